Background: an optimization exercise with open tools, aiming at small area and a short achievable clock period. Do not read the settings as production practice.
In this exercise RTL edits were held to simulation tests only and were not proved equivalent to the original.
Runs are listed by start time; runs that overlapped did not see each other's results, and the first one shown may already differ from the original design.
Not every run is shown, and edits may drop behaviour that the tests do not exercise.

==> design.v <==
module band_scale(scaled, POT, audio, clk);
input clk;			 
input [23:0] POT;		 
input signed [15:0] audio;	 
output signed [15:0] scaled;	 
wire signed [12:0] FIR_scale;	 
reg signed [12:0] FIR;		 
wire signed [28:0] scale_audio;	 
wire signed [3:0] sat;		 
wire signed [15:0] result;	 
wire sat_neg;			 
wire sat_pos;			 
assign FIR_scale = {1'b0,{POT[23:12]}};
always_ff @(posedge clk)
	FIR <= FIR_scale;
assign scale_audio = FIR*audio;
assign result = {scale_audio[25:10]};
assign sat = {scale_audio[28:25]};
assign sat_neg = sat[3] & ~&sat[2:0];
assign sat_pos = ~sat[3] & |sat[2:0];
assign scaled =	sat_neg ? 16'h8000		 
			  : sat_pos ? 16'h7FFF	 
			  : result;		 
endmodule 
module eq_mix( lft_out, rht_out,
	       POT_LP, POT_B1, POT_B2, POT_B3, POT_HP, VOLUME,
	       lft_LP, rht_LP, lft_B1, rht_B1, lft_B2, rht_B2,
	       lft_B3, rht_B3, lft_HP, rht_HP, clk );
output signed [15:0]	lft_out,
			rht_out;	 
input [23:0] 	POT_LP, POT_B1, POT_B2,
				POT_B3, POT_HP;
input [11:0]	VOLUME;  
input signed [15:0] lft_LP, rht_LP, lft_B1, rht_B1, lft_B2, rht_B2,
		    lft_B3, rht_B3, lft_HP, rht_HP;	 
input clk;			 
logic signed [15:0] lft_LP_scaled, lft_B1_scaled,
		    lft_B2_scaled, lft_B3_scaled, lft_HP_scaled,
		    rht_LP_scaled, rht_B1_scaled,
		    rht_B2_scaled, rht_B3_scaled, rht_HP_scaled;	 
logic signed [28:0] lft_sum, rht_sum;
logic signed [28:0] lft_sum_vol, rht_sum_vol;	 
logic signed [12:0] sign_vol;			 
band_scale lft_LP_BS (.scaled(lft_LP_scaled), .POT(POT_LP), .audio(lft_LP), .clk(clk));
band_scale lft_B1_BS (.scaled(lft_B1_scaled), .POT(POT_B1), .audio(lft_B1), .clk(clk));
band_scale lft_B2_BS (.scaled(lft_B2_scaled), .POT(POT_B2), .audio(lft_B2), .clk(clk));
band_scale lft_B3_BS (.scaled(lft_B3_scaled), .POT(POT_B3), .audio(lft_B3), .clk(clk));
band_scale lft_HP_BS (.scaled(lft_HP_scaled), .POT(POT_HP), .audio(lft_HP), .clk(clk));
band_scale rht_LP_BS (.scaled(rht_LP_scaled), .POT(POT_LP), .audio(rht_LP), .clk(clk));
band_scale rht_B1_BS (.scaled(rht_B1_scaled), .POT(POT_B1), .audio(rht_B1), .clk(clk));
band_scale rht_B2_BS (.scaled(rht_B2_scaled), .POT(POT_B2), .audio(rht_B2), .clk(clk));
band_scale rht_B3_BS (.scaled(rht_B3_scaled), .POT(POT_B3), .audio(rht_B3), .clk(clk));
band_scale rht_HP_BS (.scaled(rht_HP_scaled), .POT(POT_HP), .audio(rht_HP), .clk(clk));
assign sign_vol = {1'b0, VOLUME[11:0]};
always_ff @(posedge clk) begin
	lft_sum <= (lft_LP_scaled + lft_B1_scaled + lft_B2_scaled + 
				lft_B3_scaled + lft_HP_scaled);
	rht_sum <= (rht_LP_scaled + rht_B1_scaled + rht_B2_scaled +
				rht_B3_scaled + rht_HP_scaled);
end
assign lft_sum_vol = sign_vol * lft_sum;
assign rht_sum_vol = sign_vol * rht_sum;
assign lft_out = {lft_sum_vol[27:12]};
assign rht_out = {rht_sum_vol[27:12]};
endmodule
==> run.sh <==
#!/bin/bash
# synth_recipe.tcl (not shown) runs the flow's synth.tcl, then flattens the netlist and writes it again
# the make line also repeats each setting of config.mk as NAME=value (left out here)
make -C /OpenROAD-flow-scripts/flow DESIGN_CONFIG=/design/flow/config.mk WORK_HOME=/design/flow/orfs CLKGATE_MAP_FILE= SYNTH_SCRIPT=/design/flow/synth_recipe.tcl finish
==> config.mk <==
export PLATFORM = sky130hd
export DESIGN_NAME = eq_mix
export DESIGN_NICKNAME = eq_mix
export VERILOG_FILES = /design/flow/design.v
export SDC_FILE = /design/flow/constraint.sdc
export NUM_CORES = 4
export LEC_CHECK = 0
export CAP_MARGIN = 20
export CORE_MARGIN = 2
export CORE_UTILIZATION = 45
export PLACE_DENSITY = 0.6
export SLEW_MARGIN = 20
==> constraint.sdc <==
create_clock -name core_clock -period 12.0 [get_ports {clk}]
set_input_delay 2.4000 -clock core_clock [delete_from_list [all_inputs] [get_ports {clk}]]
set_output_delay 2.4000 -clock core_clock [all_outputs]
set_load 0.01 [all_outputs]
==> results of run 1 <==
layer usage:
metal / up-vias / wire length (um) / global-route usage
met5: - / 107 / 0
li1: 30400 / - / -
met4: 16 / 5760 / 0.0577
met2: 1142 / 111000 / 0.402
met3: 219 / 8060 / 0.0178
met1: 33800 / 98600 / 0.304
worst max path at each step:
| stage | from | to | slack (ps) |
|---|---|---|---|
| after floorplan | rht_B1[15] | rht_sum[19] | 70 |
| after global placement | lft_B1[7] | lft_sum[19] | -820 |
| final | rht_B1[7] | rht_sum[18] | 210 |
| after detailed placement | lft_B1[7] | lft_sum[19] | -990 |
| after global routing | rht_B1[7] | rht_sum[18] | -140 |
| after CTS | lft_B2[7] | lft_sum[17] | -10 |
state kept, by name, summed over array words and instances, names as in the netlist:
register and flops:
rht_sum 20, rht_B3_BS.FIR 12, rht_LP_BS.FIR 12, rht_HP_BS.FIR 12
rht_B2_BS.FIR 12, rht_B1_BS.FIR 12, lft_sum 20
area by class of cell:
type                            count  share of cell area
Antenna cell                        4           0.0000977
Clock buffer                        9             0.00220
Clock inverter                      7            0.000928
Inverter                         2789               0.102
Multi-Input combinational cell   6808               0.754
Sequential cell                   100              0.0196
Tap cell                         2656              0.0324
Timing Repair Buffer             1075              0.0884
tightest hold or removal path: cells and delay by family (launching register included):
| kind | cells | cell delay (ps) |
|---|---|---|
| and+or+nand+nor | 3 | 540 |
| buffers and inverters | 1 | 310 |
| AOI/OAI and AO/OA | 3 | 370 |
| DFF | 1 | 330 |
| adders and majority gates | 1 | 190 |
through the flow:
step | setup WS (ps) | cell area, um^2
after global routing | -141 | 102000
after detailed placement | -994 | 101000
after floorplan | 70.6 | 90700
after global placement | -822 | 101000
final | 208 | 102000
after CTS | -11.6 | 101000
cells by family after synthesis:
family	Yosys count
AOI/OAI and AO/OA	648
xor gates and xnor gates	305
adders and majority gates	3038
buffers and inverters	3233
DFF	100
muxes	3
and+or+nand+nor	2814
synth_stat cells (23+ instances only):
| cell | instances | area (um^2) |
|---|---|---|
| a21o_1 | 76 | 571 |
| a21oi_1 | 155 | 776 |
| a21oi_2 | 28 | 245 |
| and2_1 | 1205 | 7540 |
| clkbuf_1 | 425 | 1600 |
| dfxtp_1 | 100 | 2000 |
| fa_1 | 2248 | 45000 |
| ha_1 | 790 | 9880 |
| inv_1 | 2789 | 10500 |
| nand2_1 | 1234 | 4630 |
| nand2b_1 | 24 | 150 |
| nand3_1 | 30 | 150 |
| nand4_1 | 34 | 213 |
| nor2_1 | 147 | 552 |
| nor2b_1 | 39 | 244 |
| nor3_1 | 43 | 215 |
| o21a_1 | 115 | 863 |
| o21ai_0 | 61 | 305 |
| o21bai_1 | 23 | 173 |
| xnor2_1 | 220 | 1930 |
| xor2_1 | 83 | 727 |
repair_timing:
action | in CTS | in global routing
setup buffers | 11 | 25
cloned | 0 | 3
endpoints found under the hold margin | 0 | 0
pin swaps | 34 | 102
setup endpoints to repair | 12 | 24
resized for setup | 55 | 184
==> impl_results.md, run 1 <==
- HPWL after DPL: approximately 200,000 um
- Initial antenna violation count: 14
- Total GRT Usage: 0.228
- Final period utilization: 0.983
- Fmax: approximately 85 MHz
- R2R setup slack: 1580 ps
- Drt total wl: between 200,000 and 250,000 um
- H-tree depth: 3
- Placed Cells: 13,400
- Syn nets: 13,500
- CP max stage delay: 530 ps
- Vias per cell: around 4.9
- Slowest cell on crit path: fa_1
- Antenna viol nets, final: 0
- Fin cells: 13,400
- Final core occ: 0.512
- Post-synth EDFFs: 0
- Post-route DRC: 0
- Initial DRC count: 3,048
- DR vias: 65,600
- Worst hold endpoint: lft_sum[0]
- Num CTS Buffers: 9
- WP buf/inv: 9
- Syn Area/Cell: 8.95 um^2
- Hold Slack: around 1800 ps
- Port Buf Inserts: 264
- Fill cells: between 15,000 and 20,000
- Largest family of logic cells by synthesized area: adder cells
- Distinct cells, synth: a little over 100
- Simple-gate share of the synthesized area: 0.156
- NumNets Final: about 14,000
- Slew Viols, Final: 0
- Worst-path maximum fanout: 13
- Initial core utilization: 0.453
- Placeable Area: roughly 0.20 mm^2
- Reg-to-reg endpoint: lft_sum[17]
- Synthesis-stage register bit count: 100
- Hold path depth: 8
- I/O pin total: between 300 and 400
- Row count: approximately 160
- Grt ovf: 0
- Final Hold Fails: 0
- Post-synthesis cell area: 0.0907 mm^2
- Worst-margin pin slew: between 1000 and 1500 ps
- Initial DRT Pass Iterations: 5
- GP Congestion: just under 0.9
- Post-synthesis adder-cell area fraction: 0.605
- Storage cell area: 0.00201 mm^2
- Area of the multi-input gates: around 0.077 mm^2
- Ys flop type: dfxtp_1
- Clock net sink count: 100
- Seq/Total Area, Yosys: 0.0221
- Setup repair after global routing missed its margin: yes
- Setup CP Type: in -> reg
- CP required: 12,390 ps
- Critical path depth in cells: 42
- Yosys warns: 2
- Per-cell routed wire length: 16.6 um
- Die area: a little over 0.2 mm^2
- Max Cap Viol: 0
- Share of synthesized registers carrying an async set or reset: 0
- Layout cells sized above 1: 0.0981
- Clk Latency, worst-skew pair: ~500 ps
- Data arrival, critical path: 12,180 ps
- Cell family with most CP delay: adder cells
- Largest net degree at the start of global routing: 41
- Crit-path most repeated cell: fa_1
- Post-synthesis xor/xnor area fraction: 0.0297
- Hold Startpoint: rht_HP_BS.FIR[0]
- Gate Count Post-Synth: 10,100
- Multiplexer area fraction after synthesis: 0.000359
- Post-Route Setup TNS: 0 ps
- Final min period: 11,790 ps
- Vias in the first global route: between 70,000 and 80,000
- CTS Root Cell: clkbuf_16
- HP Class: reg -> reg
- CTS Buffer Depth: 2
- Status: complete, no violations
- R2r worst-path depth: 37
- Die height: 453 um
- Commonest non-fill, non-tap cells in the layout: 2,778 x inv_1, 2,240 x fa_1, 1,234 x nand2_1
- Leading cell type in the layout, fill and taps excluded: inv_1
- CTS hold repair buffers: 0
- Slew headroom: 0.257
- Clock Skews: 29.2 ps
- Layout area overhead: 12.9%
- Setup Viol. Count Final: 0
- First-pass GRT wire length: 377,000 um
- Clock-pin slew on the worst setup and hold paths: about 120 ps
- Compound-Gate Fraction of Synth Area: 0.0524
- Critical Path Start Type: primary input
- Crit end category: flip-flop
- CTS tree: yes
- Reg2reg start: rht_B1_BS.FIR[1]
- Width of the die: roughly 450 um
Power of run 1 is left out: the tool's default activity adds up to more than one toggle a clock period on the data nets, which glitch-free logic cannot reach.
--- run 2: outline of the changes from run 1 ---
design.v: 65 -> 1127 lines; modules unchanged: 0
  band_scale: edited, 24 -> 296 lines
  eq_mix: edited, 41 -> 831 lines, shown in part
==> module band_scale as of run 2 <==
module band_scale(scaled, G, G3, audio);
input  [11:0] G;
input  [13:0] G3;
input  signed [15:0] audio;
output signed [15:0] scaled;
wire [13:0] D1 = {2'b00, G};
wire [13:0] D2 = {1'b0, G, 1'b0};
wire [13:0] D3 = G3;
wire [15:0] x = audio;
wire s1_0 = x[0] & ~x[1];
wire s2_0 = ~x[0] & x[1];
wire s3_0 = x[0] & x[1];
wire pp0_0 = (D1[0] & s1_0) | (D3[0] & s3_0);
wire pp0_1 = (D1[1] & s1_0) | (D2[1] & s2_0) | (D3[1] & s3_0);
wire pp0_2 = (D1[2] & s1_0) | (D2[2] & s2_0) | (D3[2] & s3_0);
wire pp0_3 = (D1[3] & s1_0) | (D2[3] & s2_0) | (D3[3] & s3_0);
wire pp0_4 = (D1[4] & s1_0) | (D2[4] & s2_0) | (D3[4] & s3_0);
wire pp0_5 = (D1[5] & s1_0) | (D2[5] & s2_0) | (D3[5] & s3_0);
wire pp0_6 = (D1[6] & s1_0) | (D2[6] & s2_0) | (D3[6] & s3_0);
wire pp0_7 = (D1[7] & s1_0) | (D2[7] & s2_0) | (D3[7] & s3_0);
wire pp0_8 = (D1[8] & s1_0) | (D2[8] & s2_0) | (D3[8] & s3_0);
wire pp0_9 = (D1[9] & s1_0) | (D2[9] & s2_0) | (D3[9] & s3_0);
wire pp0_10 = (D1[10] & s1_0) | (D2[10] & s2_0) | (D3[10] & s3_0);
wire pp0_11 = (D1[11] & s1_0) | (D2[11] & s2_0) | (D3[11] & s3_0);
wire pp0_12 = (D2[12] & s2_0) | (D3[12] & s3_0);
wire pp0_13 = (D3[13] & s3_0);
wire s1_1 = x[2] & ~x[3];
wire s2_1 = ~x[2] & x[3];
wire s3_1 = x[2] & x[3];
wire pp1_0 = (D1[0] & s1_1) | (D3[0] & s3_1);
wire pp1_1 = (D1[1] & s1_1) | (D2[1] & s2_1) | (D3[1] & s3_1);
wire pp1_2 = (D1[2] & s1_1) | (D2[2] & s2_1) | (D3[2] & s3_1);
wire pp1_3 = (D1[3] & s1_1) | (D2[3] & s2_1) | (D3[3] & s3_1);
wire pp1_4 = (D1[4] & s1_1) | (D2[4] & s2_1) | (D3[4] & s3_1);
wire pp1_5 = (D1[5] & s1_1) | (D2[5] & s2_1) | (D3[5] & s3_1);
wire pp1_6 = (D1[6] & s1_1) | (D2[6] & s2_1) | (D3[6] & s3_1);
wire pp1_7 = (D1[7] & s1_1) | (D2[7] & s2_1) | (D3[7] & s3_1);
wire pp1_8 = (D1[8] & s1_1) | (D2[8] & s2_1) | (D3[8] & s3_1);
wire pp1_9 = (D1[9] & s1_1) | (D2[9] & s2_1) | (D3[9] & s3_1);
wire pp1_10 = (D1[10] & s1_1) | (D2[10] & s2_1) | (D3[10] & s3_1);
wire pp1_11 = (D1[11] & s1_1) | (D2[11] & s2_1) | (D3[11] & s3_1);
wire pp1_12 = (D2[12] & s2_1) | (D3[12] & s3_1);
wire pp1_13 = (D3[13] & s3_1);
wire s1_2 = x[4] & ~x[5];
wire s2_2 = ~x[4] & x[5];
wire s3_2 = x[4] & x[5];
wire pp2_0 = (D1[0] & s1_2) | (D3[0] & s3_2);
wire pp2_1 = (D1[1] & s1_2) | (D2[1] & s2_2) | (D3[1] & s3_2);
wire pp2_2 = (D1[2] & s1_2) | (D2[2] & s2_2) | (D3[2] & s3_2);
wire pp2_3 = (D1[3] & s1_2) | (D2[3] & s2_2) | (D3[3] & s3_2);
wire pp2_4 = (D1[4] & s1_2) | (D2[4] & s2_2) | (D3[4] & s3_2);
wire pp2_5 = (D1[5] & s1_2) | (D2[5] & s2_2) | (D3[5] & s3_2);
wire pp2_6 = (D1[6] & s1_2) | (D2[6] & s2_2) | (D3[6] & s3_2);
wire pp2_7 = (D1[7] & s1_2) | (D2[7] & s2_2) | (D3[7] & s3_2);
wire pp2_8 = (D1[8] & s1_2) | (D2[8] & s2_2) | (D3[8] & s3_2);
wire pp2_9 = (D1[9] & s1_2) | (D2[9] & s2_2) | (D3[9] & s3_2);
wire pp2_10 = (D1[10] & s1_2) | (D2[10] & s2_2) | (D3[10] & s3_2);
wire pp2_11 = (D1[11] & s1_2) | (D2[11] & s2_2) | (D3[11] & s3_2);
wire pp2_12 = (D2[12] & s2_2) | (D3[12] & s3_2);
wire pp2_13 = (D3[13] & s3_2);
wire s1_3 = x[6] & ~x[7];
wire s2_3 = ~x[6] & x[7];
wire s3_3 = x[6] & x[7];
wire pp3_0 = (D1[0] & s1_3) | (D3[0] & s3_3);
wire pp3_1 = (D1[1] & s1_3) | (D2[1] & s2_3) | (D3[1] & s3_3);
wire pp3_2 = (D1[2] & s1_3) | (D2[2] & s2_3) | (D3[2] & s3_3);
wire pp3_3 = (D1[3] & s1_3) | (D2[3] & s2_3) | (D3[3] & s3_3);
wire pp3_4 = (D1[4] & s1_3) | (D2[4] & s2_3) | (D3[4] & s3_3);
wire pp3_5 = (D1[5] & s1_3) | (D2[5] & s2_3) | (D3[5] & s3_3);
wire pp3_6 = (D1[6] & s1_3) | (D2[6] & s2_3) | (D3[6] & s3_3);
wire pp3_7 = (D1[7] & s1_3) | (D2[7] & s2_3) | (D3[7] & s3_3);
wire pp3_8 = (D1[8] & s1_3) | (D2[8] & s2_3) | (D3[8] & s3_3);
wire pp3_9 = (D1[9] & s1_3) | (D2[9] & s2_3) | (D3[9] & s3_3);
wire pp3_10 = (D1[10] & s1_3) | (D2[10] & s2_3) | (D3[10] & s3_3);
wire pp3_11 = (D1[11] & s1_3) | (D2[11] & s2_3) | (D3[11] & s3_3);
wire pp3_12 = (D2[12] & s2_3) | (D3[12] & s3_3);
wire pp3_13 = (D3[13] & s3_3);
wire s1_4 = x[8] & ~x[9];
wire s2_4 = ~x[8] & x[9];
wire s3_4 = x[8] & x[9];
wire pp4_0 = (D1[0] & s1_4) | (D3[0] & s3_4);
wire pp4_1 = (D1[1] & s1_4) | (D2[1] & s2_4) | (D3[1] & s3_4);
wire pp4_2 = (D1[2] & s1_4) | (D2[2] & s2_4) | (D3[2] & s3_4);
wire pp4_3 = (D1[3] & s1_4) | (D2[3] & s2_4) | (D3[3] & s3_4);
wire pp4_4 = (D1[4] & s1_4) | (D2[4] & s2_4) | (D3[4] & s3_4);
wire pp4_5 = (D1[5] & s1_4) | (D2[5] & s2_4) | (D3[5] & s3_4);
wire pp4_6 = (D1[6] & s1_4) | (D2[6] & s2_4) | (D3[6] & s3_4);
wire pp4_7 = (D1[7] & s1_4) | (D2[7] & s2_4) | (D3[7] & s3_4);
wire pp4_8 = (D1[8] & s1_4) | (D2[8] & s2_4) | (D3[8] & s3_4);
wire pp4_9 = (D1[9] & s1_4) | (D2[9] & s2_4) | (D3[9] & s3_4);
wire pp4_10 = (D1[10] & s1_4) | (D2[10] & s2_4) | (D3[10] & s3_4);
wire pp4_11 = (D1[11] & s1_4) | (D2[11] & s2_4) | (D3[11] & s3_4);
wire pp4_12 = (D2[12] & s2_4) | (D3[12] & s3_4);
wire pp4_13 = (D3[13] & s3_4);
wire s1_5 = x[10] & ~x[11];
wire s2_5 = ~x[10] & x[11];
wire s3_5 = x[10] & x[11];
wire pp5_0 = (D1[0] & s1_5) | (D3[0] & s3_5);
wire pp5_1 = (D1[1] & s1_5) | (D2[1] & s2_5) | (D3[1] & s3_5);
wire pp5_2 = (D1[2] & s1_5) | (D2[2] & s2_5) | (D3[2] & s3_5);
wire pp5_3 = (D1[3] & s1_5) | (D2[3] & s2_5) | (D3[3] & s3_5);
wire pp5_4 = (D1[4] & s1_5) | (D2[4] & s2_5) | (D3[4] & s3_5);
wire pp5_5 = (D1[5] & s1_5) | (D2[5] & s2_5) | (D3[5] & s3_5);
wire pp5_6 = (D1[6] & s1_5) | (D2[6] & s2_5) | (D3[6] & s3_5);
wire pp5_7 = (D1[7] & s1_5) | (D2[7] & s2_5) | (D3[7] & s3_5);
wire pp5_8 = (D1[8] & s1_5) | (D2[8] & s2_5) | (D3[8] & s3_5);
wire pp5_9 = (D1[9] & s1_5) | (D2[9] & s2_5) | (D3[9] & s3_5);
wire pp5_10 = (D1[10] & s1_5) | (D2[10] & s2_5) | (D3[10] & s3_5);
wire pp5_11 = (D1[11] & s1_5) | (D2[11] & s2_5) | (D3[11] & s3_5);
wire pp5_12 = (D2[12] & s2_5) | (D3[12] & s3_5);
wire pp5_13 = (D3[13] & s3_5);
wire s1_6 = x[12] & ~x[13];
wire s2_6 = ~x[12] & x[13];
wire s3_6 = x[12] & x[13];
wire pp6_0 = (D1[0] & s1_6) | (D3[0] & s3_6);
wire pp6_1 = (D1[1] & s1_6) | (D2[1] & s2_6) | (D3[1] & s3_6);
wire pp6_2 = (D1[2] & s1_6) | (D2[2] & s2_6) | (D3[2] & s3_6);
wire pp6_3 = (D1[3] & s1_6) | (D2[3] & s2_6) | (D3[3] & s3_6);
wire pp6_4 = (D1[4] & s1_6) | (D2[4] & s2_6) | (D3[4] & s3_6);
wire pp6_5 = (D1[5] & s1_6) | (D2[5] & s2_6) | (D3[5] & s3_6);
wire pp6_6 = (D1[6] & s1_6) | (D2[6] & s2_6) | (D3[6] & s3_6);
wire pp6_7 = (D1[7] & s1_6) | (D2[7] & s2_6) | (D3[7] & s3_6);
wire pp6_8 = (D1[8] & s1_6) | (D2[8] & s2_6) | (D3[8] & s3_6);
wire pp6_9 = (D1[9] & s1_6) | (D2[9] & s2_6) | (D3[9] & s3_6);
wire pp6_10 = (D1[10] & s1_6) | (D2[10] & s2_6) | (D3[10] & s3_6);
wire pp6_11 = (D1[11] & s1_6) | (D2[11] & s2_6) | (D3[11] & s3_6);
wire pp6_12 = (D2[12] & s2_6) | (D3[12] & s3_6);
wire pp6_13 = (D3[13] & s3_6);
wire t1 = x[14] & ~x[15];    
wire tm1 = x[14] & x[15];    
wire tm2 = ~x[14] & x[15];   
wire pp7_0 = (G[0] & t1) | (~G[0] & tm1) | tm2;
wire pp7_1 = (G[1] & t1) | (~G[1] & tm1) | (~G[0] & tm2);
wire pp7_2 = (G[2] & t1) | (~G[2] & tm1) | (~G[1] & tm2);
wire pp7_3 = (G[3] & t1) | (~G[3] & tm1) | (~G[2] & tm2);
wire pp7_4 = (G[4] & t1) | (~G[4] & tm1) | (~G[3] & tm2);
wire pp7_5 = (G[5] & t1) | (~G[5] & tm1) | (~G[4] & tm2);
wire pp7_6 = (G[6] & t1) | (~G[6] & tm1) | (~G[5] & tm2);
wire pp7_7 = (G[7] & t1) | (~G[7] & tm1) | (~G[6] & tm2);
wire pp7_8 = (G[8] & t1) | (~G[8] & tm1) | (~G[7] & tm2);
wire pp7_9 = (G[9] & t1) | (~G[9] & tm1) | (~G[8] & tm2);
wire pp7_10 = (G[10] & t1) | (~G[10] & tm1) | (~G[9] & tm2);
wire pp7_11 = (G[11] & t1) | (~G[11] & tm1) | (~G[10] & tm2);
wire pp7_12 = tm1 | (~G[11] & tm2);
wire pp7_13 = tm1 | tm2;
  wire bt0, bt1;
  assign {bt1, bt0} = {1'b0, pp0_4} + {1'b0, pp1_2} + {1'b0, pp2_0};
  wire bt2, bt3;
  assign {bt3, bt2} = {1'b0, pp0_5} + {1'b0, pp1_3} + {1'b0, pp2_1};
  wire bt4, bt5;
  assign {bt5, bt4} = {1'b0, pp0_6} + {1'b0, pp1_4} + {1'b0, pp2_2};
  wire bt6, bt7;
  assign {bt7, bt6} = {1'b0, pp3_0} + {1'b0, bt3} + {1'b0, bt4};
  wire bt8, bt9;
  assign {bt9, bt8} = {1'b0, pp0_7} + {1'b0, pp1_5} + {1'b0, pp2_3};
  wire bt10, bt11;
  assign {bt11, bt10} = {1'b0, pp3_1} + {1'b0, bt5} + {1'b0, bt8};
  wire bt12, bt13;
  assign {bt13, bt12} = {1'b0, pp0_8} + {1'b0, pp1_6} + {1'b0, pp2_4};
  wire bt14, bt15;
  assign {bt15, bt14} = {1'b0, pp3_2} + {1'b0, pp4_0} + {1'b0, bt9};
  wire bt16, bt17;
  assign {bt17, bt16} = {1'b0, bt12} + {1'b0, bt11} + {1'b0, bt14};
  wire bt18, bt19;
  assign {bt19, bt18} = {1'b0, pp0_9} + {1'b0, pp1_7} + {1'b0, pp2_5};
  wire bt20, bt21;
  assign {bt21, bt20} = {1'b0, pp3_3} + {1'b0, pp4_1} + {1'b0, bt13};
  wire bt22, bt23;
  assign {bt23, bt22} = {1'b0, bt18} + {1'b0, bt15} + {1'b0, bt20};
  wire bt24, bt25;
  assign {bt25, bt24} = {1'b0, pp0_10} + {1'b0, pp1_8} + {1'b0, pp2_6};
  wire bt26, bt27;
  assign {bt27, bt26} = {1'b0, pp3_4} + {1'b0, pp4_2} + {1'b0, pp5_0};
  wire bt28, bt29;
  assign {bt29, bt28} = {1'b0, bt19} + {1'b0, bt24} + {1'b0, bt26};
  wire bt30, bt31;
  assign {bt31, bt30} = {1'b0, bt21} + {1'b0, bt28} + {1'b0, bt23};
  wire bt32, bt33;
  assign {bt33, bt32} = {1'b0, pp0_11} + {1'b0, pp1_9} + {1'b0, pp2_7};
  wire bt34, bt35;
  assign {bt35, bt34} = {1'b0, pp3_5} + {1'b0, pp4_3} + {1'b0, pp5_1};
  wire bt36, bt37;
  assign {bt37, bt36} = {1'b0, bt25} + {1'b0, bt27} + {1'b0, bt32};
  wire bt38, bt39;
  assign {bt39, bt38} = {1'b0, bt34} + {1'b0, bt29} + {1'b0, bt36};
  wire bt40, bt41;
  assign {bt41, bt40} = {1'b0, pp0_12} + {1'b0, pp1_10} + {1'b0, pp2_8};
  wire bt42, bt43;
  assign {bt43, bt42} = {1'b0, pp3_6} + {1'b0, pp4_4} + {1'b0, pp5_2};
  wire bt44, bt45;
  assign {bt45, bt44} = {1'b0, pp6_0} + {1'b0, bt33} + {1'b0, bt35};
  wire bt46, bt47;
  assign {bt47, bt46} = {1'b0, bt40} + {1'b0, bt42} + {1'b0, bt37};
  wire bt48, bt49;
  assign {bt49, bt48} = {1'b0, bt44} + {1'b0, bt46} + {1'b0, bt39};
  wire bt50, bt51;
  assign {bt51, bt50} = {1'b0, pp0_13} + {1'b0, pp1_11} + {1'b0, pp2_9};
  wire bt52, bt53;
  assign {bt53, bt52} = {1'b0, pp3_7} + {1'b0, pp4_5} + {1'b0, pp5_3};
  wire bt54, bt55;
  assign {bt55, bt54} = {1'b0, pp6_1} + {1'b0, bt41} + {1'b0, bt43};
  wire bt56, bt57;
  assign {bt57, bt56} = {1'b0, bt50} + {1'b0, bt52} + {1'b0, bt45};
  wire bt58, bt59;
  assign {bt59, bt58} = {1'b0, bt54} + {1'b0, bt47} + {1'b0, bt56};
  wire bt60, bt61;
  assign {bt61, bt60} = {1'b0, x[15]} + {1'b0, pp1_12} + {1'b0, pp2_10};
  wire bt62, bt63;
  assign {bt63, bt62} = {1'b0, pp3_8} + {1'b0, pp4_6} + {1'b0, pp5_4};
  wire bt64, bt65;
  assign {bt65, bt64} = {1'b0, pp6_2} + {1'b0, pp7_0} + {1'b0, bt51};
  wire bt66, bt67;
  assign {bt67, bt66} = {1'b0, bt53} + {1'b0, bt60} + {1'b0, bt62};
  wire bt68, bt69;
  assign {bt69, bt68} = {1'b0, bt55} + {1'b0, bt64} + {1'b0, bt66};
  wire bt70, bt71;
  assign {bt71, bt70} = {1'b0, bt57} + {1'b0, bt68} + {1'b0, bt59};
  wire bt72, bt73;
  assign {bt73, bt72} = {1'b0, pp1_13} + {1'b0, pp2_11} + {1'b0, pp3_9};
  wire bt74, bt75;
  assign {bt75, bt74} = {1'b0, pp4_7} + {1'b0, pp5_5} + {1'b0, pp6_3};
  wire bt76, bt77;
  assign {bt77, bt76} = {1'b0, pp7_1} + {1'b0, bt61} + {1'b0, bt63};
  wire bt78, bt79;
  assign {bt79, bt78} = {1'b0, bt72} + {1'b0, bt74} + {1'b0, bt65};
  wire bt80, bt81;
  assign {bt81, bt80} = {1'b0, bt67} + {1'b0, bt76} + {1'b0, bt78};
  wire bt82, bt83;
  assign {bt83, bt82} = {1'b0, bt69} + {1'b0, bt80} + {1'b0, bt71};
  wire bt84, bt85;
  assign {bt85, bt84} = {1'b0, pp2_12} + {1'b0, pp3_10} + {1'b0, pp4_8};
  wire bt86, bt87;
  assign {bt87, bt86} = {1'b0, pp5_6} + {1'b0, pp6_4} + {1'b0, pp7_2};
  wire bt88, bt89;
  assign {bt89, bt88} = {1'b0, bt73} + {1'b0, bt75} + {1'b0, bt84};
  wire bt90, bt91;
  assign {bt91, bt90} = {1'b0, bt86} + {1'b0, bt77} + {1'b0, bt88};
  wire bt92, bt93;
  assign {bt93, bt92} = {1'b0, bt79} + {1'b0, bt90} + {1'b0, bt81};
  wire bt94, bt95;
  assign {bt95, bt94} = {1'b0, pp2_13} + {1'b0, pp3_11} + {1'b0, pp4_9};
  wire bt96, bt97;
  assign {bt97, bt96} = {1'b0, pp5_7} + {1'b0, pp6_5} + {1'b0, pp7_3};
  wire bt98, bt99;
  assign {bt99, bt98} = {1'b0, bt85} + {1'b0, bt87} + {1'b0, bt94};
  wire bt100, bt101;
  assign {bt101, bt100} = {1'b0, bt96} + {1'b0, bt89} + {1'b0, bt98};
  wire bt102, bt103;
  assign {bt103, bt102} = {1'b0, bt91} + {1'b0, bt100} + {1'b0, bt93};
  wire bt104, bt105;
  assign {bt105, bt104} = {1'b0, pp3_12} + {1'b0, pp4_10} + {1'b0, pp5_8};
  wire bt106, bt107;
  assign {bt107, bt106} = {1'b0, pp6_6} + {1'b0, pp7_4} + {1'b0, bt95};
  wire bt108, bt109;
  assign {bt109, bt108} = {1'b0, bt97} + {1'b0, bt104} + {1'b0, bt99};
  wire bt110, bt111;
  assign {bt111, bt110} = {1'b0, bt106} + {1'b0, bt101} + {1'b0, bt108};
  wire bt112, bt113;
  assign {bt113, bt112} = {1'b0, pp3_13} + {1'b0, pp4_11} + {1'b0, pp5_9};
  wire bt114, bt115;
  assign {bt115, bt114} = {1'b0, pp6_7} + {1'b0, pp7_5} + {1'b0, bt105};
  wire bt116, bt117;
  assign {bt117, bt116} = {1'b0, bt112} + {1'b0, bt107} + {1'b0, bt114};
  wire bt118, bt119;
  assign {bt119, bt118} = {1'b0, bt109} + {1'b0, bt116} + {1'b0, bt111};
  wire bt120, bt121;
  assign {bt121, bt120} = {1'b0, pp4_12} + {1'b0, pp5_10} + {1'b0, pp6_8};
  wire bt122, bt123;
  assign {bt123, bt122} = {1'b0, pp7_6} + {1'b0, bt113} + {1'b0, bt120};
  wire bt124, bt125;
  assign {bt125, bt124} = {1'b0, bt115} + {1'b0, bt122} + {1'b0, bt117};
  wire bt126, bt127;
  assign {bt127, bt126} = {1'b0, pp4_13} + {1'b0, pp5_11} + {1'b0, pp6_9};
  wire bt128, bt129;
  assign {bt129, bt128} = {1'b0, pp7_7} + {1'b0, bt121} + {1'b0, bt126};
  wire bt130, bt131;
  assign {bt131, bt130} = {1'b0, bt123} + {1'b0, bt128} + {1'b0, bt125};
  wire bt132, bt133;
  assign {bt133, bt132} = {1'b0, pp5_12} + {1'b0, pp6_10} + {1'b0, pp7_8};
  wire bt134, bt135;
  assign {bt135, bt134} = {1'b0, bt127} + {1'b0, bt132} + {1'b0, bt129};
  wire bt136, bt137;
  assign {bt137, bt136} = {1'b0, pp5_13} + {1'b0, pp6_11} + {1'b0, pp7_9};
  wire bt138, bt139;
  assign {bt139, bt138} = {1'b0, bt133} + {1'b0, bt136} + {1'b0, bt135};
  wire bt140, bt141;
  assign {bt141, bt140} = {1'b0, pp6_12} + {1'b0, pp7_10} + {1'b0, bt137};
  wire bt142, bt143;
  assign {bt143, bt142} = {1'b0, pp6_13} + {1'b0, pp7_11} + {1'b0, bt141};
wire [27:0] pa = {pp7_13, pp7_12, bt142, bt140, bt138, bt134, bt130, bt124, bt118, bt110, bt102, bt92, bt82, bt70, bt49, bt48, bt38, bt30, bt17, bt16, bt7, bt6, bt1, bt0, pp0_3, pp0_2, pp0_1, pp0_0};
wire [27:0] pb = {1'b0, bt143, 1'b0, bt139, 1'b0, bt131, 1'b0, bt119, 1'b0, bt103, 1'b0, bt83, 1'b0, 1'b0, bt58, 1'b0, bt31, 1'b0, bt22, 1'b0, bt10, 1'b0, bt2, 1'b0, pp1_1, pp1_0, 1'b0, 1'b0};
wire [27:0] p = pa + pb;
wire sat_pos = ~p[27] & (p[26] | p[25]);
wire sat_neg = p[27] & ~(p[26] & p[25]);
assign scaled = sat_pos ? 16'h7FFF : sat_neg ? 16'h8000 : p[25:10];
endmodule
==> module eq_mix as of run 2, first 38 of 831 lines <==
module eq_mix( lft_out, rht_out,
	       POT_LP, POT_B1, POT_B2, POT_B3, POT_HP, VOLUME,
	       lft_LP, rht_LP, lft_B1, rht_B1, lft_B2, rht_B2,
	       lft_B3, rht_B3, lft_HP, rht_HP, clk );
output signed [15:0] lft_out, rht_out;
input [23:0] POT_LP, POT_B1, POT_B2, POT_B3, POT_HP;
input [11:0] VOLUME;
input signed [15:0] lft_LP, rht_LP, lft_B1, rht_B1, lft_B2, rht_B2,
		    lft_B3, rht_B3, lft_HP, rht_HP;
input clk;
reg [11:0] G_LP;
always_ff @(posedge clk) G_LP <= POT_LP[23:12];
wire [13:0] G3_LP = {2'b00, G_LP} + {1'b0, G_LP, 1'b0};
reg [11:0] G_B1;
always_ff @(posedge clk) G_B1 <= POT_B1[23:12];
wire [13:0] G3_B1 = {2'b00, G_B1} + {1'b0, G_B1, 1'b0};
reg [11:0] G_B2;
always_ff @(posedge clk) G_B2 <= POT_B2[23:12];
wire [13:0] G3_B2 = {2'b00, G_B2} + {1'b0, G_B2, 1'b0};
reg [11:0] G_B3;
always_ff @(posedge clk) G_B3 <= POT_B3[23:12];
wire [13:0] G3_B3 = {2'b00, G_B3} + {1'b0, G_B3, 1'b0};
reg [11:0] G_HP;
always_ff @(posedge clk) G_HP <= POT_HP[23:12];
wire [13:0] G3_HP = {2'b00, G_HP} + {1'b0, G_HP, 1'b0};
wire signed [15:0] lft_LP_scaled;
band_scale lft_LP_BS (.scaled(lft_LP_scaled), .G(G_LP), .G3(G3_LP), .audio(lft_LP));
wire signed [15:0] lft_B1_scaled;
band_scale lft_B1_BS (.scaled(lft_B1_scaled), .G(G_B1), .G3(G3_B1), .audio(lft_B1));
wire signed [15:0] lft_B2_scaled;
band_scale lft_B2_BS (.scaled(lft_B2_scaled), .G(G_B2), .G3(G3_B2), .audio(lft_B2));
wire signed [15:0] lft_B3_scaled;
band_scale lft_B3_BS (.scaled(lft_B3_scaled), .G(G_B3), .G3(G3_B3), .audio(lft_B3));
wire signed [15:0] lft_HP_scaled;
band_scale lft_HP_BS (.scaled(lft_HP_scaled), .G(G_HP), .G3(G3_HP), .audio(lft_HP));
wire signed [15:0] rht_LP_scaled;
band_scale rht_LP_BS (.scaled(rht_LP_scaled), .G(G_LP), .G3(G3_LP), .audio(rht_LP));
wire signed [15:0] rht_B1_scaled;
==> impl_results.md, run 2 <==
- Status: complete, no violations
- HPWL after DPL: 159,000 um
- First-pass GRT wire length: 326,000 um
- WP buf/inv: 5
- Num CTS Buffers: 9
- Critical Path Start Type: primary input
- Final Hold Fails: 0
- Clock Skews: 31.7 ps
- Clk Latency, worst-skew pair: approximately 460 ps
- Largest family of logic cells by synthesized area: adder cells
- Die area: 0.140 mm^2
- Multiplexer area fraction after synthesis: 0.137
- M3 GR Usage: 0.0379
- Syn nets: 8,610
- Most Crowded Layer GR: met2
- Worst-path maximum fanout: 13
- Initial DRC count: 6,370
- Post-synth top area cell: fa_1
- Per-cell routed wire length: 23.1 um
- Antenna viol nets, final: 0
- Max Cap Viol: 0
- Slew headroom: 0.282
- Row count: 135
- Ys flop type: dfxtp_1
- Yosys warns: 1
- Distinct cells, synth: 97
- Storage cell area: 0.00197 mm^2
- Share of synthesized registers carrying an async set or reset: 0
- Final period utilization: 0.957
- Post-synth EDFFs: 0
- Width of the die: 374 um
- Post-synthesis cell area: slightly above 0.06 mm^2
- Fill cells: about 13,000
- Most common cell in the netlist: fa_1
- CP max stage delay: 590 ps
- Setup Viol. Count Final: 0
- GR Layer Usage met1: 0.411
- H-tree depth: 3
- R2R setup slack: ~700 ps
- Seq/Total Area, Yosys: 0.0318
- Total GRT Usage: 0.293
- Crit-path most repeated cell: fa_1
- Slowest cell on crit path: fa_1
- Layout cells sized above 1: 0.199
- Compound-Gate Fraction of Synth Area: 0.217
- Top Registers: lft_sum x19, rht_sum x19
- Clock-pin slew on the worst setup and hold paths: 100 ps
- Clock net sink count: 98
- Setup repair after global routing missed its margin: yes
- Data arrival, critical path: 11,850 ps
- Post-synthesis xor/xnor area fraction: 0.0635
- Port Buf Inserts: approximately 260
- Met2 Usage GRT: 0.466
- CTS tree: yes
- Area of the multi-input gates: 0.0548 mm^2
- Simple-gate share of the synthesized area: 0.0935
- Placeable Area: 0.136 mm^2
- Leading cell type in the layout, fill and taps excluded: fa_1
- Initial DRT Pass Iterations: 7
- CTS Root Cell: clkbuf_16
- CTS hold repair buffers: 0
- Initial core utilization: 0.454
- Cell family with most CP delay: adder cells
- Post-synthesis adder-cell area fraction: 0.373
- Layout area overhead: 11.4%
- Syn Area/Cell: a little under 9 um^2
- Setup CP Type: in -> reg
- Post-route DRC: 0
- Worst-margin pin slew: 1070 ps
- I/O pin total: 325
- Largest net degree at the start of global routing: 46
- Vias per cell: 6.11
- GP Congestion: 0.946
- Hold Slack: 1590 ps
- DR vias: between 50,000 and 60,000
- Crit end category: flip-flop
- Vias in the first global route: 55,100
- CP required: between 10,000 and 15,000 ps
- Final min period: 11,490 ps
- Commonest non-fill, non-tap cells in the layout: 959 x fa_1, 798 x a22oi_1, 714 x mux2_2
- Drt total wl: 208,000 um
- Slew Viols, Final: 0
- Area share of the largest cell type after synthesis: 0.314
- Grt ovf: 0
- Gate Count Post-Synth: a little over 7,000
- HP Class: reg -> reg
- Synthesis-stage register bit count: slightly below 100
- Top post-synthesis cells by area: fa_1 31%, mux2_2 13%, a22oi_1 9.8%
- NumNets Final: 8,739
- Fmax: 87.1 MHz
- Die height: 374 um
- CTS Buffer Depth: 2
- Commonest cells in the netlist: 967 x fa_1, 802 x a22oi_1, 714 x mux2_2, 632 x inv_1, 580 x clkbuf_1
- Initial antenna violation count: 3
-- run 2: cell types whose count changed after synthesis, sizes merged, moves of 167 or more --
cell	delta
ha	-502
fa	-1281
nand2	-852
a22o	+167
inv	-2157
and2	-1185
nor2	+231
mux2	+713
a22oi	+803
a21oi	+288
-- run 2: layout make-up --
| class | count | area share |
|---|---|---|
| antenna | 2 | 0.0000729 |
| clock buffer | 9 | 0.00328 |
| clock inverter | 7 | 0.00104 |
| inverter | 632 | 0.0346 |
| multi-input combinational | 5615 | 0.798 |
| sequential | 98 | 0.0286 |
| tap | 1781 | 0.0325 |
| timing repair buffer | 835 | 0.102 |
-- run 2: final timing paths --
check	to	from	cells after the start
worst max-delay path	lft_sum[15]	lft_B2[4]	37
worst min-delay path	lft_sum[0]	G_B3[0]	6
worst max register to register	lft_sum[15]	G_B2[1]	47
worst min register to register	lft_sum[0]	G_B3[0]	6
-- run 2: logic make-up after synthesis --
| group | count (synthesis) |
|---|---|
| fa+ha+maj | 1255 |
| flops | 98 |
| buf+inv | 1349 |
| simple gates | 1220 |
| compound gates | 1936 |
| mux | 757 |
| xor+xnor | 447 |
-- run 2: metrics by stage --
stage	cells	worst slack [ps]	setup TNS [ps]	util	cell area, um^2
after floorplan	7062	11.8	0	-	61600
after global placement	8952	-323	-1280	0.501	68000
after detailed placement	8952	-353	-1850	0.501	68000
after CTS	8968	84.4	0	0.504	68300
after global routing	8979	-6.82	-6.82	0.506	68600
final	8979	513	0	0.506	68600
-- run 2: timing repair --
action                     CTS  global route
buffers inserted             0             9
setup endpoints to repair    0            17
resized for setup            0            70
-- run 2: per-layer routing --
metal	vias up	share of wire
met5	-	0
met4	0	0.031
met3	354	0.074
met2	2625	0.46
met1	27100	0.43
li1	24700	-
-- run 2: worst register-to-register path: cells and delay by family, from the launching register on --
family          cells  cell delay, ps
fa+ha+maj          13            4910
compound gates     21            4320
simple gates        7             830
buf+inv             5             560
flops               1             350
xor+xnor            1             270
Power of run 2 is left out for the same reason.
## Run 3: large edit since run 2, in outline
design.v: 1127 -> 2299 lines; modules unchanged: 0
  band_scale: edited, 296 -> 490 lines
  eq_mix: edited, 831 -> 1809 lines, shown in part
==> module band_scale as of run 3 <==
module band_scale(scaled, G, G3, audio);
input  [11:0] G;
input  [13:0] G3;
input  signed [15:0] audio;
output signed [15:0] scaled;
wire [13:0] D1 = {2'b00, G};
wire [13:0] D2 = {1'b0, G, 1'b0};
wire [13:0] D3 = G3;
wire [15:0] x = audio;
wire s1_0 = x[0] & ~x[1];
wire s2_0 = ~x[0] & x[1];
wire s3_0 = x[0] & x[1];
wire pp0_0 = (D1[0] & s1_0) | (D3[0] & s3_0);
wire pp0_1 = (D1[1] & s1_0) | (D2[1] & s2_0) | (D3[1] & s3_0);
wire pp0_2 = (D1[2] & s1_0) | (D2[2] & s2_0) | (D3[2] & s3_0);
wire pp0_3 = (D1[3] & s1_0) | (D2[3] & s2_0) | (D3[3] & s3_0);
wire pp0_4 = (D1[4] & s1_0) | (D2[4] & s2_0) | (D3[4] & s3_0);
wire pp0_5 = (D1[5] & s1_0) | (D2[5] & s2_0) | (D3[5] & s3_0);
wire pp0_6 = (D1[6] & s1_0) | (D2[6] & s2_0) | (D3[6] & s3_0);
wire pp0_7 = (D1[7] & s1_0) | (D2[7] & s2_0) | (D3[7] & s3_0);
wire pp0_8 = (D1[8] & s1_0) | (D2[8] & s2_0) | (D3[8] & s3_0);
wire pp0_9 = (D1[9] & s1_0) | (D2[9] & s2_0) | (D3[9] & s3_0);
wire pp0_10 = (D1[10] & s1_0) | (D2[10] & s2_0) | (D3[10] & s3_0);
wire pp0_11 = (D1[11] & s1_0) | (D2[11] & s2_0) | (D3[11] & s3_0);
wire pp0_12 = (D2[12] & s2_0) | (D3[12] & s3_0);
wire pp0_13 = (D3[13] & s3_0);
wire s1_1 = x[2] & ~x[3];
wire s2_1 = ~x[2] & x[3];
wire s3_1 = x[2] & x[3];
wire pp1_0 = (D1[0] & s1_1) | (D3[0] & s3_1);
wire pp1_1 = (D1[1] & s1_1) | (D2[1] & s2_1) | (D3[1] & s3_1);
wire pp1_2 = (D1[2] & s1_1) | (D2[2] & s2_1) | (D3[2] & s3_1);
wire pp1_3 = (D1[3] & s1_1) | (D2[3] & s2_1) | (D3[3] & s3_1);
wire pp1_4 = (D1[4] & s1_1) | (D2[4] & s2_1) | (D3[4] & s3_1);
wire pp1_5 = (D1[5] & s1_1) | (D2[5] & s2_1) | (D3[5] & s3_1);
wire pp1_6 = (D1[6] & s1_1) | (D2[6] & s2_1) | (D3[6] & s3_1);
wire pp1_7 = (D1[7] & s1_1) | (D2[7] & s2_1) | (D3[7] & s3_1);
wire pp1_8 = (D1[8] & s1_1) | (D2[8] & s2_1) | (D3[8] & s3_1);
wire pp1_9 = (D1[9] & s1_1) | (D2[9] & s2_1) | (D3[9] & s3_1);
wire pp1_10 = (D1[10] & s1_1) | (D2[10] & s2_1) | (D3[10] & s3_1);
wire pp1_11 = (D1[11] & s1_1) | (D2[11] & s2_1) | (D3[11] & s3_1);
wire pp1_12 = (D2[12] & s2_1) | (D3[12] & s3_1);
wire pp1_13 = (D3[13] & s3_1);
wire s1_2 = x[4] & ~x[5];
wire s2_2 = ~x[4] & x[5];
wire s3_2 = x[4] & x[5];
wire pp2_0 = (D1[0] & s1_2) | (D3[0] & s3_2);
wire pp2_1 = (D1[1] & s1_2) | (D2[1] & s2_2) | (D3[1] & s3_2);
wire pp2_2 = (D1[2] & s1_2) | (D2[2] & s2_2) | (D3[2] & s3_2);
wire pp2_3 = (D1[3] & s1_2) | (D2[3] & s2_2) | (D3[3] & s3_2);
wire pp2_4 = (D1[4] & s1_2) | (D2[4] & s2_2) | (D3[4] & s3_2);
wire pp2_5 = (D1[5] & s1_2) | (D2[5] & s2_2) | (D3[5] & s3_2);
wire pp2_6 = (D1[6] & s1_2) | (D2[6] & s2_2) | (D3[6] & s3_2);
wire pp2_7 = (D1[7] & s1_2) | (D2[7] & s2_2) | (D3[7] & s3_2);
wire pp2_8 = (D1[8] & s1_2) | (D2[8] & s2_2) | (D3[8] & s3_2);
wire pp2_9 = (D1[9] & s1_2) | (D2[9] & s2_2) | (D3[9] & s3_2);
wire pp2_10 = (D1[10] & s1_2) | (D2[10] & s2_2) | (D3[10] & s3_2);
wire pp2_11 = (D1[11] & s1_2) | (D2[11] & s2_2) | (D3[11] & s3_2);
wire pp2_12 = (D2[12] & s2_2) | (D3[12] & s3_2);
wire pp2_13 = (D3[13] & s3_2);
wire s1_3 = x[6] & ~x[7];
wire s2_3 = ~x[6] & x[7];
wire s3_3 = x[6] & x[7];
wire pp3_0 = (D1[0] & s1_3) | (D3[0] & s3_3);
wire pp3_1 = (D1[1] & s1_3) | (D2[1] & s2_3) | (D3[1] & s3_3);
wire pp3_2 = (D1[2] & s1_3) | (D2[2] & s2_3) | (D3[2] & s3_3);
wire pp3_3 = (D1[3] & s1_3) | (D2[3] & s2_3) | (D3[3] & s3_3);
wire pp3_4 = (D1[4] & s1_3) | (D2[4] & s2_3) | (D3[4] & s3_3);
wire pp3_5 = (D1[5] & s1_3) | (D2[5] & s2_3) | (D3[5] & s3_3);
wire pp3_6 = (D1[6] & s1_3) | (D2[6] & s2_3) | (D3[6] & s3_3);
wire pp3_7 = (D1[7] & s1_3) | (D2[7] & s2_3) | (D3[7] & s3_3);
wire pp3_8 = (D1[8] & s1_3) | (D2[8] & s2_3) | (D3[8] & s3_3);
wire pp3_9 = (D1[9] & s1_3) | (D2[9] & s2_3) | (D3[9] & s3_3);
wire pp3_10 = (D1[10] & s1_3) | (D2[10] & s2_3) | (D3[10] & s3_3);
wire pp3_11 = (D1[11] & s1_3) | (D2[11] & s2_3) | (D3[11] & s3_3);
wire pp3_12 = (D2[12] & s2_3) | (D3[12] & s3_3);
wire pp3_13 = (D3[13] & s3_3);
wire s1_4 = x[8] & ~x[9];
wire s2_4 = ~x[8] & x[9];
wire s3_4 = x[8] & x[9];
wire pp4_0 = (D1[0] & s1_4) | (D3[0] & s3_4);
wire pp4_1 = (D1[1] & s1_4) | (D2[1] & s2_4) | (D3[1] & s3_4);
wire pp4_2 = (D1[2] & s1_4) | (D2[2] & s2_4) | (D3[2] & s3_4);
wire pp4_3 = (D1[3] & s1_4) | (D2[3] & s2_4) | (D3[3] & s3_4);
wire pp4_4 = (D1[4] & s1_4) | (D2[4] & s2_4) | (D3[4] & s3_4);
wire pp4_5 = (D1[5] & s1_4) | (D2[5] & s2_4) | (D3[5] & s3_4);
wire pp4_6 = (D1[6] & s1_4) | (D2[6] & s2_4) | (D3[6] & s3_4);
wire pp4_7 = (D1[7] & s1_4) | (D2[7] & s2_4) | (D3[7] & s3_4);
wire pp4_8 = (D1[8] & s1_4) | (D2[8] & s2_4) | (D3[8] & s3_4);
wire pp4_9 = (D1[9] & s1_4) | (D2[9] & s2_4) | (D3[9] & s3_4);
wire pp4_10 = (D1[10] & s1_4) | (D2[10] & s2_4) | (D3[10] & s3_4);
wire pp4_11 = (D1[11] & s1_4) | (D2[11] & s2_4) | (D3[11] & s3_4);
wire pp4_12 = (D2[12] & s2_4) | (D3[12] & s3_4);
wire pp4_13 = (D3[13] & s3_4);
wire s1_5 = x[10] & ~x[11];
wire s2_5 = ~x[10] & x[11];
wire s3_5 = x[10] & x[11];
wire pp5_0 = (D1[0] & s1_5) | (D3[0] & s3_5);
wire pp5_1 = (D1[1] & s1_5) | (D2[1] & s2_5) | (D3[1] & s3_5);
wire pp5_2 = (D1[2] & s1_5) | (D2[2] & s2_5) | (D3[2] & s3_5);
wire pp5_3 = (D1[3] & s1_5) | (D2[3] & s2_5) | (D3[3] & s3_5);
wire pp5_4 = (D1[4] & s1_5) | (D2[4] & s2_5) | (D3[4] & s3_5);
wire pp5_5 = (D1[5] & s1_5) | (D2[5] & s2_5) | (D3[5] & s3_5);
wire pp5_6 = (D1[6] & s1_5) | (D2[6] & s2_5) | (D3[6] & s3_5);
wire pp5_7 = (D1[7] & s1_5) | (D2[7] & s2_5) | (D3[7] & s3_5);
wire pp5_8 = (D1[8] & s1_5) | (D2[8] & s2_5) | (D3[8] & s3_5);
wire pp5_9 = (D1[9] & s1_5) | (D2[9] & s2_5) | (D3[9] & s3_5);
wire pp5_10 = (D1[10] & s1_5) | (D2[10] & s2_5) | (D3[10] & s3_5);
wire pp5_11 = (D1[11] & s1_5) | (D2[11] & s2_5) | (D3[11] & s3_5);
wire pp5_12 = (D2[12] & s2_5) | (D3[12] & s3_5);
wire pp5_13 = (D3[13] & s3_5);
wire s1_6 = x[12] & ~x[13];
wire s2_6 = ~x[12] & x[13];
wire s3_6 = x[12] & x[13];
wire pp6_0 = (D1[0] & s1_6) | (D3[0] & s3_6);
wire pp6_1 = (D1[1] & s1_6) | (D2[1] & s2_6) | (D3[1] & s3_6);
wire pp6_2 = (D1[2] & s1_6) | (D2[2] & s2_6) | (D3[2] & s3_6);
wire pp6_3 = (D1[3] & s1_6) | (D2[3] & s2_6) | (D3[3] & s3_6);
wire pp6_4 = (D1[4] & s1_6) | (D2[4] & s2_6) | (D3[4] & s3_6);
wire pp6_5 = (D1[5] & s1_6) | (D2[5] & s2_6) | (D3[5] & s3_6);
wire pp6_6 = (D1[6] & s1_6) | (D2[6] & s2_6) | (D3[6] & s3_6);
wire pp6_7 = (D1[7] & s1_6) | (D2[7] & s2_6) | (D3[7] & s3_6);
wire pp6_8 = (D1[8] & s1_6) | (D2[8] & s2_6) | (D3[8] & s3_6);
wire pp6_9 = (D1[9] & s1_6) | (D2[9] & s2_6) | (D3[9] & s3_6);
wire pp6_10 = (D1[10] & s1_6) | (D2[10] & s2_6) | (D3[10] & s3_6);
wire pp6_11 = (D1[11] & s1_6) | (D2[11] & s2_6) | (D3[11] & s3_6);
wire pp6_12 = (D2[12] & s2_6) | (D3[12] & s3_6);
wire pp6_13 = (D3[13] & s3_6);
wire t1 = x[14] & ~x[15];    
wire tm1 = x[14] & x[15];    
wire tm2 = ~x[14] & x[15];   
wire pp7_0 = (G[0] & t1) | (~G[0] & tm1) | tm2;
wire pp7_1 = (G[1] & t1) | (~G[1] & tm1) | (~G[0] & tm2);
wire pp7_2 = (G[2] & t1) | (~G[2] & tm1) | (~G[1] & tm2);
wire pp7_3 = (G[3] & t1) | (~G[3] & tm1) | (~G[2] & tm2);
wire pp7_4 = (G[4] & t1) | (~G[4] & tm1) | (~G[3] & tm2);
wire pp7_5 = (G[5] & t1) | (~G[5] & tm1) | (~G[4] & tm2);
wire pp7_6 = (G[6] & t1) | (~G[6] & tm1) | (~G[5] & tm2);
wire pp7_7 = (G[7] & t1) | (~G[7] & tm1) | (~G[6] & tm2);
wire pp7_8 = (G[8] & t1) | (~G[8] & tm1) | (~G[7] & tm2);
wire pp7_9 = (G[9] & t1) | (~G[9] & tm1) | (~G[8] & tm2);
wire pp7_10 = (G[10] & t1) | (~G[10] & tm1) | (~G[9] & tm2);
wire pp7_11 = (G[11] & t1) | (~G[11] & tm1) | (~G[10] & tm2);
wire pp7_12 = tm1 | (~G[11] & tm2);
wire pp7_13 = tm1 | tm2;
  wire bt0, bt1;
  assign bt0 = pp0_12 ^ pp1_10;
  assign bt1 = pp0_12 & pp1_10;
  wire bt2, bt3;
  assign {bt3, bt2} = {1'b0, pp0_13} + {1'b0, pp1_11} + {1'b0, pp2_9};
  wire bt4, bt5;
  assign {bt5, bt4} = {1'b0, x[15]} + {1'b0, pp1_12} + {1'b0, pp2_10};
  wire bt6, bt7;
  assign bt6 = pp3_8 ^ pp4_6;
  assign bt7 = pp3_8 & pp4_6;
  wire bt8, bt9;
  assign {bt9, bt8} = {1'b0, pp1_13} + {1'b0, pp2_11} + {1'b0, pp3_9};
  wire bt10, bt11;
  assign bt10 = pp4_7 ^ pp5_5;
  assign bt11 = pp4_7 & pp5_5;
  wire bt12, bt13;
  assign {bt13, bt12} = {1'b0, pp2_12} + {1'b0, pp3_10} + {1'b0, pp4_8};
  wire bt14, bt15;
  assign bt14 = pp2_13 ^ pp3_11;
  assign bt15 = pp2_13 & pp3_11;
  wire bt16, bt17;
  assign bt16 = pp0_8 ^ pp1_6;
  assign bt17 = pp0_8 & pp1_6;
  wire bt18, bt19;
  assign {bt19, bt18} = {1'b0, pp0_9} + {1'b0, pp1_7} + {1'b0, pp2_5};
  wire bt20, bt21;
  assign {bt21, bt20} = {1'b0, pp0_10} + {1'b0, pp1_8} + {1'b0, pp2_6};
  wire bt22, bt23;
  assign bt22 = pp3_4 ^ pp4_2;
  assign bt23 = pp3_4 & pp4_2;
  wire bt24, bt25;
  assign {bt25, bt24} = {1'b0, pp0_11} + {1'b0, pp1_9} + {1'b0, pp2_7};
  wire bt26, bt27;
  assign {bt27, bt26} = {1'b0, pp3_5} + {1'b0, pp4_3} + {1'b0, pp5_1};
  wire bt28, bt29;
  assign {bt29, bt28} = {1'b0, pp2_8} + {1'b0, pp3_6} + {1'b0, pp4_4};
  wire bt30, bt31;
  assign {bt31, bt30} = {1'b0, pp5_2} + {1'b0, pp6_0} + {1'b0, bt0};
  wire bt32, bt33;
  assign {bt33, bt32} = {1'b0, pp3_7} + {1'b0, pp4_5} + {1'b0, pp5_3};
  wire bt34, bt35;
  assign {bt35, bt34} = {1'b0, pp6_1} + {1'b0, bt1} + {1'b0, bt2};
  wire bt36, bt37;
  assign {bt37, bt36} = {1'b0, pp5_4} + {1'b0, pp6_2} + {1'b0, pp7_0};
  wire bt38, bt39;
  assign {bt39, bt38} = {1'b0, bt6} + {1'b0, bt3} + {1'b0, bt4};
  wire bt40, bt41;
  assign {bt41, bt40} = {1'b0, pp6_3} + {1'b0, pp7_1} + {1'b0, bt7};
  wire bt42, bt43;
  assign {bt43, bt42} = {1'b0, bt10} + {1'b0, bt5} + {1'b0, bt8};
  wire bt44, bt45;
  assign {bt45, bt44} = {1'b0, pp5_6} + {1'b0, pp6_4} + {1'b0, pp7_2};
  wire bt46, bt47;
  assign {bt47, bt46} = {1'b0, bt11} + {1'b0, bt9} + {1'b0, bt12};
  wire bt48, bt49;
  assign {bt49, bt48} = {1'b0, pp4_9} + {1'b0, pp5_7} + {1'b0, pp6_5};
  wire bt50, bt51;
  assign {bt51, bt50} = {1'b0, pp7_3} + {1'b0, bt14} + {1'b0, bt13};
  wire bt52, bt53;
  assign {bt53, bt52} = {1'b0, pp3_12} + {1'b0, pp4_10} + {1'b0, pp5_8};
  wire bt54, bt55;
  assign {bt55, bt54} = {1'b0, pp6_6} + {1'b0, pp7_4} + {1'b0, bt15};
  wire bt56, bt57;
  assign {bt57, bt56} = {1'b0, pp3_13} + {1'b0, pp4_11} + {1'b0, pp5_9};
  wire bt58, bt59;
  assign bt58 = pp6_7 ^ pp7_5;
  assign bt59 = pp6_7 & pp7_5;
  wire bt60, bt61;
  assign {bt61, bt60} = {1'b0, pp4_12} + {1'b0, pp5_10} + {1'b0, pp6_8};
  wire bt62, bt63;
  assign bt62 = pp4_13 ^ pp5_11;
  assign bt63 = pp4_13 & pp5_11;
  wire bt64, bt65;
  assign bt64 = pp0_6 ^ pp1_4;
  assign bt65 = pp0_6 & pp1_4;
  wire bt66, bt67;
  assign {bt67, bt66} = {1'b0, pp0_7} + {1'b0, pp1_5} + {1'b0, pp2_3};
  wire bt68, bt69;
  assign {bt69, bt68} = {1'b0, pp2_4} + {1'b0, pp3_2} + {1'b0, pp4_0};
  wire bt70, bt71;
  assign {bt71, bt70} = {1'b0, pp3_3} + {1'b0, pp4_1} + {1'b0, bt17};
  wire bt72, bt73;
  assign {bt73, bt72} = {1'b0, pp5_0} + {1'b0, bt22} + {1'b0, bt19};
  wire bt74, bt75;
  assign {bt75, bt74} = {1'b0, bt23} + {1'b0, bt21} + {1'b0, bt24};
  wire bt76, bt77;
  assign {bt77, bt76} = {1'b0, bt25} + {1'b0, bt27} + {1'b0, bt28};
  wire bt78, bt79;
  assign {bt79, bt78} = {1'b0, bt29} + {1'b0, bt32} + {1'b0, bt31};
  wire bt80, bt81;
  assign {bt81, bt80} = {1'b0, bt33} + {1'b0, bt36} + {1'b0, bt35};
  wire bt82, bt83;
  assign {bt83, bt82} = {1'b0, bt37} + {1'b0, bt40} + {1'b0, bt39};
  wire bt84, bt85;
  assign {bt85, bt84} = {1'b0, bt44} + {1'b0, bt41} + {1'b0, bt43};
  wire bt86, bt87;
  assign {bt87, bt86} = {1'b0, bt45} + {1'b0, bt48} + {1'b0, bt47};
  wire bt88, bt89;
  assign {bt89, bt88} = {1'b0, bt49} + {1'b0, bt52} + {1'b0, bt54};
  wire bt90, bt91;
  assign {bt91, bt90} = {1'b0, bt58} + {1'b0, bt53} + {1'b0, bt56};
  wire bt92, bt93;
  assign {bt93, bt92} = {1'b0, pp7_6} + {1'b0, bt59} + {1'b0, bt57};
  wire bt94, bt95;
  assign {bt95, bt94} = {1'b0, pp6_9} + {1'b0, pp7_7} + {1'b0, bt62};
  wire bt96, bt97;
  assign {bt97, bt96} = {1'b0, pp5_12} + {1'b0, pp6_10} + {1'b0, pp7_8};
  wire bt98, bt99;
  assign bt98 = pp5_13 ^ pp6_11;
  assign bt99 = pp5_13 & pp6_11;
  wire bt100, bt101;
  assign bt100 = pp0_4 ^ pp1_2;
  assign bt101 = pp0_4 & pp1_2;
  wire bt102, bt103;
  assign {bt103, bt102} = {1'b0, pp0_5} + {1'b0, pp1_3} + {1'b0, pp2_1};
  wire bt104, bt105;
  assign {bt105, bt104} = {1'b0, pp2_2} + {1'b0, pp3_0} + {1'b0, bt64};
  wire bt106, bt107;
  assign {bt107, bt106} = {1'b0, pp3_1} + {1'b0, bt65} + {1'b0, bt66};
  wire bt108, bt109;
  assign {bt109, bt108} = {1'b0, bt16} + {1'b0, bt67} + {1'b0, bt68};
  wire bt110, bt111;
  assign {bt111, bt110} = {1'b0, bt69} + {1'b0, bt18} + {1'b0, bt70};
  wire bt112, bt113;
  assign {bt113, bt112} = {1'b0, bt20} + {1'b0, bt71} + {1'b0, bt72};
  wire bt114, bt115;
  assign {bt115, bt114} = {1'b0, bt26} + {1'b0, bt73} + {1'b0, bt74};
  wire bt116, bt117;
  assign {bt117, bt116} = {1'b0, bt30} + {1'b0, bt75} + {1'b0, bt76};
  wire bt118, bt119;
  assign {bt119, bt118} = {1'b0, bt77} + {1'b0, bt34} + {1'b0, bt78};
  wire bt120, bt121;
  assign {bt121, bt120} = {1'b0, bt38} + {1'b0, bt79} + {1'b0, bt80};
  wire bt122, bt123;
  assign {bt123, bt122} = {1'b0, bt42} + {1'b0, bt81} + {1'b0, bt82};
  wire bt124, bt125;
  assign {bt125, bt124} = {1'b0, bt46} + {1'b0, bt83} + {1'b0, bt84};
  wire bt126, bt127;
  assign {bt127, bt126} = {1'b0, bt50} + {1'b0, bt85} + {1'b0, bt86};
  wire bt128, bt129;
  assign {bt129, bt128} = {1'b0, bt51} + {1'b0, bt88} + {1'b0, bt87};
  wire bt130, bt131;
  assign {bt131, bt130} = {1'b0, bt55} + {1'b0, bt90} + {1'b0, bt89};
  wire bt132, bt133;
  assign {bt133, bt132} = {1'b0, bt60} + {1'b0, bt91} + {1'b0, bt92};
  wire bt134, bt135;
  assign {bt135, bt134} = {1'b0, bt61} + {1'b0, bt94} + {1'b0, bt93};
  wire bt136, bt137;
  assign {bt137, bt136} = {1'b0, bt63} + {1'b0, bt96} + {1'b0, bt95};
  wire bt138, bt139;
  assign {bt139, bt138} = {1'b0, pp7_9} + {1'b0, bt98} + {1'b0, bt97};
  wire bt140, bt141;
  assign {bt141, bt140} = {1'b0, pp6_12} + {1'b0, pp7_10} + {1'b0, bt99};
  wire bt142, bt143;
  assign bt142 = pp6_13 ^ pp7_11;
  assign bt143 = pp6_13 & pp7_11;
wire cp_g0_0 = pp0_0 & 1'b0;
wire cp_p0_0 = pp0_0 ^ 1'b0;
wire cp_g1_0 = pp0_1 & 1'b0;
wire cp_p1_0 = pp0_1 ^ 1'b0;
wire cp_g2_0 = pp0_2 & pp1_0;
wire cp_p2_0 = pp0_2 ^ pp1_0;
wire cp_g3_0 = pp0_3 & pp1_1;
wire cp_p3_0 = pp0_3 ^ pp1_1;
wire cp_g4_0 = bt100 & pp2_0;
wire cp_p4_0 = bt100 ^ pp2_0;
wire cp_g5_0 = bt101 & bt102;
wire cp_p5_0 = bt101 ^ bt102;
wire cp_g6_0 = bt103 & bt104;
wire cp_p6_0 = bt103 ^ bt104;
wire cp_g7_0 = bt105 & bt106;
wire cp_p7_0 = bt105 ^ bt106;
wire cp_g8_0 = bt107 & bt108;
wire cp_p8_0 = bt107 ^ bt108;
wire cp_g9_0 = bt109 & bt110;
wire cp_p9_0 = bt109 ^ bt110;
wire cp_g10_0 = bt111 & bt112;
wire cp_p10_0 = bt111 ^ bt112;
wire cp_g11_0 = bt113 & bt114;
wire cp_p11_0 = bt113 ^ bt114;
wire cp_g12_0 = bt115 & bt116;
wire cp_p12_0 = bt115 ^ bt116;
wire cp_g13_0 = bt117 & bt118;
wire cp_p13_0 = bt117 ^ bt118;
wire cp_g14_0 = bt119 & bt120;
wire cp_p14_0 = bt119 ^ bt120;
wire cp_g15_0 = bt121 & bt122;
wire cp_p15_0 = bt121 ^ bt122;
wire cp_g16_0 = bt123 & bt124;
wire cp_p16_0 = bt123 ^ bt124;
wire cp_g17_0 = bt125 & bt126;
wire cp_p17_0 = bt125 ^ bt126;
wire cp_g18_0 = bt127 & bt128;
wire cp_p18_0 = bt127 ^ bt128;
wire cp_g19_0 = bt129 & bt130;
wire cp_p19_0 = bt129 ^ bt130;
wire cp_g20_0 = bt131 & bt132;
wire cp_p20_0 = bt131 ^ bt132;
wire cp_g21_0 = bt133 & bt134;
wire cp_p21_0 = bt133 ^ bt134;
wire cp_g22_0 = bt135 & bt136;
wire cp_p22_0 = bt135 ^ bt136;
wire cp_g23_0 = bt137 & bt138;
wire cp_p23_0 = bt137 ^ bt138;
wire cp_g24_0 = bt139 & bt140;
wire cp_p24_0 = bt139 ^ bt140;
wire cp_g25_0 = bt141 & bt142;
wire cp_p25_0 = bt141 ^ bt142;
wire cp_g26_0 = bt143 & pp7_12;
wire cp_p26_0 = bt143 ^ pp7_12;
wire cp_g27_0 = pp7_13 & 1'b0;
wire cp_p27_0 = pp7_13 ^ 1'b0;
wire cp_g1_1 = cp_g1_0 | (cp_p1_0 & cp_g0_0);
wire cp_p1_1 = cp_p1_0 & cp_p0_0;
wire cp_g3_1 = cp_g3_0 | (cp_p3_0 & cp_g2_0);
wire cp_p3_1 = cp_p3_0 & cp_p2_0;
wire cp_g5_1 = cp_g5_0 | (cp_p5_0 & cp_g4_0);
wire cp_p5_1 = cp_p5_0 & cp_p4_0;
wire cp_g7_1 = cp_g7_0 | (cp_p7_0 & cp_g6_0);
wire cp_p7_1 = cp_p7_0 & cp_p6_0;
wire cp_g9_1 = cp_g9_0 | (cp_p9_0 & cp_g8_0);
wire cp_p9_1 = cp_p9_0 & cp_p8_0;
wire cp_g11_1 = cp_g11_0 | (cp_p11_0 & cp_g10_0);
wire cp_p11_1 = cp_p11_0 & cp_p10_0;
wire cp_g13_1 = cp_g13_0 | (cp_p13_0 & cp_g12_0);
wire cp_p13_1 = cp_p13_0 & cp_p12_0;
wire cp_g15_1 = cp_g15_0 | (cp_p15_0 & cp_g14_0);
wire cp_p15_1 = cp_p15_0 & cp_p14_0;
wire cp_g17_1 = cp_g17_0 | (cp_p17_0 & cp_g16_0);
wire cp_p17_1 = cp_p17_0 & cp_p16_0;
wire cp_g19_1 = cp_g19_0 | (cp_p19_0 & cp_g18_0);
wire cp_p19_1 = cp_p19_0 & cp_p18_0;
wire cp_g21_1 = cp_g21_0 | (cp_p21_0 & cp_g20_0);
wire cp_p21_1 = cp_p21_0 & cp_p20_0;
wire cp_g23_1 = cp_g23_0 | (cp_p23_0 & cp_g22_0);
wire cp_p23_1 = cp_p23_0 & cp_p22_0;
wire cp_g25_1 = cp_g25_0 | (cp_p25_0 & cp_g24_0);
wire cp_p25_1 = cp_p25_0 & cp_p24_0;
wire cp_g27_1 = cp_g27_0 | (cp_p27_0 & cp_g26_0);
wire cp_p27_1 = cp_p27_0 & cp_p26_0;
wire cp_g2_2 = cp_g2_0 | (cp_p2_0 & cp_g1_1);
wire cp_p2_2 = cp_p2_0 & cp_p1_1;
wire cp_g3_2 = cp_g3_1 | (cp_p3_1 & cp_g1_1);
wire cp_p3_2 = cp_p3_1 & cp_p1_1;
wire cp_g6_2 = cp_g6_0 | (cp_p6_0 & cp_g5_1);
wire cp_p6_2 = cp_p6_0 & cp_p5_1;
wire cp_g7_2 = cp_g7_1 | (cp_p7_1 & cp_g5_1);
wire cp_p7_2 = cp_p7_1 & cp_p5_1;
wire cp_g10_2 = cp_g10_0 | (cp_p10_0 & cp_g9_1);
wire cp_p10_2 = cp_p10_0 & cp_p9_1;
wire cp_g11_2 = cp_g11_1 | (cp_p11_1 & cp_g9_1);
wire cp_p11_2 = cp_p11_1 & cp_p9_1;
wire cp_g14_2 = cp_g14_0 | (cp_p14_0 & cp_g13_1);
wire cp_p14_2 = cp_p14_0 & cp_p13_1;
wire cp_g15_2 = cp_g15_1 | (cp_p15_1 & cp_g13_1);
wire cp_p15_2 = cp_p15_1 & cp_p13_1;
wire cp_g18_2 = cp_g18_0 | (cp_p18_0 & cp_g17_1);
wire cp_p18_2 = cp_p18_0 & cp_p17_1;
wire cp_g19_2 = cp_g19_1 | (cp_p19_1 & cp_g17_1);
wire cp_p19_2 = cp_p19_1 & cp_p17_1;
wire cp_g22_2 = cp_g22_0 | (cp_p22_0 & cp_g21_1);
wire cp_p22_2 = cp_p22_0 & cp_p21_1;
wire cp_g23_2 = cp_g23_1 | (cp_p23_1 & cp_g21_1);
wire cp_p23_2 = cp_p23_1 & cp_p21_1;
wire cp_g26_2 = cp_g26_0 | (cp_p26_0 & cp_g25_1);
wire cp_p26_2 = cp_p26_0 & cp_p25_1;
wire cp_g27_2 = cp_g27_1 | (cp_p27_1 & cp_g25_1);
wire cp_p27_2 = cp_p27_1 & cp_p25_1;
wire cp_g4_3 = cp_g4_0 | (cp_p4_0 & cp_g3_2);
wire cp_p4_3 = cp_p4_0 & cp_p3_2;
wire cp_g5_3 = cp_g5_1 | (cp_p5_1 & cp_g3_2);
wire cp_p5_3 = cp_p5_1 & cp_p3_2;
wire cp_g6_3 = cp_g6_2 | (cp_p6_2 & cp_g3_2);
wire cp_p6_3 = cp_p6_2 & cp_p3_2;
wire cp_g7_3 = cp_g7_2 | (cp_p7_2 & cp_g3_2);
wire cp_p7_3 = cp_p7_2 & cp_p3_2;
wire cp_g12_3 = cp_g12_0 | (cp_p12_0 & cp_g11_2);
wire cp_p12_3 = cp_p12_0 & cp_p11_2;
wire cp_g13_3 = cp_g13_1 | (cp_p13_1 & cp_g11_2);
wire cp_p13_3 = cp_p13_1 & cp_p11_2;
wire cp_g14_3 = cp_g14_2 | (cp_p14_2 & cp_g11_2);
wire cp_p14_3 = cp_p14_2 & cp_p11_2;
wire cp_g15_3 = cp_g15_2 | (cp_p15_2 & cp_g11_2);
wire cp_p15_3 = cp_p15_2 & cp_p11_2;
wire cp_g20_3 = cp_g20_0 | (cp_p20_0 & cp_g19_2);
wire cp_p20_3 = cp_p20_0 & cp_p19_2;
wire cp_g21_3 = cp_g21_1 | (cp_p21_1 & cp_g19_2);
wire cp_p21_3 = cp_p21_1 & cp_p19_2;
wire cp_g22_3 = cp_g22_2 | (cp_p22_2 & cp_g19_2);
wire cp_p22_3 = cp_p22_2 & cp_p19_2;
wire cp_g23_3 = cp_g23_2 | (cp_p23_2 & cp_g19_2);
wire cp_p23_3 = cp_p23_2 & cp_p19_2;
wire cp_g8_4 = cp_g8_0 | (cp_p8_0 & cp_g7_3);
wire cp_p8_4 = cp_p8_0 & cp_p7_3;
wire cp_g9_4 = cp_g9_1 | (cp_p9_1 & cp_g7_3);
wire cp_p9_4 = cp_p9_1 & cp_p7_3;
wire cp_g10_4 = cp_g10_2 | (cp_p10_2 & cp_g7_3);
wire cp_p10_4 = cp_p10_2 & cp_p7_3;
wire cp_g11_4 = cp_g11_2 | (cp_p11_2 & cp_g7_3);
wire cp_p11_4 = cp_p11_2 & cp_p7_3;
wire cp_g12_4 = cp_g12_3 | (cp_p12_3 & cp_g7_3);
wire cp_p12_4 = cp_p12_3 & cp_p7_3;
wire cp_g13_4 = cp_g13_3 | (cp_p13_3 & cp_g7_3);
wire cp_p13_4 = cp_p13_3 & cp_p7_3;
wire cp_g14_4 = cp_g14_3 | (cp_p14_3 & cp_g7_3);
wire cp_p14_4 = cp_p14_3 & cp_p7_3;
wire cp_g15_4 = cp_g15_3 | (cp_p15_3 & cp_g7_3);
wire cp_p15_4 = cp_p15_3 & cp_p7_3;
wire cp_g24_4 = cp_g24_0 | (cp_p24_0 & cp_g23_3);
wire cp_p24_4 = cp_p24_0 & cp_p23_3;
wire cp_g25_4 = cp_g25_1 | (cp_p25_1 & cp_g23_3);
wire cp_p25_4 = cp_p25_1 & cp_p23_3;
wire cp_g26_4 = cp_g26_2 | (cp_p26_2 & cp_g23_3);
wire cp_p26_4 = cp_p26_2 & cp_p23_3;
wire cp_g27_4 = cp_g27_2 | (cp_p27_2 & cp_g23_3);
wire cp_p27_4 = cp_p27_2 & cp_p23_3;
wire cp_g16_5 = cp_g16_0 | (cp_p16_0 & cp_g15_4);
wire cp_p16_5 = cp_p16_0 & cp_p15_4;
wire cp_g17_5 = cp_g17_1 | (cp_p17_1 & cp_g15_4);
wire cp_p17_5 = cp_p17_1 & cp_p15_4;
wire cp_g18_5 = cp_g18_2 | (cp_p18_2 & cp_g15_4);
wire cp_p18_5 = cp_p18_2 & cp_p15_4;
wire cp_g19_5 = cp_g19_2 | (cp_p19_2 & cp_g15_4);
wire cp_p19_5 = cp_p19_2 & cp_p15_4;
wire cp_g20_5 = cp_g20_3 | (cp_p20_3 & cp_g15_4);
wire cp_p20_5 = cp_p20_3 & cp_p15_4;
wire cp_g21_5 = cp_g21_3 | (cp_p21_3 & cp_g15_4);
wire cp_p21_5 = cp_p21_3 & cp_p15_4;
wire cp_g22_5 = cp_g22_3 | (cp_p22_3 & cp_g15_4);
wire cp_p22_5 = cp_p22_3 & cp_p15_4;
wire cp_g23_5 = cp_g23_3 | (cp_p23_3 & cp_g15_4);
wire cp_p23_5 = cp_p23_3 & cp_p15_4;
wire cp_g24_5 = cp_g24_4 | (cp_p24_4 & cp_g15_4);
wire cp_p24_5 = cp_p24_4 & cp_p15_4;
wire cp_g25_5 = cp_g25_4 | (cp_p25_4 & cp_g15_4);
wire cp_p25_5 = cp_p25_4 & cp_p15_4;
wire cp_g26_5 = cp_g26_4 | (cp_p26_4 & cp_g15_4);
wire cp_p26_5 = cp_p26_4 & cp_p15_4;
wire cp_g27_5 = cp_g27_4 | (cp_p27_4 & cp_g15_4);
wire cp_p27_5 = cp_p27_4 & cp_p15_4;
wire [27:0] p = {(cp_p27_0 ^ cp_g26_5), (cp_p26_0 ^ cp_g25_5), (cp_p25_0 ^ cp_g24_5), (cp_p24_0 ^ cp_g23_5), (cp_p23_0 ^ cp_g22_5), (cp_p22_0 ^ cp_g21_5), (cp_p21_0 ^ cp_g20_5), (cp_p20_0 ^ cp_g19_5), (cp_p19_0 ^ cp_g18_5), (cp_p18_0 ^ cp_g17_5), (cp_p17_0 ^ cp_g16_5), (cp_p16_0 ^ cp_g15_4), (cp_p15_0 ^ cp_g14_4), (cp_p14_0 ^ cp_g13_4), (cp_p13_0 ^ cp_g12_4), (cp_p12_0 ^ cp_g11_4), (cp_p11_0 ^ cp_g10_4), (cp_p10_0 ^ cp_g9_4), (cp_p9_0 ^ cp_g8_4), (cp_p8_0 ^ cp_g7_3), (cp_p7_0 ^ cp_g6_3), (cp_p6_0 ^ cp_g5_3), (cp_p5_0 ^ cp_g4_3), (cp_p4_0 ^ cp_g3_2), (cp_p3_0 ^ cp_g2_2), (cp_p2_0 ^ cp_g1_1), (cp_p1_0 ^ cp_g0_0), cp_p0_0};
wire sat_pos = ~p[27] & (p[26] | p[25]);
wire sat_neg = p[27] & ~(p[26] & p[25]);
assign scaled = sat_pos ? 16'h7FFF : sat_neg ? 16'h8000 : p[25:10];
endmodule
==> module eq_mix, changes in run 3, first 25 of 1823 lines <==
@@ -44,213 +44,223 @@
 wire signed [15:0] rht_HP_scaled;
 band_scale rht_HP_BS (.scaled(rht_HP_scaled), .G(G_HP), .G3(G3_HP), .audio(rht_HP));
 wire lft_st0, lft_st1;
-assign {lft_st1, lft_st0} = {1'b0, lft_LP_scaled[0]} + {1'b0, lft_B1_scaled[0]} + {1'b0, lft_B2_scaled[0]};
+assign lft_st0 = lft_LP_scaled[0] ^ lft_B1_scaled[0];
+assign lft_st1 = lft_LP_scaled[0] & lft_B1_scaled[0];
 wire lft_st2, lft_st3;
-assign {lft_st3, lft_st2} = {1'b0, lft_B3_scaled[0]} + {1'b0, lft_HP_scaled[0]} + {1'b0, lft_st0};
+assign {lft_st3, lft_st2} = {1'b0, lft_LP_scaled[1]} + {1'b0, lft_B1_scaled[1]} + {1'b0, lft_B2_scaled[1]};
 wire lft_st4, lft_st5;
-assign {lft_st5, lft_st4} = {1'b0, lft_LP_scaled[1]} + {1'b0, lft_B1_scaled[1]} + {1'b0, lft_B2_scaled[1]};
+assign {lft_st5, lft_st4} = {1'b0, lft_LP_scaled[2]} + {1'b0, lft_B1_scaled[2]} + {1'b0, lft_B2_scaled[2]};
 wire lft_st6, lft_st7;
-assign {lft_st7, lft_st6} = {1'b0, lft_B3_scaled[1]} + {1'b0, lft_HP_scaled[1]} + {1'b0, lft_st1};
+assign {lft_st7, lft_st6} = {1'b0, lft_LP_scaled[3]} + {1'b0, lft_B1_scaled[3]} + {1'b0, lft_B2_scaled[3]};
 wire lft_st8, lft_st9;
-assign {lft_st9, lft_st8} = {1'b0, lft_st4} + {1'b0, lft_st3} + {1'b0, lft_st6};
+assign {lft_st9, lft_st8} = {1'b0, lft_LP_scaled[4]} + {1'b0, lft_B1_scaled[4]} + {1'b0, lft_B2_scaled[4]};
 wire lft_st10, lft_st11;
-assign {lft_st11, lft_st10} = {1'b0, lft_LP_scaled[2]} + {1'b0, lft_B1_scaled[2]} + {1'b0, lft_B2_scaled[2]};
+assign {lft_st11, lft_st10} = {1'b0, lft_LP_scaled[5]} + {1'b0, lft_B1_scaled[5]} + {1'b0, lft_B2_scaled[5]};
 wire lft_st12, lft_st13;
-assign {lft_st13, lft_st12} = {1'b0, lft_B3_scaled[2]} + {1'b0, lft_HP_scaled[2]} + {1'b0, lft_st5};
+assign {lft_st13, lft_st12} = {1'b0, lft_LP_scaled[6]} + {1'b0, lft_B1_scaled[6]} + {1'b0, lft_B2_scaled[6]};
--- a/config.mk
+++ b/config.mk
@@ -5,6 +5,7 @@
 export SDC_FILE = /design/flow/constraint.sdc
 export NUM_CORES = 4
 export LEC_CHECK = 0
+export ABC_AREA = 1
 export CAP_MARGIN = 20
 export CORE_MARGIN = 2
 export CORE_UTILIZATION = 45
==> impl_results.md, run 3 <==
- Critical Path Start Type: primary input
- Initial antenna violation count: 0
- Drt total wl: 235,000 um
- Worst setup path startpoint: VOLUME[2]
- Reg2reg start: G_B2[2]
- Port Buf Inserts: 264
- Initial core utilization: 0.452
- Final Cell Area: approximately 0.07 mm^2
- Die area: 0.149 mm^2
- Num CTS Buffers: 17
- Antenna viol nets, final: 0
- Seq/Total Area, Yosys: 0.0402
- Post-synth top area cell: fa_1
- GP Congestion: 0.988
- Synthesis-stage register bit count: 132
- Post-route DRC: 0
- Ys flop type: dfxtp_1
- H-tree depth: 4
- I/O pin total: 325
- Placed Cells: ~11,000
- Post_cts resized: 0
- HP Class: reg -> reg
- Area after DPL: 0.0698 mm^2
- Yosys warns: 1
- Storage cell area: 0.00264 mm^2
- Fill cells: 14,900
- Final min period: 11,020 ps
- Commonest cells in the netlist: 2,280 x inv_1, 1,998 x nand2_1, 923 x fa_1, 649 x o221ai_1, 563 x ha_1
- Clk Latency, worst-skew pair: 540 ps
- Setup CP Type: in -> out
- Setup repair after global routing missed its margin: no
- Clock Skews: 26.3 ps
- Syn Area/Cell: 6.92 um^2
- Largest net degree at the start of global routing: 32
- Final Hold Fails: 0
- Data arrival, critical path: 8620 ps
- Antenna cells: 0
- Layout cells sized above 1: 0.0264
- Max Cap Viol: 0
- Per-cell routed wire length: 20.6 um
- CTS Root Cell: clkbuf_16
- Initial DRC count: a little over 7,000
- Hold Startpoint: G_B3[11]
- CTS tree: yes
- Crit end category: output pin
- Fin cells: ~11,000
- First-pass GRT wire length: 366,000 um
- CTS hold repair buffers: 0
- NumNets Final: 11,200
- Area of the multi-input gates: 0.0526 mm^2
- Commonest non-fill, non-tap cells in the layout: 2,279 x inv_1, 1,998 x nand2_1, 923 x fa_1
- Top post-synthesis cells by area: fa_1 28%, inv_1 13%, nand2_1 11%
- Slew headroom: 0.198
- Post-synthesis cell area: 0.0658 mm^2
- Width of the die: 386 um
- Die height: about 390 um
- Distinct cells, synth: 50
- HPWL after DPL: 187,000 um
- CTS Buffer Depth: 2
- Worst-margin pin slew: 1200 ps
- Vias in the first global route: around 63,000
- Placeable Area: 0.145 mm^2
- Post-synth EDFFs: 0
- Most common cell in the netlist: inv_1
- Fmax: 90.7 MHz
- Worst-path maximum fanout: 24
- Final period utilization: 0.918
- Clock-pin slew on the worst setup and hold paths: 60 ps
- Syn nets: 11,300
- Status: complete, no violations
- Setup Viol. Count Final: 0
- Post-Route Setup TNS: 0 ps
- Area share of the largest cell type after synthesis: 0.281
- Grt ovf: 0
- CP required: 9600 ps
- Row count: 140
- Initial DRT Pass Iterations: 8
- Share of synthesized registers carrying an async set or reset: 0
- Vias per cell: 5.78
- Slew Viols, Final: 0
- Layout area overhead: 7.15%
- Total GRT Usage: 0.313
- Gate Count Post-Synth: 9,504
- Postcts setup bufs: 0
- Clock net sink count: 132
- DR vias: 65,900
- Leading cell type in the layout, fill and taps excluded: inv_1
[run 3: changes by cell type in the layout (fill, tap and decap cells not counted), moves of 111 or more]
cell | previous run | this run
inv_1 | 632 | 2279
nand2_1 | 383 | 1998
a22oi_1 | 798 | 0
mux2_2 | 714 | 0
o221ai_1 | 1 | 649
buf_4 | 562 | 107
o22ai_1 | 11 | 445
nand3_1 | 23 | 451
ha_1 | 288 | 563
a22o_1 | 168 | 0
xnor2_1 | 247 | 81
nor2b_1 | 140 | 0
xor2_1 | 191 | 73
o21ai_0 | 168 | 57
[run 3: kinds of logic (layout without fill, tap and decap cells)]
group           Yosys count  in the layout  share of synthesized area
simple gates           3031           3031                      0.188
buf+inv                2764           2741                      0.161
compound gates         1931           1931                      0.201
fa+ha+maj              1486           1486                      0.388
xor+xnor                160            160                     0.0213
flops                   132            132                     0.0402
[run 3: final timing paths]
kind	end	slack, ps	depth (start not counted)
min	rht_sb[17]	1470	7
max	rht_out[14]	980	19
max reg2reg	lft_sb[2]	2320	35
min reg2reg	rht_sb[17]	1470	7
[run 3: cell type report]
class / instances / share of cell area
Clock inverter: 15 / 0.00234
Sequential cell: 132 / 0.0375
Inverter: 2337 / 0.125
Multi-Input combinational cell: 6608 / 0.746
Clock buffer: 17 / 0.00604
Tap cell: 1917 / 0.0340
Timing Repair Buffer: 372 / 0.0491
[run 3: metrics by stage]
stage / setup WS (ps) / hold WS (ps) / util
floorplan: 3230 / 1090 / -
global route: 566 / 1530 / 0.485
detailed placement: 1270 / 1470 / 0.480
finish: 978 / 1470 / 0.485
CTS: 1270 / 1490 / 0.484
global placement: 1330 / 1470 / 0.480
[run 3: per-layer routing]
metal  vias to the layer above  routed length (um)  track usage
met4                         2                8020       0.0993
met2                      3332              102000        0.486
met1                     31300              103000        0.446
li1                      30800                   -            -
met3                       484               21100       0.0461
met5                         -                  97      0.00455
[run 3: worst max-delay path: stages]
cell and delay, ps:
clkdlybuf4s50_1 600, inv_1 110, nor2_1 140, clkinv_1 890, o221ai_1 490, inv_1 130, fa_1 520, fa_1 440
fa_1 510, inv_1 40, ha_1 300, inv_1 70, nor3_1 480, nand2_1 170, inv_1 120, nand3_1 90
nand2_1 110, xor2_1 370, clkdlybuf4s50_1 620
Power of run 3 is left out for the same reason.
==> run 4, diff against run 3 <==
==> flow/run.sh (new file) <==
#!/bin/bash
# Standard ORFS layout, with one step added after synthesis: flow/polarity.py
# complements full adders (FA(~a,~b,~c) = ~FA(a,b,c)) to remove inverters that
# synthesis leaves around them.  Registers and the rest of the flow are untouched.
set -euo pipefail
R=orfs/results/${FLOW_PLATFORM}/eq_mix/base
bash standard.sh synth > synth.log 2>&1
cp $R/1_2_yosys.v $R/1_2_yosys.standard.v
python3 flow/polarity.py $R/1_2_yosys.standard.v $R/1_2_yosys.pol.v > polarity.log 2>&1
mv $R/1_2_yosys.pol.v $R/1_2_yosys.v
rm -f $R/1_synth.odb $R/1_synth.sdc
bash standard.sh finish > layout.log 2>&1
==> flow/polarity.py (new file) <==
#!/usr/bin/env python3
"""Remove inverters around full adders in a mapped sky130hd netlist.

A full adder is self-dual: FA(~a, ~b, ~c) = (~sum, ~cout).  Synthesis leaves many
inverters between full adders and between full adders and the logic around them.
This script chooses, for each full adder, whether to complement all of its pins,
so that as few inverters as possible are needed, and rewrites the netlist.  The
logic function of every net that is not internal to this rewrite is unchanged.

usage: polarity.py IN.v OUT.v
"""
import re
import sys
from collections import defaultdict

INV_RE = re.compile(r'^sky130_fd_sc_hd__(clk)?inv_\d+$')
FA_RE = re.compile(r'^sky130_fd_sc_hd__fa_\d+$')
OUT_PINS = {'X', 'Y', 'Q', 'Q_N', 'SUM', 'COUT', 'HI', 'LO'}

src = open(sys.argv[1]).read()

inst_re = re.compile(r'^  (sky130_fd_sc_hd__\w+) (\\\S+ |\S+) ?\((.*?)\n  \);\n', re.S | re.M)
pin_re = re.compile(r'\.(\w+)\((.*?)\)(?:,|\s*$)', re.M)

cells = []          # [type, name, {pin: net}]
spans = []
for m in inst_re.finditer(src):
    pins = {}
    for pm in pin_re.finditer(m.group(3)):
        pins[pm.group(1)] = pm.group(2).strip()
    cells.append([m.group(1), m.group(2), pins])
    spans.append((m.start(), m.end()))

header = src[:spans[0][0]]
assert 'sky130_fd_sc_hd__' not in header.split('*/', 1)[-1], 'unparsed cell before the first one'
footer = src[spans[-1][1]:]
between = [src[spans[i][1]:spans[i + 1][0]] for i in range(len(spans) - 1)]
assert all(b.strip() == '' for b in between), 'unexpected text between cells'

# ports
port_nets = set()
for m in re.finditer(r'^\s*(input|output|inout)\s+(\[\d+:\d+\]\s+)?(\S+?)\s*;', header, re.M):
    name = m.group(3)
    if m.group(2):
        hi, lo = map(int, re.findall(r'\d+', m.group(2)))
        for i in range(min(hi, lo), max(hi, lo) + 1):
            port_nets.add(f'{name}[{i}]')
    else:
        port_nets.add(name)

driver = {}
loads = defaultdict(list)   # net -> [(cell index, pin)]
for ci, (typ, name, pins) in enumerate(cells):
    for p, n in pins.items():
        if p in OUT_PINS:
            driver[n] = (ci, p)
        else:
            loads[n].append((ci, p))

is_inv = [bool(INV_RE.match(c[0])) for c in cells]
is_fa = [bool(FA_RE.match(c[0])) for c in cells]


def base_of(net):
    """(base net, polarity): net == base ^ polarity, following inverter chains."""
    pol = 0
    seen = 0
    while net in driver and is_inv[driver[net][0]] and seen < 10:
        net = cells[driver[net][0]][2]['A']
        pol ^= 1
        seen += 1
    return net, pol


# inverters whose output is a port keep their output net; treat them as ordinary cells
fixed_inv = set()
for ci in range(len(cells)):
    if is_inv[ci] and cells[ci][2]['Y'] in port_nets:
        fixed_inv.add(ci)
        is_inv[ci] = False

# loads of every base signal: (cell, pin, polarity of the original connection)
base_loads = defaultdict(list)
for ci, (typ, name, pins) in enumerate(cells):
    if is_inv[ci]:
        continue
    for p, n in pins.items():
        if p in OUT_PINS:
            continue
        b, pol = base_of(n)
        base_loads[b].append((ci, p, pol))

# a base net that is a port, or driven by a fa output that is a port, stays as it is
locked = [False] * len(cells)
for n in port_nets:
    if n in driver and is_fa[driver[n][0]]:
        locked[driver[n][0]] = True

flip = [0] * len(cells)


def native(b):
    """Polarity of the physical driver output of base b relative to its original value."""
    if b in driver and is_fa[driver[b][0]]:
        return flip[driver[b][0]]
    return 0


def cost(b):
    nat = native(b)
    for ci, p, pol in base_loads[b]:
        req = pol ^ (flip[ci] if is_fa[ci] else 0)
        if req != nat:
            return 1
    return 0


def touched(ci):
    out = set()
    for p, n in cells[ci][2].items():
        if p in OUT_PINS:
            out.add(n)
        else:
            out.add(base_of(n)[0])
    return out


fa_list = [ci for ci in range(len(cells)) if is_fa[ci] and not locked[ci]]
before = sum(cost(b) for b in list(base_loads))
for it in range(30):
    changed = 0
    for ci in fa_list:
        bs = touched(ci)
        c0 = sum(cost(b) for b in bs)
        flip[ci] ^= 1
        c1 = sum(cost(b) for b in bs)
        if c1 < c0:
            changed += 1
        else:
            flip[ci] ^= 1
    if not changed:
        break
after = sum(cost(b) for b in list(base_loads))

# rewrite
new_cells = []
inv_of = {}
k = 0
extra_wires = []


def inverted(net):
    global k
    if net not in inv_of:
        k += 1
        out = f'_pol{k}_'
        extra_wires.append(out)
        new_cells.append(['sky130_fd_sc_hd__inv_1', f'_polinv{k}_', {'A': net, 'Y': out}])
        inv_of[net] = out
    return inv_of[net]


for ci, (typ, name, pins) in enumerate(cells):
    if is_inv[ci]:
        continue
    newpins = {}
    for p, n in pins.items():
        if p in OUT_PINS:
            newpins[p] = n
            continue
        b, pol = base_of(n)
        req = pol ^ (flip[ci] if is_fa[ci] else 0)
        newpins[p] = b if req == native(b) else inverted(b)
    new_cells.append([typ, name, newpins])

# a removed inverter's output net may still be a port: make sure every port is driven
drv_new = {}
for typ, name, pins in new_cells:
    for p, n in pins.items():
        if p in OUT_PINS:
            drv_new[n] = name
for n in port_nets:
    if n in driver and n not in drv_new:
        raise SystemExit(f'port {n} lost its driver')


def fmt(n):
    return n + ' ' if n.startswith('\\') else n


out = [header]
for typ, name, pins in new_cells:
    items = list(pins.items())
    body = ',\n'.join(f'    .{p}({fmt(n)})' for p, n in items)
    out.append(f'  {typ} {name}{"" if name.endswith(" ") else " "}(\n{body}\n  );\n')
out.append(footer)
text = ''.join(out)
decl = ''.join(f'  wire {w};\n' for w in extra_wires)
# put the new wire declarations before the first cell
first = text.index('  sky130_fd_sc_hd__')
text = text[:first] + decl + text[first:]
open(sys.argv[2], 'w').write(text)
n_inv_before = sum(1 for c in cells if INV_RE.match(c[0]))
n_inv_after = sum(1 for c in new_cells if INV_RE.match(c[0]))
print(f'polarity: {sum(flip)} of {len(fa_list)} full adders complemented; '
      f'inverters {n_inv_before} -> {n_inv_after} (bases needing one {before} -> {after})')
==> standard.sh (new file) <==
#!/bin/bash
# synth_recipe.tcl (not shown) runs the flow's synth.tcl, then flattens the netlist and writes it again
# the make line also repeats each setting of config.mk as NAME=value (left out here)
make -C /OpenROAD-flow-scripts/flow DESIGN_CONFIG=/design/flow/config.mk WORK_HOME=/design/flow/orfs CLKGATE_MAP_FILE= SYNTH_SCRIPT=/design/flow/synth_recipe.tcl "${@:-finish}"
removed: run.sh
==> impl_results.md, run 4 <==
- HP Class: reg -> reg
- Fmax: 93.6 MHz
- Leading cell type in the layout, fill and taps excluded: nand2_1
- Placeable Area: around 0.14 mm^2
- Clk Latency, worst-skew pair: 560 ps
- Gate Count Post-Synth: 8,600
- Pre-CTS setup slack: 1350 ps
- Largest net degree at the start of global routing: 32
- Initial antenna violation count: 1
- I/O pin total: 325
- Syn nets: approximately 10,000
- Final Hold Fails: 0
- Drt total wl: around 230,000 um
- Vias per cell: slightly above 6
- Crit end category: output pin
- Final core occ: 0.487
- Clock-pin slew on the worst setup and hold paths: 100 ps
- First-pass GRT wire length: 357,000 um
- Syn Area/Cell: 7.25 um^2
- Final min period: 10,680 ps
- CP required: around 9600 ps
- Data arrival, critical path: approximately 8300 ps
- Storage cell area: approximately 0.0026 mm^2
- Clock net sink count: 132
- Num CTS Buffers: 17
- Post_cts resized: 0
- Port Buf Inserts: 264
- Initial DRC count: 7,460
- HPWL after DPL: 181,000 um
- Status: complete, no violations
- Vias in the first global route: 61,800
- Grt ovf: 0
- Fill cells: 13,900
- Total GRT Usage: 0.321
- Critical Path Start Type: flip-flop
- Max Cap Viol: 0
- CTS tree: yes
- Die area: 0.142 mm^2
- CTS Root Cell: clkbuf_16
- DR vias: 63,200
- Row count: 136
- Final period utilization: 0.890
- Worst setup margin: about 1300 ps
- Postcts setup bufs: 0
- Slew headroom: 0.213
- Yosys warns: 1
- CTS hold repair buffers: 0
- Post-route DRC: 0
- Layout cells sized above 1: 0.0280
- Post-synthesis cell area: 0.0624 mm^2
- NumNets Final: 10,300
- GP Congestion: slightly below 1
- Layout area overhead: 7.29%
- Antenna viol nets, final: 0
- Initial DRT Pass Iterations: 6
- Slew Viols, Final: 0
- Setup CP Type: reg -> out
- Per-cell routed wire length: around 22 um
- Setup Viol. Count Final: 0
- Antenna cells: 0
- Die height: 376 um
- Worst-margin pin slew: 1180 ps
- Initial core utilization: 0.454
- Commonest non-fill, non-tap cells in the layout: 1,998 x nand2_1, 1,433 x inv_1, 923 x fa_1
- Setup repair after global routing missed its margin: no
- Clock Skews: 30.6 ps
- CTS Buffer Depth: 2
- H-tree depth: 4
- Post-Route Setup TNS: 0 ps
- Width of the die: 376 um
- Worst-path maximum fanout: 11
- Area of the multi-input gates: ~0.053 mm^2
-- run 4: final timing paths --
check / start / slack [ps] / cells after the start / end
worst max register to register: G_LP[8] / 2350 / 30 / rht_sb[14]
worst max-delay path: rht_sb[2] / 1320 / 24 / rht_out[4]
worst min-delay path: G_B3[11] / 1540 / 8 / lft_sb[17]
worst min register to register: G_B3[11] / 1540 / 8 / lft_sb[17]
-- run 4: worst max-delay path: stages, from the launching register on --
cell and delay, ps:
dfxtp_1 460, fa_1 490, fa_1 470, ha_1 310, or2_2 330, nand3_1 100
nand2_1 170, fa_1 420, xnor2_1 730, o22ai_1 130, a21oi_1 250, fa_1 470
fa_1 490, fa_1 510, inv_1 40, ha_1 310, a21o_1 180, a21oi_1 170
nor2_1 60, a211oi_1 170, nand2_1 310, inv_1 160, fa_1 420, inv_1 60
clkdlybuf4s50_1 550
-- run 4: metal layers --
metal / global-route usage / vias to the layer above / routed length (um)
met5: 0.00103 / - / 13
met4: 0.117 / 2 / 9100
met3: 0.0569 / 592 / 21100
met2: 0.512 / 3449 / 103000
met1: 0.436 / 30200 / 96400
li1: - / 28900 / -
-- run 4: cell type report --
class                           instances  area share
Clock buffer                           18     0.00656
Tap cell                             1794      0.0336
Clock inverter                         14     0.00208
Multi-Input combinational cell       6608       0.787
Timing Repair Buffer                  368      0.0514
Inverter                             1433      0.0804
Sequential cell                       132      0.0395
-- run 4: per-stage QoR --
step | hold WS [ps] | std cells | area (um^2)
after floorplan | 1090 | 8600 | 62400
after global placement | 1550 | 10300 | 66300
after detailed placement | 1560 | 10300 | 66300
after CTS | 1540 | 10400 | 66900
after global routing | 1650 | 10400 | 66900
final | 1540 | 10400 | 66900
Power of run 4 is left out for the same reason.
==> run 5, diff against run 4 <==
--- a/config.mk
+++ b/config.mk
@@ -10,4 +10,5 @@
 export CORE_MARGIN = 2
 export CORE_UTILIZATION = 45
 export PLACE_DENSITY = 0.6
+export SETUP_SLACK_MARGIN = 3.0
 export SLEW_MARGIN = 20
==> impl_results.md, run 5 <==
- Leading cell type in the layout, fill and taps excluded: nand2_1
- CTS hold repair buffers: 0
- Final min period: approximately 9000 ps
- Largest net degree at the start of global routing: 32
- Initial core utilization: 0.454
- Critical Path Start Type: primary input
- Worst-path maximum fanout: 5
- Worst setup margin: 2860 ps
- GP Congestion: 0.963
- Data arrival, critical path: 6740 ps
- Grt ovf: 0
- Layout area overhead: 11.8%
- CTS Buffer Depth: 2
- CP required: approximately 9600 ps
- Layout cells sized above 1: 0.0931
- Clock-pin slew on the worst setup and hold paths: ~100 ps
- Reg2reg start: G_B1[0]
- CP max stage delay: 520 ps
- Row count: 136
- DR vias: roughly 64,000
- Commonest non-fill, non-tap cells in the layout: 1,916 x nand2_1, 1,368 x inv_1, 896 x fa_1
- HP Class: reg -> reg
- Gate Count Post-Synth: roughly 8,600
- I/O pin total: roughly 330
- Clock Skews: between 30 and 40 ps
- Fmax: about 110 MHz
- Max Cap Viol: 0
- First-pass GRT wire length: 362,000 um
- Antenna cells: 0
- Worst-margin pin slew: 1160 ps
- CTS tree: yes
- Setup Viol. Count Final: 0
- Slew headroom: 0.226
- Crit end category: output pin
- Per-cell routed wire length: roughly 22 um
- Setup CP Type: in -> out
- Width of the die: ~380 um
- Post-Route Setup TNS: 0 ps
- Num CTS Buffers: 17
- Setup repair after global routing missed its margin: yes
- Vias in the first global route: 62,900
- Antenna viol nets, final: 0
- Pre-CTS setup slack: 1350 ps
- Slowest cell on crit path: fa_1
- Clk Latency, worst-skew pair: 560 ps
- Port Buf Inserts: 264
- Die height: 376 um
- Crit path cell chain: dlygate4sd2_1 > inv_1 > nor2_4 > clkinvlp_4 > buf_4 > o22ai_1 > a21oi_1 > fa_1 > fa_1 > fa_1 > inv_1 > ha_4 > nand2_1 > nor2_2 > nand3_1 > nand2_2 > inv_1 > fa_1 > xnor2_1 > buf_2
- CTS Root Cell: clkbuf_16
- Final period utilization: 0.762
- Syn Area/Cell: around 7.3 um^2
- Crit-path most repeated cell: fa_1
- Vias per cell: 6.11
- Initial antenna violation count: 1
- Slew Viols, Final: 0
- HPWL after DPL: between 150,000 and 200,000 um
- Yosys warns: 1
- Final Hold Fails: 0
- H-tree depth: 4
- Syn nets: 10,400
- Status: complete, no violations
- Post-route DRC: 0
- Worst setup path startpoint: VOLUME[11]
- Initial DRC count: between 8,000 and 9,000
- Placeable Area: 0.137 mm^2
- Total GRT Usage: 0.326
- Die area: 0.142 mm^2
- Drt total wl: 234,000 um
- Hold Startpoint: G_B3[11]
- NumNets Final: approximately 10,000
- Post-synthesis cell area: 0.0624 mm^2
- Initial DRT Pass Iterations: 6
- Clock net sink count: 132
-- run 5: cell count changes in the layout (fill, tap and decap cells not counted), moves of 39 or more --
cell             change
a21oi_1             -40
buf_4               +95
clkdlybuf4s50_1     -46
dfxtp_1             -61
dfxtp_2             +39
inv_1               -65
inv_2               +48
nand2_1             -82
nand2_2             +53
nor2_1              -41
-- run 5: path summary, 6_finish.rpt --
path,end,slack (ps),depth (start not counted)
worst max-delay path,rht_out[5],2860,20
worst min-delay path,lft_sb[17],1580,8
worst max register to register,lft_sb[11],3510,38
worst min register to register,lft_sb[17],1580,8
-- run 5: final cells by class --
| class | instances | area [um^2] |
|---|---|---|
| Clock buffer | 18 | 439 |
| Clock inverter | 14 | 139 |
| Fill cell | 13600 | 67800 |
| Inverter | 1433 | 5440 |
| Multi-Input combinational cell | 6611 | 54500 |
| Sequential cell | 132 | 2770 |
| Tap cell | 1794 | 2240 |
| Timing Repair Buffer | 475 | 4170 |
| Timing Repair inverter | 3 | 22.5 |
-- run 5: repair_timing --
item,in CTS,in global routing
pin swaps,99,114
resized for setup,432,285
hold endpoints to repair,0,0
cloned,6,2
endpoints found under the setup margin,92,96
buffers inserted,69,36
-- run 5: critical path: cells and delay by family --
kind | cells | cell delay, ps
xor gates and xnor gates | 1 | 170
adders and majority gates | 5 | 2140
AOI/OAI and AO/OA | 2 | 250
and+or+nand+nor | 5 | 630
buffers and inverters | 7 | 1120
-- run 5: through the flow --
step / util / cell area, um^2 / std cells / hold WS, ps
finish: 0.507 / 69700 / 10500 / 1580
global route: 0.507 / 69700 / 10500 / 1710
CTS: 0.498 / 68500 / 10400 / 1540
detailed placement: 0.482 / 66300 / 10300 / 1560
global placement: 0.482 / 66300 / 10300 / 1550
floorplan: - / 62400 / 8600 / 1090
-- run 5: per-layer routing --
metal	global-route usage	up-vias	routed length, um	part of all wire
met5	0.00103	-	13	0.000056
li1	-	29100	-	-
met2	0.520	3592	105000	0.45
met1	0.439	30600	96500	0.41
met3	0.0592	686	22300	0.095
met4	0.123	2	10200	0.043
Power of run 5 is left out for the same reason.
==> run 6, diff against run 5 <==
--- a/flow/polarity.py
+++ b/flow/polarity.py
@@ -172,6 +172,61 @@
         req = pol ^ (flip[ci] if is_fa[ci] else 0)
         newpins[p] = b if req == native(b) else inverted(b)
     new_cells.append([typ, name, newpins])
+
+# absorb an inverter into the gate driving it when the inverter is that gate's only load
+TWIN = {
+    'nand2_1': 'and2_1', 'nor2_1': 'or2_1', 'a21oi_1': 'a21o_1', 'o21ai_0': 'o21a_1',
+    'o21ai_1': 'o21a_1', 'o221ai_1': 'o221a_1', 'xnor2_1': 'xor2_1', 'xor2_1': 'xnor2_1',
+    'a221oi_1': 'a221o_1', 'nand3_1': 'and3_1', 'o22ai_1': 'o22a_1', 'a31oi_1': 'a31o_1',
+    'o211ai_1': 'o211a_1', 'o21bai_1': 'o21ba_1', 'nand4_1': 'and4_1', 'a22oi_1': 'a22o_1',
+    'nor3_1': 'or3_1', 'a211oi_1': 'a211o_1', 'a21boi_0': 'a21bo_1', 'nand2b_1': 'and2b_1',
+    'nor2b_1': 'or2b_1',
+}
+P = 'sky130_fd_sc_hd__'
+nload = defaultdict(int)
+drv_i = {}
+for i, (typ, name, pins) in enumerate(new_cells):
+    for p, n in pins.items():
+        if p in OUT_PINS:
+            drv_i[n] = i
+        else:
+            nload[n] += 1
+dead = set()
+modified = set()
+absorbed = 0
+for i, (typ, name, pins) in enumerate(new_cells):
+    if not INV_RE.match(typ):
+        continue
+    a, y = pins['A'], pins['Y']
+    if a not in drv_i or nload[a] != 1 or a in port_nets:
+        continue
+    j = drv_i[a]
+    if j in dead or j in modified:
+        continue
+    modified.add(j)
+    dt, dn, dp = new_cells[j]
+    short = dt[len(P):]
+    if short in TWIN:
+        outp = 'Y' if 'Y' in dp else 'X'
+        # output pin of the twin: X for the non-inverting ones, Y for xnor2
+        twin = TWIN[short]
+        np = {p: n for p, n in dp.items() if p != outp}
+        np['Y' if twin == 'xnor2_1' else 'X'] = y
+        new_cells[j] = [P + twin, dn, np]
+        dead.add(i)
+        absorbed += 1
+    elif short == 'ha_1':
+        if dp.get('SUM') == a:
+            g1 = [P + 'xnor2_1', dn, {'A': dp['A'], 'B': dp['B'], 'Y': y}]
+            g2 = [P + 'and2_1', dn.rstrip() + '_c' + (' ' if dn.endswith(' ') else ''), {'A': dp['A'], 'B': dp['B'], 'X': dp['COUT']}]
+        else:
+            g1 = [P + 'xor2_1', dn, {'A': dp['A'], 'B': dp['B'], 'X': dp['SUM']}]
+            g2 = [P + 'nand2_1', dn.rstrip() + '_c' + (' ' if dn.endswith(' ') else ''), {'A': dp['A'], 'B': dp['B'], 'Y': y}]
+        new_cells[j] = g1
+        new_cells.append(g2)
+        dead.add(i)
+        absorbed += 1
+new_cells = [c for i, c in enumerate(new_cells) if i not in dead]
 
 # a removed inverter's output net may still be a port: make sure every port is driven
 drv_new = {}
@@ -203,4 +258,5 @@
 n_inv_before = sum(1 for c in cells if INV_RE.match(c[0]))
 n_inv_after = sum(1 for c in new_cells if INV_RE.match(c[0]))
 print(f'polarity: {sum(flip)} of {len(fa_list)} full adders complemented; '
-      f'inverters {n_inv_before} -> {n_inv_after} (bases needing one {before} -> {after})')
+      f'inverters {n_inv_before} -> {n_inv_after} (bases needing one {before} -> {after}); '
+      f'{absorbed} absorbed into the gate driving them')
--- a/config.mk
+++ b/config.mk
@@ -8,7 +8,7 @@
 export ABC_AREA = 1
 export CAP_MARGIN = 20
 export CORE_MARGIN = 2
-export CORE_UTILIZATION = 45
-export PLACE_DENSITY = 0.6
+export CORE_UTILIZATION = 55
+export PLACE_DENSITY = 0.7
 export SETUP_SLACK_MARGIN = 3.0
 export SLEW_MARGIN = 20
==> impl_results.md, run 6 <==
- Status: complete, no violations
- Slew Viols, Final: 0
- Metal2 WL: 95,900 um
- Num CTS Buffers: 17
- Placeable Area: roughly 0.11 mm^2
- Vias in the first global route: 60,900
- Grt ovf: 0
- I/O pin total: 325
- Worst setup path startpoint: rht_sb[6]
- DR vias: 63,300
- Total GRT Usage: 0.389
- Final min period: between 9000 and 10,000 ps
- Final Hold Fails: 0
- CTS Buffer Depth: 2
- Max Used Layer: met4
- Layout cells sized above 1: 0.104
- Yosys warns: 1
- Clock-pin slew on the worst setup and hold paths: around 80 ps
- Max Cap Viol: 0
- HP Class: reg -> reg
- Critical Path Start Type: flip-flop
- Clock net sink count: 132
- Setup CP Type: reg -> out
- Initial core utilization: 0.555
- Gate Count Post-Synth: 8,130
- Setup repair after global routing missed its margin: yes
- Per-cell routed wire length: between 20 and 25 um
- Commonest non-fill, non-tap cells in the layout: 1,816 x nand2_1, 899 x fa_1, 830 x inv_1
- Storage cell area: 0.00275 mm^2
- Width of the die: 338 um
- Clock Skews: 32.2 ps
- Syn nets: around 9,800
- CP required: 9600 ps
- Antenna viol nets, final: 0
- HPWL after DPL: 172,000 um
- Slew headroom: 0.210
- Setup Viol. Count Final: 0
- Final period utilization: 0.775
- First-pass GRT wire length: 347,000 um
- Layout area overhead: 12.1%
- Die height: 338 um
- CTS hold repair buffers: 0
- Row count: 122
- Post-Route Setup TNS: 0 ps
- Fill cells: 10,000
- Drt total wl: 225,000 um
- Area of the multi-input gates: 0.0556 mm^2
- CTS tree: yes
- CTS Root Cell: clkbuf_16
- Worst-path maximum fanout: 8
- Data arrival, critical path: 6900 ps
- Reg2reg start: G_B2[10]
- Post-synthesis cell area: 0.0614 mm^2
- Die area: 0.114 mm^2
- Initial DRC count: approximately 8,700
- Met3 WL post-DR: 26,500 um
- Leading cell type in the layout, fill and taps excluded: nand2_1
- Largest net degree at the start of global routing: 32
- Post-route DRC: 0
- H-tree depth: 4
- Clk Latency, worst-skew pair: 540 ps
- Initial antenna violation count: 1
- Initial DRT Pass Iterations: 9
- Crit end category: output pin
- GP Congestion: slightly above 1
- Hold Startpoint: G_B1[11]
- Fmax: 108 MHz
- Syn Area/Cell: 7.55 um^2
- DRT met1 WL: 91,900 um
- NumNets Final: ~10,000
- Port Buf Inserts: 264
- Worst-margin pin slew: 1180 ps
- Vias per cell: 6.49
run 6: worst paths after layout:
path / end / slack, ps / depth (start not counted)
worst max-delay path: rht_out[5] / 2700 / 24
worst min-delay path: lft_sb[0] / 1490 / 7
worst max register to register: lft_sb[11] / 3380 / 26
worst min register to register: lft_sb[0] / 1490 / 7
run 6: per-layer routing:
| metal | track usage | up-vias |
|---|---|---|
| met1 | 0.540 | 30100 |
| met2 | 0.584 | 4218 |
| met3 | 0.0872 | 722 |
| met5 | 0 | - |
| met4 | 0.165 | 0 |
| li1 | - | 28300 |
run 6: critical path, cell delays in order (launching register included):
cell        delay (ps)
dfxtp_4            360
fa_1               570
fa_2               510
xor2_4             190
nand2_1             90
nand2_1             90
a21oi_4            160
nand2_4             90
fa_2               550
clkinvlp_4         190
o221a_1            350
fa_2               560
fa_2               450
fa_2               550
inv_2               50
ha_4               260
and2_4             160
nand2_4             50
nor2_4             120
nand3_2            110
nand2_4            170
inv_2               50
fa_2               350
xnor2_2            200
buf_6              140
run 6: through the flow:
step | cell area, um^2 | setup WS [ps] | util | cells | hold WS (ps)
after floorplan | 61400 | 3190 | - | 8130 | 1110
after global placement | 65100 | 1460 | 0.588 | 9581 | 1440
after detailed placement | 65100 | 1330 | 0.588 | 9581 | 1460
after CTS | 67700 | 2800 | 0.611 | 9711 | 1510
after global routing | 68800 | 2530 | 0.622 | 9747 | 1600
final | 68800 | 2700 | 0.622 | 9748 | 1490
run 6: cell type report:
type,instances,area share
Tap cell,1488,0.0271
Clock inverter,14,0.00207
Timing Repair inverter,5,0.000509
Sequential cell,132,0.0400
Inverter,890,0.0495
Timing Repair Buffer,516,0.0664
Clock buffer,18,0.00624
Multi-Input combinational cell,6683,0.808
Antenna cell,2,0.0000727
run 6: repair_timing:
action                     4_1_cts  5_1_grt
pin swaps                      133      112
cloned                           5        3
setup endpoints to repair       88       94
buffers inserted                93       32
resized for setup              448      266
Power of run 6 is left out for the same reason.
==> run 7, diff against run 6 <==
--- a/design.v
+++ b/design.v
@@ -383,107 +383,75 @@
 wire cp_p25_1 = cp_p25_0 & cp_p24_0;
 wire cp_g27_1 = cp_g27_0 | (cp_p27_0 & cp_g26_0);
 wire cp_p27_1 = cp_p27_0 & cp_p26_0;
-wire cp_g2_2 = cp_g2_0 | (cp_p2_0 & cp_g1_1);
-wire cp_p2_2 = cp_p2_0 & cp_p1_1;
 wire cp_g3_2 = cp_g3_1 | (cp_p3_1 & cp_g1_1);
 wire cp_p3_2 = cp_p3_1 & cp_p1_1;
-wire cp_g6_2 = cp_g6_0 | (cp_p6_0 & cp_g5_1);
-wire cp_p6_2 = cp_p6_0 & cp_p5_1;
 wire cp_g7_2 = cp_g7_1 | (cp_p7_1 & cp_g5_1);
 wire cp_p7_2 = cp_p7_1 & cp_p5_1;
-wire cp_g10_2 = cp_g10_0 | (cp_p10_0 & cp_g9_1);
-wire cp_p10_2 = cp_p10_0 & cp_p9_1;
 wire cp_g11_2 = cp_g11_1 | (cp_p11_1 & cp_g9_1);
 wire cp_p11_2 = cp_p11_1 & cp_p9_1;
-wire cp_g14_2 = cp_g14_0 | (cp_p14_0 & cp_g13_1);
-wire cp_p14_2 = cp_p14_0 & cp_p13_1;
 wire cp_g15_2 = cp_g15_1 | (cp_p15_1 & cp_g13_1);
 wire cp_p15_2 = cp_p15_1 & cp_p13_1;
-wire cp_g18_2 = cp_g18_0 | (cp_p18_0 & cp_g17_1);
-wire cp_p18_2 = cp_p18_0 & cp_p17_1;
 wire cp_g19_2 = cp_g19_1 | (cp_p19_1 & cp_g17_1);
 wire cp_p19_2 = cp_p19_1 & cp_p17_1;
-wire cp_g22_2 = cp_g22_0 | (cp_p22_0 & cp_g21_1);
-wire cp_p22_2 = cp_p22_0 & cp_p21_1;
 wire cp_g23_2 = cp_g23_1 | (cp_p23_1 & cp_g21_1);
 wire cp_p23_2 = cp_p23_1 & cp_p21_1;
-wire cp_g26_2 = cp_g26_0 | (cp_p26_0 & cp_g25_1);
-wire cp_p26_2 = cp_p26_0 & cp_p25_1;
 wire cp_g27_2 = cp_g27_1 | (cp_p27_1 & cp_g25_1);
 wire cp_p27_2 = cp_p27_1 & cp_p25_1;
-wire cp_g4_3 = cp_g4_0 | (cp_p4_0 & cp_g3_2);
-wire cp_p4_3 = cp_p4_0 & cp_p3_2;
-wire cp_g5_3 = cp_g5_1 | (cp_p5_1 & cp_g3_2);
-wire cp_p5_3 = cp_p5_1 & cp_p3_2;
-wire cp_g6_3 = cp_g6_2 | (cp_p6_2 & cp_g3_2);
-wire cp_p6_3 = cp_p6_2 & cp_p3_2;
 wire cp_g7_3 = cp_g7_2 | (cp_p7_2 & cp_g3_2);
 wire cp_p7_3 = cp_p7_2 & cp_p3_2;
-wire cp_g12_3 = cp_g12_0 | (cp_p12_0 & cp_g11_2);
-wire cp_p12_3 = cp_p12_0 & cp_p11_2;
-wire cp_g13_3 = cp_g13_1 | (cp_p13_1 & cp_g11_2);
-wire cp_p13_3 = cp_p13_1 & cp_p11_2;
-wire cp_g14_3 = cp_g14_2 | (cp_p14_2 & cp_g11_2);
-wire cp_p14_3 = cp_p14_2 & cp_p11_2;
 wire cp_g15_3 = cp_g15_2 | (cp_p15_2 & cp_g11_2);
 wire cp_p15_3 = cp_p15_2 & cp_p11_2;
-wire cp_g20_3 = cp_g20_0 | (cp_p20_0 & cp_g19_2);
-wire cp_p20_3 = cp_p20_0 & cp_p19_2;
-wire cp_g21_3 = cp_g21_1 | (cp_p21_1 & cp_g19_2);
-wire cp_p21_3 = cp_p21_1 & cp_p19_2;
-wire cp_g22_3 = cp_g22_2 | (cp_p22_2 & cp_g19_2);
-wire cp_p22_3 = cp_p22_2 & cp_p19_2;
 wire cp_g23_3 = cp_g23_2 | (cp_p23_2 & cp_g19_2);
 wire cp_p23_3 = cp_p23_2 & cp_p19_2;
-wire cp_g8_4 = cp_g8_0 | (cp_p8_0 & cp_g7_3);
-wire cp_p8_4 = cp_p8_0 & cp_p7_3;
-wire cp_g9_4 = cp_g9_1 | (cp_p9_1 & cp_g7_3);
-wire cp_p9_4 = cp_p9_1 & cp_p7_3;
-wire cp_g10_4 = cp_g10_2 | (cp_p10_2 & cp_g7_3);
-wire cp_p10_4 = cp_p10_2 & cp_p7_3;
-wire cp_g11_4 = cp_g11_2 | (cp_p11_2 & cp_g7_3);
-wire cp_p11_4 = cp_p11_2 & cp_p7_3;
-wire cp_g12_4 = cp_g12_3 | (cp_p12_3 & cp_g7_3);
-wire cp_p12_4 = cp_p12_3 & cp_p7_3;
-wire cp_g13_4 = cp_g13_3 | (cp_p13_3 & cp_g7_3);
-wire cp_p13_4 = cp_p13_3 & cp_p7_3;
-wire cp_g14_4 = cp_g14_3 | (cp_p14_3 & cp_g7_3);
-wire cp_p14_4 = cp_p14_3 & cp_p7_3;
 wire cp_g15_4 = cp_g15_3 | (cp_p15_3 & cp_g7_3);
 wire cp_p15_4 = cp_p15_3 & cp_p7_3;
-wire cp_g24_4 = cp_g24_0 | (cp_p24_0 & cp_g23_3);
-wire cp_p24_4 = cp_p24_0 & cp_p23_3;
-wire cp_g25_4 = cp_g25_1 | (cp_p25_1 & cp_g23_3);
-wire cp_p25_4 = cp_p25_1 & cp_p23_3;
-wire cp_g26_4 = cp_g26_2 | (cp_p26_2 & cp_g23_3);
-wire cp_p26_4 = cp_p26_2 & cp_p23_3;
-wire cp_g27_4 = cp_g27_2 | (cp_p27_2 & cp_g23_3);
-wire cp_p27_4 = cp_p27_2 & cp_p23_3;
-wire cp_g16_5 = cp_g16_0 | (cp_p16_0 & cp_g15_4);
-wire cp_p16_5 = cp_p16_0 & cp_p15_4;
-wire cp_g17_5 = cp_g17_1 | (cp_p17_1 & cp_g15_4);
-wire cp_p17_5 = cp_p17_1 & cp_p15_4;
-wire cp_g18_5 = cp_g18_2 | (cp_p18_2 & cp_g15_4);
-wire cp_p18_5 = cp_p18_2 & cp_p15_4;
-wire cp_g19_5 = cp_g19_2 | (cp_p19_2 & cp_g15_4);
-wire cp_p19_5 = cp_p19_2 & cp_p15_4;
-wire cp_g20_5 = cp_g20_3 | (cp_p20_3 & cp_g15_4);
-wire cp_p20_5 = cp_p20_3 & cp_p15_4;
-wire cp_g21_5 = cp_g21_3 | (cp_p21_3 & cp_g15_4);
-wire cp_p21_5 = cp_p21_3 & cp_p15_4;
-wire cp_g22_5 = cp_g22_3 | (cp_p22_3 & cp_g15_4);
-wire cp_p22_5 = cp_p22_3 & cp_p15_4;
-wire cp_g23_5 = cp_g23_3 | (cp_p23_3 & cp_g15_4);
-wire cp_p23_5 = cp_p23_3 & cp_p15_4;
-wire cp_g24_5 = cp_g24_4 | (cp_p24_4 & cp_g15_4);
-wire cp_p24_5 = cp_p24_4 & cp_p15_4;
-wire cp_g25_5 = cp_g25_4 | (cp_p25_4 & cp_g15_4);
-wire cp_p25_5 = cp_p25_4 & cp_p15_4;
-wire cp_g26_5 = cp_g26_4 | (cp_p26_4 & cp_g15_4);
-wire cp_p26_5 = cp_p26_4 & cp_p15_4;
-wire cp_g27_5 = cp_g27_4 | (cp_p27_4 & cp_g15_4);
-wire cp_p27_5 = cp_p27_4 & cp_p15_4;
-wire [27:0] p = {(cp_p27_0 ^ cp_g26_5), (cp_p26_0 ^ cp_g25_5), (cp_p25_0 ^ cp_g24_5), (cp_p24_0 ^ cp_g23_5), (cp_p23_0 ^ cp_g22_5), (cp_p22_0 ^ cp_g21_5), (cp_p21_0 ^ cp_g20_5), (cp_p20_0 ^ cp_g19_5), (cp_p19_0 ^ cp_g18_5), (cp_p18_0 ^ cp_g17_5), (cp_p17_0 ^ cp_g16_5), (cp_p16_0 ^ cp_g15_4), (cp_p15_0 ^ cp_g14_4), (cp_p14_0 ^ cp_g13_4), (cp_p13_0 ^ cp_g12_4), (cp_p12_0 ^ cp_g11_4), (cp_p11_0 ^ cp_g10_4), (cp_p10_0 ^ cp_g9_4), (cp_p9_0 ^ cp_g8_4), (cp_p8_0 ^ cp_g7_3), (cp_p7_0 ^ cp_g6_3), (cp_p6_0 ^ cp_g5_3), (cp_p5_0 ^ cp_g4_3), (cp_p4_0 ^ cp_g3_2), (cp_p3_0 ^ cp_g2_2), (cp_p2_0 ^ cp_g1_1), (cp_p1_0 ^ cp_g0_0), cp_p0_0};
+wire cp_g23_7 = cp_g23_3 | (cp_p23_3 & cp_g15_4);
+wire cp_p23_7 = cp_p23_3 & cp_p15_4;
+wire cp_g11_8 = cp_g11_2 | (cp_p11_2 & cp_g7_3);
+wire cp_p11_8 = cp_p11_2 & cp_p7_3;
+wire cp_g19_8 = cp_g19_2 | (cp_p19_2 & cp_g15_4);
+wire cp_p19_8 = cp_p19_2 & cp_p15_4;
+wire cp_g27_8 = cp_g27_2 | (cp_p27_2 & cp_g23_7);
+wire cp_p27_8 = cp_p27_2 & cp_p23_7;
+wire cp_g5_9 = cp_g5_1 | (cp_p5_1 & cp_g3_2);
+wire cp_p5_9 = cp_p5_1 & cp_p3_2;
+wire cp_g9_9 = cp_g9_1 | (cp_p9_1 & cp_g7_3);
+wire cp_p9_9 = cp_p9_1 & cp_p7_3;
+wire cp_g13_9 = cp_g13_1 | (cp_p13_1 & cp_g11_8);
+wire cp_p13_9 = cp_p13_1 & cp_p11_8;
+wire cp_g17_9 = cp_g17_1 | (cp_p17_1 & cp_g15_4);
+wire cp_p17_9 = cp_p17_1 & cp_p15_4;
+wire cp_g21_9 = cp_g21_1 | (cp_p21_1 & cp_g19_8);
+wire cp_p21_9 = cp_p21_1 & cp_p19_8;
+wire cp_g25_9 = cp_g25_1 | (cp_p25_1 & cp_g23_7);
+wire cp_p25_9 = cp_p25_1 & cp_p23_7;
+wire cp_g2_10 = cp_g2_0 | (cp_p2_0 & cp_g1_1);
+wire cp_p2_10 = cp_p2_0 & cp_p1_1;
+wire cp_g4_10 = cp_g4_0 | (cp_p4_0 & cp_g3_2);
+wire cp_p4_10 = cp_p4_0 & cp_p3_2;
+wire cp_g6_10 = cp_g6_0 | (cp_p6_0 & cp_g5_9);
+wire cp_p6_10 = cp_p6_0 & cp_p5_9;
+wire cp_g8_10 = cp_g8_0 | (cp_p8_0 & cp_g7_3);
+wire cp_p8_10 = cp_p8_0 & cp_p7_3;
+wire cp_g10_10 = cp_g10_0 | (cp_p10_0 & cp_g9_9);
+wire cp_p10_10 = cp_p10_0 & cp_p9_9;
+wire cp_g12_10 = cp_g12_0 | (cp_p12_0 & cp_g11_8);
+wire cp_p12_10 = cp_p12_0 & cp_p11_8;
+wire cp_g14_10 = cp_g14_0 | (cp_p14_0 & cp_g13_9);
+wire cp_p14_10 = cp_p14_0 & cp_p13_9;
+wire cp_g16_10 = cp_g16_0 | (cp_p16_0 & cp_g15_4);
+wire cp_p16_10 = cp_p16_0 & cp_p15_4;
+wire cp_g18_10 = cp_g18_0 | (cp_p18_0 & cp_g17_9);
+wire cp_p18_10 = cp_p18_0 & cp_p17_9;
+wire cp_g20_10 = cp_g20_0 | (cp_p20_0 & cp_g19_8);
+wire cp_p20_10 = cp_p20_0 & cp_p19_8;
+wire cp_g22_10 = cp_g22_0 | (cp_p22_0 & cp_g21_9);
+wire cp_p22_10 = cp_p22_0 & cp_p21_9;
+wire cp_g24_10 = cp_g24_0 | (cp_p24_0 & cp_g23_7);
+wire cp_p24_10 = cp_p24_0 & cp_p23_7;
+wire cp_g26_10 = cp_g26_0 | (cp_p26_0 & cp_g25_9);
+wire cp_p26_10 = cp_p26_0 & cp_p25_9;
+wire [27:0] p = {(cp_p27_0 ^ cp_g26_10), (cp_p26_0 ^ cp_g25_9), (cp_p25_0 ^ cp_g24_10), (cp_p24_0 ^ cp_g23_7), (cp_p23_0 ^ cp_g22_10), (cp_p22_0 ^ cp_g21_9), (cp_p21_0 ^ cp_g20_10), (cp_p20_0 ^ cp_g19_8), (cp_p19_0 ^ cp_g18_10), (cp_p18_0 ^ cp_g17_9), (cp_p17_0 ^ cp_g16_10), (cp_p16_0 ^ cp_g15_4), (cp_p15_0 ^ cp_g14_10), (cp_p14_0 ^ cp_g13_9), (cp_p13_0 ^ cp_g12_10), (cp_p12_0 ^ cp_g11_8), (cp_p11_0 ^ cp_g10_10), (cp_p10_0 ^ cp_g9_9), (cp_p9_0 ^ cp_g8_10), (cp_p8_0 ^ cp_g7_3), (cp_p7_0 ^ cp_g6_10), (cp_p6_0 ^ cp_g5_9), (cp_p5_0 ^ cp_g4_10), (cp_p4_0 ^ cp_g3_2), (cp_p3_0 ^ cp_g2_10), (cp_p2_0 ^ cp_g1_1), (cp_p1_0 ^ cp_g0_0), cp_p0_0};
 wire sat_pos = ~p[27] & (p[26] | p[25]);
 wire sat_neg = p[27] & ~(p[26] & p[25]);
 assign scaled = sat_pos ? 16'h7FFF : sat_neg ? 16'h8000 : p[25:10];
--- a/flow/polarity.py
+++ b/flow/polarity.py
@@ -172,6 +172,34 @@
         req = pol ^ (flip[ci] if is_fa[ci] else 0)
         newpins[p] = b if req == native(b) else inverted(b)
     new_cells.append([typ, name, newpins])
+
+# a half adder whose two inputs both come through inverters: a^b == ~a^~b and
+# a&b == ~(~a|~b), so use xor2 and nor2 on the inverters' inputs instead
+inv_in = {}
+for typ, name, pins in new_cells:
+    if INV_RE.match(typ):
+        inv_in[pins['Y']] = pins['A']
+ha_swapped = 0
+extra = []
+for i, (typ, name, pins) in enumerate(new_cells):
+    if typ != 'sky130_fd_sc_hd__ha_1':
+        continue
+    a, b = pins['A'], pins['B']
+    if a in inv_in and b in inv_in and a not in port_nets and b not in port_nets:
+        na, nb = inv_in[a], inv_in[b]
+        new_cells[i] = ['sky130_fd_sc_hd__xor2_1', name, {'A': na, 'B': nb, 'X': pins['SUM']}]
+        if 'COUT' in pins:
+            cname = name.rstrip() + '_n' + (' ' if name.endswith(' ') else '')
+            extra.append(['sky130_fd_sc_hd__nor2_1', cname, {'A': na, 'B': nb, 'Y': pins['COUT']}])
+        ha_swapped += 1
+new_cells += extra
+# drop inverters left without loads
+used = defaultdict(int)
+for typ, name, pins in new_cells:
+    for p, n in pins.items():
+        if p not in OUT_PINS:
+            used[n] += 1
+new_cells = [c for c in new_cells if not (INV_RE.match(c[0]) and used[c[2]['Y']] == 0 and c[2]['Y'] not in port_nets)]
 
 # absorb an inverter into the gate driving it when the inverter is that gate's only load
 TWIN = {
@@ -259,4 +287,5 @@
 n_inv_after = sum(1 for c in new_cells if INV_RE.match(c[0]))
 print(f'polarity: {sum(flip)} of {len(fa_list)} full adders complemented; '
       f'inverters {n_inv_before} -> {n_inv_after} (bases needing one {before} -> {after}); '
-      f'{absorbed} absorbed into the gate driving them')
+      f'{absorbed} absorbed into the gate driving them; {ha_swapped} half adders fed by inverters '
+      'rebuilt as xor2+nor2')
--- a/config.mk
+++ b/config.mk
@@ -8,7 +8,7 @@
 export ABC_AREA = 1
 export CAP_MARGIN = 20
 export CORE_MARGIN = 2
-export CORE_UTILIZATION = 55
-export PLACE_DENSITY = 0.7
+export CORE_UTILIZATION = 45
+export PLACE_DENSITY = 0.6
 export SETUP_SLACK_MARGIN = 3.0
 export SLEW_MARGIN = 20
==> impl_results.md, run 7 <==
- Antenna viol nets, final: 0
- Num CTS Buffers: 17
- Setup Viol. Count Final: 0
- Crit path cell chain: clkdlybuf4s50_1 > inv_1 > nor2_2 > buf_4 > a21oi_1 > fa_1 > fa_1 > fa_1 > xor2_2 > a21o_1 > a21oi_2 > nor2_2 > a211oi_4 > buf_6 > nand2_8 > buf_6 > nand3_4 > nand2_4 > xor2_4 > buf_6
- H-tree depth: 4
- Layout area overhead: 17.7%
- First-pass GRT wire length: 349,000 um
- Yosys warns: 1
- Clock net sink count: 132
- HP Class: reg -> reg
- Clock-pin slew on the worst setup and hold paths: 90 ps
- Fmax: 109 MHz
- Hold Startpoint: G_HP[11]
- Initial DRT Pass Iterations: 8
- Layout cells sized above 1: 0.164
- Die area: about 0.14 mm^2
- Commonest non-fill, non-tap cells in the layout: 1,121 x nand2_1, 932 x fa_1, 781 x inv_1
- Worst-margin pin slew: about 1200 ps
- DR vias: 59,600
- CTS hold repair buffers: 0
- Initial DRC count: ~7,000
- Worst-path maximum fanout: 15
- Max Cap Viol: 0
- Reg2reg start: G_B2[4]
- Worst setup path startpoint: VOLUME[11]
- Drt total wl: approximately 230,000 um
- Status: complete, no violations
- Final Cell Area: 0.0704 mm^2
- CTS Buffer Depth: 2
- Row count: 133
- Post-synthesis cell area: 0.0598 mm^2
- Port Buf Inserts: 264
- Vias in the first global route: 58,100
- Syn nets: about 9,100
- Post-Route Setup TNS: 0 ps
- GP Congestion: a little under 1
- Crit end category: output pin
- NumNets Final: 9,355
- CTS Root Cell: clkbuf_16
- Slowest cell on crit path: fa_1
- Leading cell type in the layout, fill and taps excluded: nand2_1
- Total GRT Usage: 0.330
- Area after DPL: 0.0641 mm^2
- Largest net degree at the start of global routing: 35
- Slew Viols, Final: 0
- Post-route DRC: 0
- Grt ovf: 0
- Critical Path Start Type: primary input
- Setup repair after global routing missed its margin: yes
- Final Hold Fails: 0
- Initial core utilization: 0.454
- CP required: 9600 ps
- CTS tree: yes
- Die height: roughly 370 um
- Final period utilization: 0.766
- CP max stage delay: 520 ps
- Data arrival, critical path: between 6000 and 7000 ps
- Syn Area/Cell: 8.04 um^2
- I/O pin total: roughly 330
- Slew headroom: 0.201
- Setup CP Type: in -> out
- Clock Skews: between 30 and 40 ps
- Clk Latency, worst-skew pair: 550 ps
- Final min period: 9190 ps
- HPWL after DPL: 174,000 um
- Placeable Area: approximately 0.13 mm^2
- Gate Count Post-Synth: 7,437
- Vias per cell: 6.31
- Per-cell routed wire length: 24.4 um
- Width of the die: 369 um
- Initial antenna violation count: 1
==> run 7: timing repair <==
action,4_1_cts,5_1_grt
pin swaps,126,188
endpoints found under the setup margin,100,100
cloned,8,6
resized for setup,640,615
buffers inserted,118,95
==> run 7: per-layer routing <==
layer,up-vias,GRT usage,routed length [um]
met3,662,0.0569,23500
li1,26300,-,-
met5,-,0,0
met2,3639,0.502,100000
met1,28900,0.466,95900
met4,0,0.130,10400
==> run 7: area by class of cell <==
class / count / area, um^2
diodes: 2 / 5.00
clock buffers: 17 / 425
clock inverters: 15 / 179
fillers: 12300 / 61300
inverters: 888 / 3430
multi-input cells: 5988 / 55700
flip-flops and latches: 132 / 2750
well taps: 1755 / 2200
repair buffers: 627 / 5590
repair inverters: 11 / 80.1
==> run 7: path summary, 6_finish.rpt <==
check	endpoint	slack, ps	cells after the start
setup / recovery	rht_out[14]	2810	20
hold / removal	rht_sb[17]	1400	4
setup reg to reg	rht_sb[4]	3360	32
hold reg to reg	rht_sb[17]	1400	4
==> run 7: worst max-delay path, delay by kind of cell <==
family / cells / cell delay, ps
AO/OA/AOI/OAI: 4 / 780
XOR/XNOR: 2 / 380
buffers and inverters: 6 / 1370
AND/OR/NAND/NOR: 5 / 380
adder cells (fa/ha/maj): 3 / 1470
==> run 7: metrics by stage <==
step / cells / hold WS, ps / worst slack, ps / util
floorplan: 7437 / 983 / 3130 / -
global placement: 9173 / 1400 / 1380 / 0.487
detailed placement: 9173 / 1450 / 1330 / 0.487
CTS: 9331 / 1440 / 2830 / 0.511
global route: 9434 / 1460 / 2660 / 0.534
finish: 9435 / 1400 / 2810 / 0.535
Power of run 7 is left out for the same reason.
==> run 8, diff against run 7 <==
==> design.v: back to that of run 3 <==
==> flow/run.sh (replaced) <==
#!/bin/bash
# Standard ORFS layout, with one step added after synthesis: flow/polarity.py
# complements full adders (FA(~a,~b,~c) = ~FA(a,b,c)) to remove inverters that
# synthesis leaves around them, and folds inverters into the gates next to them.
# Registers and the rest of the flow are untouched.
set -euo pipefail
R=orfs/results/${FLOW_PLATFORM}/eq_mix/base
bash standard.sh synth > synth.log 2>&1
cp $R/1_2_yosys.v $R/1_2_yosys.standard.v
python3 flow/polarity.py $R/1_2_yosys.standard.v $R/1_2_yosys.pol.v > polarity.log 2>&1
mv $R/1_2_yosys.pol.v $R/1_2_yosys.v
rm -f $R/1_synth.odb $R/1_synth.sdc
# port buffers: a plain buf_4 instead of the delay buffer buffer_ports picks by default
bash standard.sh finish "BUFFER_PORTS_ARGS=-buffer_cell sky130_fd_sc_hd__buf_4" > layout.log 2>&1
--- a/config.mk
+++ b/config.mk
@@ -10,5 +10,5 @@
 export CORE_MARGIN = 2
 export CORE_UTILIZATION = 45
 export PLACE_DENSITY = 0.6
-export SETUP_SLACK_MARGIN = 3.0
+export SETUP_SLACK_MARGIN = 2.8
 export SLEW_MARGIN = 20
==> impl_results.md, run 8 <==
- Status: complete, no violations
- First-pass GRT wire length: around 350,000 um
- Gate Count Post-Synth: 8,104
- Largest net degree at the start of global routing: 33
- DR vias: 62,000
- Worst-margin pin slew: 1140 ps
- Drt total wl: 227,000 um
- Post-synthesis cell area: roughly 0.061 mm^2
- CTS tree: yes
- Die area: 0.139 mm^2
- HP Class: reg -> reg
- M3 GR Usage: 0.0476
- Width of the die: between 300 and 400 um
- Yosys warns: 1
- Slew headroom: 0.241
- Final min period: 9210 ps
- Clock-pin slew on the worst setup and hold paths: 70 ps
- Per-cell routed wire length: around 23 um
- Setup repair after global routing missed its margin: yes
- Total GRT Usage: 0.318
- Reg-to-reg endpoint: lft_sb[5]
- Initial DRC count: 7,920
- Hold Startpoint: G_B3[11]
- Vias in the first global route: 59,400
- Critical Path Start Type: flip-flop
- Initial DRT Pass Iterations: 7
- CTS hold repair buffers: 0
- Final Cell Area: 0.0675 mm^2
- I/O pin total: 325
- GR Layer Usage met1: 0.455
- CTS Buffer Depth: 2
- R2r worst-path depth: 33
- Final Hold Fails: 0
- Port Buf Inserts: 264
- Initial antenna violation count: 2
- Row count: approximately 140
- Setup CP Type: reg -> out
- Worst hold endpoint: rht_sb[17]
- Initial core utilization: 0.453
- Layout area overhead: 10.3%
- Final period utilization: 0.768
- H-tree depth: 4
- Syn Area/Cell: 7.55 um^2
- Syn nets: 9,788
- Fill cells: approximately 13,000
- NumNets Final: 9,845
- Clock net sink count: 132
- CTS Root Cell: clkbuf_16
- Most Crowded Layer GR: met2
- Clk Latency, worst-skew pair: 540 ps
- Num CTS Buffers: 17
- Vias per cell: just over 6
- Met2 Usage GRT: 0.489
- GP Congestion: about 1
- Commonest non-fill, non-tap cells in the layout: 1,858 x nand2_1, 898 x fa_1, 822 x inv_1
- Reg2reg start: G_LP[1]
- Post-route DRC: 0
- Post-Route Setup TNS: 0 ps
- HPWL after DPL: 177,000 um
- CP required: 9600 ps
- Placeable Area: 0.135 mm^2
- Max Cap Viol: 0
- Worst-path maximum fanout: 6
- Fmax: 109 MHz
- Setup Viol. Count Final: 0
- Leading cell type in the layout, fill and taps excluded: nand2_1
- Die height: about 370 um
- Clock Skews: 24.8 ps
- Crit end category: output pin
- Layout cells sized above 1: 0.109
- Grt ovf: 0
- Antenna viol nets, final: 0
- Hold path depth: 7
- Slew Viols, Final: 0
- Data arrival, critical path: 6810 ps
- R2R setup slack: 3310 ps
- Area after DPL: 0.0646 mm^2
run 8: cell types whose count changed in the layout (fill, tap and decap cells not counted), sizes merged, moves of 40 or more:
cell           before   now
nand2            1273  1935
nand3             262   442
clkdlybuf4s50     175     0
o21ai             188    69
nor2              339   421
fa               1003   923
buf               388   462
ha                394   468
xor2              253   189
o221a              97    44
a31oi              44     4
run 8: final cells by class:
cell class                 count  area, um^2  area share
timing repair buffer         462        3610      0.0535
clock inverter                13         173     0.00256
timing repair inverter         2        15.0    0.000222
inverter                     842        3190      0.0472
tap                         1781        2230      0.0330
multi-input combinational   6704       55100       0.816
antenna                        2        5.00   0.0000742
clock buffer                  18         429     0.00636
sequential                   132        2760      0.0408
run 8: worst max-delay path by stage:
stage	from	end	slack, ps	cells after the start
2_1_floorplan	VOLUME[4]	lft_out[5]	3230	19
3_3_place_gp	VOLUME[1]	lft_out[5]	2330	18
3_5_place_dp	VOLUME[4]	lft_out[5]	2280	18
4_1_cts	rht_sa[9]	rht_out[14]	2730	24
5_1_grt	rht_sa[13]	rht_out[14]	2520	23
6_report	rht_sa[12]	rht_out[14]	2790	23
run 8: per-stage QoR:
stage               utilization  std cells  hold WS, ps  setup slack [ps]
floorplan                     -       8104         1090              3230
global placement          0.478       9838         1440              2330
detailed placement        0.478       9838         1470              2280
CTS                       0.490       9894         1480              2730
global route              0.499       9956         1560              2520
finish                    0.499       9956         1490              2790
run 8: worst max-delay path: stages, from the launching register on:
cell and delay [ps]:
dfxtp_2 360, fa_1 510, fa_2 620, xor2_4 260
nand2_1 180, nor3_2 250, nand2_2 70, nand2_2 90
fa_2 450, inv_2 140, o221a_1 280, fa_2 460
fa_1 490, fa_2 600, nor2_1 50, a21o_1 210
a21oi_2 210, o21bai_4 120, a21oi_2 190, o21ai_4 100
a21oi_2 140, nand2_1 90, xor2_2 230, buf_4 170
run 8: what timing repair did:
item / CTS / global route
pin swaps: 41 / 102
hold endpoints to repair: 0 / 0
cloned: 3 / 0
gates resized for setup: 167 / 207
endpoints found under the setup margin: 32 / 87
setup buffers: 22 / 57
run 8: metal layers:
metal | share of wire | routed length [um]
met5 | 0 | 0
met1 | 0.43 | 97600
met3 | 0.095 | 21500
met2 | 0.44 | 98900
met4 | 0.038 | 8720
Power of run 8 is left out for the same reason.
==> run 9, diff against run 8 <==
--- a/flow/run.sh
+++ b/flow/run.sh
@@ -10,5 +10,5 @@
 python3 flow/polarity.py $R/1_2_yosys.standard.v $R/1_2_yosys.pol.v > polarity.log 2>&1
 mv $R/1_2_yosys.pol.v $R/1_2_yosys.v
 rm -f $R/1_synth.odb $R/1_synth.sdc
-# port buffers: a plain buf_4 instead of the delay buffer buffer_ports picks by default
-bash standard.sh finish "BUFFER_PORTS_ARGS=-buffer_cell sky130_fd_sc_hd__buf_4" > layout.log 2>&1
+# port buffers: a plain buf_2 instead of the delay buffer buffer_ports picks by default
+bash standard.sh finish "BUFFER_PORTS_ARGS=-buffer_cell sky130_fd_sc_hd__buf_2" > layout.log 2>&1
==> impl_results.md, run 9 <==
- Fmax: 108 MHz
- Fill cells: 13,300
- Reg2reg start: G_B2[10]
- Clock-pin slew on the worst setup and hold paths: 70 ps
- Post-route DRC: 0
- Row count: 135
- Drt total wl: 227,000 um
- Total GRT Usage: 0.318
- Final Hold Fails: 0
- R2R setup slack: ~3200 ps
- CTS Buffer Depth: 2
- GP Congestion: 0.986
- Port Buf Inserts: 264
- HP Class: reg -> reg
- Critical Path Start Type: primary input
- Num CTS Buffers: 17
- Setup repair after global routing missed its margin: yes
- Final core occ: 0.494
- First-pass GRT wire length: 351,000 um
- Initial DRC count: 7,489
- Data arrival, critical path: 6820 ps
- Reg-to-reg endpoint: lft_sb[5]
- Die area: 0.139 mm^2
- Layout area overhead: 9.06%
- Width of the die: 373 um
- Die height: 373 um
- Final period utilization: 0.768
- Vias per cell: 6.22
- CP required: 9600 ps
- Initial antenna violation count: 5
- Slew Viols, Final: 0
- Hold path depth: 8
- Antenna viol nets, final: 0
- Storage cell area: 0.00274 mm^2
- NumNets Final: 9,852
- Final min period: 9220 ps
- Setup Viol. Count Final: 0
- Worst-margin pin slew: 1180 ps
- Status: complete, no violations
- R2r worst-path depth: 26
- Grt ovf: 0
- Max Cap Viol: 0
- Per-cell routed wire length: about 23 um
- DR vias: 62,000
- Yosys warns: 1
- Initial DRT Pass Iterations: 7
- Leading cell type in the layout, fill and taps excluded: nand2_1
- Syn Area/Cell: 7.55 um^2
- Syn nets: 9,788
- Hold Startpoint: G_B3[11]
- Post-synthesis cell area: 0.0612 mm^2
- Vias in the first global route: 59,800
- Placeable Area: 0.135 mm^2
- Layout cells sized above 1: 0.110
- H-tree depth: 4
- Initial core utilization: 0.453
- I/O pin total: about 330
- Post-Route Setup TNS: 0 ps
- HPWL after DPL: 176,000 um
- Gate Count Post-Synth: 8,104
- Setup CP Type: in -> out
- CTS Root Cell: clkbuf_16
- Largest net degree at the start of global routing: 33
- Commonest non-fill, non-tap cells in the layout: 1,858 x nand2_1, 898 x fa_1, 817 x inv_1
- Area of the multi-input gates: 0.0550 mm^2
- Worst-path maximum fanout: 16
- Clock Skews: a little under 20 ps
- Clock net sink count: 132
- Slew headroom: 0.216
- Worst hold endpoint: lft_sb[17]
- CTS tree: yes
- Clk Latency, worst-skew pair: 530 ps
- Crit end category: output pin
[run 9: routing by layer]
layer / share of wire / vias to the layer above / GRT usage / routed length [um]
met1: 0.42 / 29900 / 0.450 / 96200
met2: 0.44 / 3517 / 0.490 / 99600
met5: 0 / - / 0 / 0
met4: 0.037 / 0 / 0.109 / 8300
met3: 0.10 / 527 / 0.0549 / 23300
li1: - / 28100 / - / -
[run 9: per-stage QoR]
step / hold WS, ps / cells / cell area [um^2] / setup slack [ps]
after floorplan: 1090 / 8104 / 61200 / 3230
after global placement: 1450 / 9844 / 64000 / 2010
after detailed placement: 1440 / 9844 / 64000 / 1980
after CTS: 1450 / 9903 / 65400 / 2770
after global routing: 1550 / 9966 / 66700 / 2550
final: 1450 / 9966 / 66700 / 2780
[run 9: how the worst max path moves through the flow]
stage,start,slack (ps),to
2_1_floorplan,VOLUME[4],3230,lft_out[5]
3_3_place_gp,VOLUME[4],2010,lft_out[5]
3_5_place_dp,VOLUME[4],1980,lft_out[5]
4_1_cts,lft_sa[10],2770,lft_out[15]
5_1_grt,rht_sa[4],2550,rht_out[5]
6_report,VOLUME[7],2780,rht_out[7]
[run 9: repair_timing]
action                     in CTS  in global routing
gates cloned                    3                  1
hold buffers                    0                  0
pin swaps                      55                123
buffers inserted               24                 58
setup endpoints to repair      62                 88
gates resized for setup       158                207
[run 9: final cells by class]
type / count / area share
multi-input cells: 6703 / 0.825
inverters: 842 / 0.0479
repair buffers: 469 / 0.0438
flip-flops and latches: 132 / 0.0410
well taps: 1781 / 0.0334
clock buffers: 20 / 0.00699
clock inverters: 12 / 0.00174
repair inverters: 3 / 0.000338
diodes: 4 / 0.000150
[run 9: worst max-delay path, stage by stage]
cell and delay [ps]:
buf_2 110, inv_1 70, nor2_1 140, buf_6 170, inv_1 140, buf_4 260
o22ai_1 190, a21oi_1 110, fa_2 460, fa_1 540, fa_1 460, xor2_2 210
a21o_1 220, a21oi_2 170, nor2_1 70, a211oi_2 260, nand2_4 130, buf_6 160
nand3_1 70, nand2_2 70, xor2_2 220, buf_2 180
Power of run 9 is left out for the same reason.
==> run 10, diff against run 9 <==
--- a/design.v
+++ b/design.v
@@ -1405,132 +1405,222 @@
 wire lft_vc_p27_0 = lft_vt147 ^ lft_vt148;
 wire lft_vc_g1_1 = lft_vc_g1_0 | (lft_vc_p1_0 & lft_vc_g0_0);
 wire lft_vc_p1_1 = lft_vc_p1_0 & lft_vc_p0_0;
+wire lft_vc_g2_1 = lft_vc_g2_0 | (lft_vc_p2_0 & lft_vc_g1_0);
+wire lft_vc_p2_1 = lft_vc_p2_0 & lft_vc_p1_0;
 wire lft_vc_g3_1 = lft_vc_g3_0 | (lft_vc_p3_0 & lft_vc_g2_0);
 wire lft_vc_p3_1 = lft_vc_p3_0 & lft_vc_p2_0;
+wire lft_vc_g4_1 = lft_vc_g4_0 | (lft_vc_p4_0 & lft_vc_g3_0);
+wire lft_vc_p4_1 = lft_vc_p4_0 & lft_vc_p3_0;
 wire lft_vc_g5_1 = lft_vc_g5_0 | (lft_vc_p5_0 & lft_vc_g4_0);
 wire lft_vc_p5_1 = lft_vc_p5_0 & lft_vc_p4_0;
+wire lft_vc_g6_1 = lft_vc_g6_0 | (lft_vc_p6_0 & lft_vc_g5_0);
+wire lft_vc_p6_1 = lft_vc_p6_0 & lft_vc_p5_0;
 wire lft_vc_g7_1 = lft_vc_g7_0 | (lft_vc_p7_0 & lft_vc_g6_0);
 wire lft_vc_p7_1 = lft_vc_p7_0 & lft_vc_p6_0;
+wire lft_vc_g8_1 = lft_vc_g8_0 | (lft_vc_p8_0 & lft_vc_g7_0);
+wire lft_vc_p8_1 = lft_vc_p8_0 & lft_vc_p7_0;
 wire lft_vc_g9_1 = lft_vc_g9_0 | (lft_vc_p9_0 & lft_vc_g8_0);
 wire lft_vc_p9_1 = lft_vc_p9_0 & lft_vc_p8_0;
+wire lft_vc_g10_1 = lft_vc_g10_0 | (lft_vc_p10_0 & lft_vc_g9_0);
+wire lft_vc_p10_1 = lft_vc_p10_0 & lft_vc_p9_0;
 wire lft_vc_g11_1 = lft_vc_g11_0 | (lft_vc_p11_0 & lft_vc_g10_0);
 wire lft_vc_p11_1 = lft_vc_p11_0 & lft_vc_p10_0;
+wire lft_vc_g12_1 = lft_vc_g12_0 | (lft_vc_p12_0 & lft_vc_g11_0);
+wire lft_vc_p12_1 = lft_vc_p12_0 & lft_vc_p11_0;
 wire lft_vc_g13_1 = lft_vc_g13_0 | (lft_vc_p13_0 & lft_vc_g12_0);
 wire lft_vc_p13_1 = lft_vc_p13_0 & lft_vc_p12_0;
+wire lft_vc_g14_1 = lft_vc_g14_0 | (lft_vc_p14_0 & lft_vc_g13_0);
+wire lft_vc_p14_1 = lft_vc_p14_0 & lft_vc_p13_0;
 wire lft_vc_g15_1 = lft_vc_g15_0 | (lft_vc_p15_0 & lft_vc_g14_0);
 wire lft_vc_p15_1 = lft_vc_p15_0 & lft_vc_p14_0;
+wire lft_vc_g16_1 = lft_vc_g16_0 | (lft_vc_p16_0 & lft_vc_g15_0);
+wire lft_vc_p16_1 = lft_vc_p16_0 & lft_vc_p15_0;
 wire lft_vc_g17_1 = lft_vc_g17_0 | (lft_vc_p17_0 & lft_vc_g16_0);
 wire lft_vc_p17_1 = lft_vc_p17_0 & lft_vc_p16_0;
+wire lft_vc_g18_1 = lft_vc_g18_0 | (lft_vc_p18_0 & lft_vc_g17_0);
+wire lft_vc_p18_1 = lft_vc_p18_0 & lft_vc_p17_0;
 wire lft_vc_g19_1 = lft_vc_g19_0 | (lft_vc_p19_0 & lft_vc_g18_0);
 wire lft_vc_p19_1 = lft_vc_p19_0 & lft_vc_p18_0;
+wire lft_vc_g20_1 = lft_vc_g20_0 | (lft_vc_p20_0 & lft_vc_g19_0);
+wire lft_vc_p20_1 = lft_vc_p20_0 & lft_vc_p19_0;
 wire lft_vc_g21_1 = lft_vc_g21_0 | (lft_vc_p21_0 & lft_vc_g20_0);
 wire lft_vc_p21_1 = lft_vc_p21_0 & lft_vc_p20_0;
+wire lft_vc_g22_1 = lft_vc_g22_0 | (lft_vc_p22_0 & lft_vc_g21_0);
+wire lft_vc_p22_1 = lft_vc_p22_0 & lft_vc_p21_0;
 wire lft_vc_g23_1 = lft_vc_g23_0 | (lft_vc_p23_0 & lft_vc_g22_0);
 wire lft_vc_p23_1 = lft_vc_p23_0 & lft_vc_p22_0;
+wire lft_vc_g24_1 = lft_vc_g24_0 | (lft_vc_p24_0 & lft_vc_g23_0);
+wire lft_vc_p24_1 = lft_vc_p24_0 & lft_vc_p23_0;
 wire lft_vc_g25_1 = lft_vc_g25_0 | (lft_vc_p25_0 & lft_vc_g24_0);
 wire lft_vc_p25_1 = lft_vc_p25_0 & lft_vc_p24_0;
+wire lft_vc_g26_1 = lft_vc_g26_0 | (lft_vc_p26_0 & lft_vc_g25_0);
+wire lft_vc_p26_1 = lft_vc_p26_0 & lft_vc_p25_0;
 wire lft_vc_g27_1 = lft_vc_g27_0 | (lft_vc_p27_0 & lft_vc_g26_0);
 wire lft_vc_p27_1 = lft_vc_p27_0 & lft_vc_p26_0;
-wire lft_vc_g2_2 = lft_vc_g2_0 | (lft_vc_p2_0 & lft_vc_g1_1);
-wire lft_vc_p2_2 = lft_vc_p2_0 & lft_vc_p1_1;
+wire lft_vc_g2_2 = lft_vc_g2_1 | (lft_vc_p2_1 & lft_vc_g0_0);
+wire lft_vc_p2_2 = lft_vc_p2_1 & lft_vc_p0_0;
 wire lft_vc_g3_2 = lft_vc_g3_1 | (lft_vc_p3_1 & lft_vc_g1_1);
 wire lft_vc_p3_2 = lft_vc_p3_1 & lft_vc_p1_1;
-wire lft_vc_g6_2 = lft_vc_g6_0 | (lft_vc_p6_0 & lft_vc_g5_1);
-wire lft_vc_p6_2 = lft_vc_p6_0 & lft_vc_p5_1;
+wire lft_vc_g4_2 = lft_vc_g4_1 | (lft_vc_p4_1 & lft_vc_g2_1);
+wire lft_vc_p4_2 = lft_vc_p4_1 & lft_vc_p2_1;
+wire lft_vc_g5_2 = lft_vc_g5_1 | (lft_vc_p5_1 & lft_vc_g3_1);
+wire lft_vc_p5_2 = lft_vc_p5_1 & lft_vc_p3_1;
+wire lft_vc_g6_2 = lft_vc_g6_1 | (lft_vc_p6_1 & lft_vc_g4_1);
+wire lft_vc_p6_2 = lft_vc_p6_1 & lft_vc_p4_1;
 wire lft_vc_g7_2 = lft_vc_g7_1 | (lft_vc_p7_1 & lft_vc_g5_1);
 wire lft_vc_p7_2 = lft_vc_p7_1 & lft_vc_p5_1;
-wire lft_vc_g10_2 = lft_vc_g10_0 | (lft_vc_p10_0 & lft_vc_g9_1);
-wire lft_vc_p10_2 = lft_vc_p10_0 & lft_vc_p9_1;
+wire lft_vc_g8_2 = lft_vc_g8_1 | (lft_vc_p8_1 & lft_vc_g6_1);
+wire lft_vc_p8_2 = lft_vc_p8_1 & lft_vc_p6_1;
+wire lft_vc_g9_2 = lft_vc_g9_1 | (lft_vc_p9_1 & lft_vc_g7_1);
+wire lft_vc_p9_2 = lft_vc_p9_1 & lft_vc_p7_1;
+wire lft_vc_g10_2 = lft_vc_g10_1 | (lft_vc_p10_1 & lft_vc_g8_1);
+wire lft_vc_p10_2 = lft_vc_p10_1 & lft_vc_p8_1;
 wire lft_vc_g11_2 = lft_vc_g11_1 | (lft_vc_p11_1 & lft_vc_g9_1);
 wire lft_vc_p11_2 = lft_vc_p11_1 & lft_vc_p9_1;
-wire lft_vc_g14_2 = lft_vc_g14_0 | (lft_vc_p14_0 & lft_vc_g13_1);
-wire lft_vc_p14_2 = lft_vc_p14_0 & lft_vc_p13_1;
+wire lft_vc_g12_2 = lft_vc_g12_1 | (lft_vc_p12_1 & lft_vc_g10_1);
+wire lft_vc_p12_2 = lft_vc_p12_1 & lft_vc_p10_1;
+wire lft_vc_g13_2 = lft_vc_g13_1 | (lft_vc_p13_1 & lft_vc_g11_1);
+wire lft_vc_p13_2 = lft_vc_p13_1 & lft_vc_p11_1;
+wire lft_vc_g14_2 = lft_vc_g14_1 | (lft_vc_p14_1 & lft_vc_g12_1);
+wire lft_vc_p14_2 = lft_vc_p14_1 & lft_vc_p12_1;
 wire lft_vc_g15_2 = lft_vc_g15_1 | (lft_vc_p15_1 & lft_vc_g13_1);
 wire lft_vc_p15_2 = lft_vc_p15_1 & lft_vc_p13_1;
-wire lft_vc_g18_2 = lft_vc_g18_0 | (lft_vc_p18_0 & lft_vc_g17_1);
-wire lft_vc_p18_2 = lft_vc_p18_0 & lft_vc_p17_1;
+wire lft_vc_g16_2 = lft_vc_g16_1 | (lft_vc_p16_1 & lft_vc_g14_1);
+wire lft_vc_p16_2 = lft_vc_p16_1 & lft_vc_p14_1;
+wire lft_vc_g17_2 = lft_vc_g17_1 | (lft_vc_p17_1 & lft_vc_g15_1);
+wire lft_vc_p17_2 = lft_vc_p17_1 & lft_vc_p15_1;
+wire lft_vc_g18_2 = lft_vc_g18_1 | (lft_vc_p18_1 & lft_vc_g16_1);
+wire lft_vc_p18_2 = lft_vc_p18_1 & lft_vc_p16_1;
 wire lft_vc_g19_2 = lft_vc_g19_1 | (lft_vc_p19_1 & lft_vc_g17_1);
 wire lft_vc_p19_2 = lft_vc_p19_1 & lft_vc_p17_1;
-wire lft_vc_g22_2 = lft_vc_g22_0 | (lft_vc_p22_0 & lft_vc_g21_1);
-wire lft_vc_p22_2 = lft_vc_p22_0 & lft_vc_p21_1;
+wire lft_vc_g20_2 = lft_vc_g20_1 | (lft_vc_p20_1 & lft_vc_g18_1);
+wire lft_vc_p20_2 = lft_vc_p20_1 & lft_vc_p18_1;
+wire lft_vc_g21_2 = lft_vc_g21_1 | (lft_vc_p21_1 & lft_vc_g19_1);
+wire lft_vc_p21_2 = lft_vc_p21_1 & lft_vc_p19_1;
+wire lft_vc_g22_2 = lft_vc_g22_1 | (lft_vc_p22_1 & lft_vc_g20_1);
+wire lft_vc_p22_2 = lft_vc_p22_1 & lft_vc_p20_1;
 wire lft_vc_g23_2 = lft_vc_g23_1 | (lft_vc_p23_1 & lft_vc_g21_1);
 wire lft_vc_p23_2 = lft_vc_p23_1 & lft_vc_p21_1;
-wire lft_vc_g26_2 = lft_vc_g26_0 | (lft_vc_p26_0 & lft_vc_g25_1);
-wire lft_vc_p26_2 = lft_vc_p26_0 & lft_vc_p25_1;
+wire lft_vc_g24_2 = lft_vc_g24_1 | (lft_vc_p24_1 & lft_vc_g22_1);
+wire lft_vc_p24_2 = lft_vc_p24_1 & lft_vc_p22_1;
+wire lft_vc_g25_2 = lft_vc_g25_1 | (lft_vc_p25_1 & lft_vc_g23_1);
+wire lft_vc_p25_2 = lft_vc_p25_1 & lft_vc_p23_1;
+wire lft_vc_g26_2 = lft_vc_g26_1 | (lft_vc_p26_1 & lft_vc_g24_1);
+wire lft_vc_p26_2 = lft_vc_p26_1 & lft_vc_p24_1;
 wire lft_vc_g27_2 = lft_vc_g27_1 | (lft_vc_p27_1 & lft_vc_g25_1);
 wire lft_vc_p27_2 = lft_vc_p27_1 & lft_vc_p25_1;
-wire lft_vc_g4_3 = lft_vc_g4_0 | (lft_vc_p4_0 & lft_vc_g3_2);
-wire lft_vc_p4_3 = lft_vc_p4_0 & lft_vc_p3_2;
-wire lft_vc_g5_3 = lft_vc_g5_1 | (lft_vc_p5_1 & lft_vc_g3_2);
-wire lft_vc_p5_3 = lft_vc_p5_1 & lft_vc_p3_2;
-wire lft_vc_g6_3 = lft_vc_g6_2 | (lft_vc_p6_2 & lft_vc_g3_2);
-wire lft_vc_p6_3 = lft_vc_p6_2 & lft_vc_p3_2;
+wire lft_vc_g4_3 = lft_vc_g4_2 | (lft_vc_p4_2 & lft_vc_g0_0);
+wire lft_vc_p4_3 = lft_vc_p4_2 & lft_vc_p0_0;
+wire lft_vc_g5_3 = lft_vc_g5_2 | (lft_vc_p5_2 & lft_vc_g1_1);
+wire lft_vc_p5_3 = lft_vc_p5_2 & lft_vc_p1_1;
+wire lft_vc_g6_3 = lft_vc_g6_2 | (lft_vc_p6_2 & lft_vc_g2_2);
+wire lft_vc_p6_3 = lft_vc_p6_2 & lft_vc_p2_2;
 wire lft_vc_g7_3 = lft_vc_g7_2 | (lft_vc_p7_2 & lft_vc_g3_2);
 wire lft_vc_p7_3 = lft_vc_p7_2 & lft_vc_p3_2;
-wire lft_vc_g12_3 = lft_vc_g12_0 | (lft_vc_p12_0 & lft_vc_g11_2);
-wire lft_vc_p12_3 = lft_vc_p12_0 & lft_vc_p11_2;
-wire lft_vc_g13_3 = lft_vc_g13_1 | (lft_vc_p13_1 & lft_vc_g11_2);
-wire lft_vc_p13_3 = lft_vc_p13_1 & lft_vc_p11_2;
-wire lft_vc_g14_3 = lft_vc_g14_2 | (lft_vc_p14_2 & lft_vc_g11_2);
-wire lft_vc_p14_3 = lft_vc_p14_2 & lft_vc_p11_2;
+wire lft_vc_g8_3 = lft_vc_g8_2 | (lft_vc_p8_2 & lft_vc_g4_2);
+wire lft_vc_p8_3 = lft_vc_p8_2 & lft_vc_p4_2;
+wire lft_vc_g9_3 = lft_vc_g9_2 | (lft_vc_p9_2 & lft_vc_g5_2);
+wire lft_vc_p9_3 = lft_vc_p9_2 & lft_vc_p5_2;
+wire lft_vc_g10_3 = lft_vc_g10_2 | (lft_vc_p10_2 & lft_vc_g6_2);
+wire lft_vc_p10_3 = lft_vc_p10_2 & lft_vc_p6_2;
+wire lft_vc_g11_3 = lft_vc_g11_2 | (lft_vc_p11_2 & lft_vc_g7_2);
+wire lft_vc_p11_3 = lft_vc_p11_2 & lft_vc_p7_2;
+wire lft_vc_g12_3 = lft_vc_g12_2 | (lft_vc_p12_2 & lft_vc_g8_2);
+wire lft_vc_p12_3 = lft_vc_p12_2 & lft_vc_p8_2;
+wire lft_vc_g13_3 = lft_vc_g13_2 | (lft_vc_p13_2 & lft_vc_g9_2);
+wire lft_vc_p13_3 = lft_vc_p13_2 & lft_vc_p9_2;
+wire lft_vc_g14_3 = lft_vc_g14_2 | (lft_vc_p14_2 & lft_vc_g10_2);
+wire lft_vc_p14_3 = lft_vc_p14_2 & lft_vc_p10_2;
 wire lft_vc_g15_3 = lft_vc_g15_2 | (lft_vc_p15_2 & lft_vc_g11_2);
 wire lft_vc_p15_3 = lft_vc_p15_2 & lft_vc_p11_2;
-wire lft_vc_g20_3 = lft_vc_g20_0 | (lft_vc_p20_0 & lft_vc_g19_2);
-wire lft_vc_p20_3 = lft_vc_p20_0 & lft_vc_p19_2;
-wire lft_vc_g21_3 = lft_vc_g21_1 | (lft_vc_p21_1 & lft_vc_g19_2);
-wire lft_vc_p21_3 = lft_vc_p21_1 & lft_vc_p19_2;
-wire lft_vc_g22_3 = lft_vc_g22_2 | (lft_vc_p22_2 & lft_vc_g19_2);
-wire lft_vc_p22_3 = lft_vc_p22_2 & lft_vc_p19_2;
+wire lft_vc_g16_3 = lft_vc_g16_2 | (lft_vc_p16_2 & lft_vc_g12_2);
+wire lft_vc_p16_3 = lft_vc_p16_2 & lft_vc_p12_2;
+wire lft_vc_g17_3 = lft_vc_g17_2 | (lft_vc_p17_2 & lft_vc_g13_2);
+wire lft_vc_p17_3 = lft_vc_p17_2 & lft_vc_p13_2;
+wire lft_vc_g18_3 = lft_vc_g18_2 | (lft_vc_p18_2 & lft_vc_g14_2);
+wire lft_vc_p18_3 = lft_vc_p18_2 & lft_vc_p14_2;
+wire lft_vc_g19_3 = lft_vc_g19_2 | (lft_vc_p19_2 & lft_vc_g15_2);
+wire lft_vc_p19_3 = lft_vc_p19_2 & lft_vc_p15_2;
+wire lft_vc_g20_3 = lft_vc_g20_2 | (lft_vc_p20_2 & lft_vc_g16_2);
+wire lft_vc_p20_3 = lft_vc_p20_2 & lft_vc_p16_2;
+wire lft_vc_g21_3 = lft_vc_g21_2 | (lft_vc_p21_2 & lft_vc_g17_2);
+wire lft_vc_p21_3 = lft_vc_p21_2 & lft_vc_p17_2;
+wire lft_vc_g22_3 = lft_vc_g22_2 | (lft_vc_p22_2 & lft_vc_g18_2);
+wire lft_vc_p22_3 = lft_vc_p22_2 & lft_vc_p18_2;
 wire lft_vc_g23_3 = lft_vc_g23_2 | (lft_vc_p23_2 & lft_vc_g19_2);
 wire lft_vc_p23_3 = lft_vc_p23_2 & lft_vc_p19_2;
-wire lft_vc_g8_4 = lft_vc_g8_0 | (lft_vc_p8_0 & lft_vc_g7_3);
-wire lft_vc_p8_4 = lft_vc_p8_0 & lft_vc_p7_3;
-wire lft_vc_g9_4 = lft_vc_g9_1 | (lft_vc_p9_1 & lft_vc_g7_3);
-wire lft_vc_p9_4 = lft_vc_p9_1 & lft_vc_p7_3;
-wire lft_vc_g10_4 = lft_vc_g10_2 | (lft_vc_p10_2 & lft_vc_g7_3);
-wire lft_vc_p10_4 = lft_vc_p10_2 & lft_vc_p7_3;
-wire lft_vc_g11_4 = lft_vc_g11_2 | (lft_vc_p11_2 & lft_vc_g7_3);
-wire lft_vc_p11_4 = lft_vc_p11_2 & lft_vc_p7_3;
-wire lft_vc_g12_4 = lft_vc_g12_3 | (lft_vc_p12_3 & lft_vc_g7_3);
-wire lft_vc_p12_4 = lft_vc_p12_3 & lft_vc_p7_3;
-wire lft_vc_g13_4 = lft_vc_g13_3 | (lft_vc_p13_3 & lft_vc_g7_3);
-wire lft_vc_p13_4 = lft_vc_p13_3 & lft_vc_p7_3;
-wire lft_vc_g14_4 = lft_vc_g14_3 | (lft_vc_p14_3 & lft_vc_g7_3);
-wire lft_vc_p14_4 = lft_vc_p14_3 & lft_vc_p7_3;
+wire lft_vc_g24_3 = lft_vc_g24_2 | (lft_vc_p24_2 & lft_vc_g20_2);
+wire lft_vc_p24_3 = lft_vc_p24_2 & lft_vc_p20_2;
+wire lft_vc_g25_3 = lft_vc_g25_2 | (lft_vc_p25_2 & lft_vc_g21_2);
+wire lft_vc_p25_3 = lft_vc_p25_2 & lft_vc_p21_2;
+wire lft_vc_g26_3 = lft_vc_g26_2 | (lft_vc_p26_2 & lft_vc_g22_2);
+wire lft_vc_p26_3 = lft_vc_p26_2 & lft_vc_p22_2;
+wire lft_vc_g27_3 = lft_vc_g27_2 | (lft_vc_p27_2 & lft_vc_g23_2);
+wire lft_vc_p27_3 = lft_vc_p27_2 & lft_vc_p23_2;
+wire lft_vc_g8_4 = lft_vc_g8_3 | (lft_vc_p8_3 & lft_vc_g0_0);
+wire lft_vc_p8_4 = lft_vc_p8_3 & lft_vc_p0_0;
+wire lft_vc_g9_4 = lft_vc_g9_3 | (lft_vc_p9_3 & lft_vc_g1_1);
+wire lft_vc_p9_4 = lft_vc_p9_3 & lft_vc_p1_1;
+wire lft_vc_g10_4 = lft_vc_g10_3 | (lft_vc_p10_3 & lft_vc_g2_2);
+wire lft_vc_p10_4 = lft_vc_p10_3 & lft_vc_p2_2;
+wire lft_vc_g11_4 = lft_vc_g11_3 | (lft_vc_p11_3 & lft_vc_g3_2);
+wire lft_vc_p11_4 = lft_vc_p11_3 & lft_vc_p3_2;
+wire lft_vc_g12_4 = lft_vc_g12_3 | (lft_vc_p12_3 & lft_vc_g4_3);
+wire lft_vc_p12_4 = lft_vc_p12_3 & lft_vc_p4_3;
+wire lft_vc_g13_4 = lft_vc_g13_3 | (lft_vc_p13_3 & lft_vc_g5_3);
+wire lft_vc_p13_4 = lft_vc_p13_3 & lft_vc_p5_3;
+wire lft_vc_g14_4 = lft_vc_g14_3 | (lft_vc_p14_3 & lft_vc_g6_3);
+wire lft_vc_p14_4 = lft_vc_p14_3 & lft_vc_p6_3;
 wire lft_vc_g15_4 = lft_vc_g15_3 | (lft_vc_p15_3 & lft_vc_g7_3);
 wire lft_vc_p15_4 = lft_vc_p15_3 & lft_vc_p7_3;
-wire lft_vc_g24_4 = lft_vc_g24_0 | (lft_vc_p24_0 & lft_vc_g23_3);
-wire lft_vc_p24_4 = lft_vc_p24_0 & lft_vc_p23_3;
-wire lft_vc_g25_4 = lft_vc_g25_1 | (lft_vc_p25_1 & lft_vc_g23_3);
-wire lft_vc_p25_4 = lft_vc_p25_1 & lft_vc_p23_3;
-wire lft_vc_g26_4 = lft_vc_g26_2 | (lft_vc_p26_2 & lft_vc_g23_3);
-wire lft_vc_p26_4 = lft_vc_p26_2 & lft_vc_p23_3;
-wire lft_vc_g27_4 = lft_vc_g27_2 | (lft_vc_p27_2 & lft_vc_g23_3);
-wire lft_vc_p27_4 = lft_vc_p27_2 & lft_vc_p23_3;
-wire lft_vc_g16_5 = lft_vc_g16_0 | (lft_vc_p16_0 & lft_vc_g15_4);
-wire lft_vc_p16_5 = lft_vc_p16_0 & lft_vc_p15_4;
-wire lft_vc_g17_5 = lft_vc_g17_1 | (lft_vc_p17_1 & lft_vc_g15_4);
-wire lft_vc_p17_5 = lft_vc_p17_1 & lft_vc_p15_4;
-wire lft_vc_g18_5 = lft_vc_g18_2 | (lft_vc_p18_2 & lft_vc_g15_4);
-wire lft_vc_p18_5 = lft_vc_p18_2 & lft_vc_p15_4;
-wire lft_vc_g19_5 = lft_vc_g19_2 | (lft_vc_p19_2 & lft_vc_g15_4);
-wire lft_vc_p19_5 = lft_vc_p19_2 & lft_vc_p15_4;
-wire lft_vc_g20_5 = lft_vc_g20_3 | (lft_vc_p20_3 & lft_vc_g15_4);
-wire lft_vc_p20_5 = lft_vc_p20_3 & lft_vc_p15_4;
-wire lft_vc_g21_5 = lft_vc_g21_3 | (lft_vc_p21_3 & lft_vc_g15_4);
-wire lft_vc_p21_5 = lft_vc_p21_3 & lft_vc_p15_4;
-wire lft_vc_g22_5 = lft_vc_g22_3 | (lft_vc_p22_3 & lft_vc_g15_4);
-wire lft_vc_p22_5 = lft_vc_p22_3 & lft_vc_p15_4;
-wire lft_vc_g23_5 = lft_vc_g23_3 | (lft_vc_p23_3 & lft_vc_g15_4);
-wire lft_vc_p23_5 = lft_vc_p23_3 & lft_vc_p15_4;
-wire lft_vc_g24_5 = lft_vc_g24_4 | (lft_vc_p24_4 & lft_vc_g15_4);
-wire lft_vc_p24_5 = lft_vc_p24_4 & lft_vc_p15_4;
-wire lft_vc_g25_5 = lft_vc_g25_4 | (lft_vc_p25_4 & lft_vc_g15_4);
-wire lft_vc_p25_5 = lft_vc_p25_4 & lft_vc_p15_4;
-wire lft_vc_g26_5 = lft_vc_g26_4 | (lft_vc_p26_4 & lft_vc_g15_4);
-wire lft_vc_p26_5 = lft_vc_p26_4 & lft_vc_p15_4;
-wire lft_vc_g27_5 = lft_vc_g27_4 | (lft_vc_p27_4 & lft_vc_g15_4);
-wire lft_vc_p27_5 = lft_vc_p27_4 & lft_vc_p15_4;
+wire lft_vc_g16_4 = lft_vc_g16_3 | (lft_vc_p16_3 & lft_vc_g8_3);
+wire lft_vc_p16_4 = lft_vc_p16_3 & lft_vc_p8_3;
+wire lft_vc_g17_4 = lft_vc_g17_3 | (lft_vc_p17_3 & lft_vc_g9_3);
+wire lft_vc_p17_4 = lft_vc_p17_3 & lft_vc_p9_3;
+wire lft_vc_g18_4 = lft_vc_g18_3 | (lft_vc_p18_3 & lft_vc_g10_3);
+wire lft_vc_p18_4 = lft_vc_p18_3 & lft_vc_p10_3;
+wire lft_vc_g19_4 = lft_vc_g19_3 | (lft_vc_p19_3 & lft_vc_g11_3);
+wire lft_vc_p19_4 = lft_vc_p19_3 & lft_vc_p11_3;
+wire lft_vc_g20_4 = lft_vc_g20_3 | (lft_vc_p20_3 & lft_vc_g12_3);
+wire lft_vc_p20_4 = lft_vc_p20_3 & lft_vc_p12_3;
+wire lft_vc_g21_4 = lft_vc_g21_3 | (lft_vc_p21_3 & lft_vc_g13_3);
+wire lft_vc_p21_4 = lft_vc_p21_3 & lft_vc_p13_3;
+wire lft_vc_g22_4 = lft_vc_g22_3 | (lft_vc_p22_3 & lft_vc_g14_3);
+wire lft_vc_p22_4 = lft_vc_p22_3 & lft_vc_p14_3;
+wire lft_vc_g23_4 = lft_vc_g23_3 | (lft_vc_p23_3 & lft_vc_g15_3);
+wire lft_vc_p23_4 = lft_vc_p23_3 & lft_vc_p15_3;
+wire lft_vc_g24_4 = lft_vc_g24_3 | (lft_vc_p24_3 & lft_vc_g16_3);
+wire lft_vc_p24_4 = lft_vc_p24_3 & lft_vc_p16_3;
+wire lft_vc_g25_4 = lft_vc_g25_3 | (lft_vc_p25_3 & lft_vc_g17_3);
+wire lft_vc_p25_4 = lft_vc_p25_3 & lft_vc_p17_3;
+wire lft_vc_g26_4 = lft_vc_g26_3 | (lft_vc_p26_3 & lft_vc_g18_3);
+wire lft_vc_p26_4 = lft_vc_p26_3 & lft_vc_p18_3;
+wire lft_vc_g27_4 = lft_vc_g27_3 | (lft_vc_p27_3 & lft_vc_g19_3);
+wire lft_vc_p27_4 = lft_vc_p27_3 & lft_vc_p19_3;
+wire lft_vc_g16_5 = lft_vc_g16_4 | (lft_vc_p16_4 & lft_vc_g0_0);
+wire lft_vc_p16_5 = lft_vc_p16_4 & lft_vc_p0_0;
+wire lft_vc_g17_5 = lft_vc_g17_4 | (lft_vc_p17_4 & lft_vc_g1_1);
+wire lft_vc_p17_5 = lft_vc_p17_4 & lft_vc_p1_1;
+wire lft_vc_g18_5 = lft_vc_g18_4 | (lft_vc_p18_4 & lft_vc_g2_2);
+wire lft_vc_p18_5 = lft_vc_p18_4 & lft_vc_p2_2;
+wire lft_vc_g19_5 = lft_vc_g19_4 | (lft_vc_p19_4 & lft_vc_g3_2);
+wire lft_vc_p19_5 = lft_vc_p19_4 & lft_vc_p3_2;
+wire lft_vc_g20_5 = lft_vc_g20_4 | (lft_vc_p20_4 & lft_vc_g4_3);
+wire lft_vc_p20_5 = lft_vc_p20_4 & lft_vc_p4_3;
+wire lft_vc_g21_5 = lft_vc_g21_4 | (lft_vc_p21_4 & lft_vc_g5_3);
+wire lft_vc_p21_5 = lft_vc_p21_4 & lft_vc_p5_3;
+wire lft_vc_g22_5 = lft_vc_g22_4 | (lft_vc_p22_4 & lft_vc_g6_3);
+wire lft_vc_p22_5 = lft_vc_p22_4 & lft_vc_p6_3;
+wire lft_vc_g23_5 = lft_vc_g23_4 | (lft_vc_p23_4 & lft_vc_g7_3);
+wire lft_vc_p23_5 = lft_vc_p23_4 & lft_vc_p7_3;
+wire lft_vc_g24_5 = lft_vc_g24_4 | (lft_vc_p24_4 & lft_vc_g8_4);
+wire lft_vc_p24_5 = lft_vc_p24_4 & lft_vc_p8_4;
+wire lft_vc_g25_5 = lft_vc_g25_4 | (lft_vc_p25_4 & lft_vc_g9_4);
+wire lft_vc_p25_5 = lft_vc_p25_4 & lft_vc_p9_4;
+wire lft_vc_g26_5 = lft_vc_g26_4 | (lft_vc_p26_4 & lft_vc_g10_4);
+wire lft_vc_p26_5 = lft_vc_p26_4 & lft_vc_p10_4;
+wire lft_vc_g27_5 = lft_vc_g27_4 | (lft_vc_p27_4 & lft_vc_g11_4);
+wire lft_vc_p27_5 = lft_vc_p27_4 & lft_vc_p11_4;
 wire [27:0] lft_vp = {(lft_vc_p27_0 ^ lft_vc_g26_5), (lft_vc_p26_0 ^ lft_vc_g25_5), (lft_vc_p25_0 ^ lft_vc_g24_5), (lft_vc_p24_0 ^ lft_vc_g23_5), (lft_vc_p23_0 ^ lft_vc_g22_5), (lft_vc_p22_0 ^ lft_vc_g21_5), (lft_vc_p21_0 ^ lft_vc_g20_5), (lft_vc_p20_0 ^ lft_vc_g19_5), (lft_vc_p19_0 ^ lft_vc_g18_5), (lft_vc_p18_0 ^ lft_vc_g17_5), (lft_vc_p17_0 ^ lft_vc_g16_5), (lft_vc_p16_0 ^ lft_vc_g15_4), (lft_vc_p15_0 ^ lft_vc_g14_4), (lft_vc_p14_0 ^ lft_vc_g13_4), (lft_vc_p13_0 ^ lft_vc_g12_4), (lft_vc_p12_0 ^ lft_vc_g11_4), (lft_vc_p11_0 ^ lft_vc_g10_4), (lft_vc_p10_0 ^ lft_vc_g9_4), (lft_vc_p9_0 ^ lft_vc_g8_4), (lft_vc_p8_0 ^ lft_vc_g7_3), (lft_vc_p7_0 ^ lft_vc_g6_3), (lft_vc_p6_0 ^ lft_vc_g5_3), (lft_vc_p5_0 ^ lft_vc_g4_3), (lft_vc_p4_0 ^ lft_vc_g3_2), (lft_vc_p3_0 ^ lft_vc_g2_2), (lft_vc_p2_0 ^ lft_vc_g1_1), (lft_vc_p1_0 ^ lft_vc_g0_0), lft_vc_p0_0};
 assign lft_out = lft_vp[27:12];
 wire rht_sc_g0_0 = rht_sa[0] & rht_sb[0];
@@ -2168,132 +2258,222 @@
 wire rht_vc_p27_0 = rht_vt147 ^ rht_vt148;
 wire rht_vc_g1_1 = rht_vc_g1_0 | (rht_vc_p1_0 & rht_vc_g0_0);
 wire rht_vc_p1_1 = rht_vc_p1_0 & rht_vc_p0_0;
+wire rht_vc_g2_1 = rht_vc_g2_0 | (rht_vc_p2_0 & rht_vc_g1_0);
+wire rht_vc_p2_1 = rht_vc_p2_0 & rht_vc_p1_0;
 wire rht_vc_g3_1 = rht_vc_g3_0 | (rht_vc_p3_0 & rht_vc_g2_0);
 wire rht_vc_p3_1 = rht_vc_p3_0 & rht_vc_p2_0;
+wire rht_vc_g4_1 = rht_vc_g4_0 | (rht_vc_p4_0 & rht_vc_g3_0);
+wire rht_vc_p4_1 = rht_vc_p4_0 & rht_vc_p3_0;
 wire rht_vc_g5_1 = rht_vc_g5_0 | (rht_vc_p5_0 & rht_vc_g4_0);
 wire rht_vc_p5_1 = rht_vc_p5_0 & rht_vc_p4_0;
+wire rht_vc_g6_1 = rht_vc_g6_0 | (rht_vc_p6_0 & rht_vc_g5_0);
+wire rht_vc_p6_1 = rht_vc_p6_0 & rht_vc_p5_0;
 wire rht_vc_g7_1 = rht_vc_g7_0 | (rht_vc_p7_0 & rht_vc_g6_0);
 wire rht_vc_p7_1 = rht_vc_p7_0 & rht_vc_p6_0;
+wire rht_vc_g8_1 = rht_vc_g8_0 | (rht_vc_p8_0 & rht_vc_g7_0);
+wire rht_vc_p8_1 = rht_vc_p8_0 & rht_vc_p7_0;
 wire rht_vc_g9_1 = rht_vc_g9_0 | (rht_vc_p9_0 & rht_vc_g8_0);
 wire rht_vc_p9_1 = rht_vc_p9_0 & rht_vc_p8_0;
+wire rht_vc_g10_1 = rht_vc_g10_0 | (rht_vc_p10_0 & rht_vc_g9_0);
+wire rht_vc_p10_1 = rht_vc_p10_0 & rht_vc_p9_0;
 wire rht_vc_g11_1 = rht_vc_g11_0 | (rht_vc_p11_0 & rht_vc_g10_0);
 wire rht_vc_p11_1 = rht_vc_p11_0 & rht_vc_p10_0;
+wire rht_vc_g12_1 = rht_vc_g12_0 | (rht_vc_p12_0 & rht_vc_g11_0);
+wire rht_vc_p12_1 = rht_vc_p12_0 & rht_vc_p11_0;
 wire rht_vc_g13_1 = rht_vc_g13_0 | (rht_vc_p13_0 & rht_vc_g12_0);
 wire rht_vc_p13_1 = rht_vc_p13_0 & rht_vc_p12_0;
+wire rht_vc_g14_1 = rht_vc_g14_0 | (rht_vc_p14_0 & rht_vc_g13_0);
+wire rht_vc_p14_1 = rht_vc_p14_0 & rht_vc_p13_0;
 wire rht_vc_g15_1 = rht_vc_g15_0 | (rht_vc_p15_0 & rht_vc_g14_0);
 wire rht_vc_p15_1 = rht_vc_p15_0 & rht_vc_p14_0;
+wire rht_vc_g16_1 = rht_vc_g16_0 | (rht_vc_p16_0 & rht_vc_g15_0);
+wire rht_vc_p16_1 = rht_vc_p16_0 & rht_vc_p15_0;
 wire rht_vc_g17_1 = rht_vc_g17_0 | (rht_vc_p17_0 & rht_vc_g16_0);
 wire rht_vc_p17_1 = rht_vc_p17_0 & rht_vc_p16_0;
+wire rht_vc_g18_1 = rht_vc_g18_0 | (rht_vc_p18_0 & rht_vc_g17_0);
+wire rht_vc_p18_1 = rht_vc_p18_0 & rht_vc_p17_0;
 wire rht_vc_g19_1 = rht_vc_g19_0 | (rht_vc_p19_0 & rht_vc_g18_0);
 wire rht_vc_p19_1 = rht_vc_p19_0 & rht_vc_p18_0;
+wire rht_vc_g20_1 = rht_vc_g20_0 | (rht_vc_p20_0 & rht_vc_g19_0);
+wire rht_vc_p20_1 = rht_vc_p20_0 & rht_vc_p19_0;
 wire rht_vc_g21_1 = rht_vc_g21_0 | (rht_vc_p21_0 & rht_vc_g20_0);
 wire rht_vc_p21_1 = rht_vc_p21_0 & rht_vc_p20_0;
+wire rht_vc_g22_1 = rht_vc_g22_0 | (rht_vc_p22_0 & rht_vc_g21_0);
+wire rht_vc_p22_1 = rht_vc_p22_0 & rht_vc_p21_0;
 wire rht_vc_g23_1 = rht_vc_g23_0 | (rht_vc_p23_0 & rht_vc_g22_0);
 wire rht_vc_p23_1 = rht_vc_p23_0 & rht_vc_p22_0;
+wire rht_vc_g24_1 = rht_vc_g24_0 | (rht_vc_p24_0 & rht_vc_g23_0);
+wire rht_vc_p24_1 = rht_vc_p24_0 & rht_vc_p23_0;
 wire rht_vc_g25_1 = rht_vc_g25_0 | (rht_vc_p25_0 & rht_vc_g24_0);
 wire rht_vc_p25_1 = rht_vc_p25_0 & rht_vc_p24_0;
+wire rht_vc_g26_1 = rht_vc_g26_0 | (rht_vc_p26_0 & rht_vc_g25_0);
+wire rht_vc_p26_1 = rht_vc_p26_0 & rht_vc_p25_0;
 wire rht_vc_g27_1 = rht_vc_g27_0 | (rht_vc_p27_0 & rht_vc_g26_0);
 wire rht_vc_p27_1 = rht_vc_p27_0 & rht_vc_p26_0;
-wire rht_vc_g2_2 = rht_vc_g2_0 | (rht_vc_p2_0 & rht_vc_g1_1);
-wire rht_vc_p2_2 = rht_vc_p2_0 & rht_vc_p1_1;
+wire rht_vc_g2_2 = rht_vc_g2_1 | (rht_vc_p2_1 & rht_vc_g0_0);
+wire rht_vc_p2_2 = rht_vc_p2_1 & rht_vc_p0_0;
 wire rht_vc_g3_2 = rht_vc_g3_1 | (rht_vc_p3_1 & rht_vc_g1_1);
 wire rht_vc_p3_2 = rht_vc_p3_1 & rht_vc_p1_1;
-wire rht_vc_g6_2 = rht_vc_g6_0 | (rht_vc_p6_0 & rht_vc_g5_1);
-wire rht_vc_p6_2 = rht_vc_p6_0 & rht_vc_p5_1;
+wire rht_vc_g4_2 = rht_vc_g4_1 | (rht_vc_p4_1 & rht_vc_g2_1);
+wire rht_vc_p4_2 = rht_vc_p4_1 & rht_vc_p2_1;
+wire rht_vc_g5_2 = rht_vc_g5_1 | (rht_vc_p5_1 & rht_vc_g3_1);
+wire rht_vc_p5_2 = rht_vc_p5_1 & rht_vc_p3_1;
+wire rht_vc_g6_2 = rht_vc_g6_1 | (rht_vc_p6_1 & rht_vc_g4_1);
+wire rht_vc_p6_2 = rht_vc_p6_1 & rht_vc_p4_1;
 wire rht_vc_g7_2 = rht_vc_g7_1 | (rht_vc_p7_1 & rht_vc_g5_1);
 wire rht_vc_p7_2 = rht_vc_p7_1 & rht_vc_p5_1;
-wire rht_vc_g10_2 = rht_vc_g10_0 | (rht_vc_p10_0 & rht_vc_g9_1);
-wire rht_vc_p10_2 = rht_vc_p10_0 & rht_vc_p9_1;
+wire rht_vc_g8_2 = rht_vc_g8_1 | (rht_vc_p8_1 & rht_vc_g6_1);
+wire rht_vc_p8_2 = rht_vc_p8_1 & rht_vc_p6_1;
+wire rht_vc_g9_2 = rht_vc_g9_1 | (rht_vc_p9_1 & rht_vc_g7_1);
+wire rht_vc_p9_2 = rht_vc_p9_1 & rht_vc_p7_1;
+wire rht_vc_g10_2 = rht_vc_g10_1 | (rht_vc_p10_1 & rht_vc_g8_1);
+wire rht_vc_p10_2 = rht_vc_p10_1 & rht_vc_p8_1;
 wire rht_vc_g11_2 = rht_vc_g11_1 | (rht_vc_p11_1 & rht_vc_g9_1);
 wire rht_vc_p11_2 = rht_vc_p11_1 & rht_vc_p9_1;
-wire rht_vc_g14_2 = rht_vc_g14_0 | (rht_vc_p14_0 & rht_vc_g13_1);
-wire rht_vc_p14_2 = rht_vc_p14_0 & rht_vc_p13_1;
+wire rht_vc_g12_2 = rht_vc_g12_1 | (rht_vc_p12_1 & rht_vc_g10_1);
+wire rht_vc_p12_2 = rht_vc_p12_1 & rht_vc_p10_1;
+wire rht_vc_g13_2 = rht_vc_g13_1 | (rht_vc_p13_1 & rht_vc_g11_1);
+wire rht_vc_p13_2 = rht_vc_p13_1 & rht_vc_p11_1;
+wire rht_vc_g14_2 = rht_vc_g14_1 | (rht_vc_p14_1 & rht_vc_g12_1);
+wire rht_vc_p14_2 = rht_vc_p14_1 & rht_vc_p12_1;
 wire rht_vc_g15_2 = rht_vc_g15_1 | (rht_vc_p15_1 & rht_vc_g13_1);
 wire rht_vc_p15_2 = rht_vc_p15_1 & rht_vc_p13_1;
-wire rht_vc_g18_2 = rht_vc_g18_0 | (rht_vc_p18_0 & rht_vc_g17_1);
-wire rht_vc_p18_2 = rht_vc_p18_0 & rht_vc_p17_1;
+wire rht_vc_g16_2 = rht_vc_g16_1 | (rht_vc_p16_1 & rht_vc_g14_1);
+wire rht_vc_p16_2 = rht_vc_p16_1 & rht_vc_p14_1;
+wire rht_vc_g17_2 = rht_vc_g17_1 | (rht_vc_p17_1 & rht_vc_g15_1);
+wire rht_vc_p17_2 = rht_vc_p17_1 & rht_vc_p15_1;
+wire rht_vc_g18_2 = rht_vc_g18_1 | (rht_vc_p18_1 & rht_vc_g16_1);
+wire rht_vc_p18_2 = rht_vc_p18_1 & rht_vc_p16_1;
 wire rht_vc_g19_2 = rht_vc_g19_1 | (rht_vc_p19_1 & rht_vc_g17_1);
 wire rht_vc_p19_2 = rht_vc_p19_1 & rht_vc_p17_1;
-wire rht_vc_g22_2 = rht_vc_g22_0 | (rht_vc_p22_0 & rht_vc_g21_1);
-wire rht_vc_p22_2 = rht_vc_p22_0 & rht_vc_p21_1;
+wire rht_vc_g20_2 = rht_vc_g20_1 | (rht_vc_p20_1 & rht_vc_g18_1);
+wire rht_vc_p20_2 = rht_vc_p20_1 & rht_vc_p18_1;
+wire rht_vc_g21_2 = rht_vc_g21_1 | (rht_vc_p21_1 & rht_vc_g19_1);
+wire rht_vc_p21_2 = rht_vc_p21_1 & rht_vc_p19_1;
+wire rht_vc_g22_2 = rht_vc_g22_1 | (rht_vc_p22_1 & rht_vc_g20_1);
+wire rht_vc_p22_2 = rht_vc_p22_1 & rht_vc_p20_1;
 wire rht_vc_g23_2 = rht_vc_g23_1 | (rht_vc_p23_1 & rht_vc_g21_1);
 wire rht_vc_p23_2 = rht_vc_p23_1 & rht_vc_p21_1;
-wire rht_vc_g26_2 = rht_vc_g26_0 | (rht_vc_p26_0 & rht_vc_g25_1);
-wire rht_vc_p26_2 = rht_vc_p26_0 & rht_vc_p25_1;
+wire rht_vc_g24_2 = rht_vc_g24_1 | (rht_vc_p24_1 & rht_vc_g22_1);
+wire rht_vc_p24_2 = rht_vc_p24_1 & rht_vc_p22_1;
+wire rht_vc_g25_2 = rht_vc_g25_1 | (rht_vc_p25_1 & rht_vc_g23_1);
+wire rht_vc_p25_2 = rht_vc_p25_1 & rht_vc_p23_1;
+wire rht_vc_g26_2 = rht_vc_g26_1 | (rht_vc_p26_1 & rht_vc_g24_1);
+wire rht_vc_p26_2 = rht_vc_p26_1 & rht_vc_p24_1;
 wire rht_vc_g27_2 = rht_vc_g27_1 | (rht_vc_p27_1 & rht_vc_g25_1);
 wire rht_vc_p27_2 = rht_vc_p27_1 & rht_vc_p25_1;
-wire rht_vc_g4_3 = rht_vc_g4_0 | (rht_vc_p4_0 & rht_vc_g3_2);
-wire rht_vc_p4_3 = rht_vc_p4_0 & rht_vc_p3_2;
-wire rht_vc_g5_3 = rht_vc_g5_1 | (rht_vc_p5_1 & rht_vc_g3_2);
-wire rht_vc_p5_3 = rht_vc_p5_1 & rht_vc_p3_2;
-wire rht_vc_g6_3 = rht_vc_g6_2 | (rht_vc_p6_2 & rht_vc_g3_2);
-wire rht_vc_p6_3 = rht_vc_p6_2 & rht_vc_p3_2;
+wire rht_vc_g4_3 = rht_vc_g4_2 | (rht_vc_p4_2 & rht_vc_g0_0);
+wire rht_vc_p4_3 = rht_vc_p4_2 & rht_vc_p0_0;
+wire rht_vc_g5_3 = rht_vc_g5_2 | (rht_vc_p5_2 & rht_vc_g1_1);
+wire rht_vc_p5_3 = rht_vc_p5_2 & rht_vc_p1_1;
+wire rht_vc_g6_3 = rht_vc_g6_2 | (rht_vc_p6_2 & rht_vc_g2_2);
+wire rht_vc_p6_3 = rht_vc_p6_2 & rht_vc_p2_2;
 wire rht_vc_g7_3 = rht_vc_g7_2 | (rht_vc_p7_2 & rht_vc_g3_2);
 wire rht_vc_p7_3 = rht_vc_p7_2 & rht_vc_p3_2;
-wire rht_vc_g12_3 = rht_vc_g12_0 | (rht_vc_p12_0 & rht_vc_g11_2);
-wire rht_vc_p12_3 = rht_vc_p12_0 & rht_vc_p11_2;
-wire rht_vc_g13_3 = rht_vc_g13_1 | (rht_vc_p13_1 & rht_vc_g11_2);
-wire rht_vc_p13_3 = rht_vc_p13_1 & rht_vc_p11_2;
-wire rht_vc_g14_3 = rht_vc_g14_2 | (rht_vc_p14_2 & rht_vc_g11_2);
-wire rht_vc_p14_3 = rht_vc_p14_2 & rht_vc_p11_2;
+wire rht_vc_g8_3 = rht_vc_g8_2 | (rht_vc_p8_2 & rht_vc_g4_2);
+wire rht_vc_p8_3 = rht_vc_p8_2 & rht_vc_p4_2;
+wire rht_vc_g9_3 = rht_vc_g9_2 | (rht_vc_p9_2 & rht_vc_g5_2);
+wire rht_vc_p9_3 = rht_vc_p9_2 & rht_vc_p5_2;
+wire rht_vc_g10_3 = rht_vc_g10_2 | (rht_vc_p10_2 & rht_vc_g6_2);
+wire rht_vc_p10_3 = rht_vc_p10_2 & rht_vc_p6_2;
+wire rht_vc_g11_3 = rht_vc_g11_2 | (rht_vc_p11_2 & rht_vc_g7_2);
+wire rht_vc_p11_3 = rht_vc_p11_2 & rht_vc_p7_2;
+wire rht_vc_g12_3 = rht_vc_g12_2 | (rht_vc_p12_2 & rht_vc_g8_2);
+wire rht_vc_p12_3 = rht_vc_p12_2 & rht_vc_p8_2;
+wire rht_vc_g13_3 = rht_vc_g13_2 | (rht_vc_p13_2 & rht_vc_g9_2);
+wire rht_vc_p13_3 = rht_vc_p13_2 & rht_vc_p9_2;
+wire rht_vc_g14_3 = rht_vc_g14_2 | (rht_vc_p14_2 & rht_vc_g10_2);
+wire rht_vc_p14_3 = rht_vc_p14_2 & rht_vc_p10_2;
 wire rht_vc_g15_3 = rht_vc_g15_2 | (rht_vc_p15_2 & rht_vc_g11_2);
 wire rht_vc_p15_3 = rht_vc_p15_2 & rht_vc_p11_2;
-wire rht_vc_g20_3 = rht_vc_g20_0 | (rht_vc_p20_0 & rht_vc_g19_2);
-wire rht_vc_p20_3 = rht_vc_p20_0 & rht_vc_p19_2;
-wire rht_vc_g21_3 = rht_vc_g21_1 | (rht_vc_p21_1 & rht_vc_g19_2);
-wire rht_vc_p21_3 = rht_vc_p21_1 & rht_vc_p19_2;
-wire rht_vc_g22_3 = rht_vc_g22_2 | (rht_vc_p22_2 & rht_vc_g19_2);
-wire rht_vc_p22_3 = rht_vc_p22_2 & rht_vc_p19_2;
+wire rht_vc_g16_3 = rht_vc_g16_2 | (rht_vc_p16_2 & rht_vc_g12_2);
+wire rht_vc_p16_3 = rht_vc_p16_2 & rht_vc_p12_2;
+wire rht_vc_g17_3 = rht_vc_g17_2 | (rht_vc_p17_2 & rht_vc_g13_2);
+wire rht_vc_p17_3 = rht_vc_p17_2 & rht_vc_p13_2;
+wire rht_vc_g18_3 = rht_vc_g18_2 | (rht_vc_p18_2 & rht_vc_g14_2);
+wire rht_vc_p18_3 = rht_vc_p18_2 & rht_vc_p14_2;
+wire rht_vc_g19_3 = rht_vc_g19_2 | (rht_vc_p19_2 & rht_vc_g15_2);
+wire rht_vc_p19_3 = rht_vc_p19_2 & rht_vc_p15_2;
+wire rht_vc_g20_3 = rht_vc_g20_2 | (rht_vc_p20_2 & rht_vc_g16_2);
+wire rht_vc_p20_3 = rht_vc_p20_2 & rht_vc_p16_2;
+wire rht_vc_g21_3 = rht_vc_g21_2 | (rht_vc_p21_2 & rht_vc_g17_2);
+wire rht_vc_p21_3 = rht_vc_p21_2 & rht_vc_p17_2;
+wire rht_vc_g22_3 = rht_vc_g22_2 | (rht_vc_p22_2 & rht_vc_g18_2);
+wire rht_vc_p22_3 = rht_vc_p22_2 & rht_vc_p18_2;
 wire rht_vc_g23_3 = rht_vc_g23_2 | (rht_vc_p23_2 & rht_vc_g19_2);
 wire rht_vc_p23_3 = rht_vc_p23_2 & rht_vc_p19_2;
-wire rht_vc_g8_4 = rht_vc_g8_0 | (rht_vc_p8_0 & rht_vc_g7_3);
-wire rht_vc_p8_4 = rht_vc_p8_0 & rht_vc_p7_3;
-wire rht_vc_g9_4 = rht_vc_g9_1 | (rht_vc_p9_1 & rht_vc_g7_3);
-wire rht_vc_p9_4 = rht_vc_p9_1 & rht_vc_p7_3;
-wire rht_vc_g10_4 = rht_vc_g10_2 | (rht_vc_p10_2 & rht_vc_g7_3);
-wire rht_vc_p10_4 = rht_vc_p10_2 & rht_vc_p7_3;
-wire rht_vc_g11_4 = rht_vc_g11_2 | (rht_vc_p11_2 & rht_vc_g7_3);
-wire rht_vc_p11_4 = rht_vc_p11_2 & rht_vc_p7_3;
-wire rht_vc_g12_4 = rht_vc_g12_3 | (rht_vc_p12_3 & rht_vc_g7_3);
-wire rht_vc_p12_4 = rht_vc_p12_3 & rht_vc_p7_3;
-wire rht_vc_g13_4 = rht_vc_g13_3 | (rht_vc_p13_3 & rht_vc_g7_3);
-wire rht_vc_p13_4 = rht_vc_p13_3 & rht_vc_p7_3;
-wire rht_vc_g14_4 = rht_vc_g14_3 | (rht_vc_p14_3 & rht_vc_g7_3);
-wire rht_vc_p14_4 = rht_vc_p14_3 & rht_vc_p7_3;
+wire rht_vc_g24_3 = rht_vc_g24_2 | (rht_vc_p24_2 & rht_vc_g20_2);
+wire rht_vc_p24_3 = rht_vc_p24_2 & rht_vc_p20_2;
+wire rht_vc_g25_3 = rht_vc_g25_2 | (rht_vc_p25_2 & rht_vc_g21_2);
+wire rht_vc_p25_3 = rht_vc_p25_2 & rht_vc_p21_2;
+wire rht_vc_g26_3 = rht_vc_g26_2 | (rht_vc_p26_2 & rht_vc_g22_2);
+wire rht_vc_p26_3 = rht_vc_p26_2 & rht_vc_p22_2;
+wire rht_vc_g27_3 = rht_vc_g27_2 | (rht_vc_p27_2 & rht_vc_g23_2);
+wire rht_vc_p27_3 = rht_vc_p27_2 & rht_vc_p23_2;
+wire rht_vc_g8_4 = rht_vc_g8_3 | (rht_vc_p8_3 & rht_vc_g0_0);
+wire rht_vc_p8_4 = rht_vc_p8_3 & rht_vc_p0_0;
+wire rht_vc_g9_4 = rht_vc_g9_3 | (rht_vc_p9_3 & rht_vc_g1_1);
+wire rht_vc_p9_4 = rht_vc_p9_3 & rht_vc_p1_1;
+wire rht_vc_g10_4 = rht_vc_g10_3 | (rht_vc_p10_3 & rht_vc_g2_2);
+wire rht_vc_p10_4 = rht_vc_p10_3 & rht_vc_p2_2;
+wire rht_vc_g11_4 = rht_vc_g11_3 | (rht_vc_p11_3 & rht_vc_g3_2);
+wire rht_vc_p11_4 = rht_vc_p11_3 & rht_vc_p3_2;
+wire rht_vc_g12_4 = rht_vc_g12_3 | (rht_vc_p12_3 & rht_vc_g4_3);
+wire rht_vc_p12_4 = rht_vc_p12_3 & rht_vc_p4_3;
+wire rht_vc_g13_4 = rht_vc_g13_3 | (rht_vc_p13_3 & rht_vc_g5_3);
+wire rht_vc_p13_4 = rht_vc_p13_3 & rht_vc_p5_3;
+wire rht_vc_g14_4 = rht_vc_g14_3 | (rht_vc_p14_3 & rht_vc_g6_3);
+wire rht_vc_p14_4 = rht_vc_p14_3 & rht_vc_p6_3;
 wire rht_vc_g15_4 = rht_vc_g15_3 | (rht_vc_p15_3 & rht_vc_g7_3);
 wire rht_vc_p15_4 = rht_vc_p15_3 & rht_vc_p7_3;
-wire rht_vc_g24_4 = rht_vc_g24_0 | (rht_vc_p24_0 & rht_vc_g23_3);
-wire rht_vc_p24_4 = rht_vc_p24_0 & rht_vc_p23_3;
-wire rht_vc_g25_4 = rht_vc_g25_1 | (rht_vc_p25_1 & rht_vc_g23_3);
-wire rht_vc_p25_4 = rht_vc_p25_1 & rht_vc_p23_3;
-wire rht_vc_g26_4 = rht_vc_g26_2 | (rht_vc_p26_2 & rht_vc_g23_3);
-wire rht_vc_p26_4 = rht_vc_p26_2 & rht_vc_p23_3;
-wire rht_vc_g27_4 = rht_vc_g27_2 | (rht_vc_p27_2 & rht_vc_g23_3);
-wire rht_vc_p27_4 = rht_vc_p27_2 & rht_vc_p23_3;
-wire rht_vc_g16_5 = rht_vc_g16_0 | (rht_vc_p16_0 & rht_vc_g15_4);
-wire rht_vc_p16_5 = rht_vc_p16_0 & rht_vc_p15_4;
-wire rht_vc_g17_5 = rht_vc_g17_1 | (rht_vc_p17_1 & rht_vc_g15_4);
-wire rht_vc_p17_5 = rht_vc_p17_1 & rht_vc_p15_4;
-wire rht_vc_g18_5 = rht_vc_g18_2 | (rht_vc_p18_2 & rht_vc_g15_4);
-wire rht_vc_p18_5 = rht_vc_p18_2 & rht_vc_p15_4;
-wire rht_vc_g19_5 = rht_vc_g19_2 | (rht_vc_p19_2 & rht_vc_g15_4);
-wire rht_vc_p19_5 = rht_vc_p19_2 & rht_vc_p15_4;
-wire rht_vc_g20_5 = rht_vc_g20_3 | (rht_vc_p20_3 & rht_vc_g15_4);
-wire rht_vc_p20_5 = rht_vc_p20_3 & rht_vc_p15_4;
-wire rht_vc_g21_5 = rht_vc_g21_3 | (rht_vc_p21_3 & rht_vc_g15_4);
-wire rht_vc_p21_5 = rht_vc_p21_3 & rht_vc_p15_4;
-wire rht_vc_g22_5 = rht_vc_g22_3 | (rht_vc_p22_3 & rht_vc_g15_4);
-wire rht_vc_p22_5 = rht_vc_p22_3 & rht_vc_p15_4;
-wire rht_vc_g23_5 = rht_vc_g23_3 | (rht_vc_p23_3 & rht_vc_g15_4);
-wire rht_vc_p23_5 = rht_vc_p23_3 & rht_vc_p15_4;
-wire rht_vc_g24_5 = rht_vc_g24_4 | (rht_vc_p24_4 & rht_vc_g15_4);
-wire rht_vc_p24_5 = rht_vc_p24_4 & rht_vc_p15_4;
-wire rht_vc_g25_5 = rht_vc_g25_4 | (rht_vc_p25_4 & rht_vc_g15_4);
-wire rht_vc_p25_5 = rht_vc_p25_4 & rht_vc_p15_4;
-wire rht_vc_g26_5 = rht_vc_g26_4 | (rht_vc_p26_4 & rht_vc_g15_4);
-wire rht_vc_p26_5 = rht_vc_p26_4 & rht_vc_p15_4;
-wire rht_vc_g27_5 = rht_vc_g27_4 | (rht_vc_p27_4 & rht_vc_g15_4);
-wire rht_vc_p27_5 = rht_vc_p27_4 & rht_vc_p15_4;
+wire rht_vc_g16_4 = rht_vc_g16_3 | (rht_vc_p16_3 & rht_vc_g8_3);
+wire rht_vc_p16_4 = rht_vc_p16_3 & rht_vc_p8_3;
+wire rht_vc_g17_4 = rht_vc_g17_3 | (rht_vc_p17_3 & rht_vc_g9_3);
+wire rht_vc_p17_4 = rht_vc_p17_3 & rht_vc_p9_3;
+wire rht_vc_g18_4 = rht_vc_g18_3 | (rht_vc_p18_3 & rht_vc_g10_3);
+wire rht_vc_p18_4 = rht_vc_p18_3 & rht_vc_p10_3;
+wire rht_vc_g19_4 = rht_vc_g19_3 | (rht_vc_p19_3 & rht_vc_g11_3);
+wire rht_vc_p19_4 = rht_vc_p19_3 & rht_vc_p11_3;
+wire rht_vc_g20_4 = rht_vc_g20_3 | (rht_vc_p20_3 & rht_vc_g12_3);
+wire rht_vc_p20_4 = rht_vc_p20_3 & rht_vc_p12_3;
+wire rht_vc_g21_4 = rht_vc_g21_3 | (rht_vc_p21_3 & rht_vc_g13_3);
+wire rht_vc_p21_4 = rht_vc_p21_3 & rht_vc_p13_3;
+wire rht_vc_g22_4 = rht_vc_g22_3 | (rht_vc_p22_3 & rht_vc_g14_3);
+wire rht_vc_p22_4 = rht_vc_p22_3 & rht_vc_p14_3;
+wire rht_vc_g23_4 = rht_vc_g23_3 | (rht_vc_p23_3 & rht_vc_g15_3);
+wire rht_vc_p23_4 = rht_vc_p23_3 & rht_vc_p15_3;
+wire rht_vc_g24_4 = rht_vc_g24_3 | (rht_vc_p24_3 & rht_vc_g16_3);
+wire rht_vc_p24_4 = rht_vc_p24_3 & rht_vc_p16_3;
+wire rht_vc_g25_4 = rht_vc_g25_3 | (rht_vc_p25_3 & rht_vc_g17_3);
+wire rht_vc_p25_4 = rht_vc_p25_3 & rht_vc_p17_3;
+wire rht_vc_g26_4 = rht_vc_g26_3 | (rht_vc_p26_3 & rht_vc_g18_3);
+wire rht_vc_p26_4 = rht_vc_p26_3 & rht_vc_p18_3;
+wire rht_vc_g27_4 = rht_vc_g27_3 | (rht_vc_p27_3 & rht_vc_g19_3);
+wire rht_vc_p27_4 = rht_vc_p27_3 & rht_vc_p19_3;
+wire rht_vc_g16_5 = rht_vc_g16_4 | (rht_vc_p16_4 & rht_vc_g0_0);
+wire rht_vc_p16_5 = rht_vc_p16_4 & rht_vc_p0_0;
+wire rht_vc_g17_5 = rht_vc_g17_4 | (rht_vc_p17_4 & rht_vc_g1_1);
+wire rht_vc_p17_5 = rht_vc_p17_4 & rht_vc_p1_1;
+wire rht_vc_g18_5 = rht_vc_g18_4 | (rht_vc_p18_4 & rht_vc_g2_2);
+wire rht_vc_p18_5 = rht_vc_p18_4 & rht_vc_p2_2;
+wire rht_vc_g19_5 = rht_vc_g19_4 | (rht_vc_p19_4 & rht_vc_g3_2);
+wire rht_vc_p19_5 = rht_vc_p19_4 & rht_vc_p3_2;
+wire rht_vc_g20_5 = rht_vc_g20_4 | (rht_vc_p20_4 & rht_vc_g4_3);
+wire rht_vc_p20_5 = rht_vc_p20_4 & rht_vc_p4_3;
+wire rht_vc_g21_5 = rht_vc_g21_4 | (rht_vc_p21_4 & rht_vc_g5_3);
+wire rht_vc_p21_5 = rht_vc_p21_4 & rht_vc_p5_3;
+wire rht_vc_g22_5 = rht_vc_g22_4 | (rht_vc_p22_4 & rht_vc_g6_3);
+wire rht_vc_p22_5 = rht_vc_p22_4 & rht_vc_p6_3;
+wire rht_vc_g23_5 = rht_vc_g23_4 | (rht_vc_p23_4 & rht_vc_g7_3);
+wire rht_vc_p23_5 = rht_vc_p23_4 & rht_vc_p7_3;
+wire rht_vc_g24_5 = rht_vc_g24_4 | (rht_vc_p24_4 & rht_vc_g8_4);
+wire rht_vc_p24_5 = rht_vc_p24_4 & rht_vc_p8_4;
+wire rht_vc_g25_5 = rht_vc_g25_4 | (rht_vc_p25_4 & rht_vc_g9_4);
+wire rht_vc_p25_5 = rht_vc_p25_4 & rht_vc_p9_4;
+wire rht_vc_g26_5 = rht_vc_g26_4 | (rht_vc_p26_4 & rht_vc_g10_4);
+wire rht_vc_p26_5 = rht_vc_p26_4 & rht_vc_p10_4;
+wire rht_vc_g27_5 = rht_vc_g27_4 | (rht_vc_p27_4 & rht_vc_g11_4);
+wire rht_vc_p27_5 = rht_vc_p27_4 & rht_vc_p11_4;
 wire [27:0] rht_vp = {(rht_vc_p27_0 ^ rht_vc_g26_5), (rht_vc_p26_0 ^ rht_vc_g25_5), (rht_vc_p25_0 ^ rht_vc_g24_5), (rht_vc_p24_0 ^ rht_vc_g23_5), (rht_vc_p23_0 ^ rht_vc_g22_5), (rht_vc_p22_0 ^ rht_vc_g21_5), (rht_vc_p21_0 ^ rht_vc_g20_5), (rht_vc_p20_0 ^ rht_vc_g19_5), (rht_vc_p19_0 ^ rht_vc_g18_5), (rht_vc_p18_0 ^ rht_vc_g17_5), (rht_vc_p17_0 ^ rht_vc_g16_5), (rht_vc_p16_0 ^ rht_vc_g15_4), (rht_vc_p15_0 ^ rht_vc_g14_4), (rht_vc_p14_0 ^ rht_vc_g13_4), (rht_vc_p13_0 ^ rht_vc_g12_4), (rht_vc_p12_0 ^ rht_vc_g11_4), (rht_vc_p11_0 ^ rht_vc_g10_4), (rht_vc_p10_0 ^ rht_vc_g9_4), (rht_vc_p9_0 ^ rht_vc_g8_4), (rht_vc_p8_0 ^ rht_vc_g7_3), (rht_vc_p7_0 ^ rht_vc_g6_3), (rht_vc_p6_0 ^ rht_vc_g5_3), (rht_vc_p5_0 ^ rht_vc_g4_3), (rht_vc_p4_0 ^ rht_vc_g3_2), (rht_vc_p3_0 ^ rht_vc_g2_2), (rht_vc_p2_0 ^ rht_vc_g1_1), (rht_vc_p1_0 ^ rht_vc_g0_0), rht_vc_p0_0};
 assign rht_out = rht_vp[27:12];
 endmodule
==> impl_results.md, run 10 <==
- Crit end category: output pin
- Yosys warns: 1
- CP required: 9600 ps
- Post-route DRC: 0
- Clock Skews: 33.9 ps
- Slowest cell on crit path: fa_2
- Worst-path maximum fanout: 11
- CTS Root Cell: clkbuf_16
- GP Congestion: a little under 1
- Worst setup path startpoint: VOLUME[8]
- Width of the die: 375 um
- Setup Viol. Count Final: 0
- Layout cells sized above 1: 0.119
- Syn Area/Cell: 7.53 um^2
- Vias in the first global route: 61,000
- Worst-margin pin slew: 1160 ps
- Antenna viol nets, final: 0
- Critical Path Start Type: primary input
- R2R setup slack: 3240 ps
- CTS Buffer Depth: 2
- Die area: 0.141 mm^2
- Reg2reg start: G_LP[10]
- CTS tree: yes
- Initial antenna violation count: 6
- Num CTS Buffers: 17
- First-pass GRT wire length: roughly 360,000 um
- Setup CP Type: in -> out
- Row count: 136
- Data arrival, critical path: 6790 ps
- Initial DRC count: about 7,000
- Per-cell routed wire length: ~23 um
- H-tree depth: 4
- Leading cell type in the layout, fill and taps excluded: nand2_1
- Layout area overhead: 9.41%
- Initial DRT Pass Iterations: 8
- Drt total wl: approximately 230,000 um
- CP max stage delay: 610 ps
- Slew headroom: 0.229
- Status: complete, no violations
- CTS hold repair buffers: 0
- Fmax: between 100 and 150 MHz
- Clock-pin slew on the worst setup and hold paths: around 60 ps
- Port Buf Inserts: 264
- Post-synthesis cell area: about 0.062 mm^2
- Die height: 375 um
- Clock net sink count: 132
- Final period utilization: 0.766
- DR vias: 63,100
- Commonest non-fill, non-tap cells in the layout: 1,870 x nand2_1, 893 x fa_1, 856 x inv_1
- I/O pin total: 325
- Slew Viols, Final: 0
- Post-Route Setup TNS: 0 ps
- Critical Path End: lft_out[12]
- Max Cap Viol: 0
- Largest net degree at the start of global routing: 34
- Final min period: 9190 ps
- HP Class: reg -> reg
- Gate Count Post-Synth: 8,245
- HPWL after DPL: 180,000 um
- Grt ovf: 0
- Crit path cell chain: buf_2 > inv_1 > nor2_1 > clkinvlp_4 > o22ai_1 > a31oi_1 > fa_1 > fa_1 > fa_2 > xor2_4 > nand2_2 > o21ai_1 > nand3_1 > a21oi_1 > a211oi_1 > nand2_1 > xor2_1 > buf_2
- NumNets Final: 9,990
- Clk Latency, worst-skew pair: 550 ps
- R2r worst-path depth: 31
- Initial core utilization: 0.452
- Placeable Area: 0.137 mm^2
- Vias per cell: 6.23
- Setup repair after global routing missed its margin: yes
- Syn nets: between 9,000 and 10,000
- Final Hold Fails: 0
- Total GRT Usage: 0.319
- Reg-to-reg endpoint: rht_sb[6]
## run 10: repair_timing
| item | 4_1_cts | 5_1_grt |
|---|---|---|
| setup endpoints to repair | 32 | 94 |
| buffers inserted | 13 | 64 |
| gates resized for setup | 105 | 307 |
| pin swaps | 26 | 142 |
| cloned | 0 | 4 |
## run 10: through the flow
step | utilization | hold slack, ps | cells | setup slack (ps) | instance area [um^2]
global route | 0.495 | 1510 | 10100 | 2620 | 67900
floorplan | - | 1090 | 8245 | 3140 | 62000
global placement | 0.474 | 1410 | 10000 | 2530 | 64900
CTS | 0.483 | 1410 | 10100 | 2760 | 66200
detailed placement | 0.474 | 1410 | 10000 | 2530 | 64900
finish | 0.495 | 1430 | 10100 | 2810 | 67900
## run 10: layer usage
layer  vias up  global-route usage  wire length (um)
met4         2               0.118              8770
li1      28700                   -                 -
met3       561              0.0534             21700
met5         -                   0                11
met1     30400               0.448             98300
met2      3413               0.493            102000
## run 10: layout make-up
cell class | instances | area (um^2)
well taps | 1794 | 2240
fillers | 13500 | 69300
repair inverters | 4 | 27.5
flip-flops and latches | 132 | 2740
inverters | 872 | 3300
multi-input cells | 6813 | 56000
clock inverters | 13 | 188
clock buffers | 19 | 443
repair buffers | 472 | 2920
diodes | 5 | 12.5
## run 10: worst min-delay path by stage
stage,cells past startpoint,end,startpoint
final,8,lft_sb[0],G_B1[11]
after global routing,7,rht_sb[17],G_HP[11]
after CTS,7,rht_sb[17],G_HP[11]
after detailed placement,7,rht_sb[17],G_HP[11]
after global placement,7,rht_sb[17],G_B3[11]
after floorplan,12,rht_sa[0],G_HP[1]
## run 10: worst max-delay path: cells and delay by family
family	cells	cell delay [ps]
xor gates and xnor gates	2	410
AOI/OAI and AO/OA	5	850
buffers and inverters	4	870
and+or+nand+nor	4	690
adders and majority gates	3	1550
Power of run 10 is left out for the same reason.
==> run 11, diff against run 10 <==
--- a/config.mk
+++ b/config.mk
@@ -10,5 +10,5 @@
 export CORE_MARGIN = 2
 export CORE_UTILIZATION = 45
 export PLACE_DENSITY = 0.6
-export SETUP_SLACK_MARGIN = 2.8
+export SETUP_SLACK_MARGIN = 3.2
 export SLEW_MARGIN = 20
==> impl_results.md, run 11 <==
- Per-cell routed wire length: 22.7 um
- CP max stage delay: between 600 and 700 ps
- Status: complete, no violations
- Worst-margin pin slew: 1140 ps
- Final period utilization: 0.753
- Critical Path Start Type: primary input
- Cell family with most CP delay: adder cells
- HP Class: reg -> reg
- Yosys warns: 1
- Die area: 0.141 mm^2
- Setup CP Type: in -> out
- Initial core utilization: 0.452
- Fmax: 111 MHz
- Crit path cell chain: buf_2 > inv_1 > nor2_1 > buf_4 > clkinvlp_4 > buf_4 > o22ai_1 > a21oi_1 > fa_1 > fa_1 > fa_1 > xor2_2 > nand2_2 > nor2_4 > inv_1 > o21ai_0 > a211oi_1 > nand2_1 > xor2_1 > buf_2
- Post-synthesis cell area: 0.0620 mm^2
- Gate Count Post-Synth: 8,245
- Slew headroom: 0.239
- Setup repair after global routing missed its margin: yes
- Syn Area/Cell: 7.53 um^2
- WP buf/inv: 7
- CTS tree: yes
- Initial DRC count: 6,950
- Die height: 375 um
- DR vias: 63,500
- Worst-path maximum fanout: 17
- Clock net sink count: roughly 130
- Clk Latency, worst-skew pair: roughly 550 ps
- Syn nets: about 10,000
- I/O pin total: 325
- Largest net degree at the start of global routing: 34
- Layout cells sized above 1: 0.141
- Drt total wl: 232,000 um
- Grt ovf: 0
- NumNets Final: approximately 10,000
- Num CTS Buffers: 17
- Row count: 136
- Data arrival, critical path: 6640 ps
- Fill cells: 13,400
- HPWL after DPL: 180,000 um
- Initial DRT Pass Iterations: 6
- Post-Route Setup TNS: 0 ps
- Clock Skews: 36.6 ps
- Leading cell type in the layout, fill and taps excluded: nand2_1
- Width of the die: 375 um
- Vias in the first global route: 61,800
- Layout area overhead: 11.2%
- Initial antenna violation count: 6
- H-tree depth: 4
- Final min period: between 9000 and 10,000 ps
- Placeable Area: roughly 0.14 mm^2
- Vias per cell: 6.24
- Max Cap Viol: 0
- CP required: 9600 ps
- CTS Buffer Depth: 2
- Hold Slack: 1400 ps
- Crit-path most repeated cell: fa_1
- GP Congestion: 0.956
- Antenna viol nets, final: 0
- Total GRT Usage: 0.321
- Port Buf Inserts: 264
- Final Hold Fails: 0
- Crit end category: output pin
- Post-route DRC: 0
- Slew Viols, Final: 0
- First-pass GRT wire length: 358,000 um
- Commonest non-fill, non-tap cells in the layout: 1,817 x nand2_1, 890 x fa_1, 839 x inv_1
- Slowest cell on crit path: fa_1
- Setup Viol. Count Final: 0
- Clock-pin slew on the worst setup and hold paths: 80 ps
- CTS Root Cell: clkbuf_16
## run 11: cell types whose count changed in the layout (fill, tap and decap cells not counted), moves of 15 or more
cell	change
buf_4	+39
inv_1	-17
nand2_1	-53
nand2_2	+38
nand2_4	+15
nor2_1	-15
## run 11: worst paths after layout
kind	start	endpoint	slack (ps)	cells past startpoint
max	VOLUME[9]	lft_out[12]	2960	20
min	G_B3[11]	rht_sb[17]	1400	7
max reg2reg	G_B1[2]	rht_sb[2]	3560	32
min reg2reg	G_B3[11]	rht_sb[17]	1400	7
## run 11: routing by layer
metal  wire length, um  GRT usage  vias to the layer above  share of wire
met3             21600     0.0528                      588          0.093
li1                  -          -                    28800              -
met5                12          0                        -       0.000052
met2            103000      0.506                     3416           0.44
met4              9320      0.114                        2          0.040
met1             98000      0.443                    30700           0.42
## run 11: worst register-to-register path: cells and delay by family (launching register included)
kind	cells	cell delay (ps)
xor+xnor	1	150
simple gates	11	1570
buf+inv	3	670
flops	1	310
compound gates	8	1490
fa+ha+maj	9	4130
## run 11: timing repair
action,in CTS,in global routing
pin swaps,136,183
hold endpoints to repair,0,0
buffers inserted,81,57
cloned,4,0
endpoints found under the setup margin,89,95
resized for setup,317,303
hold buffers,0,0
## run 11: area by class of cell
class | count | area (um^2) | share of cell area
Antenna cell | 4 | 10.0 | 0.000145
Clock buffer | 18 | 429 | 0.00622
Clock inverter | 14 | 161 | 0.00234
Inverter | 872 | 3320 | 0.0482
Multi-Input combinational cell | 6813 | 56600 | 0.820
Sequential cell | 132 | 2760 | 0.0400
Tap cell | 1794 | 2240 | 0.0325
Timing Repair Buffer | 529 | 3440 | 0.0499
Timing Repair inverter | 4 | 30.0 | 0.000435
## run 11: per-stage QoR
| step | instance area, um^2 | setup WS (ps) | utilization | instances |
|---|---|---|---|---|
| after floorplan | 62000 | 3260 | - | 8245 |
| after global placement | 64900 | 2490 | 0.473 | 10000 |
| after detailed placement | 64900 | 2480 | 0.473 | 10000 |
| after CTS | 67400 | 2980 | 0.492 | 10100 |
| after global routing | 69000 | 2730 | 0.503 | 10200 |
| final | 69000 | 2960 | 0.503 | 10200 |
Power of run 11 is left out for the same reason.
==> run 12, diff against run 11 <==
--- a/design.v
+++ b/design.v
@@ -999,78 +999,132 @@
 wire lft_s3_p18_0 = lft_t369 ^ lft_t370;
 wire lft_s3_g1_1 = lft_s3_g1_0 | (lft_s3_p1_0 & lft_s3_g0_0);
 wire lft_s3_p1_1 = lft_s3_p1_0 & lft_s3_p0_0;
+wire lft_s3_g2_1 = lft_s3_g2_0 | (lft_s3_p2_0 & lft_s3_g1_0);
+wire lft_s3_p2_1 = lft_s3_p2_0 & lft_s3_p1_0;
 wire lft_s3_g3_1 = lft_s3_g3_0 | (lft_s3_p3_0 & lft_s3_g2_0);
 wire lft_s3_p3_1 = lft_s3_p3_0 & lft_s3_p2_0;
+wire lft_s3_g4_1 = lft_s3_g4_0 | (lft_s3_p4_0 & lft_s3_g3_0);
+wire lft_s3_p4_1 = lft_s3_p4_0 & lft_s3_p3_0;
 wire lft_s3_g5_1 = lft_s3_g5_0 | (lft_s3_p5_0 & lft_s3_g4_0);
 wire lft_s3_p5_1 = lft_s3_p5_0 & lft_s3_p4_0;
+wire lft_s3_g6_1 = lft_s3_g6_0 | (lft_s3_p6_0 & lft_s3_g5_0);
+wire lft_s3_p6_1 = lft_s3_p6_0 & lft_s3_p5_0;
 wire lft_s3_g7_1 = lft_s3_g7_0 | (lft_s3_p7_0 & lft_s3_g6_0);
 wire lft_s3_p7_1 = lft_s3_p7_0 & lft_s3_p6_0;
+wire lft_s3_g8_1 = lft_s3_g8_0 | (lft_s3_p8_0 & lft_s3_g7_0);
+wire lft_s3_p8_1 = lft_s3_p8_0 & lft_s3_p7_0;
 wire lft_s3_g9_1 = lft_s3_g9_0 | (lft_s3_p9_0 & lft_s3_g8_0);
 wire lft_s3_p9_1 = lft_s3_p9_0 & lft_s3_p8_0;
+wire lft_s3_g10_1 = lft_s3_g10_0 | (lft_s3_p10_0 & lft_s3_g9_0);
+wire lft_s3_p10_1 = lft_s3_p10_0 & lft_s3_p9_0;
 wire lft_s3_g11_1 = lft_s3_g11_0 | (lft_s3_p11_0 & lft_s3_g10_0);
 wire lft_s3_p11_1 = lft_s3_p11_0 & lft_s3_p10_0;
+wire lft_s3_g12_1 = lft_s3_g12_0 | (lft_s3_p12_0 & lft_s3_g11_0);
+wire lft_s3_p12_1 = lft_s3_p12_0 & lft_s3_p11_0;
 wire lft_s3_g13_1 = lft_s3_g13_0 | (lft_s3_p13_0 & lft_s3_g12_0);
 wire lft_s3_p13_1 = lft_s3_p13_0 & lft_s3_p12_0;
+wire lft_s3_g14_1 = lft_s3_g14_0 | (lft_s3_p14_0 & lft_s3_g13_0);
+wire lft_s3_p14_1 = lft_s3_p14_0 & lft_s3_p13_0;
 wire lft_s3_g15_1 = lft_s3_g15_0 | (lft_s3_p15_0 & lft_s3_g14_0);
 wire lft_s3_p15_1 = lft_s3_p15_0 & lft_s3_p14_0;
+wire lft_s3_g16_1 = lft_s3_g16_0 | (lft_s3_p16_0 & lft_s3_g15_0);
+wire lft_s3_p16_1 = lft_s3_p16_0 & lft_s3_p15_0;
 wire lft_s3_g17_1 = lft_s3_g17_0 | (lft_s3_p17_0 & lft_s3_g16_0);
 wire lft_s3_p17_1 = lft_s3_p17_0 & lft_s3_p16_0;
-wire lft_s3_g2_2 = lft_s3_g2_0 | (lft_s3_p2_0 & lft_s3_g1_1);
-wire lft_s3_p2_2 = lft_s3_p2_0 & lft_s3_p1_1;
+wire lft_s3_g18_1 = lft_s3_g18_0 | (lft_s3_p18_0 & lft_s3_g17_0);
+wire lft_s3_p18_1 = lft_s3_p18_0 & lft_s3_p17_0;
+wire lft_s3_g2_2 = lft_s3_g2_1 | (lft_s3_p2_1 & lft_s3_g0_0);
+wire lft_s3_p2_2 = lft_s3_p2_1 & lft_s3_p0_0;
 wire lft_s3_g3_2 = lft_s3_g3_1 | (lft_s3_p3_1 & lft_s3_g1_1);
 wire lft_s3_p3_2 = lft_s3_p3_1 & lft_s3_p1_1;
-wire lft_s3_g6_2 = lft_s3_g6_0 | (lft_s3_p6_0 & lft_s3_g5_1);
-wire lft_s3_p6_2 = lft_s3_p6_0 & lft_s3_p5_1;
+wire lft_s3_g4_2 = lft_s3_g4_1 | (lft_s3_p4_1 & lft_s3_g2_1);
+wire lft_s3_p4_2 = lft_s3_p4_1 & lft_s3_p2_1;
+wire lft_s3_g5_2 = lft_s3_g5_1 | (lft_s3_p5_1 & lft_s3_g3_1);
+wire lft_s3_p5_2 = lft_s3_p5_1 & lft_s3_p3_1;
+wire lft_s3_g6_2 = lft_s3_g6_1 | (lft_s3_p6_1 & lft_s3_g4_1);
+wire lft_s3_p6_2 = lft_s3_p6_1 & lft_s3_p4_1;
 wire lft_s3_g7_2 = lft_s3_g7_1 | (lft_s3_p7_1 & lft_s3_g5_1);
 wire lft_s3_p7_2 = lft_s3_p7_1 & lft_s3_p5_1;
-wire lft_s3_g10_2 = lft_s3_g10_0 | (lft_s3_p10_0 & lft_s3_g9_1);
-wire lft_s3_p10_2 = lft_s3_p10_0 & lft_s3_p9_1;
+wire lft_s3_g8_2 = lft_s3_g8_1 | (lft_s3_p8_1 & lft_s3_g6_1);
+wire lft_s3_p8_2 = lft_s3_p8_1 & lft_s3_p6_1;
+wire lft_s3_g9_2 = lft_s3_g9_1 | (lft_s3_p9_1 & lft_s3_g7_1);
+wire lft_s3_p9_2 = lft_s3_p9_1 & lft_s3_p7_1;
+wire lft_s3_g10_2 = lft_s3_g10_1 | (lft_s3_p10_1 & lft_s3_g8_1);
+wire lft_s3_p10_2 = lft_s3_p10_1 & lft_s3_p8_1;
 wire lft_s3_g11_2 = lft_s3_g11_1 | (lft_s3_p11_1 & lft_s3_g9_1);
 wire lft_s3_p11_2 = lft_s3_p11_1 & lft_s3_p9_1;
-wire lft_s3_g14_2 = lft_s3_g14_0 | (lft_s3_p14_0 & lft_s3_g13_1);
-wire lft_s3_p14_2 = lft_s3_p14_0 & lft_s3_p13_1;
+wire lft_s3_g12_2 = lft_s3_g12_1 | (lft_s3_p12_1 & lft_s3_g10_1);
+wire lft_s3_p12_2 = lft_s3_p12_1 & lft_s3_p10_1;
+wire lft_s3_g13_2 = lft_s3_g13_1 | (lft_s3_p13_1 & lft_s3_g11_1);
+wire lft_s3_p13_2 = lft_s3_p13_1 & lft_s3_p11_1;
+wire lft_s3_g14_2 = lft_s3_g14_1 | (lft_s3_p14_1 & lft_s3_g12_1);
+wire lft_s3_p14_2 = lft_s3_p14_1 & lft_s3_p12_1;
 wire lft_s3_g15_2 = lft_s3_g15_1 | (lft_s3_p15_1 & lft_s3_g13_1);
 wire lft_s3_p15_2 = lft_s3_p15_1 & lft_s3_p13_1;
-wire lft_s3_g18_2 = lft_s3_g18_0 | (lft_s3_p18_0 & lft_s3_g17_1);
-wire lft_s3_p18_2 = lft_s3_p18_0 & lft_s3_p17_1;
-wire lft_s3_g4_3 = lft_s3_g4_0 | (lft_s3_p4_0 & lft_s3_g3_2);
-wire lft_s3_p4_3 = lft_s3_p4_0 & lft_s3_p3_2;
-wire lft_s3_g5_3 = lft_s3_g5_1 | (lft_s3_p5_1 & lft_s3_g3_2);
-wire lft_s3_p5_3 = lft_s3_p5_1 & lft_s3_p3_2;
-wire lft_s3_g6_3 = lft_s3_g6_2 | (lft_s3_p6_2 & lft_s3_g3_2);
-wire lft_s3_p6_3 = lft_s3_p6_2 & lft_s3_p3_2;
+wire lft_s3_g16_2 = lft_s3_g16_1 | (lft_s3_p16_1 & lft_s3_g14_1);
+wire lft_s3_p16_2 = lft_s3_p16_1 & lft_s3_p14_1;
+wire lft_s3_g17_2 = lft_s3_g17_1 | (lft_s3_p17_1 & lft_s3_g15_1);
+wire lft_s3_p17_2 = lft_s3_p17_1 & lft_s3_p15_1;
+wire lft_s3_g18_2 = lft_s3_g18_1 | (lft_s3_p18_1 & lft_s3_g16_1);
+wire lft_s3_p18_2 = lft_s3_p18_1 & lft_s3_p16_1;
+wire lft_s3_g4_3 = lft_s3_g4_2 | (lft_s3_p4_2 & lft_s3_g0_0);
+wire lft_s3_p4_3 = lft_s3_p4_2 & lft_s3_p0_0;
+wire lft_s3_g5_3 = lft_s3_g5_2 | (lft_s3_p5_2 & lft_s3_g1_1);
+wire lft_s3_p5_3 = lft_s3_p5_2 & lft_s3_p1_1;
+wire lft_s3_g6_3 = lft_s3_g6_2 | (lft_s3_p6_2 & lft_s3_g2_2);
+wire lft_s3_p6_3 = lft_s3_p6_2 & lft_s3_p2_2;
 wire lft_s3_g7_3 = lft_s3_g7_2 | (lft_s3_p7_2 & lft_s3_g3_2);
 wire lft_s3_p7_3 = lft_s3_p7_2 & lft_s3_p3_2;
-wire lft_s3_g12_3 = lft_s3_g12_0 | (lft_s3_p12_0 & lft_s3_g11_2);
-wire lft_s3_p12_3 = lft_s3_p12_0 & lft_s3_p11_2;
-wire lft_s3_g13_3 = lft_s3_g13_1 | (lft_s3_p13_1 & lft_s3_g11_2);
-wire lft_s3_p13_3 = lft_s3_p13_1 & lft_s3_p11_2;
-wire lft_s3_g14_3 = lft_s3_g14_2 | (lft_s3_p14_2 & lft_s3_g11_2);
-wire lft_s3_p14_3 = lft_s3_p14_2 & lft_s3_p11_2;
+wire lft_s3_g8_3 = lft_s3_g8_2 | (lft_s3_p8_2 & lft_s3_g4_2);
+wire lft_s3_p8_3 = lft_s3_p8_2 & lft_s3_p4_2;
+wire lft_s3_g9_3 = lft_s3_g9_2 | (lft_s3_p9_2 & lft_s3_g5_2);
+wire lft_s3_p9_3 = lft_s3_p9_2 & lft_s3_p5_2;
+wire lft_s3_g10_3 = lft_s3_g10_2 | (lft_s3_p10_2 & lft_s3_g6_2);
+wire lft_s3_p10_3 = lft_s3_p10_2 & lft_s3_p6_2;
+wire lft_s3_g11_3 = lft_s3_g11_2 | (lft_s3_p11_2 & lft_s3_g7_2);
+wire lft_s3_p11_3 = lft_s3_p11_2 & lft_s3_p7_2;
+wire lft_s3_g12_3 = lft_s3_g12_2 | (lft_s3_p12_2 & lft_s3_g8_2);
+wire lft_s3_p12_3 = lft_s3_p12_2 & lft_s3_p8_2;
+wire lft_s3_g13_3 = lft_s3_g13_2 | (lft_s3_p13_2 & lft_s3_g9_2);
+wire lft_s3_p13_3 = lft_s3_p13_2 & lft_s3_p9_2;
+wire lft_s3_g14_3 = lft_s3_g14_2 | (lft_s3_p14_2 & lft_s3_g10_2);
+wire lft_s3_p14_3 = lft_s3_p14_2 & lft_s3_p10_2;
 wire lft_s3_g15_3 = lft_s3_g15_2 | (lft_s3_p15_2 & lft_s3_g11_2);
 wire lft_s3_p15_3 = lft_s3_p15_2 & lft_s3_p11_2;
-wire lft_s3_g8_4 = lft_s3_g8_0 | (lft_s3_p8_0 & lft_s3_g7_3);
-wire lft_s3_p8_4 = lft_s3_p8_0 & lft_s3_p7_3;
-wire lft_s3_g9_4 = lft_s3_g9_1 | (lft_s3_p9_1 & lft_s3_g7_3);
-wire lft_s3_p9_4 = lft_s3_p9_1 & lft_s3_p7_3;
-wire lft_s3_g10_4 = lft_s3_g10_2 | (lft_s3_p10_2 & lft_s3_g7_3);
-wire lft_s3_p10_4 = lft_s3_p10_2 & lft_s3_p7_3;
-wire lft_s3_g11_4 = lft_s3_g11_2 | (lft_s3_p11_2 & lft_s3_g7_3);
-wire lft_s3_p11_4 = lft_s3_p11_2 & lft_s3_p7_3;
-wire lft_s3_g12_4 = lft_s3_g12_3 | (lft_s3_p12_3 & lft_s3_g7_3);
-wire lft_s3_p12_4 = lft_s3_p12_3 & lft_s3_p7_3;
-wire lft_s3_g13_4 = lft_s3_g13_3 | (lft_s3_p13_3 & lft_s3_g7_3);
-wire lft_s3_p13_4 = lft_s3_p13_3 & lft_s3_p7_3;
-wire lft_s3_g14_4 = lft_s3_g14_3 | (lft_s3_p14_3 & lft_s3_g7_3);
-wire lft_s3_p14_4 = lft_s3_p14_3 & lft_s3_p7_3;
+wire lft_s3_g16_3 = lft_s3_g16_2 | (lft_s3_p16_2 & lft_s3_g12_2);
+wire lft_s3_p16_3 = lft_s3_p16_2 & lft_s3_p12_2;
+wire lft_s3_g17_3 = lft_s3_g17_2 | (lft_s3_p17_2 & lft_s3_g13_2);
+wire lft_s3_p17_3 = lft_s3_p17_2 & lft_s3_p13_2;
+wire lft_s3_g18_3 = lft_s3_g18_2 | (lft_s3_p18_2 & lft_s3_g14_2);
+wire lft_s3_p18_3 = lft_s3_p18_2 & lft_s3_p14_2;
+wire lft_s3_g8_4 = lft_s3_g8_3 | (lft_s3_p8_3 & lft_s3_g0_0);
+wire lft_s3_p8_4 = lft_s3_p8_3 & lft_s3_p0_0;
+wire lft_s3_g9_4 = lft_s3_g9_3 | (lft_s3_p9_3 & lft_s3_g1_1);
+wire lft_s3_p9_4 = lft_s3_p9_3 & lft_s3_p1_1;
+wire lft_s3_g10_4 = lft_s3_g10_3 | (lft_s3_p10_3 & lft_s3_g2_2);
+wire lft_s3_p10_4 = lft_s3_p10_3 & lft_s3_p2_2;
+wire lft_s3_g11_4 = lft_s3_g11_3 | (lft_s3_p11_3 & lft_s3_g3_2);
+wire lft_s3_p11_4 = lft_s3_p11_3 & lft_s3_p3_2;
+wire lft_s3_g12_4 = lft_s3_g12_3 | (lft_s3_p12_3 & lft_s3_g4_3);
+wire lft_s3_p12_4 = lft_s3_p12_3 & lft_s3_p4_3;
+wire lft_s3_g13_4 = lft_s3_g13_3 | (lft_s3_p13_3 & lft_s3_g5_3);
+wire lft_s3_p13_4 = lft_s3_p13_3 & lft_s3_p5_3;
+wire lft_s3_g14_4 = lft_s3_g14_3 | (lft_s3_p14_3 & lft_s3_g6_3);
+wire lft_s3_p14_4 = lft_s3_p14_3 & lft_s3_p6_3;
 wire lft_s3_g15_4 = lft_s3_g15_3 | (lft_s3_p15_3 & lft_s3_g7_3);
 wire lft_s3_p15_4 = lft_s3_p15_3 & lft_s3_p7_3;
-wire lft_s3_g16_5 = lft_s3_g16_0 | (lft_s3_p16_0 & lft_s3_g15_4);
-wire lft_s3_p16_5 = lft_s3_p16_0 & lft_s3_p15_4;
-wire lft_s3_g17_5 = lft_s3_g17_1 | (lft_s3_p17_1 & lft_s3_g15_4);
-wire lft_s3_p17_5 = lft_s3_p17_1 & lft_s3_p15_4;
-wire lft_s3_g18_5 = lft_s3_g18_2 | (lft_s3_p18_2 & lft_s3_g15_4);
-wire lft_s3_p18_5 = lft_s3_p18_2 & lft_s3_p15_4;
+wire lft_s3_g16_4 = lft_s3_g16_3 | (lft_s3_p16_3 & lft_s3_g8_3);
+wire lft_s3_p16_4 = lft_s3_p16_3 & lft_s3_p8_3;
+wire lft_s3_g17_4 = lft_s3_g17_3 | (lft_s3_p17_3 & lft_s3_g9_3);
+wire lft_s3_p17_4 = lft_s3_p17_3 & lft_s3_p9_3;
+wire lft_s3_g18_4 = lft_s3_g18_3 | (lft_s3_p18_3 & lft_s3_g10_3);
+wire lft_s3_p18_4 = lft_s3_p18_3 & lft_s3_p10_3;
+wire lft_s3_g16_5 = lft_s3_g16_4 | (lft_s3_p16_4 & lft_s3_g0_0);
+wire lft_s3_p16_5 = lft_s3_p16_4 & lft_s3_p0_0;
+wire lft_s3_g17_5 = lft_s3_g17_4 | (lft_s3_p17_4 & lft_s3_g1_1);
+wire lft_s3_p17_5 = lft_s3_p17_4 & lft_s3_p1_1;
+wire lft_s3_g18_5 = lft_s3_g18_4 | (lft_s3_p18_4 & lft_s3_g2_2);
+wire lft_s3_p18_5 = lft_s3_p18_4 & lft_s3_p2_2;
 wire [19:0] lft_D3 = {lft_sum[18], {(lft_s3_p18_0 ^ lft_s3_g17_5), (lft_s3_p17_0 ^ lft_s3_g16_5), (lft_s3_p16_0 ^ lft_s3_g15_4), (lft_s3_p15_0 ^ lft_s3_g14_4), (lft_s3_p14_0 ^ lft_s3_g13_4), (lft_s3_p13_0 ^ lft_s3_g12_4), (lft_s3_p12_0 ^ lft_s3_g11_4), (lft_s3_p11_0 ^ lft_s3_g10_4), (lft_s3_p10_0 ^ lft_s3_g9_4), (lft_s3_p9_0 ^ lft_s3_g8_4), (lft_s3_p8_0 ^ lft_s3_g7_3), (lft_s3_p7_0 ^ lft_s3_g6_3), (lft_s3_p6_0 ^ lft_s3_g5_3), (lft_s3_p5_0 ^ lft_s3_g4_3), (lft_s3_p4_0 ^ lft_s3_g3_2), (lft_s3_p3_0 ^ lft_s3_g2_2), (lft_s3_p2_0 ^ lft_s3_g1_1), (lft_s3_p1_0 ^ lft_s3_g0_0), lft_s3_p0_0}};
 wire lft_vp0_0 = (lft_D1[0] & v1_0) | (lft_D2[0] & v2_0) | (lft_D3[0] & v3_0);
 wire lft_vp0_1 = (lft_D1[1] & v1_0) | (lft_D2[1] & v2_0) | (lft_D3[1] & v3_0);
@@ -1852,78 +1906,132 @@
 wire rht_s3_p18_0 = rht_t369 ^ rht_t370;
 wire rht_s3_g1_1 = rht_s3_g1_0 | (rht_s3_p1_0 & rht_s3_g0_0);
 wire rht_s3_p1_1 = rht_s3_p1_0 & rht_s3_p0_0;
+wire rht_s3_g2_1 = rht_s3_g2_0 | (rht_s3_p2_0 & rht_s3_g1_0);
+wire rht_s3_p2_1 = rht_s3_p2_0 & rht_s3_p1_0;
 wire rht_s3_g3_1 = rht_s3_g3_0 | (rht_s3_p3_0 & rht_s3_g2_0);
 wire rht_s3_p3_1 = rht_s3_p3_0 & rht_s3_p2_0;
+wire rht_s3_g4_1 = rht_s3_g4_0 | (rht_s3_p4_0 & rht_s3_g3_0);
+wire rht_s3_p4_1 = rht_s3_p4_0 & rht_s3_p3_0;
 wire rht_s3_g5_1 = rht_s3_g5_0 | (rht_s3_p5_0 & rht_s3_g4_0);
 wire rht_s3_p5_1 = rht_s3_p5_0 & rht_s3_p4_0;
+wire rht_s3_g6_1 = rht_s3_g6_0 | (rht_s3_p6_0 & rht_s3_g5_0);
+wire rht_s3_p6_1 = rht_s3_p6_0 & rht_s3_p5_0;
 wire rht_s3_g7_1 = rht_s3_g7_0 | (rht_s3_p7_0 & rht_s3_g6_0);
 wire rht_s3_p7_1 = rht_s3_p7_0 & rht_s3_p6_0;
+wire rht_s3_g8_1 = rht_s3_g8_0 | (rht_s3_p8_0 & rht_s3_g7_0);
+wire rht_s3_p8_1 = rht_s3_p8_0 & rht_s3_p7_0;
 wire rht_s3_g9_1 = rht_s3_g9_0 | (rht_s3_p9_0 & rht_s3_g8_0);
 wire rht_s3_p9_1 = rht_s3_p9_0 & rht_s3_p8_0;
+wire rht_s3_g10_1 = rht_s3_g10_0 | (rht_s3_p10_0 & rht_s3_g9_0);
+wire rht_s3_p10_1 = rht_s3_p10_0 & rht_s3_p9_0;
 wire rht_s3_g11_1 = rht_s3_g11_0 | (rht_s3_p11_0 & rht_s3_g10_0);
 wire rht_s3_p11_1 = rht_s3_p11_0 & rht_s3_p10_0;
+wire rht_s3_g12_1 = rht_s3_g12_0 | (rht_s3_p12_0 & rht_s3_g11_0);
+wire rht_s3_p12_1 = rht_s3_p12_0 & rht_s3_p11_0;
 wire rht_s3_g13_1 = rht_s3_g13_0 | (rht_s3_p13_0 & rht_s3_g12_0);
 wire rht_s3_p13_1 = rht_s3_p13_0 & rht_s3_p12_0;
+wire rht_s3_g14_1 = rht_s3_g14_0 | (rht_s3_p14_0 & rht_s3_g13_0);
+wire rht_s3_p14_1 = rht_s3_p14_0 & rht_s3_p13_0;
 wire rht_s3_g15_1 = rht_s3_g15_0 | (rht_s3_p15_0 & rht_s3_g14_0);
 wire rht_s3_p15_1 = rht_s3_p15_0 & rht_s3_p14_0;
+wire rht_s3_g16_1 = rht_s3_g16_0 | (rht_s3_p16_0 & rht_s3_g15_0);
+wire rht_s3_p16_1 = rht_s3_p16_0 & rht_s3_p15_0;
 wire rht_s3_g17_1 = rht_s3_g17_0 | (rht_s3_p17_0 & rht_s3_g16_0);
 wire rht_s3_p17_1 = rht_s3_p17_0 & rht_s3_p16_0;
-wire rht_s3_g2_2 = rht_s3_g2_0 | (rht_s3_p2_0 & rht_s3_g1_1);
-wire rht_s3_p2_2 = rht_s3_p2_0 & rht_s3_p1_1;
+wire rht_s3_g18_1 = rht_s3_g18_0 | (rht_s3_p18_0 & rht_s3_g17_0);
+wire rht_s3_p18_1 = rht_s3_p18_0 & rht_s3_p17_0;
+wire rht_s3_g2_2 = rht_s3_g2_1 | (rht_s3_p2_1 & rht_s3_g0_0);
+wire rht_s3_p2_2 = rht_s3_p2_1 & rht_s3_p0_0;
 wire rht_s3_g3_2 = rht_s3_g3_1 | (rht_s3_p3_1 & rht_s3_g1_1);
 wire rht_s3_p3_2 = rht_s3_p3_1 & rht_s3_p1_1;
-wire rht_s3_g6_2 = rht_s3_g6_0 | (rht_s3_p6_0 & rht_s3_g5_1);
-wire rht_s3_p6_2 = rht_s3_p6_0 & rht_s3_p5_1;
+wire rht_s3_g4_2 = rht_s3_g4_1 | (rht_s3_p4_1 & rht_s3_g2_1);
+wire rht_s3_p4_2 = rht_s3_p4_1 & rht_s3_p2_1;
+wire rht_s3_g5_2 = rht_s3_g5_1 | (rht_s3_p5_1 & rht_s3_g3_1);
+wire rht_s3_p5_2 = rht_s3_p5_1 & rht_s3_p3_1;
+wire rht_s3_g6_2 = rht_s3_g6_1 | (rht_s3_p6_1 & rht_s3_g4_1);
+wire rht_s3_p6_2 = rht_s3_p6_1 & rht_s3_p4_1;
 wire rht_s3_g7_2 = rht_s3_g7_1 | (rht_s3_p7_1 & rht_s3_g5_1);
 wire rht_s3_p7_2 = rht_s3_p7_1 & rht_s3_p5_1;
-wire rht_s3_g10_2 = rht_s3_g10_0 | (rht_s3_p10_0 & rht_s3_g9_1);
-wire rht_s3_p10_2 = rht_s3_p10_0 & rht_s3_p9_1;
+wire rht_s3_g8_2 = rht_s3_g8_1 | (rht_s3_p8_1 & rht_s3_g6_1);
+wire rht_s3_p8_2 = rht_s3_p8_1 & rht_s3_p6_1;
+wire rht_s3_g9_2 = rht_s3_g9_1 | (rht_s3_p9_1 & rht_s3_g7_1);
+wire rht_s3_p9_2 = rht_s3_p9_1 & rht_s3_p7_1;
+wire rht_s3_g10_2 = rht_s3_g10_1 | (rht_s3_p10_1 & rht_s3_g8_1);
+wire rht_s3_p10_2 = rht_s3_p10_1 & rht_s3_p8_1;
 wire rht_s3_g11_2 = rht_s3_g11_1 | (rht_s3_p11_1 & rht_s3_g9_1);
 wire rht_s3_p11_2 = rht_s3_p11_1 & rht_s3_p9_1;
-wire rht_s3_g14_2 = rht_s3_g14_0 | (rht_s3_p14_0 & rht_s3_g13_1);
-wire rht_s3_p14_2 = rht_s3_p14_0 & rht_s3_p13_1;
+wire rht_s3_g12_2 = rht_s3_g12_1 | (rht_s3_p12_1 & rht_s3_g10_1);
+wire rht_s3_p12_2 = rht_s3_p12_1 & rht_s3_p10_1;
+wire rht_s3_g13_2 = rht_s3_g13_1 | (rht_s3_p13_1 & rht_s3_g11_1);
+wire rht_s3_p13_2 = rht_s3_p13_1 & rht_s3_p11_1;
+wire rht_s3_g14_2 = rht_s3_g14_1 | (rht_s3_p14_1 & rht_s3_g12_1);
+wire rht_s3_p14_2 = rht_s3_p14_1 & rht_s3_p12_1;
 wire rht_s3_g15_2 = rht_s3_g15_1 | (rht_s3_p15_1 & rht_s3_g13_1);
 wire rht_s3_p15_2 = rht_s3_p15_1 & rht_s3_p13_1;
-wire rht_s3_g18_2 = rht_s3_g18_0 | (rht_s3_p18_0 & rht_s3_g17_1);
-wire rht_s3_p18_2 = rht_s3_p18_0 & rht_s3_p17_1;
-wire rht_s3_g4_3 = rht_s3_g4_0 | (rht_s3_p4_0 & rht_s3_g3_2);
-wire rht_s3_p4_3 = rht_s3_p4_0 & rht_s3_p3_2;
-wire rht_s3_g5_3 = rht_s3_g5_1 | (rht_s3_p5_1 & rht_s3_g3_2);
-wire rht_s3_p5_3 = rht_s3_p5_1 & rht_s3_p3_2;
-wire rht_s3_g6_3 = rht_s3_g6_2 | (rht_s3_p6_2 & rht_s3_g3_2);
-wire rht_s3_p6_3 = rht_s3_p6_2 & rht_s3_p3_2;
+wire rht_s3_g16_2 = rht_s3_g16_1 | (rht_s3_p16_1 & rht_s3_g14_1);
+wire rht_s3_p16_2 = rht_s3_p16_1 & rht_s3_p14_1;
+wire rht_s3_g17_2 = rht_s3_g17_1 | (rht_s3_p17_1 & rht_s3_g15_1);
+wire rht_s3_p17_2 = rht_s3_p17_1 & rht_s3_p15_1;
+wire rht_s3_g18_2 = rht_s3_g18_1 | (rht_s3_p18_1 & rht_s3_g16_1);
+wire rht_s3_p18_2 = rht_s3_p18_1 & rht_s3_p16_1;
+wire rht_s3_g4_3 = rht_s3_g4_2 | (rht_s3_p4_2 & rht_s3_g0_0);
+wire rht_s3_p4_3 = rht_s3_p4_2 & rht_s3_p0_0;
+wire rht_s3_g5_3 = rht_s3_g5_2 | (rht_s3_p5_2 & rht_s3_g1_1);
+wire rht_s3_p5_3 = rht_s3_p5_2 & rht_s3_p1_1;
+wire rht_s3_g6_3 = rht_s3_g6_2 | (rht_s3_p6_2 & rht_s3_g2_2);
+wire rht_s3_p6_3 = rht_s3_p6_2 & rht_s3_p2_2;
 wire rht_s3_g7_3 = rht_s3_g7_2 | (rht_s3_p7_2 & rht_s3_g3_2);
 wire rht_s3_p7_3 = rht_s3_p7_2 & rht_s3_p3_2;
-wire rht_s3_g12_3 = rht_s3_g12_0 | (rht_s3_p12_0 & rht_s3_g11_2);
-wire rht_s3_p12_3 = rht_s3_p12_0 & rht_s3_p11_2;
-wire rht_s3_g13_3 = rht_s3_g13_1 | (rht_s3_p13_1 & rht_s3_g11_2);
-wire rht_s3_p13_3 = rht_s3_p13_1 & rht_s3_p11_2;
-wire rht_s3_g14_3 = rht_s3_g14_2 | (rht_s3_p14_2 & rht_s3_g11_2);
-wire rht_s3_p14_3 = rht_s3_p14_2 & rht_s3_p11_2;
+wire rht_s3_g8_3 = rht_s3_g8_2 | (rht_s3_p8_2 & rht_s3_g4_2);
+wire rht_s3_p8_3 = rht_s3_p8_2 & rht_s3_p4_2;
+wire rht_s3_g9_3 = rht_s3_g9_2 | (rht_s3_p9_2 & rht_s3_g5_2);
+wire rht_s3_p9_3 = rht_s3_p9_2 & rht_s3_p5_2;
+wire rht_s3_g10_3 = rht_s3_g10_2 | (rht_s3_p10_2 & rht_s3_g6_2);
+wire rht_s3_p10_3 = rht_s3_p10_2 & rht_s3_p6_2;
+wire rht_s3_g11_3 = rht_s3_g11_2 | (rht_s3_p11_2 & rht_s3_g7_2);
+wire rht_s3_p11_3 = rht_s3_p11_2 & rht_s3_p7_2;
+wire rht_s3_g12_3 = rht_s3_g12_2 | (rht_s3_p12_2 & rht_s3_g8_2);
+wire rht_s3_p12_3 = rht_s3_p12_2 & rht_s3_p8_2;
+wire rht_s3_g13_3 = rht_s3_g13_2 | (rht_s3_p13_2 & rht_s3_g9_2);
+wire rht_s3_p13_3 = rht_s3_p13_2 & rht_s3_p9_2;
+wire rht_s3_g14_3 = rht_s3_g14_2 | (rht_s3_p14_2 & rht_s3_g10_2);
+wire rht_s3_p14_3 = rht_s3_p14_2 & rht_s3_p10_2;
 wire rht_s3_g15_3 = rht_s3_g15_2 | (rht_s3_p15_2 & rht_s3_g11_2);
 wire rht_s3_p15_3 = rht_s3_p15_2 & rht_s3_p11_2;
-wire rht_s3_g8_4 = rht_s3_g8_0 | (rht_s3_p8_0 & rht_s3_g7_3);
-wire rht_s3_p8_4 = rht_s3_p8_0 & rht_s3_p7_3;
-wire rht_s3_g9_4 = rht_s3_g9_1 | (rht_s3_p9_1 & rht_s3_g7_3);
-wire rht_s3_p9_4 = rht_s3_p9_1 & rht_s3_p7_3;
-wire rht_s3_g10_4 = rht_s3_g10_2 | (rht_s3_p10_2 & rht_s3_g7_3);
-wire rht_s3_p10_4 = rht_s3_p10_2 & rht_s3_p7_3;
-wire rht_s3_g11_4 = rht_s3_g11_2 | (rht_s3_p11_2 & rht_s3_g7_3);
-wire rht_s3_p11_4 = rht_s3_p11_2 & rht_s3_p7_3;
-wire rht_s3_g12_4 = rht_s3_g12_3 | (rht_s3_p12_3 & rht_s3_g7_3);
-wire rht_s3_p12_4 = rht_s3_p12_3 & rht_s3_p7_3;
-wire rht_s3_g13_4 = rht_s3_g13_3 | (rht_s3_p13_3 & rht_s3_g7_3);
-wire rht_s3_p13_4 = rht_s3_p13_3 & rht_s3_p7_3;
-wire rht_s3_g14_4 = rht_s3_g14_3 | (rht_s3_p14_3 & rht_s3_g7_3);
-wire rht_s3_p14_4 = rht_s3_p14_3 & rht_s3_p7_3;
+wire rht_s3_g16_3 = rht_s3_g16_2 | (rht_s3_p16_2 & rht_s3_g12_2);
+wire rht_s3_p16_3 = rht_s3_p16_2 & rht_s3_p12_2;
+wire rht_s3_g17_3 = rht_s3_g17_2 | (rht_s3_p17_2 & rht_s3_g13_2);
+wire rht_s3_p17_3 = rht_s3_p17_2 & rht_s3_p13_2;
+wire rht_s3_g18_3 = rht_s3_g18_2 | (rht_s3_p18_2 & rht_s3_g14_2);
+wire rht_s3_p18_3 = rht_s3_p18_2 & rht_s3_p14_2;
+wire rht_s3_g8_4 = rht_s3_g8_3 | (rht_s3_p8_3 & rht_s3_g0_0);
+wire rht_s3_p8_4 = rht_s3_p8_3 & rht_s3_p0_0;
+wire rht_s3_g9_4 = rht_s3_g9_3 | (rht_s3_p9_3 & rht_s3_g1_1);
+wire rht_s3_p9_4 = rht_s3_p9_3 & rht_s3_p1_1;
+wire rht_s3_g10_4 = rht_s3_g10_3 | (rht_s3_p10_3 & rht_s3_g2_2);
+wire rht_s3_p10_4 = rht_s3_p10_3 & rht_s3_p2_2;
+wire rht_s3_g11_4 = rht_s3_g11_3 | (rht_s3_p11_3 & rht_s3_g3_2);
+wire rht_s3_p11_4 = rht_s3_p11_3 & rht_s3_p3_2;
+wire rht_s3_g12_4 = rht_s3_g12_3 | (rht_s3_p12_3 & rht_s3_g4_3);
+wire rht_s3_p12_4 = rht_s3_p12_3 & rht_s3_p4_3;
+wire rht_s3_g13_4 = rht_s3_g13_3 | (rht_s3_p13_3 & rht_s3_g5_3);
+wire rht_s3_p13_4 = rht_s3_p13_3 & rht_s3_p5_3;
+wire rht_s3_g14_4 = rht_s3_g14_3 | (rht_s3_p14_3 & rht_s3_g6_3);
+wire rht_s3_p14_4 = rht_s3_p14_3 & rht_s3_p6_3;
 wire rht_s3_g15_4 = rht_s3_g15_3 | (rht_s3_p15_3 & rht_s3_g7_3);
 wire rht_s3_p15_4 = rht_s3_p15_3 & rht_s3_p7_3;
-wire rht_s3_g16_5 = rht_s3_g16_0 | (rht_s3_p16_0 & rht_s3_g15_4);
-wire rht_s3_p16_5 = rht_s3_p16_0 & rht_s3_p15_4;
-wire rht_s3_g17_5 = rht_s3_g17_1 | (rht_s3_p17_1 & rht_s3_g15_4);
-wire rht_s3_p17_5 = rht_s3_p17_1 & rht_s3_p15_4;
-wire rht_s3_g18_5 = rht_s3_g18_2 | (rht_s3_p18_2 & rht_s3_g15_4);
-wire rht_s3_p18_5 = rht_s3_p18_2 & rht_s3_p15_4;
+wire rht_s3_g16_4 = rht_s3_g16_3 | (rht_s3_p16_3 & rht_s3_g8_3);
+wire rht_s3_p16_4 = rht_s3_p16_3 & rht_s3_p8_3;
+wire rht_s3_g17_4 = rht_s3_g17_3 | (rht_s3_p17_3 & rht_s3_g9_3);
+wire rht_s3_p17_4 = rht_s3_p17_3 & rht_s3_p9_3;
+wire rht_s3_g18_4 = rht_s3_g18_3 | (rht_s3_p18_3 & rht_s3_g10_3);
+wire rht_s3_p18_4 = rht_s3_p18_3 & rht_s3_p10_3;
+wire rht_s3_g16_5 = rht_s3_g16_4 | (rht_s3_p16_4 & rht_s3_g0_0);
+wire rht_s3_p16_5 = rht_s3_p16_4 & rht_s3_p0_0;
+wire rht_s3_g17_5 = rht_s3_g17_4 | (rht_s3_p17_4 & rht_s3_g1_1);
+wire rht_s3_p17_5 = rht_s3_p17_4 & rht_s3_p1_1;
+wire rht_s3_g18_5 = rht_s3_g18_4 | (rht_s3_p18_4 & rht_s3_g2_2);
+wire rht_s3_p18_5 = rht_s3_p18_4 & rht_s3_p2_2;
 wire [19:0] rht_D3 = {rht_sum[18], {(rht_s3_p18_0 ^ rht_s3_g17_5), (rht_s3_p17_0 ^ rht_s3_g16_5), (rht_s3_p16_0 ^ rht_s3_g15_4), (rht_s3_p15_0 ^ rht_s3_g14_4), (rht_s3_p14_0 ^ rht_s3_g13_4), (rht_s3_p13_0 ^ rht_s3_g12_4), (rht_s3_p12_0 ^ rht_s3_g11_4), (rht_s3_p11_0 ^ rht_s3_g10_4), (rht_s3_p10_0 ^ rht_s3_g9_4), (rht_s3_p9_0 ^ rht_s3_g8_4), (rht_s3_p8_0 ^ rht_s3_g7_3), (rht_s3_p7_0 ^ rht_s3_g6_3), (rht_s3_p6_0 ^ rht_s3_g5_3), (rht_s3_p5_0 ^ rht_s3_g4_3), (rht_s3_p4_0 ^ rht_s3_g3_2), (rht_s3_p3_0 ^ rht_s3_g2_2), (rht_s3_p2_0 ^ rht_s3_g1_1), (rht_s3_p1_0 ^ rht_s3_g0_0), rht_s3_p0_0}};
 wire rht_vp0_0 = (rht_D1[0] & v1_0) | (rht_D2[0] & v2_0) | (rht_D3[0] & v3_0);
 wire rht_vp0_1 = (rht_D1[1] & v1_0) | (rht_D2[1] & v2_0) | (rht_D3[1] & v3_0);
==> impl_results.md, run 12 <==
- Initial antenna violation count: 7
- Area of the multi-input gates: around 0.057 mm^2
- Die height: 376 um
- Total GRT Usage: 0.326
- Critical Path End: rht_out[12]
- Num CTS Buffers: 17
- Reg2reg start: G_B2[6]
- Clk Latency, worst-skew pair: 550 ps
- I/O pin total: 325
- Layout cells sized above 1: 0.140
- Syn nets: roughly 10,000
- Worst-margin pin slew: 1090 ps
- Commonest non-fill, non-tap cells in the layout: 1,931 x nand2_1, 892 x fa_1, 807 x inv_1
- First-pass GRT wire length: 363,000 um
- Clock Skews: 28.1 ps
- M3 GR Usage: 0.0606
- Setup repair after global routing missed its margin: yes
- Hold Slack: 1340 ps
- Setup CP Type: in -> out
- R2R setup slack: 3560 ps
- CTS Root Cell: clkbuf_16
- Storage cell area: approximately 0.0027 mm^2
- Vias in the first global route: 62,100
- Antenna viol nets, final: 0
- HPWL after DPL: 182,000 um
- Placeable Area: ~0.14 mm^2
- Final core occ: 0.509
- Syn Area/Cell: 7.48 um^2
- Initial DRC count: 8,219
- CP required: approximately 9600 ps
- Largest net degree at the start of global routing: 32
- CP max stage delay: 530 ps
- Post-route DRC: 0
- DR vias: 64,600
- Grt ovf: 0
- Leading cell type in the layout, fill and taps excluded: nand2_1
- Gate Count Post-Synth: about 8,400
- Slew Viols, Final: 0
- Fill cells: ~13,000
- Critical path depth in cells: 21
- Width of the die: 376 um
- Die area: between 0.1 and 0.15 mm^2
- Row count: 136
- Initial core utilization: 0.453
- Critical Path Start Type: primary input
- Data arrival, critical path: approximately 6600 ps
- Crit path cell chain: buf_2 > inv_1 > nor2_1 > buf_4 > clkinvlp_4 > buf_6 > o22ai_1 > a21oi_1 > fa_1 > fa_1 > fa_1 > xor2_2 > buf_4 > a21oi_2 > o21ai_2 > a21oi_1 > o21ai_0 > a21oi_1 > nand2_1 > xor2_1 > buf_2
- Reg-to-reg endpoint: lft_sb[9]
- Initial DRT Pass Iterations: 7
- Worst setup path startpoint: VOLUME[8]
- Cell family with most CP delay: adder cells
- Final Hold Fails: 0
- Yosys warns: 1
- Placed Cells: between 10,000 and 15,000
- Clock-pin slew on the worst setup and hold paths: approximately 80 ps
- R2r worst-path depth: 28
- Post-Route Setup TNS: 0 ps
- Final min period: 8960 ps
- Per-cell routed wire length: around 23 um
- Post-synthesis cell area: 0.0624 mm^2
- Setup Viol. Count Final: 0
- NumNets Final: 10,200
- Clock net sink count: 132
- Slowest cell on crit path: fa_1
- GR Layer Usage met1: 0.460
- Layout area overhead: 12.2%
- Crit end category: output pin
- Status: complete, no violations
- H-tree depth: 4
- CTS tree: yes
- Met2 Usage GRT: 0.496
- WP buf/inv: 7
- Final period utilization: 0.747
- Drt total wl: roughly 240,000 um
- Fmax: 112 MHz
- Worst-path maximum fanout: 19
- Slew headroom: 0.269
- Most Crowded Layer GR: met2
- Port Buf Inserts: 264
- Max Cap Viol: 0
- GP Congestion: 0.983
- CTS Buffer Depth: 2
- HP Class: reg -> reg
- Fin cells: 10,300
- Vias per cell: 6.26
## run 12: routing by layer
| layer | up-vias | part of all wire | wire length, um |
|---|---|---|---|
| met4 | 8 | 0.041 | 9630 |
| met3 | 676 | 0.10 | 24300 |
| li1 | 29200 | - | - |
| met5 | - | 0.00019 | 46 |
| met1 | 30900 | 0.42 | 100000 |
| met2 | 3814 | 0.43 | 103000 |
## run 12: worst reg2reg max path, delay by kind of cell (launching register included)
family                     cells  cell delay, ps
xor gates and xnor gates       1             220
AOI/OAI and AO/OA              8            1400
adders and majority gates      9            4270
and+or+nand+nor                9            1550
buffers and inverters          1             260
DFF                            1             620
## run 12: how the worst min path moves through the flow
stage	start	endpoint	slack (ps)	cells past startpoint
after floorplan	G_B3[11]	lft_sb[17]	1110	8
after global placement	G_B3[11]	rht_sb[17]	1360	8
after detailed placement	G_HP[11]	lft_sb[17]	1370	8
after CTS	G_HP[11]	lft_sb[17]	1380	8
after global routing	G_HP[11]	lft_sb[17]	1480	8
final	G_HP[11]	lft_sb[17]	1340	8
## run 12: cell type report
class,count,area share
multi-input combinational,6942,0.818
antenna,4,0.000143
clock buffer,18,0.00613
timing repair buffer,570,0.0557
clock inverter,14,0.00236
tap,1794,0.0320
sequential,132,0.0391
timing repair inverter,8,0.000822
inverter,842,0.0459
## run 12: timing repair
item,CTS,global route
hold endpoints to repair,0,0
pin swaps,99,203
gates cloned,8,0
endpoints found under the setup margin,87,95
gates resized for setup,330,349
setup buffers,109,67
hold buffers,0,0
## run 12: through the flow
stage,setup slack [ps],cell area (um^2)
2_1_floorplan,3260,62400
3_3_place_gp,1930,65300
3_5_place_dp,1940,65300
4_1_cts,3150,68200
5_1_grt,2810,70100
6_report,3040,70100
Power of run 12 is left out for the same reason.
==> run 13, diff against run 12 <==
==> design.v: back to that of run 3 <==
--- a/config.mk
+++ b/config.mk
@@ -10,5 +10,5 @@
 export CORE_MARGIN = 2
 export CORE_UTILIZATION = 45
 export PLACE_DENSITY = 0.6
-export SETUP_SLACK_MARGIN = 3.2
+export SETUP_SLACK_MARGIN = 2.5
 export SLEW_MARGIN = 20
==> impl_results.md, run 13 <==
- Status: complete, no violations
- Layout area overhead: 7.52%
- Clk Latency, worst-skew pair: between 500 and 600 ps
- Vias in the first global route: 59,600
- CTS hold repair buffers: 0
- CTS Buffer Depth: 2
- Initial DRC count: 7,467
- Syn nets: between 9,000 and 10,000
- Grt ovf: 0
- I/O pin total: 325
- First-pass GRT wire length: 349,000 um
- Setup Viol. Count Final: 0
- NumNets Final: 9,811
- Placeable Area: roughly 0.14 mm^2
- Post-route DRC: 0
- Per-cell routed wire length: about 23 um
- H-tree depth: 4
- Gate Count Post-Synth: 8,104
- Slowest cell on crit path: clkinvlp_2
- CP max stage delay: a little over 700 ps
- Layout cells sized above 1: 0.0909
- Vias per cell: 6.23
- Width of the die: 373 um
- Hold Slack: 1460 ps
- Die area: 0.139 mm^2
- Leading cell type in the layout, fill and taps excluded: nand2_1
- DRT met1 WL: 96,000 um
- Slew Viols, Final: 0
- Final min period: 9350 ps
- Row count: 135
- Crit path cell chain: buf_2 > nor2_1 > buf_4 > clkinvlp_2 > o22ai_1 > a21oi_1 > fa_1 > fa_1 > fa_1 > xor2_2 > inv_1 > nor3_4 > nand2_1 > inv_1 > nand3_1 > nand2_1 > xor2_1 > buf_2
- Data arrival, critical path: 6950 ps
- CTS Root Cell: clkbuf_16
- Commonest non-fill, non-tap cells in the layout: 1,882 x nand2_1, 908 x fa_1, 832 x inv_1
- Hold path depth: 8
- Clock net sink count: 132
- GP Congestion: 0.986
- Worst hold endpoint: lft_sb[17]
- HPWL after DPL: 176,000 um
- Met3 WL post-DR: 23,100 um
- Initial antenna violation count: 5
- CTS tree: yes
- DR vias: 61,900
- Initial core utilization: 0.453
- WP buf/inv: 6
- CP required: 9600 ps
- Setup repair after global routing missed its margin: yes
- R2R setup slack: 2930 ps
- Crit end category: output pin
- Reg2reg start: G_B2[1]
- Post-synthesis cell area: 0.0612 mm^2
- Final Hold Fails: 0
- Cell family with most CP delay: buffers and inverters
- Final period utilization: 0.779
- Storage cell area: 0.00270 mm^2
- R2r worst-path depth: 36
- Total GRT Usage: 0.317
- Num CTS Buffers: 17
- Area after DPL: ~0.064 mm^2
- Antenna viol nets, final: 0
- Largest net degree at the start of global routing: 33
- Initial DRT Pass Iterations: 13
- Area of the multi-input gates: around 0.054 mm^2
- Fill cells: ~13,000
- Metal2 WL: 99,200 um
- Reg-to-reg endpoint: lft_sb[5]
- Final Cell Area: around 0.066 mm^2
- Crit-path most repeated cell: fa_1
- Max Used Layer: met4
- Yosys warns: 1
- HP Class: reg -> reg
- Setup CP Type: in -> out
- Die height: 373 um
- Port Buf Inserts: 264
- Hold Startpoint: G_B3[11]
- Post-Route Setup TNS: 0 ps
- Max Cap Viol: 0
- Slew headroom: 0.225
- Worst-path maximum fanout: 17
- Clock-pin slew on the worst setup and hold paths: roughly 60 ps
- Critical Path Start Type: primary input
- Syn Area/Cell: 7.55 um^2
- Worst-margin pin slew: between 1000 and 1500 ps
- Fmax: between 100 and 150 MHz
- Clock Skews: 19.6 ps
- Drt total wl: between 200,000 and 250,000 um
-- run 13: changes by cell type in the layout (fill, tap and decap cells not counted), moves of 32 or more --
cell,delta
nor2_2,-32
nor2_1,+60
o21ai_0,-34
o22ai_1,+63
a21oi_2,-40
nand2_2,-56
nand2_1,-49
buf_4,-111
a21oi_1,+34
-- run 13: worst reg2reg max path, delay by kind of cell (launching register included) --
family	cells	cell delay, ps
adders and majority gates	9	4480
and+or+nand+nor	18	2630
buffers and inverters	6	1270
DFF	1	310
AOI/OAI and AO/OA	3	260
-- run 13: layer usage --
| layer | global-route usage | vias up |
|---|---|---|
| li1 | - | 28000 |
| met1 | 0.450 | 29700 |
| met2 | 0.488 | 3617 |
| met3 | 0.0543 | 522 |
| met4 | 0.106 | 0 |
| met5 | 0 | - |
-- run 13: worst max-delay path by stage --
stage / startpoint / to / slack (ps) / cells past startpoint
after floorplan: VOLUME[4] / lft_out[5] / 3230 / 19
after global placement: VOLUME[4] / lft_out[5] / 2010 / 20
after detailed placement: VOLUME[4] / lft_out[5] / 1980 / 20
after CTS: rht_sa[2] / rht_out[5] / 2480 / 22
after global routing: rht_sa[9] / rht_out[14] / 2450 / 25
final: VOLUME[8] / lft_out[14] / 2650 / 18
-- run 13: cell type report --
cell class              count  area share
clock inverters            12     0.00177
repair buffers            428      0.0390
diodes                      4    0.000152
well taps                1781      0.0339
inverters                 842      0.0484
repair inverters            3    0.000304
clock buffers              20     0.00709
flip-flops and latches    132      0.0410
multi-input cells        6703       0.828
-- run 13: timing repair --
item,CTS,global route
pin swaps,6,52
gates resized for setup,60,145
setup buffers,5,37
gates cloned,2,1
setup endpoints to repair,24,87
-- run 13: per-stage QoR --
stage                     std cells   util  setup slack, ps
after floorplan                8104      -             3230
after global placement         9844  0.473             2010
after detailed placement       9844  0.473             1980
after CTS                      9883  0.480             2480
after global routing           9925  0.487             2450
final                          9925  0.487             2650
Power of run 13 is left out for the same reason.
==> run 14, diff against run 13 <==
--- a/config.mk
+++ b/config.mk
@@ -10,5 +10,5 @@
 export CORE_MARGIN = 2
 export CORE_UTILIZATION = 45
 export PLACE_DENSITY = 0.6
-export SETUP_SLACK_MARGIN = 2.5
+export SETUP_SLACK_MARGIN = 3.0
 export SLEW_MARGIN = 20
==> impl_results.md, run 14 <==
- Status: complete, no violations
- Critical Path End: rht_out[4]
- CTS tree: yes
- I/O pin total: 325
- Initial DRT Pass Iterations: 7
- Crit end category: output pin
- Critical Path Start Type: flip-flop
- CP max stage delay: 590 ps
- Width of the die: 373 um
- Fmax: 109 MHz
- Setup repair after global routing missed its margin: yes
- Critical path depth in cells: 24
- Hold path depth: 8
- H-tree depth: 4
- Slew Viols, Final: 0
- HPWL after DPL: between 150,000 and 200,000 um
- Final period utilization: 0.767
- Fin cells: 9,989
- First-pass GRT wire length: 352,000 um
- Setup CP Type: reg -> out
- CP required: between 9000 and 10,000 ps
- Post-Route Setup TNS: 0 ps
- Area of the multi-input gates: 0.0553 mm^2
- Commonest non-fill, non-tap cells in the layout: 1,848 x nand2_1, 898 x fa_1, 808 x inv_1
- Initial DRC count: 7,510
- Initial antenna violation count: 5
- Total GRT Usage: 0.320
- Initial core utilization: 0.453
- Syn nets: 9,788
- Antenna viol nets, final: 0
- Drt total wl: 228,000 um
- NumNets Final: 9,875
- GP Congestion: 0.986
- Die area: 0.139 mm^2
- Worst-margin pin slew: 1200 ps
- Final min period: 9210 ps
- DR vias: 62,200
- Largest net degree at the start of global routing: 33
- Worst setup margin: 2790 ps
- Fill cells: 13,300
- CTS Buffer Depth: 2
- Row count: approximately 140
- Storage cell area: 0.00276 mm^2
- Slowest cell on crit path: fa_1
- Leading cell type in the layout, fill and taps excluded: nand2_1
- Syn Area/Cell: 7.55 um^2
- Layout cells sized above 1: 0.118
- Per-cell routed wire length: 22.8 um
- Post-synthesis cell area: 0.0612 mm^2
- Gate Count Post-Synth: 8,104
- Reg-to-reg endpoint: lft_sb[5]
- Placeable Area: 0.135 mm^2
- Max Cap Viol: 0
- Post-route DRC: 0
- Final Hold Fails: 0
- Vias in the first global route: 60,100
- Num CTS Buffers: 17
- HP Class: reg -> reg
- Crit-path most repeated cell: fa_1
- Pre-CTS setup slack: 1980 ps
- Yosys warns: 1
- R2R setup slack: 3370 ps
- WP buf/inv: 3
- Setup Viol. Count Final: 0
- Clock net sink count: 132
- Worst-path maximum fanout: 6
- Reg2reg start: G_B2[2]
- Crit path cell chain: fa_1 > fa_1 > xor2_2 > nand2_1 > nand2_1 > a21oi_2 > nand2_4 > fa_2 > xnor2_4 > o22ai_2 > a21oi_2 > fa_1 > fa_1 > fa_1 > xor2_2 > a21o_1 > a21oi_2 > nor2_2 > a211oi_2 > nand2_4 > inv_2 > fa_2 > inv_2 > buf_6
- Slew headroom: 0.199
- Placed Cells: 9,844
- CTS Root Cell: clkbuf_16
- Layout area overhead: 9.87%
- Grt ovf: 0
- CTS hold repair buffers: 0
- Port Buf Inserts: 264
- Clk Latency, worst-skew pair: between 500 and 600 ps
- Clock Skews: 17.1 ps
- Worst setup path startpoint: rht_sa[4]
- Die height: 373 um
- Cell family with most CP delay: adder cells
- Vias per cell: 6.23
- Data arrival, critical path: between 6000 and 7000 ps
- R2r worst-path depth: 36
- Clock-pin slew on the worst setup and hold paths: roughly 60 ps
-- run 14: layout make-up --
type,count,area share
timing repair inverter,3,0.000335
clock buffer,20,0.00694
tap,1781,0.0331
antenna,4,0.000149
multi-input combinational,6703,0.822
sequential,132,0.0410
inverter,842,0.0476
timing repair buffer,492,0.0469
clock inverter,12,0.00173
-- run 14: per-layer routing --
metal  up-vias  wire (um)  global-route usage
met1     29900      96600               0.452
met4         0       8680               0.111
met3       532      22900              0.0541
met5         -          0                   0
met2      3621      99900               0.493
li1      28100          -                   -
-- run 14: through the flow --
stage	util	hold slack, ps	cell area, um^2
4_1_cts	0.489	1450	66100
6_report	0.497	1440	67200
2_1_floorplan	-	1090	61200
3_5_place_dp	0.473	1440	64000
3_3_place_gp	0.473	1450	64000
5_1_grt	0.497	1550	67200
-- run 14: what timing repair did --
action	in CTS	in global routing
pin swaps	104	104
buffers inserted	58	47
endpoints found under the setup margin	90	91
gates cloned	3	1
resized for setup	246	191
-- run 14: worst min-delay path by stage --
stage / start / endpoint
after floorplan: G_B3[11] / rht_sb[17]
after global placement: G_B3[11] / lft_sb[17]
after detailed placement: G_B3[11] / lft_sb[17]
after CTS: G_B3[11] / lft_sb[17]
after global routing: G_B3[11] / lft_sb[17]
final: G_B3[11] / lft_sb[17]
-- run 14: worst min-delay path: cells and delay by family (launching register included) --
| kind | cells | cell delay (ps) |
|---|---|---|
| flip-flops | 1 | 440 |
| AND/OR/NAND/NOR | 4 | 430 |
| adder cells (fa/ha/maj) | 1 | 150 |
| AO/OA/AOI/OAI | 3 | 360 |
Power of run 14 is left out for the same reason.
==> run 15, diff against run 14 <==
--- a/design.v
+++ b/design.v
@@ -1835,124 +1835,124 @@
 wire rht_s3_g18_5 = rht_s3_g18_2 | (rht_s3_p18_2 & rht_s3_g15_4);
 wire rht_s3_p18_5 = rht_s3_p18_2 & rht_s3_p15_4;
 wire [19:0] rht_D3 = {rht_sum[18], {(rht_s3_p18_0 ^ rht_s3_g17_5), (rht_s3_p17_0 ^ rht_s3_g16_5), (rht_s3_p16_0 ^ rht_s3_g15_4), (rht_s3_p15_0 ^ rht_s3_g14_4), (rht_s3_p14_0 ^ rht_s3_g13_4), (rht_s3_p13_0 ^ rht_s3_g12_4), (rht_s3_p12_0 ^ rht_s3_g11_4), (rht_s3_p11_0 ^ rht_s3_g10_4), (rht_s3_p10_0 ^ rht_s3_g9_4), (rht_s3_p9_0 ^ rht_s3_g8_4), (rht_s3_p8_0 ^ rht_s3_g7_3), (rht_s3_p7_0 ^ rht_s3_g6_3), (rht_s3_p6_0 ^ rht_s3_g5_3), (rht_s3_p5_0 ^ rht_s3_g4_3), (rht_s3_p4_0 ^ rht_s3_g3_2), (rht_s3_p3_0 ^ rht_s3_g2_2), (rht_s3_p2_0 ^ rht_s3_g1_1), (rht_s3_p1_0 ^ rht_s3_g0_0), rht_s3_p0_0}};
-wire rht_vp0_0 = (rht_D1[0] & v1_0) | (rht_D2[0] & v2_0) | (rht_D3[0] & v3_0);
-wire rht_vp0_1 = (rht_D1[1] & v1_0) | (rht_D2[1] & v2_0) | (rht_D3[1] & v3_0);
-wire rht_vp0_2 = (rht_D1[2] & v1_0) | (rht_D2[2] & v2_0) | (rht_D3[2] & v3_0);
-wire rht_vp0_3 = (rht_D1[3] & v1_0) | (rht_D2[3] & v2_0) | (rht_D3[3] & v3_0);
-wire rht_vp0_4 = (rht_D1[4] & v1_0) | (rht_D2[4] & v2_0) | (rht_D3[4] & v3_0);
-wire rht_vp0_5 = (rht_D1[5] & v1_0) | (rht_D2[5] & v2_0) | (rht_D3[5] & v3_0);
-wire rht_vp0_6 = (rht_D1[6] & v1_0) | (rht_D2[6] & v2_0) | (rht_D3[6] & v3_0);
-wire rht_vp0_7 = (rht_D1[7] & v1_0) | (rht_D2[7] & v2_0) | (rht_D3[7] & v3_0);
-wire rht_vp0_8 = (rht_D1[8] & v1_0) | (rht_D2[8] & v2_0) | (rht_D3[8] & v3_0);
-wire rht_vp0_9 = (rht_D1[9] & v1_0) | (rht_D2[9] & v2_0) | (rht_D3[9] & v3_0);
-wire rht_vp0_10 = (rht_D1[10] & v1_0) | (rht_D2[10] & v2_0) | (rht_D3[10] & v3_0);
-wire rht_vp0_11 = (rht_D1[11] & v1_0) | (rht_D2[11] & v2_0) | (rht_D3[11] & v3_0);
-wire rht_vp0_12 = (rht_D1[12] & v1_0) | (rht_D2[12] & v2_0) | (rht_D3[12] & v3_0);
-wire rht_vp0_13 = (rht_D1[13] & v1_0) | (rht_D2[13] & v2_0) | (rht_D3[13] & v3_0);
-wire rht_vp0_14 = (rht_D1[14] & v1_0) | (rht_D2[14] & v2_0) | (rht_D3[14] & v3_0);
-wire rht_vp0_15 = (rht_D1[15] & v1_0) | (rht_D2[15] & v2_0) | (rht_D3[15] & v3_0);
-wire rht_vp0_16 = (rht_D1[16] & v1_0) | (rht_D2[16] & v2_0) | (rht_D3[16] & v3_0);
-wire rht_vp0_17 = (rht_D1[17] & v1_0) | (rht_D2[17] & v2_0) | (rht_D3[17] & v3_0);
-wire rht_vp0_18 = (rht_D1[18] & v1_0) | (rht_D2[18] & v2_0) | (rht_D3[18] & v3_0);
-wire rht_vp0_19 = (rht_D1[19] & v1_0) | (rht_D2[19] & v2_0) | (rht_D3[19] & v3_0);
-wire rht_vp1_0 = (rht_D1[0] & v1_1) | (rht_D2[0] & v2_1) | (rht_D3[0] & v3_1);
-wire rht_vp1_1 = (rht_D1[1] & v1_1) | (rht_D2[1] & v2_1) | (rht_D3[1] & v3_1);
-wire rht_vp1_2 = (rht_D1[2] & v1_1) | (rht_D2[2] & v2_1) | (rht_D3[2] & v3_1);
-wire rht_vp1_3 = (rht_D1[3] & v1_1) | (rht_D2[3] & v2_1) | (rht_D3[3] & v3_1);
-wire rht_vp1_4 = (rht_D1[4] & v1_1) | (rht_D2[4] & v2_1) | (rht_D3[4] & v3_1);
-wire rht_vp1_5 = (rht_D1[5] & v1_1) | (rht_D2[5] & v2_1) | (rht_D3[5] & v3_1);
-wire rht_vp1_6 = (rht_D1[6] & v1_1) | (rht_D2[6] & v2_1) | (rht_D3[6] & v3_1);
-wire rht_vp1_7 = (rht_D1[7] & v1_1) | (rht_D2[7] & v2_1) | (rht_D3[7] & v3_1);
-wire rht_vp1_8 = (rht_D1[8] & v1_1) | (rht_D2[8] & v2_1) | (rht_D3[8] & v3_1);
-wire rht_vp1_9 = (rht_D1[9] & v1_1) | (rht_D2[9] & v2_1) | (rht_D3[9] & v3_1);
-wire rht_vp1_10 = (rht_D1[10] & v1_1) | (rht_D2[10] & v2_1) | (rht_D3[10] & v3_1);
-wire rht_vp1_11 = (rht_D1[11] & v1_1) | (rht_D2[11] & v2_1) | (rht_D3[11] & v3_1);
-wire rht_vp1_12 = (rht_D1[12] & v1_1) | (rht_D2[12] & v2_1) | (rht_D3[12] & v3_1);
-wire rht_vp1_13 = (rht_D1[13] & v1_1) | (rht_D2[13] & v2_1) | (rht_D3[13] & v3_1);
-wire rht_vp1_14 = (rht_D1[14] & v1_1) | (rht_D2[14] & v2_1) | (rht_D3[14] & v3_1);
-wire rht_vp1_15 = (rht_D1[15] & v1_1) | (rht_D2[15] & v2_1) | (rht_D3[15] & v3_1);
-wire rht_vp1_16 = (rht_D1[16] & v1_1) | (rht_D2[16] & v2_1) | (rht_D3[16] & v3_1);
-wire rht_vp1_17 = (rht_D1[17] & v1_1) | (rht_D2[17] & v2_1) | (rht_D3[17] & v3_1);
-wire rht_vp1_18 = (rht_D1[18] & v1_1) | (rht_D2[18] & v2_1) | (rht_D3[18] & v3_1);
-wire rht_vp1_19 = ~((rht_D1[19] & v1_1) | (rht_D2[19] & v2_1) | (rht_D3[19] & v3_1));
-wire rht_vp2_0 = (rht_D1[0] & v1_2) | (rht_D2[0] & v2_2) | (rht_D3[0] & v3_2);
-wire rht_vp2_1 = (rht_D1[1] & v1_2) | (rht_D2[1] & v2_2) | (rht_D3[1] & v3_2);
-wire rht_vp2_2 = (rht_D1[2] & v1_2) | (rht_D2[2] & v2_2) | (rht_D3[2] & v3_2);
-wire rht_vp2_3 = (rht_D1[3] & v1_2) | (rht_D2[3] & v2_2) | (rht_D3[3] & v3_2);
-wire rht_vp2_4 = (rht_D1[4] & v1_2) | (rht_D2[4] & v2_2) | (rht_D3[4] & v3_2);
-wire rht_vp2_5 = (rht_D1[5] & v1_2) | (rht_D2[5] & v2_2) | (rht_D3[5] & v3_2);
-wire rht_vp2_6 = (rht_D1[6] & v1_2) | (rht_D2[6] & v2_2) | (rht_D3[6] & v3_2);
-wire rht_vp2_7 = (rht_D1[7] & v1_2) | (rht_D2[7] & v2_2) | (rht_D3[7] & v3_2);
-wire rht_vp2_8 = (rht_D1[8] & v1_2) | (rht_D2[8] & v2_2) | (rht_D3[8] & v3_2);
-wire rht_vp2_9 = (rht_D1[9] & v1_2) | (rht_D2[9] & v2_2) | (rht_D3[9] & v3_2);
-wire rht_vp2_10 = (rht_D1[10] & v1_2) | (rht_D2[10] & v2_2) | (rht_D3[10] & v3_2);
-wire rht_vp2_11 = (rht_D1[11] & v1_2) | (rht_D2[11] & v2_2) | (rht_D3[11] & v3_2);
-wire rht_vp2_12 = (rht_D1[12] & v1_2) | (rht_D2[12] & v2_2) | (rht_D3[12] & v3_2);
-wire rht_vp2_13 = (rht_D1[13] & v1_2) | (rht_D2[13] & v2_2) | (rht_D3[13] & v3_2);
-wire rht_vp2_14 = (rht_D1[14] & v1_2) | (rht_D2[14] & v2_2) | (rht_D3[14] & v3_2);
-wire rht_vp2_15 = (rht_D1[15] & v1_2) | (rht_D2[15] & v2_2) | (rht_D3[15] & v3_2);
-wire rht_vp2_16 = (rht_D1[16] & v1_2) | (rht_D2[16] & v2_2) | (rht_D3[16] & v3_2);
-wire rht_vp2_17 = (rht_D1[17] & v1_2) | (rht_D2[17] & v2_2) | (rht_D3[17] & v3_2);
-wire rht_vp2_18 = (rht_D1[18] & v1_2) | (rht_D2[18] & v2_2) | (rht_D3[18] & v3_2);
-wire rht_vp2_19 = ~((rht_D1[19] & v1_2) | (rht_D2[19] & v2_2) | (rht_D3[19] & v3_2));
-wire rht_vp3_0 = (rht_D1[0] & v1_3) | (rht_D2[0] & v2_3) | (rht_D3[0] & v3_3);
-wire rht_vp3_1 = (rht_D1[1] & v1_3) | (rht_D2[1] & v2_3) | (rht_D3[1] & v3_3);
-wire rht_vp3_2 = (rht_D1[2] & v1_3) | (rht_D2[2] & v2_3) | (rht_D3[2] & v3_3);
-wire rht_vp3_3 = (rht_D1[3] & v1_3) | (rht_D2[3] & v2_3) | (rht_D3[3] & v3_3);
-wire rht_vp3_4 = (rht_D1[4] & v1_3) | (rht_D2[4] & v2_3) | (rht_D3[4] & v3_3);
-wire rht_vp3_5 = (rht_D1[5] & v1_3) | (rht_D2[5] & v2_3) | (rht_D3[5] & v3_3);
-wire rht_vp3_6 = (rht_D1[6] & v1_3) | (rht_D2[6] & v2_3) | (rht_D3[6] & v3_3);
-wire rht_vp3_7 = (rht_D1[7] & v1_3) | (rht_D2[7] & v2_3) | (rht_D3[7] & v3_3);
-wire rht_vp3_8 = (rht_D1[8] & v1_3) | (rht_D2[8] & v2_3) | (rht_D3[8] & v3_3);
-wire rht_vp3_9 = (rht_D1[9] & v1_3) | (rht_D2[9] & v2_3) | (rht_D3[9] & v3_3);
-wire rht_vp3_10 = (rht_D1[10] & v1_3) | (rht_D2[10] & v2_3) | (rht_D3[10] & v3_3);
-wire rht_vp3_11 = (rht_D1[11] & v1_3) | (rht_D2[11] & v2_3) | (rht_D3[11] & v3_3);
-wire rht_vp3_12 = (rht_D1[12] & v1_3) | (rht_D2[12] & v2_3) | (rht_D3[12] & v3_3);
-wire rht_vp3_13 = (rht_D1[13] & v1_3) | (rht_D2[13] & v2_3) | (rht_D3[13] & v3_3);
-wire rht_vp3_14 = (rht_D1[14] & v1_3) | (rht_D2[14] & v2_3) | (rht_D3[14] & v3_3);
-wire rht_vp3_15 = (rht_D1[15] & v1_3) | (rht_D2[15] & v2_3) | (rht_D3[15] & v3_3);
-wire rht_vp3_16 = (rht_D1[16] & v1_3) | (rht_D2[16] & v2_3) | (rht_D3[16] & v3_3);
-wire rht_vp3_17 = (rht_D1[17] & v1_3) | (rht_D2[17] & v2_3) | (rht_D3[17] & v3_3);
-wire rht_vp3_18 = (rht_D1[18] & v1_3) | (rht_D2[18] & v2_3) | (rht_D3[18] & v3_3);
-wire rht_vp3_19 = ~((rht_D1[19] & v1_3) | (rht_D2[19] & v2_3) | (rht_D3[19] & v3_3));
-wire rht_vp4_0 = (rht_D1[0] & v1_4) | (rht_D2[0] & v2_4) | (rht_D3[0] & v3_4);
-wire rht_vp4_1 = (rht_D1[1] & v1_4) | (rht_D2[1] & v2_4) | (rht_D3[1] & v3_4);
-wire rht_vp4_2 = (rht_D1[2] & v1_4) | (rht_D2[2] & v2_4) | (rht_D3[2] & v3_4);
-wire rht_vp4_3 = (rht_D1[3] & v1_4) | (rht_D2[3] & v2_4) | (rht_D3[3] & v3_4);
-wire rht_vp4_4 = (rht_D1[4] & v1_4) | (rht_D2[4] & v2_4) | (rht_D3[4] & v3_4);
-wire rht_vp4_5 = (rht_D1[5] & v1_4) | (rht_D2[5] & v2_4) | (rht_D3[5] & v3_4);
-wire rht_vp4_6 = (rht_D1[6] & v1_4) | (rht_D2[6] & v2_4) | (rht_D3[6] & v3_4);
-wire rht_vp4_7 = (rht_D1[7] & v1_4) | (rht_D2[7] & v2_4) | (rht_D3[7] & v3_4);
-wire rht_vp4_8 = (rht_D1[8] & v1_4) | (rht_D2[8] & v2_4) | (rht_D3[8] & v3_4);
-wire rht_vp4_9 = (rht_D1[9] & v1_4) | (rht_D2[9] & v2_4) | (rht_D3[9] & v3_4);
-wire rht_vp4_10 = (rht_D1[10] & v1_4) | (rht_D2[10] & v2_4) | (rht_D3[10] & v3_4);
-wire rht_vp4_11 = (rht_D1[11] & v1_4) | (rht_D2[11] & v2_4) | (rht_D3[11] & v3_4);
-wire rht_vp4_12 = (rht_D1[12] & v1_4) | (rht_D2[12] & v2_4) | (rht_D3[12] & v3_4);
-wire rht_vp4_13 = (rht_D1[13] & v1_4) | (rht_D2[13] & v2_4) | (rht_D3[13] & v3_4);
-wire rht_vp4_14 = (rht_D1[14] & v1_4) | (rht_D2[14] & v2_4) | (rht_D3[14] & v3_4);
-wire rht_vp4_15 = (rht_D1[15] & v1_4) | (rht_D2[15] & v2_4) | (rht_D3[15] & v3_4);
-wire rht_vp4_16 = (rht_D1[16] & v1_4) | (rht_D2[16] & v2_4) | (rht_D3[16] & v3_4);
-wire rht_vp4_17 = (rht_D1[17] & v1_4) | (rht_D2[17] & v2_4) | (rht_D3[17] & v3_4);
-wire rht_vp4_18 = (rht_D1[18] & v1_4) | (rht_D2[18] & v2_4) | (rht_D3[18] & v3_4);
-wire rht_vp4_19 = ~((rht_D1[19] & v1_4) | (rht_D2[19] & v2_4) | (rht_D3[19] & v3_4));
-wire rht_vp5_0 = (rht_D1[0] & v1_5) | (rht_D2[0] & v2_5) | (rht_D3[0] & v3_5);
-wire rht_vp5_1 = (rht_D1[1] & v1_5) | (rht_D2[1] & v2_5) | (rht_D3[1] & v3_5);
-wire rht_vp5_2 = (rht_D1[2] & v1_5) | (rht_D2[2] & v2_5) | (rht_D3[2] & v3_5);
-wire rht_vp5_3 = (rht_D1[3] & v1_5) | (rht_D2[3] & v2_5) | (rht_D3[3] & v3_5);
-wire rht_vp5_4 = (rht_D1[4] & v1_5) | (rht_D2[4] & v2_5) | (rht_D3[4] & v3_5);
-wire rht_vp5_5 = (rht_D1[5] & v1_5) | (rht_D2[5] & v2_5) | (rht_D3[5] & v3_5);
-wire rht_vp5_6 = (rht_D1[6] & v1_5) | (rht_D2[6] & v2_5) | (rht_D3[6] & v3_5);
-wire rht_vp5_7 = (rht_D1[7] & v1_5) | (rht_D2[7] & v2_5) | (rht_D3[7] & v3_5);
-wire rht_vp5_8 = (rht_D1[8] & v1_5) | (rht_D2[8] & v2_5) | (rht_D3[8] & v3_5);
-wire rht_vp5_9 = (rht_D1[9] & v1_5) | (rht_D2[9] & v2_5) | (rht_D3[9] & v3_5);
-wire rht_vp5_10 = (rht_D1[10] & v1_5) | (rht_D2[10] & v2_5) | (rht_D3[10] & v3_5);
-wire rht_vp5_11 = (rht_D1[11] & v1_5) | (rht_D2[11] & v2_5) | (rht_D3[11] & v3_5);
-wire rht_vp5_12 = (rht_D1[12] & v1_5) | (rht_D2[12] & v2_5) | (rht_D3[12] & v3_5);
-wire rht_vp5_13 = (rht_D1[13] & v1_5) | (rht_D2[13] & v2_5) | (rht_D3[13] & v3_5);
-wire rht_vp5_14 = (rht_D1[14] & v1_5) | (rht_D2[14] & v2_5) | (rht_D3[14] & v3_5);
-wire rht_vp5_15 = (rht_D1[15] & v1_5) | (rht_D2[15] & v2_5) | (rht_D3[15] & v3_5);
-wire rht_vp5_16 = (rht_D1[16] & v1_5) | (rht_D2[16] & v2_5) | (rht_D3[16] & v3_5);
-wire rht_vp5_17 = (rht_D1[17] & v1_5) | (rht_D2[17] & v2_5) | (rht_D3[17] & v3_5);
+wire rht_vp0_0 = (V[1] ? (V[0] ? rht_D3[0] : rht_D2[0]) : (V[0] & rht_D1[0]));
+wire rht_vp0_1 = (V[1] ? (V[0] ? rht_D3[1] : rht_D2[1]) : (V[0] & rht_D1[1]));
+wire rht_vp0_2 = (V[1] ? (V[0] ? rht_D3[2] : rht_D2[2]) : (V[0] & rht_D1[2]));
+wire rht_vp0_3 = (V[1] ? (V[0] ? rht_D3[3] : rht_D2[3]) : (V[0] & rht_D1[3]));
+wire rht_vp0_4 = (V[1] ? (V[0] ? rht_D3[4] : rht_D2[4]) : (V[0] & rht_D1[4]));
+wire rht_vp0_5 = (V[1] ? (V[0] ? rht_D3[5] : rht_D2[5]) : (V[0] & rht_D1[5]));
+wire rht_vp0_6 = (V[1] ? (V[0] ? rht_D3[6] : rht_D2[6]) : (V[0] & rht_D1[6]));
+wire rht_vp0_7 = (V[1] ? (V[0] ? rht_D3[7] : rht_D2[7]) : (V[0] & rht_D1[7]));
+wire rht_vp0_8 = (V[1] ? (V[0] ? rht_D3[8] : rht_D2[8]) : (V[0] & rht_D1[8]));
+wire rht_vp0_9 = (V[1] ? (V[0] ? rht_D3[9] : rht_D2[9]) : (V[0] & rht_D1[9]));
+wire rht_vp0_10 = (V[1] ? (V[0] ? rht_D3[10] : rht_D2[10]) : (V[0] & rht_D1[10]));
+wire rht_vp0_11 = (V[1] ? (V[0] ? rht_D3[11] : rht_D2[11]) : (V[0] & rht_D1[11]));
+wire rht_vp0_12 = (V[1] ? (V[0] ? rht_D3[12] : rht_D2[12]) : (V[0] & rht_D1[12]));
+wire rht_vp0_13 = (V[1] ? (V[0] ? rht_D3[13] : rht_D2[13]) : (V[0] & rht_D1[13]));
+wire rht_vp0_14 = (V[1] ? (V[0] ? rht_D3[14] : rht_D2[14]) : (V[0] & rht_D1[14]));
+wire rht_vp0_15 = (V[1] ? (V[0] ? rht_D3[15] : rht_D2[15]) : (V[0] & rht_D1[15]));
+wire rht_vp0_16 = (V[1] ? (V[0] ? rht_D3[16] : rht_D2[16]) : (V[0] & rht_D1[16]));
+wire rht_vp0_17 = (V[1] ? (V[0] ? rht_D3[17] : rht_D2[17]) : (V[0] & rht_D1[17]));
+wire rht_vp0_18 = (V[1] ? (V[0] ? rht_D3[18] : rht_D2[18]) : (V[0] & rht_D1[18]));
+wire rht_vp0_19 = (V[1] ? (V[0] ? rht_D3[19] : rht_D2[19]) : (V[0] & rht_D1[19]));
+wire rht_vp1_0 = (V[3] ? (V[2] ? rht_D3[0] : rht_D2[0]) : (V[2] & rht_D1[0]));
+wire rht_vp1_1 = (V[3] ? (V[2] ? rht_D3[1] : rht_D2[1]) : (V[2] & rht_D1[1]));
+wire rht_vp1_2 = (V[3] ? (V[2] ? rht_D3[2] : rht_D2[2]) : (V[2] & rht_D1[2]));
+wire rht_vp1_3 = (V[3] ? (V[2] ? rht_D3[3] : rht_D2[3]) : (V[2] & rht_D1[3]));
+wire rht_vp1_4 = (V[3] ? (V[2] ? rht_D3[4] : rht_D2[4]) : (V[2] & rht_D1[4]));
+wire rht_vp1_5 = (V[3] ? (V[2] ? rht_D3[5] : rht_D2[5]) : (V[2] & rht_D1[5]));
+wire rht_vp1_6 = (V[3] ? (V[2] ? rht_D3[6] : rht_D2[6]) : (V[2] & rht_D1[6]));
+wire rht_vp1_7 = (V[3] ? (V[2] ? rht_D3[7] : rht_D2[7]) : (V[2] & rht_D1[7]));
+wire rht_vp1_8 = (V[3] ? (V[2] ? rht_D3[8] : rht_D2[8]) : (V[2] & rht_D1[8]));
+wire rht_vp1_9 = (V[3] ? (V[2] ? rht_D3[9] : rht_D2[9]) : (V[2] & rht_D1[9]));
+wire rht_vp1_10 = (V[3] ? (V[2] ? rht_D3[10] : rht_D2[10]) : (V[2] & rht_D1[10]));
+wire rht_vp1_11 = (V[3] ? (V[2] ? rht_D3[11] : rht_D2[11]) : (V[2] & rht_D1[11]));
+wire rht_vp1_12 = (V[3] ? (V[2] ? rht_D3[12] : rht_D2[12]) : (V[2] & rht_D1[12]));
+wire rht_vp1_13 = (V[3] ? (V[2] ? rht_D3[13] : rht_D2[13]) : (V[2] & rht_D1[13]));
+wire rht_vp1_14 = (V[3] ? (V[2] ? rht_D3[14] : rht_D2[14]) : (V[2] & rht_D1[14]));
+wire rht_vp1_15 = (V[3] ? (V[2] ? rht_D3[15] : rht_D2[15]) : (V[2] & rht_D1[15]));
+wire rht_vp1_16 = (V[3] ? (V[2] ? rht_D3[16] : rht_D2[16]) : (V[2] & rht_D1[16]));
+wire rht_vp1_17 = (V[3] ? (V[2] ? rht_D3[17] : rht_D2[17]) : (V[2] & rht_D1[17]));
+wire rht_vp1_18 = (V[3] ? (V[2] ? rht_D3[18] : rht_D2[18]) : (V[2] & rht_D1[18]));
+wire rht_vp1_19 = ~((V[3] ? (V[2] ? rht_D3[19] : rht_D2[19]) : (V[2] & rht_D1[19])));
+wire rht_vp2_0 = (V[5] ? (V[4] ? rht_D3[0] : rht_D2[0]) : (V[4] & rht_D1[0]));
+wire rht_vp2_1 = (V[5] ? (V[4] ? rht_D3[1] : rht_D2[1]) : (V[4] & rht_D1[1]));
+wire rht_vp2_2 = (V[5] ? (V[4] ? rht_D3[2] : rht_D2[2]) : (V[4] & rht_D1[2]));
+wire rht_vp2_3 = (V[5] ? (V[4] ? rht_D3[3] : rht_D2[3]) : (V[4] & rht_D1[3]));
+wire rht_vp2_4 = (V[5] ? (V[4] ? rht_D3[4] : rht_D2[4]) : (V[4] & rht_D1[4]));
+wire rht_vp2_5 = (V[5] ? (V[4] ? rht_D3[5] : rht_D2[5]) : (V[4] & rht_D1[5]));
+wire rht_vp2_6 = (V[5] ? (V[4] ? rht_D3[6] : rht_D2[6]) : (V[4] & rht_D1[6]));
+wire rht_vp2_7 = (V[5] ? (V[4] ? rht_D3[7] : rht_D2[7]) : (V[4] & rht_D1[7]));
+wire rht_vp2_8 = (V[5] ? (V[4] ? rht_D3[8] : rht_D2[8]) : (V[4] & rht_D1[8]));
+wire rht_vp2_9 = (V[5] ? (V[4] ? rht_D3[9] : rht_D2[9]) : (V[4] & rht_D1[9]));
+wire rht_vp2_10 = (V[5] ? (V[4] ? rht_D3[10] : rht_D2[10]) : (V[4] & rht_D1[10]));
+wire rht_vp2_11 = (V[5] ? (V[4] ? rht_D3[11] : rht_D2[11]) : (V[4] & rht_D1[11]));
+wire rht_vp2_12 = (V[5] ? (V[4] ? rht_D3[12] : rht_D2[12]) : (V[4] & rht_D1[12]));
+wire rht_vp2_13 = (V[5] ? (V[4] ? rht_D3[13] : rht_D2[13]) : (V[4] & rht_D1[13]));
+wire rht_vp2_14 = (V[5] ? (V[4] ? rht_D3[14] : rht_D2[14]) : (V[4] & rht_D1[14]));
+wire rht_vp2_15 = (V[5] ? (V[4] ? rht_D3[15] : rht_D2[15]) : (V[4] & rht_D1[15]));
+wire rht_vp2_16 = (V[5] ? (V[4] ? rht_D3[16] : rht_D2[16]) : (V[4] & rht_D1[16]));
+wire rht_vp2_17 = (V[5] ? (V[4] ? rht_D3[17] : rht_D2[17]) : (V[4] & rht_D1[17]));
+wire rht_vp2_18 = (V[5] ? (V[4] ? rht_D3[18] : rht_D2[18]) : (V[4] & rht_D1[18]));
+wire rht_vp2_19 = ~((V[5] ? (V[4] ? rht_D3[19] : rht_D2[19]) : (V[4] & rht_D1[19])));
+wire rht_vp3_0 = (V[7] ? (V[6] ? rht_D3[0] : rht_D2[0]) : (V[6] & rht_D1[0]));
+wire rht_vp3_1 = (V[7] ? (V[6] ? rht_D3[1] : rht_D2[1]) : (V[6] & rht_D1[1]));
+wire rht_vp3_2 = (V[7] ? (V[6] ? rht_D3[2] : rht_D2[2]) : (V[6] & rht_D1[2]));
+wire rht_vp3_3 = (V[7] ? (V[6] ? rht_D3[3] : rht_D2[3]) : (V[6] & rht_D1[3]));
+wire rht_vp3_4 = (V[7] ? (V[6] ? rht_D3[4] : rht_D2[4]) : (V[6] & rht_D1[4]));
+wire rht_vp3_5 = (V[7] ? (V[6] ? rht_D3[5] : rht_D2[5]) : (V[6] & rht_D1[5]));
+wire rht_vp3_6 = (V[7] ? (V[6] ? rht_D3[6] : rht_D2[6]) : (V[6] & rht_D1[6]));
+wire rht_vp3_7 = (V[7] ? (V[6] ? rht_D3[7] : rht_D2[7]) : (V[6] & rht_D1[7]));
+wire rht_vp3_8 = (V[7] ? (V[6] ? rht_D3[8] : rht_D2[8]) : (V[6] & rht_D1[8]));
+wire rht_vp3_9 = (V[7] ? (V[6] ? rht_D3[9] : rht_D2[9]) : (V[6] & rht_D1[9]));
+wire rht_vp3_10 = (V[7] ? (V[6] ? rht_D3[10] : rht_D2[10]) : (V[6] & rht_D1[10]));
+wire rht_vp3_11 = (V[7] ? (V[6] ? rht_D3[11] : rht_D2[11]) : (V[6] & rht_D1[11]));
+wire rht_vp3_12 = (V[7] ? (V[6] ? rht_D3[12] : rht_D2[12]) : (V[6] & rht_D1[12]));
+wire rht_vp3_13 = (V[7] ? (V[6] ? rht_D3[13] : rht_D2[13]) : (V[6] & rht_D1[13]));
+wire rht_vp3_14 = (V[7] ? (V[6] ? rht_D3[14] : rht_D2[14]) : (V[6] & rht_D1[14]));
+wire rht_vp3_15 = (V[7] ? (V[6] ? rht_D3[15] : rht_D2[15]) : (V[6] & rht_D1[15]));
+wire rht_vp3_16 = (V[7] ? (V[6] ? rht_D3[16] : rht_D2[16]) : (V[6] & rht_D1[16]));
+wire rht_vp3_17 = (V[7] ? (V[6] ? rht_D3[17] : rht_D2[17]) : (V[6] & rht_D1[17]));
+wire rht_vp3_18 = (V[7] ? (V[6] ? rht_D3[18] : rht_D2[18]) : (V[6] & rht_D1[18]));
+wire rht_vp3_19 = ~((V[7] ? (V[6] ? rht_D3[19] : rht_D2[19]) : (V[6] & rht_D1[19])));
+wire rht_vp4_0 = (V[9] ? (V[8] ? rht_D3[0] : rht_D2[0]) : (V[8] & rht_D1[0]));
+wire rht_vp4_1 = (V[9] ? (V[8] ? rht_D3[1] : rht_D2[1]) : (V[8] & rht_D1[1]));
+wire rht_vp4_2 = (V[9] ? (V[8] ? rht_D3[2] : rht_D2[2]) : (V[8] & rht_D1[2]));
+wire rht_vp4_3 = (V[9] ? (V[8] ? rht_D3[3] : rht_D2[3]) : (V[8] & rht_D1[3]));
+wire rht_vp4_4 = (V[9] ? (V[8] ? rht_D3[4] : rht_D2[4]) : (V[8] & rht_D1[4]));
+wire rht_vp4_5 = (V[9] ? (V[8] ? rht_D3[5] : rht_D2[5]) : (V[8] & rht_D1[5]));
+wire rht_vp4_6 = (V[9] ? (V[8] ? rht_D3[6] : rht_D2[6]) : (V[8] & rht_D1[6]));
+wire rht_vp4_7 = (V[9] ? (V[8] ? rht_D3[7] : rht_D2[7]) : (V[8] & rht_D1[7]));
+wire rht_vp4_8 = (V[9] ? (V[8] ? rht_D3[8] : rht_D2[8]) : (V[8] & rht_D1[8]));
+wire rht_vp4_9 = (V[9] ? (V[8] ? rht_D3[9] : rht_D2[9]) : (V[8] & rht_D1[9]));
+wire rht_vp4_10 = (V[9] ? (V[8] ? rht_D3[10] : rht_D2[10]) : (V[8] & rht_D1[10]));
+wire rht_vp4_11 = (V[9] ? (V[8] ? rht_D3[11] : rht_D2[11]) : (V[8] & rht_D1[11]));
+wire rht_vp4_12 = (V[9] ? (V[8] ? rht_D3[12] : rht_D2[12]) : (V[8] & rht_D1[12]));
+wire rht_vp4_13 = (V[9] ? (V[8] ? rht_D3[13] : rht_D2[13]) : (V[8] & rht_D1[13]));
+wire rht_vp4_14 = (V[9] ? (V[8] ? rht_D3[14] : rht_D2[14]) : (V[8] & rht_D1[14]));
+wire rht_vp4_15 = (V[9] ? (V[8] ? rht_D3[15] : rht_D2[15]) : (V[8] & rht_D1[15]));
+wire rht_vp4_16 = (V[9] ? (V[8] ? rht_D3[16] : rht_D2[16]) : (V[8] & rht_D1[16]));
+wire rht_vp4_17 = (V[9] ? (V[8] ? rht_D3[17] : rht_D2[17]) : (V[8] & rht_D1[17]));
+wire rht_vp4_18 = (V[9] ? (V[8] ? rht_D3[18] : rht_D2[18]) : (V[8] & rht_D1[18]));
+wire rht_vp4_19 = ~((V[9] ? (V[8] ? rht_D3[19] : rht_D2[19]) : (V[8] & rht_D1[19])));
+wire rht_vp5_0 = (V[11] ? (V[10] ? rht_D3[0] : rht_D2[0]) : (V[10] & rht_D1[0]));
+wire rht_vp5_1 = (V[11] ? (V[10] ? rht_D3[1] : rht_D2[1]) : (V[10] & rht_D1[1]));
+wire rht_vp5_2 = (V[11] ? (V[10] ? rht_D3[2] : rht_D2[2]) : (V[10] & rht_D1[2]));
+wire rht_vp5_3 = (V[11] ? (V[10] ? rht_D3[3] : rht_D2[3]) : (V[10] & rht_D1[3]));
+wire rht_vp5_4 = (V[11] ? (V[10] ? rht_D3[4] : rht_D2[4]) : (V[10] & rht_D1[4]));
+wire rht_vp5_5 = (V[11] ? (V[10] ? rht_D3[5] : rht_D2[5]) : (V[10] & rht_D1[5]));
+wire rht_vp5_6 = (V[11] ? (V[10] ? rht_D3[6] : rht_D2[6]) : (V[10] & rht_D1[6]));
+wire rht_vp5_7 = (V[11] ? (V[10] ? rht_D3[7] : rht_D2[7]) : (V[10] & rht_D1[7]));
+wire rht_vp5_8 = (V[11] ? (V[10] ? rht_D3[8] : rht_D2[8]) : (V[10] & rht_D1[8]));
+wire rht_vp5_9 = (V[11] ? (V[10] ? rht_D3[9] : rht_D2[9]) : (V[10] & rht_D1[9]));
+wire rht_vp5_10 = (V[11] ? (V[10] ? rht_D3[10] : rht_D2[10]) : (V[10] & rht_D1[10]));
+wire rht_vp5_11 = (V[11] ? (V[10] ? rht_D3[11] : rht_D2[11]) : (V[10] & rht_D1[11]));
+wire rht_vp5_12 = (V[11] ? (V[10] ? rht_D3[12] : rht_D2[12]) : (V[10] & rht_D1[12]));
+wire rht_vp5_13 = (V[11] ? (V[10] ? rht_D3[13] : rht_D2[13]) : (V[10] & rht_D1[13]));
+wire rht_vp5_14 = (V[11] ? (V[10] ? rht_D3[14] : rht_D2[14]) : (V[10] & rht_D1[14]));
+wire rht_vp5_15 = (V[11] ? (V[10] ? rht_D3[15] : rht_D2[15]) : (V[10] & rht_D1[15]));
+wire rht_vp5_16 = (V[11] ? (V[10] ? rht_D3[16] : rht_D2[16]) : (V[10] & rht_D1[16]));
+wire rht_vp5_17 = (V[11] ? (V[10] ? rht_D3[17] : rht_D2[17]) : (V[10] & rht_D1[17]));
 wire rht_vt0, rht_vt1;
 assign rht_vt0 = rht_vp0_8 ^ rht_vp1_6;
 assign rht_vt1 = rht_vp0_8 & rht_vp1_6;
--- a/config.mk
+++ b/config.mk
@@ -10,5 +10,5 @@
 export CORE_MARGIN = 2
 export CORE_UTILIZATION = 45
 export PLACE_DENSITY = 0.6
-export SETUP_SLACK_MARGIN = 3.0
+export SETUP_SLACK_MARGIN = 2.8
 export SLEW_MARGIN = 20
==> impl_results.md, run 15 <==
- Status: complete, no violations
- Final Cell Area: 0.0672 mm^2
- CTS Root Cell: clkbuf_16
- CTS Buffer Depth: 2
- HPWL after DPL: 178,000 um
- Syn nets: 9,548
- Layout area overhead: 9.57%
- H-tree depth: 4
- Worst-margin pin slew: roughly 1200 ps
- Row count: 135
- Metal2 WL: 104,000 um
- Post-route DRC: 0
- CTS tree: yes
- Setup repair after global routing missed its margin: yes
- Fill cells: 13,200
- Fin cells: 9,740
- Layout cells sized above 1: 0.132
- Post-Route Setup TNS: 0 ps
- Final min period: about 9200 ps
- HP Class: reg -> reg
- Clock-pin slew on the worst setup and hold paths: 70 ps
- Vias in the first global route: between 50,000 and 60,000
- Syn Area/Cell: 7.80 um^2
- Worst setup margin: 2850 ps
- DR vias: between 60,000 and 70,000
- Setup Viol. Count Final: 0
- Storage cell area: 0.00277 mm^2
- Post-synthesis cell area: 0.0613 mm^2
- Antenna viol nets, final: 0
- Num CTS Buffers: 17
- Slew headroom: 0.191
- Clock Skews: 24.7 ps
- Fmax: 109 MHz
- Slew Viols, Final: 0
- Vias per cell: about 6.3
- Total GRT Usage: 0.323
- Yosys warns: 1
- Max Cap Viol: 0
- Final period utilization: 0.763
- Drt total wl: 230,000 um
- Pre-CTS setup slack: between 1500 and 2000 ps
- Final Hold Fails: 0
- Worst-path maximum fanout: 15
- Commonest non-fill, non-tap cells in the layout: 1,536 x nand2_1, 895 x fa_1, 784 x inv_1
- DRT met1 WL: between 90,000 and 100,000 um
- Clk Latency, worst-skew pair: ~560 ps
- Hold path depth: 8
- Max Used Layer: met5
- Leading cell type in the layout, fill and taps excluded: nand2_1
- Crit end category: output pin
- I/O pin total: 325
- First-pass GRT wire length: 354,000 um
- Initial core utilization: 0.453
- NumNets Final: 9,631
- Per-cell routed wire length: 23.6 um
- Port Buf Inserts: 264
- Die area: 0.139 mm^2
- Width of the die: approximately 370 um
- CTS hold repair buffers: 0
- Clock net sink count: between 100 and 150
- Largest net degree at the start of global routing: 32
- Area after DPL: 0.0639 mm^2
- Initial DRT Pass Iterations: 8
- CP required: 9600 ps
- Placed Cells: 9,575
- Die height: 373 um
- Critical Path Start Type: primary input
- R2r worst-path depth: 25
- Area of the multi-input gates: 0.0551 mm^2
- GP Congestion: slightly below 1
- Initial DRC count: 6,787
- Grt ovf: 0
- Placeable Area: 0.135 mm^2
- Data arrival, critical path: 6750 ps
- Setup CP Type: in -> out
- Initial antenna violation count: 9
- Gate Count Post-Synth: 7,858
- Met3 WL post-DR: 20,200 um
## run 15: changes by cell type in the layout (fill, tap and decap cells not counted), sizes merged, moves of 16 or more
cell    before   now
xor2       189   205
xnor2       66    82
o22ai      435   397
nand2     1934  1657
o221ai     605   650
a21o       188   206
or2         61    40
nand3      442   383
inv        839   803
a21oi      406   426
o21bai      84   107
o221a       44    22
o21ai       69   190
nor2       421   326
## run 15: worst max-delay path, stage by stage
cell,delay (ps)
buf_8,170
clkinvlp_4,170
nor2_1,170
buf_6,130
clkinvlp_4,70
buf_4,150
buf_4,170
o22ai_1,190
a31oi_2,90
fa_1,540
fa_1,430
fa_1,530
xor2_2,180
a21o_1,210
a21oi_2,150
o21bai_2,110
nand2_1,90
nand2_2,60
a21o_1,200
nand2_1,100
nand3_2,90
nand3b_1,160
nand2_1,50
buf_2,120
## run 15: metal layers
layer	global-route usage	vias up
met5	0	-
met4	0.142	4
met3	0.0460	636
met2	0.512	3563
met1	0.438	29400
li1	-	27600
## run 15: final cells by class
type,instances,area share
antenna,5,0.000186
sequential,132,0.0413
timing repair buffer,502,0.0488
tap,1781,0.0332
inverter,818,0.0471
clock inverter,14,0.00225
clock buffer,18,0.00654
multi-input combinational,6469,0.821
timing repair inverter,1,0.000112
## run 15: path summary, 6_finish.rpt
path	from	endpoint	slack (ps)
setup reg to reg	G_B2[10]	rht_sb[6]	3250
setup / recovery	VOLUME[5]	lft_out[15]	2850
hold reg to reg	G_HP[11]	rht_sb[17]	1440
hold / removal	G_HP[11]	rht_sb[17]	1440
## run 15: repair_timing
item,in CTS,in global routing
endpoints found under the setup margin,38,89
pin swaps,34,145
gates resized for setup,179,236
buffers inserted,64,63
cloned,1,0
## run 15: through the flow
stage           util  hold WS (ps)
6_report       0.497          1440
5_1_grt        0.497          1540
4_1_cts        0.486          1450
3_5_place_dp   0.473          1430
3_3_place_gp   0.473          1430
2_1_floorplan      -          1120
Power of run 15 is left out for the same reason.

## separate check: timing with driven ports
No port has a modelled driver above. Below, the same layouts with a new extraction and two added sets of constraints.
Step 1, drivers: a clkbuf_16 drives clk and a buf_2 each remaining input, both assumed.
Step 2 moves the port delays by t, midway between the first and last clock arrival at a register: inputs arrive t later, outputs are due t later. That takes back most of the time a late clock gives input paths.
a / b / c = ideal / step 1 / step 2; a / b = the first two.
run	t, ns	slack for setup (ns)	latest minus earliest clock arrival (ns)
run 1	0.566	0.208 / 0.259 / -0.307	0.029 / 0.030
run 2	0.524	0.513 / 0.556 / 0.032	0.031 / 0.032
run 3	0.587	0.978 / 0.941 / 0.941	0.027 / 0.027
run 4	0.626	1.317 / 1.232 / 1.298	0.033 / 0.034
run 5	0.627	2.856 / 2.796 / 2.703	0.033 / 0.033
run 6	0.593	2.700 / 2.631 / 2.692	0.033 / 0.032
run 7	0.594	2.807 / 2.764 / 2.624	0.037 / 0.036
run 8	0.599	2.786 / 2.717 / 2.714	0.025 / 0.024
run 9	0.579	2.779 / 2.735 / 2.744	0.024 / 0.023
run 10	0.601	2.812 / 2.785 / 2.641	0.035 / 0.035
run 11	0.593	2.960 / 2.901 / 2.908	0.039 / 0.039
run 12	0.608	3.035 / 2.999 / 2.894	0.029 / 0.030
run 13	0.578	2.652 / 2.628 / 2.628	0.023 / 0.022
run 14	0.577	2.794 / 2.728 / 2.869	0.021 / 0.021
run 15	0.613	2.849 / 2.784 / 2.734	0.025 / 0.025
Met with ideal ports but missed after step 2: setup timing in run 1. For run 1, which loses most, drivers alone change the setup slack by +0.051 ns; drivers and shift together by -0.515 ns.
